Source: an optimization exercise on an open RTL-to-GDS flow (aim: small area, a short achievable clock period and few clock cycles). Production flows keep margins and buffers that such runs may drop.
Where RTL was checked, it was by simulation tests only, not by an equivalence proof against the original.
Order is by start time. A run may have started before the one above it ended, and the first run may already hold edits.
Some runs may be left out. An edit can pass the tests and still lose a function that they never use.
No functional check of the RTL was part of runs 3, 5 to 10, 13, 14, 16 to 20, 25, 26, 31, 32 and 35.
No activity file was given, so power comes from the tool's default toggle rates.

File: flow/config.mk
export PLATFORM = sky130hd
export DESIGN_NAME = seq_multi
export DESIGN_NICKNAME = seq_multi
export VERILOG_FILES = /design/flow/design.v
export SDC_FILE = /design/flow/constraint.sdc
export NUM_CORES = 4
export LEC_CHECK = 0
export CAP_MARGIN = 20
export CORE_MARGIN = 2
export CORE_UTILIZATION = 40
export SLEW_MARGIN = 20
File: flow/constraint.sdc
create_clock -name core_clock -period 5.0 [get_ports {clk}]
set_input_delay 1.0000 -clock core_clock [delete_from_list [all_inputs] [get_ports {clk}]]
set_output_delay 1.0000 -clock core_clock [all_outputs]
set_load 0.01 [all_outputs]
File: flow/design.v
`timescale 1ns / 1ps
module seq_multi #(
    parameter WIDTH = 32
) 
(
    input wire logic clk,
    input wire logic rst,
    input wire logic start,
    input wire logic [WIDTH - 1:0] multiplier,
    input wire logic [WIDTH - 1:0] multiplicand,
    output logic busy,
    output logic [(WIDTH * 2) - 1:0] product
);
    logic[(WIDTH * 2):0] product_reg;
    logic[WIDTH - 1:0] multiplicand_reg;
    logic state;
    logic nextState;
    logic[7:0] counter;  
    localparam IDLE  = 1'b0;
    localparam BUSY  = 1'b1; 
    always_ff@(posedge clk)
    begin
        if (rst) begin
            state <= IDLE;
            counter <= 0;
            nextState <= IDLE;
        end else begin
        state <= nextState;
        case(state)
            IDLE:
                if (start) begin
                    product_reg <= multiplier;
                    multiplicand_reg <= multiplicand;
                    counter <= 0;
                    nextState <= BUSY;
                end
            BUSY: begin
                counter <= counter + 1;
                if (counter == WIDTH - 1)
                    nextState <= IDLE;
                else begin
                    if (product_reg[0])
                        product_reg <= {product_reg[(WIDTH * 2):WIDTH] + multiplicand_reg, product_reg[WIDTH - 1:0]} >> 1;
                    else
                        product_reg <= product_reg >> 1;
                end
            end 
        endcase
        end
    end
    assign busy = state == BUSY | nextState == BUSY;
    assign product = product_reg[(WIDTH * 2) - 1:0];
endmodule
File: flow/run.sh
#!/bin/bash
# synth_recipe.tcl (not shown) runs the flow's synth.tcl, then flattens the netlist and writes it again
# the make line also repeats each setting of config.mk as NAME=value (left out here)
make -C /OpenROAD-flow-scripts/flow DESIGN_CONFIG=/design/flow/config.mk WORK_HOME=/design/flow/orfs CLKGATE_MAP_FILE= SYNTH_SCRIPT=/design/flow/synth_recipe.tcl finish
==> metrics.yaml, run 1 <==
fin_ws_ps: 1778
clock_latency_ps: 370
finalCritPeriodShare_pct: 64.44
hp-start: "nextState"
multi_input_area_um2: 2892
fp.dieW_um: 127.5
final_cells: 866
grt_max_degree: 48
first_iter_violations: 368
antenna_found_initial: 0
fmax_mhz: 310.4
rsz0062_at_grt: "no"
ys_seq_elements: 106
fp.dieArea_um2: 16260
overflow: 0
detail_route.wl_per_cell_um: 18.49
critPathLaunchType: "register"
numCtsBuffers: 9
chipHeight_um: 127.5
routed_wl_um: 16010
cts.sinks: 106
place_inst: 850
ant_nets: 0
synth_fp_nets: 656
htreeDepth: 3
hold_viol: 0
peakVddDrop_v: 0.0001837
clk_pin_slew_ps: 80
leakage_uw: 0.002820
synth_seq_area_share_pct: 50.51
drive_gt1_share_pct: 10.03
start_util_pct: 40.60
min_period_ps: 3222
vias: 4959
synth_edf_count: 96
track_usage_pct: 19.96
row_count: 45
dpl.hpwl_um: 11650
max_slew.worst_pin.slew_ps: 991.0
grt_pass1_wl_um: 25810
dp_slack_ps: 1619
regArea_um2: 3084
power_density_nw_per_um2: 286.7
ys_warn_count: 1
yosysUniqueCellTypes: 66
syn_inst: 555
drt-vias-per-instance: 5.726
gp_congestion: 0.8840
area_growth_pct: 29.25
r2r_start: "product_reg[32]"
cts_setup_buffers: 0
worst_clock_skew_ps: 11.71
hold_path.class: "reg2reg"
antenna_cells: 0
largest_reg_flops: 64
criticalPathCategory: "reg2reg"
synth_area_um2: 6103
cts_hold_buf: 0
dr.pass1.iters: 5
cts_tree: "yes"
ctsResizeCount: 0
status: "no timing/DRC/antenna violations"
nets: 774
finalSetupTns_ps: 0
maxCapViolations: 0
relSlewSlack_pct: 33.94
io_buffer_count: 131
crit_required_ps: 5120
critical_path_arrival_ps: 3340
ys_async_sr_fraction_pct: 0
ff2ff_path_depth: 8
drc: 0
crit_start: "product_reg[32]"
hold_depth: 1
slew_violations: 0
num-fill-cells: 1339
ioPinCount: 132
root_buffer: "clkbuf_16"
ys.flop_type: "edfxtp_1"
avgSynthCellArea_um2: 11.00
grt_pass1_vias: 5017
clockBufferDepth: 2
crit_path_end_kind: "register"
critPathMaxFanout: 4
fp.coreArea_um2: 15030
setup_violations: 0
[synthesized netlist by cell type, types with 4 or more instances]
cell type	number	share of area, %
nor3_1	14	1.1
mux2_2	32	5.9
inv_1	5	0.31
a41oi_1	6	0.86
nand4_1	15	1.5
nor3b_1	4	0.49
or3_1	8	0.82
o21ai_0	33	2.7
and3_1	7	0.72
nand2b_1	4	0.41
clkbuf_1	24	1.5
o311ai_0	4	0.57
ha_1	33	6.8
edfxtp_1	96	47
xor2_1	4	0.57
xnor2_1	7	1.0
o211ai_1	5	0.62
nand3_1	17	1.4
o31ai_1	4	0.49
mux2i_1	7	1.1
nor2_1	45	2.8
a32o_1	4	0.66
dfxtp_1	10	3.3
a21oi_1	43	3.5
a21o_1	18	2.2
nand2_1	40	2.5
a211oi_1	8	0.98
[critical path: stages, from the launching register on]
cell and delay [ps]:
edfxtp_1 430, ha_1 260, fa_1 420, a211oi_1 410
o211ai_1 210, a211oi_1 490, nor4b_1 190, or3_1 340
a32o_1 240
[per-stage QoR]
stage	hold slack, ps	util [%]	area [µm²]	power, µW
floorplan	453.9	-	6108	1342
global placement	502.8	50.44	7582	1530
detailed placement	488.0	50.44	7582	1535
CTS	503.9	52.48	7889	2278
global route	519.0	52.48	7889	2356
finish	498.3	52.48	7889	2262
[power by group]
part | switching (µW) | internal, µW | total [µW]
clock network | 374 | 370 | 744
registers | 42.2 | 1030 | 1070
logic | 231 | 219 | 450
total | 647 | 1610 | 2260
[placed cells by master, fill, tap and decap left out, types with 3 or more instances in the layout]
master,Yosys,final
inv_1,5,5
clkbuf_16,0,9
or3_1,8,8
clkdlybuf4s50_1,0,131
xor2_1,4,4
o31ai_1,4,4
dfxtp_1,10,9
a211oi_1,8,8
o311ai_0,4,4
buf_4,0,5
a21o_1,18,18
nor3b_1,4,4
nand2_1,40,40
nand2b_1,4,4
o21ai_0,33,33
edfxtp_1,96,96
a221o_1,3,3
nor2_1,45,44
a41oi_1,6,6
nand4_1,15,15
and3_1,7,7
a21oi_1,43,43
nor3_1,14,13
inv_8,0,3
nand3_1,17,17
o211ai_1,5,5
o21bai_1,3,3
o21a_1,3,3
mux2_2,32,32
ha_1,33,33
o22ai_1,3,3
a32o_1,4,4
mux2i_1,7,7
xnor2_1,7,7
[cell families (layout without fill, tap and decap cells)]
group | after synthesis | after routing | synth area share, %
AND/OR/NAND/NOR | 168 | 168 | 13.51
AO/OA/AOI/OAI | 162 | 162 | 17.92
flip-flops | 106 | 106 | 50.51
multiplexers | 39 | 39 | 7.052
buffers and inverters | 35 | 158 | 2.337
adder cells (fa/ha/maj) | 34 | 34 | 7.093
XOR/XNOR | 11 | 11 | 1.578
[final cells by class]
class                           instances  share of cell area [%]
Sequential cell                       106                   39.10
Multi-Input combinational cell        414                   36.65
Tap cell                              188                   2.982
Clock buffer                           10                   3.029
Inverter                                6                  0.2855
Clock inverter                          6                  0.8565
Timing Repair Buffer                  136                   17.10
[per-layer routing]
metal | vias up | part of all wire (%) | global-route usage [%]
li1 | 2404 | - | -
met1 | 2397 | 45 | 25.56
met2 | 143 | 48 | 33.47
met3 | 15 | 5.9 | 5.151
met4 | 0 | 1.3 | 5.753
met5 | - | 0 | 0
[worst paths after layout]
path	slack [ps]	end
max	1780	product_reg[57]
min	500	state
min reg2reg	500	state
max reg2reg	1780	product_reg[57]
Testbench counts, summed over its fixed seeds: cycles 17,920.
==> run 2, diff against run 1 <==
==> flow/design.v (replaced) <==
module seq_multi #(
    parameter WIDTH = 32
)
(
    input wire logic clk,
    input wire logic rst,
    input wire logic start,
    input wire logic [WIDTH - 1:0] multiplier,
    input wire logic [WIDTH - 1:0] multiplicand,
    output logic busy,
    output logic [(WIDTH * 2) - 1:0] product
);
    logic [31:0] m;           
    logic [32:0] h;           
    logic [32:0] x;           
    logic [2:0]  cnt;
    logic neg_a, one_a, two_a, neg_b, one_b, two_b;
    wire accept = start & ~busy;
    function automatic [2:0] benc(input b1, input b0, input bp);
        benc[2] = b1 & ~(b0 & bp);                      
        benc[1] = b0 ^ bp;                              
        benc[0] = (b1 & ~b0 & ~bp) | (~b1 & b0 & bp);   
    endfunction
    wire [33:0] sel_a = ({34{one_a}} & {2'b00, m}) | ({34{two_a}} & {1'b0, m, 1'b0});
    wire [33:0] sel_b = ({34{one_b}} & {2'b00, m}) | ({34{two_b}} & {1'b0, m, 1'b0});
    wire [33:0] ppa = sel_a ^ {34{neg_a}};
    wire [33:0] ppb = sel_b ^ {34{neg_b}};
    wire [36:0] op_h  = {{4{h[32]}}, h};
    wire [36:0] op_a  = {{3{ppa[33]}}, ppa};
    wire [36:0] op_b  = {ppb[33], ppb, 2'b00};
    wire [36:0] cs_s, cs_c;
    assign cs_s[0] = op_h[0];
    assign cs_c[0] = op_a[0];
    assign cs_s[1] = op_h[1] ^ op_a[1] ^ neg_b;
    assign cs_c[1] = neg_b;
    genvar i;
    generate
        for (i = 2; i < 37; i = i + 1) begin : g_csa
            assign cs_s[i] = op_h[i] ^ op_a[i] ^ op_b[i];
        end
        for (i = 2; i < 37; i = i + 1) begin : g_csc
            if (i == 2)
                assign cs_c[i] = (op_h[1] & op_a[1]) | (op_h[1] & neg_b) | (op_a[1] & neg_b);
            else
                assign cs_c[i] = (op_h[i-1] & op_a[i-1]) | (op_h[i-1] & op_b[i-1]) | (op_a[i-1] & op_b[i-1]);
        end
    endgenerate
    wire [36:0] sum = cs_s + cs_c + {36'd0, neg_a};
    wire [2:0] nxt_a = benc(x[5], x[4], x[3]);
    wire [2:0] nxt_b = benc(x[7], x[6], x[5]);
    wire [2:0] ini_a = benc(multiplier[2], multiplier[1], 1'b0);
    wire [2:0] ini_b = benc(multiplier[4], multiplier[3], multiplier[2]);
    wire [31:0] p0 = multiplier[0] ? multiplicand : 32'd0;
    always_ff @(posedge clk) begin
        if (rst) begin
            busy <= 1'b0;
            cnt <= 3'd0;
        end else if (accept) begin
            busy <= 1'b1;
            cnt <= 3'd0;
        end else if (busy) begin
            cnt <= cnt + 3'd1;
            if (cnt == 3'd7)
                busy <= 1'b0;
        end
        if (accept) begin
            m <= multiplicand;
            h <= {2'b00, p0[31:1]};
            x <= {p0[0], 1'b0, multiplier[31:1]};
            {neg_a, one_a, two_a} <= ini_a;
            {neg_b, one_b, two_b} <= ini_b;
        end else if (busy) begin
            h <= sum[36:4];
            x <= {sum[3:0], x[32:4]};
            {neg_a, one_a, two_a} <= nxt_a;
            {neg_b, one_b, two_b} <= nxt_b;
        end
    end
    assign product = {h[30:0], x};
endmodule
==> run 2 against run 1 <==
  * Fmax is 26% lower
  * Sequential cell count is 2 higher
  * Utilization fell by 4.4 points
  * Critical path depth up 6
  * Largest cell class is now multi-input gates
==> metrics.yaml, run 2 <==
rsz0062_at_grt: "no"
ys_async_sr_fraction_pct: 0
track_usage_pct: 19.44
critical-path-slowest-cell: "edfxtp_1"
max_slew.worst_pin.slew_ps: 968.9
min_period_ps: 4330
yosysUniqueCellTypes: 62
hold_viol: 0
synth_area_um2: 8761
vias: 6832
root_buffer: "clkbuf_16"
ys_seq_elements: 108
fp.dieW_um: 152.0
cts_hold_buf: 0
antenna_found_initial: 0
fp.coreArea_um2: 21690
htreeDepth: 3
finalCritPeriodShare_pct: 86.59
numCtsBuffers: 9
overflow: 0
synth_fp_nets: 1048
routed_wl_um: 22410
cts_tree: "yes"
critPathLaunchType: "register"
clock_latency_ps: 370
gp_congestion: 0.8835
avgSynthCellArea_um2: 9.681
dpl.hpwl_um: 16390
crit_chain: "inv_1 -> buf_4 -> xnor2_1 -> fa_1 -> inv_1 -> ha_1 -> a21o_1 -> a221o_1 -> o21ai_1 -> o21ai_1 -> a21oi_1 -> o21ai_1 -> nor4b_1 -> nor3_1"
detail_route.wl_per_cell_um: 17.78
synth_edf_count: 101
grt_max_degree: 75
finalSetupTns_ps: 0
cp_slowest_stage_delay_ps: 560
ys.flop_type: "edfxtp_1"
grt_pass1_vias: 6747
fp.dieArea_um2: 23100
yosys.area.top_type: "edfxtp_1"
antenna_cells: 0
ys_warn_count: 1
slew_violations: 0
chipHeight_um: 152.0
crit_required_ps: 5130
nets: 1118
fin_util_pct: 48.11
hold_path.class: "reg2reg"
critical_path_arrival_ps: 4460
dr.pass1.iters: 8
grt_pass1_wl_um: 36070
ant_nets: 0
first_iter_violations: 566
setup_violations: 0
critPathMaxFanout: 14
worst_clock_skew_ps: 13.90
fmax_mhz: 231.0
final_common_cell: "clkdlybuf4s50_1"
cts_setup_buffers: 0
ctsResizeCount: 0
drt-vias-per-instance: 5.422
synth_seq_area_share_pct: 36.22
syn_inst: 905
cp_common_cell: "o21ai_1"
start_util_pct: 40.39
ys_top_cells_by_count: "edfxtp_1, inv_1, xnor2_1"
clockBufferDepth: 2
cts.sinks: 108
yosysTopAreaCellShare_pct: 34.62
drc: 0
r2r_setup_slack_ps: 670
synthTopCellsByArea: "edfxtp_1, xnor2_1, fa_1, ha_1, a22oi_1"
maxCapViolations: 0
relSlewSlack_pct: 35.41
row_count: 54
ioPinCount: 132
clk_pin_slew_ps: 90
final_cell_mix: "clkdlybuf4s50_1, edfxtp_1, inv_1"
drive_gt1_share_pct: 4.286
criticalPathCategory: "reg2reg"
io_buffer_count: 131
crit_path_end_kind: "register"
area_growth_pct: 19.11
status: "no timing/DRC/antenna violations"
[run 2: changes by cell type in the layout (fill, tap and decap cells not counted), moves of 8 or more]
cell,delta
ha_1,+8
nor2_1,-12
nand4_1,-11
nand3_1,+26
fa_1,+34
xnor2_1,+77
xor2_1,+10
mux2_2,-31
a22o_1,+30
o21ai_1,+17
or3_1,-8
a22oi_1,+60
inv_1,+95
nand2_1,+8
[run 2: per-layer routing]
metal  up-vias  routed length, µm  global-route usage, %
li1       3330                  -                      -
met5         -                  0                      0
met2       168              10780                  32.52
met4         0                315                  4.139
met3        20                974                  4.307
met1      3314              10340                  26.00
[run 2: final cells by class]
type	count	area, µm²
Sequential cell	108	3174
Timing Repair Buffer	145	1441
Inverter	103	389.1
Fill cell	2065	11250
Clock buffer	9	225.2
Tap cell	280	350.3
Multi-Input combinational cell	608	4756
Clock inverter	7	98.84
[run 2: critical path, delay by kind of cell, from the launching register on]
kind / cells / cell delay [ps]
fa+ha+maj: 2 / 890
buf+inv: 3 / 450
simple gates: 2 / 420
flops: 1 / 560
compound gates: 6 / 1600
xor+xnor: 1 / 150
[run 2: final timing paths]
check,startpoint,to,cells after the start
hold reg to reg,x[31],x[31],2
setup / recovery,neg_a,h[27],14
hold / removal,x[31],x[31],2
setup reg to reg,neg_a,h[27],14
[run 2: logic make-up after synthesis]
group	Yosys count	synth area share [%]
XOR/XNOR	98	9.797
buffers and inverters	189	9.497
AND/OR/NAND/NOR	172	9.426
AO/OA/AOI/OAI	259	20.85
multiplexers	3	0.3570
adder cells (fa/ha/maj)	76	13.85
flip-flops	108	36.22
[run 2: stage by stage]
stage / hold slack, ps / setup slack, ps / cells / area, µm²
floorplan: 500.1 / 594.4 / 905 / 8761
global placement: 512.6 / 766.7 / 1244 / 10110
detailed placement: 515.5 / 702.0 / 1244 / 10110
CTS: 533.0 / 683.0 / 1260 / 10440
global route: 541.3 / 427.8 / 1260 / 10440
finish: 522.6 / 670.4 / 1260 / 10440
Testbench counts for the RTL of run 2, summed over its fixed seeds: cycles 4,608.
Power of run 2 is not shown: the default activity estimate is doubtful for this run.
==> run 3, diff against run 2 <==
==> flow/design.v (replaced) <==
module seq_multi #(
    parameter WIDTH = 32
)
(
    input wire logic clk,
    input wire logic rst,
    input wire logic start,
    input wire logic [WIDTH - 1:0] multiplier,
    input wire logic [WIDTH - 1:0] multiplicand,
    output logic busy,
    output logic [(WIDTH * 2) - 1:0] product
);
    logic [63:0] s, c;         
    logic [31:0] m;            
    logic [31:17] q;           
    wire accept = start & ~busy;
    wire [63:0] pa = s + c;
    assign product = pa;
    wire [31:0] ms = busy ? m : multiplicand;
    wire [33:0] qa = {1'b0, multiplier, 1'b0};     
    wire [16:0] qb = {1'b0, q[31:17], 1'b0};       
    wire ng0 = busy ? ((qb[2]) & ~((qb[1]) & (qb[0]))) : ((qa[2]) & ~((qa[1]) & (qa[0])));
    wire on0 = busy ? ((qb[1]) ^ (qb[0])) : ((qa[1]) ^ (qa[0]));
    wire tw0 = busy ? (((qb[2]) & ~(qb[1]) & ~(qb[0])) | (~(qb[2]) & (qb[1]) & (qb[0]))) : (((qa[2]) & ~(qa[1]) & ~(qa[0])) | (~(qa[2]) & (qa[1]) & (qa[0])));
    wire ng1 = busy ? ((qb[4]) & ~((qb[3]) & (qb[2]))) : ((qa[4]) & ~((qa[3]) & (qa[2])));
    wire on1 = busy ? ((qb[3]) ^ (qb[2])) : ((qa[3]) ^ (qa[2]));
    wire tw1 = busy ? (((qb[4]) & ~(qb[3]) & ~(qb[2])) | (~(qb[4]) & (qb[3]) & (qb[2]))) : (((qa[4]) & ~(qa[3]) & ~(qa[2])) | (~(qa[4]) & (qa[3]) & (qa[2])));
    wire ng2 = busy ? ((qb[6]) & ~((qb[5]) & (qb[4]))) : ((qa[6]) & ~((qa[5]) & (qa[4])));
    wire on2 = busy ? ((qb[5]) ^ (qb[4])) : ((qa[5]) ^ (qa[4]));
    wire tw2 = busy ? (((qb[6]) & ~(qb[5]) & ~(qb[4])) | (~(qb[6]) & (qb[5]) & (qb[4]))) : (((qa[6]) & ~(qa[5]) & ~(qa[4])) | (~(qa[6]) & (qa[5]) & (qa[4])));
    wire ng3 = busy ? ((qb[8]) & ~((qb[7]) & (qb[6]))) : ((qa[8]) & ~((qa[7]) & (qa[6])));
    wire on3 = busy ? ((qb[7]) ^ (qb[6])) : ((qa[7]) ^ (qa[6]));
    wire tw3 = busy ? (((qb[8]) & ~(qb[7]) & ~(qb[6])) | (~(qb[8]) & (qb[7]) & (qb[6]))) : (((qa[8]) & ~(qa[7]) & ~(qa[6])) | (~(qa[8]) & (qa[7]) & (qa[6])));
    wire ng4 = busy ? ((qb[10]) & ~((qb[9]) & (qb[8]))) : ((qa[10]) & ~((qa[9]) & (qa[8])));
    wire on4 = busy ? ((qb[9]) ^ (qb[8])) : ((qa[9]) ^ (qa[8]));
    wire tw4 = busy ? (((qb[10]) & ~(qb[9]) & ~(qb[8])) | (~(qb[10]) & (qb[9]) & (qb[8]))) : (((qa[10]) & ~(qa[9]) & ~(qa[8])) | (~(qa[10]) & (qa[9]) & (qa[8])));
    wire ng5 = busy ? ((qb[12]) & ~((qb[11]) & (qb[10]))) : ((qa[12]) & ~((qa[11]) & (qa[10])));
    wire on5 = busy ? ((qb[11]) ^ (qb[10])) : ((qa[11]) ^ (qa[10]));
    wire tw5 = busy ? (((qb[12]) & ~(qb[11]) & ~(qb[10])) | (~(qb[12]) & (qb[11]) & (qb[10]))) : (((qa[12]) & ~(qa[11]) & ~(qa[10])) | (~(qa[12]) & (qa[11]) & (qa[10])));
    wire ng6 = busy ? ((qb[14]) & ~((qb[13]) & (qb[12]))) : ((qa[14]) & ~((qa[13]) & (qa[12])));
    wire on6 = busy ? ((qb[13]) ^ (qb[12])) : ((qa[13]) ^ (qa[12]));
    wire tw6 = busy ? (((qb[14]) & ~(qb[13]) & ~(qb[12])) | (~(qb[14]) & (qb[13]) & (qb[12]))) : (((qa[14]) & ~(qa[13]) & ~(qa[12])) | (~(qa[14]) & (qa[13]) & (qa[12])));
    wire ng7 = busy ? ((qb[16]) & ~((qb[15]) & (qb[14]))) : ((qa[16]) & ~((qa[15]) & (qa[14])));
    wire on7 = busy ? ((qb[15]) ^ (qb[14])) : ((qa[15]) ^ (qa[14]));
    wire tw7 = busy ? (((qb[16]) & ~(qb[15]) & ~(qb[14])) | (~(qb[16]) & (qb[15]) & (qb[14]))) : (((qa[16]) & ~(qa[15]) & ~(qa[14])) | (~(qa[16]) & (qa[15]) & (qa[14])));
    wire [7:0] ng = {ng7, ng6, ng5, ng4, ng3, ng2, ng1, ng0};
    wire [7:0] on = {on7, on6, on5, on4, on3, on2, on1, on0};
    wire [7:0] tw = {tw7, tw6, tw5, tw4, tw3, tw2, tw1, tw0};
    wire on8 = ~busy & (multiplier[16] ^ multiplier[15]);
    wire tw8 = ~busy & multiplier[16] & multiplier[15];
    wire [33:0] ms2 = {1'b0, ms, 1'b0};    
    wire [32:0] pp0 = (({33{on[0]}} & ms2[33:1]) | ({33{tw[0]}} & ms2[32:0])) ^ {33{ng[0]}};
    wire [32:0] pp1 = (({33{on[1]}} & ms2[33:1]) | ({33{tw[1]}} & ms2[32:0])) ^ {33{ng[1]}};
    wire [32:0] pp2 = (({33{on[2]}} & ms2[33:1]) | ({33{tw[2]}} & ms2[32:0])) ^ {33{ng[2]}};
    wire [32:0] pp3 = (({33{on[3]}} & ms2[33:1]) | ({33{tw[3]}} & ms2[32:0])) ^ {33{ng[3]}};
    wire [32:0] pp4 = (({33{on[4]}} & ms2[33:1]) | ({33{tw[4]}} & ms2[32:0])) ^ {33{ng[4]}};
    wire [32:0] pp5 = (({33{on[5]}} & ms2[33:1]) | ({33{tw[5]}} & ms2[32:0])) ^ {33{ng[5]}};
    wire [32:0] pp6 = (({33{on[6]}} & ms2[33:1]) | ({33{tw[6]}} & ms2[32:0])) ^ {33{ng[6]}};
    wire [32:0] pp7 = (({33{on[7]}} & ms2[33:1]) | ({33{tw[7]}} & ms2[32:0])) ^ {33{ng[7]}};
    wire [32:0] u8 = ({33{on8}} & ms2[33:1]) | ({33{tw8}} & ms2[32:0]);
    wire hs0, hc0;
    wire hs1, hc1;
    wire fs0, fc0;
    wire hs2, hc2;
    wire fs1, fc1;
    wire hs3, hc3;
    wire fs2, fc2;
    wire fs3, fc3;
    wire hs4, hc4;
    wire fs4, fc4;
    wire fs5, fc5;
    wire hs5, hc5;
    wire fs6, fc6;
    wire fs7, fc7;
    wire fs8, fc8;
    wire fs9, fc9;
    wire fs10, fc10;
    wire fs11, fc11;
    wire fs12, fc12;
    wire fs13, fc13;
    wire fs14, fc14;
    wire fs15, fc15;
    wire fs16, fc16;
    wire fs17, fc17;
    wire fs18, fc18;
    wire fs19, fc19;
    wire fs20, fc20;
    wire fs21, fc21;
    wire fs22, fc22;
    wire fs23, fc23;
    wire fs24, fc24;
    wire fs25, fc25;
    wire fs26, fc26;
    wire fs27, fc27;
    wire fs28, fc28;
    wire fs29, fc29;
    wire fs30, fc30;
    wire fs31, fc31;
    wire fs32, fc32;
    wire fs33, fc33;
    wire fs34, fc34;
    wire fs35, fc35;
    wire fs36, fc36;
    wire fs37, fc37;
    wire fs38, fc38;
    wire fs39, fc39;
    wire fs40, fc40;
    wire fs41, fc41;
    wire fs42, fc42;
    wire fs43, fc43;
    wire fs44, fc44;
    wire fs45, fc45;
    wire fs46, fc46;
    wire fs47, fc47;
    wire fs48, fc48;
    wire fs49, fc49;
    wire fs50, fc50;
    wire fs51, fc51;
    wire fs52, fc52;
    wire fs53, fc53;
    wire fs54, fc54;
    wire fs55, fc55;
    wire fs56, fc56;
    wire fs57, fc57;
    wire fs58, fc58;
    wire fs59, fc59;
    wire fs60, fc60;
    wire fs61, fc61;
    wire fs62, fc62;
    wire fs63, fc63;
    wire fs64, fc64;
    wire fs65, fc65;
    wire fs66, fc66;
    wire fs67, fc67;
    wire fs68, fc68;
    wire fs69, fc69;
    wire fs70, fc70;
    wire fs71, fc71;
    wire fs72, fc72;
    wire fs73, fc73;
    wire hs6, hc6;
    wire fs74, fc74;
    wire fs75, fc75;
    wire fs76, fc76;
    wire hs7, hc7;
    wire fs77, fc77;
    wire hs8, hc8;
    wire hs9, hc9;
    wire hs10, hc10;
    wire fs78, fc78;
    wire hs11, hc11;
    wire fs79, fc79;
    wire hs12, hc12;
    wire fs80, fc80;
    wire fs81, fc81;
    wire fs82, fc82;
    wire fs83, fc83;
    wire fs84, fc84;
    wire fs85, fc85;
    wire fs86, fc86;
    wire fs87, fc87;
    wire fs88, fc88;
    wire fs89, fc89;
    wire fs90, fc90;
    wire fs91, fc91;
    wire fs92, fc92;
    wire fs93, fc93;
    wire fs94, fc94;
    wire fs95, fc95;
    wire fs96, fc96;
    wire fs97, fc97;
    wire fs98, fc98;
    wire fs99, fc99;
    wire fs100, fc100;
    wire fs101, fc101;
    wire fs102, fc102;
    wire fs103, fc103;
    wire fs104, fc104;
    wire fs105, fc105;
    wire fs106, fc106;
    wire fs107, fc107;
    wire fs108, fc108;
    wire fs109, fc109;
    wire fs110, fc110;
    wire fs111, fc111;
    wire fs112, fc112;
    wire fs113, fc113;
    wire fs114, fc114;
    wire fs115, fc115;
    wire fs116, fc116;
    wire fs117, fc117;
    wire fs118, fc118;
    wire fs119, fc119;
    wire fs120, fc120;
    wire fs121, fc121;
    wire fs122, fc122;
    wire fs123, fc123;
    wire fs124, fc124;
    wire fs125, fc125;
    wire fs126, fc126;
    wire fs127, fc127;
    wire fs128, fc128;
    wire fs129, fc129;
    wire fs130, fc130;
    wire fs131, fc131;
    wire fs132, fc132;
    wire fs133, fc133;
    wire fs134, fc134;
    wire fs135, fc135;
    wire fs136, fc136;
    wire fs137, fc137;
    wire fs138, fc138;
    wire fs139, fc139;
    wire fs140, fc140;
    wire fs141, fc141;
    wire fs142, fc142;
    wire fs143, fc143;
    wire fs144, fc144;
    wire fs145, fc145;
    wire fs146, fc146;
    wire fs147, fc147;
    wire fs148, fc148;
    wire hs13, hc13;
    wire fs149, fc149;
    wire hs14, hc14;
    wire hs15, hc15;
    wire hs16, hc16;
    wire fs150, fc150;
    wire fs151, fc151;
    wire fs152, fc152;
    wire fs153, fc153;
    wire fs154, fc154;
    wire fs155, fc155;
    wire fs156, fc156;
    wire fs157, fc157;
    wire fs158, fc158;
    wire fs159, fc159;
    wire fs160, fc160;
    wire fs161, fc161;
    wire fs162, fc162;
    wire fs163, fc163;
    wire fs164, fc164;
    wire fs165, fc165;
    wire fs166, fc166;
    wire fs167, fc167;
    wire fs168, fc168;
    wire fs169, fc169;
    wire fs170, fc170;
    wire fs171, fc171;
    wire fs172, fc172;
    wire fs173, fc173;
    wire fs174, fc174;
    wire fs175, fc175;
    wire fs176, fc176;
    wire fs177, fc177;
    wire fs178, fc178;
    wire fs179, fc179;
    wire fs180, fc180;
    wire fs181, fc181;
    wire fs182, fc182;
    wire fs183, fc183;
    wire fs184, fc184;
    wire fs185, fc185;
    wire fs186, fc186;
    wire fs187, fc187;
    wire fs188, fc188;
    wire fs189, fc189;
    wire fs190, fc190;
    wire fs191, fc191;
    wire hs17, hc17;
    wire hs18, hc18;
    wire hs19, hc19;
    wire fs192, fc192;
    wire fs193, fc193;
    wire fs194, fc194;
    wire fs195, fc195;
    wire fs196, fc196;
    wire fs197, fc197;
    wire fs198, fc198;
    wire fs199, fc199;
    wire fs200, fc200;
    wire fs201, fc201;
    wire fs202, fc202;
    wire fs203, fc203;
    wire fs204, fc204;
    wire fs205, fc205;
    wire fs206, fc206;
    wire fs207, fc207;
    wire fs208, fc208;
    wire fs209, fc209;
    wire fs210, fc210;
    wire fs211, fc211;
    wire fs212, fc212;
    wire fs213, fc213;
    wire fs214, fc214;
    wire fs215, fc215;
    wire fs216, fc216;
    wire fs217, fc217;
    wire fs218, fc218;
    wire fs219, fc219;
    wire fs220, fc220;
    wire fs221, fc221;
    wire fs222, fc222;
    wire fs223, fc223;
    wire fs224, fc224;
    wire fs225, fc225;
    wire fs226, fc226;
    wire fs227, fc227;
    wire fs228, fc228;
    wire fs229, fc229;
    wire fs230, fc230;
    wire fs231, fc231;
    wire fs232, fc232;
    wire fs233, fc233;
    wire fs234, fc234;
    wire fs235, fc235;
    wire fs236, fc236;
    wire fs237, fc237;
    wire hs20, hc20;
    assign hs0 = (ng[4]) ^ (pp0[8]);
    assign hc0 = (ng[4]) & (pp0[8]);
    assign hs1 = (pp0[9]) ^ (pp1[7]);
    assign hc1 = (pp0[9]) & (pp1[7]);
    assign fs0 = (ng[5]) ^ (pp0[10]) ^ (pp1[8]);
    assign fc0 = ((ng[5]) & (pp0[10])) | ((ng[5]) & (pp1[8])) | ((pp0[10]) & (pp1[8]));
    assign hs2 = (pp2[6]) ^ (pp3[4]);
    assign hc2 = (pp2[6]) & (pp3[4]);
    assign fs1 = (pp0[11]) ^ (pp1[9]) ^ (pp2[7]);
    assign fc1 = ((pp0[11]) & (pp1[9])) | ((pp0[11]) & (pp2[7])) | ((pp1[9]) & (pp2[7]));
    assign hs3 = (pp3[5]) ^ (pp4[3]);
    assign hc3 = (pp3[5]) & (pp4[3]);
    assign fs2 = (ng[6]) ^ (pp0[12]) ^ (pp1[10]);
    assign fc2 = ((ng[6]) & (pp0[12])) | ((ng[6]) & (pp1[10])) | ((pp0[12]) & (pp1[10]));
    assign fs3 = (pp2[8]) ^ (pp3[6]) ^ (pp4[4]);
    assign fc3 = ((pp2[8]) & (pp3[6])) | ((pp2[8]) & (pp4[4])) | ((pp3[6]) & (pp4[4]));
    assign hs4 = (pp5[2]) ^ (pp6[0]);
    assign hc4 = (pp5[2]) & (pp6[0]);
    assign fs4 = (pp0[13]) ^ (pp1[11]) ^ (pp2[9]);
    assign fc4 = ((pp0[13]) & (pp1[11])) | ((pp0[13]) & (pp2[9])) | ((pp1[11]) & (pp2[9]));
    assign fs5 = (pp3[7]) ^ (pp4[5]) ^ (pp5[3]);
    assign fc5 = ((pp3[7]) & (pp4[5])) | ((pp3[7]) & (pp5[3])) | ((pp4[5]) & (pp5[3]));
    assign hs5 = (pp6[1]) ^ ((busy & pa[30]));
    assign hc5 = (pp6[1]) & ((busy & pa[30]));
    assign fs6 = (pp0[14]) ^ (pp1[12]) ^ (pp2[10]);
    assign fc6 = ((pp0[14]) & (pp1[12])) | ((pp0[14]) & (pp2[10])) | ((pp1[12]) & (pp2[10]));
    assign fs7 = (pp3[8]) ^ (pp4[6]) ^ (pp5[4]);
    assign fc7 = ((pp3[8]) & (pp4[6])) | ((pp3[8]) & (pp5[4])) | ((pp4[6]) & (pp5[4]));
    assign fs8 = (pp6[2]) ^ (pp7[0]) ^ ((busy & pa[31]) | ng[7]);
    assign fc8 = ((pp6[2]) & (pp7[0])) | ((pp6[2]) & ((busy & pa[31]) | ng[7])) | ((pp7[0]) & ((busy & pa[31]) | ng[7]));
    assign fs9 = (pp0[15]) ^ (pp1[13]) ^ (pp2[11]);
    assign fc9 = ((pp0[15]) & (pp1[13])) | ((pp0[15]) & (pp2[11])) | ((pp1[13]) & (pp2[11]));
    assign fs10 = (pp3[9]) ^ (pp4[7]) ^ (pp5[5]);
    assign fc10 = ((pp3[9]) & (pp4[7])) | ((pp3[9]) & (pp5[5])) | ((pp4[7]) & (pp5[5]));
    assign fs11 = (pp6[3]) ^ (pp7[1]) ^ ((busy & pa[32]));
    assign fc11 = ((pp6[3]) & (pp7[1])) | ((pp6[3]) & ((busy & pa[32]))) | ((pp7[1]) & ((busy & pa[32])));
    assign fs12 = (pp0[16]) ^ (pp1[14]) ^ (pp2[12]);
    assign fc12 = ((pp0[16]) & (pp1[14])) | ((pp0[16]) & (pp2[12])) | ((pp1[14]) & (pp2[12]));
    assign fs13 = (pp3[10]) ^ (pp4[8]) ^ (pp5[6]);
    assign fc13 = ((pp3[10]) & (pp4[8])) | ((pp3[10]) & (pp5[6])) | ((pp4[8]) & (pp5[6]));
    assign fs14 = (pp6[4]) ^ (pp7[2]) ^ (u8[0] | (busy & pa[33]));
    assign fc14 = ((pp6[4]) & (pp7[2])) | ((pp6[4]) & (u8[0] | (busy & pa[33]))) | ((pp7[2]) & (u8[0] | (busy & pa[33])));
    assign fs15 = (pp0[17]) ^ (pp1[15]) ^ (pp2[13]);
    assign fc15 = ((pp0[17]) & (pp1[15])) | ((pp0[17]) & (pp2[13])) | ((pp1[15]) & (pp2[13]));
    assign fs16 = (pp3[11]) ^ (pp4[9]) ^ (pp5[7]);
    assign fc16 = ((pp3[11]) & (pp4[9])) | ((pp3[11]) & (pp5[7])) | ((pp4[9]) & (pp5[7]));
    assign fs17 = (pp6[5]) ^ (pp7[3]) ^ (u8[1] | (busy & pa[34]));
    assign fc17 = ((pp6[5]) & (pp7[3])) | ((pp6[5]) & (u8[1] | (busy & pa[34]))) | ((pp7[3]) & (u8[1] | (busy & pa[34])));
    assign fs18 = (pp0[18]) ^ (pp1[16]) ^ (pp2[14]);
    assign fc18 = ((pp0[18]) & (pp1[16])) | ((pp0[18]) & (pp2[14])) | ((pp1[16]) & (pp2[14]));
    assign fs19 = (pp3[12]) ^ (pp4[10]) ^ (pp5[8]);
    assign fc19 = ((pp3[12]) & (pp4[10])) | ((pp3[12]) & (pp5[8])) | ((pp4[10]) & (pp5[8]));
    assign fs20 = (pp6[6]) ^ (pp7[4]) ^ (u8[2] | (busy & pa[35]));
    assign fc20 = ((pp6[6]) & (pp7[4])) | ((pp6[6]) & (u8[2] | (busy & pa[35]))) | ((pp7[4]) & (u8[2] | (busy & pa[35])));
    assign fs21 = (pp0[19]) ^ (pp1[17]) ^ (pp2[15]);
    assign fc21 = ((pp0[19]) & (pp1[17])) | ((pp0[19]) & (pp2[15])) | ((pp1[17]) & (pp2[15]));
    assign fs22 = (pp3[13]) ^ (pp4[11]) ^ (pp5[9]);
    assign fc22 = ((pp3[13]) & (pp4[11])) | ((pp3[13]) & (pp5[9])) | ((pp4[11]) & (pp5[9]));
    assign fs23 = (pp6[7]) ^ (pp7[5]) ^ (u8[3] | (busy & pa[36]));
    assign fc23 = ((pp6[7]) & (pp7[5])) | ((pp6[7]) & (u8[3] | (busy & pa[36]))) | ((pp7[5]) & (u8[3] | (busy & pa[36])));
    assign fs24 = (pp0[20]) ^ (pp1[18]) ^ (pp2[16]);
    assign fc24 = ((pp0[20]) & (pp1[18])) | ((pp0[20]) & (pp2[16])) | ((pp1[18]) & (pp2[16]));
    assign fs25 = (pp3[14]) ^ (pp4[12]) ^ (pp5[10]);
    assign fc25 = ((pp3[14]) & (pp4[12])) | ((pp3[14]) & (pp5[10])) | ((pp4[12]) & (pp5[10]));
    assign fs26 = (pp6[8]) ^ (pp7[6]) ^ (u8[4] | (busy & pa[37]));
    assign fc26 = ((pp6[8]) & (pp7[6])) | ((pp6[8]) & (u8[4] | (busy & pa[37]))) | ((pp7[6]) & (u8[4] | (busy & pa[37])));
    assign fs27 = (pp0[21]) ^ (pp1[19]) ^ (pp2[17]);
    assign fc27 = ((pp0[21]) & (pp1[19])) | ((pp0[21]) & (pp2[17])) | ((pp1[19]) & (pp2[17]));
    assign fs28 = (pp3[15]) ^ (pp4[13]) ^ (pp5[11]);
    assign fc28 = ((pp3[15]) & (pp4[13])) | ((pp3[15]) & (pp5[11])) | ((pp4[13]) & (pp5[11]));
    assign fs29 = (pp6[9]) ^ (pp7[7]) ^ (u8[5] | (busy & pa[38]));
    assign fc29 = ((pp6[9]) & (pp7[7])) | ((pp6[9]) & (u8[5] | (busy & pa[38]))) | ((pp7[7]) & (u8[5] | (busy & pa[38])));
    assign fs30 = (pp0[22]) ^ (pp1[20]) ^ (pp2[18]);
    assign fc30 = ((pp0[22]) & (pp1[20])) | ((pp0[22]) & (pp2[18])) | ((pp1[20]) & (pp2[18]));
    assign fs31 = (pp3[16]) ^ (pp4[14]) ^ (pp5[12]);
    assign fc31 = ((pp3[16]) & (pp4[14])) | ((pp3[16]) & (pp5[12])) | ((pp4[14]) & (pp5[12]));
    assign fs32 = (pp6[10]) ^ (pp7[8]) ^ (u8[6] | (busy & pa[39]));
    assign fc32 = ((pp6[10]) & (pp7[8])) | ((pp6[10]) & (u8[6] | (busy & pa[39]))) | ((pp7[8]) & (u8[6] | (busy & pa[39])));
    assign fs33 = (pp0[23]) ^ (pp1[21]) ^ (pp2[19]);
    assign fc33 = ((pp0[23]) & (pp1[21])) | ((pp0[23]) & (pp2[19])) | ((pp1[21]) & (pp2[19]));
    assign fs34 = (pp3[17]) ^ (pp4[15]) ^ (pp5[13]);
    assign fc34 = ((pp3[17]) & (pp4[15])) | ((pp3[17]) & (pp5[13])) | ((pp4[15]) & (pp5[13]));
    assign fs35 = (pp6[11]) ^ (pp7[9]) ^ (u8[7] | (busy & pa[40]));
    assign fc35 = ((pp6[11]) & (pp7[9])) | ((pp6[11]) & (u8[7] | (busy & pa[40]))) | ((pp7[9]) & (u8[7] | (busy & pa[40])));
    assign fs36 = (pp0[24]) ^ (pp1[22]) ^ (pp2[20]);
    assign fc36 = ((pp0[24]) & (pp1[22])) | ((pp0[24]) & (pp2[20])) | ((pp1[22]) & (pp2[20]));
    assign fs37 = (pp3[18]) ^ (pp4[16]) ^ (pp5[14]);
    assign fc37 = ((pp3[18]) & (pp4[16])) | ((pp3[18]) & (pp5[14])) | ((pp4[16]) & (pp5[14]));
    assign fs38 = (pp6[12]) ^ (pp7[10]) ^ (u8[8] | (busy & pa[41]));
    assign fc38 = ((pp6[12]) & (pp7[10])) | ((pp6[12]) & (u8[8] | (busy & pa[41]))) | ((pp7[10]) & (u8[8] | (busy & pa[41])));
    assign fs39 = (pp0[25]) ^ (pp1[23]) ^ (pp2[21]);
    assign fc39 = ((pp0[25]) & (pp1[23])) | ((pp0[25]) & (pp2[21])) | ((pp1[23]) & (pp2[21]));
    assign fs40 = (pp3[19]) ^ (pp4[17]) ^ (pp5[15]);
    assign fc40 = ((pp3[19]) & (pp4[17])) | ((pp3[19]) & (pp5[15])) | ((pp4[17]) & (pp5[15]));
    assign fs41 = (pp6[13]) ^ (pp7[11]) ^ (u8[9] | (busy & pa[42]));
    assign fc41 = ((pp6[13]) & (pp7[11])) | ((pp6[13]) & (u8[9] | (busy & pa[42]))) | ((pp7[11]) & (u8[9] | (busy & pa[42])));
    assign fs42 = (pp0[26]) ^ (pp1[24]) ^ (pp2[22]);
    assign fc42 = ((pp0[26]) & (pp1[24])) | ((pp0[26]) & (pp2[22])) | ((pp1[24]) & (pp2[22]));
    assign fs43 = (pp3[20]) ^ (pp4[18]) ^ (pp5[16]);
    assign fc43 = ((pp3[20]) & (pp4[18])) | ((pp3[20]) & (pp5[16])) | ((pp4[18]) & (pp5[16]));
    assign fs44 = (pp6[14]) ^ (pp7[12]) ^ (u8[10] | (busy & pa[43]));
    assign fc44 = ((pp6[14]) & (pp7[12])) | ((pp6[14]) & (u8[10] | (busy & pa[43]))) | ((pp7[12]) & (u8[10] | (busy & pa[43])));
    assign fs45 = (pp0[27]) ^ (pp1[25]) ^ (pp2[23]);
    assign fc45 = ((pp0[27]) & (pp1[25])) | ((pp0[27]) & (pp2[23])) | ((pp1[25]) & (pp2[23]));
    assign fs46 = (pp3[21]) ^ (pp4[19]) ^ (pp5[17]);
    assign fc46 = ((pp3[21]) & (pp4[19])) | ((pp3[21]) & (pp5[17])) | ((pp4[19]) & (pp5[17]));
    assign fs47 = (pp6[15]) ^ (pp7[13]) ^ (u8[11] | (busy & pa[44]));
    assign fc47 = ((pp6[15]) & (pp7[13])) | ((pp6[15]) & (u8[11] | (busy & pa[44]))) | ((pp7[13]) & (u8[11] | (busy & pa[44])));
    assign fs48 = (pp0[28]) ^ (pp1[26]) ^ (pp2[24]);
    assign fc48 = ((pp0[28]) & (pp1[26])) | ((pp0[28]) & (pp2[24])) | ((pp1[26]) & (pp2[24]));
    assign fs49 = (pp3[22]) ^ (pp4[20]) ^ (pp5[18]);
    assign fc49 = ((pp3[22]) & (pp4[20])) | ((pp3[22]) & (pp5[18])) | ((pp4[20]) & (pp5[18]));
    assign fs50 = (pp6[16]) ^ (pp7[14]) ^ (u8[12] | (busy & pa[45]));
    assign fc50 = ((pp6[16]) & (pp7[14])) | ((pp6[16]) & (u8[12] | (busy & pa[45]))) | ((pp7[14]) & (u8[12] | (busy & pa[45])));
    assign fs51 = (pp0[29]) ^ (pp1[27]) ^ (pp2[25]);
    assign fc51 = ((pp0[29]) & (pp1[27])) | ((pp0[29]) & (pp2[25])) | ((pp1[27]) & (pp2[25]));
    assign fs52 = (pp3[23]) ^ (pp4[21]) ^ (pp5[19]);
    assign fc52 = ((pp3[23]) & (pp4[21])) | ((pp3[23]) & (pp5[19])) | ((pp4[21]) & (pp5[19]));
    assign fs53 = (pp6[17]) ^ (pp7[15]) ^ (u8[13] | (busy & pa[46]));
    assign fc53 = ((pp6[17]) & (pp7[15])) | ((pp6[17]) & (u8[13] | (busy & pa[46]))) | ((pp7[15]) & (u8[13] | (busy & pa[46])));
    assign fs54 = (pp0[30]) ^ (pp1[28]) ^ (pp2[26]);
    assign fc54 = ((pp0[30]) & (pp1[28])) | ((pp0[30]) & (pp2[26])) | ((pp1[28]) & (pp2[26]));
    assign fs55 = (pp3[24]) ^ (pp4[22]) ^ (pp5[20]);
    assign fc55 = ((pp3[24]) & (pp4[22])) | ((pp3[24]) & (pp5[20])) | ((pp4[22]) & (pp5[20]));
    assign fs56 = (pp6[18]) ^ (pp7[16]) ^ (u8[14] | (busy & pa[47]));
    assign fc56 = ((pp6[18]) & (pp7[16])) | ((pp6[18]) & (u8[14] | (busy & pa[47]))) | ((pp7[16]) & (u8[14] | (busy & pa[47])));
    assign fs57 = (pp0[31]) ^ (pp1[29]) ^ (pp2[27]);
    assign fc57 = ((pp0[31]) & (pp1[29])) | ((pp0[31]) & (pp2[27])) | ((pp1[29]) & (pp2[27]));
    assign fs58 = (pp3[25]) ^ (pp4[23]) ^ (pp5[21]);
    assign fc58 = ((pp3[25]) & (pp4[23])) | ((pp3[25]) & (pp5[21])) | ((pp4[23]) & (pp5[21]));
    assign fs59 = (pp6[19]) ^ (pp7[17]) ^ (u8[15] | (busy & pa[48]));
    assign fc59 = ((pp6[19]) & (pp7[17])) | ((pp6[19]) & (u8[15] | (busy & pa[48]))) | ((pp7[17]) & (u8[15] | (busy & pa[48])));
    assign fs60 = (pp0[32]) ^ (pp1[30]) ^ (pp2[28]);
    assign fc60 = ((pp0[32]) & (pp1[30])) | ((pp0[32]) & (pp2[28])) | ((pp1[30]) & (pp2[28]));
    assign fs61 = (pp3[26]) ^ (pp4[24]) ^ (pp5[22]);
    assign fc61 = ((pp3[26]) & (pp4[24])) | ((pp3[26]) & (pp5[22])) | ((pp4[24]) & (pp5[22]));
    assign fs62 = (pp6[20]) ^ (pp7[18]) ^ (u8[16] | (busy & pa[49]));
    assign fc62 = ((pp6[20]) & (pp7[18])) | ((pp6[20]) & (u8[16] | (busy & pa[49]))) | ((pp7[18]) & (u8[16] | (busy & pa[49])));
    assign fs63 = (ng[0]) ^ (pp1[31]) ^ (pp2[29]);
    assign fc63 = ((ng[0]) & (pp1[31])) | ((ng[0]) & (pp2[29])) | ((pp1[31]) & (pp2[29]));
    assign fs64 = (pp3[27]) ^ (pp4[25]) ^ (pp5[23]);
    assign fc64 = ((pp3[27]) & (pp4[25])) | ((pp3[27]) & (pp5[23])) | ((pp4[25]) & (pp5[23]));
    assign fs65 = (pp6[21]) ^ (pp7[19]) ^ (u8[17] | (busy & pa[50]));
    assign fc65 = ((pp6[21]) & (pp7[19])) | ((pp6[21]) & (u8[17] | (busy & pa[50]))) | ((pp7[19]) & (u8[17] | (busy & pa[50])));
    assign fs66 = (ng[0]) ^ (pp1[32]) ^ (pp2[30]);
    assign fc66 = ((ng[0]) & (pp1[32])) | ((ng[0]) & (pp2[30])) | ((pp1[32]) & (pp2[30]));
    assign fs67 = (pp3[28]) ^ (pp4[26]) ^ (pp5[24]);
    assign fc67 = ((pp3[28]) & (pp4[26])) | ((pp3[28]) & (pp5[24])) | ((pp4[26]) & (pp5[24]));
    assign fs68 = (pp6[22]) ^ (pp7[20]) ^ (u8[18] | (busy & pa[51]));
    assign fc68 = ((pp6[22]) & (pp7[20])) | ((pp6[22]) & (u8[18] | (busy & pa[51]))) | ((pp7[20]) & (u8[18] | (busy & pa[51])));
    assign fs69 = (~ng[0]) ^ (~ng[1]) ^ (pp2[31]);
    assign fc69 = ((~ng[0]) & (~ng[1])) | ((~ng[0]) & (pp2[31])) | ((~ng[1]) & (pp2[31]));
    assign fs70 = (pp3[29]) ^ (pp4[27]) ^ (pp5[25]);
    assign fc70 = ((pp3[29]) & (pp4[27])) | ((pp3[29]) & (pp5[25])) | ((pp4[27]) & (pp5[25]));
    assign fs71 = (pp6[23]) ^ (pp7[21]) ^ (u8[19] | (busy & pa[52]));
    assign fc71 = ((pp6[23]) & (pp7[21])) | ((pp6[23]) & (u8[19] | (busy & pa[52]))) | ((pp7[21]) & (u8[19] | (busy & pa[52])));
    assign fs72 = (1'b1) ^ (pp2[32]) ^ (pp3[30]);
    assign fc72 = ((1'b1) & (pp2[32])) | ((1'b1) & (pp3[30])) | ((pp2[32]) & (pp3[30]));
    assign fs73 = (pp4[28]) ^ (pp5[26]) ^ (pp6[24]);
    assign fc73 = ((pp4[28]) & (pp5[26])) | ((pp4[28]) & (pp6[24])) | ((pp5[26]) & (pp6[24]));
    assign hs6 = (pp7[22]) ^ (u8[20] | (busy & pa[53]));
    assign hc6 = (pp7[22]) & (u8[20] | (busy & pa[53]));
    assign fs74 = (~ng[2]) ^ (pp3[31]) ^ (pp4[29]);
    assign fc74 = ((~ng[2]) & (pp3[31])) | ((~ng[2]) & (pp4[29])) | ((pp3[31]) & (pp4[29]));
    assign fs75 = (pp5[27]) ^ (pp6[25]) ^ (pp7[23]);
    assign fc75 = ((pp5[27]) & (pp6[25])) | ((pp5[27]) & (pp7[23])) | ((pp6[25]) & (pp7[23]));
    assign fs76 = (1'b1) ^ (pp3[32]) ^ (pp4[30]);
    assign fc76 = ((1'b1) & (pp3[32])) | ((1'b1) & (pp4[30])) | ((pp3[32]) & (pp4[30]));
    assign hs7 = (pp5[28]) ^ (pp6[26]);
    assign hc7 = (pp5[28]) & (pp6[26]);
    assign fs77 = (~ng[3]) ^ (pp4[31]) ^ (pp5[29]);
    assign fc77 = ((~ng[3]) & (pp4[31])) | ((~ng[3]) & (pp5[29])) | ((pp4[31]) & (pp5[29]));
    assign hs8 = (1'b1) ^ (pp4[32]);
    assign hc8 = (1'b1) & (pp4[32]);
    assign hs9 = (ng[2]) ^ (pp0[4]);
    assign hc9 = (ng[2]) & (pp0[4]);
    assign hs10 = (pp0[5]) ^ (pp1[3]);
    assign hc10 = (pp0[5]) & (pp1[3]);
    assign fs78 = (ng[3]) ^ (pp0[6]) ^ (pp1[4]);
    assign fc78 = ((ng[3]) & (pp0[6])) | ((ng[3]) & (pp1[4])) | ((pp0[6]) & (pp1[4]));
    assign hs11 = (pp2[2]) ^ (pp3[0]);
    assign hc11 = (pp2[2]) & (pp3[0]);
    assign fs79 = (pp0[7]) ^ (pp1[5]) ^ (pp2[3]);
    assign fc79 = ((pp0[7]) & (pp1[5])) | ((pp0[7]) & (pp2[3])) | ((pp1[5]) & (pp2[3]));
    assign hs12 = (pp3[1]) ^ ((busy & pa[24]));
    assign hc12 = (pp3[1]) & ((busy & pa[24]));
    assign fs80 = (pp1[6]) ^ (pp2[4]) ^ (pp3[2]);
    assign fc80 = ((pp1[6]) & (pp2[4])) | ((pp1[6]) & (pp3[2])) | ((pp2[4]) & (pp3[2]));
    assign fs81 = (pp4[0]) ^ (hs0) ^ ((busy & pa[25]));
    assign fc81 = ((pp4[0]) & (hs0)) | ((pp4[0]) & ((busy & pa[25]))) | ((hs0) & ((busy & pa[25])));
    assign fs82 = (pp2[5]) ^ (pp3[3]) ^ (pp4[1]);
    assign fc82 = ((pp2[5]) & (pp3[3])) | ((pp2[5]) & (pp4[1])) | ((pp3[3]) & (pp4[1]));
    assign fs83 = (hc0) ^ (hs1) ^ ((busy & pa[26]));
    assign fc83 = ((hc0) & (hs1)) | ((hc0) & ((busy & pa[26]))) | ((hs1) & ((busy & pa[26])));
    assign fs84 = (pp4[2]) ^ (pp5[0]) ^ (hc1);
    assign fc84 = ((pp4[2]) & (pp5[0])) | ((pp4[2]) & (hc1)) | ((pp5[0]) & (hc1));
    assign fs85 = (hs2) ^ ((busy & pa[27])) ^ (fs0);
    assign fc85 = ((hs2) & ((busy & pa[27]))) | ((hs2) & (fs0)) | (((busy & pa[27])) & (fs0));
    assign fs86 = (pp5[1]) ^ (hc2) ^ (hs3);
    assign fc86 = ((pp5[1]) & (hc2)) | ((pp5[1]) & (hs3)) | ((hc2) & (hs3));
    assign fs87 = ((busy & pa[28])) ^ (fc0) ^ (fs1);
    assign fc87 = (((busy & pa[28])) & (fc0)) | (((busy & pa[28])) & (fs1)) | ((fc0) & (fs1));
    assign fs88 = (hc3) ^ (hs4) ^ ((busy & pa[29]));
    assign fc88 = ((hc3) & (hs4)) | ((hc3) & ((busy & pa[29]))) | ((hs4) & ((busy & pa[29])));
    assign fs89 = (fc1) ^ (fs2) ^ (fs3);
    assign fc89 = ((fc1) & (fs2)) | ((fc1) & (fs3)) | ((fs2) & (fs3));
    assign fs90 = (hc4) ^ (fc2) ^ (fc3);
    assign fc90 = ((hc4) & (fc2)) | ((hc4) & (fc3)) | ((fc2) & (fc3));
    assign fs91 = (fs4) ^ (fs5) ^ (hs5);
    assign fc91 = ((fs4) & (fs5)) | ((fs4) & (hs5)) | ((fs5) & (hs5));
    assign fs92 = (fc4) ^ (fc5) ^ (fs6);
    assign fc92 = ((fc4) & (fc5)) | ((fc4) & (fs6)) | ((fc5) & (fs6));
    assign fs93 = (fs7) ^ (hc5) ^ (fs8);
    assign fc93 = ((fs7) & (hc5)) | ((fs7) & (fs8)) | ((hc5) & (fs8));
    assign fs94 = (fc6) ^ (fc7) ^ (fs9);
    assign fc94 = ((fc6) & (fc7)) | ((fc6) & (fs9)) | ((fc7) & (fs9));
    assign fs95 = (fs10) ^ (fc8) ^ (fs11);
    assign fc95 = ((fs10) & (fc8)) | ((fs10) & (fs11)) | ((fc8) & (fs11));
    assign fs96 = (fc9) ^ (fc10) ^ (fs12);
    assign fc96 = ((fc9) & (fc10)) | ((fc9) & (fs12)) | ((fc10) & (fs12));
    assign fs97 = (fs13) ^ (fc11) ^ (fs14);
    assign fc97 = ((fs13) & (fc11)) | ((fs13) & (fs14)) | ((fc11) & (fs14));
    assign fs98 = (fc12) ^ (fc13) ^ (fs15);
    assign fc98 = ((fc12) & (fc13)) | ((fc12) & (fs15)) | ((fc13) & (fs15));
    assign fs99 = (fs16) ^ (fc14) ^ (fs17);
    assign fc99 = ((fs16) & (fc14)) | ((fs16) & (fs17)) | ((fc14) & (fs17));
    assign fs100 = (fc15) ^ (fc16) ^ (fs18);
    assign fc100 = ((fc15) & (fc16)) | ((fc15) & (fs18)) | ((fc16) & (fs18));
    assign fs101 = (fs19) ^ (fc17) ^ (fs20);
    assign fc101 = ((fs19) & (fc17)) | ((fs19) & (fs20)) | ((fc17) & (fs20));
    assign fs102 = (fc18) ^ (fc19) ^ (fs21);
    assign fc102 = ((fc18) & (fc19)) | ((fc18) & (fs21)) | ((fc19) & (fs21));
    assign fs103 = (fs22) ^ (fc20) ^ (fs23);
    assign fc103 = ((fs22) & (fc20)) | ((fs22) & (fs23)) | ((fc20) & (fs23));
    assign fs104 = (fc21) ^ (fc22) ^ (fs24);
    assign fc104 = ((fc21) & (fc22)) | ((fc21) & (fs24)) | ((fc22) & (fs24));
    assign fs105 = (fs25) ^ (fc23) ^ (fs26);
    assign fc105 = ((fs25) & (fc23)) | ((fs25) & (fs26)) | ((fc23) & (fs26));
    assign fs106 = (fc24) ^ (fc25) ^ (fs27);
    assign fc106 = ((fc24) & (fc25)) | ((fc24) & (fs27)) | ((fc25) & (fs27));
    assign fs107 = (fs28) ^ (fc26) ^ (fs29);
    assign fc107 = ((fs28) & (fc26)) | ((fs28) & (fs29)) | ((fc26) & (fs29));
    assign fs108 = (fc27) ^ (fc28) ^ (fs30);
    assign fc108 = ((fc27) & (fc28)) | ((fc27) & (fs30)) | ((fc28) & (fs30));
    assign fs109 = (fs31) ^ (fc29) ^ (fs32);
    assign fc109 = ((fs31) & (fc29)) | ((fs31) & (fs32)) | ((fc29) & (fs32));
    assign fs110 = (fc30) ^ (fc31) ^ (fs33);
    assign fc110 = ((fc30) & (fc31)) | ((fc30) & (fs33)) | ((fc31) & (fs33));
    assign fs111 = (fs34) ^ (fc32) ^ (fs35);
    assign fc111 = ((fs34) & (fc32)) | ((fs34) & (fs35)) | ((fc32) & (fs35));
    assign fs112 = (fc33) ^ (fc34) ^ (fs36);
    assign fc112 = ((fc33) & (fc34)) | ((fc33) & (fs36)) | ((fc34) & (fs36));
    assign fs113 = (fs37) ^ (fc35) ^ (fs38);
    assign fc113 = ((fs37) & (fc35)) | ((fs37) & (fs38)) | ((fc35) & (fs38));
    assign fs114 = (fc36) ^ (fc37) ^ (fs39);
    assign fc114 = ((fc36) & (fc37)) | ((fc36) & (fs39)) | ((fc37) & (fs39));
    assign fs115 = (fs40) ^ (fc38) ^ (fs41);
    assign fc115 = ((fs40) & (fc38)) | ((fs40) & (fs41)) | ((fc38) & (fs41));
    assign fs116 = (fc39) ^ (fc40) ^ (fs42);
    assign fc116 = ((fc39) & (fc40)) | ((fc39) & (fs42)) | ((fc40) & (fs42));
    assign fs117 = (fs43) ^ (fc41) ^ (fs44);
    assign fc117 = ((fs43) & (fc41)) | ((fs43) & (fs44)) | ((fc41) & (fs44));
    assign fs118 = (fc42) ^ (fc43) ^ (fs45);
    assign fc118 = ((fc42) & (fc43)) | ((fc42) & (fs45)) | ((fc43) & (fs45));
    assign fs119 = (fs46) ^ (fc44) ^ (fs47);
    assign fc119 = ((fs46) & (fc44)) | ((fs46) & (fs47)) | ((fc44) & (fs47));
    assign fs120 = (fc45) ^ (fc46) ^ (fs48);
    assign fc120 = ((fc45) & (fc46)) | ((fc45) & (fs48)) | ((fc46) & (fs48));
    assign fs121 = (fs49) ^ (fc47) ^ (fs50);
    assign fc121 = ((fs49) & (fc47)) | ((fs49) & (fs50)) | ((fc47) & (fs50));
    assign fs122 = (fc48) ^ (fc49) ^ (fs51);
    assign fc122 = ((fc48) & (fc49)) | ((fc48) & (fs51)) | ((fc49) & (fs51));
    assign fs123 = (fs52) ^ (fc50) ^ (fs53);
    assign fc123 = ((fs52) & (fc50)) | ((fs52) & (fs53)) | ((fc50) & (fs53));
    assign fs124 = (fc51) ^ (fc52) ^ (fs54);
    assign fc124 = ((fc51) & (fc52)) | ((fc51) & (fs54)) | ((fc52) & (fs54));
    assign fs125 = (fs55) ^ (fc53) ^ (fs56);
    assign fc125 = ((fs55) & (fc53)) | ((fs55) & (fs56)) | ((fc53) & (fs56));
    assign fs126 = (fc54) ^ (fc55) ^ (fs57);
    assign fc126 = ((fc54) & (fc55)) | ((fc54) & (fs57)) | ((fc55) & (fs57));
    assign fs127 = (fs58) ^ (fc56) ^ (fs59);
    assign fc127 = ((fs58) & (fc56)) | ((fs58) & (fs59)) | ((fc56) & (fs59));
    assign fs128 = (fc57) ^ (fc58) ^ (fs60);
    assign fc128 = ((fc57) & (fc58)) | ((fc57) & (fs60)) | ((fc58) & (fs60));
    assign fs129 = (fs61) ^ (fc59) ^ (fs62);
    assign fc129 = ((fs61) & (fc59)) | ((fs61) & (fs62)) | ((fc59) & (fs62));
    assign fs130 = (fc60) ^ (fc61) ^ (fs63);
    assign fc130 = ((fc60) & (fc61)) | ((fc60) & (fs63)) | ((fc61) & (fs63));
    assign fs131 = (fs64) ^ (fc62) ^ (fs65);
    assign fc131 = ((fs64) & (fc62)) | ((fs64) & (fs65)) | ((fc62) & (fs65));
    assign fs132 = (fc63) ^ (fc64) ^ (fs66);
    assign fc132 = ((fc63) & (fc64)) | ((fc63) & (fs66)) | ((fc64) & (fs66));
    assign fs133 = (fs67) ^ (fc65) ^ (fs68);
    assign fc133 = ((fs67) & (fc65)) | ((fs67) & (fs68)) | ((fc65) & (fs68));
    assign fs134 = (fc66) ^ (fc67) ^ (fs69);
    assign fc134 = ((fc66) & (fc67)) | ((fc66) & (fs69)) | ((fc67) & (fs69));
    assign fs135 = (fs70) ^ (fc68) ^ (fs71);
    assign fc135 = ((fs70) & (fc68)) | ((fs70) & (fs71)) | ((fc68) & (fs71));
    assign fs136 = (fc69) ^ (fc70) ^ (fs72);
    assign fc136 = ((fc69) & (fc70)) | ((fc69) & (fs72)) | ((fc70) & (fs72));
    assign fs137 = (fs73) ^ (hs6) ^ (fc71);
    assign fc137 = ((fs73) & (hs6)) | ((fs73) & (fc71)) | ((hs6) & (fc71));
    assign fs138 = (u8[21] | (busy & pa[54])) ^ (fc72) ^ (fc73);
    assign fc138 = ((u8[21] | (busy & pa[54])) & (fc72)) | ((u8[21] | (busy & pa[54])) & (fc73)) | ((fc72) & (fc73));
    assign fs139 = (fs74) ^ (fs75) ^ (hc6);
    assign fc139 = ((fs74) & (fs75)) | ((fs74) & (hc6)) | ((fs75) & (hc6));
    assign fs140 = (pp7[24]) ^ (hs7) ^ (u8[22] | (busy & pa[55]));
    assign fc140 = ((pp7[24]) & (hs7)) | ((pp7[24]) & (u8[22] | (busy & pa[55]))) | ((hs7) & (u8[22] | (busy & pa[55])));
    assign fs141 = (fc74) ^ (fc75) ^ (fs76);
    assign fc141 = ((fc74) & (fc75)) | ((fc74) & (fs76)) | ((fc75) & (fs76));
    assign fs142 = (pp6[27]) ^ (pp7[25]) ^ (hc7);
    assign fc142 = ((pp6[27]) & (pp7[25])) | ((pp6[27]) & (hc7)) | ((pp7[25]) & (hc7));
    assign fs143 = (u8[23] | (busy & pa[56])) ^ (fc76) ^ (fs77);
    assign fc143 = ((u8[23] | (busy & pa[56])) & (fc76)) | ((u8[23] | (busy & pa[56])) & (fs77)) | ((fc76) & (fs77));
    assign fs144 = (pp5[30]) ^ (pp6[28]) ^ (pp7[26]);
    assign fc144 = ((pp5[30]) & (pp6[28])) | ((pp5[30]) & (pp7[26])) | ((pp6[28]) & (pp7[26]));
    assign fs145 = (hs8) ^ (u8[24] | (busy & pa[57])) ^ (fc77);
    assign fc145 = ((hs8) & (u8[24] | (busy & pa[57]))) | ((hs8) & (fc77)) | ((u8[24] | (busy & pa[57])) & (fc77));
    assign fs146 = (~ng[4]) ^ (pp5[31]) ^ (pp6[29]);
    assign fc146 = ((~ng[4]) & (pp5[31])) | ((~ng[4]) & (pp6[29])) | ((pp5[31]) & (pp6[29]));
    assign fs147 = (pp7[27]) ^ (hc8) ^ (u8[25] | (busy & pa[58]));
    assign fc147 = ((pp7[27]) & (hc8)) | ((pp7[27]) & (u8[25] | (busy & pa[58]))) | ((hc8) & (u8[25] | (busy & pa[58])));
    assign fs148 = (1'b1) ^ (pp5[32]) ^ (pp6[30]);
    assign fc148 = ((1'b1) & (pp5[32])) | ((1'b1) & (pp6[30])) | ((pp5[32]) & (pp6[30]));
    assign hs13 = (pp7[28]) ^ (u8[26] | (busy & pa[59]));
    assign hc13 = (pp7[28]) & (u8[26] | (busy & pa[59]));
    assign fs149 = (~ng[5]) ^ (pp6[31]) ^ (pp7[29]);
    assign fc149 = ((~ng[5]) & (pp6[31])) | ((~ng[5]) & (pp7[29])) | ((pp6[31]) & (pp7[29]));
    assign hs14 = (1'b1) ^ (pp6[32]);
    assign hc14 = (1'b1) & (pp6[32]);
    assign hs15 = (ng[1]) ^ (pp0[2]);
    assign hc15 = (ng[1]) & (pp0[2]);
    assign hs16 = (pp0[3]) ^ (pp1[1]);
    assign hc16 = (pp0[3]) & (pp1[1]);
    assign fs150 = (pp1[2]) ^ (pp2[0]) ^ (hs9);
    assign fc150 = ((pp1[2]) & (pp2[0])) | ((pp1[2]) & (hs9)) | ((pp2[0]) & (hs9));
    assign fs151 = (pp2[1]) ^ (hc9) ^ (hs10);
    assign fc151 = ((pp2[1]) & (hc9)) | ((pp2[1]) & (hs10)) | ((hc9) & (hs10));
    assign fs152 = (hc10) ^ (hs11) ^ ((busy & pa[23]));
    assign fc152 = ((hc10) & (hs11)) | ((hc10) & ((busy & pa[23]))) | ((hs11) & ((busy & pa[23])));
    assign fs153 = (hc11) ^ (fc78) ^ (fs79);
    assign fc153 = ((hc11) & (fc78)) | ((hc11) & (fs79)) | ((fc78) & (fs79));
    assign fs154 = (fc79) ^ (fs80) ^ (hc12);
    assign fc154 = ((fc79) & (fs80)) | ((fc79) & (hc12)) | ((fs80) & (hc12));
    assign fs155 = (fc80) ^ (fs82) ^ (fc81);
    assign fc155 = ((fc80) & (fs82)) | ((fc80) & (fc81)) | ((fs82) & (fc81));
    assign fs156 = (fc82) ^ (fs84) ^ (fc83);
    assign fc156 = ((fc82) & (fs84)) | ((fc82) & (fc83)) | ((fs84) & (fc83));
    assign fs157 = (fc84) ^ (fs86) ^ (fc85);
    assign fc157 = ((fc84) & (fs86)) | ((fc84) & (fc85)) | ((fs86) & (fc85));
    assign fs158 = (fc86) ^ (fs88) ^ (fc87);
    assign fc158 = ((fc86) & (fs88)) | ((fc86) & (fc87)) | ((fs88) & (fc87));
    assign fs159 = (fc88) ^ (fs90) ^ (fc89);
    assign fc159 = ((fc88) & (fs90)) | ((fc88) & (fc89)) | ((fs90) & (fc89));
    assign fs160 = (fc90) ^ (fs92) ^ (fc91);
    assign fc160 = ((fc90) & (fs92)) | ((fc90) & (fc91)) | ((fs92) & (fc91));
    assign fs161 = (fc92) ^ (fs94) ^ (fc93);
    assign fc161 = ((fc92) & (fs94)) | ((fc92) & (fc93)) | ((fs94) & (fc93));
    assign fs162 = (fc94) ^ (fs96) ^ (fc95);
    assign fc162 = ((fc94) & (fs96)) | ((fc94) & (fc95)) | ((fs96) & (fc95));
    assign fs163 = (fc96) ^ (fs98) ^ (fc97);
    assign fc163 = ((fc96) & (fs98)) | ((fc96) & (fc97)) | ((fs98) & (fc97));
    assign fs164 = (fc98) ^ (fs100) ^ (fc99);
    assign fc164 = ((fc98) & (fs100)) | ((fc98) & (fc99)) | ((fs100) & (fc99));
    assign fs165 = (fc100) ^ (fs102) ^ (fc101);
    assign fc165 = ((fc100) & (fs102)) | ((fc100) & (fc101)) | ((fs102) & (fc101));
    assign fs166 = (fc102) ^ (fs104) ^ (fc103);
    assign fc166 = ((fc102) & (fs104)) | ((fc102) & (fc103)) | ((fs104) & (fc103));
    assign fs167 = (fc104) ^ (fs106) ^ (fc105);
    assign fc167 = ((fc104) & (fs106)) | ((fc104) & (fc105)) | ((fs106) & (fc105));
    assign fs168 = (fc106) ^ (fs108) ^ (fc107);
    assign fc168 = ((fc106) & (fs108)) | ((fc106) & (fc107)) | ((fs108) & (fc107));
    assign fs169 = (fc108) ^ (fs110) ^ (fc109);
    assign fc169 = ((fc108) & (fs110)) | ((fc108) & (fc109)) | ((fs110) & (fc109));
    assign fs170 = (fc110) ^ (fs112) ^ (fc111);
    assign fc170 = ((fc110) & (fs112)) | ((fc110) & (fc111)) | ((fs112) & (fc111));
    assign fs171 = (fc112) ^ (fs114) ^ (fc113);
    assign fc171 = ((fc112) & (fs114)) | ((fc112) & (fc113)) | ((fs114) & (fc113));
    assign fs172 = (fc114) ^ (fs116) ^ (fc115);
    assign fc172 = ((fc114) & (fs116)) | ((fc114) & (fc115)) | ((fs116) & (fc115));
    assign fs173 = (fc116) ^ (fs118) ^ (fc117);
    assign fc173 = ((fc116) & (fs118)) | ((fc116) & (fc117)) | ((fs118) & (fc117));
    assign fs174 = (fc118) ^ (fs120) ^ (fc119);
    assign fc174 = ((fc118) & (fs120)) | ((fc118) & (fc119)) | ((fs120) & (fc119));
    assign fs175 = (fc120) ^ (fs122) ^ (fc121);
    assign fc175 = ((fc120) & (fs122)) | ((fc120) & (fc121)) | ((fs122) & (fc121));
    assign fs176 = (fc122) ^ (fs124) ^ (fc123);
    assign fc176 = ((fc122) & (fs124)) | ((fc122) & (fc123)) | ((fs124) & (fc123));
    assign fs177 = (fc124) ^ (fs126) ^ (fc125);
    assign fc177 = ((fc124) & (fs126)) | ((fc124) & (fc125)) | ((fs126) & (fc125));
    assign fs178 = (fc126) ^ (fs128) ^ (fc127);
    assign fc178 = ((fc126) & (fs128)) | ((fc126) & (fc127)) | ((fs128) & (fc127));
    assign fs179 = (fc128) ^ (fs130) ^ (fc129);
    assign fc179 = ((fc128) & (fs130)) | ((fc128) & (fc129)) | ((fs130) & (fc129));
    assign fs180 = (fc130) ^ (fs132) ^ (fc131);
    assign fc180 = ((fc130) & (fs132)) | ((fc130) & (fc131)) | ((fs132) & (fc131));
    assign fs181 = (fc132) ^ (fs134) ^ (fc133);
    assign fc181 = ((fc132) & (fs134)) | ((fc132) & (fc133)) | ((fs134) & (fc133));
    assign fs182 = (fc134) ^ (fs136) ^ (fc135);
    assign fc182 = ((fc134) & (fs136)) | ((fc134) & (fc135)) | ((fs136) & (fc135));
    assign fs183 = (fs138) ^ (fc136) ^ (fs139);
    assign fc183 = ((fs138) & (fc136)) | ((fs138) & (fs139)) | ((fc136) & (fs139));
    assign fs184 = (fs140) ^ (fc138) ^ (fs141);
    assign fc184 = ((fs140) & (fc138)) | ((fs140) & (fs141)) | ((fc138) & (fs141));
    assign fs185 = (fs142) ^ (fc140) ^ (fc141);
    assign fc185 = ((fs142) & (fc140)) | ((fs142) & (fc141)) | ((fc140) & (fc141));
    assign fs186 = (fs144) ^ (fc142) ^ (fs145);
    assign fc186 = ((fs144) & (fc142)) | ((fs144) & (fs145)) | ((fc142) & (fs145));
    assign fs187 = (fc144) ^ (fs146) ^ (fs147);
    assign fc187 = ((fc144) & (fs146)) | ((fc144) & (fs147)) | ((fs146) & (fs147));
    assign fs188 = (fc146) ^ (fs148) ^ (hs13);
    assign fc188 = ((fc146) & (fs148)) | ((fc146) & (hs13)) | ((fs148) & (hs13));
    assign fs189 = (u8[27] | (busy & pa[60])) ^ (fc148) ^ (fs149);
    assign fc189 = ((u8[27] | (busy & pa[60])) & (fc148)) | ((u8[27] | (busy & pa[60])) & (fs149)) | ((fc148) & (fs149));
    assign fs190 = (pp7[30]) ^ (hs14) ^ (u8[28] | (busy & pa[61]));
    assign fc190 = ((pp7[30]) & (hs14)) | ((pp7[30]) & (u8[28] | (busy & pa[61]))) | ((hs14) & (u8[28] | (busy & pa[61])));
    assign fs191 = (~ng[6]) ^ (pp7[31]) ^ (hc14);
    assign fc191 = ((~ng[6]) & (pp7[31])) | ((~ng[6]) & (hc14)) | ((pp7[31]) & (hc14));
    assign hs17 = (1'b1) ^ (pp7[32]);
    assign hc17 = (1'b1) & (pp7[32]);
    assign hs18 = (ng[0]) ^ (pp0[0]);
    assign hc18 = (ng[0]) & (pp0[0]);
    assign hs19 = (pp0[1]) ^ ((busy & pa[18]));
    assign hc19 = (pp0[1]) & ((busy & pa[18]));
    assign fs192 = (pp1[0]) ^ (hs15) ^ ((busy & pa[19]));
    assign fc192 = ((pp1[0]) & (hs15)) | ((pp1[0]) & ((busy & pa[19]))) | ((hs15) & ((busy & pa[19])));
    assign fs193 = (hc15) ^ (hs16) ^ ((busy & pa[20]));
    assign fc193 = ((hc15) & (hs16)) | ((hc15) & ((busy & pa[20]))) | ((hs16) & ((busy & pa[20])));
    assign fs194 = (hc16) ^ ((busy & pa[21])) ^ (fs150);
    assign fc194 = ((hc16) & ((busy & pa[21]))) | ((hc16) & (fs150)) | (((busy & pa[21])) & (fs150));
    assign fs195 = ((busy & pa[22])) ^ (fc150) ^ (fs151);
    assign fc195 = (((busy & pa[22])) & (fc150)) | (((busy & pa[22])) & (fs151)) | ((fc150) & (fs151));
    assign fs196 = (fs78) ^ (fc151) ^ (fs152);
    assign fc196 = ((fs78) & (fc151)) | ((fs78) & (fs152)) | ((fc151) & (fs152));
    assign fs197 = (hs12) ^ (fc152) ^ (fs153);
    assign fc197 = ((hs12) & (fc152)) | ((hs12) & (fs153)) | ((fc152) & (fs153));
    assign fs198 = (fs81) ^ (fc153) ^ (fs154);
    assign fc198 = ((fs81) & (fc153)) | ((fs81) & (fs154)) | ((fc153) & (fs154));
    assign fs199 = (fs83) ^ (fc154) ^ (fs155);
    assign fc199 = ((fs83) & (fc154)) | ((fs83) & (fs155)) | ((fc154) & (fs155));
    assign fs200 = (fs85) ^ (fc155) ^ (fs156);
    assign fc200 = ((fs85) & (fc155)) | ((fs85) & (fs156)) | ((fc155) & (fs156));
    assign fs201 = (fs87) ^ (fc156) ^ (fs157);
    assign fc201 = ((fs87) & (fc156)) | ((fs87) & (fs157)) | ((fc156) & (fs157));
    assign fs202 = (fs89) ^ (fc157) ^ (fs158);
    assign fc202 = ((fs89) & (fc157)) | ((fs89) & (fs158)) | ((fc157) & (fs158));
    assign fs203 = (fs91) ^ (fc158) ^ (fs159);
    assign fc203 = ((fs91) & (fc158)) | ((fs91) & (fs159)) | ((fc158) & (fs159));
    assign fs204 = (fs93) ^ (fc159) ^ (fs160);
    assign fc204 = ((fs93) & (fc159)) | ((fs93) & (fs160)) | ((fc159) & (fs160));
    assign fs205 = (fs95) ^ (fc160) ^ (fs161);
    assign fc205 = ((fs95) & (fc160)) | ((fs95) & (fs161)) | ((fc160) & (fs161));
    assign fs206 = (fs97) ^ (fc161) ^ (fs162);
    assign fc206 = ((fs97) & (fc161)) | ((fs97) & (fs162)) | ((fc161) & (fs162));
    assign fs207 = (fs99) ^ (fc162) ^ (fs163);
    assign fc207 = ((fs99) & (fc162)) | ((fs99) & (fs163)) | ((fc162) & (fs163));
    assign fs208 = (fs101) ^ (fc163) ^ (fs164);
    assign fc208 = ((fs101) & (fc163)) | ((fs101) & (fs164)) | ((fc163) & (fs164));
    assign fs209 = (fs103) ^ (fc164) ^ (fs165);
    assign fc209 = ((fs103) & (fc164)) | ((fs103) & (fs165)) | ((fc164) & (fs165));
    assign fs210 = (fs105) ^ (fc165) ^ (fs166);
    assign fc210 = ((fs105) & (fc165)) | ((fs105) & (fs166)) | ((fc165) & (fs166));
    assign fs211 = (fs107) ^ (fc166) ^ (fs167);
    assign fc211 = ((fs107) & (fc166)) | ((fs107) & (fs167)) | ((fc166) & (fs167));
    assign fs212 = (fs109) ^ (fc167) ^ (fs168);
    assign fc212 = ((fs109) & (fc167)) | ((fs109) & (fs168)) | ((fc167) & (fs168));
    assign fs213 = (fs111) ^ (fc168) ^ (fs169);
    assign fc213 = ((fs111) & (fc168)) | ((fs111) & (fs169)) | ((fc168) & (fs169));
    assign fs214 = (fs113) ^ (fc169) ^ (fs170);
    assign fc214 = ((fs113) & (fc169)) | ((fs113) & (fs170)) | ((fc169) & (fs170));
    assign fs215 = (fs115) ^ (fc170) ^ (fs171);
    assign fc215 = ((fs115) & (fc170)) | ((fs115) & (fs171)) | ((fc170) & (fs171));
    assign fs216 = (fs117) ^ (fc171) ^ (fs172);
    assign fc216 = ((fs117) & (fc171)) | ((fs117) & (fs172)) | ((fc171) & (fs172));
    assign fs217 = (fs119) ^ (fc172) ^ (fs173);
    assign fc217 = ((fs119) & (fc172)) | ((fs119) & (fs173)) | ((fc172) & (fs173));
    assign fs218 = (fs121) ^ (fc173) ^ (fs174);
    assign fc218 = ((fs121) & (fc173)) | ((fs121) & (fs174)) | ((fc173) & (fs174));
    assign fs219 = (fs123) ^ (fc174) ^ (fs175);
    assign fc219 = ((fs123) & (fc174)) | ((fs123) & (fs175)) | ((fc174) & (fs175));
    assign fs220 = (fs125) ^ (fc175) ^ (fs176);
    assign fc220 = ((fs125) & (fc175)) | ((fs125) & (fs176)) | ((fc175) & (fs176));
    assign fs221 = (fs127) ^ (fc176) ^ (fs177);
    assign fc221 = ((fs127) & (fc176)) | ((fs127) & (fs177)) | ((fc176) & (fs177));
    assign fs222 = (fs129) ^ (fc177) ^ (fs178);
    assign fc222 = ((fs129) & (fc177)) | ((fs129) & (fs178)) | ((fc177) & (fs178));
    assign fs223 = (fs131) ^ (fc178) ^ (fs179);
    assign fc223 = ((fs131) & (fc178)) | ((fs131) & (fs179)) | ((fc178) & (fs179));
    assign fs224 = (fs133) ^ (fc179) ^ (fs180);
    assign fc224 = ((fs133) & (fc179)) | ((fs133) & (fs180)) | ((fc179) & (fs180));
    assign fs225 = (fs135) ^ (fc180) ^ (fs181);
    assign fc225 = ((fs135) & (fc180)) | ((fs135) & (fs181)) | ((fc180) & (fs181));
    assign fs226 = (fs137) ^ (fc181) ^ (fs182);
    assign fc226 = ((fs137) & (fc181)) | ((fs137) & (fs182)) | ((fc181) & (fs182));
    assign fs227 = (fc137) ^ (fs183) ^ (fc182);
    assign fc227 = ((fc137) & (fs183)) | ((fc137) & (fc182)) | ((fs183) & (fc182));
    assign fs228 = (fc139) ^ (fs184) ^ (fc183);
    assign fc228 = ((fc139) & (fs184)) | ((fc139) & (fc183)) | ((fs184) & (fc183));
    assign fs229 = (fs143) ^ (fc184) ^ (fs185);
    assign fc229 = ((fs143) & (fc184)) | ((fs143) & (fs185)) | ((fc184) & (fs185));
    assign fs230 = (fc143) ^ (fc185) ^ (fs186);
    assign fc230 = ((fc143) & (fc185)) | ((fc143) & (fs186)) | ((fc185) & (fs186));
    assign fs231 = (fc145) ^ (fs187) ^ (fc186);
    assign fc231 = ((fc145) & (fs187)) | ((fc145) & (fc186)) | ((fs187) & (fc186));
    assign fs232 = (fc147) ^ (fs188) ^ (fc187);
    assign fc232 = ((fc147) & (fs188)) | ((fc147) & (fc187)) | ((fs188) & (fc187));
    assign fs233 = (hc13) ^ (fs189) ^ (fc188);
    assign fc233 = ((hc13) & (fs189)) | ((hc13) & (fc188)) | ((fs189) & (fc188));
    assign fs234 = (fc149) ^ (fs190) ^ (fc189);
    assign fc234 = ((fc149) & (fs190)) | ((fc149) & (fc189)) | ((fs190) & (fc189));
    assign fs235 = (u8[29] | (busy & pa[62])) ^ (fs191) ^ (fc190);
    assign fc235 = ((u8[29] | (busy & pa[62])) & (fs191)) | ((u8[29] | (busy & pa[62])) & (fc190)) | ((fs191) & (fc190));
    assign fs236 = (hs17) ^ (u8[30] | (busy & pa[63])) ^ (fc191);
    assign fc236 = ((hs17) & (u8[30] | (busy & pa[63]))) | ((hs17) & (fc191)) | ((u8[30] | (busy & pa[63])) & (fc191));
    assign fs237 = (~ng[7]) ^ (u8[31]) ^ (hc17);
    assign fc237 = ((~ng[7]) & (u8[31])) | ((~ng[7]) & (hc17)) | ((u8[31]) & (hc17));
    assign hs20 = (1'b1) ^ (u8[32]);
    assign hc20 = (1'b1) & (u8[32]);
    wire [63:0] ts = {1'b1, 1'b1, 1'b1, 1'b1, 1'b1, 1'b1, 1'b1, 1'b1, 1'b1, 1'b1, 1'b1, 1'b1, 1'b1, 1'b1, 1'b1, hs20, fs237, fc235, fs235, fs234, fs233, fs232, fc230, fc229, fs229, fs228, fc226, fc225, fc224, fc223, fc222, fc221, fc220, fc219, fc218, fc217, fc216, fc215, fc214, fc213, fc212, fc211, fc210, fc209, fc208, fc207, fc206, fc205, fc204, fc203, fc202, fc201, fc200, fc199, fc198, fc197, fc196, fc195, fc194, fc193, fc192, hc19, hc18, hs18};
    wire [63:0] tc = {1'b0, 1'b0, 1'b0, 1'b0, 1'b0, 1'b0, 1'b0, 1'b0, 1'b0, 1'b0, 1'b0, 1'b0, 1'b0, 1'b0, hc20, fc237, fc236, fs236, fc234, fc233, fc232, fc231, fs231, fs230, fc228, fc227, fs227, fs226, fs225, fs224, fs223, fs222, fs221, fs220, fs219, fs218, fs217, fs216, fs215, fs214, fs213, fs212, fs211, fs210, fs209, fs208, fs207, fs206, fs205, fs204, fs203, fs202, fs201, fs200, fs199, fs198, fs197, fs196, fs195, fs194, fs193, fs192, hs19, (busy & pa[17])};
    wire [63:0] s_b = {ts[46:0], pa[16:0]};
    wire [63:0] c_b = {tc[46:0], 17'd0};
    always_ff @(posedge clk) begin
        busy <= ~rst & accept;
        if (~busy) begin
            m <= multiplicand;
            q <= multiplier[31:17];
        end
        if (accept) begin
            s <= ts;
            c <= tc;
        end else if (busy) begin
            s <= s_b;
            c <= c_b;
        end else begin
            s <= pa;
            c <= 64'd0;
        end
    end
endmodule
==> run 3 against run 2 <==
  * Now fails the layout checks on negative setup slack
  * Critical endpoint is now s[38]
  * Final cell count rose to 2.9 times the previous value
  * Die area grew 150%
  * Non-clock buffer count up 437
  * Highest routed layer unchanged
  * Fmax is 15% lower
  * Critical path type unchanged
  * Worst hold slack gained 70 ps
  * Sequential cell count is 68 higher
  * Critical path depth increased by 4
  * First-iteration DRC count rose to 4.0 times the previous value
  * Setup slack worse by 750 ps
  * Synthesized cell count grew to 2.8 times the previous value
  * Clock-buffer cell count is 12 higher
==> metrics.yaml, run 3 <==
path_buf_inv: 3
start_util_pct: 40.54
gp_congestion: 0.9741
grt_pass1_vias: 20610
fp.coreArea_um2: 54030
final_cells: 3619
area_growth_pct: 30.96
ys.flop_type: "dfxtp_1"
drive_gt1_share_pct: 26.41
final_common_cell: "buf_4"
fin_ws_ps: -77.82
dpl_cell_area_um2: 26810
dp_slack_ps: -529.7
criticalPathCategory: "reg2reg"
ant_nets: 0
finalCritPeriodShare_pct: 101.6
fmax_mhz: 196.9
htreeDepth: 4
crit_path_end_kind: "register"
ys_async_sr_fraction_pct: 0
final_area_um2: 28680
grt_max_degree: 90
overflow: 0
routed_wl_um: 85180
cts.sinks: 176
crit_chain: "ha_4 -> nand4_1 -> or3_4 -> or2_1 -> or3b_1 -> o2111a_2 -> buf_6 -> buf_6 -> a211o_4 -> a21o_4 -> a211o_1 -> o221ai_4 -> fa_1 -> fa_2 -> fa_2 -> buf_12 -> mux2i_1 -> o21ai_1"
worst_clock_skew_ps: 13.65
slew_violations: 0
clk_pin_slew_ps: 70
cp_slowest_stage_delay_ps: 570
place_inst: 3555
min_period_ps: 5078
critical-path-slowest-cell: "fa_2"
ys_seq_elements: 176
critPathMaxFanout: 3
final_cell_mix: "buf_4, inv_1, xnor2_1"
row_count: 85
yosysUniqueCellTypes: 85
synth_edf_count: 15
maxCapViolations: 0
nets: 3308
crit_required_ps: 5370
grt_pass1_wl_um: 127700
syn_inst: 2500
yosys.area.top_type: "fa_1"
numCtsBuffers: 17
io_buffer_count: 131
antenna_cells: 0
clock_latency_ps: 500
ys_top_cells_by_count: "inv_1, xnor2_1, fa_1"
num-fill-cells: 4990
yosysTopAreaCellShare_pct: 21.39
hold_path.class: "reg2reg"
rsz0062_at_grt: "yes"
setup_violations: 6
synth_area_um2: 21900
vias: 20790
detail_route.wl_per_cell_um: 23.54
so_faults: "negative setup slack"
crit_family: "adder cells"
critical_path_arrival_ps: 5450
cts_tree: "yes"
synth_seq_area_share_pct: 16.77
avgSynthCellArea_um2: 8.761
ioPinCount: 132
synth_fp_nets: 2897
dpl.hpwl_um: 69250
critPathLaunchType: "register"
drc: 0
chipHeight_um: 238
cts_hold_buf: 0
fp.dieW_um: 238
drt-vias-per-instance: 5.746
max_slew.worst_pin.slew_ps: 942.1
track_usage_pct: 29.95
root_buffer: "clkbuf_16"
first_iter_violations: 2276
synth.most_common_cell: "inv_1"
relSlewSlack_pct: 37.06
antenna_found_initial: 0
hold_viol: 0
status: "complete, but fails checks"
synthTopCellsByArea: "fa_1, dfxtp_1, xnor2_1, a22oi_1, ha_1"
clockBufferDepth: 2
fp.dieArea_um2: 56640
dr.pass1.iters: 6
ys_warn_count: 1
-- run 3: cell types whose count changed after synthesis, sizes merged, moves of 85 or more --
cell	change
fa	+199
xnor2	+195
inv	+184
a22oi	+169
dfxtp	+154
clkbuf	+120
nand2	+118
edfxtp	-86
a21oi	+85
-- run 3: metal layers --
metal  track usage [%]  part of all wire [%]
met2             44.66                    43
met4             9.943                   3.1
met5                 0                     0
met1             43.87                    45
met3             4.975                   9.2
-- run 3: repair_timing --
item                                    4_1_cts  5_1_grt
endpoints found under the setup margin      103       99
pin swaps                                    44       71
gates cloned                                  0        0
gates resized for setup                     129      144
setup buffers                                19       19
-- run 3: per-stage QoR --
| step | util [%] | setup TNS (ps) | hold slack (ps) |
|---|---|---|---|
| after global placement | 49.62 | -27170 | 585.3 |
| after floorplan | - | -284.4 | 453.4 |
| after detailed placement | 49.62 | -29860 | 592.7 |
| after CTS | 51.87 | -265.8 | 620.0 |
| after global routing | 53.09 | -3092 | 589.4 |
| final | 53.09 | -265.0 | 592.2 |
-- run 3: worst paths after layout --
check        startpoint    end  slack [ps]  cells past startpoint
max reg2reg       s[29]  s[38]         -80                     18
min                m[0]  s[17]         590                      2
min reg2reg        m[0]  s[17]         590                      2
max               s[29]  s[38]         -80                     18
-- run 3: cells by family after synthesis --
kind of cell             count (synthesis)  synth area share [%]
XOR/XNOR                               319                 12.76
AND/OR/NAND/NOR                        416                 9.043
multiplexers                            76                 3.696
other                                    1               0.01712
buffers and inverters                  478                 9.020
AO/OA/AOI/OAI                          704                 21.82
flip-flops                             176                 16.77
adder cells (fa/ha/maj)                330                 26.87
-- run 3: area by class of cell --
| class | instances | area, µm² | area share, % |
|---|---|---|---|
| repair buffers | 582 | 5075 | 17.69 |
| well taps | 696 | 870.8 | 3.036 |
| clock inverters | 10 | 77.57 | 0.2704 |
| inverters | 288 | 1081 | 3.769 |
| multi-input cells | 1846 | 17420 | 60.74 |
| clock buffers | 21 | 460.4 | 1.605 |
| flip-flops and latches | 176 | 3697 | 12.89 |
-- run 3: worst reg2reg max path: cells and delay by family (launching register included) --
family                     cells  cell delay, ps
adders and majority gates      4            1820
and+or+nand+nor                4            1050
AOI/OAI and AO/OA              6            1210
buffers and inverters          3             400
DFF                            1             340
muxes                          1             130
Power of run 3 is not shown: the default activity estimate is doubtful for this run.
==> run 4, diff against run 3 <==
==> flow/design.v: back to that of run 2 <==
--- a/flow/config.mk
+++ b/flow/config.mk
@@ -6,6 +6,8 @@
 export NUM_CORES = 4
 export LEC_CHECK = 0
+export ABC_CLOCK_PERIOD_IN_PS = 2000
 export CAP_MARGIN = 20
 export CORE_MARGIN = 2
 export CORE_UTILIZATION = 40
+export SETUP_SLACK_MARGIN = 2.6
 export SLEW_MARGIN = 20
==> run 4 against run 3 <==
  * The run now finishes clean
  * Highest routed layer unchanged
  * Clock-buffer cell count down 11
  * Area after synthesis is 60% lower
  * Worst hold slack got worse by 70 ps
  * Sequential share of layout area rose by 14 points
  * Critical path depth decreased by 4
==> metrics.yaml, run 4 <==
hold_path.class: "reg2reg"
detail_route.wl_per_cell_um: 18.58
num-fill-cells: 1910
maxCapViolations: 0
rsz0062_at_grt: "yes"
ys_top_cells_by_count: "edfxtp_1, inv_1, xnor2_1"
cts_hold_buf: 0
cts.sinks: 108
ant_nets: 0
grt_pass1_wl_um: 38430
avgSynthCellArea_um2: 9.681
final_common_cell: "clkdlybuf4s50_1"
grt_pass1_vias: 7169
routed_wl_um: 24260
cts_tree: "yes"
area_growth_pct: 36.15
start_util_pct: 40.39
synth_seq_area_share_pct: 36.22
numCtsBuffers: 9
row_count: 54
clk_pin_slew_ps: 80
slew_violations: 0
fp.dieArea_um2: 23100
setup_violations: 0
fmax_mhz: 269.4
critical_path_arrival_ps: 3820
crit_family: "compound AO/OA/AOI/OAI gates"
yosys.area.top_type: "edfxtp_1"
synth_area_um2: 8761
critPathMaxFanout: 6
ioPinCount: 132
drc: 0
path_buf_inv: 2
final_cell_mix: "clkdlybuf4s50_1, edfxtp_1, inv_1"
ys.flop_type: "edfxtp_1"
track_usage_pct: 20.66
drive_gt1_share_pct: 23.00
io_buffer_count: 131
finalCritPeriodShare_pct: 74.25
max_slew.worst_pin.slew_ps: 774.2
root_buffer: "clkbuf_16"
yosysTopAreaCellShare_pct: 34.62
crit_required_ps: 5100
cp_common_cell: "a211o_1"
drt-vias-per-instance: 5.456
dr.pass1.iters: 5
fp.dieW_um: 152.0
ys_warn_count: 1
min_period_ps: 3712
clockBufferDepth: 2
synth_fp_nets: 1048
hold_viol: 0
crit_chain: "buf_6 -> buf_4 -> a22oi_2 -> xnor2_2 -> fa_2 -> ha_2 -> a211o_1 -> a211oi_2 -> nor2_1 -> a211o_1 -> a2111oi_4 -> nor4_2 -> mux2i_1 -> o311ai_1"
critPathLaunchType: "register"
vias: 7126
clock_latency_ps: 370
finalSetupTns_ps: 0
ys_async_sr_fraction_pct: 0
worst_clock_skew_ps: 13.98
synth_edf_count: 101
antenna_found_initial: 0
htreeDepth: 3
gp_congestion: 0.8584
grt_max_degree: 55
nets: 1164
relSlewSlack_pct: 48.22
antenna_cells: 0
ys_seq_elements: 108
synthTopCellsByArea: "edfxtp_1, xnor2_1, fa_1, ha_1, a22oi_1"
cp_slowest_stage_delay_ps: 450
dpl.hpwl_um: 16920
critical-path-slowest-cell: "fa_2"
fp.coreArea_um2: 21690
overflow: 0
crit_path_end_kind: "register"
chipHeight_um: 152.0
first_iter_violations: 492
criticalPathCategory: "reg2reg"
yosysUniqueCellTypes: 62
syn_inst: 905
status: "no timing/DRC/antenna violations"
==> run 4: tightest hold or removal path: stages (launching register included) <==
cell	delay, ps
dfxtp_1	350
nand2b_1	70
o21ai_0	60
==> run 4: repair_timing <==
| action | CTS | global route |
|---|---|---|
| buffers inserted | 32 | 13 |
| setup endpoints to repair | 158 | 87 |
| resized for setup | 100 | 66 |
| pin swaps | 34 | 39 |
| gates cloned | 3 | 0 |
==> run 4: cell families (layout without fill, tap and decap cells) <==
| logic type | Yosys count | in the layout | synth area share (%) |
|---|---|---|---|
| mux | 3 | 3 | 0.3570 |
| flops | 108 | 108 | 36.22 |
| xor+xnor | 98 | 98 | 9.797 |
| simple gates | 172 | 172 | 9.426 |
| fa+ha+maj | 76 | 76 | 13.85 |
| buf+inv | 189 | 310 | 9.497 |
| compound gates | 259 | 259 | 20.85 |
==> run 4: cell type report <==
| class | count | area (µm²) | share of cell area, % |
|---|---|---|---|
| well taps | 280 | 350.3 | 2.937 |
| clock buffers | 10 | 239.0 | 2.004 |
| multi-input cells | 608 | 5748 | 48.19 |
| repair buffers | 190 | 1907 | 15.99 |
| flip-flops and latches | 108 | 3177 | 26.63 |
| inverters | 103 | 434.2 | 3.640 |
| clock inverters | 6 | 63.81 | 0.5350 |
| repair inverters | 1 | 8.758 | 0.07343 |
==> run 4: through the flow <==
step                      cells  utilization (%)  hold WS, ps  instance area (µm²)  worst slack [ps]
after global placement     1242            47.81        502.4                10370             797.4
after floorplan             905                -        500.1                 9228              1308
after CTS                  1293            52.85        523.5                11460              1337
final                      1306            55.00        522.0                11930              1288
after global routing       1306            55.00        562.0                11930              1139
after detailed placement   1242            47.81        511.2                10370             656.6
==> run 4: final timing paths <==
kind,from,to,slack [ps],depth (start not counted)
min reg2reg,x[31],x[31],520,2
min,x[31],x[31],520,2
max reg2reg,one_a,h[26],1290,14
max,one_a,h[26],1290,14
==> run 4: metal layers <==
layer / routed length (µm) / share of wire, % / track usage [%]
met4: 437 / 1.8 / 6.053
met5: 0 / 0 / 0
met1: 11050 / 46 / 27.56
met3: 937 / 3.9 / 3.679
met2: 11840 / 49 / 34.53
Testbench counts for the RTL of run 4, summed over its fixed seeds: cycles 4,608.
Power of run 4 is not shown: the default activity estimate is doubtful for this run.
--- run 5: outline of the changes from run 4 ---
flow/design.v: 80 -> 970 lines; modules unchanged: 0
  seq_multi: edited, 80 -> 970 lines, shown in part
==> module seq_multi, changes in run 5, first 42 of 1021 lines <==
@@ -11,70 +11,960 @@
     output logic [(WIDTH * 2) - 1:0] product
 );
-    logic [31:0] m;           
-    logic [32:0] h;           
-    logic [32:0] x;           
-    logic [2:0]  cnt;
-    logic neg_a, one_a, two_a, neg_b, one_b, two_b;
+    logic [63:0] s, c;         
+    logic [31:0] m;            
+    logic [31:17] q;           
+    logic n8;                  
     wire accept = start & ~busy;
-    function automatic [2:0] benc(input b1, input b0, input bp);
-        benc[2] = b1 & ~(b0 & bp);                      
-        benc[1] = b0 ^ bp;                              
-        benc[0] = (b1 & ~b0 & ~bp) | (~b1 & b0 & bp);   
-    endfunction
-    wire [33:0] sel_a = ({34{one_a}} & {2'b00, m}) | ({34{two_a}} & {1'b0, m, 1'b0});
-    wire [33:0] sel_b = ({34{one_b}} & {2'b00, m}) | ({34{two_b}} & {1'b0, m, 1'b0});
-    wire [33:0] ppa = sel_a ^ {34{neg_a}};
-    wire [33:0] ppb = sel_b ^ {34{neg_b}};
-    wire [36:0] op_h  = {{4{h[32]}}, h};
-    wire [36:0] op_a  = {{3{ppa[33]}}, ppa};
-    wire [36:0] op_b  = {ppb[33], ppb, 2'b00};
-    wire [36:0] cs_s, cs_c;
-    assign cs_s[0] = op_h[0];
-    assign cs_c[0] = op_a[0];
-    assign cs_s[1] = op_h[1] ^ op_a[1] ^ neg_b;
-    assign cs_c[1] = neg_b;
-    genvar i;
-    generate
-        for (i = 2; i < 37; i = i + 1) begin : g_csa
-            assign cs_s[i] = op_h[i] ^ op_a[i] ^ op_b[i];
-        end
-        for (i = 2; i < 37; i = i + 1) begin : g_csc
-            if (i == 2)
-                assign cs_c[i] = (op_h[1] & op_a[1]) | (op_h[1] & neg_b) | (op_a[1] & neg_b);
-            else
-                assign cs_c[i] = (op_h[i-1] & op_a[i-1]) | (op_h[i-1] & op_b[i-1]) | (op_a[i-1] & op_b[i-1]);
-        end
-    endgenerate
--- a/flow/config.mk
+++ b/flow/config.mk
@@ -6,8 +6,6 @@
 export NUM_CORES = 4
 export LEC_CHECK = 0
-export ABC_CLOCK_PERIOD_IN_PS = 2000
 export CAP_MARGIN = 20
 export CORE_MARGIN = 2
 export CORE_UTILIZATION = 40
-export SETUP_SLACK_MARGIN = 2.6
 export SLEW_MARGIN = 20
==> run 5 against run 4 <==
  * Sequential cell count is 68 higher
  * Via count grew to 3.3 times the previous value
  * Non-clock buffer count is 324 higher
  * Final cell count grew to 3.0 times the previous value
  * Sequential share of layout area is 14 points lower
  * Register-to-register slack worse by 1100 ps
  * Largest cell class unchanged
  * Clock-buffer cell count is 9 higher
==> metrics.yaml, run 5 <==
dpl.hpwl_um: 85080
yosys.area.top_type: "fa_1"
ys_seq_elements: 176
synthTopCellsByArea: "fa_1, dfxtp_1, xnor2_1, o22ai_1, inv_1"
row_count: 89
drive_gt1_share_pct: 15.94
avgSynthCellArea_um2: 8.268
setup_violations: 0
vias: 23450
synth_fp_nets: 3353
htreeDepth: 4
numCtsBuffers: 17
drc: 0
max_slew.worst_pin.slew_ps: 796.4
crit_path_end_kind: "primary output"
antenna_found_initial: 2
cts_hold_buf: 0
min_period_ps: 4894
clockBufferDepth: 2
synth_seq_area_share_pct: 15.33
use_met3_pct: 6.959
crit_family: "compound AO/OA/AOI/OAI gates"
critPathLaunchType: "register"
fmax_mhz: 204.3
fp.dieW_um: 248.8
met1_usage_pct: 47.18
ys_top_cells_by_count: "inv_1, fa_1, xnor2_1"
clk_pin_slew_ps: 80
crit_chain: "ha_2 -> and3_1 -> and3_1 -> a21oi_1 -> o21ai_1 -> a31oi_4 -> o41ai_4 -> a311oi_2 -> xnor2_1 -> clkdlybuf4s50_1"
critical-path-slowest-cell: "clkdlybuf4s50_1"
start_util_pct: 40.54
clock_latency_ps: 500
grt_pass1_vias: 23230
final_cells: 3960
dr.pass1.iters: 6
hold_viol: 0
root_buffer: "clkbuf_16"
nets: 3628
grt_max_degree: 58
relSlewSlack_pct: 46.35
io_buffer_count: 131
overflow: 0
crit_required_ps: 4000
worst_clock_skew_ps: 11.46
drt-vias-per-instance: 5.921
ioPinCount: 132
rsz0062_at_grt: "yes"
yosysUniqueCellTypes: 73
synth_area_um2: 23970
ant_nets: 0
slew_violations: 0
area_growth_pct: 22.98
critPathMaxFanout: 9
cts.sinks: 176
gp_congestion: 1.010
status: "no timing/DRC/antenna violations"
fp.coreArea_um2: 59130
syn_inst: 2899
synth.most_common_cell: "inv_1"
synth_edf_count: 15
ys.flop_type: "dfxtp_1"
criticalPathCategory: "reg2out"
ys_warn_count: 1
finalSetupTns_ps: 0
fp.dieArea_um2: 61900
routed_wl_um: 103300
grt_use_met2_pct: 48.70
cts_tree: "yes"
maxCapViolations: 0
final_cell_mix: "inv_1, buf_4, fa_1"
path_buf_inv: 1
detail_route.wl_per_cell_um: 26.08
yosysTopAreaCellShare_pct: 23.55
ys_async_sr_fraction_pct: 0
first_iter_violations: 2947
grt_pass1_wl_um: 151800
critical_path_arrival_ps: 3890
track_usage_pct: 32.99
finalCritPeriodShare_pct: 97.89
final_area_um2: 29480
cp_slowest_stage_delay_ps: 600
dpl_cell_area_um2: 28580
cp_common_cell: "and3_1"
chipHeight_um: 248.8
place_inst: 3922
hold_path.class: "reg2reg"
final_common_cell: "inv_1"
grt.busiest_layer: "met2"
## run 5: worst paths after layout
kind	startpoint	to	slack, ps	depth (start not counted)
setup / recovery	s[22]	product[61]	110	10
hold / removal	m[19]	m[19]	550	2
setup reg to reg	busy	s[31]	180	16
hold reg to reg	m[19]	m[19]	550	2
## run 5: cell type report
type,count,area [µm²]
Fill cell,5695,29650
Multi-Input combinational cell,2102,18270
Timing Repair Buffer,514,4583
Sequential cell,176,3677
Inverter,363,1364
Tap cell,773,967.2
Clock buffer,19,442.9
Clock inverter,12,170.2
Antenna cell,1,2.502
## run 5: what timing repair did
action,4_1_cts,5_1_grt
gates resized for setup,11,43
pin swaps,3,11
cloned,0,1
endpoints found under the hold margin,0,0
buffers inserted,2,3
setup endpoints to repair,16,53
## run 5: stage by stage
step	worst slack, ps	utilization, %	hold WS, ps
6_report	105.6	49.85	545.9
5_1_grt	-4.601	49.85	598.2
4_1_cts	4.056	49.50	539.9
3_5_place_dp	-512.2	48.34	519.7
3_3_place_gp	-537.6	48.34	508.4
2_1_floorplan	43.40	-	542.4
## run 5: logic make-up (layout without fill, tap and decap cells)
family	after synthesis	in the layout	synth area share [%]
AOI/OAI and AO/OA	796	796	21.12
buffers and inverters	621	908	9.808
and+or+nand+nor	528	528	9.996
adders and majority gates	387	387	29.03
xor gates and xnor gates	310	310	11.36
DFF	176	176	15.33
muxes	80	80	3.341
other	1	2	0.01565
## run 5: metal layers
metal  vias to the layer above  wire (µm)
li1                      10340          -
met1                     11510      44260
met2                      1393      43420
met3                       203      11380
met4                         2       4227
met5                         -         12
## run 5: worst min-delay path, stage by stage (launching register included)
cell	delay [ps]
dfxtp_1	350
mux2i_1	100
inv_1	70
Power of run 5 is not shown: the default activity estimate is doubtful for this run.
==> run 6, diff against run 5 <==
==> flow/flow/run.sh (new file) <==
#!/bin/bash
# The standard layout, with the port buffers made of buf_4 cells instead of the
# delay-buffer cells buffer_ports picks by default.
set -euo pipefail
export BUFFER_PORTS_ARGS="-buffer_cell sky130_fd_sc_hd__buf_4"
bash standard.sh finish > standard.log 2>&1
==> flow/standard.sh (new file) <==
#!/bin/bash
# synth_recipe.tcl (not shown) runs the flow's synth.tcl, then flattens the netlist and writes it again
# the make line also repeats each setting of config.mk as NAME=value (left out here)
make -C /OpenROAD-flow-scripts/flow DESIGN_CONFIG=/design/flow/config.mk WORK_HOME=/design/flow/orfs CLKGATE_MAP_FILE= SYNTH_SCRIPT=/design/flow/synth_recipe.tcl "${@:-finish}"
removed: flow/run.sh
==> run 6 against run 5 <==
  * Synthesized cell count is the same
  * Cell area decreased by 5.8%
  * Register-to-register slack lost 50 ps
  * Critical path depth is 8 higher
  * Setup slack better by 25 ps
  * Worst hold slack worse by 12 ps
  * Die area unchanged
  * Largest cell class unchanged
  * Sequential cell count unchanged
  * Routed wire length shrank 0.89%
==> metrics.yaml, run 6 <==
status: "no timing/DRC/antenna violations"
final_common_cell: "inv_1"
place_inst: 3758
avgSynthCellArea_um2: 8.268
grt_pass1_wl_um: 149900
synth_area_um2: 23970
drive_gt1_share_pct: 14.19
grt_max_degree: 111
worst_clock_skew_ps: 16.89
area_growth_pct: 15.91
ant_nets: 0
drc: 0
synth_seq_area_share_pct: 15.33
clk_pin_slew_ps: 80
chipHeight_um: 248.8
hold_viol: 0
max_slew.worst_pin.slew_ps: 777.9
clock_latency_ps: 500
ys_async_sr_fraction_pct: 0
grt_pass1_vias: 22390
ys_warn_count: 1
start_util_pct: 40.54
setup_violations: 0
fin_util_pct: 46.98
slew_violations: 0
ioPinCount: 132
syn_inst: 2899
yosysTopAreaCellShare_pct: 23.55
clockBufferDepth: 2
ys_top_cells_by_count: "inv_1, fa_1, xnor2_1"
fp.dieW_um: 248.8
finalCritPeriodShare_pct: 97.38
rsz0062_at_grt: "no"
dpl.hpwl_um: 82980
overflow: 0
synth_edf_count: 15
row_count: 89
maxCapViolations: 0
ys_seq_elements: 176
final_cells: 3792
synth_fp_nets: 3353
track_usage_pct: 32.77
drt-vias-per-instance: 5.997
criticalPathCategory: "reg2reg"
critPathMaxFanout: 60
crit_required_ps: 5390
fp.dieArea_um2: 61900
cts.sinks: 176
numCtsBuffers: 17
min_period_ps: 4869
synthTopCellsByArea: "fa_1, dfxtp_1, xnor2_1, o22ai_1, inv_1"
crit_path_end_kind: "register"
htreeDepth: 4
fmax_mhz: 205.4
gp_congestion: 1.029
finalSetupTns_ps: 0
yosys.area.top_type: "fa_1"
relSlewSlack_pct: 47.77
antenna_found_initial: 2
fp.coreArea_um2: 59130
yosysUniqueCellTypes: 73
dr.pass1.iters: 6
nets: 3461
io_buffer_count: 131
final_area_um2: 27780
dpl_cell_area_um2: 27150
synth.most_common_cell: "inv_1"
vias: 22740
detail_route.wl_per_cell_um: 27.00
r2r_setup_slack_ps: 130
multi_input_area_um2: 18090
num-fill-cells: 5811
final_cell_mix: "inv_1, buf_4, fa_1"
ys.flop_type: "dfxtp_1"
first_iter_violations: 2711
routed_wl_um: 102400
hold_path.class: "reg2reg"
critical_path_arrival_ps: 5260
root_buffer: "clkbuf_16"
critPathLaunchType: "register"
regArea_um2: 3677
cts_tree: "yes"
[run 6: cell counts after synthesis]
No cell type changed its count.
[run 6: repair_timing]
action / CTS / global route
resized for setup: 0 / 5
setup endpoints to repair: 0 / 23
hold buffers: 0 / 0
setup buffers: 0 / 3
[run 6: per-stage QoR]
| step | setup slack (ps) | hold slack [ps] |
|---|---|---|
| global route | 27.29 | 561.6 |
| detailed placement | -379.5 | 510.5 |
| CTS | 90.76 | 527.8 |
| floorplan | 43.40 | 542.4 |
| global placement | -393.0 | 492.5 |
| finish | 131.1 | 534.2 |
[run 6: area by class of cell]
type / count / area share (%)
Antenna cell: 2 / 0.01801
Multi-Input combinational cell: 2102 / 65.11
Sequential cell: 176 / 13.24
Clock inverter: 11 / 0.4729
Timing Repair Buffer: 347 / 11.19
Tap cell: 773 / 3.481
Inverter: 363 / 4.909
Clock buffer: 18 / 1.581
[run 6: worst paths after layout]
path	start	end	cells past startpoint
setup / recovery	busy	s[27]	18
hold / removal	m[19]	m[19]	2
setup reg to reg	busy	s[27]	18
hold reg to reg	m[19]	m[19]	2
[run 6: critical path, stage by stage, from the launching register on]
cell and delay, ps:
dfxtp_4 550, buf_12 310, mux2i_1 340, buf_12 200
inv_1 70, mux2i_1 130, a221oi_1 90, buf_4 170
a21oi_1 400, fa_1 270, inv_1 60, fa_1 530
inv_1 70, fa_1 510, fa_1 520, nand2_1 100
nand2_1 100, a21oi_1 180, a21oi_1 60
[run 6: kinds of logic (layout without fill, tap and decap cells)]
kind of cell    after synthesis  after routing  synth area share [%]
other cells                   1              3               0.01565
flops                       176            176                 15.33
xor+xnor                    310            310                 11.36
compound gates              796            796                 21.12
fa+ha+maj                   387            387                 29.03
buf+inv                     621            739                 9.808
simple gates                528            528                 9.996
mux                          80             80                 3.341
[run 6: per-layer routing]
| metal | wire [µm] | up-vias | share of wire, % | global-route usage [%] |
|---|---|---|---|---|
| met4 | 4234 | 0 | 4.1 | 12.31 |
| met5 | 0 | - | 0 | 0 |
| met2 | 43270 | 1405 | 42 | 48.56 |
| li1 | - | 10000 | - | - |
| met3 | 11210 | 193 | 11 | 7.837 |
| met1 | 43660 | 11140 | 43 | 46.11 |
Power of run 6 is not shown: the default activity estimate is doubtful for this run.
==> run 7, diff against run 6 <==
--- a/flow/config.mk
+++ b/flow/config.mk
@@ -9,3 +9,4 @@
 export CORE_MARGIN = 2
 export CORE_UTILIZATION = 40
+export SETUP_SLACK_MARGIN = 0.5
 export SLEW_MARGIN = 20
==> run 7 against run 6 <==
  * Routed wire length grew 2.2%
  * Cell area grew 3.6%
  * Via count grew 1.7%
  * Clock-buffer cell count shrank 1
  * Clock skew shrank 1.9 ps
  * First-iteration DRC count grew 8.3%
  * Setup slack gained 370 ps
  * Global-route usage grew 0.30 points
  * Non-clock buffer count shrank 3
  * Critical path depth shrank 8
  * Fmax grew 8.3%
  * Sequential share of layout area shrank 0.44 points
==> metrics.yaml, run 7 <==
syn_inst: 2899
relSlewSlack_pct: 45.66
htreeDepth: 4
routed_wl_um: 104600
synth_edf_count: 15
yosys.area_share.simple_pct: 9.996
synthMuxAreaShare_pct: 3.341
antenna_found_initial: 4
ys_top_cells_by_count: "inv_1, fa_1, xnor2_1"
fp.dieArea_um2: 61900
vias: 23130
hold_path.class: "reg2reg"
cts.sinks: 176
rsz0062_at_grt: "yes"
yosysTopAreaCellShare_pct: 23.55
crit_path_end_kind: "primary output"
slew_violations: 0
start_util_pct: 40.54
clockBufferDepth: 2
nets: 3458
synth_top_family_by_area: "adder cells"
synthTopCellsByArea: "fa_1, dfxtp_1, xnor2_1, o22ai_1, inv_1"
cts_tree: "yes"
status: "no timing/DRC/antenna violations"
yosysUniqueCellTypes: 73
root_buffer: "clkbuf_16"
hold_viol: 0
gp_congestion: 1.005
maxCapViolations: 0
critPathMaxFanout: 7
r2r_start: "busy"
synthXorXnorAreaFrac_pct: 11.36
final_common_cell: "inv_1"
first_iter_violations: 2935
overflow: 0
dr.pass1.iters: 6
grt_pass1_vias: 22230
synth_area_um2: 23970
ys_warn_count: 1
critical_path_arrival_ps: 3500
ys_seq_elements: 176
r2r_setup_slack_ps: 510
worstHoldEndpoint: "m[18]"
fp.coreArea_um2: 59130
grt_pass1_wl_um: 152100
dpl.hpwl_um: 81970
synth_compound_area_share_pct: 21.12
dpl_cell_area_um2: 26760
ys_async_sr_fraction_pct: 0
min_period_ps: 4496
track_usage_pct: 33.07
final_cell_mix: "inv_1, buf_4, xnor2_1"
row_count: 89
drt-vias-per-instance: 6.099
hp-start: "m[18]"
final_area_um2: 28800
detail_route.wl_per_cell_um: 27.59
area_growth_pct: 20.13
io_buffer_count: 131
ff2ff_path_depth: 15
synthAdderAreaFrac_pct: 29.03
setup_violations: 0
fp.dieW_um: 248.8
worst_clock_skew_ps: 15.03
chipHeight_um: 248.8
avgSynthCellArea_um2: 8.268
ioPinCount: 132
clk_pin_slew_ps: 80
drc: 0
finalCritPeriodShare_pct: 89.91
grt_max_degree: 60
synth.most_common_cell: "inv_1"
hold_depth: 2
max_slew.worst_pin.slew_ps: 813.2
critPathLaunchType: "register"
yosys.area.top_type: "fa_1"
clock_latency_ps: 510
fmax_mhz: 222.4
cts_hold_buf: 0
r2r-end: "c[26]"
crit_required_ps: 4000
synth_seq_area_share_pct: 15.33
synth_fp_nets: 3353
num-fill-cells: 5693
criticalPathCategory: "reg2out"
numCtsBuffers: 17
ant_nets: 0
drive_gt1_share_pct: 20.22
ys.flop_type: "dfxtp_1"
==> run 7: metrics by stage <==
| step | instances | utilization (%) | hold slack [ps] | setup slack (ps) | TNS (ps) |
|---|---|---|---|---|---|
| 2_1_floorplan | 2899 | - | 508.2 | 459.1 | 0 |
| 3_3_place_gp | 3709 | 45.25 | 498.0 | 2.677 | 0 |
| 3_5_place_dp | 3709 | 45.25 | 517.6 | -8.908 | -8.908 |
| 4_1_cts | 3751 | 46.96 | 537.3 | 460.7 | 0 |
| 5_1_grt | 3791 | 48.69 | 552.1 | 396.1 | 0 |
| 6_report | 3792 | 48.70 | 547.5 | 504.3 | 0 |
==> run 7: metal layers <==
metal | track usage, % | wire length (µm) | vias to the layer above | part of all wire (%)
li1 | - | - | 10010 | -
met4 | 9.385 | 3148 | 0 | 3.0
met1 | 47.79 | 44590 | 11580 | 43
met2 | 49.83 | 45680 | 1360 | 44
met3 | 6.688 | 11210 | 188 | 11
met5 | 0 | 0 | - | 0
==> run 7: final cells by class <==
class	count	area (µm²)	share of cell area, %
multi-input cells	2102	19000	65.98
diodes	2	5.005	0.01738
clock buffers	17	425.4	1.477
flip-flops and latches	176	3685	12.80
repair buffers	344	3128	10.86
inverters	363	1378	4.784
well taps	773	967.2	3.359
clock inverters	15	209.0	0.7256
==> run 7: cell families (layout without fill, tap and decap cells) <==
| group | Yosys count | count (layout) |
|---|---|---|
| AOI/OAI and AO/OA | 796 | 796 |
| xor gates and xnor gates | 310 | 310 |
| adders and majority gates | 387 | 387 |
| buffers and inverters | 621 | 739 |
| DFF | 176 | 176 |
| muxes | 80 | 80 |
| other | 1 | 3 |
| and+or+nand+nor | 528 | 528 |
==> run 7: critical path, stage by stage, from the launching register on <==
cell	delay [ps]
dfxtp_1	310
ha_2	500
and3_1	280
and3_1	240
a21oi_1	80
o21ai_1	150
a31oi_4	100
o41a_1	540
o31a_1	310
xnor2_2	270
buf_4	190
==> run 7: worst max-delay path by stage <==
stage / to / depth (start not counted) / from / slack [ps]
floorplan: s[19] / 16 / multiplier[1] / 460
global placement: s[27] / 18 / multiplier[3] / 3
detailed placement: s[27] / 18 / multiplier[3] / -9
CTS: s[20] / 18 / multiplier[1] / 460
global route: s[20] / 17 / q[17] / 400
finish: product[53] / 10 / s[24] / 500
==> run 7: what timing repair did <==
item	in CTS	in global routing
setup buffers	8	37
cloned	2	2
hold endpoints to repair	0	0
setup endpoints to repair	88	98
resized for setup	45	173
pin swaps	16	90
Power of run 7 is not shown: the default activity estimate is doubtful for this run.
--- run 8: outline of the changes from run 7 ---
flow/design.v: 970 -> 975 lines; modules unchanged: 0
  seq_multi: edited, 970 -> 975 lines, shown in part
==> module seq_multi as of run 8, first 38 of 975 lines <==
module seq_multi #(
    parameter WIDTH = 32
)
(
    input wire logic clk,
    input wire logic rst,
    input wire logic start,
    input wire logic [WIDTH - 1:0] multiplier,
    input wire logic [WIDTH - 1:0] multiplicand,
    output logic busy,
    output logic [(WIDTH * 2) - 1:0] product
);
    logic [63:0] s, c;         
    logic [31:0] m;            
    logic [31:17] q;           
    logic n8;                  
    logic bm, bq, bx, bd;
    wire accept = start & ~busy;
    assign product = s + c;
    wire [31:0] ms = bm ? m : multiplicand;
    wire [32:0] qa = {multiplier, 1'b0};     
    wire ng0 = ~bq & (qa[2]);
    wire on0 = ~bq & (qa[1] ^ qa[0]);
    wire tw0 = ~bq & ((qa[2] & ~qa[1] & ~qa[0]) | (~qa[2] & qa[1] & qa[0]));
    wire ng1 = bq ? (q[19]) : (qa[4]);
    wire on1 = bq ? (q[18] ^ q[17]) : (qa[3] ^ qa[2]);
    wire tw1 = bq ? ((q[19] & ~q[18] & ~q[17]) | (~q[19] & q[18] & q[17])) : ((qa[4] & ~qa[3] & ~qa[2]) | (~qa[4] & qa[3] & qa[2]));
    wire ng2 = bq ? (q[21]) : (qa[6]);
    wire on2 = bq ? (q[20] ^ q[19]) : (qa[5] ^ qa[4]);
    wire tw2 = bq ? ((q[21] & ~q[20] & ~q[19]) | (~q[21] & q[20] & q[19])) : ((qa[6] & ~qa[5] & ~qa[4]) | (~qa[6] & qa[5] & qa[4]));
    wire ng3 = bq ? (q[23]) : (qa[8]);
    wire on3 = bq ? (q[22] ^ q[21]) : (qa[7] ^ qa[6]);
    wire tw3 = bq ? ((q[23] & ~q[22] & ~q[21]) | (~q[23] & q[22] & q[21])) : ((qa[8] & ~qa[7] & ~qa[6]) | (~qa[8] & qa[7] & qa[6]));
    wire ng4 = bq ? (q[25]) : (qa[10]);
    wire on4 = bq ? (q[24] ^ q[23]) : (qa[9] ^ qa[8]);
    wire tw4 = bq ? ((q[25] & ~q[24] & ~q[23]) | (~q[25] & q[24] & q[23])) : ((qa[10] & ~qa[9] & ~qa[8]) | (~qa[10] & qa[9] & qa[8]));
    wire ng5 = bq ? (q[27]) : (qa[12]);
    wire on5 = bq ? (q[26] ^ q[25]) : (qa[11] ^ qa[10]);
==> run 8 against run 7 <==
  * Still clean
  * Non-clock buffer count fell by 10
  * Setup slack improved by 27 ps
  * First-iteration DRC count decreased by 6.7%
  * Critical endpoint is now product[57]
  * Highest routed layer is now met5
==> metrics.yaml, run 8 <==
status: "no timing/DRC/antenna violations"
clockBufferDepth: 2
fin_util_pct: 48.64
num-fill-cells: 5611
grt_pass1_wl_um: 146100
slew_violations: 0
final_cells: 3701
overflow: 0
dp_slack_ps: -280.2
finalSetupTns_ps: 0
ioPinCount: 132
ys_warn_count: 1
cts_tree: "yes"
cts.sinks: 180
clock_latency_ps: 510
relSlewSlack_pct: 37.14
min_period_ps: 4469
track_usage_pct: 33.12
r2r_setup_slack_ps: 540
hold_viol: 0
final_cell_mix: "inv_1, buf_4, o22ai_1"
start_util_pct: 40.57
fin_ws_ps: 531.2
numCtsBuffers: 17
clk_pin_slew_ps: 80
drc: 0
worst_clock_skew_ps: 15.36
critPathMaxFanout: 9
synth_edf_count: 15
ys_async_sr_fraction_pct: 0
critical-path-slowest-cell: "ha_2"
drt-vias-per-instance: 6.011
dr.pass1.iters: 6
synth.most_common_cell: "inv_1"
place_inst: 3624
drive_gt1_share_pct: 18.67
grt_max_degree: 56
cts_hold_buf: 0
nets: 3378
root_buffer: "clkbuf_16"
row_count: 88
criticalPathCategory: "reg2out"
grt_use_met2_pct: 47.99
maxCapViolations: 0
fp.coreArea_um2: 57920
avgSynthCellArea_um2: 8.453
yosys.area.top_type: "fa_1"
antenna_found_initial: 1
routed_wl_um: 101700
yosysTopAreaCellShare_pct: 24.02
yosysUniqueCellTypes: 76
synth_seq_area_share_pct: 15.97
ys.flop_type: "dfxtp_1"
io_buffer_count: 131
finalCritPeriodShare_pct: 89.38
hold_path.class: "reg2reg"
syn_inst: 2780
ys_top_cells_by_count: "inv_1, fa_1, o22ai_1"
synth_fp_nets: 3235
setup_violations: 0
gp_congestion: 0.9987
use_met3_pct: 9.956
fmax_mhz: 223.8
fp.dieW_um: 246.4
multi_input_area_um2: 18320
crit_family: "compound AO/OA/AOI/OAI gates"
critPathLaunchType: "register"
crit_chain: "ha_2 -> a21o_1 -> a21o_1 -> a211oi_1 -> o31a_1 -> o221ai_2 -> a31oi_4 -> o311ai_1 -> xnor2_1 -> buf_4 -> buf_4"
ys_seq_elements: 180
dpl.hpwl_um: 78160
detail_route.wl_per_cell_um: 27.48
grt_pass1_vias: 21470
htreeDepth: 4
met1_usage_pct: 46.86
fp.dieArea_um2: 60700
max_slew.worst_pin.slew_ps: 916.7
rsz0062_at_grt: "yes"
grt.busiest_layer: "met2"
area_growth_pct: 19.87
crit_path_end_kind: "primary output"
ant_nets: 0
critical_path_arrival_ps: 3470
path_buf_inv: 2
cp_slowest_stage_delay_ps: 370
final_common_cell: "inv_1"
regArea_um2: 3764
synthTopCellsByArea: "fa_1, dfxtp_1, xnor2_1, o22ai_1, inv_1"
first_iter_violations: 2739
vias: 22250
chipHeight_um: 246.4
crit_required_ps: 4000
synth_area_um2: 23500
[run 8: cell types whose count changed after synthesis, sizes merged, moves of 22 or more]
cell / change
a21oi: -87
xor2: +41
nor2: -49
nand2: +22
a221oi: -34
clkbuf: -45
mux2i: -37
[run 8: cell type report]
cell class                 instances  area share, %
tap                              765          3.398
antenna                            1       0.008884
clock buffer                      18          1.524
clock inverter                    13         0.6130
inverter                         361          4.811
multi-input combinational       2029          65.03
sequential                       180          13.36
timing repair buffer             334          11.25
[run 8: final timing paths]
| kind | from | depth (start not counted) | end |
|---|---|---|---|
| max | c[22] | 11 | product[57] |
| min | busy | 1 | busy |
| max reg2reg | q[19] | 17 | s[24] |
| min reg2reg | busy | 1 | busy |
[run 8: kinds of logic after synthesis]
| kind of cell | count (synthesis) | share of synthesized area (%) |
|---|---|---|
| xor gates and xnor gates | 339 | 12.64 |
| adders and majority gates | 388 | 29.67 |
| buffers and inverters | 571 | 9.307 |
| DFF | 180 | 15.97 |
| and+or+nand+nor | 518 | 10.21 |
| AOI/OAI and AO/OA | 740 | 20.33 |
| muxes | 44 | 1.880 |
[run 8: through the flow]
step | cell area (µm²) | hold slack [ps]
2_1_floorplan | 23620 | 442.8
3_3_place_gp | 26480 | 403.8
3_5_place_dp | 26500 | 408.3
4_1_cts | 27360 | 418.6
5_1_grt | 28170 | 449.3
6_report | 28170 | 415.8
[run 8: timing repair]
action,CTS,global route
setup buffers,9,29
pin swaps,6,36
gates resized for setup,35,98
setup endpoints to repair,51,75
cloned,0,7
[run 8: worst register-to-register path: stages (launching register included)]
cell,delay (ps)
edfxtp_1,410
or3b_2,480
nand3_1,100
o21ai_2,70
buf_12,180
o22ai_2,240
xnor2_2,140
ha_1,280
fa_1,550
inv_1,60
fa_1,410
inv_1,90
fa_1,410
inv_2,110
fa_2,310
nor2_1,100
a211oi_2,320
a21oi_1,70
[run 8: routing by layer]
layer | share of wire [%] | vias to the layer above
li1 | - | 9638
met1 | 42 | 10910
met2 | 42 | 1503
met3 | 13 | 191
met4 | 3.8 | 2
met5 | 0.013 | -
Power of run 8 is not shown: the default activity estimate is doubtful for this run.
==> run 9: too many edits to list; what changed since run 8 <==
flow/design.v: 975 -> 975 lines; modules unchanged: 0
  seq_multi: edited, 975 -> 975 lines, shown in part
==> module seq_multi, changes in run 9, first 33 of 795 lines <==
@@ -404,5 +404,5 @@
     assign hc20 = (ng[0] | xb[34]) & (pp1[32]);
     assign fs0 = (xb[35]) ^ (~ng[0]) ^ (~ng[1]);
-    assign fc0 = ((xb[35]) & (~ng[0])) | ((~ng[1]) & ((xb[35]) ^ (~ng[0])));
+    assign fc0 = ((xb[35]) ^ (~ng[0])) ? (~ng[1]) : (xb[35]);
     assign hs21 = (1'b1) ^ (xb[36]);
     assign hc21 = (1'b1) & (xb[36]);
@@ -412,183 +412,183 @@
     assign hc23 = (yb[9]) & (pp1[7]);
     assign fs1 = (yb[10]) ^ (ng[5]) ^ (pp1[8]);
-    assign fc1 = ((yb[10]) & (ng[5])) | ((pp1[8]) & ((yb[10]) ^ (ng[5])));
+    assign fc1 = ((yb[10]) ^ (ng[5])) ? (pp1[8]) : (yb[10]);
     assign hs24 = (pp2[6]) ^ (pp3[4]);
     assign hc24 = (pp2[6]) & (pp3[4]);
     assign fs2 = (yb[11]) ^ (pp1[9]) ^ (pp2[7]);
-    assign fc2 = ((yb[11]) & (pp1[9])) | ((pp2[7]) & ((yb[11]) ^ (pp1[9])));
+    assign fc2 = ((yb[11]) ^ (pp1[9])) ? (pp2[7]) : (yb[11]);
     assign hs25 = (pp3[5]) ^ (pp4[3]);
     assign hc25 = (pp3[5]) & (pp4[3]);
     assign fs3 = (yb[12]) ^ (ng[6]) ^ (pp1[10]);
-    assign fc3 = ((yb[12]) & (ng[6])) | ((pp1[10]) & ((yb[12]) ^ (ng[6])));
+    assign fc3 = ((yb[12]) ^ (ng[6])) ? (pp1[10]) : (yb[12]);
     assign fs4 = (pp2[8]) ^ (pp3[6]) ^ (pp4[4]);
-    assign fc4 = ((pp2[8]) & (pp3[6])) | ((pp4[4]) & ((pp2[8]) ^ (pp3[6])));
+    assign fc4 = ((pp2[8]) ^ (pp3[6])) ? (pp4[4]) : (pp2[8]);
     assign hs26 = (pp5[2]) ^ (pp6[0]);
     assign hc26 = (pp5[2]) & (pp6[0]);
     assign fs5 = (yb[13]) ^ (pp1[11]) ^ (pp2[9]);
-    assign fc5 = ((yb[13]) & (pp1[11])) | ((pp2[9]) & ((yb[13]) ^ (pp1[11])));
+    assign fc5 = ((yb[13]) ^ (pp1[11])) ? (pp2[9]) : (yb[13]);
     assign fs6 = (pp3[7]) ^ (pp4[5]) ^ (pp5[3]);
-    assign fc6 = ((pp3[7]) & (pp4[5])) | ((pp5[3]) & ((pp3[7]) ^ (pp4[5])));
+    assign fc6 = ((pp3[7]) ^ (pp4[5])) ? (pp5[3]) : (pp3[7]);
==> run 9 against run 8 <==
  * Still clean
  * Global-route usage shrank 2.9 points
  * Area after synthesis grew 11%
  * Utilization shrank 1.3 points
  * Register-to-register slack gained 80 ps
  * Sequential share of layout area shrank 0.99 points
  * Via count grew 10%
  * Fmax shrank 6.7%
  * Clock-buffer cell count shrank 1
  * Routed wire length grew 2.8%
==> metrics.yaml, run 9 <==
relSlewSlack_pct: 34.41
synth_fp_nets: 3293
antenna_found_initial: 1
grt_max_degree: 91
clockBufferDepth: 2
hold_viol: 0
whs_ps: 417.6
crit_path_end_kind: "primary output"
fp.coreArea_um2: 64350
num-fill-cells: 6256
synth_area_um2: 26030
path_buf_inv: 3
drt-vias-per-instance: 5.976
clk_pin_slew_ps: 100
met1_usage_pct: 44.23
fmax_mhz: 208.8
rsz0062_at_grt: "yes"
ys_async_sr_fraction_pct: 0
cp_common_cell: "o211ai_1"
avgSynthCellArea_um2: 8.443
gp_congestion: 0.9792
row_count: 93
use_met3_pct: 6.093
grt_pass1_wl_um: 151100
yosys.area_share.simple_pct: 10.04
synthXorXnorAreaFrac_pct: 30.02
synth_seq_area_share_pct: 14.42
synth_compound_area_share_pct: 20.23
routed_wl_um: 104600
cp_slowest_stage_delay_ps: 400
dr.pass1.iters: 6
status: "no timing/DRC/antenna violations"
grt.busiest_layer: "met1"
synth_edf_count: 15
dpl.hpwl_um: 81020
final_cell_mix: "xnor2_1, buf_4, nand2_1"
numCtsBuffers: 17
chipHeight_um: 259.1
finalSetupTns_ps: 0
area_growth_pct: 17.15
fp.dieW_um: 259.1
fin_ws_ps: 210.9
criticalPathCategory: "reg2out"
nets: 3440
synthAdderAreaFrac_pct: 15.79
setup_violations: 0
final_common_cell: "xnor2_1"
grt_pass1_vias: 22630
ioPinCount: 132
yosys.area.top_type: "xnor2_1"
clock_latency_ps: 500
hold_path.class: "reg2reg"
critPathMaxFanout: 3
ys_warn_count: 1
max_slew.worst_pin.slew_ps: 983.8
critical_path_arrival_ps: 3790
worst_clock_skew_ps: 31.10
ys.flop_type: "dfxtp_1"
min_period_ps: 4789
root_buffer: "clkbuf_16"
maxCapViolations: 0
dp_slack_ps: 98.98
crit_required_ps: 4000
drc: 0
grt_use_met2_pct: 42.69
ys_top_cells_by_count: "xnor2_1, nand2_1, maj3_1"
htreeDepth: 4
crit_chain: "ha_4 -> inv_2 -> fa_2 -> nor2b_1 -> o21a_1 -> o21ai_4 -> a211oi_2 -> o311a_1 -> o211ai_1 -> o211ai_1 -> a311oi_1 -> buf_4 -> o211ai_1 -> o211a_1 -> xor2_2 -> buf_4"
crit_family: "compound AO/OA/AOI/OAI gates"
cts.sinks: 180
slew_violations: 0
synthTopCellsByArea: "xnor2_1, dfxtp_1, maj3_1, ha_1, xor2_1"
cts_tree: "yes"
track_usage_pct: 30.24
critPathLaunchType: "register"
ys_seq_elements: 180
cts_hold_buf: 0
finalCritPeriodShare_pct: 95.78
overflow: 0
synth.most_common_cell: "xnor2_1"
vias: 24500
yosysTopAreaCellShare_pct: 21.77
start_util_pct: 40.45
fp.dieArea_um2: 67130
syn_inst: 3083
io_buffer_count: 131
drive_gt1_share_pct: 19.09
yosysUniqueCellTypes: 91
detail_route.wl_per_cell_um: 25.50
critical-path-slowest-cell: "o311a_1"
synth_top_family_by_area: "XOR/XNOR gates"
synthMuxAreaShare_pct: 3.240
ant_nets: 0
first_iter_violations: 3192
[run 9: cell types whose count changed after synthesis, moves of 50 or more]
cell      before  now
clkbuf_1     163  109
fa_1         282   36
inv_1        354  154
maj3_1         0  171
o22ai_1      267  130
o32ai_1        0   97
xnor2_1      254  647
xor2_1        85  135
[run 9: cell type report]
type                            count  area (µm²)  area share (%)
Antenna cell                        2       5.005         0.01641
Clock inverter                     15       215.2          0.7058
Multi-Input combinational cell   2527       21510           70.55
Tap cell                          855        1070           3.508
Sequential cell                   180        3774           12.38
Clock buffer                       17       425.4           1.395
Timing Repair Buffer              345        2893           9.487
Inverter                          159       596.8           1.957
[run 9: worst paths after layout]
path         start  depth (start not counted)  slack (ps)           to
max reg2reg  q[29]                         11         620        c[37]
min           busy                          1         420         busy
min reg2reg   busy                          1         420         busy
max           s[0]                         16         210  product[60]
[run 9: kinds of logic after synthesis]
kind of cell | Yosys count
adders and majority gates | 344
DFF | 180
and+or+nand+nor | 560
muxes | 73
xor gates and xnor gates | 826
AOI/OAI and AO/OA | 724
buffers and inverters | 376
[run 9: stage by stage]
stage                     std cells  util (%)  area (µm²)
final                          4100     47.39       30490
after global routing           4098     47.38       30490
after CTS                      4074     46.73       30070
after detailed placement       4027     44.92       28900
after global placement         4027     44.92       28900
after floorplan                3083         -       26070
[run 9: per-layer routing]
metal  up-vias  share of wire, %
met5         -             0.018
met4         4               4.3
met3       210                11
met2      1409                40
met1     11770                44
li1      11110                 -
[run 9: timing repair]
item | 4_1_cts | 5_1_grt
pin swaps | 31 | 22
gates cloned | 0 | 0
resized for setup | 75 | 42
setup endpoints to repair | 30 | 51
setup buffers | 15 | 24
endpoints found under the hold margin | 0 | 0
Power of run 9 is not shown: the default activity estimate is doubtful for this run.
--- run 10: outline of the changes from run 9 ---
flow/design.v: 975 -> 872 lines; modules unchanged: 0
  seq_multi: edited, 975 -> 872 lines, shown in part
==> module seq_multi, changes in run 10, first 57 of 1266 lines <==
@@ -17,5 +17,5 @@
     logic bm, bq, bx, bd;
     wire accept = start & ~busy;
-    assign product = s + c;
+    assign product = {s[63:16] + c[63:16], s[15:0]};
     wire [31:0] ms = bm ? m : multiplicand;
     wire [32:0] qa = {multiplier, 1'b0};     
@@ -60,46 +60,27 @@
     wire [32:0] pp7 = (({33{on[7]}} & ms2[33:1]) | ({33{tw[7]}} & ms2[32:0])) ^ {33{ng[7]}};
     wire [32:0] pp8 = (({33{on[8]}} & ms2[33:1]) | ({33{tw[8]}} & ms2[32:0])) ^ {33{ng[8]}};
+    wire [31:0] lo = s[30:0] + c[30:0];
+    wire cy = lo[31];
     wire [47:0] corr = {q[31] ? m : 32'd0, 16'd0};
-    wire [47:0] xr = s[63:16] ^ c[63:16] ^ corr;
-    wire [48:0] yr = {(s[63:16] & c[63:16]) | (s[63:16] & corr) | (c[63:16] & corr), 1'b0};
+    wire [47:0] sh = {s[63:31], 15'd0};
+    wire [47:0] ch = {c[63:31], 15'd0};
+    wire [47:0] xr = {sh[47:15] ^ ch[47:15] ^ corr[47:15], lo[30:16]};
+    wire [48:0] yr = {(sh & ch) | (sh & corr) | (ch & corr), 1'b0};
     wire [47:0] xb = {48{bx}} & xr;
     wire [48:0] yb = {49{bx}} & yr;
-    wire [16:0] lo = s[15:0] + c[15:0];
-    wire cy = lo[16];
     wire hs0, hc0;
     wire hs1, hc1;
     wire hs2, hc2;
     wire hs3, hc3;
-    wire hs4, hc4;
-    wire hs5, hc5;
-    wire hs6, hc6;
-    wire hs7, hc7;
-    wire hs8, hc8;
-    wire hs9, hc9;
-    wire hs10, hc10;
-    wire hs11, hc11;
-    wire hs12, hc12;
-    wire hs13, hc13;
-    wire hs14, hc14;
-    wire hs15, hc15;
-    wire hs16, hc16;
-    wire hs17, hc17;
-    wire hs18, hc18;
-    wire hs19, hc19;
-    wire hs20, hc20;
     wire fs0, fc0;
-    wire hs21, hc21;
-    wire hs22, hc22;
-    wire hs23, hc23;
+    wire hs4, hc4;
     wire fs1, fc1;
-    wire hs24, hc24;
+    wire hs5, hc5;
     wire fs2, fc2;
-    wire hs25, hc25;
     wire fs3, fc3;
+    wire hs6, hc6;
     wire fs4, fc4;
==> run 10 against run 9 <==
  * Die area is 10% lower
  * Final cell count is 8.8% lower
  * Cell area is 6.8% lower
  * Register-to-register slack worse by 220 ps
  * Non-clock buffer count is 39 higher
==> metrics.yaml, run 10 <==
relSlewSlack_pct: 38.76
detail_route.wl_per_cell_um: 26.59
cp_slowest_stage_delay_ps: 610
ys_seq_elements: 180
drive_gt1_share_pct: 21.25
cts.sinks: 180
crit_start: "s[1]"
row_count: 88
fp.coreArea_um2: 57700
fp.dieW_um: 245.5
min_period_ps: 4600
cp.depth: 21
io_buffer_count: 131
final_common_cell: "buf_4"
finalCritPeriodShare_pct: 92.01
start_util_pct: 40.44
synthTopCellsByArea: "fa_1, dfxtp_1, xnor2_1, o22ai_1, inv_1"
nets: 3381
drc: 0
syn_inst: 2786
hold_depth: 1
grt_pass1_wl_um: 144900
slew_violations: 0
vias: 22370
hp-start: "busy"
crit_required_ps: 5380
worst_clock_skew_ps: 29.09
dpl.hpwl_um: 76860
synth.most_common_cell: "inv_1"
ant_nets: 0
critical_path_arrival_ps: 4980
whs_ps: 424.8
numCtsBuffers: 17
critPathLaunchType: "register"
rsz0062_at_grt: "yes"
hold_viol: 0
critPathMaxFanout: 2
clk_pin_slew_ps: 100
setup_violations: 0
ioPinCount: 132
yosys.area.top_type: "fa_1"
clock_latency_ps: 510
final_cells: 3740
maxCapViolations: 0
max_slew.worst_pin.slew_ps: 918.5
status: "no timing/DRC/antenna violations"
fp.dieArea_um2: 60280
path_buf_inv: 6
ff2ff_path_depth: 21
gp_congestion: 1.006
antenna_found_initial: 1
grt_pass1_vias: 21520
area_growth_pct: 21.78
synth_area_um2: 23330
fmax_mhz: 217.4
synth_seq_area_share_pct: 16.77
r2r_setup_slack_ps: 400
hold_path.class: "reg2reg"
track_usage_pct: 32.82
htreeDepth: 4
critical-path-slowest-cell: "fa_2"
ys_warn_count: 1
num-fill-cells: 5622
synth_fp_nets: 3206
cts_tree: "yes"
overflow: 0
crit_family: "adder cells"
chipHeight_um: 245.5
avgSynthCellArea_um2: 8.375
r2r_start: "s[1]"
routed_wl_um: 99430
final_cell_mix: "buf_4, inv_1, xnor2_1"
root_buffer: "clkbuf_16"
ys.flop_type: "dfxtp_1"
ys_async_sr_fraction_pct: 0
cp_common_cell: "fa_2"
ys_top_cells_by_count: "inv_1, fa_1, xnor2_1"
yosysTopAreaCellShare_pct: 22.99
drt-vias-per-instance: 5.980
cts_hold_buf: 0
yosysUniqueCellTypes: 79
clockBufferDepth: 2
first_iter_violations: 3030
place_inst: 3644
crit_path_end_kind: "register"
criticalPathCategory: "reg2reg"
grt_max_degree: 73
synth_edf_count: 31
dr.pass1.iters: 6
crit_chain: "buf_6 -> ha_4 -> a21o_1 -> nand4_1 -> a21oi_2 -> o21ai_1 -> nand2_2 -> a21oi_4 -> o21ai_1 -> buf_4 -> a21oi_2 -> a211oi_2 -> buf_4 -> fa_2 -> inv_2 -> fa_2 -> inv_2 -> fa_2 -> inv_2 -> fa_2 -> o22ai_2"
## run 10: cell count changes after synthesis, sizes merged, moves of 17 or more
cell	delta
a21o	-17
a221oi	-17
buf	-60
clkbuf	+71
fa	+232
ha	-22
inv	+181
maj3	-201
o21ai	+27
o22ai	+130
o32ai	-124
xnor2	-389
xnor3	-23
xor2	-57
## run 10: kinds of logic after synthesis
kind of cell	count (synthesis)	share of synthesized area, %
mux	58	2.488
compound gates	723	19.70
buf+inv	568	9.513
flops	180	16.77
simple gates	561	11.07
fa+ha+maj	353	27.55
xor+xnor	343	12.91
## run 10: worst reg2reg max path, stage by stage, from the launching register on
cell and delay (ps):
edfxtp_1 410, buf_6 140, ha_4 240, a21o_1 190, nand4_1 190, a21oi_2 220, o21ai_1 110, nand2_2 130
a21oi_4 90, o21ai_1 140, buf_4 140, a21oi_2 50, a211oi_2 140, buf_4 180, fa_2 440, inv_2 70
fa_2 190, inv_2 40, fa_2 590, inv_2 50, fa_2 610, o22ai_2 90
## run 10: path summary, 6_finish.rpt
check / to
worst max-delay path: c[16]
worst max register to register: c[16]
worst min-delay path: busy
worst min register to register: busy
## run 10: cell type report
type / count / area, µm² / area share [%]
diodes: 1 / 2.502 / 0.008807
flip-flops and latches: 180 / 3934 / 13.84
multi-input cells: 2038 / 18150 / 63.88
repair buffers: 384 / 3455 / 12.16
clock buffers: 17 / 425.4 / 1.497
clock inverters: 15 / 212.7 / 0.7486
inverters: 340 / 1276 / 4.491
well taps: 765 / 957.2 / 3.369
## run 10: per-stage QoR
| stage | util (%) | TNS [ps] | cell area (µm²) | worst slack [ps] |
|---|---|---|---|---|
| after global placement | 45.90 | -1075 | 26480 | -243.3 |
| after CTS | 48.37 | 0 | 27910 | 397.7 |
| final | 49.25 | 0 | 28410 | 399.5 |
| after floorplan | - | 0 | 23460 | 497.6 |
| after global routing | 49.25 | 0 | 28410 | 267.9 |
| after detailed placement | 45.90 | -1313 | 26480 | -243.2 |
## run 10: routing by layer
layer / GRT usage, % / vias to the layer above / part of all wire (%)
li1: - / 9674 / -
met4: 10.45 / 0 / 3.4
met1: 48.98 / 11090 / 44
met2: 46.01 / 1420 / 41
met3: 8.000 / 187 / 12
met5: 0 / - / 0
## run 10: repair_timing
item	4_1_cts	5_1_grt
setup buffers	38	25
gates cloned	0	0
gates resized for setup	113	86
endpoints found under the setup margin	71	90
pin swaps	58	58
Power of run 10 is not shown: the default activity estimate is doubtful for this run.
## Run 11: large edit since run 10, in outline
flow/design.v: 872 -> 912 lines; modules unchanged: 0
  seq_multi: edited, 872 -> 912 lines, shown in part
==> module seq_multi, changes in run 11, first 59 of 1173 lines <==
@@ -60,13 +60,11 @@
     wire [32:0] pp7 = (({33{on[7]}} & ms2[33:1]) | ({33{tw[7]}} & ms2[32:0])) ^ {33{ng[7]}};
     wire [32:0] pp8 = (({33{on[8]}} & ms2[33:1]) | ({33{tw[8]}} & ms2[32:0])) ^ {33{ng[8]}};
-    wire [31:0] lo = s[30:0] + c[30:0];
-    wire cy = lo[31];
-    wire [47:0] corr = {q[31] ? m : 32'd0, 16'd0};
-    wire [47:0] sh = {s[63:31], 15'd0};
-    wire [47:0] ch = {c[63:31], 15'd0};
-    wire [47:0] xr = {sh[47:15] ^ ch[47:15] ^ corr[47:15], lo[30:16]};
-    wire [48:0] yr = {(sh & ch) | (sh & corr) | (ch & corr), 1'b0};
+    wire [47:0] corr = {q[31] ? m : 32'd0, 1'b0, q[31], 14'd0};
+    wire [47:0] xr = s[63:16] ^ c[63:16] ^ corr;
+    wire [48:0] yr = {(s[63:16] & c[63:16]) | (s[63:16] & corr) | (c[63:16] & corr), 1'b0};
     wire [47:0] xb = {48{bx}} & xr;
     wire [48:0] yb = {49{bx}} & yr;
+    wire [16:0] lo = s[15:0] + c[15:0];
+    wire cy = lo[16];
     wire hs0, hc0;
     wire hs1, hc1;
@@ -82,4 +80,5 @@
     wire fs4, fc4;
     wire fs5, fc5;
+    wire hs7, hc7;
     wire fs6, fc6;
     wire fs7, fc7;
@@ -151,22 +150,22 @@
     wire fs73, fc73;
     wire fs74, fc74;
-    wire hs7, hc7;
     wire fs75, fc75;
     wire fs76, fc76;
     wire fs77, fc77;
-    wire hs8, hc8;
     wire fs78, fc78;
-    wire hs9, hc9;
-    wire hs10, hc10;
-    wire hs11, hc11;
     wire fs79, fc79;
-    wire hs12, hc12;
+    wire hs8, hc8;
     wire fs80, fc80;
-    wire hs13, hc13;
     wire fs81, fc81;
     wire fs82, fc82;
+    wire hs9, hc9;
     wire fs83, fc83;
+    wire hs10, hc10;
+    wire hs11, hc11;
+    wire hs12, hc12;
     wire fs84, fc84;
+    wire hs13, hc13;
     wire fs85, fc85;
+    wire hs14, hc14;
     wire fs86, fc86;
     wire fs87, fc87;
@@ -233,9 +232,5 @@
     wire fs148, fc148;
     wire fs149, fc149;
-    wire hs14, hc14;
==> run 11 against run 10 <==
  * Utilization down 1.2 points
  * Sequential share of layout area up 0.63 points
  * Non-clock buffer count down 48
  * Synthesized cell count down 4.3%
  * Critical path depth down 8
==> metrics.yaml, run 11 <==
synth_edf_count: 31
numCtsBuffers: 17
vias: 21350
rsz0062_at_grt: "yes"
worst_clock_skew_ps: 25.16
first_iter_violations: 2661
finalCritPeriodShare_pct: 90.27
crit_path_end_kind: "primary output"
dr.pass1.iters: 6
synth_area_um2: 22930
syn_inst: 2665
track_usage_pct: 32.51
status: "no timing/DRC/antenna violations"
fp.dieW_um: 243.5
synth_seq_area_share_pct: 17.06
maxCapViolations: 0
clock_latency_ps: 510
critPathLaunchType: "register"
critPathMaxFanout: 3
synth_fp_nets: 3101
routed_wl_um: 96920
yosys.area.top_type: "fa_1"
hold_viol: 0
synthTopCellsByArea: "fa_1, dfxtp_1, xnor2_1, o22ai_1, inv_1"
area_growth_pct: 18.27
critical-path-slowest-cell: "fa_2"
hold_path.class: "reg2reg"
cts.sinks: 180
antenna_found_initial: 2
dpl.hpwl_um: 75060
final_cell_mix: "inv_1, buf_4, o22ai_1"
ys_warn_count: 1
ys_top_cells_by_count: "inv_1, fa_1, o22ai_1"
criticalPathCategory: "reg2out"
cp_common_cell: "buf_4"
start_util_pct: 40.60
synth.most_common_cell: "inv_1"
slew_violations: 0
relSlewSlack_pct: 36.17
drt-vias-per-instance: 5.982
gp_congestion: 0.9645
fp.dieArea_um2: 59270
crit_family: "compound AO/OA/AOI/OAI gates"
ys.flop_type: "dfxtp_1"
detail_route.wl_per_cell_um: 27.16
path_buf_inv: 3
grt_pass1_wl_um: 141500
ant_nets: 0
clockBufferDepth: 2
crit_chain: "ha_4 -> inv_4 -> fa_2 -> nor2b_4 -> o2111ai_4 -> a311oi_2 -> buf_4 -> nor4_4 -> o31a_1 -> o31ai_4 -> a31oi_2 -> xnor2_2 -> buf_4"
crit_required_ps: 4000
drc: 0
io_buffer_count: 131
overflow: 0
whs_ps: 427.9
num-fill-cells: 5459
grt_max_degree: 74
root_buffer: "clkbuf_16"
avgSynthCellArea_um2: 8.606
yosysTopAreaCellShare_pct: 24.70
clk_pin_slew_ps: 90
finalSetupTns_ps: 0
row_count: 87
ys_seq_elements: 180
fmax_mhz: 221.6
ys_async_sr_fraction_pct: 0
setup_violations: 0
cp_slowest_stage_delay_ps: 380
grt_pass1_vias: 20680
min_period_ps: 4514
fp.coreArea_um2: 56500
nets: 3235
htreeDepth: 4
final_common_cell: "inv_1"
cts_hold_buf: 0
max_slew.worst_pin.slew_ps: 957.5
drive_gt1_share_pct: 17.25
chipHeight_um: 243.5
critical_path_arrival_ps: 3510
yosysUniqueCellTypes: 78
ioPinCount: 132
cts_tree: "yes"
==> run 11: logic make-up (layout without fill, tap and decap cells) <==
group / count (synthesis) / after routing / share of synthesized area [%]
other cells: 0 / 1 / 0
buf+inv: 562 / 709 / 9.531
compound gates: 723 / 723 / 20.02
simple gates: 450 / 450 / 9.149
fa+ha+maj: 369 / 369 / 29.39
xor+xnor: 335 / 335 / 12.83
mux: 46 / 46 / 2.013
flops: 180 / 180 / 17.06
==> run 11: worst register-to-register path, stage by stage, from the launching register on <==
cell,delay [ps]
dfxtp_4,450
buf_12,210
mux2i_2,420
inv_1,180
o21ai_0,240
a22oi_1,180
o21ai_1,380
ha_1,320
fa_1,500
inv_1,60
fa_1,550
inv_1,60
fa_1,440
nor2_1,110
a21oi_1,60
==> run 11: layer usage <==
metal	global-route usage [%]	share of wire, %	wire length (µm)
met1	47.39	43	41630
met4	11.62	4.1	3990
met3	8.196	12	11640
met5	0	0.024	23
met2	46.20	41	39640
==> run 11: what timing repair did <==
item                       in CTS  in global routing
gates cloned                    0                  1
setup endpoints to repair      87                 74
pin swaps                      11                 27
gates resized for setup        32                 65
buffers inserted               16                 18
==> run 11: layout make-up <==
type                       count  area, µm²  area share [%]
multi-input combinational   1923      17340           63.94
sequential                   180       3926           14.48
timing repair buffer         336       3028           11.16
inverter                     341       1282           4.728
tap                          756      945.9           3.487
clock buffer                  18      429.2           1.582
clock inverter                14      165.2          0.6089
antenna                        1      2.502        0.009226
==> run 11: stage by stage <==
step / cells / cell area (µm²) / setup slack, ps / util (%)
final: 3569 / 27120 / 486.5 / 48.01
after global routing: 3568 / 27120 / 396.5 / 48.01
after CTS: 3549 / 26700 / 423.9 / 47.26
after detailed placement: 3501 / 25820 / -428.4 / 45.70
after global placement: 3501 / 25820 / -556.8 / 45.70
after floorplan: 2665 / 22970 / 436.9 / -
==> run 11: worst paths after layout <==
| kind | from | end | slack (ps) | cells after the start |
|---|---|---|---|---|
| hold reg to reg | busy | busy | 430 | 1 |
| setup reg to reg | bm | s[14] | 550 | 14 |
| setup / recovery | s[16] | product[62] | 490 | 13 |
| hold / removal | busy | busy | 430 | 1 |
Testbench counts for the RTL of run 11, summed over its fixed seeds: cycles 1,024.
Power of run 11 is not shown: the default activity estimate is doubtful for this run.
==> run 12, diff against run 11 <==
--- a/flow/config.mk
+++ b/flow/config.mk
@@ -8,5 +8,5 @@
 export CAP_MARGIN = 20
 export CORE_MARGIN = 2
-export CORE_UTILIZATION = 40
-export SETUP_SLACK_MARGIN = 0.5
+export CORE_UTILIZATION = 45
+export SETUP_SLACK_MARGIN = 1.0
 export SLEW_MARGIN = 20
==> run 12 against run 11 <==
  * Fmax is 2.5% higher
  * Setup slack better by 110 ps
  * Non-clock buffer count grew 282
  * Utilization grew 20 points
  * Synthesized cell count did not move
  * Critical path depth shrank 1
  * Critical endpoint is now product[54]
==> metrics.yaml, run 12 <==
status: "no timing/DRC/antenna violations"
critical_path_arrival_ps: 3400
synth_fp_nets: 3101
antenna_found_initial: 1
fp.dieArea_um2: 52790
drt-vias-per-instance: 6.433
drive_gt1_share_pct: 43.65
avgSynthCellArea_um2: 8.606
fp.dieW_um: 229.8
synthXorXnorAreaFrac_pct: 12.83
cts.sinks: 180
detail_route.wl_per_cell_um: 30.54
synth_compound_area_share_pct: 20.02
grt_pass1_wl_um: 152900
synthMuxAreaShare_pct: 2.013
max_slew.worst_pin.slew_ps: 1148
dpl.hpwl_um: 73870
finalCritPeriodShare_pct: 88.10
yosysUniqueCellTypes: 78
dp_slack_ps: -81.59
critPathMaxFanout: 9
htreeDepth: 4
critPathLaunchType: "register"
synth_area_um2: 22930
final_common_cell: "buf_4"
ys_async_sr_fraction_pct: 0
fin_ws_ps: 595.1
ys_top_cells_by_count: "inv_1, fa_1, o22ai_1"
yosys.area_share.simple_pct: 9.149
first_iter_violations: 3801
hold_path.class: "reg2reg"
synth_seq_area_share_pct: 17.06
synth_edf_count: 31
dpl_cell_area_um2: 25700
clock_latency_ps: 510
synth_top_family_by_area: "adder cells"
final_cell_mix: "buf_4, inv_1, nand2_1"
cts_tree: "yes"
rsz0062_at_grt: "yes"
synthAdderAreaFrac_pct: 29.39
final_area_um2: 34330
relSlewSlack_pct: 23.47
io_buffer_count: 131
synth.most_common_cell: "inv_1"
ys_warn_count: 1
clockBufferDepth: 2
dr.pass1.iters: 6
ys.flop_type: "dfxtp_1"
synthTopCellsByArea: "fa_1, dfxtp_1, xnor2_1, o22ai_1, inv_1"
routed_wl_um: 115000
crit_required_ps: 4000
yosysTopAreaCellShare_pct: 24.70
fp.coreArea_um2: 50270
slew_violations: 0
area_growth_pct: 49.68
clk_pin_slew_ps: 80
crit_path_end_kind: "primary output"
chipHeight_um: 229.8
syn_inst: 2665
gp_congestion: 1.012
overflow: 0
ys_seq_elements: 180
min_period_ps: 4405
setup_violations: 0
track_usage_pct: 39.77
grt_max_degree: 74
drc: 0
row_count: 82
hold_viol: 0
maxCapViolations: 0
vias: 24230
ioPinCount: 132
worst_clock_skew_ps: 12.87
numCtsBuffers: 17
grt_pass1_vias: 22660
num-fill-cells: 3673
root_buffer: "clkbuf_16"
yosys.area.top_type: "fa_1"
ant_nets: 0
start_util_pct: 45.62
fmax_mhz: 227.0
criticalPathCategory: "reg2out"
nets: 3518
-- run 12: kinds of logic after synthesis --
family          count (synthesis)
xor+xnor                      335
compound gates                723
mux                            46
fa+ha+maj                     369
simple gates                  450
flops                         180
buf+inv                       562
-- run 12: worst max-delay path, stage by stage (launching register included) --
cell	delay [ps]
dfxtp_1	350
ha_2	490
nand4_1	120
or2_1	280
a311oi_2	200
buf_4	180
nor4_4	40
o31a_1	370
o31ai_4	290
buf_4	160
buf_6	100
xor2_4	190
buf_6	130
-- run 12: area by class of cell --
| type | instances | area (µm²) | area share (%) |
|---|---|---|---|
| sequential | 180 | 3940 | 11.48 |
| antenna | 1 | 2.502 | 0.007289 |
| clock buffer | 20 | 467.9 | 1.363 |
| clock inverter | 10 | 112.6 | 0.3280 |
| multi-input combinational | 1924 | 21010 | 61.21 |
| inverter | 341 | 1300 | 3.787 |
| tap | 672 | 840.8 | 2.449 |
| timing repair buffer | 618 | 6654 | 19.38 |
-- run 12: path summary, 6_finish.rpt --
path                            cells past startpoint  slack [ps]   from     endpoint
worst min register to register                      1         420   busy         busy
worst max register to register                     14         640  q[17]        c[36]
worst max-delay path                               12         600  c[29]  product[54]
worst min-delay path                                1         420   busy         busy
-- run 12: stage by stage --
step | cells | utilization [%] | setup TNS, ps | hold slack (ps)
2_1_floorplan | 2665 | - | 0 | 442.8
3_3_place_gp | 3366 | 51.12 | 0 | 403.5
3_5_place_dp | 3366 | 51.12 | -279.6 | 412.3
4_1_cts | 3609 | 61.14 | 0 | 423.9
5_1_grt | 3765 | 68.28 | 0 | 449.0
6_report | 3766 | 68.29 | 0 | 421.4
-- run 12: timing repair --
action,4_1_cts,5_1_grt
gates cloned,20,11
pin swaps,203,280
hold buffers,0,0
setup endpoints to repair,129,134
setup buffers,193,145
endpoints found under the hold margin,0,0
resized for setup,452,472
-- run 12: metal layers --
layer	GRT usage (%)	share of wire, %
met1	55.06	38
met2	57.09	41
met3	10.16	13
met4	20.87	7.3
met5	0	0
Power of run 12 is not shown: the default activity estimate is doubtful for this run.
==> run 13, diff against run 12 <==
--- a/flow/design.v
+++ b/flow/design.v
@@ -17,34 +17,38 @@
     logic bm, bq, bx, bd;
     wire accept = start & ~busy;
+    wire pa_m = start & ~bm;
+    wire pa_q = start & ~bq;
+    wire pa_x = start & ~bx;
+    wire pa_d = start & ~bd;
     assign product = {s[63:16] + c[63:16], s[15:0]};
-    wire [31:0] ms = bm ? m : multiplicand;
+    wire [31:0] ms = pa_m ? multiplicand : m;
     wire [32:0] qa = {multiplier, 1'b0};     
-    wire ng0 = ~bq & (qa[2]);
-    wire on0 = ~bq & (qa[1] ^ qa[0]);
-    wire tw0 = ~bq & ((qa[2] & ~qa[1] & ~qa[0]) | (~qa[2] & qa[1] & qa[0]));
-    wire ng1 = bq ? (q[19]) : (qa[4]);
-    wire on1 = bq ? (q[18] ^ q[17]) : (qa[3] ^ qa[2]);
-    wire tw1 = bq ? ((q[19] & ~q[18] & ~q[17]) | (~q[19] & q[18] & q[17])) : ((qa[4] & ~qa[3] & ~qa[2]) | (~qa[4] & qa[3] & qa[2]));
-    wire ng2 = bq ? (q[21]) : (qa[6]);
-    wire on2 = bq ? (q[20] ^ q[19]) : (qa[5] ^ qa[4]);
-    wire tw2 = bq ? ((q[21] & ~q[20] & ~q[19]) | (~q[21] & q[20] & q[19])) : ((qa[6] & ~qa[5] & ~qa[4]) | (~qa[6] & qa[5] & qa[4]));
-    wire ng3 = bq ? (q[23]) : (qa[8]);
-    wire on3 = bq ? (q[22] ^ q[21]) : (qa[7] ^ qa[6]);
-    wire tw3 = bq ? ((q[23] & ~q[22] & ~q[21]) | (~q[23] & q[22] & q[21])) : ((qa[8] & ~qa[7] & ~qa[6]) | (~qa[8] & qa[7] & qa[6]));
-    wire ng4 = bq ? (q[25]) : (qa[10]);
-    wire on4 = bq ? (q[24] ^ q[23]) : (qa[9] ^ qa[8]);
-    wire tw4 = bq ? ((q[25] & ~q[24] & ~q[23]) | (~q[25] & q[24] & q[23])) : ((qa[10] & ~qa[9] & ~qa[8]) | (~qa[10] & qa[9] & qa[8]));
-    wire ng5 = bq ? (q[27]) : (qa[12]);
-    wire on5 = bq ? (q[26] ^ q[25]) : (qa[11] ^ qa[10]);
-    wire tw5 = bq ? ((q[27] & ~q[26] & ~q[25]) | (~q[27] & q[26] & q[25])) : ((qa[12] & ~qa[11] & ~qa[10]) | (~qa[12] & qa[11] & qa[10]));
-    wire ng6 = bq ? (q[29]) : (qa[14]);
-    wire on6 = bq ? (q[28] ^ q[27]) : (qa[13] ^ qa[12]);
-    wire tw6 = bq ? ((q[29] & ~q[28] & ~q[27]) | (~q[29] & q[28] & q[27])) : ((qa[14] & ~qa[13] & ~qa[12]) | (~qa[14] & qa[13] & qa[12]));
-    wire ng7 = bq ? (q[31]) : (qa[16]);
-    wire on7 = bq ? (q[30] ^ q[29]) : (qa[15] ^ qa[14]);
-    wire tw7 = bq ? ((q[31] & ~q[30] & ~q[29]) | (~q[31] & q[30] & q[29])) : ((qa[16] & ~qa[15] & ~qa[14]) | (~qa[16] & qa[15] & qa[14]));
-    wire ng8 = ~bq & (qa[18]);
-    wire on8 = ~bq & (qa[17] ^ qa[16]);
-    wire tw8 = ~bq & ((qa[18] & ~qa[17] & ~qa[16]) | (~qa[18] & qa[17] & qa[16]));
+    wire ng0 = pa_q & (qa[2]);
+    wire on0 = pa_q & (qa[1] ^ qa[0]);
+    wire tw0 = pa_q & ((qa[2] & ~qa[1] & ~qa[0]) | (~qa[2] & qa[1] & qa[0]));
+    wire ng1 = pa_q ? (qa[4]) : (q[19]);
+    wire on1 = pa_q ? (qa[3] ^ qa[2]) : (q[18] ^ q[17]);
+    wire tw1 = pa_q ? ((qa[4] & ~qa[3] & ~qa[2]) | (~qa[4] & qa[3] & qa[2])) : ((q[19] & ~q[18] & ~q[17]) | (~q[19] & q[18] & q[17]));
+    wire ng2 = pa_q ? (qa[6]) : (q[21]);
+    wire on2 = pa_q ? (qa[5] ^ qa[4]) : (q[20] ^ q[19]);
+    wire tw2 = pa_q ? ((qa[6] & ~qa[5] & ~qa[4]) | (~qa[6] & qa[5] & qa[4])) : ((q[21] & ~q[20] & ~q[19]) | (~q[21] & q[20] & q[19]));
+    wire ng3 = pa_q ? (qa[8]) : (q[23]);
+    wire on3 = pa_q ? (qa[7] ^ qa[6]) : (q[22] ^ q[21]);
+    wire tw3 = pa_q ? ((qa[8] & ~qa[7] & ~qa[6]) | (~qa[8] & qa[7] & qa[6])) : ((q[23] & ~q[22] & ~q[21]) | (~q[23] & q[22] & q[21]));
+    wire ng4 = pa_q ? (qa[10]) : (q[25]);
+    wire on4 = pa_q ? (qa[9] ^ qa[8]) : (q[24] ^ q[23]);
+    wire tw4 = pa_q ? ((qa[10] & ~qa[9] & ~qa[8]) | (~qa[10] & qa[9] & qa[8])) : ((q[25] & ~q[24] & ~q[23]) | (~q[25] & q[24] & q[23]));
+    wire ng5 = pa_q ? (qa[12]) : (q[27]);
+    wire on5 = pa_q ? (qa[11] ^ qa[10]) : (q[26] ^ q[25]);
+    wire tw5 = pa_q ? ((qa[12] & ~qa[11] & ~qa[10]) | (~qa[12] & qa[11] & qa[10])) : ((q[27] & ~q[26] & ~q[25]) | (~q[27] & q[26] & q[25]));
+    wire ng6 = pa_q ? (qa[14]) : (q[29]);
+    wire on6 = pa_q ? (qa[13] ^ qa[12]) : (q[28] ^ q[27]);
+    wire tw6 = pa_q ? ((qa[14] & ~qa[13] & ~qa[12]) | (~qa[14] & qa[13] & qa[12])) : ((q[29] & ~q[28] & ~q[27]) | (~q[29] & q[28] & q[27]));
+    wire ng7 = pa_q ? (qa[16]) : (q[31]);
+    wire on7 = pa_q ? (qa[15] ^ qa[14]) : (q[30] ^ q[29]);
+    wire tw7 = pa_q ? ((qa[16] & ~qa[15] & ~qa[14]) | (~qa[16] & qa[15] & qa[14])) : ((q[31] & ~q[30] & ~q[29]) | (~q[31] & q[30] & q[29]));
+    wire ng8 = pa_q & (qa[18]);
+    wire on8 = pa_q & (qa[17] ^ qa[16]);
+    wire tw8 = pa_q & ((qa[18] & ~qa[17] & ~qa[16]) | (~qa[18] & qa[17] & qa[16]));
     wire [8:0] ng = {ng8, ng7, ng6, ng5, ng4, ng3, ng2, ng1, ng0};
     wire [8:0] on = {on8, on7, on6, on5, on4, on3, on2, on1, on0};
@@ -63,6 +67,6 @@
     wire [47:0] xr = s[63:16] ^ c[63:16] ^ corr;
     wire [48:0] yr = {(s[63:16] & c[63:16]) | (s[63:16] & corr) | (c[63:16] & corr), 1'b0};
-    wire [47:0] xb = {48{bx}} & xr;
-    wire [48:0] yb = {49{bx}} & yr;
+    wire [47:0] xb = {48{~pa_x}} & xr;
+    wire [48:0] yb = {49{~pa_x}} & yr;
     wire [16:0] lo = s[15:0] + c[15:0];
     wire cy = lo[16];
@@ -368,6 +372,6 @@
     assign hs7 = (pp6[1]) ^ (pp0[13] | xb[13]);
     assign hc7 = (pp6[1]) & (pp0[13] | xb[13]);
-    assign fs6 = ((~bq & ng[7]) | yb[14]) ^ (pp1[12]) ^ (pp2[10]);
-    assign fc6 = (((~bq & ng[7]) | yb[14]) & (pp1[12])) | ((pp2[10]) & (((~bq & ng[7]) | yb[14]) ^ (pp1[12])));
+    assign fs6 = ((pa_q & ng[7]) | yb[14]) ^ (pp1[12]) ^ (pp2[10]);
+    assign fc6 = (((pa_q & ng[7]) | yb[14]) & (pp1[12])) | ((pp2[10]) & (((pa_q & ng[7]) | yb[14]) ^ (pp1[12])));
     assign fs7 = (pp3[8]) ^ (pp4[6]) ^ (pp5[4]);
     assign fc7 = ((pp3[8]) & (pp4[6])) | ((pp5[4]) & ((pp3[8]) ^ (pp4[6])));
@@ -694,6 +698,6 @@
     assign hs16 = (1'b1) ^ (xb[46]);
     assign hc16 = (1'b1) & (xb[46]);
-    assign hs17 = ((bx & n8)) ^ (ng[0]);
-    assign hc17 = ((bx & n8)) & (ng[0]);
+    assign hs17 = (n8) ^ (ng[0]);
+    assign hc17 = (n8) & (ng[0]);
     assign hs18 = (yb[2]) ^ (ng[1]);
     assign hc18 = (yb[2]) & (ng[1]);
@@ -788,6 +792,6 @@
     assign fs203 = (xb[47]) ^ (hc16) ^ (~ng[7]);
     assign fc203 = ((xb[47]) & (hc16)) | ((~ng[7]) & ((xb[47]) ^ (hc16)));
-    assign hs20 = ((bx & cy)) ^ (hs17);
-    assign hc20 = ((bx & cy)) & (hs17);
+    assign hs20 = ((~pa_x & cy)) ^ (hs17);
+    assign hc20 = ((~pa_x & cy)) & (hs17);
     assign fs204 = (yb[1]) ^ (hc17) ^ (pp0[1] | xb[1]);
     assign fc204 = ((yb[1]) & (hc17)) | ((pp0[1] | xb[1]) & ((yb[1]) ^ (hc17)));
@@ -894,18 +898,14 @@
         bx <= ~rst & start & ~bx;
         bd <= ~rst & start & ~bd;
-        if (~bm) begin
+        if (~bm)
             m <= multiplicand;
-            q <= multiplier[31:17];
-            n8 <= multiplier[17];
-        end
-        if (start & ~bd) begin
+        q <= accept ? multiplier[31:17] : 15'd0;
+        n8 <= accept & multiplier[17];
+        if (pa_d) begin
             s <= ts;
             c <= tc;
-        end else if (bd) begin
+        end else begin
             s <= {ts[47:0], lo[15:0]};
             c <= {tc[47:0], 16'd0};
-        end else begin
-            s[63:16] <= product[63:16];
-            c <= 64'd0;
         end
     end
--- a/flow/config.mk
+++ b/flow/config.mk
@@ -8,5 +8,5 @@
 export CAP_MARGIN = 20
 export CORE_MARGIN = 2
-export CORE_UTILIZATION = 45
-export SETUP_SLACK_MARGIN = 1.0
+export CORE_UTILIZATION = 40
+export SETUP_SLACK_MARGIN = 0.5
 export SLEW_MARGIN = 20
==> run 13 against run 12 <==
  * Still clean
  * Setup slack lost 170 ps
  * Routed wire length shrank 22%
  * Sequential cell count grew 1
  * First-iteration DRC count shrank 47%
  * Final cell count shrank 3.5%
  * Via count shrank 15%
  * Clock-buffer cell count shrank 2
  * Critical endpoint is now c[32]
==> metrics.yaml, run 13 <==
status: "no timing/DRC/antenna violations"
nets: 3301
detail_route.wl_per_cell_um: 24.63
rsz0062_at_grt: "yes"
overflow: 0
numCtsBuffers: 17
synth_fp_nets: 3095
final_common_cell: "inv_1"
gp_congestion: 0.9684
ys_seq_elements: 181
hold_viol: 0
avgSynthCellArea_um2: 8.622
yosysUniqueCellTypes: 81
synth_area_um2: 22930
dpl.hpwl_um: 70030
ys_top_cells_by_count: "inv_1, nand2_1, fa_1"
start_util_pct: 40.58
hold_path.class: "reg2reg"
crit_family: "adder cells"
syn_inst: 2659
ys.flop_type: "dfxtp_1"
clk_pin_slew_ps: 80
htreeDepth: 4
root_buffer: "clkbuf_16"
criticalPathCategory: "in2reg"
synth_seq_area_share_pct: 17.20
ys_async_sr_fraction_pct: 0
ys_warn_count: 1
fmax_mhz: 218.7
synthTopCellsByArea: "fa_1, dfxtp_1, xnor2_1, o22ai_1, inv_1"
place_inst: 3555
cp_slowest_stage_delay_ps: 600
maxCapViolations: 0
critPathMaxFanout: 8
synth_top_family_by_area: "adder cells"
slew_violations: 0
crit_path_end_kind: "register"
antenna_cells: 0
chipHeight_um: 243.4
yosys.area_share.simple_pct: 11.73
num-fill-cells: 5321
drc: 0
final_cell_mix: "inv_1, buf_4, nand2_1"
setup_violations: 0
dpl_cell_area_um2: 26900
critical-path-slowest-cell: "fa_2"
synthMuxAreaShare_pct: 3.285
critical_path_arrival_ps: 5020
grt_max_degree: 80
path_buf_inv: 8
whs_ps: 568.4
ant_nets: 0
finalCritPeriodShare_pct: 91.45
vias: 20560
relSlewSlack_pct: 35.71
synthAdderAreaFrac_pct: 29.40
fp.dieW_um: 243.4
clock_latency_ps: 520
cts_tree: "yes"
yosys.area.top_type: "fa_1"
io_buffer_count: 131
synth_compound_area_share_pct: 15.74
dr.pass1.iters: 6
row_count: 87
fp.dieArea_um2: 59250
final_cells: 3634
synth.most_common_cell: "inv_1"
synth_edf_count: 32
grt_pass1_vias: 20080
fp.coreArea_um2: 56500
final_area_um2: 28480
drive_gt1_share_pct: 23.63
drt-vias-per-instance: 5.657
track_usage_pct: 30.14
clockBufferDepth: 2
synthXorXnorAreaFrac_pct: 12.87
crit_required_ps: 5450
grt_pass1_wl_um: 132000
first_iter_violations: 2031
worst_clock_skew_ps: 26.85
ioPinCount: 132
max_slew.worst_pin.slew_ps: 964.3
min_period_ps: 4573
critPathLaunchType: "input pin"
crit_chain: "buf_6 -> nor2b_4 -> buf_12 -> buf_12 -> buf_4 -> mux2i_4 -> buf_12 -> buf_6 -> o22ai_1 -> xnor2_1 -> fa_1 -> fa_1 -> inv_2 -> fa_1 -> inv_1 -> fa_2 -> nand2_2 -> nand2_2"
area_growth_pct: 24.20
cts.sinks: 181
routed_wl_um: 89490
yosysTopAreaCellShare_pct: 24.71
antenna_found_initial: 0
[run 13: cell count changes after synthesis, sizes merged, moves of 30 or more]
cell and delta:
a22oi -32, and2 +32, buf +41, clkbuf -56, mux2 +30, nand2 +113, o21ai -53
[run 13: final timing paths]
| check | startpoint | endpoint | slack, ps | cells after the start |
|---|---|---|---|---|
| hold reg to reg | c[0] | s[0] | 570 | 3 |
| setup reg to reg | q[31] | c[34] | 640 | 12 |
| setup / recovery | start | c[32] | 430 | 18 |
| hold / removal | c[0] | s[0] | 570 | 3 |
[run 13: final cells by class]
cell class / count / area, µm² / area share (%)
Multi-Input combinational cell: 1935 / 17730 / 62.27
Clock inverter: 14 / 137.6 / 0.4833
Tap cell: 756 / 945.9 / 3.322
Sequential cell: 181 / 3944 / 13.85
Timing Repair Buffer: 393 / 4024 / 14.13
Inverter: 337 / 1265 / 4.442
Clock buffer: 18 / 429.2 / 1.507
[run 13: layer usage]
layer / track usage [%] / wire (µm) / vias to the layer above
met4: 10.09 / 2988 / 0
met1: 45.38 / 39890 / 10180
met5: 0 / 0 / -
met2: 41.52 / 36530 / 1150
met3: 7.535 / 10080 / 145
li1: - / - / 9087
[run 13: cells by family (layout without fill, tap and decap cells)]
| family | Yosys count | count (layout) |
|---|---|---|
| compound gates | 570 | 570 |
| mux | 71 | 71 |
| flops | 181 | 181 |
| buf+inv | 543 | 762 |
| xor+xnor | 337 | 337 |
| fa+ha+maj | 369 | 369 |
| simple gates | 588 | 588 |
[run 13: repair_timing]
| action | 4_1_cts | 5_1_grt |
|---|---|---|
| buffers inserted | 9 | 36 |
| hold buffers | 0 | 0 |
| endpoints found under the setup margin | 24 | 94 |
| resized for setup | 14 | 149 |
| pin swaps | 5 | 87 |
| gates cloned | 0 | 2 |
[run 13: metrics by stage]
step / util, % / setup slack (ps) / setup TNS, ps
2_1_floorplan: - / 457.9 / 0
3_3_place_gp: 47.61 / -148.4 / -2064
3_5_place_dp: 47.61 / -175.8 / -2961
4_1_cts: 48.85 / 456.4 / 0
5_1_grt: 50.40 / 351.7 / 0
6_report: 50.40 / 427.3 / 0
[run 13: tightest hold or removal path, stage by stage (launching register included)]
cell and delay [ps]:
dfxtp_1 320, ha_1 120, nand2_1 40, o21ai_0 60
Power of run 13 is not shown: the default activity estimate is doubtful for this run.
==> run 14, diff against run 13 <==
--- a/flow/design.v
+++ b/flow/design.v
@@ -17,38 +17,34 @@
     logic bm, bq, bx, bd;
     wire accept = start & ~busy;
-    wire pa_m = start & ~bm;
-    wire pa_q = start & ~bq;
-    wire pa_x = start & ~bx;
-    wire pa_d = start & ~bd;
     assign product = {s[63:16] + c[63:16], s[15:0]};
-    wire [31:0] ms = pa_m ? multiplicand : m;
+    wire [31:0] ms = bm ? m : multiplicand;
     wire [32:0] qa = {multiplier, 1'b0};     
-    wire ng0 = pa_q & (qa[2]);
-    wire on0 = pa_q & (qa[1] ^ qa[0]);
-    wire tw0 = pa_q & ((qa[2] & ~qa[1] & ~qa[0]) | (~qa[2] & qa[1] & qa[0]));
-    wire ng1 = pa_q ? (qa[4]) : (q[19]);
-    wire on1 = pa_q ? (qa[3] ^ qa[2]) : (q[18] ^ q[17]);
-    wire tw1 = pa_q ? ((qa[4] & ~qa[3] & ~qa[2]) | (~qa[4] & qa[3] & qa[2])) : ((q[19] & ~q[18] & ~q[17]) | (~q[19] & q[18] & q[17]));
-    wire ng2 = pa_q ? (qa[6]) : (q[21]);
-    wire on2 = pa_q ? (qa[5] ^ qa[4]) : (q[20] ^ q[19]);
-    wire tw2 = pa_q ? ((qa[6] & ~qa[5] & ~qa[4]) | (~qa[6] & qa[5] & qa[4])) : ((q[21] & ~q[20] & ~q[19]) | (~q[21] & q[20] & q[19]));
-    wire ng3 = pa_q ? (qa[8]) : (q[23]);
-    wire on3 = pa_q ? (qa[7] ^ qa[6]) : (q[22] ^ q[21]);
-    wire tw3 = pa_q ? ((qa[8] & ~qa[7] & ~qa[6]) | (~qa[8] & qa[7] & qa[6])) : ((q[23] & ~q[22] & ~q[21]) | (~q[23] & q[22] & q[21]));
-    wire ng4 = pa_q ? (qa[10]) : (q[25]);
-    wire on4 = pa_q ? (qa[9] ^ qa[8]) : (q[24] ^ q[23]);
-    wire tw4 = pa_q ? ((qa[10] & ~qa[9] & ~qa[8]) | (~qa[10] & qa[9] & qa[8])) : ((q[25] & ~q[24] & ~q[23]) | (~q[25] & q[24] & q[23]));
-    wire ng5 = pa_q ? (qa[12]) : (q[27]);
-    wire on5 = pa_q ? (qa[11] ^ qa[10]) : (q[26] ^ q[25]);
-    wire tw5 = pa_q ? ((qa[12] & ~qa[11] & ~qa[10]) | (~qa[12] & qa[11] & qa[10])) : ((q[27] & ~q[26] & ~q[25]) | (~q[27] & q[26] & q[25]));
-    wire ng6 = pa_q ? (qa[14]) : (q[29]);
-    wire on6 = pa_q ? (qa[13] ^ qa[12]) : (q[28] ^ q[27]);
-    wire tw6 = pa_q ? ((qa[14] & ~qa[13] & ~qa[12]) | (~qa[14] & qa[13] & qa[12])) : ((q[29] & ~q[28] & ~q[27]) | (~q[29] & q[28] & q[27]));
-    wire ng7 = pa_q ? (qa[16]) : (q[31]);
-    wire on7 = pa_q ? (qa[15] ^ qa[14]) : (q[30] ^ q[29]);
-    wire tw7 = pa_q ? ((qa[16] & ~qa[15] & ~qa[14]) | (~qa[16] & qa[15] & qa[14])) : ((q[31] & ~q[30] & ~q[29]) | (~q[31] & q[30] & q[29]));
-    wire ng8 = pa_q & (qa[18]);
-    wire on8 = pa_q & (qa[17] ^ qa[16]);
-    wire tw8 = pa_q & ((qa[18] & ~qa[17] & ~qa[16]) | (~qa[18] & qa[17] & qa[16]));
+    wire ng0 = ~bq & (qa[2]);
+    wire on0 = ~bq & (qa[1] ^ qa[0]);
+    wire tw0 = ~bq & ((qa[2] & ~qa[1] & ~qa[0]) | (~qa[2] & qa[1] & qa[0]));
+    wire ng1 = bq ? (q[19]) : (qa[4]);
+    wire on1 = bq ? (q[18] ^ q[17]) : (qa[3] ^ qa[2]);
+    wire tw1 = bq ? ((q[19] & ~q[18] & ~q[17]) | (~q[19] & q[18] & q[17])) : ((qa[4] & ~qa[3] & ~qa[2]) | (~qa[4] & qa[3] & qa[2]));
+    wire ng2 = bq ? (q[21]) : (qa[6]);
+    wire on2 = bq ? (q[20] ^ q[19]) : (qa[5] ^ qa[4]);
+    wire tw2 = bq ? ((q[21] & ~q[20] & ~q[19]) | (~q[21] & q[20] & q[19])) : ((qa[6] & ~qa[5] & ~qa[4]) | (~qa[6] & qa[5] & qa[4]));
+    wire ng3 = bq ? (q[23]) : (qa[8]);
+    wire on3 = bq ? (q[22] ^ q[21]) : (qa[7] ^ qa[6]);
+    wire tw3 = bq ? ((q[23] & ~q[22] & ~q[21]) | (~q[23] & q[22] & q[21])) : ((qa[8] & ~qa[7] & ~qa[6]) | (~qa[8] & qa[7] & qa[6]));
+    wire ng4 = bq ? (q[25]) : (qa[10]);
+    wire on4 = bq ? (q[24] ^ q[23]) : (qa[9] ^ qa[8]);
+    wire tw4 = bq ? ((q[25] & ~q[24] & ~q[23]) | (~q[25] & q[24] & q[23])) : ((qa[10] & ~qa[9] & ~qa[8]) | (~qa[10] & qa[9] & qa[8]));
+    wire ng5 = bq ? (q[27]) : (qa[12]);
+    wire on5 = bq ? (q[26] ^ q[25]) : (qa[11] ^ qa[10]);
+    wire tw5 = bq ? ((q[27] & ~q[26] & ~q[25]) | (~q[27] & q[26] & q[25])) : ((qa[12] & ~qa[11] & ~qa[10]) | (~qa[12] & qa[11] & qa[10]));
+    wire ng6 = bq ? (q[29]) : (qa[14]);
+    wire on6 = bq ? (q[28] ^ q[27]) : (qa[13] ^ qa[12]);
+    wire tw6 = bq ? ((q[29] & ~q[28] & ~q[27]) | (~q[29] & q[28] & q[27])) : ((qa[14] & ~qa[13] & ~qa[12]) | (~qa[14] & qa[13] & qa[12]));
+    wire ng7 = bq ? (q[31]) : (qa[16]);
+    wire on7 = bq ? (q[30] ^ q[29]) : (qa[15] ^ qa[14]);
+    wire tw7 = bq ? ((q[31] & ~q[30] & ~q[29]) | (~q[31] & q[30] & q[29])) : ((qa[16] & ~qa[15] & ~qa[14]) | (~qa[16] & qa[15] & qa[14]));
+    wire ng8 = ~bq & (qa[18]);
+    wire on8 = ~bq & (qa[17] ^ qa[16]);
+    wire tw8 = ~bq & ((qa[18] & ~qa[17] & ~qa[16]) | (~qa[18] & qa[17] & qa[16]));
     wire [8:0] ng = {ng8, ng7, ng6, ng5, ng4, ng3, ng2, ng1, ng0};
     wire [8:0] on = {on8, on7, on6, on5, on4, on3, on2, on1, on0};
@@ -67,6 +63,6 @@
     wire [47:0] xr = s[63:16] ^ c[63:16] ^ corr;
     wire [48:0] yr = {(s[63:16] & c[63:16]) | (s[63:16] & corr) | (c[63:16] & corr), 1'b0};
-    wire [47:0] xb = {48{~pa_x}} & xr;
-    wire [48:0] yb = {49{~pa_x}} & yr;
+    wire [47:0] xb = {48{bx}} & xr;
+    wire [48:0] yb = {49{bx}} & yr;
     wire [16:0] lo = s[15:0] + c[15:0];
     wire cy = lo[16];
@@ -372,6 +368,6 @@
     assign hs7 = (pp6[1]) ^ (pp0[13] | xb[13]);
     assign hc7 = (pp6[1]) & (pp0[13] | xb[13]);
-    assign fs6 = ((pa_q & ng[7]) | yb[14]) ^ (pp1[12]) ^ (pp2[10]);
-    assign fc6 = (((pa_q & ng[7]) | yb[14]) & (pp1[12])) | ((pp2[10]) & (((pa_q & ng[7]) | yb[14]) ^ (pp1[12])));
+    assign fs6 = ((~bq & ng[7]) | yb[14]) ^ (pp1[12]) ^ (pp2[10]);
+    assign fc6 = (((~bq & ng[7]) | yb[14]) & (pp1[12])) | ((pp2[10]) & (((~bq & ng[7]) | yb[14]) ^ (pp1[12])));
     assign fs7 = (pp3[8]) ^ (pp4[6]) ^ (pp5[4]);
     assign fc7 = ((pp3[8]) & (pp4[6])) | ((pp5[4]) & ((pp3[8]) ^ (pp4[6])));
@@ -698,6 +694,6 @@
     assign hs16 = (1'b1) ^ (xb[46]);
     assign hc16 = (1'b1) & (xb[46]);
-    assign hs17 = (n8) ^ (ng[0]);
-    assign hc17 = (n8) & (ng[0]);
+    assign hs17 = ((bx & n8)) ^ (ng[0]);
+    assign hc17 = ((bx & n8)) & (ng[0]);
     assign hs18 = (yb[2]) ^ (ng[1]);
     assign hc18 = (yb[2]) & (ng[1]);
@@ -792,6 +788,6 @@
     assign fs203 = (xb[47]) ^ (hc16) ^ (~ng[7]);
     assign fc203 = ((xb[47]) & (hc16)) | ((~ng[7]) & ((xb[47]) ^ (hc16)));
-    assign hs20 = ((~pa_x & cy)) ^ (hs17);
-    assign hc20 = ((~pa_x & cy)) & (hs17);
+    assign hs20 = ((bx & cy)) ^ (hs17);
+    assign hc20 = ((bx & cy)) & (hs17);
     assign fs204 = (yb[1]) ^ (hc17) ^ (pp0[1] | xb[1]);
     assign fc204 = ((yb[1]) & (hc17)) | ((pp0[1] | xb[1]) & ((yb[1]) ^ (hc17)));
@@ -898,12 +894,13 @@
         bx <= ~rst & start & ~bx;
         bd <= ~rst & start & ~bd;
-        if (~bm)
+        if (~bm) begin
             m <= multiplicand;
-        q <= accept ? multiplier[31:17] : 15'd0;
-        n8 <= accept & multiplier[17];
-        if (pa_d) begin
+            q <= multiplier[31:17];
+            n8 <= multiplier[17];
+        end
+        if (start & ~bd) begin
             s <= ts;
             c <= tc;
-        end else begin
+        end else if (bd) begin
             s <= {ts[47:0], lo[15:0]};
             c <= {tc[47:0], 16'd0};
==> run 14 against run 13 <==
  * Still clean
  * Clock-buffer cell count unchanged
  * Non-clock buffer count shrank 99
  * Sequential cell count is 1 lower
  * Utilization decreased by 3.0 points
  * Setup slack better by 120 ps
  * Die area increased by 2.1%
  * Global-route usage is 0.11 points lower
  * Critical path depth fell by 6
  * Area after synthesis grew 2.1%
  * Worst hold slack lost 150 ps
==> metrics.yaml, run 14 <==
status: "no timing/DRC/antenna violations"
first_iter_violations: 2433
cts.sinks: 180
slew_violations: 0
place_inst: 3433
grt_max_degree: 64
dp_slack_ps: -81.78
cts_hold_buf: 0
whs_ps: 419.4
critical_path_arrival_ps: 4700
crit_path_end_kind: "register"
syn_inst: 2601
setup_violations: 0
grt_pass1_vias: 20410
io_buffer_count: 131
fmax_mhz: 224.6
gp_congestion: 0.9587
min_period_ps: 4453
ys_seq_elements: 180
maxCapViolations: 0
avgSynthCellArea_um2: 9.001
row_count: 88
ys_warn_count: 1
antenna_found_initial: 0
fin_util_pct: 47.40
hold_path.class: "reg2reg"
ys_async_sr_fraction_pct: 0
r2r_setup_slack_ps: 550
max_slew.worst_pin.slew_ps: 1102
synth_area_um2: 23410
synth_seq_area_share_pct: 20.31
synth_edf_count: 115
clockBufferDepth: 2
nets: 3150
critPathMaxFanout: 17
finalCritPeriodShare_pct: 89.05
grt_pass1_wl_um: 133600
fp.dieW_um: 245.9
detail_route.wl_per_cell_um: 25.89
dpl.hpwl_um: 68950
hold_viol: 0
htreeDepth: 4
area_growth_pct: 17.05
drt-vias-per-instance: 5.905
crit_required_ps: 5250
ys.flop_type: "edfxtp_1"
synth_fp_nets: 3037
ys_top_cells_by_count: "inv_1, fa_1, o22ai_1"
ant_nets: 0
fin_ws_ps: 547.5
yosysTopAreaCellShare_pct: 24.20
drive_gt1_share_pct: 15.99
chipHeight_um: 245.9
final_cells: 3492
critPathLaunchType: "register"
cts_tree: "yes"
track_usage_pct: 30.03
fp.dieArea_um2: 60480
vias: 20620
rsz0062_at_grt: "yes"
relSlewSlack_pct: 26.38
final_common_cell: "inv_1"
drc: 0
yosysUniqueCellTypes: 63
dr.pass1.iters: 6
root_buffer: "clkbuf_16"
overflow: 0
criticalPathCategory: "reg2reg"
synth.most_common_cell: "inv_1"
clk_pin_slew_ps: 80
yosys.area.top_type: "fa_1"
clock_latency_ps: 510
synthTopCellsByArea: "fa_1, edfxtp_1, xnor2_1, o22ai_1, dfxtp_1"
ioPinCount: 132
fp.coreArea_um2: 57810
antenna_cells: 0
start_util_pct: 40.50
numCtsBuffers: 17
final_cell_mix: "inv_1, fa_1, xnor2_1"
routed_wl_um: 90410
worst_clock_skew_ps: 16.54
## run 14: area by class of cell
type                    instances  area (µm²)
repair buffers                294        2815
multi-input cells            1887       17010
fillers                      5461       30400
clock inverters                14       163.9
clock buffers                  18       439.2
flip-flops and latches        180        4763
well taps                     765       957.2
inverters                     334        1256
## run 14: final timing paths
kind / from / to / cells past startpoint
setup / recovery: bm / c[27] / 12
hold / removal: busy / busy / 1
setup reg to reg: bm / c[27] / 12
hold reg to reg: busy / busy / 1
## run 14: metal layers
layer  wire length, µm  vias up  track usage [%]
li1                  -     9004                -
met1             36990    10040            41.96
met2             38080     1374            43.15
met3             10880      207            8.131
met4              4465        0            13.57
met5                 0        -                0
## run 14: cells by family after synthesis
| logic type | synth area share (%) |
|---|---|
| DFF | 20.31 |
| buffers and inverters | 8.888 |
| AOI/OAI and AO/OA | 17.47 |
| xor gates and xnor gates | 12.27 |
| and+or+nand+nor | 8.332 |
| adders and majority gates | 28.80 |
| muxes | 3.934 |
## run 14: timing repair
| action | 4_1_cts | 5_1_grt |
|---|---|---|
| setup endpoints to repair | 21 | 51 |
| cloned | 0 | 1 |
| endpoints found under the hold margin | 0 | 0 |
| pin swaps | 4 | 22 |
| setup buffers | 8 | 18 |
| gates resized for setup | 14 | 62 |
## run 14: per-stage QoR
step / TNS, ps / cell area (µm²)
after floorplan: 0 / 23460
after global placement: -76.93 / 26250
after detailed placement: -333.4 / 26250
after CTS: 0 / 26990
after global routing: 0 / 27400
final: 0 / 27400
## run 14: critical path: stages, from the launching register on
cell and delay [ps]:
dfxtp_4 410, buf_12 200, mux2i_2 310, buf_4 310
o22ai_1 140, xnor2_1 240, fa_1 490, fa_1 560
inv_1 60, fa_1 520, fa_2 670, buf_4 150
mux2i_1 60
Power of run 14 is not shown: the default activity estimate is doubtful for this run.
==> run 15, diff against run 14 <==
--- a/flow/design.v
+++ b/flow/design.v
@@ -905,4 +905,7 @@
             s <= {ts[47:0], lo[15:0]};
             c <= {tc[47:0], 16'd0};
+        end else begin
+            s[63:16] <= product[63:16];
+            c <= 64'd0;
         end
     end
--- a/flow/config.mk
+++ b/flow/config.mk
@@ -8,5 +8,5 @@
 export CAP_MARGIN = 20
 export CORE_MARGIN = 2
-export CORE_UTILIZATION = 40
+export CORE_UTILIZATION = 50
 export SETUP_SLACK_MARGIN = 0.5
 export SLEW_MARGIN = 20
==> run 15 against run 14 <==
  * Cell area decreased by 2.2%
  * Sequential share of layout area decreased by 2.7 points
  * Register-to-register slack improved by 50 ps
  * Via count increased by 3.5%
  * Clock-buffer cell count decreased by 1
  * Critical path depth decreased by 2
  * Die area decreased by 21%
  * Sequential cell count unchanged
  * Worst hold slack got worse by 6.1 ps
  * Critical path type is now reg2out
  * Largest cell class unchanged
==> metrics.yaml, run 15 <==
status: "no timing/DRC/antenna violations"
setup_violations: 0
clockBufferDepth: 2
start_util_pct: 50.65
chipHeight_um: 218.2
maxCapViolations: 0
ys_top_cells_by_count: "inv_1, fa_1, o22ai_1"
dpl.hpwl_um: 73340
crit_chain: "ha_2 -> and3_1 -> and3_1 -> and4_1 -> or3_1 -> a21oi_2 -> o31a_2 -> o21ai_0 -> xor2_1 -> buf_4"
routed_wl_um: 94920
finalSetupTns_ps: 0
ys_async_sr_fraction_pct: 0
row_count: 78
final_cell_mix: "inv_1, o22ai_1, buf_4"
fp.coreArea_um2: 45280
ys_seq_elements: 180
grt_pass1_wl_um: 139300
cp_slowest_stage_delay_ps: 400
drc: 0
cts_tree: "yes"
io_buffer_count: 131
final_common_cell: "inv_1"
dpl_cell_area_um2: 25570
grt_max_degree: 74
synth_edf_count: 31
criticalPathCategory: "reg2out"
overflow: 0
yosys.area.top_type: "fa_1"
worst_clock_skew_ps: 22.80
ant_nets: 0
fp.dieW_um: 218.2
clk_pin_slew_ps: 80
min_period_ps: 4439
ioPinCount: 132
syn_inst: 2665
fp.dieArea_um2: 47600
numCtsBuffers: 17
antenna_cells: 0
synth_seq_area_share_pct: 17.06
max_slew.worst_pin.slew_ps: 929.0
ff2ff_path_depth: 10
synth_area_um2: 22930
cts.sinks: 180
rsz0062_at_grt: "yes"
hold_path.class: "reg2reg"
crit_required_ps: 4000
avgSynthCellArea_um2: 8.606
drt-vias-per-instance: 6.278
crit_start: "c[25]"
ys.flop_type: "dfxtp_1"
drive_gt1_share_pct: 16.51
gp_congestion: 1.006
vias: 21330
area_growth_pct: 16.85
yosysUniqueCellTypes: 78
cp_common_cell: "and3_1"
nets: 3221
first_iter_violations: 3111
critPathMaxFanout: 7
hold_viol: 0
slew_violations: 0
htreeDepth: 4
synth.most_common_cell: "inv_1"
critical-path-slowest-cell: "or3_1"
r2r_setup_slack_ps: 600
final_cells: 3398
clock_latency_ps: 510
grt_pass1_vias: 20640
ys_warn_count: 1
dr.pass1.iters: 6
yosysTopAreaCellShare_pct: 24.70
fmax_mhz: 225.3
final_area_um2: 26800
r2r_start: "bq"
antenna_found_initial: 2
finalCritPeriodShare_pct: 88.78
synthTopCellsByArea: "fa_1, dfxtp_1, xnor2_1, o22ai_1, inv_1"
detail_route.wl_per_cell_um: 27.93
track_usage_pct: 40.43
r2r-end: "c[33]"
synth_fp_nets: 3101
root_buffer: "clkbuf_16"
relSlewSlack_pct: 38.07
critPathLaunchType: "register"
place_inst: 3334
num-fill-cells: 4145
crit_path_end_kind: "primary output"
endpoint: "product[51]"
critical_path_arrival_ps: 3440
==> run 15: cell types whose count changed after synthesis, sizes merged, moves of 9 or more <==
| cell | change |
|---|---|
| a31oi | +9 |
| nor3 | -11 |
| edfxtp | -84 |
| dfxtp | +84 |
| nor2 | -13 |
| xnor2 | +10 |
| mux2i | -47 |
| a21o | +9 |
| o22ai | +9 |
| clkbuf | +19 |
==> run 15: what timing repair did <==
item | in CTS | in global routing
cloned | 0 | 1
buffers inserted | 10 | 21
gates resized for setup | 14 | 63
pin swaps | 6 | 18
hold buffers | 0 | 0
setup endpoints to repair | 48 | 71
==> run 15: routing by layer <==
| layer | vias to the layer above | routed length (µm) | share of wire, % | track usage (%) |
|---|---|---|---|---|
| met4 | 4 | 3261 | 3.4 | 13.20 |
| met2 | 1438 | 38470 | 41 | 55.52 |
| met5 | - | 40 | 0.042 | 0 |
| met1 | 10510 | 40240 | 42 | 59.99 |
| met3 | 185 | 12900 | 14 | 12.29 |
| li1 | 9202 | - | - | - |
==> run 15: worst min path at each step <==
stage / startpoint / endpoint / slack, ps / depth (start not counted)
floorplan: busy / busy / 440 / 1
global placement: busy / busy / 410 / 1
detailed placement: busy / busy / 410 / 1
CTS: busy / busy / 420 / 1
global route: busy / busy / 450 / 1
finish: busy / busy / 410 / 1
==> run 15: area by class of cell <==
class | count | area [µm²] | share of cell area, %
Clock buffer | 17 | 425.4 | 1.587
Clock inverter | 15 | 162.7 | 0.6070
Inverter | 341 | 1290 | 4.814
Multi-Input combinational cell | 1923 | 17270 | 64.43
Sequential cell | 180 | 3924 | 14.64
Tap cell | 600 | 750.7 | 2.801
Timing Repair Buffer | 322 | 2979 | 11.12
==> run 15: through the flow <==
stage / util, % / hold WS [ps] / worst slack (ps)
2_1_floorplan: - / 442.8 / 436.9
3_3_place_gp: 56.47 / 405.4 / -98.92
3_5_place_dp: 56.47 / 407.2 / -91.38
4_1_cts: 58.19 / 418.1 / 396.6
5_1_grt: 59.18 / 448.2 / 422.9
6_report: 59.18 / 413.3 / 560.9
==> run 15: cells by family (layout without fill, tap and decap cells) <==
logic type	Yosys count	count (layout)	synth area share, %
simple gates	450	450	9.149
fa+ha+maj	369	369	29.39
flops	180	180	17.06
xor+xnor	335	335	12.83
mux	46	46	2.013
buf+inv	562	695	9.531
compound gates	723	723	20.02
==> run 15: critical path, delay by kind of cell, from the launching register on <==
kind	cells	cell delay, ps
buf+inv	1	190
fa+ha+maj	1	350
simple gates	4	1050
xor+xnor	1	330
flops	1	340
compound gates	3	670
Testbench counts for the RTL of run 15, summed over its fixed seeds: cycles 1,024.
Power of run 15 is not shown: the default activity estimate is doubtful for this run.
==> run 16, diff against run 15 <==
--- a/flow/design.v
+++ b/flow/design.v
@@ -17,5 +17,6 @@
     logic bm, bq, bx, bd;
     wire accept = start & ~busy;
-    assign product = {s[63:16] + c[63:16], s[15:0]};
+    wire [47:0] hsum;
+    assign product = {hsum, s[15:0]};
     wire [31:0] ms = bm ? m : multiplicand;
     wire [32:0] qa = {multiplier, 1'b0};     
@@ -65,6 +66,178 @@
     wire [47:0] xb = {48{bx}} & xr;
     wire [48:0] yb = {49{bx}} & yr;
-    wire [16:0] lo = s[15:0] + c[15:0];
+    wire [16:0] lo;
     wire cy = lo[16];
+    wire [47:0] ha_p = s[63:16] ^ c[63:16];
+    wire [47:0] ha_g = s[63:16] & c[63:16];
+    wire ha_gg0 = ha_g[1] | (ha_p[1] & ha_g[0]);
+    wire ha_gg1 = ha_g[3] | (ha_p[3] & ha_g[2]);
+    wire ha_pp1 = ha_p[3] & ha_p[2];
+    wire ha_gg2 = ha_g[5] | (ha_p[5] & ha_g[4]);
+    wire ha_pp2 = ha_p[5] & ha_p[4];
+    wire ha_gg3 = ha_g[7] | (ha_p[7] & ha_g[6]);
+    wire ha_pp3 = ha_p[7] & ha_p[6];
+    wire ha_gg4 = ha_g[9] | (ha_p[9] & ha_g[8]);
+    wire ha_pp4 = ha_p[9] & ha_p[8];
+    wire ha_gg5 = ha_g[11] | (ha_p[11] & ha_g[10]);
+    wire ha_pp5 = ha_p[11] & ha_p[10];
+    wire ha_gg6 = ha_g[13] | (ha_p[13] & ha_g[12]);
+    wire ha_pp6 = ha_p[13] & ha_p[12];
+    wire ha_gg7 = ha_g[15] | (ha_p[15] & ha_g[14]);
+    wire ha_pp7 = ha_p[15] & ha_p[14];
+    wire ha_gg8 = ha_g[17] | (ha_p[17] & ha_g[16]);
+    wire ha_pp8 = ha_p[17] & ha_p[16];
+    wire ha_gg9 = ha_g[19] | (ha_p[19] & ha_g[18]);
+    wire ha_pp9 = ha_p[19] & ha_p[18];
+    wire ha_gg10 = ha_g[21] | (ha_p[21] & ha_g[20]);
+    wire ha_pp10 = ha_p[21] & ha_p[20];
+    wire ha_gg11 = ha_g[23] | (ha_p[23] & ha_g[22]);
+    wire ha_pp11 = ha_p[23] & ha_p[22];
+    wire ha_gg12 = ha_g[25] | (ha_p[25] & ha_g[24]);
+    wire ha_pp12 = ha_p[25] & ha_p[24];
+    wire ha_gg13 = ha_g[27] | (ha_p[27] & ha_g[26]);
+    wire ha_pp13 = ha_p[27] & ha_p[26];
+    wire ha_gg14 = ha_g[29] | (ha_p[29] & ha_g[28]);
+    wire ha_pp14 = ha_p[29] & ha_p[28];
+    wire ha_gg15 = ha_g[31] | (ha_p[31] & ha_g[30]);
+    wire ha_pp15 = ha_p[31] & ha_p[30];
+    wire ha_gg16 = ha_g[33] | (ha_p[33] & ha_g[32]);
+    wire ha_pp16 = ha_p[33] & ha_p[32];
+    wire ha_gg17 = ha_g[35] | (ha_p[35] & ha_g[34]);
+    wire ha_pp17 = ha_p[35] & ha_p[34];
+    wire ha_gg18 = ha_g[37] | (ha_p[37] & ha_g[36]);
+    wire ha_pp18 = ha_p[37] & ha_p[36];
+    wire ha_gg19 = ha_g[39] | (ha_p[39] & ha_g[38]);
+    wire ha_pp19 = ha_p[39] & ha_p[38];
+    wire ha_gg20 = ha_g[41] | (ha_p[41] & ha_g[40]);
+    wire ha_pp20 = ha_p[41] & ha_p[40];
+    wire ha_gg21 = ha_g[43] | (ha_p[43] & ha_g[42]);
+    wire ha_pp21 = ha_p[43] & ha_p[42];
+    wire ha_gg22 = ha_g[45] | (ha_p[45] & ha_g[44]);
+    wire ha_pp22 = ha_p[45] & ha_p[44];
+    wire ha_gg23 = ha_g[47] | (ha_p[47] & ha_g[46]);
+    wire ha_pp23 = ha_p[47] & ha_p[46];
+    wire ha_gg24 = ha_gg1 | (ha_pp1 & ha_gg0);
+    wire ha_gg25 = ha_gg3 | (ha_pp3 & ha_gg2);
+    wire ha_pp25 = ha_pp3 & ha_pp2;
+    wire ha_gg26 = ha_gg5 | (ha_pp5 & ha_gg4);
+    wire ha_pp26 = ha_pp5 & ha_pp4;
+    wire ha_gg27 = ha_gg7 | (ha_pp7 & ha_gg6);
+    wire ha_pp27 = ha_pp7 & ha_pp6;
+    wire ha_gg28 = ha_gg9 | (ha_pp9 & ha_gg8);
+    wire ha_pp28 = ha_pp9 & ha_pp8;
+    wire ha_gg29 = ha_gg11 | (ha_pp11 & ha_gg10);
+    wire ha_pp29 = ha_pp11 & ha_pp10;
+    wire ha_gg30 = ha_gg13 | (ha_pp13 & ha_gg12);
+    wire ha_pp30 = ha_pp13 & ha_pp12;
+    wire ha_gg31 = ha_gg15 | (ha_pp15 & ha_gg14);
+    wire ha_pp31 = ha_pp15 & ha_pp14;
+    wire ha_gg32 = ha_gg17 | (ha_pp17 & ha_gg16);
+    wire ha_pp32 = ha_pp17 & ha_pp16;
+    wire ha_gg33 = ha_gg19 | (ha_pp19 & ha_gg18);
+    wire ha_pp33 = ha_pp19 & ha_pp18;
+    wire ha_gg34 = ha_gg21 | (ha_pp21 & ha_gg20);
+    wire ha_pp34 = ha_pp21 & ha_pp20;
+    wire ha_gg35 = ha_gg23 | (ha_pp23 & ha_gg22);
+    wire ha_pp35 = ha_pp23 & ha_pp22;
+    wire ha_gg36 = ha_gg25 | (ha_pp25 & ha_gg24);
+    wire ha_gg37 = ha_gg27 | (ha_pp27 & ha_gg26);
+    wire ha_pp37 = ha_pp27 & ha_pp26;
+    wire ha_gg38 = ha_gg29 | (ha_pp29 & ha_gg28);
+    wire ha_pp38 = ha_pp29 & ha_pp28;
+    wire ha_gg39 = ha_gg31 | (ha_pp31 & ha_gg30);
+    wire ha_pp39 = ha_pp31 & ha_pp30;
+    wire ha_gg40 = ha_gg33 | (ha_pp33 & ha_gg32);
+    wire ha_pp40 = ha_pp33 & ha_pp32;
+    wire ha_gg41 = ha_gg35 | (ha_pp35 & ha_gg34);
+    wire ha_pp41 = ha_pp35 & ha_pp34;
+    wire ha_gg42 = ha_gg37 | (ha_pp37 & ha_gg36);
+    wire ha_gg43 = ha_gg39 | (ha_pp39 & ha_gg38);
+    wire ha_pp43 = ha_pp39 & ha_pp38;
+    wire ha_gg44 = ha_gg41 | (ha_pp41 & ha_gg40);
+    wire ha_pp44 = ha_pp41 & ha_pp40;
+    wire ha_gg45 = ha_gg43 | (ha_pp43 & ha_gg42);
+    wire ha_gg46 = ha_gg44 | (ha_pp44 & ha_gg45);
+    wire ha_gg47 = ha_gg38 | (ha_pp38 & ha_gg42);
+    wire ha_gg48 = ha_gg40 | (ha_pp40 & ha_gg45);
+    wire ha_gg49 = ha_gg26 | (ha_pp26 & ha_gg36);
+    wire ha_gg50 = ha_gg28 | (ha_pp28 & ha_gg42);
+    wire ha_gg51 = ha_gg30 | (ha_pp30 & ha_gg47);
+    wire ha_gg52 = ha_gg32 | (ha_pp32 & ha_gg45);
+    wire ha_gg53 = ha_gg34 | (ha_pp34 & ha_gg48);
+    wire ha_gg54 = ha_gg2 | (ha_pp2 & ha_gg24);
+    wire ha_gg55 = ha_gg4 | (ha_pp4 & ha_gg36);
+    wire ha_gg56 = ha_gg6 | (ha_pp6 & ha_gg49);
+    wire ha_gg57 = ha_gg8 | (ha_pp8 & ha_gg42);
+    wire ha_gg58 = ha_gg10 | (ha_pp10 & ha_gg50);
+    wire ha_gg59 = ha_gg12 | (ha_pp12 & ha_gg47);
+    wire ha_gg60 = ha_gg14 | (ha_pp14 & ha_gg51);
+    wire ha_gg61 = ha_gg16 | (ha_pp16 & ha_gg45);
+    wire ha_gg62 = ha_gg18 | (ha_pp18 & ha_gg52);
+    wire ha_gg63 = ha_gg20 | (ha_pp20 & ha_gg48);
+    wire ha_gg64 = ha_gg22 | (ha_pp22 & ha_gg53);
+    wire ha_gg65 = ha_g[2] | (ha_p[2] & ha_gg0);
+    wire ha_gg66 = ha_g[4] | (ha_p[4] & ha_gg24);
+    wire ha_gg67 = ha_g[6] | (ha_p[6] & ha_gg54);
+    wire ha_gg68 = ha_g[8] | (ha_p[8] & ha_gg36);
+    wire ha_gg69 = ha_g[10] | (ha_p[10] & ha_gg55);
+    wire ha_gg70 = ha_g[12] | (ha_p[12] & ha_gg49);
+    wire ha_gg71 = ha_g[14] | (ha_p[14] & ha_gg56);
+    wire ha_gg72 = ha_g[16] | (ha_p[16] & ha_gg42);
+    wire ha_gg73 = ha_g[18] | (ha_p[18] & ha_gg57);
+    wire ha_gg74 = ha_g[20] | (ha_p[20] & ha_gg50);
+    wire ha_gg75 = ha_g[22] | (ha_p[22] & ha_gg58);
+    wire ha_gg76 = ha_g[24] | (ha_p[24] & ha_gg47);
+    wire ha_gg77 = ha_g[26] | (ha_p[26] & ha_gg59);
+    wire ha_gg78 = ha_g[28] | (ha_p[28] & ha_gg51);
+    wire ha_gg79 = ha_g[30] | (ha_p[30] & ha_gg60);
+    wire ha_gg80 = ha_g[32] | (ha_p[32] & ha_gg45);
+    wire ha_gg81 = ha_g[34] | (ha_p[34] & ha_gg61);
+    wire ha_gg82 = ha_g[36] | (ha_p[36] & ha_gg52);
+    wire ha_gg83 = ha_g[38] | (ha_p[38] & ha_gg62);
+    wire ha_gg84 = ha_g[40] | (ha_p[40] & ha_gg48);
+    wire ha_gg85 = ha_g[42] | (ha_p[42] & ha_gg63);
+    wire ha_gg86 = ha_g[44] | (ha_p[44] & ha_gg53);
+    wire ha_gg87 = ha_g[46] | (ha_p[46] & ha_gg64);
+    assign hsum = {ha_p[47] ^ ha_gg87, ha_p[46] ^ ha_gg64, ha_p[45] ^ ha_gg86, ha_p[44] ^ ha_gg53, ha_p[43] ^ ha_gg85, ha_p[42] ^ ha_gg63, ha_p[41] ^ ha_gg84, ha_p[40] ^ ha_gg48, ha_p[39] ^ ha_gg83, ha_p[38] ^ ha_gg62, ha_p[37] ^ ha_gg82, ha_p[36] ^ ha_gg52, ha_p[35] ^ ha_gg81, ha_p[34] ^ ha_gg61, ha_p[33] ^ ha_gg80, ha_p[32] ^ ha_gg45, ha_p[31] ^ ha_gg79, ha_p[30] ^ ha_gg60, ha_p[29] ^ ha_gg78, ha_p[28] ^ ha_gg51, ha_p[27] ^ ha_gg77, ha_p[26] ^ ha_gg59, ha_p[25] ^ ha_gg76, ha_p[24] ^ ha_gg47, ha_p[23] ^ ha_gg75, ha_p[22] ^ ha_gg58, ha_p[21] ^ ha_gg74, ha_p[20] ^ ha_gg50, ha_p[19] ^ ha_gg73, ha_p[18] ^ ha_gg57, ha_p[17] ^ ha_gg72, ha_p[16] ^ ha_gg42, ha_p[15] ^ ha_gg71, ha_p[14] ^ ha_gg56, ha_p[13] ^ ha_gg70, ha_p[12] ^ ha_gg49, ha_p[11] ^ ha_gg69, ha_p[10] ^ ha_gg55, ha_p[9] ^ ha_gg68, ha_p[8] ^ ha_gg36, ha_p[7] ^ ha_gg67, ha_p[6] ^ ha_gg54, ha_p[5] ^ ha_gg66, ha_p[4] ^ ha_gg24, ha_p[3] ^ ha_gg65, ha_p[2] ^ ha_gg0, ha_p[1] ^ ha_g[0], ha_p[0]};
+    wire [15:0] la_p = s[15:0] ^ c[15:0];
+    wire [15:0] la_g = s[15:0] & c[15:0];
+    wire la_gg0 = la_g[1] | (la_p[1] & la_g[0]);
+    wire la_gg1 = la_g[3] | (la_p[3] & la_g[2]);
+    wire la_pp1 = la_p[3] & la_p[2];
+    wire la_gg2 = la_g[5] | (la_p[5] & la_g[4]);
+    wire la_pp2 = la_p[5] & la_p[4];
+    wire la_gg3 = la_g[7] | (la_p[7] & la_g[6]);
+    wire la_pp3 = la_p[7] & la_p[6];
+    wire la_gg4 = la_g[9] | (la_p[9] & la_g[8]);
+    wire la_pp4 = la_p[9] & la_p[8];
+    wire la_gg5 = la_g[11] | (la_p[11] & la_g[10]);
+    wire la_pp5 = la_p[11] & la_p[10];
+    wire la_gg6 = la_g[13] | (la_p[13] & la_g[12]);
+    wire la_pp6 = la_p[13] & la_p[12];
+    wire la_gg7 = la_g[15] | (la_p[15] & la_g[14]);
+    wire la_pp7 = la_p[15] & la_p[14];
+    wire la_gg8 = la_gg1 | (la_pp1 & la_gg0);
+    wire la_gg9 = la_gg3 | (la_pp3 & la_gg2);
+    wire la_pp9 = la_pp3 & la_pp2;
+    wire la_gg10 = la_gg5 | (la_pp5 & la_gg4);
+    wire la_pp10 = la_pp5 & la_pp4;
+    wire la_gg11 = la_gg7 | (la_pp7 & la_gg6);
+    wire la_pp11 = la_pp7 & la_pp6;
+    wire la_gg12 = la_gg9 | (la_pp9 & la_gg8);
+    wire la_gg13 = la_gg11 | (la_pp11 & la_gg10);
+    wire la_pp13 = la_pp11 & la_pp10;
+    wire la_gg14 = la_gg13 | (la_pp13 & la_gg12);
+    wire la_gg15 = la_gg10 | (la_pp10 & la_gg12);
+    wire la_gg16 = la_gg2 | (la_pp2 & la_gg8);
+    wire la_gg17 = la_gg4 | (la_pp4 & la_gg12);
+    wire la_gg18 = la_gg6 | (la_pp6 & la_gg15);
+    wire la_gg19 = la_g[2] | (la_p[2] & la_gg0);
+    wire la_gg20 = la_g[4] | (la_p[4] & la_gg8);
+    wire la_gg21 = la_g[6] | (la_p[6] & la_gg16);
+    wire la_gg22 = la_g[8] | (la_p[8] & la_gg12);
+    wire la_gg23 = la_g[10] | (la_p[10] & la_gg17);
+    wire la_gg24 = la_g[12] | (la_p[12] & la_gg15);
+    wire la_gg25 = la_g[14] | (la_p[14] & la_gg18);
+    assign lo = {la_gg14, la_p[15] ^ la_gg25, la_p[14] ^ la_gg18, la_p[13] ^ la_gg24, la_p[12] ^ la_gg15, la_p[11] ^ la_gg23, la_p[10] ^ la_gg17, la_p[9] ^ la_gg22, la_p[8] ^ la_gg12, la_p[7] ^ la_gg21, la_p[6] ^ la_gg16, la_p[5] ^ la_gg20, la_p[4] ^ la_gg8, la_p[3] ^ la_gg19, la_p[2] ^ la_gg0, la_p[1] ^ la_g[0], la_p[0]};
     wire hs0, hc0;
     wire hs1, hc1;
==> run 16 against run 15 <==
  * Routed wire length down 11%
  * Sequential share of layout area rose by 0.81 points
  * Fmax shrank 5.7%
  * Synthesized cell count is 8.6% lower
  * Clock-buffer cell count grew 1
==> metrics.yaml, run 16 <==
fp.dieArea_um2: 45390
overflow: 0
syn_inst: 2437
synth_seq_area_share_pct: 17.91
final_cell_mix: "inv_1, fa_1, o22ai_1"
root_buffer: "clkbuf_16"
r2r_start: "q[19]"
ys_seq_elements: 180
area_growth_pct: 16.58
critPathMaxFanout: 4
finalCritPeriodShare_pct: 94.18
first_iter_violations: 2692
worst_clock_skew_ps: 24.59
chipHeight_um: 213.1
rsz0062_at_grt: "yes"
synth.most_common_cell: "inv_1"
min_period_ps: 4709
synth_area_um2: 21850
synth_edf_count: 31
critical_path_arrival_ps: 3710
fp.coreArea_um2: 43080
routed_wl_um: 84460
ys.flop_type: "dfxtp_1"
grt_max_degree: 82
setup_violations: 0
synthTopCellsByArea: "fa_1, dfxtp_1, xnor2_1, o22ai_1, inv_1"
relSlewSlack_pct: 28.58
ys_async_sr_fraction_pct: 0
ys_top_cells_by_count: "inv_1, fa_1, o22ai_1"
slew_violations: 0
regArea_um2: 3936
crit_required_ps: 4000
yosys.area.top_type: "fa_1"
detail_route.wl_per_cell_um: 26.96
num-fill-cells: 3869
ant_nets: 0
avgSynthCellArea_um2: 8.967
finalSetupTns_ps: 0
yosysUniqueCellTypes: 50
numCtsBuffers: 17
crit_start: "c[16]"
dr.pass1.iters: 6
fmax_mhz: 212.4
nets: 2998
status: "no timing/DRC/antenna violations"
hp-start: "busy"
cts_tree: "yes"
hold_viol: 0
drive_gt1_share_pct: 16.45
track_usage_pct: 38.23
fp.dieW_um: 213.1
clockBufferDepth: 2
drt-vias-per-instance: 6.153
vias: 19280
yosysTopAreaCellShare_pct: 28.67
max_slew.worst_pin.slew_ps: 1071
ys_warn_count: 1
htreeDepth: 4
io_buffer_count: 131
multi_input_area_um2: 16360
row_count: 76
grt_pass1_vias: 19130
clk_pin_slew_ps: 80
clock_latency_ps: 520
fin_ws_ps: 291.1
critPathLaunchType: "register"
gp_congestion: 1.020
synth_fp_nets: 2901
ioPinCount: 132
maxCapViolations: 0
cts.sinks: 180
dp_slack_ps: 132.2
crit_path_end_kind: "primary output"
criticalPathCategory: "reg2out"
start_util_pct: 50.73
final_common_cell: "inv_1"
antenna_found_initial: 1
hold_path.class: "reg2reg"
grt_pass1_wl_um: 125100
whs_ps: 423.4
dpl.hpwl_um: 62650
drc: 0
## run 16: cell count changes after synthesis, moves of 14 or more
| cell | change |
|---|---|
| xor2_1 | +23 |
| nand4_1 | -14 |
| a21o_1 | -17 |
| fa_1 | +30 |
| clkbuf_1 | -57 |
| buf_2 | +46 |
| xnor2_1 | -48 |
| buf_1 | -17 |
| a21oi_1 | -23 |
## run 16: final timing paths
| kind | slack, ps | end | cells past startpoint |
|---|---|---|---|
| max | 290 | product[54] | 15 |
| min | 420 | busy | 1 |
| max reg2reg | 600 | s[29] | 14 |
| min reg2reg | 420 | busy | 1 |
## run 16: through the flow
stage	util (%)	instance area [µm²]	cells
after detailed placement	56.29	24250	3077
final	59.14	25480	3133
after global routing	59.14	25470	3132
after CTS	58.43	25170	3123
after floorplan	-	21870	2437
after global placement	56.29	24250	3077
## run 16: per-layer routing
layer,GRT usage [%],vias to the layer above,share of wire (%)
li1,-,8199,-
met1,54.64,9555,41
met2,53.33,1339,41
met3,11.35,183,13
met4,16.81,2,4.7
met5,0,-,0.014
## run 16: kinds of logic (layout without fill, tap and decap cells)
| family | after synthesis | count (layout) | share of synthesized area (%) |
|---|---|---|---|
| AO/OA/AOI/OAI | 590 | 590 | 16.59 |
| buffers and inverters | 527 | 637 | 9.642 |
| adder cells (fa/ha/maj) | 397 | 397 | 33.48 |
| AND/OR/NAND/NOR | 388 | 388 | 7.879 |
| XOR/XNOR | 309 | 309 | 12.38 |
| flip-flops | 180 | 180 | 17.91 |
| multiplexers | 46 | 46 | 2.107 |
| other | 0 | 1 | 0 |
## run 16: repair_timing
action | in CTS | in global routing
setup endpoints to repair | 33 | 67
endpoints found under the hold margin | 0 | 0
resized for setup | 41 | 58
hold buffers | 0 | 0
pin swaps | 16 | 16
setup buffers | 14 | 9
## run 16: area by class of cell
type	instances	area share, %
repair buffers	269	10.21
inverters	336	4.960
well taps	585	2.873
clock inverters	14	0.5648
flip-flops and latches	180	15.45
diodes	1	0.009823
multi-input cells	1730	64.21
clock buffers	18	1.724
## run 16: critical path, stage by stage (launching register included)
cell and delay [ps]:
dfxtp_2 350, ha_4 130, inv_2 40, fa_2 340, nand2b_4 170, a21oi_4 230
nor2_4 80, o21ai_4 180, a31o_4 210, a31oi_4 150, buf_6 180, o21ai_2 160
a21o_1 140, a21o_1 150, fa_2 510, buf_4 180
Power of run 16 is not shown: the default activity estimate is doubtful for this run.
==> run 17, diff against run 16 <==
--- a/flow/design.v
+++ b/flow/design.v
@@ -117,87 +117,167 @@
     wire ha_gg23 = ha_g[47] | (ha_p[47] & ha_g[46]);
     wire ha_pp23 = ha_p[47] & ha_p[46];
-    wire ha_gg24 = ha_gg1 | (ha_pp1 & ha_gg0);
-    wire ha_gg25 = ha_gg3 | (ha_pp3 & ha_gg2);
-    wire ha_pp25 = ha_pp3 & ha_pp2;
-    wire ha_gg26 = ha_gg5 | (ha_pp5 & ha_gg4);
-    wire ha_pp26 = ha_pp5 & ha_pp4;
-    wire ha_gg27 = ha_gg7 | (ha_pp7 & ha_gg6);
-    wire ha_pp27 = ha_pp7 & ha_pp6;
-    wire ha_gg28 = ha_gg9 | (ha_pp9 & ha_gg8);
-    wire ha_pp28 = ha_pp9 & ha_pp8;
-    wire ha_gg29 = ha_gg11 | (ha_pp11 & ha_gg10);
-    wire ha_pp29 = ha_pp11 & ha_pp10;
-    wire ha_gg30 = ha_gg13 | (ha_pp13 & ha_gg12);
-    wire ha_pp30 = ha_pp13 & ha_pp12;
-    wire ha_gg31 = ha_gg15 | (ha_pp15 & ha_gg14);
-    wire ha_pp31 = ha_pp15 & ha_pp14;
-    wire ha_gg32 = ha_gg17 | (ha_pp17 & ha_gg16);
-    wire ha_pp32 = ha_pp17 & ha_pp16;
-    wire ha_gg33 = ha_gg19 | (ha_pp19 & ha_gg18);
-    wire ha_pp33 = ha_pp19 & ha_pp18;
-    wire ha_gg34 = ha_gg21 | (ha_pp21 & ha_gg20);
-    wire ha_pp34 = ha_pp21 & ha_pp20;
-    wire ha_gg35 = ha_gg23 | (ha_pp23 & ha_gg22);
-    wire ha_pp35 = ha_pp23 & ha_pp22;
-    wire ha_gg36 = ha_gg25 | (ha_pp25 & ha_gg24);
-    wire ha_gg37 = ha_gg27 | (ha_pp27 & ha_gg26);
-    wire ha_pp37 = ha_pp27 & ha_pp26;
-    wire ha_gg38 = ha_gg29 | (ha_pp29 & ha_gg28);
-    wire ha_pp38 = ha_pp29 & ha_pp28;
-    wire ha_gg39 = ha_gg31 | (ha_pp31 & ha_gg30);
-    wire ha_pp39 = ha_pp31 & ha_pp30;
-    wire ha_gg40 = ha_gg33 | (ha_pp33 & ha_gg32);
-    wire ha_pp40 = ha_pp33 & ha_pp32;
-    wire ha_gg41 = ha_gg35 | (ha_pp35 & ha_gg34);
-    wire ha_pp41 = ha_pp35 & ha_pp34;
-    wire ha_gg42 = ha_gg37 | (ha_pp37 & ha_gg36);
-    wire ha_gg43 = ha_gg39 | (ha_pp39 & ha_gg38);
-    wire ha_pp43 = ha_pp39 & ha_pp38;
-    wire ha_gg44 = ha_gg41 | (ha_pp41 & ha_gg40);
-    wire ha_pp44 = ha_pp41 & ha_pp40;
-    wire ha_gg45 = ha_gg43 | (ha_pp43 & ha_gg42);
-    wire ha_gg46 = ha_gg44 | (ha_pp44 & ha_gg45);
-    wire ha_gg47 = ha_gg38 | (ha_pp38 & ha_gg42);
-    wire ha_gg48 = ha_gg40 | (ha_pp40 & ha_gg45);
-    wire ha_gg49 = ha_gg26 | (ha_pp26 & ha_gg36);
-    wire ha_gg50 = ha_gg28 | (ha_pp28 & ha_gg42);
-    wire ha_gg51 = ha_gg30 | (ha_pp30 & ha_gg47);
-    wire ha_gg52 = ha_gg32 | (ha_pp32 & ha_gg45);
-    wire ha_gg53 = ha_gg34 | (ha_pp34 & ha_gg48);
-    wire ha_gg54 = ha_gg2 | (ha_pp2 & ha_gg24);
-    wire ha_gg55 = ha_gg4 | (ha_pp4 & ha_gg36);
-    wire ha_gg56 = ha_gg6 | (ha_pp6 & ha_gg49);
-    wire ha_gg57 = ha_gg8 | (ha_pp8 & ha_gg42);
-    wire ha_gg58 = ha_gg10 | (ha_pp10 & ha_gg50);
-    wire ha_gg59 = ha_gg12 | (ha_pp12 & ha_gg47);
-    wire ha_gg60 = ha_gg14 | (ha_pp14 & ha_gg51);
-    wire ha_gg61 = ha_gg16 | (ha_pp16 & ha_gg45);
-    wire ha_gg62 = ha_gg18 | (ha_pp18 & ha_gg52);
-    wire ha_gg63 = ha_gg20 | (ha_pp20 & ha_gg48);
-    wire ha_gg64 = ha_gg22 | (ha_pp22 & ha_gg53);
-    wire ha_gg65 = ha_g[2] | (ha_p[2] & ha_gg0);
-    wire ha_gg66 = ha_g[4] | (ha_p[4] & ha_gg24);
-    wire ha_gg67 = ha_g[6] | (ha_p[6] & ha_gg54);
-    wire ha_gg68 = ha_g[8] | (ha_p[8] & ha_gg36);
-    wire ha_gg69 = ha_g[10] | (ha_p[10] & ha_gg55);
-    wire ha_gg70 = ha_g[12] | (ha_p[12] & ha_gg49);
-    wire ha_gg71 = ha_g[14] | (ha_p[14] & ha_gg56);
-    wire ha_gg72 = ha_g[16] | (ha_p[16] & ha_gg42);
-    wire ha_gg73 = ha_g[18] | (ha_p[18] & ha_gg57);
-    wire ha_gg74 = ha_g[20] | (ha_p[20] & ha_gg50);
-    wire ha_gg75 = ha_g[22] | (ha_p[22] & ha_gg58);
-    wire ha_gg76 = ha_g[24] | (ha_p[24] & ha_gg47);
-    wire ha_gg77 = ha_g[26] | (ha_p[26] & ha_gg59);
-    wire ha_gg78 = ha_g[28] | (ha_p[28] & ha_gg51);
-    wire ha_gg79 = ha_g[30] | (ha_p[30] & ha_gg60);
-    wire ha_gg80 = ha_g[32] | (ha_p[32] & ha_gg45);
-    wire ha_gg81 = ha_g[34] | (ha_p[34] & ha_gg61);
-    wire ha_gg82 = ha_g[36] | (ha_p[36] & ha_gg52);
-    wire ha_gg83 = ha_g[38] | (ha_p[38] & ha_gg62);
-    wire ha_gg84 = ha_g[40] | (ha_p[40] & ha_gg48);
-    wire ha_gg85 = ha_g[42] | (ha_p[42] & ha_gg63);
-    wire ha_gg86 = ha_g[44] | (ha_p[44] & ha_gg53);
-    wire ha_gg87 = ha_g[46] | (ha_p[46] & ha_gg64);
-    assign hsum = {ha_p[47] ^ ha_gg87, ha_p[46] ^ ha_gg64, ha_p[45] ^ ha_gg86, ha_p[44] ^ ha_gg53, ha_p[43] ^ ha_gg85, ha_p[42] ^ ha_gg63, ha_p[41] ^ ha_gg84, ha_p[40] ^ ha_gg48, ha_p[39] ^ ha_gg83, ha_p[38] ^ ha_gg62, ha_p[37] ^ ha_gg82, ha_p[36] ^ ha_gg52, ha_p[35] ^ ha_gg81, ha_p[34] ^ ha_gg61, ha_p[33] ^ ha_gg80, ha_p[32] ^ ha_gg45, ha_p[31] ^ ha_gg79, ha_p[30] ^ ha_gg60, ha_p[29] ^ ha_gg78, ha_p[28] ^ ha_gg51, ha_p[27] ^ ha_gg77, ha_p[26] ^ ha_gg59, ha_p[25] ^ ha_gg76, ha_p[24] ^ ha_gg47, ha_p[23] ^ ha_gg75, ha_p[22] ^ ha_gg58, ha_p[21] ^ ha_gg74, ha_p[20] ^ ha_gg50, ha_p[19] ^ ha_gg73, ha_p[18] ^ ha_gg57, ha_p[17] ^ ha_gg72, ha_p[16] ^ ha_gg42, ha_p[15] ^ ha_gg71, ha_p[14] ^ ha_gg56, ha_p[13] ^ ha_gg70, ha_p[12] ^ ha_gg49, ha_p[11] ^ ha_gg69, ha_p[10] ^ ha_gg55, ha_p[9] ^ ha_gg68, ha_p[8] ^ ha_gg36, ha_p[7] ^ ha_gg67, ha_p[6] ^ ha_gg54, ha_p[5] ^ ha_gg66, ha_p[4] ^ ha_gg24, ha_p[3] ^ ha_gg65, ha_p[2] ^ ha_gg0, ha_p[1] ^ ha_g[0], ha_p[0]};
+    wire ha_gg24 = ha_g[2] | (ha_p[2] & ha_gg0);
+    wire ha_gg25 = ha_gg1 | (ha_pp1 & ha_gg0);
+    wire ha_gg26 = ha_g[6] | (ha_p[6] & ha_gg2);
+    wire ha_pp26 = ha_p[6] & ha_pp2;
+    wire ha_gg27 = ha_gg3 | (ha_pp3 & ha_gg2);
+    wire ha_pp27 = ha_pp3 & ha_pp2;
+    wire ha_gg28 = ha_g[10] | (ha_p[10] & ha_gg4);
+    wire ha_pp28 = ha_p[10] & ha_pp4;
+    wire ha_gg29 = ha_gg5 | (ha_pp5 & ha_gg4);
+    wire ha_pp29 = ha_pp5 & ha_pp4;
+    wire ha_gg30 = ha_g[14] | (ha_p[14] & ha_gg6);
+    wire ha_pp30 = ha_p[14] & ha_pp6;
+    wire ha_gg31 = ha_gg7 | (ha_pp7 & ha_gg6);
+    wire ha_pp31 = ha_pp7 & ha_pp6;
+    wire ha_gg32 = ha_g[18] | (ha_p[18] & ha_gg8);
+    wire ha_pp32 = ha_p[18] & ha_pp8;
+    wire ha_gg33 = ha_gg9 | (ha_pp9 & ha_gg8);
+    wire ha_pp33 = ha_pp9 & ha_pp8;
+    wire ha_gg34 = ha_g[22] | (ha_p[22] & ha_gg10);
+    wire ha_pp34 = ha_p[22] & ha_pp10;
+    wire ha_gg35 = ha_gg11 | (ha_pp11 & ha_gg10);
+    wire ha_pp35 = ha_pp11 & ha_pp10;
+    wire ha_gg36 = ha_g[26] | (ha_p[26] & ha_gg12);
+    wire ha_pp36 = ha_p[26] & ha_pp12;
+    wire ha_gg37 = ha_gg13 | (ha_pp13 & ha_gg12);
+    wire ha_pp37 = ha_pp13 & ha_pp12;
+    wire ha_gg38 = ha_g[30] | (ha_p[30] & ha_gg14);
+    wire ha_pp38 = ha_p[30] & ha_pp14;
+    wire ha_gg39 = ha_gg15 | (ha_pp15 & ha_gg14);
+    wire ha_pp39 = ha_pp15 & ha_pp14;
+    wire ha_gg40 = ha_g[34] | (ha_p[34] & ha_gg16);
+    wire ha_pp40 = ha_p[34] & ha_pp16;
+    wire ha_gg41 = ha_gg17 | (ha_pp17 & ha_gg16);
+    wire ha_pp41 = ha_pp17 & ha_pp16;
+    wire ha_gg42 = ha_g[38] | (ha_p[38] & ha_gg18);
+    wire ha_pp42 = ha_p[38] & ha_pp18;
+    wire ha_gg43 = ha_gg19 | (ha_pp19 & ha_gg18);
+    wire ha_pp43 = ha_pp19 & ha_pp18;
+    wire ha_gg44 = ha_g[42] | (ha_p[42] & ha_gg20);
+    wire ha_pp44 = ha_p[42] & ha_pp20;
+    wire ha_gg45 = ha_gg21 | (ha_pp21 & ha_gg20);
+    wire ha_pp45 = ha_pp21 & ha_pp20;
+    wire ha_gg46 = ha_g[46] | (ha_p[46] & ha_gg22);
+    wire ha_pp46 = ha_p[46] & ha_pp22;
+    wire ha_gg47 = ha_gg23 | (ha_pp23 & ha_gg22);
+    wire ha_pp47 = ha_pp23 & ha_pp22;
+    wire ha_gg48 = ha_g[4] | (ha_p[4] & ha_gg25);
+    wire ha_gg49 = ha_gg2 | (ha_pp2 & ha_gg25);
+    wire ha_gg50 = ha_gg26 | (ha_pp26 & ha_gg25);
+    wire ha_gg51 = ha_gg27 | (ha_pp27 & ha_gg25);
+    wire ha_gg52 = ha_g[12] | (ha_p[12] & ha_gg29);
+    wire ha_pp52 = ha_p[12] & ha_pp29;
+    wire ha_gg53 = ha_gg6 | (ha_pp6 & ha_gg29);
+    wire ha_pp53 = ha_pp6 & ha_pp29;
+    wire ha_gg54 = ha_gg30 | (ha_pp30 & ha_gg29);
+    wire ha_pp54 = ha_pp30 & ha_pp29;
+    wire ha_gg55 = ha_gg31 | (ha_pp31 & ha_gg29);
+    wire ha_pp55 = ha_pp31 & ha_pp29;
+    wire ha_gg56 = ha_g[20] | (ha_p[20] & ha_gg33);
+    wire ha_pp56 = ha_p[20] & ha_pp33;
+    wire ha_gg57 = ha_gg10 | (ha_pp10 & ha_gg33);
+    wire ha_pp57 = ha_pp10 & ha_pp33;
+    wire ha_gg58 = ha_gg34 | (ha_pp34 & ha_gg33);
+    wire ha_pp58 = ha_pp34 & ha_pp33;
+    wire ha_gg59 = ha_gg35 | (ha_pp35 & ha_gg33);
+    wire ha_pp59 = ha_pp35 & ha_pp33;
+    wire ha_gg60 = ha_g[28] | (ha_p[28] & ha_gg37);
+    wire ha_pp60 = ha_p[28] & ha_pp37;
+    wire ha_gg61 = ha_gg14 | (ha_pp14 & ha_gg37);
+    wire ha_pp61 = ha_pp14 & ha_pp37;
+    wire ha_gg62 = ha_gg38 | (ha_pp38 & ha_gg37);
+    wire ha_pp62 = ha_pp38 & ha_pp37;
+    wire ha_gg63 = ha_gg39 | (ha_pp39 & ha_gg37);
+    wire ha_pp63 = ha_pp39 & ha_pp37;
+    wire ha_gg64 = ha_g[36] | (ha_p[36] & ha_gg41);
+    wire ha_pp64 = ha_p[36] & ha_pp41;
+    wire ha_gg65 = ha_gg18 | (ha_pp18 & ha_gg41);
+    wire ha_pp65 = ha_pp18 & ha_pp41;
+    wire ha_gg66 = ha_gg42 | (ha_pp42 & ha_gg41);
+    wire ha_pp66 = ha_pp42 & ha_pp41;
+    wire ha_gg67 = ha_gg43 | (ha_pp43 & ha_gg41);
+    wire ha_pp67 = ha_pp43 & ha_pp41;
+    wire ha_gg68 = ha_g[44] | (ha_p[44] & ha_gg45);
+    wire ha_pp68 = ha_p[44] & ha_pp45;
+    wire ha_gg69 = ha_gg22 | (ha_pp22 & ha_gg45);
+    wire ha_pp69 = ha_pp22 & ha_pp45;
+    wire ha_gg70 = ha_gg46 | (ha_pp46 & ha_gg45);
+    wire ha_pp70 = ha_pp46 & ha_pp45;
+    wire ha_gg71 = ha_gg47 | (ha_pp47 & ha_gg45);
+    wire ha_pp71 = ha_pp47 & ha_pp45;
+    wire ha_gg72 = ha_g[8] | (ha_p[8] & ha_gg51);
+    wire ha_gg73 = ha_gg4 | (ha_pp4 & ha_gg51);
+    wire ha_gg74 = ha_gg28 | (ha_pp28 & ha_gg51);
+    wire ha_gg75 = ha_gg29 | (ha_pp29 & ha_gg51);
+    wire ha_gg76 = ha_gg52 | (ha_pp52 & ha_gg51);
+    wire ha_gg77 = ha_gg53 | (ha_pp53 & ha_gg51);
+    wire ha_gg78 = ha_gg54 | (ha_pp54 & ha_gg51);
+    wire ha_gg79 = ha_gg55 | (ha_pp55 & ha_gg51);
+    wire ha_gg80 = ha_g[24] | (ha_p[24] & ha_gg59);
+    wire ha_pp80 = ha_p[24] & ha_pp59;
+    wire ha_gg81 = ha_gg12 | (ha_pp12 & ha_gg59);
+    wire ha_pp81 = ha_pp12 & ha_pp59;
+    wire ha_gg82 = ha_gg36 | (ha_pp36 & ha_gg59);
+    wire ha_pp82 = ha_pp36 & ha_pp59;
+    wire ha_gg83 = ha_gg37 | (ha_pp37 & ha_gg59);
+    wire ha_pp83 = ha_pp37 & ha_pp59;
+    wire ha_gg84 = ha_gg60 | (ha_pp60 & ha_gg59);
+    wire ha_pp84 = ha_pp60 & ha_pp59;
+    wire ha_gg85 = ha_gg61 | (ha_pp61 & ha_gg59);
+    wire ha_pp85 = ha_pp61 & ha_pp59;
+    wire ha_gg86 = ha_gg62 | (ha_pp62 & ha_gg59);
+    wire ha_pp86 = ha_pp62 & ha_pp59;
+    wire ha_gg87 = ha_gg63 | (ha_pp63 & ha_gg59);
+    wire ha_pp87 = ha_pp63 & ha_pp59;
+    wire ha_gg88 = ha_g[40] | (ha_p[40] & ha_gg67);
+    wire ha_pp88 = ha_p[40] & ha_pp67;
+    wire ha_gg89 = ha_gg20 | (ha_pp20 & ha_gg67);
+    wire ha_pp89 = ha_pp20 & ha_pp67;
+    wire ha_gg90 = ha_gg44 | (ha_pp44 & ha_gg67);
+    wire ha_pp90 = ha_pp44 & ha_pp67;
+    wire ha_gg91 = ha_gg45 | (ha_pp45 & ha_gg67);
+    wire ha_pp91 = ha_pp45 & ha_pp67;
+    wire ha_gg92 = ha_gg68 | (ha_pp68 & ha_gg67);
+    wire ha_pp92 = ha_pp68 & ha_pp67;
+    wire ha_gg93 = ha_gg69 | (ha_pp69 & ha_gg67);
+    wire ha_pp93 = ha_pp69 & ha_pp67;
+    wire ha_gg94 = ha_gg70 | (ha_pp70 & ha_gg67);
+    wire ha_pp94 = ha_pp70 & ha_pp67;
+    wire ha_gg95 = ha_gg71 | (ha_pp71 & ha_gg67);
+    wire ha_pp95 = ha_pp71 & ha_pp67;
+    wire ha_gg96 = ha_g[16] | (ha_p[16] & ha_gg79);
+    wire ha_gg97 = ha_gg8 | (ha_pp8 & ha_gg79);
+    wire ha_gg98 = ha_gg32 | (ha_pp32 & ha_gg79);
+    wire ha_gg99 = ha_gg33 | (ha_pp33 & ha_gg79);
+    wire ha_gg100 = ha_gg56 | (ha_pp56 & ha_gg79);
+    wire ha_gg101 = ha_gg57 | (ha_pp57 & ha_gg79);
+    wire ha_gg102 = ha_gg58 | (ha_pp58 & ha_gg79);
+    wire ha_gg103 = ha_gg59 | (ha_pp59 & ha_gg79);
+    wire ha_gg104 = ha_gg80 | (ha_pp80 & ha_gg79);
+    wire ha_gg105 = ha_gg81 | (ha_pp81 & ha_gg79);
+    wire ha_gg106 = ha_gg82 | (ha_pp82 & ha_gg79);
+    wire ha_gg107 = ha_gg83 | (ha_pp83 & ha_gg79);
+    wire ha_gg108 = ha_gg84 | (ha_pp84 & ha_gg79);
+    wire ha_gg109 = ha_gg85 | (ha_pp85 & ha_gg79);
+    wire ha_gg110 = ha_gg86 | (ha_pp86 & ha_gg79);
+    wire ha_gg111 = ha_gg87 | (ha_pp87 & ha_gg79);
+    wire ha_gg112 = ha_g[32] | (ha_p[32] & ha_gg111);
+    wire ha_gg113 = ha_gg16 | (ha_pp16 & ha_gg111);
+    wire ha_gg114 = ha_gg40 | (ha_pp40 & ha_gg111);
+    wire ha_gg115 = ha_gg41 | (ha_pp41 & ha_gg111);
+    wire ha_gg116 = ha_gg64 | (ha_pp64 & ha_gg111);
+    wire ha_gg117 = ha_gg65 | (ha_pp65 & ha_gg111);
+    wire ha_gg118 = ha_gg66 | (ha_pp66 & ha_gg111);
+    wire ha_gg119 = ha_gg67 | (ha_pp67 & ha_gg111);
+    wire ha_gg120 = ha_gg88 | (ha_pp88 & ha_gg111);
+    wire ha_gg121 = ha_gg89 | (ha_pp89 & ha_gg111);
+    wire ha_gg122 = ha_gg90 | (ha_pp90 & ha_gg111);
+    wire ha_gg123 = ha_gg91 | (ha_pp91 & ha_gg111);
+    wire ha_gg124 = ha_gg92 | (ha_pp92 & ha_gg111);
+    wire ha_gg125 = ha_gg93 | (ha_pp93 & ha_gg111);
+    wire ha_gg126 = ha_gg94 | (ha_pp94 & ha_gg111);
+    wire ha_gg127 = ha_gg95 | (ha_pp95 & ha_gg111);
+    assign hsum = {ha_p[47] ^ ha_gg126, ha_p[46] ^ ha_gg125, ha_p[45] ^ ha_gg124, ha_p[44] ^ ha_gg123, ha_p[43] ^ ha_gg122, ha_p[42] ^ ha_gg121, ha_p[41] ^ ha_gg120, ha_p[40] ^ ha_gg119, ha_p[39] ^ ha_gg118, ha_p[38] ^ ha_gg117, ha_p[37] ^ ha_gg116, ha_p[36] ^ ha_gg115, ha_p[35] ^ ha_gg114, ha_p[34] ^ ha_gg113, ha_p[33] ^ ha_gg112, ha_p[32] ^ ha_gg111, ha_p[31] ^ ha_gg110, ha_p[30] ^ ha_gg109, ha_p[29] ^ ha_gg108, ha_p[28] ^ ha_gg107, ha_p[27] ^ ha_gg106, ha_p[26] ^ ha_gg105, ha_p[25] ^ ha_gg104, ha_p[24] ^ ha_gg103, ha_p[23] ^ ha_gg102, ha_p[22] ^ ha_gg101, ha_p[21] ^ ha_gg100, ha_p[20] ^ ha_gg99, ha_p[19] ^ ha_gg98, ha_p[18] ^ ha_gg97, ha_p[17] ^ ha_gg96, ha_p[16] ^ ha_gg79, ha_p[15] ^ ha_gg78, ha_p[14] ^ ha_gg77, ha_p[13] ^ ha_gg76, ha_p[12] ^ ha_gg75, ha_p[11] ^ ha_gg74, ha_p[10] ^ ha_gg73, ha_p[9] ^ ha_gg72, ha_p[8] ^ ha_gg51, ha_p[7] ^ ha_gg50, ha_p[6] ^ ha_gg49, ha_p[5] ^ ha_gg48, ha_p[4] ^ ha_gg25, ha_p[3] ^ ha_gg24, ha_p[2] ^ ha_gg0, ha_p[1] ^ ha_g[0], ha_p[0]};
     wire [15:0] la_p = s[15:0] ^ c[15:0];
     wire [15:0] la_g = s[15:0] & c[15:0];
==> run 17 against run 16 <==
  * Cell area up 0.51%
  * Area after synthesis rose by 0.65%
  * Synthesized cell count increased by 2.2%
  * Utilization barely moved
  * Routed wire length up 2.8%
  * Worst hold slack got worse by 7.7 ps
  * First-iteration DRC count down 8.6%
  * Sequential cell count is the same
  * Critical path type unchanged
  * Critical endpoint is now product[40]
  * Sequential share of layout area down 0.092 points
  * Setup slack improved by 250 ps
==> metrics.yaml, run 17 <==
ioPinCount: 132
critPathMaxFanout: 6
nets: 3045
row_count: 76
max_slew.worst_pin.slew_ps: 929.1
htreeDepth: 4
io_buffer_count: 131
synth_edf_count: 31
fp.dieArea_um2: 45680
ys_seq_elements: 180
drt-vias-per-instance: 6.187
fp.coreArea_um2: 43270
antenna_found_initial: 0
criticalPathCategory: "reg2out"
drc: 0
maxCapViolations: 0
status: "no timing/DRC/antenna violations"
worst_clock_skew_ps: 23.88
gp_congestion: 1.014
hold_viol: 0
drive_gt1_share_pct: 16.35
chipHeight_um: 213.7
finalSetupTns_ps: 0
ys_warn_count: 1
avgSynthCellArea_um2: 8.829
fp.dieW_um: 213.7
numCtsBuffers: 17
ys_async_sr_fraction_pct: 0
yosysTopAreaCellShare_pct: 26.85
cts_tree: "yes"
min_period_ps: 4460
overflow: 0
critical_path_arrival_ps: 3460
relSlewSlack_pct: 37.83
clock_latency_ps: 510
first_iter_violations: 2460
final_common_cell: "inv_1"
grt_max_degree: 68
area_growth_pct: 16.42
syn_inst: 2491
critPathLaunchType: "register"
track_usage_pct: 38.85
cts_hold_buf: 0
crit_required_ps: 4000
rsz0062_at_grt: "yes"
synth_seq_area_share_pct: 17.79
synth_area_um2: 21990
fmax_mhz: 224.2
dpl.hpwl_um: 65190
root_buffer: "clkbuf_16"
slew_violations: 0
hold_path.class: "reg2reg"
setup_violations: 0
cts.sinks: 180
ys.flop_type: "dfxtp_1"
yosysUniqueCellTypes: 68
dr.pass1.iters: 5
crit_path_end_kind: "primary output"
ant_nets: 0
ys_top_cells_by_count: "inv_1, fa_1, o22ai_1"
start_util_pct: 50.83
antenna_cells: 0
synthTopCellsByArea: "fa_1, dfxtp_1, xnor2_1, o22ai_1, inv_1"
routed_wl_um: 86820
detail_route.wl_per_cell_um: 27.16
synth_fp_nets: 2938
yosys.area.top_type: "fa_1"
clockBufferDepth: 2
finalCritPeriodShare_pct: 89.21
synth.most_common_cell: "inv_1"
vias: 19770
grt_pass1_wl_um: 128000
grt_pass1_vias: 19480
clk_pin_slew_ps: 80
final_cell_mix: "inv_1, fa_1, o22ai_1"
-- run 17: cell types whose count changed after synthesis, sizes merged, moves of 5 or more --
cell | previous run | this run
a21boi | 0 | 5
a21oi | 75 | 65
and3 | 13 | 22
buf | 77 | 38
clkbuf | 114 | 157
fa | 313 | 295
nand2b | 11 | 17
nor3 | 4 | 12
xnor2 | 228 | 260
xor2 | 81 | 62
-- run 17: worst max-delay path, cell delays in order (launching register included) --
cell and delay (ps):
dfxtp_1 390, ha_4 230, a21o_1 160, a22o_1 220, a21o_1 170, a221o_2 480, a21boi_4 350, o21ai_4 150
xor2_1 570, buf_4 240
-- run 17: worst paths after layout --
path         start     endpoint  slack (ps)  cells past startpoint
max reg2reg     bm        s[31]         640                     14
min           busy         busy         420                      1
min reg2reg   busy         busy         420                      1
max          c[23]  product[40]         540                      9
-- run 17: logic make-up (layout without fill, tap and decap cells) --
family	after synthesis	in the layout	synth area share [%]
AO/OA/AOI/OAI	621	622	17.93
XOR/XNOR	322	322	12.82
adder cells (fa/ha/maj)	380	380	31.69
buffers and inverters	534	653	9.392
flip-flops	180	180	17.79
multiplexers	43	43	1.957
AND/OR/NAND/NOR	411	411	8.414
-- run 17: area by class of cell --
cell class / count / area (µm²)
Sequential cell: 180 / 3933
Inverter: 339 / 1272
Timing Repair Buffer: 282 / 2511
Clock buffer: 17 / 425.4
Multi-Input combinational cell: 1778 / 16550
Clock inverter: 15 / 183.9
Fill cell: 3868 / 17660
Tap cell: 585 / 732.0
-- run 17: timing repair --
item | 4_1_cts | 5_1_grt
resized for setup | 28 | 56
pin swaps | 13 | 15
endpoints found under the hold margin | 0 | 0
buffers inserted | 15 | 15
cloned | 1 | 0
endpoints found under the setup margin | 31 | 54
-- run 17: routing by layer --
metal | track usage (%) | up-vias | routed length [µm]
met5 | 0 | - | 0
met4 | 17.07 | 0 | 4261
met3 | 12.64 | 198 | 11270
met2 | 53.74 | 1284 | 35670
met1 | 55.25 | 9816 | 35620
li1 | - | 8475 | -
-- run 17: per-stage QoR --
stage	std cells	setup slack, ps	util (%)	hold WS (ps)	area [µm²]
after floorplan	2491	505.7	-	442.8	22020
after global placement	3133	-364.9	56.18	400.9	24310
after detailed placement	3133	-119.9	56.20	409.1	24310
after CTS	3181	499.3	58.34	419.1	25240
after global routing	3196	439.5	59.18	456.6	25600
final	3196	539.6	59.18	415.7	25600
Power of run 17 is not shown: the default activity estimate is doubtful for this run.
==> run 18, diff against run 17 <==
==> flow/flow/run.sh (replaced) <==
#!/bin/bash
# The standard layout, with the port buffers made of buf_1 cells instead of the
# delay-buffer cells buffer_ports picks by default.
set -euo pipefail
export BUFFER_PORTS_ARGS="-buffer_cell sky130_fd_sc_hd__buf_1"
bash standard.sh finish > standard.log 2>&1
==> run 18 against run 17 <==
  * Setup slack better by 2.8 ps
  * Routed wire length shrank 0.76%
  * Critical path type unchanged
  * Utilization down 0.69 points
  * Clock-buffer cell count increased by 1
  * Sequential share of layout area up 0.16 points
  * Die area is the same
  * Global-route usage decreased by 0.30 points
  * Still clean on timing, DRC and antenna
  * Non-clock buffer count increased by 16
==> metrics.yaml, run 18 <==
maxCapViolations: 0
overflow: 0
chipHeight_um: 213.7
worst_clock_skew_ps: 17.86
synth_fp_nets: 2938
io_buffer_count: 131
synthTopCellsByArea: "fa_1, dfxtp_1, xnor2_1, o22ai_1, inv_1"
synth_area_um2: 21990
fin_ws_ps: 542.4
ys_warn_count: 1
hold_depth: 1
final_cell_mix: "inv_1, fa_1, o22ai_1"
ys_top_cells_by_count: "inv_1, fa_1, o22ai_1"
yosys.area.top_type: "fa_1"
hp-start: "busy"
rsz0062_at_grt: "yes"
syn_inst: 2491
ys_seq_elements: 180
multi_input_area_um2: 16470
synth_seq_area_share_pct: 17.79
root_buffer: "clkbuf_16"
routed_wl_um: 86160
cts.sinks: 180
place_inst: 3148
whs_ps: 424.8
critical_path_arrival_ps: 3460
regArea_um2: 3928
max_slew.worst_pin.slew_ps: 957.4
first_iter_violations: 2811
grt_pass1_vias: 19240
fmax_mhz: 224.3
row_count: 76
detail_route.wl_per_cell_um: 26.82
synth_edf_count: 31
gp_congestion: 1.002
status: "no timing/DRC/antenna violations"
ys_async_sr_fraction_pct: 0
numCtsBuffers: 17
clockBufferDepth: 2
setup_violations: 0
crit_start: "c[42]"
ioPinCount: 132
track_usage_pct: 38.55
clock_latency_ps: 500
ys.flop_type: "dfxtp_1"
final_common_cell: "inv_1"
vias: 19810
nets: 3060
drc: 0
critPathLaunchType: "register"
dpl.hpwl_um: 65800
slew_violations: 0
drt-vias-per-instance: 6.166
final_cells: 3212
clk_pin_slew_ps: 80
cts_tree: "yes"
critPathMaxFanout: 7
num-fill-cells: 3903
crit_path_end_kind: "primary output"
r2r_start: "bm"
min_period_ps: 4458
yosysUniqueCellTypes: 68
htreeDepth: 4
dp_slack_ps: -94.29
start_util_pct: 50.83
dr.pass1.iters: 6
area_growth_pct: 15.05
worstHoldEndpoint: "busy"
finalSetupTns_ps: 0
grt_pass1_wl_um: 126900
fp.dieW_um: 213.7
r2r_setup_slack_ps: 650
yosysTopAreaCellShare_pct: 26.85
finalCritPeriodShare_pct: 89.15
fp.dieArea_um2: 45680
crit_required_ps: 4000
ant_nets: 0
grt_max_degree: 76
relSlewSlack_pct: 36.18
fp.coreArea_um2: 43270
hold_viol: 0
criticalPathCategory: "reg2out"
synth.most_common_cell: "inv_1"
drive_gt1_share_pct: 12.22
antenna_found_initial: 1
ff2ff_path_depth: 13
r2r-end: "s[33]"
hold_path.class: "reg2reg"
avgSynthCellArea_um2: 8.829
run 18: worst max-delay path by stage:
stage	endpoint	slack, ps	depth (start not counted)
2_1_floorplan	s[41]	510	14
3_3_place_gp	s[28]	20	16
3_5_place_dp	s[28]	-90	16
4_1_cts	product[59]	450	14
5_1_grt	product[53]	450	13
6_report	product[58]	540	10
run 18: layout make-up:
| cell class | count | area share, % |
|---|---|---|
| diodes | 1 | 0.009889 |
| clock buffers | 18 | 1.696 |
| clock inverters | 14 | 0.6725 |
| inverters | 339 | 5.029 |
| multi-input cells | 1777 | 65.11 |
| flip-flops and latches | 180 | 15.52 |
| well taps | 585 | 2.893 |
| repair buffers | 298 | 9.073 |
run 18: logic make-up (layout without fill, tap and decap cells):
group                      after synthesis  count (layout)  synth area share, %
DFF                                    180             180                17.79
muxes                                   43              43                1.957
AOI/OAI and AO/OA                      621             621                17.93
adders and majority gates              380             380                31.69
other                                    0               1                    0
buffers and inverters                  534             669                9.392
and+or+nand+nor                        411             411                8.414
xor gates and xnor gates               322             322                12.82
run 18: per-stage QoR:
step / cell area (µm²) / utilization [%]
finish: 25300 / 58.48
detailed placement: 24070 / 55.63
floorplan: 22020 / -
CTS: 24920 / 57.59
global placement: 24070 / 55.63
global route: 25300 / 58.48
run 18: worst max-delay path: stages (launching register included):
cell and delay, ps:
dfxtp_1 340, ha_1 410, and4_1 290, and3_1 270, a221o_1 420, a41oi_4 320, o31ai_2 110, buf_4 180
a31oi_2 250, xnor2_2 170, buf_2 180
run 18: per-layer routing:
layer	vias to the layer above	share of wire (%)	track usage, %
li1	8516	-	-
met1	9775	42	55.78
met2	1312	41	53.07
met3	200	13	11.34
met4	2	4.7	17.05
met5	-	0.015	0
run 18: timing repair:
action	in CTS	in global routing
setup endpoints to repair	52	81
pin swaps	12	22
gates cloned	0	1
gates resized for setup	28	61
buffers inserted	11	19
hold buffers	0	0
hold endpoints to repair	0	0
Power of run 18 is not shown: the default activity estimate is doubtful for this run.
==> run 19, diff against run 18 <==
--- a/flow/config.mk
+++ b/flow/config.mk
@@ -9,4 +9,4 @@
 export CORE_MARGIN = 2
 export CORE_UTILIZATION = 50
-export SETUP_SLACK_MARGIN = 0.5
+export SETUP_SLACK_MARGIN = 0.3
 export SLEW_MARGIN = 20
==> run 19 against run 18 <==
  * Still clean
  * Global-route usage is 0.85 points lower
  * Non-clock buffer count is 25 lower
  * Via count is 1.3% lower
  * Utilization is 1.3 points lower
  * Sequential share of layout area is 0.34 points higher
  * Worst hold slack worse by 11 ps
  * Final cell count is 0.78% lower
  * Die area stayed put
  * Routed wire length is 2.0% lower
  * Area after synthesis stayed put
==> metrics.yaml, run 19 <==
synthTopCellsByArea: "fa_1, dfxtp_1, xnor2_1, o22ai_1, inv_1"
worst_clock_skew_ps: 20.04
cts_tree: "yes"
setup_violations: 0
io_buffer_count: 131
htreeDepth: 4
ff2ff_path_depth: 13
dr.pass1.iters: 6
critical_path_arrival_ps: 3630
ioPinCount: 132
cts.sinks: 180
final_common_cell: "inv_1"
dpl.hpwl_um: 65280
drive_gt1_share_pct: 8.997
status: "no timing/DRC/antenna violations"
hold_path.class: "reg2reg"
yosysTopAreaCellShare_pct: 26.85
synth_edf_count: 31
nets: 3035
fmax_mhz: 216.0
hold_depth: 1
row_count: 76
synth_area_um2: 21990
whs_ps: 413.9
place_inst: 3141
gp_congestion: 0.9967
first_iter_violations: 2860
synth.most_common_cell: "inv_1"
crit_required_ps: 4000
grt.busiest_layer: "met1"
cp_slowest_stage_delay_ps: 450
slew_violations: 0
detail_route.wl_per_cell_um: 26.51
ys_top_cells_by_count: "inv_1, fa_1, o22ai_1"
critical-path-slowest-cell: "a221o_2"
grt_use_met2_pct: 53.67
clockBufferDepth: 2
fp.coreArea_um2: 43270
yosys.area.top_type: "fa_1"
clk_pin_slew_ps: 80
cts_hold_buf: 0
fp.dieW_um: 213.7
met1_usage_pct: 54.94
criticalPathCategory: "reg2out"
critPathMaxFanout: 6
crit_path_end_kind: "primary output"
drc: 0
fp.dieArea_um2: 45680
ys.flop_type: "dfxtp_1"
vias: 19550
synth_fp_nets: 2938
maxCapViolations: 0
crit_chain: "ha_1 -> a21oi_2 -> o21ai_0 -> a211o_1 -> a221o_2 -> a21boi_4 -> o21ai_4 -> a31o_1 -> xor2_1 -> buf_1"
final_cells: 3187
chipHeight_um: 213.7
yosysUniqueCellTypes: 68
syn_inst: 2491
start_util_pct: 50.83
ys_async_sr_fraction_pct: 0
avgSynthCellArea_um2: 8.829
ys_seq_elements: 180
drt-vias-per-instance: 6.135
min_period_ps: 4630
synth_seq_area_share_pct: 17.79
ys_warn_count: 1
track_usage_pct: 37.70
area_growth_pct: 12.42
routed_wl_um: 84480
critPathLaunchType: "register"
finalCritPeriodShare_pct: 92.60
rsz0062_at_grt: "no"
clock_latency_ps: 500
ant_nets: 0
numCtsBuffers: 17
hold_viol: 0
final_cell_mix: "inv_1, fa_1, o22ai_1"
relSlewSlack_pct: 31.11
finalSetupTns_ps: 0
max_slew.worst_pin.slew_ps: 1033
use_met3_pct: 9.666
grt_pass1_wl_um: 124700
grt_max_degree: 80
antenna_found_initial: 1
grt_pass1_vias: 19110
root_buffer: "clkbuf_16"
overflow: 0
## run 19: cell counts after synthesis
Identical to the previous run, type by type.
## run 19: cell families after synthesis
family | share of synthesized area, %
DFF | 17.79
and+or+nand+nor | 8.414
adders and majority gates | 31.69
buffers and inverters | 9.392
AOI/OAI and AO/OA | 17.93
muxes | 1.957
xor gates and xnor gates | 12.82
## run 19: per-layer routing
layer  wire [µm]  part of all wire, %  vias to the layer above
li1            -                    -                     8468
met1       35640                   42                     9682
met2       35220                   42                     1237
met3       10190                   12                      164
met4        3428                  4.1                        0
met5           0                    0                        -
## run 19: final cells by class
cell class,instances,area (µm²)
Antenna cell,1,2.502
Clock buffer,20,446.7
Clock inverter,12,145.1
Fill cell,3943,18540
Inverter,339,1272
Multi-Input combinational cell,1777,16220
Sequential cell,180,3921
Tap cell,585,732.0
Timing Repair Buffer,273,1987
## run 19: metrics by stage
step	area [µm²]	utilization, %	setup WS, ps
after floorplan	22000	-	310.4
after global placement	23950	55.36	41.23
after detailed placement	23950	55.36	-16.97
after CTS	24600	56.87	302.1
after global routing	24720	57.14	258.4
final	24730	57.15	369.9
## run 19: worst max-delay path, delay by kind of cell, from the launching register on
kind                       cells  cell delay [ps]
adders and majority gates      1              370
buffers and inverters          1              200
DFF                            1              300
xor gates and xnor gates       1              370
AOI/OAI and AO/OA              7             1890
## run 19: repair_timing
item / in CTS / in global routing
setup buffers: 4 / 9
gates resized for setup: 7 / 7
endpoints found under the setup margin: 9 / 19
pin swaps: 4 / 7
## run 19: path summary, 6_finish.rpt
| kind | endpoint | slack [ps] | from |
|---|---|---|---|
| setup / recovery | product[42] | 370 | c[27] |
| setup reg to reg | s[22] | 460 | bm |
| hold / removal | busy | 410 | busy |
| hold reg to reg | busy | 410 | busy |
Power of run 19 is not shown: the default activity estimate is doubtful for this run.
==> run 20, diff against run 19 <==
--- a/flow/config.mk
+++ b/flow/config.mk
@@ -9,4 +9,4 @@
 export CORE_MARGIN = 2
 export CORE_UTILIZATION = 50
-export SETUP_SLACK_MARGIN = 0.3
+export SETUP_SLACK_MARGIN = 0.7
 export SLEW_MARGIN = 20
==> run 20 against run 19 <==
  * Sequential cell count unchanged
  * First-iteration DRC count up 0.66%
  * Fmax up 3.9%
  * Critical endpoint is now product[45]
  * Largest cell class unchanged
==> metrics.yaml, run 20 <==
crit_required_ps: 4000
num-fill-cells: 3714
io_buffer_count: 131
grt_pass1_vias: 19590
maxCapViolations: 0
cp_slowest_stage_delay_ps: 460
relSlewSlack_pct: 29.43
row_count: 76
dr.pass1.iters: 7
slew_violations: 0
start_util_pct: 50.83
clk_pin_slew_ps: 70
min_period_ps: 4458
drt-vias-per-instance: 6.150
syn_inst: 2491
synth.most_common_cell: "inv_1"
worst_clock_skew_ps: 11.08
clock_latency_ps: 510
grt_max_degree: 80
dpl.hpwl_um: 68810
yosys.area.top_type: "fa_1"
track_usage_pct: 39.74
critPathMaxFanout: 5
fp.dieW_um: 213.7
ys_async_sr_fraction_pct: 0
critical-path-slowest-cell: "a221o_2"
final_cell_mix: "inv_1, o22ai_1, xnor2_1, fa_1, buf_4"
ys_seq_elements: 180
finalCritPeriodShare_pct: 89.15
area_growth_pct: 24.85
crit_chain: "ha_4 -> a21oi_4 -> o21ai_1 -> a211o_1 -> a221o_2 -> buf_6 -> a21boi_4 -> o211ai_1 -> a21oi_2 -> xnor2_1 -> buf_2"
hold_viol: 0
fin_util_pct: 63.47
root_buffer: "clkbuf_16"
regArea_um2: 3953
fmax_mhz: 224.3
numCtsBuffers: 17
synth_edf_count: 31
finalSetupTns_ps: 0
ys_top_cells_by_count: "inv_1, fa_1, o22ai_1"
path_buf_inv: 2
detail_route.wl_per_cell_um: 27.54
htreeDepth: 4
hold_path.class: "reg2reg"
rsz0062_at_grt: "yes"
grt_pass1_wl_um: 129800
nets: 3199
cts.sinks: 180
overflow: 0
drive_gt1_share_pct: 23.11
gp_congestion: 1.022
max_slew.worst_pin.slew_ps: 1059
critical_path_arrival_ps: 3460
ioPinCount: 132
drc: 0
yosysTopAreaCellShare_pct: 26.85
crit_path_end_kind: "primary output"
clockBufferDepth: 2
avgSynthCellArea_um2: 8.829
antenna_found_initial: 3
synth_fp_nets: 2938
synth_area_um2: 21990
yosysUniqueCellTypes: 68
chipHeight_um: 213.7
crit_family: "compound AO/OA/AOI/OAI gates"
synthTopCellsByArea: "fa_1, dfxtp_1, xnor2_1, o22ai_1, inv_1"
cts_tree: "yes"
status: "no timing/DRC/antenna violations"
fp.coreArea_um2: 43270
fp.dieArea_um2: 45680
ant_nets: 0
critPathLaunchType: "register"
criticalPathCategory: "reg2out"
final_common_cell: "inv_1"
routed_wl_um: 92310
vias: 20620
first_iter_violations: 2879
ys_warn_count: 1
synth_seq_area_share_pct: 17.79
ys.flop_type: "dfxtp_1"
setup_violations: 0
cts_hold_buf: 0
multi_input_area_um2: 17300
whs_ps: 422.2
-- run 20: cell counts after synthesis --
Identical to the previous run, type by type.
-- run 20: cell type report --
cell class | instances | area share (%)
sequential | 180 | 14.39
clock inverter | 12 | 0.4374
timing repair buffer | 437 | 13.17
clock buffer | 20 | 1.668
tap | 585 | 2.666
inverter | 339 | 4.634
multi-input combinational | 1777 | 63.01
antenna | 2 | 0.01823
-- run 20: kinds of logic after synthesis --
group / count (synthesis) / synth area share, %
buffers and inverters: 534 / 9.392
XOR/XNOR: 322 / 12.82
flip-flops: 180 / 17.79
multiplexers: 43 / 1.957
AND/OR/NAND/NOR: 411 / 8.414
adder cells (fa/ha/maj): 380 / 31.69
AO/OA/AOI/OAI: 621 / 17.93
-- run 20: path summary, 6_finish.rpt --
path | from | end | slack [ps] | depth (start not counted)
worst max register to register | bm | c[17] | 710 | 13
worst max-delay path | s[27] | product[45] | 540 | 11
worst min-delay path | busy | busy | 420 | 1
worst min register to register | busy | busy | 420 | 1
-- run 20: metal layers --
layer,share of wire (%),track usage (%)
met1,41,57.45
met2,41,55.61
met3,14,12.61
met5,0.0054,0
met4,4.8,14.37
-- run 20: what timing repair did --
action                                  4_1_cts  5_1_grt
gates cloned                                  1        6
resized for setup                            90      220
endpoints found under the setup margin       68      118
buffers inserted                             33       99
pin swaps                                    31       93
-- run 20: metrics by stage --
| stage | area [µm²] | worst slack [ps] | cells |
|---|---|---|---|
| 3_5_place_dp | 24330 | 69.73 | 3179 |
| 2_1_floorplan | 22260 | 669.4 | 2491 |
| 6_report | 27460 | 542.4 | 3352 |
| 5_1_grt | 27460 | 521.8 | 3350 |
| 4_1_cts | 25600 | 545.0 | 3245 |
| 3_3_place_gp | 24330 | 139.5 | 3179 |
Power of run 20 is not shown: the default activity estimate is doubtful for this run.
==> run 21, diff against run 20 <==
--- a/flow/design.v
+++ b/flow/design.v
@@ -17,6 +17,7 @@
     logic bm, bq, bx, bd;
     wire accept = start & ~busy;
-    wire [47:0] hsum;
-    assign product = {hsum, s[15:0]};
+    wire need_b = |multiplier[31:17];
+    wire [63:0] psum;
+    assign product = psum;
     wire [31:0] ms = bm ? m : multiplicand;
     wire [32:0] qa = {multiplier, 1'b0};     
@@ -68,6 +69,6 @@
     wire [16:0] lo;
     wire cy = lo[16];
-    wire [47:0] ha_p = s[63:16] ^ c[63:16];
-    wire [47:0] ha_g = s[63:16] & c[63:16];
+    wire [63:0] ha_p = s ^ c;
+    wire [63:0] ha_g = s & c;
     wire ha_gg0 = ha_g[1] | (ha_p[1] & ha_g[0]);
     wire ha_gg1 = ha_g[3] | (ha_p[3] & ha_g[2]);
@@ -117,167 +118,279 @@
     wire ha_gg23 = ha_g[47] | (ha_p[47] & ha_g[46]);
     wire ha_pp23 = ha_p[47] & ha_p[46];
-    wire ha_gg24 = ha_g[2] | (ha_p[2] & ha_gg0);
-    wire ha_gg25 = ha_gg1 | (ha_pp1 & ha_gg0);
-    wire ha_gg26 = ha_g[6] | (ha_p[6] & ha_gg2);
-    wire ha_pp26 = ha_p[6] & ha_pp2;
-    wire ha_gg27 = ha_gg3 | (ha_pp3 & ha_gg2);
-    wire ha_pp27 = ha_pp3 & ha_pp2;
-    wire ha_gg28 = ha_g[10] | (ha_p[10] & ha_gg4);
-    wire ha_pp28 = ha_p[10] & ha_pp4;
-    wire ha_gg29 = ha_gg5 | (ha_pp5 & ha_gg4);
-    wire ha_pp29 = ha_pp5 & ha_pp4;
-    wire ha_gg30 = ha_g[14] | (ha_p[14] & ha_gg6);
-    wire ha_pp30 = ha_p[14] & ha_pp6;
-    wire ha_gg31 = ha_gg7 | (ha_pp7 & ha_gg6);
-    wire ha_pp31 = ha_pp7 & ha_pp6;
-    wire ha_gg32 = ha_g[18] | (ha_p[18] & ha_gg8);
-    wire ha_pp32 = ha_p[18] & ha_pp8;
-    wire ha_gg33 = ha_gg9 | (ha_pp9 & ha_gg8);
-    wire ha_pp33 = ha_pp9 & ha_pp8;
-    wire ha_gg34 = ha_g[22] | (ha_p[22] & ha_gg10);
-    wire ha_pp34 = ha_p[22] & ha_pp10;
-    wire ha_gg35 = ha_gg11 | (ha_pp11 & ha_gg10);
-    wire ha_pp35 = ha_pp11 & ha_pp10;
-    wire ha_gg36 = ha_g[26] | (ha_p[26] & ha_gg12);
-    wire ha_pp36 = ha_p[26] & ha_pp12;
-    wire ha_gg37 = ha_gg13 | (ha_pp13 & ha_gg12);
-    wire ha_pp37 = ha_pp13 & ha_pp12;
-    wire ha_gg38 = ha_g[30] | (ha_p[30] & ha_gg14);
-    wire ha_pp38 = ha_p[30] & ha_pp14;
-    wire ha_gg39 = ha_gg15 | (ha_pp15 & ha_gg14);
-    wire ha_pp39 = ha_pp15 & ha_pp14;
-    wire ha_gg40 = ha_g[34] | (ha_p[34] & ha_gg16);
-    wire ha_pp40 = ha_p[34] & ha_pp16;
-    wire ha_gg41 = ha_gg17 | (ha_pp17 & ha_gg16);
-    wire ha_pp41 = ha_pp17 & ha_pp16;
-    wire ha_gg42 = ha_g[38] | (ha_p[38] & ha_gg18);
-    wire ha_pp42 = ha_p[38] & ha_pp18;
-    wire ha_gg43 = ha_gg19 | (ha_pp19 & ha_gg18);
-    wire ha_pp43 = ha_pp19 & ha_pp18;
-    wire ha_gg44 = ha_g[42] | (ha_p[42] & ha_gg20);
-    wire ha_pp44 = ha_p[42] & ha_pp20;
-    wire ha_gg45 = ha_gg21 | (ha_pp21 & ha_gg20);
-    wire ha_pp45 = ha_pp21 & ha_pp20;
-    wire ha_gg46 = ha_g[46] | (ha_p[46] & ha_gg22);
-    wire ha_pp46 = ha_p[46] & ha_pp22;
-    wire ha_gg47 = ha_gg23 | (ha_pp23 & ha_gg22);
-    wire ha_pp47 = ha_pp23 & ha_pp22;
-    wire ha_gg48 = ha_g[4] | (ha_p[4] & ha_gg25);
-    wire ha_gg49 = ha_gg2 | (ha_pp2 & ha_gg25);
-    wire ha_gg50 = ha_gg26 | (ha_pp26 & ha_gg25);
-    wire ha_gg51 = ha_gg27 | (ha_pp27 & ha_gg25);
-    wire ha_gg52 = ha_g[12] | (ha_p[12] & ha_gg29);
-    wire ha_pp52 = ha_p[12] & ha_pp29;
-    wire ha_gg53 = ha_gg6 | (ha_pp6 & ha_gg29);
-    wire ha_pp53 = ha_pp6 & ha_pp29;
-    wire ha_gg54 = ha_gg30 | (ha_pp30 & ha_gg29);
-    wire ha_pp54 = ha_pp30 & ha_pp29;
-    wire ha_gg55 = ha_gg31 | (ha_pp31 & ha_gg29);
-    wire ha_pp55 = ha_pp31 & ha_pp29;
-    wire ha_gg56 = ha_g[20] | (ha_p[20] & ha_gg33);
-    wire ha_pp56 = ha_p[20] & ha_pp33;
-    wire ha_gg57 = ha_gg10 | (ha_pp10 & ha_gg33);
-    wire ha_pp57 = ha_pp10 & ha_pp33;
-    wire ha_gg58 = ha_gg34 | (ha_pp34 & ha_gg33);
-    wire ha_pp58 = ha_pp34 & ha_pp33;
-    wire ha_gg59 = ha_gg35 | (ha_pp35 & ha_gg33);
-    wire ha_pp59 = ha_pp35 & ha_pp33;
-    wire ha_gg60 = ha_g[28] | (ha_p[28] & ha_gg37);
-    wire ha_pp60 = ha_p[28] & ha_pp37;
-    wire ha_gg61 = ha_gg14 | (ha_pp14 & ha_gg37);
-    wire ha_pp61 = ha_pp14 & ha_pp37;
-    wire ha_gg62 = ha_gg38 | (ha_pp38 & ha_gg37);
-    wire ha_pp62 = ha_pp38 & ha_pp37;
-    wire ha_gg63 = ha_gg39 | (ha_pp39 & ha_gg37);
-    wire ha_pp63 = ha_pp39 & ha_pp37;
-    wire ha_gg64 = ha_g[36] | (ha_p[36] & ha_gg41);
-    wire ha_pp64 = ha_p[36] & ha_pp41;
-    wire ha_gg65 = ha_gg18 | (ha_pp18 & ha_gg41);
-    wire ha_pp65 = ha_pp18 & ha_pp41;
-    wire ha_gg66 = ha_gg42 | (ha_pp42 & ha_gg41);
-    wire ha_pp66 = ha_pp42 & ha_pp41;
-    wire ha_gg67 = ha_gg43 | (ha_pp43 & ha_gg41);
-    wire ha_pp67 = ha_pp43 & ha_pp41;
-    wire ha_gg68 = ha_g[44] | (ha_p[44] & ha_gg45);
-    wire ha_pp68 = ha_p[44] & ha_pp45;
-    wire ha_gg69 = ha_gg22 | (ha_pp22 & ha_gg45);
-    wire ha_pp69 = ha_pp22 & ha_pp45;
-    wire ha_gg70 = ha_gg46 | (ha_pp46 & ha_gg45);
-    wire ha_pp70 = ha_pp46 & ha_pp45;
-    wire ha_gg71 = ha_gg47 | (ha_pp47 & ha_gg45);
-    wire ha_pp71 = ha_pp47 & ha_pp45;
-    wire ha_gg72 = ha_g[8] | (ha_p[8] & ha_gg51);
-    wire ha_gg73 = ha_gg4 | (ha_pp4 & ha_gg51);
-    wire ha_gg74 = ha_gg28 | (ha_pp28 & ha_gg51);
-    wire ha_gg75 = ha_gg29 | (ha_pp29 & ha_gg51);
-    wire ha_gg76 = ha_gg52 | (ha_pp52 & ha_gg51);
-    wire ha_gg77 = ha_gg53 | (ha_pp53 & ha_gg51);
-    wire ha_gg78 = ha_gg54 | (ha_pp54 & ha_gg51);
-    wire ha_gg79 = ha_gg55 | (ha_pp55 & ha_gg51);
-    wire ha_gg80 = ha_g[24] | (ha_p[24] & ha_gg59);
-    wire ha_pp80 = ha_p[24] & ha_pp59;
-    wire ha_gg81 = ha_gg12 | (ha_pp12 & ha_gg59);
-    wire ha_pp81 = ha_pp12 & ha_pp59;
-    wire ha_gg82 = ha_gg36 | (ha_pp36 & ha_gg59);
-    wire ha_pp82 = ha_pp36 & ha_pp59;
-    wire ha_gg83 = ha_gg37 | (ha_pp37 & ha_gg59);
-    wire ha_pp83 = ha_pp37 & ha_pp59;
-    wire ha_gg84 = ha_gg60 | (ha_pp60 & ha_gg59);
-    wire ha_pp84 = ha_pp60 & ha_pp59;
-    wire ha_gg85 = ha_gg61 | (ha_pp61 & ha_gg59);
-    wire ha_pp85 = ha_pp61 & ha_pp59;
-    wire ha_gg86 = ha_gg62 | (ha_pp62 & ha_gg59);
-    wire ha_pp86 = ha_pp62 & ha_pp59;
-    wire ha_gg87 = ha_gg63 | (ha_pp63 & ha_gg59);
-    wire ha_pp87 = ha_pp63 & ha_pp59;
-    wire ha_gg88 = ha_g[40] | (ha_p[40] & ha_gg67);
-    wire ha_pp88 = ha_p[40] & ha_pp67;
-    wire ha_gg89 = ha_gg20 | (ha_pp20 & ha_gg67);
-    wire ha_pp89 = ha_pp20 & ha_pp67;
-    wire ha_gg90 = ha_gg44 | (ha_pp44 & ha_gg67);
-    wire ha_pp90 = ha_pp44 & ha_pp67;
-    wire ha_gg91 = ha_gg45 | (ha_pp45 & ha_gg67);
-    wire ha_pp91 = ha_pp45 & ha_pp67;
-    wire ha_gg92 = ha_gg68 | (ha_pp68 & ha_gg67);
-    wire ha_pp92 = ha_pp68 & ha_pp67;
-    wire ha_gg93 = ha_gg69 | (ha_pp69 & ha_gg67);
-    wire ha_pp93 = ha_pp69 & ha_pp67;
-    wire ha_gg94 = ha_gg70 | (ha_pp70 & ha_gg67);
-    wire ha_pp94 = ha_pp70 & ha_pp67;
-    wire ha_gg95 = ha_gg71 | (ha_pp71 & ha_gg67);
-    wire ha_pp95 = ha_pp71 & ha_pp67;
-    wire ha_gg96 = ha_g[16] | (ha_p[16] & ha_gg79);
-    wire ha_gg97 = ha_gg8 | (ha_pp8 & ha_gg79);
-    wire ha_gg98 = ha_gg32 | (ha_pp32 & ha_gg79);
-    wire ha_gg99 = ha_gg33 | (ha_pp33 & ha_gg79);
-    wire ha_gg100 = ha_gg56 | (ha_pp56 & ha_gg79);
-    wire ha_gg101 = ha_gg57 | (ha_pp57 & ha_gg79);
-    wire ha_gg102 = ha_gg58 | (ha_pp58 & ha_gg79);
-    wire ha_gg103 = ha_gg59 | (ha_pp59 & ha_gg79);
-    wire ha_gg104 = ha_gg80 | (ha_pp80 & ha_gg79);
-    wire ha_gg105 = ha_gg81 | (ha_pp81 & ha_gg79);
-    wire ha_gg106 = ha_gg82 | (ha_pp82 & ha_gg79);
-    wire ha_gg107 = ha_gg83 | (ha_pp83 & ha_gg79);
-    wire ha_gg108 = ha_gg84 | (ha_pp84 & ha_gg79);
-    wire ha_gg109 = ha_gg85 | (ha_pp85 & ha_gg79);
-    wire ha_gg110 = ha_gg86 | (ha_pp86 & ha_gg79);
-    wire ha_gg111 = ha_gg87 | (ha_pp87 & ha_gg79);
-    wire ha_gg112 = ha_g[32] | (ha_p[32] & ha_gg111);
-    wire ha_gg113 = ha_gg16 | (ha_pp16 & ha_gg111);
-    wire ha_gg114 = ha_gg40 | (ha_pp40 & ha_gg111);
-    wire ha_gg115 = ha_gg41 | (ha_pp41 & ha_gg111);
-    wire ha_gg116 = ha_gg64 | (ha_pp64 & ha_gg111);
-    wire ha_gg117 = ha_gg65 | (ha_pp65 & ha_gg111);
-    wire ha_gg118 = ha_gg66 | (ha_pp66 & ha_gg111);
-    wire ha_gg119 = ha_gg67 | (ha_pp67 & ha_gg111);
-    wire ha_gg120 = ha_gg88 | (ha_pp88 & ha_gg111);
-    wire ha_gg121 = ha_gg89 | (ha_pp89 & ha_gg111);
-    wire ha_gg122 = ha_gg90 | (ha_pp90 & ha_gg111);
-    wire ha_gg123 = ha_gg91 | (ha_pp91 & ha_gg111);
-    wire ha_gg124 = ha_gg92 | (ha_pp92 & ha_gg111);
-    wire ha_gg125 = ha_gg93 | (ha_pp93 & ha_gg111);
-    wire ha_gg126 = ha_gg94 | (ha_pp94 & ha_gg111);
-    wire ha_gg127 = ha_gg95 | (ha_pp95 & ha_gg111);
-    assign hsum = {ha_p[47] ^ ha_gg126, ha_p[46] ^ ha_gg125, ha_p[45] ^ ha_gg124, ha_p[44] ^ ha_gg123, ha_p[43] ^ ha_gg122, ha_p[42] ^ ha_gg121, ha_p[41] ^ ha_gg120, ha_p[40] ^ ha_gg119, ha_p[39] ^ ha_gg118, ha_p[38] ^ ha_gg117, ha_p[37] ^ ha_gg116, ha_p[36] ^ ha_gg115, ha_p[35] ^ ha_gg114, ha_p[34] ^ ha_gg113, ha_p[33] ^ ha_gg112, ha_p[32] ^ ha_gg111, ha_p[31] ^ ha_gg110, ha_p[30] ^ ha_gg109, ha_p[29] ^ ha_gg108, ha_p[28] ^ ha_gg107, ha_p[27] ^ ha_gg106, ha_p[26] ^ ha_gg105, ha_p[25] ^ ha_gg104, ha_p[24] ^ ha_gg103, ha_p[23] ^ ha_gg102, ha_p[22] ^ ha_gg101, ha_p[21] ^ ha_gg100, ha_p[20] ^ ha_gg99, ha_p[19] ^ ha_gg98, ha_p[18] ^ ha_gg97, ha_p[17] ^ ha_gg96, ha_p[16] ^ ha_gg79, ha_p[15] ^ ha_gg78, ha_p[14] ^ ha_gg77, ha_p[13] ^ ha_gg76, ha_p[12] ^ ha_gg75, ha_p[11] ^ ha_gg74, ha_p[10] ^ ha_gg73, ha_p[9] ^ ha_gg72, ha_p[8] ^ ha_gg51, ha_p[7] ^ ha_gg50, ha_p[6] ^ ha_gg49, ha_p[5] ^ ha_gg48, ha_p[4] ^ ha_gg25, ha_p[3] ^ ha_gg24, ha_p[2] ^ ha_gg0, ha_p[1] ^ ha_g[0], ha_p[0]};
+    wire ha_gg24 = ha_g[49] | (ha_p[49] & ha_g[48]);
+    wire ha_pp24 = ha_p[49] & ha_p[48];
+    wire ha_gg25 = ha_g[51] | (ha_p[51] & ha_g[50]);
+    wire ha_pp25 = ha_p[51] & ha_p[50];
+    wire ha_gg26 = ha_g[53] | (ha_p[53] & ha_g[52]);
+    wire ha_pp26 = ha_p[53] & ha_p[52];
+    wire ha_gg27 = ha_g[55] | (ha_p[55] & ha_g[54]);
+    wire ha_pp27 = ha_p[55] & ha_p[54];
+    wire ha_gg28 = ha_g[57] | (ha_p[57] & ha_g[56]);
+    wire ha_pp28 = ha_p[57] & ha_p[56];
+    wire ha_gg29 = ha_g[59] | (ha_p[59] & ha_g[58]);
+    wire ha_pp29 = ha_p[59] & ha_p[58];
+    wire ha_gg30 = ha_g[61] | (ha_p[61] & ha_g[60]);
+    wire ha_pp30 = ha_p[61] & ha_p[60];
+    wire ha_gg31 = ha_g[63] | (ha_p[63] & ha_g[62]);
+    wire ha_pp31 = ha_p[63] & ha_p[62];
+    wire ha_gg32 = ha_g[2] | (ha_p[2] & ha_gg0);
+    wire ha_gg33 = ha_gg1 | (ha_pp1 & ha_gg0);
+    wire ha_gg34 = ha_g[6] | (ha_p[6] & ha_gg2);
+    wire ha_pp34 = ha_p[6] & ha_pp2;
+    wire ha_gg35 = ha_gg3 | (ha_pp3 & ha_gg2);
+    wire ha_pp35 = ha_pp3 & ha_pp2;
+    wire ha_gg36 = ha_g[10] | (ha_p[10] & ha_gg4);
+    wire ha_pp36 = ha_p[10] & ha_pp4;
+    wire ha_gg37 = ha_gg5 | (ha_pp5 & ha_gg4);
+    wire ha_pp37 = ha_pp5 & ha_pp4;
+    wire ha_gg38 = ha_g[14] | (ha_p[14] & ha_gg6);
+    wire ha_pp38 = ha_p[14] & ha_pp6;
+    wire ha_gg39 = ha_gg7 | (ha_pp7 & ha_gg6);
+    wire ha_pp39 = ha_pp7 & ha_pp6;
+    wire ha_gg40 = ha_g[18] | (ha_p[18] & ha_gg8);
+    wire ha_pp40 = ha_p[18] & ha_pp8;
+    wire ha_gg41 = ha_gg9 | (ha_pp9 & ha_gg8);
+    wire ha_pp41 = ha_pp9 & ha_pp8;
+    wire ha_gg42 = ha_g[22] | (ha_p[22] & ha_gg10);
+    wire ha_pp42 = ha_p[22] & ha_pp10;
+    wire ha_gg43 = ha_gg11 | (ha_pp11 & ha_gg10);
+    wire ha_pp43 = ha_pp11 & ha_pp10;
+    wire ha_gg44 = ha_g[26] | (ha_p[26] & ha_gg12);
+    wire ha_pp44 = ha_p[26] & ha_pp12;
+    wire ha_gg45 = ha_gg13 | (ha_pp13 & ha_gg12);
+    wire ha_pp45 = ha_pp13 & ha_pp12;
+    wire ha_gg46 = ha_g[30] | (ha_p[30] & ha_gg14);
+    wire ha_pp46 = ha_p[30] & ha_pp14;
+    wire ha_gg47 = ha_gg15 | (ha_pp15 & ha_gg14);
+    wire ha_pp47 = ha_pp15 & ha_pp14;
+    wire ha_gg48 = ha_g[34] | (ha_p[34] & ha_gg16);
+    wire ha_pp48 = ha_p[34] & ha_pp16;
+    wire ha_gg49 = ha_gg17 | (ha_pp17 & ha_gg16);
+    wire ha_pp49 = ha_pp17 & ha_pp16;
+    wire ha_gg50 = ha_g[38] | (ha_p[38] & ha_gg18);
+    wire ha_pp50 = ha_p[38] & ha_pp18;
+    wire ha_gg51 = ha_gg19 | (ha_pp19 & ha_gg18);
+    wire ha_pp51 = ha_pp19 & ha_pp18;
+    wire ha_gg52 = ha_g[42] | (ha_p[42] & ha_gg20);
+    wire ha_pp52 = ha_p[42] & ha_pp20;
+    wire ha_gg53 = ha_gg21 | (ha_pp21 & ha_gg20);
+    wire ha_pp53 = ha_pp21 & ha_pp20;
+    wire ha_gg54 = ha_g[46] | (ha_p[46] & ha_gg22);
+    wire ha_pp54 = ha_p[46] & ha_pp22;
+    wire ha_gg55 = ha_gg23 | (ha_pp23 & ha_gg22);
+    wire ha_pp55 = ha_pp23 & ha_pp22;
+    wire ha_gg56 = ha_g[50] | (ha_p[50] & ha_gg24);
+    wire ha_pp56 = ha_p[50] & ha_pp24;
+    wire ha_gg57 = ha_gg25 | (ha_pp25 & ha_gg24);
+    wire ha_pp57 = ha_pp25 & ha_pp24;
+    wire ha_gg58 = ha_g[54] | (ha_p[54] & ha_gg26);
+    wire ha_pp58 = ha_p[54] & ha_pp26;
+    wire ha_gg59 = ha_gg27 | (ha_pp27 & ha_gg26);
+    wire ha_pp59 = ha_pp27 & ha_pp26;
+    wire ha_gg60 = ha_g[58] | (ha_p[58] & ha_gg28);
+    wire ha_pp60 = ha_p[58] & ha_pp28;
+    wire ha_gg61 = ha_gg29 | (ha_pp29 & ha_gg28);
+    wire ha_pp61 = ha_pp29 & ha_pp28;
+    wire ha_gg62 = ha_g[62] | (ha_p[62] & ha_gg30);
+    wire ha_pp62 = ha_p[62] & ha_pp30;
+    wire ha_gg63 = ha_gg31 | (ha_pp31 & ha_gg30);
+    wire ha_pp63 = ha_pp31 & ha_pp30;
+    wire ha_gg64 = ha_g[4] | (ha_p[4] & ha_gg33);
+    wire ha_gg65 = ha_gg2 | (ha_pp2 & ha_gg33);
+    wire ha_gg66 = ha_gg34 | (ha_pp34 & ha_gg33);
+    wire ha_gg67 = ha_gg35 | (ha_pp35 & ha_gg33);
+    wire ha_gg68 = ha_g[12] | (ha_p[12] & ha_gg37);
+    wire ha_pp68 = ha_p[12] & ha_pp37;
+    wire ha_gg69 = ha_gg6 | (ha_pp6 & ha_gg37);
+    wire ha_pp69 = ha_pp6 & ha_pp37;
+    wire ha_gg70 = ha_gg38 | (ha_pp38 & ha_gg37);
+    wire ha_pp70 = ha_pp38 & ha_pp37;
+    wire ha_gg71 = ha_gg39 | (ha_pp39 & ha_gg37);
+    wire ha_pp71 = ha_pp39 & ha_pp37;
+    wire ha_gg72 = ha_g[20] | (ha_p[20] & ha_gg41);
+    wire ha_pp72 = ha_p[20] & ha_pp41;
+    wire ha_gg73 = ha_gg10 | (ha_pp10 & ha_gg41);
+    wire ha_pp73 = ha_pp10 & ha_pp41;
+    wire ha_gg74 = ha_gg42 | (ha_pp42 & ha_gg41);
+    wire ha_pp74 = ha_pp42 & ha_pp41;
+    wire ha_gg75 = ha_gg43 | (ha_pp43 & ha_gg41);
+    wire ha_pp75 = ha_pp43 & ha_pp41;
+    wire ha_gg76 = ha_g[28] | (ha_p[28] & ha_gg45);
+    wire ha_pp76 = ha_p[28] & ha_pp45;
+    wire ha_gg77 = ha_gg14 | (ha_pp14 & ha_gg45);
+    wire ha_pp77 = ha_pp14 & ha_pp45;
+    wire ha_gg78 = ha_gg46 | (ha_pp46 & ha_gg45);
+    wire ha_pp78 = ha_pp46 & ha_pp45;
+    wire ha_gg79 = ha_gg47 | (ha_pp47 & ha_gg45);
+    wire ha_pp79 = ha_pp47 & ha_pp45;
+    wire ha_gg80 = ha_g[36] | (ha_p[36] & ha_gg49);
+    wire ha_pp80 = ha_p[36] & ha_pp49;
+    wire ha_gg81 = ha_gg18 | (ha_pp18 & ha_gg49);
+    wire ha_pp81 = ha_pp18 & ha_pp49;
+    wire ha_gg82 = ha_gg50 | (ha_pp50 & ha_gg49);
+    wire ha_pp82 = ha_pp50 & ha_pp49;
+    wire ha_gg83 = ha_gg51 | (ha_pp51 & ha_gg49);
+    wire ha_pp83 = ha_pp51 & ha_pp49;
+    wire ha_gg84 = ha_g[44] | (ha_p[44] & ha_gg53);
+    wire ha_pp84 = ha_p[44] & ha_pp53;
+    wire ha_gg85 = ha_gg22 | (ha_pp22 & ha_gg53);
+    wire ha_pp85 = ha_pp22 & ha_pp53;
+    wire ha_gg86 = ha_gg54 | (ha_pp54 & ha_gg53);
+    wire ha_pp86 = ha_pp54 & ha_pp53;
+    wire ha_gg87 = ha_gg55 | (ha_pp55 & ha_gg53);
+    wire ha_pp87 = ha_pp55 & ha_pp53;
+    wire ha_gg88 = ha_g[52] | (ha_p[52] & ha_gg57);
+    wire ha_pp88 = ha_p[52] & ha_pp57;
+    wire ha_gg89 = ha_gg26 | (ha_pp26 & ha_gg57);
+    wire ha_pp89 = ha_pp26 & ha_pp57;
+    wire ha_gg90 = ha_gg58 | (ha_pp58 & ha_gg57);
+    wire ha_pp90 = ha_pp58 & ha_pp57;
+    wire ha_gg91 = ha_gg59 | (ha_pp59 & ha_gg57);
+    wire ha_pp91 = ha_pp59 & ha_pp57;
+    wire ha_gg92 = ha_g[60] | (ha_p[60] & ha_gg61);
+    wire ha_pp92 = ha_p[60] & ha_pp61;
+    wire ha_gg93 = ha_gg30 | (ha_pp30 & ha_gg61);
+    wire ha_pp93 = ha_pp30 & ha_pp61;
+    wire ha_gg94 = ha_gg62 | (ha_pp62 & ha_gg61);
+    wire ha_pp94 = ha_pp62 & ha_pp61;
+    wire ha_gg95 = ha_gg63 | (ha_pp63 & ha_gg61);
+    wire ha_pp95 = ha_pp63 & ha_pp61;
+    wire ha_gg96 = ha_g[8] | (ha_p[8] & ha_gg67);
+    wire ha_gg97 = ha_gg4 | (ha_pp4 & ha_gg67);
+    wire ha_gg98 = ha_gg36 | (ha_pp36 & ha_gg67);
+    wire ha_gg99 = ha_gg37 | (ha_pp37 & ha_gg67);
+    wire ha_gg100 = ha_gg68 | (ha_pp68 & ha_gg67);
+    wire ha_gg101 = ha_gg69 | (ha_pp69 & ha_gg67);
+    wire ha_gg102 = ha_gg70 | (ha_pp70 & ha_gg67);
+    wire ha_gg103 = ha_gg71 | (ha_pp71 & ha_gg67);
+    wire ha_gg104 = ha_g[24] | (ha_p[24] & ha_gg75);
+    wire ha_pp104 = ha_p[24] & ha_pp75;
+    wire ha_gg105 = ha_gg12 | (ha_pp12 & ha_gg75);
+    wire ha_pp105 = ha_pp12 & ha_pp75;
+    wire ha_gg106 = ha_gg44 | (ha_pp44 & ha_gg75);
+    wire ha_pp106 = ha_pp44 & ha_pp75;
+    wire ha_gg107 = ha_gg45 | (ha_pp45 & ha_gg75);
+    wire ha_pp107 = ha_pp45 & ha_pp75;
+    wire ha_gg108 = ha_gg76 | (ha_pp76 & ha_gg75);
+    wire ha_pp108 = ha_pp76 & ha_pp75;
+    wire ha_gg109 = ha_gg77 | (ha_pp77 & ha_gg75);
+    wire ha_pp109 = ha_pp77 & ha_pp75;
+    wire ha_gg110 = ha_gg78 | (ha_pp78 & ha_gg75);
+    wire ha_pp110 = ha_pp78 & ha_pp75;
+    wire ha_gg111 = ha_gg79 | (ha_pp79 & ha_gg75);
+    wire ha_pp111 = ha_pp79 & ha_pp75;
+    wire ha_gg112 = ha_g[40] | (ha_p[40] & ha_gg83);
+    wire ha_pp112 = ha_p[40] & ha_pp83;
+    wire ha_gg113 = ha_gg20 | (ha_pp20 & ha_gg83);
+    wire ha_pp113 = ha_pp20 & ha_pp83;
+    wire ha_gg114 = ha_gg52 | (ha_pp52 & ha_gg83);
+    wire ha_pp114 = ha_pp52 & ha_pp83;
+    wire ha_gg115 = ha_gg53 | (ha_pp53 & ha_gg83);
+    wire ha_pp115 = ha_pp53 & ha_pp83;
+    wire ha_gg116 = ha_gg84 | (ha_pp84 & ha_gg83);
+    wire ha_pp116 = ha_pp84 & ha_pp83;
+    wire ha_gg117 = ha_gg85 | (ha_pp85 & ha_gg83);
+    wire ha_pp117 = ha_pp85 & ha_pp83;
+    wire ha_gg118 = ha_gg86 | (ha_pp86 & ha_gg83);
+    wire ha_pp118 = ha_pp86 & ha_pp83;
+    wire ha_gg119 = ha_gg87 | (ha_pp87 & ha_gg83);
+    wire ha_pp119 = ha_pp87 & ha_pp83;
+    wire ha_gg120 = ha_g[56] | (ha_p[56] & ha_gg91);
+    wire ha_pp120 = ha_p[56] & ha_pp91;
+    wire ha_gg121 = ha_gg28 | (ha_pp28 & ha_gg91);
+    wire ha_pp121 = ha_pp28 & ha_pp91;
+    wire ha_gg122 = ha_gg60 | (ha_pp60 & ha_gg91);
+    wire ha_pp122 = ha_pp60 & ha_pp91;
+    wire ha_gg123 = ha_gg61 | (ha_pp61 & ha_gg91);
+    wire ha_pp123 = ha_pp61 & ha_pp91;
+    wire ha_gg124 = ha_gg92 | (ha_pp92 & ha_gg91);
+    wire ha_pp124 = ha_pp92 & ha_pp91;
+    wire ha_gg125 = ha_gg93 | (ha_pp93 & ha_gg91);
+    wire ha_pp125 = ha_pp93 & ha_pp91;
+    wire ha_gg126 = ha_gg94 | (ha_pp94 & ha_gg91);
+    wire ha_pp126 = ha_pp94 & ha_pp91;
+    wire ha_gg127 = ha_gg95 | (ha_pp95 & ha_gg91);
+    wire ha_pp127 = ha_pp95 & ha_pp91;
+    wire ha_gg128 = ha_g[16] | (ha_p[16] & ha_gg103);
+    wire ha_gg129 = ha_gg8 | (ha_pp8 & ha_gg103);
+    wire ha_gg130 = ha_gg40 | (ha_pp40 & ha_gg103);
+    wire ha_gg131 = ha_gg41 | (ha_pp41 & ha_gg103);
+    wire ha_gg132 = ha_gg72 | (ha_pp72 & ha_gg103);
+    wire ha_gg133 = ha_gg73 | (ha_pp73 & ha_gg103);
+    wire ha_gg134 = ha_gg74 | (ha_pp74 & ha_gg103);
+    wire ha_gg135 = ha_gg75 | (ha_pp75 & ha_gg103);
+    wire ha_gg136 = ha_gg104 | (ha_pp104 & ha_gg103);
+    wire ha_gg137 = ha_gg105 | (ha_pp105 & ha_gg103);
+    wire ha_gg138 = ha_gg106 | (ha_pp106 & ha_gg103);
+    wire ha_gg139 = ha_gg107 | (ha_pp107 & ha_gg103);
+    wire ha_gg140 = ha_gg108 | (ha_pp108 & ha_gg103);
+    wire ha_gg141 = ha_gg109 | (ha_pp109 & ha_gg103);
+    wire ha_gg142 = ha_gg110 | (ha_pp110 & ha_gg103);
+    wire ha_gg143 = ha_gg111 | (ha_pp111 & ha_gg103);
+    wire ha_gg144 = ha_g[48] | (ha_p[48] & ha_gg119);
+    wire ha_pp144 = ha_p[48] & ha_pp119;
+    wire ha_gg145 = ha_gg24 | (ha_pp24 & ha_gg119);
+    wire ha_pp145 = ha_pp24 & ha_pp119;
+    wire ha_gg146 = ha_gg56 | (ha_pp56 & ha_gg119);
+    wire ha_pp146 = ha_pp56 & ha_pp119;
+    wire ha_gg147 = ha_gg57 | (ha_pp57 & ha_gg119);
+    wire ha_pp147 = ha_pp57 & ha_pp119;
+    wire ha_gg148 = ha_gg88 | (ha_pp88 & ha_gg119);
+    wire ha_pp148 = ha_pp88 & ha_pp119;
+    wire ha_gg149 = ha_gg89 | (ha_pp89 & ha_gg119);
+    wire ha_pp149 = ha_pp89 & ha_pp119;
+    wire ha_gg150 = ha_gg90 | (ha_pp90 & ha_gg119);
+    wire ha_pp150 = ha_pp90 & ha_pp119;
+    wire ha_gg151 = ha_gg91 | (ha_pp91 & ha_gg119);
+    wire ha_pp151 = ha_pp91 & ha_pp119;
+    wire ha_gg152 = ha_gg120 | (ha_pp120 & ha_gg119);
+    wire ha_pp152 = ha_pp120 & ha_pp119;
+    wire ha_gg153 = ha_gg121 | (ha_pp121 & ha_gg119);
+    wire ha_pp153 = ha_pp121 & ha_pp119;
+    wire ha_gg154 = ha_gg122 | (ha_pp122 & ha_gg119);
+    wire ha_pp154 = ha_pp122 & ha_pp119;
+    wire ha_gg155 = ha_gg123 | (ha_pp123 & ha_gg119);
+    wire ha_pp155 = ha_pp123 & ha_pp119;
+    wire ha_gg156 = ha_gg124 | (ha_pp124 & ha_gg119);
+    wire ha_pp156 = ha_pp124 & ha_pp119;
+    wire ha_gg157 = ha_gg125 | (ha_pp125 & ha_gg119);
+    wire ha_pp157 = ha_pp125 & ha_pp119;
+    wire ha_gg158 = ha_gg126 | (ha_pp126 & ha_gg119);
+    wire ha_pp158 = ha_pp126 & ha_pp119;
+    wire ha_gg159 = ha_gg127 | (ha_pp127 & ha_gg119);
+    wire ha_pp159 = ha_pp127 & ha_pp119;
+    wire ha_gg160 = ha_g[32] | (ha_p[32] & ha_gg143);
+    wire ha_gg161 = ha_gg16 | (ha_pp16 & ha_gg143);
+    wire ha_gg162 = ha_gg48 | (ha_pp48 & ha_gg143);
+    wire ha_gg163 = ha_gg49 | (ha_pp49 & ha_gg143);
+    wire ha_gg164 = ha_gg80 | (ha_pp80 & ha_gg143);
+    wire ha_gg165 = ha_gg81 | (ha_pp81 & ha_gg143);
+    wire ha_gg166 = ha_gg82 | (ha_pp82 & ha_gg143);
+    wire ha_gg167 = ha_gg83 | (ha_pp83 & ha_gg143);
+    wire ha_gg168 = ha_gg112 | (ha_pp112 & ha_gg143);
+    wire ha_gg169 = ha_gg113 | (ha_pp113 & ha_gg143);
+    wire ha_gg170 = ha_gg114 | (ha_pp114 & ha_gg143);
+    wire ha_gg171 = ha_gg115 | (ha_pp115 & ha_gg143);
+    wire ha_gg172 = ha_gg116 | (ha_pp116 & ha_gg143);
+    wire ha_gg173 = ha_gg117 | (ha_pp117 & ha_gg143);
+    wire ha_gg174 = ha_gg118 | (ha_pp118 & ha_gg143);
+    wire ha_gg175 = ha_gg119 | (ha_pp119 & ha_gg143);
+    wire ha_gg176 = ha_gg144 | (ha_pp144 & ha_gg143);
+    wire ha_gg177 = ha_gg145 | (ha_pp145 & ha_gg143);
+    wire ha_gg178 = ha_gg146 | (ha_pp146 & ha_gg143);
+    wire ha_gg179 = ha_gg147 | (ha_pp147 & ha_gg143);
+    wire ha_gg180 = ha_gg148 | (ha_pp148 & ha_gg143);
+    wire ha_gg181 = ha_gg149 | (ha_pp149 & ha_gg143);
+    wire ha_gg182 = ha_gg150 | (ha_pp150 & ha_gg143);
+    wire ha_gg183 = ha_gg151 | (ha_pp151 & ha_gg143);
+    wire ha_gg184 = ha_gg152 | (ha_pp152 & ha_gg143);
+    wire ha_gg185 = ha_gg153 | (ha_pp153 & ha_gg143);
+    wire ha_gg186 = ha_gg154 | (ha_pp154 & ha_gg143);
+    wire ha_gg187 = ha_gg155 | (ha_pp155 & ha_gg143);
+    wire ha_gg188 = ha_gg156 | (ha_pp156 & ha_gg143);
+    wire ha_gg189 = ha_gg157 | (ha_pp157 & ha_gg143);
+    wire ha_gg190 = ha_gg158 | (ha_pp158 & ha_gg143);
+    wire ha_gg191 = ha_gg159 | (ha_pp159 & ha_gg143);
+    assign psum = {ha_p[63] ^ ha_gg190, ha_p[62] ^ ha_gg189, ha_p[61] ^ ha_gg188, ha_p[60] ^ ha_gg187, ha_p[59] ^ ha_gg186, ha_p[58] ^ ha_gg185, ha_p[57] ^ ha_gg184, ha_p[56] ^ ha_gg183, ha_p[55] ^ ha_gg182, ha_p[54] ^ ha_gg181, ha_p[53] ^ ha_gg180, ha_p[52] ^ ha_gg179, ha_p[51] ^ ha_gg178, ha_p[50] ^ ha_gg177, ha_p[49] ^ ha_gg176, ha_p[48] ^ ha_gg175, ha_p[47] ^ ha_gg174, ha_p[46] ^ ha_gg173, ha_p[45] ^ ha_gg172, ha_p[44] ^ ha_gg171, ha_p[43] ^ ha_gg170, ha_p[42] ^ ha_gg169, ha_p[41] ^ ha_gg168, ha_p[40] ^ ha_gg167, ha_p[39] ^ ha_gg166, ha_p[38] ^ ha_gg165, ha_p[37] ^ ha_gg164, ha_p[36] ^ ha_gg163, ha_p[35] ^ ha_gg162, ha_p[34] ^ ha_gg161, ha_p[33] ^ ha_gg160, ha_p[32] ^ ha_gg143, ha_p[31] ^ ha_gg142, ha_p[30] ^ ha_gg141, ha_p[29] ^ ha_gg140, ha_p[28] ^ ha_gg139, ha_p[27] ^ ha_gg138, ha_p[26] ^ ha_gg137, ha_p[25] ^ ha_gg136, ha_p[24] ^ ha_gg135, ha_p[23] ^ ha_gg134, ha_p[22] ^ ha_gg133, ha_p[21] ^ ha_gg132, ha_p[20] ^ ha_gg131, ha_p[19] ^ ha_gg130, ha_p[18] ^ ha_gg129, ha_p[17] ^ ha_gg128, ha_p[16] ^ ha_gg103, ha_p[15] ^ ha_gg102, ha_p[14] ^ ha_gg101, ha_p[13] ^ ha_gg100, ha_p[12] ^ ha_gg99, ha_p[11] ^ ha_gg98, ha_p[10] ^ ha_gg97, ha_p[9] ^ ha_gg96, ha_p[8] ^ ha_gg67, ha_p[7] ^ ha_gg66, ha_p[6] ^ ha_gg65, ha_p[5] ^ ha_gg64, ha_p[4] ^ ha_gg33, ha_p[3] ^ ha_gg32, ha_p[2] ^ ha_gg0, ha_p[1] ^ ha_g[0], ha_p[0]};
     wire [15:0] la_p = s[15:0] ^ c[15:0];
     wire [15:0] la_g = s[15:0] & c[15:0];
@@ -1142,9 +1255,9 @@
     wire [63:0] tc = {1'b0, 1'b0, 1'b0, 1'b0, 1'b0, 1'b0, 1'b0, 1'b0, 1'b0, 1'b0, 1'b0, 1'b0, 1'b0, 1'b0, fc251, fc250, fc249, fs249, fc247, fc246, fc245, fs245, fs244, fs243, fs242, fs241, fs240, fs239, fs238, fs237, fs236, fs235, fs234, fs233, fs232, fs231, fs230, fs229, fs228, fs227, fs226, fs225, fs224, fs223, fs222, fs221, fs220, fs219, fs218, fs217, fs216, fs215, fs214, fs213, fs212, fs211, fs210, fs209, fs208, fs207, fs206, fs205, fs204, hs20};
     always_ff @(posedge clk) begin
-        busy <= ~rst & accept;
-        bm <= ~rst & start & ~bm;
-        bq <= ~rst & start & ~bq;
-        bx <= ~rst & start & ~bx;
-        bd <= ~rst & start & ~bd;
+        busy <= ~rst & accept & need_b;
+        bm <= ~rst & start & ~bm & need_b;
+        bq <= ~rst & start & ~bq & need_b;
+        bx <= ~rst & start & ~bx & need_b;
+        bd <= ~rst & start & ~bd & need_b;
         if (~bm) begin
             m <= multiplicand;
@@ -1159,5 +1272,5 @@
             c <= {tc[47:0], 16'd0};
         end else begin
-            s[63:16] <= product[63:16];
+            s <= product;
             c <= 64'd0;
         end
--- a/flow/config.mk
+++ b/flow/config.mk
@@ -9,4 +9,4 @@
 export CORE_MARGIN = 2
 export CORE_UTILIZATION = 50
-export SETUP_SLACK_MARGIN = 0.7
+export SETUP_SLACK_MARGIN = 0.5
 export SLEW_MARGIN = 20
==> run 21 against run 20 <==
  * Still clean on timing, DRC and antenna
  * Die area is 0.48% lower
  * Synthesized cell count increased by 1.6%
  * Clock skew is 8.5 ps higher
  * Critical endpoint is now product[55]
==> metrics.yaml, run 21 <==
root_buffer: "clkbuf_16"
ys.flop_type: "dfxtp_1"
antenna_found_initial: 0
cts_tree: "yes"
synthTopCellsByArea: "fa_1, dfxtp_1, xnor2_1, o22ai_1, inv_1"
row_count: 76
slew_violations: 0
grt_pass1_wl_um: 132900
critPathLaunchType: "register"
hold_path.class: "reg2reg"
max_slew.worst_pin.slew_ps: 1052
yosysUniqueCellTypes: 63
ys_async_sr_fraction_pct: 0
clock_latency_ps: 510
area_growth_pct: 18.24
ys_seq_elements: 180
final_area_um2: 25880
first_iter_violations: 3066
ys_top_cells_by_count: "inv_1, fa_1, o22ai_1"
yosysTopAreaCellShare_pct: 26.62
htreeDepth: 4
synth_edf_count: 15
final_common_cell: "inv_1"
gp_congestion: 1.023
min_period_ps: 4527
drive_gt1_share_pct: 14.15
yosys.area.top_type: "fa_1"
final_cell_mix: "inv_1, fa_1, o22ai_1"
fmax_mhz: 220.9
ys_warn_count: 1
fp.dieW_um: 213.2
rsz0062_at_grt: "yes"
overflow: 0
synth.most_common_cell: "inv_1"
worst_clock_skew_ps: 19.61
cts.sinks: 180
dpl.hpwl_um: 69290
hold_viol: 0
nets: 3136
clk_pin_slew_ps: 90
detail_route.wl_per_cell_um: 28.03
setup_violations: 0
critPathMaxFanout: 4
ioPinCount: 132
grt_pass1_vias: 19770
ant_nets: 0
routed_wl_um: 92300
synth_seq_area_share_pct: 17.15
numCtsBuffers: 17
io_buffer_count: 131
avgSynthCellArea_um2: 8.647
start_util_pct: 50.70
syn_inst: 2531
drt-vias-per-instance: 6.220
clockBufferDepth: 2
finalCritPeriodShare_pct: 90.53
crit_required_ps: 4000
maxCapViolations: 0
fp.dieArea_um2: 45460
crit_path_end_kind: "primary output"
dr.pass1.iters: 6
grt_max_degree: 56
critical_path_arrival_ps: 3530
vias: 20480
relSlewSlack_pct: 29.72
synth_area_um2: 21890
track_usage_pct: 40.97
fp.coreArea_um2: 43170
dpl_cell_area_um2: 24190
synth_fp_nets: 2974
drc: 0
chipHeight_um: 213.2
criticalPathCategory: "reg2out"
status: "no timing/DRC/antenna violations"
==> run 21: cell count changes after synthesis, sizes merged, moves of 8 or more <==
cell,delta
a21o,-8
a21oi,+25
buf,-21
dfxtp,+16
edfxtp,-16
inv,+14
nor2,+15
==> run 21: path summary, 6_finish.rpt <==
kind                 end  slack, ps  start  depth (start not counted)
max          product[55]        470  s[13]                         11
min                 busy        420   busy                          1
max reg2reg        s[47]        570     bm                         14
min reg2reg         busy        420   busy                          1
==> run 21: final cells by class <==
type | instances | area (µm²)
fillers | 3935 | 17290
multi-input cells | 1821 | 16830
flip-flops and latches | 180 | 3781
repair buffers | 321 | 2601
inverters | 352 | 1329
well taps | 585 | 732.0
clock buffers | 18 | 439.2
clock inverters | 14 | 157.7
diodes | 2 | 5.005
==> run 21: cells by family after synthesis <==
group                      after synthesis  synth area share [%]
DFF                                    180                 17.15
xor gates and xnor gates               329                 13.17
and+or+nand+nor                        448                 9.404
adders and majority gates              376                 31.48
muxes                                   46                 2.110
AOI/OAI and AO/OA                      622                 17.60
buffers and inverters                  530                 9.090
==> run 21: critical path, cell delays in order, from the launching register on <==
cell and delay, ps:
dfxtp_2 340, ha_4 250, and4_4 190, nor2b_4 120, a221o_1 310, a311o_2 430
a31o_4 300, a31oi_4 290, o21ai_4 140, a41oi_2 260, xnor2_2 190, buf_2 200
==> run 21: layer usage <==
layer / routed length, µm / GRT usage (%) / vias to the layer above
met5: 0 / 0 / -
met4: 3651 / 13.27 / 0
met3: 13450 / 14.22 / 211
met2: 37640 / 57.73 / 1479
met1: 37560 / 58.53 / 10070
li1: - / - / 8727
==> run 21: through the flow <==
step / std cells / setup TNS [ps] / setup WS (ps) / util [%] / hold WS, ps
after global placement: 3209 / -173.0 / -50.23 / 56.04 / 401.7
after CTS: 3262 / 0 / 421.6 / 58.69 / 422.0
final: 3293 / 0 / 473.4 / 59.94 / 417.0
after floorplan: 2531 / 0 / 494.3 / - / 442.8
after global routing: 3291 / 0 / 405.7 / 59.93 / 455.4
after detailed placement: 3209 / -129.7 / -43.87 / 56.04 / 412.1
==> run 21: what timing repair did <==
| action | in CTS | in global routing |
|---|---|---|
| buffers inserted | 20 | 27 |
| gates cloned | 1 | 2 |
| pin swaps | 28 | 23 |
| hold buffers | 0 | 0 |
| gates resized for setup | 74 | 74 |
| setup endpoints to repair | 44 | 73 |
Testbench counts for the RTL of run 21, summed over its fixed seeds: cycles 907.
Power of run 21 is not shown: the default activity estimate is doubtful for this run.
==> run 22, diff against run 21 <==
--- a/flow/config.mk
+++ b/flow/config.mk
@@ -8,5 +8,5 @@
 export CAP_MARGIN = 20
 export CORE_MARGIN = 2
-export CORE_UTILIZATION = 50
+export CORE_UTILIZATION = 55
 export SETUP_SLACK_MARGIN = 0.5
 export SLEW_MARGIN = 20
==> run 22 against run 21 <==
  * Still clean
  * Global-route usage increased by 2.0 points
  * Setup slack improved by 24 ps
  * Die area decreased by 8.9%
  * Area after synthesis unchanged
  * Final cell count decreased by 1.9%
  * Clock-buffer cell count increased by 2
  * Sequential share of layout area increased by 0.070 points
  * Register-to-register slack improved by 80 ps
  * Non-clock buffer count decreased by 3
  * Utilization increased by 5.0 points
  * Critical path type unchanged
==> metrics.yaml, run 22 <==
status: "no timing/DRC/antenna violations"
clockBufferDepth: 2
crit_required_ps: 4000
yosysTopAreaCellShare_pct: 26.62
numCtsBuffers: 17
setup_violations: 0
area_growth_pct: 17.44
root_buffer: "clkbuf_16"
worst_clock_skew_ps: 17.42
maxCapViolations: 0
grt_pass1_vias: 19850
max_slew.worst_pin.slew_ps: 1132
cp_slowest_stage_delay_ps: 390
critical-path-slowest-cell: "a311o_1"
finalCritPeriodShare_pct: 90.06
synth.most_common_cell: "inv_1"
critical_path_arrival_ps: 3500
cts_hold_buf: 0
synth_seq_area_share_pct: 17.15
fp.dieW_um: 203.5
syn_inst: 2531
final_cells: 3229
overflow: 0
min_period_ps: 4503
ys_async_sr_fraction_pct: 0
drive_gt1_share_pct: 14.98
final_common_cell: "inv_1"
row_count: 73
chipHeight_um: 203.5
crit_chain: "ha_4 -> and4_4 -> nor2b_4 -> a221o_1 -> a311o_1 -> a31o_4 -> a31oi_4 -> buf_6 -> nor2b_1 -> o21a_2 -> nor2_2 -> xnor2_1 -> buf_2"
cts.sinks: 180
hold_path.class: "reg2reg"
drt-vias-per-instance: 6.282
final_cell_mix: "inv_1, fa_1, o22ai_1"
finalSetupTns_ps: 0
fmax_mhz: 222.1
vias: 20290
place_inst: 3148
drc: 0
ioPinCount: 132
synth_fp_nets: 2974
relSlewSlack_pct: 24.32
ys_seq_elements: 180
htreeDepth: 4
yosysUniqueCellTypes: 63
grt_max_degree: 70
slew_violations: 0
antenna_found_initial: 2
dr.pass1.iters: 6
routed_wl_um: 87680
io_buffer_count: 131
criticalPathCategory: "reg2out"
clock_latency_ps: 500
synth_edf_count: 15
dpl.hpwl_um: 66350
rsz0062_at_grt: "yes"
first_iter_violations: 2595
nets: 3133
avgSynthCellArea_um2: 8.647
synth_area_um2: 21890
clk_pin_slew_ps: 80
start_util_pct: 55.34
track_usage_pct: 42.99
cts_tree: "yes"
fp.dieArea_um2: 41400
hold_viol: 0
fp.coreArea_um2: 39550
ant_nets: 0
ys_top_cells_by_count: "inv_1, fa_1, o22ai_1"
ys_warn_count: 1
yosys.area.top_type: "fa_1"
synthTopCellsByArea: "fa_1, dfxtp_1, xnor2_1, o22ai_1, inv_1"
grt_pass1_wl_um: 129400
critPathLaunchType: "register"
ys.flop_type: "dfxtp_1"
gp_congestion: 1.014
detail_route.wl_per_cell_um: 27.15
critPathMaxFanout: 4
crit_path_end_kind: "primary output"
## run 22: cell types whose count changed in the layout (fill, tap and decap cells not counted), sizes merged
| cell | delta |
|---|---|
| clkinv | -1 |
| buf | -6 |
| bufbuf | -1 |
| clkbuf | +6 |
| diode | -1 |
| clkinvlp | -1 |
## run 22: worst max-delay path, delay by kind of cell, from the launching register on
kind	cells	cell delay [ps]
AOI/OAI and AO/OA	5	1520
xor gates and xnor gates	1	110
adders and majority gates	1	250
buffers and inverters	2	290
DFF	1	350
and+or+nand+nor	4	470
## run 22: path summary, 6_finish.rpt
path / start / endpoint / slack, ps / depth (start not counted)
worst max-delay path: c[14] / product[50] / 500 / 13
worst min-delay path: busy / busy / 430 / 1
worst max register to register: bm / s[24] / 650 / 15
worst min register to register: busy / busy / 430 / 1
## run 22: what timing repair did
item,CTS,global route
setup buffers,17,31
endpoints found under the setup margin,56,110
gates cloned,0,0
pin swaps,35,40
resized for setup,85,78
hold endpoints to repair,0,0
## run 22: layout make-up
type	count	area (µm²)
clock buffer	20	446.7
sequential	180	3774
tap	525	656.9
inverter	352	1333
clock inverter	12	110.1
antenna	1	2.502
timing repair buffer	318	2481
multi-input combinational	1821	16900
fill	3386	13850
## run 22: per-layer routing
layer	vias to the layer above	routed length [µm]	share of wire (%)	global-route usage (%)
met1	9977	35340	40	60.79
met5	-	15	0.017	1.190
met3	183	12650	14	15.80
li1	8722	-	-	-
met2	1402	36240	41	59.82
met4	2	3430	3.9	15.77
## run 22: stage by stage
step | hold slack [ps] | utilization, % | setup WS, ps | area (µm²)
global placement | 398.9 | 60.87 | -40.70 | 24070
global route | 438.7 | 64.99 | 378.0 | 25700
CTS | 425.7 | 63.66 | 418.1 | 25180
floorplan | 442.8 | - | 494.3 | 21930
finish | 427.9 | 64.99 | 497.2 | 25700
detailed placement | 411.2 | 60.87 | -47.24 | 24070
## run 22: cell families (layout without fill, tap and decap cells)
family	after synthesis	in the layout	share of synthesized area, %
AO/OA/AOI/OAI	622	622	17.60
XOR/XNOR	329	329	13.17
buffers and inverters	530	702	9.090
adder cells (fa/ha/maj)	376	376	31.48
multiplexers	46	46	2.110
flip-flops	180	180	17.15
AND/OR/NAND/NOR	448	448	9.404
other	0	1	0
Power of run 22 is not shown: the default activity estimate is doubtful for this run.
==> run 23, diff against run 22 <==
--- a/flow/config.mk
+++ b/flow/config.mk
@@ -6,7 +6,7 @@
 export NUM_CORES = 4
 export LEC_CHECK = 0
-export CAP_MARGIN = 20
+export CAP_MARGIN = 5
 export CORE_MARGIN = 2
 export CORE_UTILIZATION = 55
 export SETUP_SLACK_MARGIN = 0.5
-export SLEW_MARGIN = 20
+export SLEW_MARGIN = 5
==> run 23 against run 22 <==
  * Global-route usage stayed put
  * Setup slack is the same
  * Utilization did not move
  * Worst hold slack unchanged
  * Clock skew unchanged
  * Clock-buffer cell count unchanged
  * Final cell count is the same
  * Cell area unchanged
  * Sequential cell count is the same
  * Die area did not move
  * First-iteration DRC count unchanged
  * Fmax did not move
==> metrics.yaml, run 23 <==
synth_fp_nets: 2974
first_iter_violations: 2595
drc: 0
ff2ff_path_depth: 15
finalSetupTns_ps: 0
ioPinCount: 132
yosys.area.top_type: "fa_1"
ys_top_cells_by_count: "inv_1, fa_1, o22ai_1"
synth_seq_area_share_pct: 17.15
io_buffer_count: 131
synthTopCellsByArea: "fa_1, dfxtp_1, xnor2_1, o22ai_1, inv_1"
numCtsBuffers: 17
clk_pin_slew_ps: 80
dr.pass1.iters: 6
ys_warn_count: 1
routed_wl_um: 87680
cts_hold_buf: 0
criticalPathCategory: "reg2out"
critical_path_arrival_ps: 3500
critPathLaunchType: "register"
nets: 3133
hp-start: "busy"
max_slew.worst_pin.slew_ps: 1132
status: "no timing/DRC/antenna violations"
hold_viol: 0
fp.coreArea_um2: 39550
synth_edf_count: 15
drive_gt1_share_pct: 14.98
grt_max_degree: 70
finalCritPeriodShare_pct: 90.06
crit_required_ps: 4000
htreeDepth: 4
whs_ps: 427.9
overflow: 0
vias: 20290
yosysTopAreaCellShare_pct: 26.62
chipHeight_um: 203.5
detail_route.wl_per_cell_um: 27.15
fin_util_pct: 64.99
worst_clock_skew_ps: 17.42
clockBufferDepth: 2
drt-vias-per-instance: 6.282
r2r_setup_slack_ps: 650
syn_inst: 2531
cts_tree: "yes"
relSlewSlack_pct: 24.32
gp_congestion: 1.014
grt_pass1_vias: 19850
slew_violations: 0
worstHoldEndpoint: "busy"
synth.most_common_cell: "inv_1"
cts.sinks: 180
root_buffer: "clkbuf_16"
final_area_um2: 25700
antenna_found_initial: 2
ant_nets: 0
avgSynthCellArea_um2: 8.647
dpl_cell_area_um2: 24070
fmax_mhz: 222.1
crit_path_end_kind: "primary output"
critPathMaxFanout: 4
grt_pass1_wl_um: 129400
setup_violations: 0
final_common_cell: "inv_1"
ys_seq_elements: 180
clock_latency_ps: 500
dpl.hpwl_um: 66350
fp.dieW_um: 203.5
row_count: 73
ys.flop_type: "dfxtp_1"
final_cell_mix: "inv_1, fa_1, o22ai_1"
start_util_pct: 55.34
rsz0062_at_grt: "yes"
r2r_start: "bm"
track_usage_pct: 42.99
synth_area_um2: 21890
r2r-end: "s[24]"
yosysUniqueCellTypes: 63
area_growth_pct: 17.44
fp.dieArea_um2: 41400
ys_async_sr_fraction_pct: 0
maxCapViolations: 0
hold_path.class: "reg2reg"
hold_depth: 1
min_period_ps: 4503
## run 23: cell counts after synthesis
No cell type changed its count.
## run 23: cells by family after synthesis
group / count (synthesis) / synth area share, %
adder cells (fa/ha/maj): 376 / 31.48
XOR/XNOR: 329 / 13.17
AND/OR/NAND/NOR: 448 / 9.404
buffers and inverters: 530 / 9.090
flip-flops: 180 / 17.15
multiplexers: 46 / 2.110
AO/OA/AOI/OAI: 622 / 17.60
## run 23: metrics by stage
step	instances	setup WS, ps
4_1_cts	3197	418.1
5_1_grt	3229	378.0
3_5_place_dp	3148	-47.24
3_3_place_gp	3148	-40.70
6_report	3229	497.2
2_1_floorplan	2531	494.3
## run 23: final cells by class
cell class	count	area, µm²
multi-input cells	1821	16900
fillers	3386	13850
flip-flops and latches	180	3774
repair buffers	318	2481
inverters	352	1333
well taps	525	656.9
clock buffers	20	446.7
clock inverters	12	110.1
diodes	1	2.502
## run 23: worst max-delay path by stage
stage,from,to,cells past startpoint
6_report,c[14],product[50],13
5_1_grt,c[0],product[38],14
4_1_cts,c[0],product[27],15
3_5_place_dp,multiplier[15],s[17],15
3_3_place_gp,multiplier[15],s[37],16
2_1_floorplan,multiplier[1],s[14],16
## run 23: worst max-delay path: stages (launching register included)
cell and delay, ps:
dfxtp_2 350, ha_4 250, and4_4 170, nor2b_4 130, a221o_1 310, a311o_1 390, a31o_4 310, a31oi_4 260
buf_6 150, nor2b_1 50, o21a_2 250, nor2_2 120, xnor2_1 110, buf_2 140
## run 23: timing repair
item / in CTS / in global routing
resized for setup: 85 / 78
endpoints found under the setup margin: 56 / 110
setup buffers: 17 / 31
pin swaps: 35 / 40
## run 23: routing by layer
layer / track usage [%] / routed length (µm)
met5: 1.190 / 15
met4: 15.77 / 3430
met3: 15.80 / 12650
met2: 59.82 / 36240
met1: 60.79 / 35340
Power of run 23 is not shown: the default activity estimate is doubtful for this run.
==> run 24, diff against run 23 <==
--- a/flow/config.mk
+++ b/flow/config.mk
@@ -6,7 +6,8 @@
 export NUM_CORES = 4
 export LEC_CHECK = 0
-export CAP_MARGIN = 5
+export CAP_MARGIN = 20
 export CORE_MARGIN = 2
 export CORE_UTILIZATION = 55
 export SETUP_SLACK_MARGIN = 0.5
-export SLEW_MARGIN = 5
+export SLEW_MARGIN = 20
+export TNS_END_PERCENT = 20
==> run 24 against run 23 <==
  * Still clean on timing, DRC and antenna
  * Highest routed layer unchanged
  * Critical endpoint is now product[40]
  * Largest cell class unchanged
  * Fmax fell by 2.4%
  * Via count rose by 0.10%
  * Clock skew fell by 5.5 ps
==> metrics.yaml, run 24 <==
area_growth_pct: 16.18
ys.flop_type: "dfxtp_1"
yosysTopAreaCellShare_pct: 26.62
final_cell_mix: "inv_1, fa_1, o22ai_1"
detail_route.wl_per_cell_um: 27.16
nets: 3111
ys_warn_count: 1
clk_pin_slew_ps: 80
clockBufferDepth: 2
ys_top_cells_by_count: "inv_1, fa_1, o22ai_1"
clock_latency_ps: 510
htreeDepth: 4
finalCritPeriodShare_pct: 92.24
cts_tree: "yes"
io_buffer_count: 131
syn_inst: 2531
avgSynthCellArea_um2: 8.647
synthXorXnorAreaFrac_pct: 13.17
track_usage_pct: 42.59
yosysUniqueCellTypes: 63
synthAdderAreaFrac_pct: 31.48
vias: 20310
crit_required_ps: 4000
critPathMaxFanout: 5
ys_seq_elements: 180
yosys.area_share.simple_pct: 9.404
cts_hold_buf: 0
worst_clock_skew_ps: 11.93
ioPinCount: 132
max_slew.worst_pin.slew_ps: 1078
grt_max_degree: 63
ant_nets: 0
num-fill-cells: 3421
multi_input_area_um2: 16770
chipHeight_um: 203.5
numCtsBuffers: 17
status: "no timing/DRC/antenna violations"
drt-vias-per-instance: 6.334
cts.sinks: 180
synth_edf_count: 15
row_count: 73
start_util_pct: 55.34
synthMuxAreaShare_pct: 2.110
final_common_cell: "inv_1"
fmax_mhz: 216.8
first_iter_violations: 2840
min_period_ps: 4612
setup_violations: 0
fp.coreArea_um2: 39550
synth.most_common_cell: "inv_1"
synth_compound_area_share_pct: 17.60
fp.dieArea_um2: 41400
root_buffer: "clkbuf_16"
synth_seq_area_share_pct: 17.15
drc: 0
dpl.hpwl_um: 65940
synthTopCellsByArea: "fa_1, dfxtp_1, xnor2_1, o22ai_1, inv_1"
criticalPathCategory: "reg2out"
hold_path.class: "reg2reg"
grt_pass1_vias: 19470
dr.pass1.iters: 5
maxCapViolations: 0
crit_path_end_kind: "primary output"
synth_fp_nets: 2974
fp.dieW_um: 203.5
routed_wl_um: 87090
yosys.area.top_type: "fa_1"
ys_async_sr_fraction_pct: 0
fin_util_pct: 64.30
antenna_cells: 0
gp_congestion: 1.023
slew_violations: 0
overflow: 0
synth_top_family_by_area: "adder cells"
regArea_um2: 3772
antenna_found_initial: 4
rsz0062_at_grt: "yes"
grt_pass1_wl_um: 128200
drive_gt1_share_pct: 12.87
hold_viol: 0
critPathLaunchType: "register"
relSlewSlack_pct: 27.94
critical_path_arrival_ps: 3610
synth_area_um2: 21890
-- run 24: cell counts after synthesis --
No cell type changed its count.
-- run 24: what timing repair did --
action | CTS | global route
setup buffers | 18 | 17
gates resized for setup | 64 | 71
endpoints found under the setup margin | 45 | 92
cloned | 0 | 1
pin swaps | 21 | 27
-- run 24: metrics by stage --
stage               cells  setup TNS [ps]  hold slack (ps)  cell area (µm²)  worst slack [ps]
global placement     3138          -71.08            399.1            23960            -47.99
CTS                  3188               0            419.3            25030             377.3
finish               3206               0            417.8            25430             388.0
global route         3206               0            449.7            25430             298.4
detailed placement   3138          -190.7            401.8            23960            -63.19
floorplan            2531               0            442.8            21920             494.3
-- run 24: cell families (layout without fill, tap and decap cells) --
group | after synthesis | count (layout)
AOI/OAI and AO/OA | 622 | 622
buffers and inverters | 530 | 680
and+or+nand+nor | 448 | 448
adders and majority gates | 376 | 376
xor gates and xnor gates | 329 | 329
DFF | 180 | 180
muxes | 46 | 46
-- run 24: final cells by class --
type                       count  area share (%)
tap                          525           2.583
multi-input combinational   1821           65.96
clock buffer                  17           1.673
timing repair buffer         296           9.049
sequential                   180           14.84
inverter                     352           5.226
clock inverter                15          0.6741
-- run 24: final timing paths --
kind	from	endpoint	slack, ps	cells after the start
worst max-delay path	c[0]	product[40]	390	14
worst min-delay path	busy	busy	420	1
worst max register to register	bm	s[37]	390	14
worst min register to register	busy	busy	420	1
-- run 24: per-layer routing --
| layer | part of all wire (%) | track usage [%] | up-vias |
|---|---|---|---|
| met1 | 41 | 62.70 | 9922 |
| met3 | 14 | 12.21 | 203 |
| met4 | 4.5 | 17.02 | 4 |
| met5 | 0.023 | 0 | - |
| li1 | - | - | 8688 |
| met2 | 40 | 58.52 | 1490 |
-- run 24: critical path: stages (launching register included) --
cell and delay (ps):
dfxtp_2 320, ha_2 160, inv_2 30, fa_2 330, nand2b_4 150, a21o_1 210
a31oi_4 170, a311o_1 310, a31o_4 280, inv_8 60, o21ai_4 220, a21oi_4 100
buf_12 160, xnor2_2 370, buf_1 230
Power of run 24 is not shown: the default activity estimate is doubtful for this run.
==> run 25, diff against run 24 <==
--- a/flow/design.v
+++ b/flow/design.v
@@ -67,6 +67,5 @@
     wire [47:0] xb = {48{bx}} & xr;
     wire [48:0] yb = {49{bx}} & yr;
-    wire [16:0] lo;
-    wire cy = lo[16];
+    wire cy;                   
     wire [63:0] ha_p = s ^ c;
     wire [63:0] ha_g = s & c;
@@ -393,44 +392,5 @@
     wire ha_gg191 = ha_gg159 | (ha_pp159 & ha_gg143);
     assign psum = {ha_p[63] ^ ha_gg190, ha_p[62] ^ ha_gg189, ha_p[61] ^ ha_gg188, ha_p[60] ^ ha_gg187, ha_p[59] ^ ha_gg186, ha_p[58] ^ ha_gg185, ha_p[57] ^ ha_gg184, ha_p[56] ^ ha_gg183, ha_p[55] ^ ha_gg182, ha_p[54] ^ ha_gg181, ha_p[53] ^ ha_gg180, ha_p[52] ^ ha_gg179, ha_p[51] ^ ha_gg178, ha_p[50] ^ ha_gg177, ha_p[49] ^ ha_gg176, ha_p[48] ^ ha_gg175, ha_p[47] ^ ha_gg174, ha_p[46] ^ ha_gg173, ha_p[45] ^ ha_gg172, ha_p[44] ^ ha_gg171, ha_p[43] ^ ha_gg170, ha_p[42] ^ ha_gg169, ha_p[41] ^ ha_gg168, ha_p[40] ^ ha_gg167, ha_p[39] ^ ha_gg166, ha_p[38] ^ ha_gg165, ha_p[37] ^ ha_gg164, ha_p[36] ^ ha_gg163, ha_p[35] ^ ha_gg162, ha_p[34] ^ ha_gg161, ha_p[33] ^ ha_gg160, ha_p[32] ^ ha_gg143, ha_p[31] ^ ha_gg142, ha_p[30] ^ ha_gg141, ha_p[29] ^ ha_gg140, ha_p[28] ^ ha_gg139, ha_p[27] ^ ha_gg138, ha_p[26] ^ ha_gg137, ha_p[25] ^ ha_gg136, ha_p[24] ^ ha_gg135, ha_p[23] ^ ha_gg134, ha_p[22] ^ ha_gg133, ha_p[21] ^ ha_gg132, ha_p[20] ^ ha_gg131, ha_p[19] ^ ha_gg130, ha_p[18] ^ ha_gg129, ha_p[17] ^ ha_gg128, ha_p[16] ^ ha_gg103, ha_p[15] ^ ha_gg102, ha_p[14] ^ ha_gg101, ha_p[13] ^ ha_gg100, ha_p[12] ^ ha_gg99, ha_p[11] ^ ha_gg98, ha_p[10] ^ ha_gg97, ha_p[9] ^ ha_gg96, ha_p[8] ^ ha_gg67, ha_p[7] ^ ha_gg66, ha_p[6] ^ ha_gg65, ha_p[5] ^ ha_gg64, ha_p[4] ^ ha_gg33, ha_p[3] ^ ha_gg32, ha_p[2] ^ ha_gg0, ha_p[1] ^ ha_g[0], ha_p[0]};
-    wire [15:0] la_p = s[15:0] ^ c[15:0];
-    wire [15:0] la_g = s[15:0] & c[15:0];
-    wire la_gg0 = la_g[1] | (la_p[1] & la_g[0]);
-    wire la_gg1 = la_g[3] | (la_p[3] & la_g[2]);
-    wire la_pp1 = la_p[3] & la_p[2];
-    wire la_gg2 = la_g[5] | (la_p[5] & la_g[4]);
-    wire la_pp2 = la_p[5] & la_p[4];
-    wire la_gg3 = la_g[7] | (la_p[7] & la_g[6]);
-    wire la_pp3 = la_p[7] & la_p[6];
-    wire la_gg4 = la_g[9] | (la_p[9] & la_g[8]);
-    wire la_pp4 = la_p[9] & la_p[8];
-    wire la_gg5 = la_g[11] | (la_p[11] & la_g[10]);
-    wire la_pp5 = la_p[11] & la_p[10];
-    wire la_gg6 = la_g[13] | (la_p[13] & la_g[12]);
-    wire la_pp6 = la_p[13] & la_p[12];
-    wire la_gg7 = la_g[15] | (la_p[15] & la_g[14]);
-    wire la_pp7 = la_p[15] & la_p[14];
-    wire la_gg8 = la_gg1 | (la_pp1 & la_gg0);
-    wire la_gg9 = la_gg3 | (la_pp3 & la_gg2);
-    wire la_pp9 = la_pp3 & la_pp2;
-    wire la_gg10 = la_gg5 | (la_pp5 & la_gg4);
-    wire la_pp10 = la_pp5 & la_pp4;
-    wire la_gg11 = la_gg7 | (la_pp7 & la_gg6);
-    wire la_pp11 = la_pp7 & la_pp6;
-    wire la_gg12 = la_gg9 | (la_pp9 & la_gg8);
-    wire la_gg13 = la_gg11 | (la_pp11 & la_gg10);
-    wire la_pp13 = la_pp11 & la_pp10;
-    wire la_gg14 = la_gg13 | (la_pp13 & la_gg12);
-    wire la_gg15 = la_gg10 | (la_pp10 & la_gg12);
-    wire la_gg16 = la_gg2 | (la_pp2 & la_gg8);
-    wire la_gg17 = la_gg4 | (la_pp4 & la_gg12);
-    wire la_gg18 = la_gg6 | (la_pp6 & la_gg15);
-    wire la_gg19 = la_g[2] | (la_p[2] & la_gg0);
-    wire la_gg20 = la_g[4] | (la_p[4] & la_gg8);
-    wire la_gg21 = la_g[6] | (la_p[6] & la_gg16);
-    wire la_gg22 = la_g[8] | (la_p[8] & la_gg12);
-    wire la_gg23 = la_g[10] | (la_p[10] & la_gg17);
-    wire la_gg24 = la_g[12] | (la_p[12] & la_gg15);
-    wire la_gg25 = la_g[14] | (la_p[14] & la_gg18);
-    assign lo = {la_gg14, la_p[15] ^ la_gg25, la_p[14] ^ la_gg18, la_p[13] ^ la_gg24, la_p[12] ^ la_gg15, la_p[11] ^ la_gg23, la_p[10] ^ la_gg17, la_p[9] ^ la_gg22, la_p[8] ^ la_gg12, la_p[7] ^ la_gg21, la_p[6] ^ la_gg16, la_p[5] ^ la_gg20, la_p[4] ^ la_gg8, la_p[3] ^ la_gg19, la_p[2] ^ la_gg0, la_p[1] ^ la_g[0], la_p[0]};
+    assign cy = ha_gg103;
     wire hs0, hc0;
     wire hs1, hc1;
@@ -1269,5 +1229,5 @@
             c <= tc;
         end else if (bd) begin
-            s <= {ts[47:0], lo[15:0]};
+            s <= {ts[47:0], product[15:0]};
             c <= {tc[47:0], 16'd0};
         end else begin
--- a/flow/config.mk
+++ b/flow/config.mk
@@ -11,3 +11,2 @@
 export SETUP_SLACK_MARGIN = 0.5
 export SLEW_MARGIN = 20
-export TNS_END_PERCENT = 20
==> run 25 against run 24 <==
  * Still clean
  * Sequential cell count stayed put
  * Final cell count fell by 0.53%
  * Die area shrank 1.0%
  * Clock-buffer cell count increased by 1
  * Fmax is 0.16% lower
  * Worst hold slack gained 3.2 ps
  * Critical path depth is 1 lower
  * Cell area down 0.47%
  * Global-route usage increased by 0.096 points
  * Sequential share of layout area hardly changed
  * Via count fell by 0.41%
  * Critical path type unchanged
==> metrics.yaml, run 25 <==
synth_seq_area_share_pct: 17.33
fp.dieW_um: 202.4
synth_fp_nets: 2929
worstHoldEndpoint: "busy"
critPathLaunchType: "register"
regArea_um2: 3764
hold_depth: 1
chipHeight_um: 202.4
criticalPathCategory: "reg2out"
crit_required_ps: 4000
final_common_cell: "inv_1"
dpl_cell_area_um2: 23820
critPathMaxFanout: 5
overflow: 0
numCtsBuffers: 17
final_cells: 3189
num-fill-cells: 3308
ys_warn_count: 1
hp-start: "busy"
slew_violations: 0
path_buf_inv: 3
synthTopCellsByArea: "fa_1, dfxtp_1, xnor2_1, o22ai_1, inv_1"
track_usage_pct: 42.68
worst_clock_skew_ps: 13.76
fmax_mhz: 216.5
area_growth_pct: 16.86
final_cell_mix: "inv_1, o22ai_1, fa_1"
start_util_pct: 55.91
max_slew.worst_pin.slew_ps: 976.1
cts.sinks: 180
root_buffer: "clkbuf_16"
antenna_cells: 0
syn_inst: 2490
multi_input_area_um2: 16560
min_period_ps: 4619
vias: 20220
clockBufferDepth: 2
row_count: 72
crit_path_end_kind: "primary output"
top_layer_used: "met4"
clk_pin_slew_ps: 80
io_buffer_count: 131
grt_pass1_vias: 19340
ant_nets: 0
hold_path.class: "reg2reg"
finalSetupTns_ps: 0
clock_latency_ps: 490
ys_seq_elements: 180
fp.coreArea_um2: 38740
first_iter_violations: 2606
drt-met1-wl_um: 35440
r2r-end: "c[17]"
status: "no timing/DRC/antenna violations"
drive_gt1_share_pct: 14.64
grt_pass1_wl_um: 127800
crit_chain: "ha_1 -> a21oi_1 -> o21ai_0 -> inv_1 -> o221ai_2 -> nor2_4 -> o31ai_4 -> buf_6 -> a31oi_4 -> nor2b_2 -> nor3_2 -> a211oi_1 -> buf_2"
fin_ws_ps: 380.6
cts_tree: "yes"
wl_met3_um: 12630
drc: 0
ys.flop_type: "dfxtp_1"
nets: 3098
synth_area_um2: 21660
synth.most_common_cell: "inv_1"
setup_violations: 0
grt_max_degree: 65
rsz0062_at_grt: "yes"
crit_family: "compound AO/OA/AOI/OAI gates"
synth_edf_count: 15
yosysUniqueCellTypes: 61
ioPinCount: 132
place_inst: 3107
routed_wl_um: 86700
ys_async_sr_fraction_pct: 0
critical-path-slowest-cell: "o21ai_0"
yosys.area.top_type: "fa_1"
relSlewSlack_pct: 34.77
cp_slowest_stage_delay_ps: 440
final_area_um2: 25310
hold_viol: 0
finalCritPeriodShare_pct: 92.39
cts_hold_buf: 0
ff2ff_path_depth: 12
r2r_setup_slack_ps: 570
yosysTopAreaCellShare_pct: 26.53
avgSynthCellArea_um2: 8.698
dr.pass1.iters: 10
gp_congestion: 1.056
ys_top_cells_by_count: "inv_1, fa_1, o22ai_1"
detail_route.wl_per_cell_um: 27.19
maxCapViolations: 0
antenna_found_initial: 0
dpl.hpwl_um: 67080
htreeDepth: 4
r2r_start: "q[31]"
fp.dieArea_um2: 40980
critical_path_arrival_ps: 3620
met2_length_um: 34600
dp_slack_ps: -163.2
drt-vias-per-instance: 6.342
[run 25: cell types whose count changed after synthesis, moves of 4 or more]
| cell | change |
|---|---|
| xor2_1 | +23 |
| xnor2_1 | -20 |
| nor2_1 | -18 |
| a21o_1 | +10 |
| nand2_1 | +7 |
| nor3_1 | -6 |
| a21oi_1 | -5 |
| a2bb2oi_1 | +5 |
| and3_1 | -5 |
| inv_1 | -5 |
| o22ai_1 | +5 |
| a31oi_1 | +4 |
| fa_1 | -4 |
| nand3_1 | -4 |
[run 25: layer usage]
layer	vias to the layer above	track usage (%)
li1	8608	-
met1	9881	62.68
met2	1528	58.02
met3	207	13.64
met4	0	16.48
met5	-	0
[run 25: per-stage QoR]
step	hold slack (ps)	utilization [%]
after floorplan	442.8	-
after global placement	400.6	61.49
after detailed placement	403.4	61.49
after CTS	422.3	64.11
after global routing	448.2	65.33
final	420.9	65.33
[run 25: final cells by class]
cell class              count  area share (%)
inverters                 346           5.132
repair buffers            326           9.739
clock buffers              18           1.696
well taps                 518           2.561
multi-input cells        1788           65.45
clock inverters            13          0.5537
flip-flops and latches    180           14.87
[run 25: worst max-delay path by stage]
| stage | startpoint | endpoint | slack, ps | depth (start not counted) |
|---|---|---|---|---|
| 3_5_place_dp | multiplier[17] | s[37] | -160 | 16 |
| 3_3_place_gp | multiplier[17] | s[37] | -160 | 16 |
| 5_1_grt | c[30] | product[58] | 280 | 11 |
| 6_report | s[25] | product[60] | 380 | 13 |
| 2_1_floorplan | multiplier[13] | s[36] | 470 | 15 |
| 4_1_cts | s[0] | product[60] | 330 | 15 |
[run 25: cells by family (layout without fill, tap and decap cells)]
logic type / count (synthesis) / in the layout / synth area share, %
fa+ha+maj: 372 / 372 / 31.44
buf+inv: 522 / 703 / 9.047
xor+xnor: 332 / 332 / 13.43
mux: 47 / 47 / 2.172
compound gates: 631 / 631 / 18.20
simple gates: 406 / 406 / 8.383
flops: 180 / 180 / 17.33
[run 25: timing repair]
item	CTS	global route
pin swaps	29	41
endpoints found under the setup margin	42	101
gates resized for setup	52	95
buffers inserted	31	20
Power of run 25 is not shown: the default activity estimate is doubtful for this run.
==> run 26: too many edits to list; what changed since run 25 <==
flow/design.v: 1238 -> 1536 lines; modules unchanged: 0
  seq_multi: edited, 1238 -> 1536 lines, shown in part
==> module seq_multi, changes in run 26, first 41 of 959 lines <==
@@ -67,330 +67,628 @@
     wire [47:0] xb = {48{bx}} & xr;
     wire [48:0] yb = {49{bx}} & yr;
-    wire cy;                   
+    wire [16:0] lo;
+    wire cy = lo[16];
     wire [63:0] ha_p = s ^ c;
     wire [63:0] ha_g = s & c;
     wire ha_gg0 = ha_g[1] | (ha_p[1] & ha_g[0]);
-    wire ha_gg1 = ha_g[3] | (ha_p[3] & ha_g[2]);
-    wire ha_pp1 = ha_p[3] & ha_p[2];
-    wire ha_gg2 = ha_g[5] | (ha_p[5] & ha_g[4]);
-    wire ha_pp2 = ha_p[5] & ha_p[4];
-    wire ha_gg3 = ha_g[7] | (ha_p[7] & ha_g[6]);
-    wire ha_pp3 = ha_p[7] & ha_p[6];
-    wire ha_gg4 = ha_g[9] | (ha_p[9] & ha_g[8]);
-    wire ha_pp4 = ha_p[9] & ha_p[8];
-    wire ha_gg5 = ha_g[11] | (ha_p[11] & ha_g[10]);
-    wire ha_pp5 = ha_p[11] & ha_p[10];
-    wire ha_gg6 = ha_g[13] | (ha_p[13] & ha_g[12]);
-    wire ha_pp6 = ha_p[13] & ha_p[12];
-    wire ha_gg7 = ha_g[15] | (ha_p[15] & ha_g[14]);
-    wire ha_pp7 = ha_p[15] & ha_p[14];
-    wire ha_gg8 = ha_g[17] | (ha_p[17] & ha_g[16]);
-    wire ha_pp8 = ha_p[17] & ha_p[16];
-    wire ha_gg9 = ha_g[19] | (ha_p[19] & ha_g[18]);
-    wire ha_pp9 = ha_p[19] & ha_p[18];
-    wire ha_gg10 = ha_g[21] | (ha_p[21] & ha_g[20]);
-    wire ha_pp10 = ha_p[21] & ha_p[20];
-    wire ha_gg11 = ha_g[23] | (ha_p[23] & ha_g[22]);
-    wire ha_pp11 = ha_p[23] & ha_p[22];
-    wire ha_gg12 = ha_g[25] | (ha_p[25] & ha_g[24]);
-    wire ha_pp12 = ha_p[25] & ha_p[24];
-    wire ha_gg13 = ha_g[27] | (ha_p[27] & ha_g[26]);
-    wire ha_pp13 = ha_p[27] & ha_p[26];
-    wire ha_gg14 = ha_g[29] | (ha_p[29] & ha_g[28]);
-    wire ha_pp14 = ha_p[29] & ha_p[28];
-    wire ha_gg15 = ha_g[31] | (ha_p[31] & ha_g[30]);
-    wire ha_pp15 = ha_p[31] & ha_p[30];
-    wire ha_gg16 = ha_g[33] | (ha_p[33] & ha_g[32]);
-    wire ha_pp16 = ha_p[33] & ha_p[32];
==> run 26 against run 25 <==
  * Critical path type is now reg2reg
  * First-iteration DRC count increased by 19%
  * Global-route usage increased by 1.2 points
  * Setup slack improved by 160 ps
==> metrics.yaml, run 26 <==
fmax_mhz: 224.4
drt-vias-per-instance: 6.508
ff2ff_path_depth: 13
syn_inst: 2792
dr.pass1.iters: 7
grt.busiest_layer: "met2"
ys_top_cells_by_count: "inv_1, fa_1, o22ai_1"
crit_chain: "buf_4 -> nand2_1 -> fa_1 -> nand2b_1 -> inv_1 -> fa_1 -> inv_1 -> fa_1 -> fa_1 -> inv_1 -> fa_1 -> a21oi_1 -> a22oi_1"
hp-start: "busy"
ys_async_sr_fraction_pct: 0
critPathLaunchType: "register"
status: "no timing/DRC/antenna violations"
cp_slowest_stage_delay_ps: 580
yosysUniqueCellTypes: 99
maxCapViolations: 0
r2r-end: "s[39]"
max_slew.worst_pin.slew_ps: 1024
r2r_setup_slack_ps: 540
slew_violations: 0
fp.dieW_um: 211.8
num-fill-cells: 3821
ys_warn_count: 1
synth_area_um2: 23750
fp.dieArea_um2: 44860
synth.most_common_cell: "inv_1"
nets: 3336
critical-path-slowest-cell: "edfxtp_1"
crit_path_end_kind: "register"
htreeDepth: 4
first_iter_violations: 3113
area_growth_pct: 13.82
avgSynthCellArea_um2: 8.507
grt_pass1_vias: 21800
track_usage_pct: 43.87
detail_route.wl_per_cell_um: 28.09
drc: 0
cts_hold_buf: 0
critPathMaxFanout: 17
yosys.area.top_type: "fa_1"
hold_path.class: "reg2reg"
gp_congestion: 1.037
grt_use_met2_pct: 61.92
vias: 22730
routed_wl_um: 98080
rsz0062_at_grt: "yes"
numCtsBuffers: 17
clk_pin_slew_ps: 80
synth_seq_area_share_pct: 15.80
r2r_start: "q[31]"
criticalPathCategory: "reg2reg"
antenna_cells: 0
clock_latency_ps: 500
finalCritPeriodShare_pct: 89.14
yosysTopAreaCellShare_pct: 24.36
met1_usage_pct: 60.50
critical_path_arrival_ps: 4810
ys_seq_elements: 180
grt_max_degree: 58
fp.coreArea_um2: 42890
use_met3_pct: 17.68
antenna_found_initial: 0
synth_edf_count: 15
start_util_pct: 55.38
ys.flop_type: "dfxtp_1"
synthTopCellsByArea: "fa_1, dfxtp_1, xnor2_1, o22ai_1, inv_1"
crit_required_ps: 5360
grt_pass1_wl_um: 142500
drive_gt1_share_pct: 12.49
clockBufferDepth: 2
ant_nets: 0
min_period_ps: 4457
ioPinCount: 132
cts.sinks: 180
final_common_cell: "inv_1"
worst_clock_skew_ps: 13.73
root_buffer: "clkbuf_16"
hold_viol: 0
io_buffer_count: 131
fin_util_pct: 63.04
overflow: 0
worstHoldEndpoint: "busy"
chipHeight_um: 211.8
cts_tree: "yes"
dpl.hpwl_um: 75540
hold_depth: 1
synth_fp_nets: 3234
final_cell_mix: "inv_1, o22ai_1, fa_1"
relSlewSlack_pct: 31.09
row_count: 76
setup_violations: 0
cp_common_cell: "fa_1"
[run 26: cell count changes after synthesis, sizes merged, moves of 9 or more]
cell / before / now
nor2: 94 / 123
or3: 1 / 10
nand3: 9 / 19
a21o: 25 / 35
xor2: 87 / 65
a211oi: 7 / 17
clkbuf: 162 / 177
nand4: 7 / 24
buf: 14 / 33
o21ai: 134 / 155
xnor2: 245 / 271
inv: 345 / 356
a21oi: 83 / 114
[run 26: final cells by class]
cell class	count	area, µm²	share of cell area, %
timing repair buffer	293	2177	8.053
inverter	358	1346	4.980
sequential	180	3765	13.93
clock buffer	17	425.4	1.574
clock inverter	15	178.9	0.6619
multi-input combinational	2044	18410	68.10
tap	585	732.0	2.708
[run 26: kinds of logic (layout without fill, tap and decap cells)]
logic type / Yosys count / in the layout / share of synthesized area (%)
mux: 53 / 53 / 2.234
compound gates: 763 / 763 / 21.07
fa+ha+maj: 375 / 375 / 28.89
buf+inv: 568 / 683 / 9.135
flops: 180 / 180 / 15.80
simple gates: 517 / 517 / 10.42
xor+xnor: 336 / 336 / 12.45
[run 26: layer usage]
layer | routed length [µm] | part of all wire (%) | vias up
met5 | 0 | 0 | -
met1 | 38950 | 40 | 11100
met4 | 4163 | 4.2 | 0
li1 | - | - | 9658
met2 | 39780 | 41 | 1706
met3 | 15190 | 15 | 263
[run 26: timing repair]
action	CTS	global route
pin swaps	8	29
resized for setup	31	90
endpoints found under the setup margin	37	89
setup buffers	6	37
gates cloned	0	1
[run 26: worst max path at each step]
| stage | startpoint | end | slack (ps) | cells past startpoint |
|---|---|---|---|---|
| 2_1_floorplan | multiplier[1] | c[13] | 500 | 14 |
| 3_3_place_gp | multiplier[15] | c[20] | -5 | 14 |
| 3_5_place_dp | multiplier[15] | c[20] | -80 | 14 |
| 4_1_cts | c[9] | product[58] | 490 | 11 |
| 5_1_grt | c[6] | product[58] | 440 | 12 |
| 6_report | q[31] | s[39] | 540 | 13 |
[run 26: critical path, delay by kind of cell (launching register included)]
family | cells | cell delay, ps
DFF | 1 | 580
buffers and inverters | 4 | 540
adders and majority gates | 5 | 2570
AOI/OAI and AO/OA | 2 | 320
and+or+nand+nor | 2 | 310
[run 26: through the flow]
step                std cells  worst slack (ps)  area (µm²)  hold slack (ps)  setup TNS (ps)
floorplan                2792             495.7       23780            442.8               0
global placement         3416            -5.208       25600            398.3          -5.208
detailed placement       3416            -84.52       25600            404.0          -399.3
CTS                      3454             493.8       26380            415.8               0
global route             3492             436.6       27030            429.9               0
finish                   3492             542.8       27030            411.7               0
Power of run 26 is not shown: the default activity estimate is doubtful for this run.
==> run 27, diff against run 26 <==
==> flow/design.v: back to that of run 21 <==
--- a/flow/config.mk
+++ b/flow/config.mk
@@ -8,5 +8,5 @@
 export CAP_MARGIN = 20
 export CORE_MARGIN = 2
-export CORE_UTILIZATION = 55
+export CORE_UTILIZATION = 65
 export SETUP_SLACK_MARGIN = 0.5
 export SLEW_MARGIN = 20
==> run 27 against run 26 <==
  * Die area down 22%
  * Synthesized cell count down 9.3%
  * Utilization up 13 points
  * Worst hold slack better by 12 ps
  * Sequential cell count unchanged
  * First-iteration DRC count down 4.7%
  * Clock skew up 4.7 ps
  * Critical endpoint is now product[53]
==> metrics.yaml, run 27 <==
vias: 20890
synth_seq_area_share_pct: 17.15
grt_max_degree: 65
routed_wl_um: 85110
fmax_mhz: 218.8
r2r_setup_slack_ps: 520
area_growth_pct: 15.96
gp_congestion: 1.068
relSlewSlack_pct: 22.00
ys_warn_count: 1
first_iter_violations: 2968
yosysUniqueCellTypes: 63
avgSynthCellArea_um2: 8.647
synthTopCellsByArea: "fa_1, dfxtp_1, xnor2_1, o22ai_1, inv_1"
yosysTopAreaCellShare_pct: 26.62
critPathMaxFanout: 4
dpl.hpwl_um: 63630
synth_area_um2: 21890
dr.pass1.iters: 8
detail_route.wl_per_cell_um: 27.11
grt_pass1_wl_um: 125900
cp_slowest_stage_delay_ps: 350
htreeDepth: 4
hold_viol: 0
fin_util_pct: 76.07
crit_path_end_kind: "primary output"
crit_chain: "ha_4 -> inv_2 -> fa_2 -> nand2b_4 -> a21o_1 -> a31oi_4 -> a311o_1 -> a31o_4 -> a31oi_4 -> o21ai_4 -> buf_4 -> a21oi_4 -> xnor2_2 -> buf_2"
ys_seq_elements: 180
drc: 0
row_count: 67
clk_pin_slew_ps: 80
min_period_ps: 4570
critical_path_arrival_ps: 3570
ys_async_sr_fraction_pct: 0
final_cell_mix: "inv_1, fa_1, o22ai_1"
track_usage_pct: 48.07
nets: 3119
cp_common_cell: "a31oi_4"
ioPinCount: 132
finalCritPeriodShare_pct: 91.40
chipHeight_um: 187.5
final_common_cell: "inv_1"
synth_edf_count: 15
root_buffer: "clkbuf_16"
status: "no timing/DRC/antenna violations"
drt-vias-per-instance: 6.653
fp.dieW_um: 187.5
ant_nets: 0
ys_top_cells_by_count: "inv_1, fa_1, o22ai_1"
rsz0062_at_grt: "yes"
crit_family: "compound AO/OA/AOI/OAI gates"
critical-path-slowest-cell: "dfxtp_2"
finalSetupTns_ps: 0
slew_violations: 0
yosys.area.top_type: "fa_1"
grt_pass1_vias: 20370
start_util_pct: 65.60
drive_gt1_share_pct: 13.65
ys.flop_type: "dfxtp_1"
cts_tree: "yes"
antenna_found_initial: 2
numCtsBuffers: 17
maxCapViolations: 0
fp.coreArea_um2: 33360
critPathLaunchType: "register"
hold_path.class: "reg2reg"
path_buf_inv: 3
clock_latency_ps: 460
cts.sinks: 180
crit_required_ps: 4000
synth_fp_nets: 2974
syn_inst: 2531
overflow: 0
max_slew.worst_pin.slew_ps: 1169
io_buffer_count: 131
criticalPathCategory: "reg2out"
clockBufferDepth: 2
synth.most_common_cell: "inv_1"
setup_violations: 0
worst_clock_skew_ps: 18.42
fp.dieArea_um2: 35150
-- run 27: kinds of logic after synthesis --
| group | after synthesis | synth area share [%] |
|---|---|---|
| AND/OR/NAND/NOR | 448 | 9.404 |
| XOR/XNOR | 329 | 13.17 |
| multiplexers | 46 | 2.110 |
| AO/OA/AOI/OAI | 622 | 17.60 |
| adder cells (fa/ha/maj) | 376 | 31.48 |
| buffers and inverters | 530 | 9.090 |
| flip-flops | 180 | 17.15 |
-- run 27: metal layers --
metal | GRT usage, % | vias to the layer above | share of wire, %
met5 | 0 | - | 0
met4 | 20.78 | 0 | 5.8
met3 | 19.20 | 336 | 17
met2 | 67.23 | 1879 | 40
met1 | 66.07 | 9980 | 37
li1 | - | 8690 | -
-- run 27: cell type report --
type	instances	area (µm²)
antenna	2	5.005
inverter	352	1331
tap	448	560.5
timing repair buffer	304	2318
clock inverter	14	158.9
sequential	180	3780
fill	2457	7985
clock buffer	18	429.2
multi-input combinational	1821	16800
-- run 27: worst paths after layout --
path,startpoint,endpoint,depth (start not counted)
min reg2reg,busy,busy,1
max reg2reg,q[31],c[49],10
max,c[0],product[53],14
min,busy,busy,1
-- run 27: stage by stage --
step / worst slack (ps) / std cells / hold WS, ps / instance area, µm²
after floorplan: 494.3 / 2531 / 442.8 / 21930
after global placement: 7.873 / 3065 / 401.6 / 23820
after detailed placement: -53.62 / 3065 / 413.0 / 23820
after CTS: 464.3 / 3105 / 424.9 / 24720
after global routing: 370.1 / 3137 / 452.6 / 25370
final: 430.0 / 3139 / 423.9 / 25380
-- run 27: timing repair --
action	CTS	global route
setup endpoints to repair	61	87
pin swaps	13	42
cloned	0	1
setup buffers	8	31
hold buffers	0	0
gates resized for setup	57	98
-- run 27: worst reg2reg max path: cells and delay by family (launching register included) --
family | cells | cell delay [ps]
compound gates | 2 | 740
fa+ha+maj | 5 | 2810
flops | 1 | 410
simple gates | 1 | 110
buf+inv | 2 | 260
Testbench counts for the RTL of run 27, summed over its fixed seeds: cycles 907.
Power of run 27 is not shown: the default activity estimate is doubtful for this run.
==> run 28, diff against run 27 <==
--- a/flow/config.mk
+++ b/flow/config.mk
@@ -8,5 +8,6 @@
 export CAP_MARGIN = 20
 export CORE_MARGIN = 2
-export CORE_UTILIZATION = 65
+export CORE_UTILIZATION = 55
+export GPL_TIMING_DRIVEN = 0
 export SETUP_SLACK_MARGIN = 0.5
 export SLEW_MARGIN = 20
==> run 28 against run 27 <==
  * Global-route usage up 3.3 points
  * Utilization fell by 7.5 points
  * Worst hold slack improved by 10 ps
  * Clock skew barely moved
  * Non-clock buffer count grew 171
  * Still clean on timing, DRC and antenna
==> metrics.yaml, run 28 <==
dr.pass1.iters: 8
synthXorXnorAreaFrac_pct: 13.17
overflow: 0
synth_top_family_by_area: "adder cells"
antenna_cells: 0
finalCritPeriodShare_pct: 92.60
ys_seq_elements: 180
synth.most_common_cell: "inv_1"
crit_required_ps: 4000
ys_async_sr_fraction_pct: 0
num-fill-cells: 3156
hold_path.class: "reg2reg"
fin_util_pct: 68.62
clockBufferDepth: 2
first_iter_violations: 3829
dpl.hpwl_um: 82010
avgSynthCellArea_um2: 8.647
fmax_mhz: 216.0
ys_warn_count: 1
maxCapViolations: 0
numCtsBuffers: 17
worst_clock_skew_ps: 18.22
crit_path_end_kind: "primary output"
slew_violations: 0
status: "no timing/DRC/antenna violations"
synthTopCellsByArea: "fa_1, dfxtp_1, xnor2_1, o22ai_1, inv_1"
chipHeight_um: 203.5
grt_pass1_vias: 21670
syn_inst: 2531
criticalPathCategory: "reg2out"
synth_compound_area_share_pct: 17.60
crit_chain: "ha_4 -> inv_2 -> fa_2 -> nand2b_4 -> a21o_1 -> a31oi_4 -> a311o_1 -> a31o_4 -> inv_8 -> o22ai_4 -> o221ai_4 -> o21ai_2 -> nor2_1 -> xnor2_1 -> buf_2"
yosysUniqueCellTypes: 63
synth_fp_nets: 2974
cts_hold_buf: 0
start_util_pct: 55.34
synth_edf_count: 15
vias: 22690
synth_area_um2: 21890
min_period_ps: 4630
detail_route.wl_per_cell_um: 31.91
critPathLaunchType: "register"
cts_tree: "yes"
fp.coreArea_um2: 39550
ant_nets: 0
antenna_found_initial: 5
relSlewSlack_pct: 22.62
track_usage_pct: 51.34
fp.dieArea_um2: 41400
critPathMaxFanout: 5
cp_slowest_stage_delay_ps: 360
finalSetupTns_ps: 0
io_buffer_count: 129
clock_latency_ps: 510
ys.flop_type: "dfxtp_1"
yosys.area.top_type: "fa_1"
root_buffer: "clkbuf_16"
nets: 3290
area_growth_pct: 23.99
synthMuxAreaShare_pct: 2.110
hold_viol: 0
ioPinCount: 132
path_buf_inv: 3
gp_congestion: 1.074
grt_pass1_wl_um: 150000
drc: 0
yosysTopAreaCellShare_pct: 26.62
critical_path_arrival_ps: 3630
synthAdderAreaFrac_pct: 31.48
crit_family: "compound AO/OA/AOI/OAI gates"
critical-path-slowest-cell: "a311o_1"
fp.dieW_um: 203.5
drt-vias-per-instance: 6.702
grt_max_degree: 19
yosys.area_share.simple_pct: 9.404
max_slew.worst_pin.slew_ps: 1161
synth_seq_area_share_pct: 17.15
clk_pin_slew_ps: 70
setup_violations: 0
final_cell_mix: "inv_1, fa_1, o22ai_1"
rsz0062_at_grt: "yes"
routed_wl_um: 108000
row_count: 73
final_common_cell: "inv_1"
ys_top_cells_by_count: "inv_1, fa_1, o22ai_1"
htreeDepth: 4
drive_gt1_share_pct: 19.97
cts.sinks: 180
-- run 28: cell types whose count changed in the layout (fill, tap and decap cells not counted), moves of 11 or more --
cell | previous run | this run
buf_6 | 5 | 19
mux2i_1 | 36 | 9
buf_4 | 132 | 166
o22ai_2 | 2 | 22
buf_2 | 15 | 26
mux2i_4 | 4 | 36
clkbuf_4 | 0 | 18
clkbuf_8 | 0 | 15
clkbuf_1 | 1 | 47
buf_12 | 35 | 16
fa_1 | 275 | 256
fa_2 | 16 | 35
clkbuf_2 | 9 | 50
o22ai_1 | 274 | 254
-- run 28: cells by family (layout without fill, tap and decap cells) --
logic type | Yosys count | after routing
AO/OA/AOI/OAI | 622 | 622
XOR/XNOR | 329 | 329
adder cells (fa/ha/maj) | 376 | 376
buffers and inverters | 530 | 859
flip-flops | 180 | 180
multiplexers | 46 | 46
AND/OR/NAND/NOR | 448 | 448
-- run 28: worst paths after layout --
path / slack, ps / startpoint / endpoint / cells after the start
worst max-delay path: 370 / c[0] / product[63] / 15
worst min-delay path: 430 / busy / busy / 1
worst max register to register: 450 / q[31] / c[31] / 12
worst min register to register: 430 / busy / busy / 1
-- run 28: through the flow --
step | cell area [µm²] | setup slack [ps] | hold slack (ps) | std cells
3_5_place_dp | 23130 | -1078 | 414.4 | 3185
4_1_cts | 26030 | 432.8 | 431.1 | 3321
5_1_grt | 27140 | 274.0 | 452.9 | 3385
6_report | 27140 | 369.9 | 434.2 | 3385
3_3_place_gp | 23070 | -1370 | 401.4 | 3185
2_1_floorplan | 21930 | 494.3 | 442.8 | 2531
-- run 28: what timing repair did --
action                                  4_1_cts  5_1_grt
buffers inserted                            103       61
pin swaps                                    39       70
resized for setup                           383      216
cloned                                        1        3
endpoints found under the setup margin      158      126
-- run 28: worst register-to-register path: stages, from the launching register on --
cell      delay (ps)
edfxtp_1         450
buf_8            160
buf_4            120
clkbuf_2         300
nand2_1          190
fa_1             580
o22ai_1          150
fa_1             570
inv_1             60
fa_1             440
fa_1             540
fa_2             720
o22ai_1          120
-- run 28: per-layer routing --
layer | share of wire (%) | vias to the layer above | global-route usage (%)
li1 | - | 9068 | -
met1 | 36 | 10860 | 65.58
met2 | 40 | 2170 | 73.60
met3 | 15 | 576 | 18.79
met4 | 8.7 | 10 | 32.35
met5 | 0.053 | - | 0
-- run 28: area by class of cell --
| class | count | area [µm²] | area share (%) |
|---|---|---|---|
| repair buffers | 297 | 2026 | 7.465 |
| well taps | 525 | 656.9 | 2.421 |
| plain buffers | 178 | 1267 | 4.671 |
| clock inverters | 14 | 190.2 | 0.7008 |
| flip-flops and latches | 180 | 3770 | 13.89 |
| inverters | 352 | 1334 | 4.915 |
| clock buffers | 18 | 439.2 | 1.618 |
| multi-input cells | 1821 | 17450 | 64.32 |
Power of run 28 is not shown: the default activity estimate is doubtful for this run.
==> run 29, diff against run 28 <==
--- a/flow/config.mk
+++ b/flow/config.mk
@@ -9,5 +9,5 @@
 export CORE_MARGIN = 2
 export CORE_UTILIZATION = 55
-export GPL_TIMING_DRIVEN = 0
+export PLACE_DENSITY = 0.68
 export SETUP_SLACK_MARGIN = 0.5
 export SLEW_MARGIN = 20
==> run 29 against run 28 <==
  * Still clean
  * Synthesized cell count is the same
  * Clock skew shrank 1.7 ps
  * Cell area shrank 6.2%
  * Worst hold slack lost 18 ps
  * Register-to-register slack gained 160 ps
  * Non-clock buffer count shrank 159
  * Sequential share of layout area grew 0.94 points
  * Clock-buffer cell count is the same
  * Area after synthesis is the same
  * Global-route usage shrank 9.3 points
  * First-iteration DRC count shrank 19%
  * Setup slack gained 10 ps
  * Critical endpoint is now product[43]
==> metrics.yaml, run 29 <==
row_count: 73
regArea_um2: 3777
cts_tree: "yes"
ys_warn_count: 1
critPathMaxFanout: 5
start_util_pct: 55.34
avgSynthCellArea_um2: 8.647
nets: 3131
synth_fp_nets: 2974
detail_route.wl_per_cell_um: 26.57
root_buffer: "clkbuf_16"
synthTopCellsByArea: "fa_1, dfxtp_1, xnor2_1, o22ai_1, inv_1"
dpl.hpwl_um: 64670
antenna_cells: 0
fp.dieW_um: 203.5
yosysUniqueCellTypes: 63
synth_edf_count: 15
drc: 0
first_iter_violations: 3085
ant_nets: 0
cts.sinks: 180
crit_path_end_kind: "primary output"
vias: 20520
clock_latency_ps: 510
gp_congestion: 1.056
ys_async_sr_fraction_pct: 0
io_buffer_count: 131
clockBufferDepth: 2
drive_gt1_share_pct: 14.44
final_common_cell: "inv_1"
multi_input_area_um2: 16820
slew_violations: 0
fin_ws_ps: 380.3
crit_required_ps: 4000
ioPinCount: 132
maxCapViolations: 0
htreeDepth: 4
cts_hold_buf: 0
dp_slack_ps: -84.52
max_slew.worst_pin.slew_ps: 1042
synth.most_common_cell: "inv_1"
yosys.area.top_type: "fa_1"
final_area_um2: 25470
criticalPathCategory: "reg2out"
hold_path.class: "reg2reg"
synth_seq_area_share_pct: 17.15
relSlewSlack_pct: 30.35
dpl_cell_area_um2: 23840
status: "no timing/DRC/antenna violations"
antenna_found_initial: 0
clk_pin_slew_ps: 80
grt_max_degree: 65
hold_viol: 0
setup_violations: 0
r2r_setup_slack_ps: 610
ys_top_cells_by_count: "inv_1, fa_1, o22ai_1"
rsz0062_at_grt: "yes"
ff2ff_path_depth: 11
routed_wl_um: 85700
numCtsBuffers: 17
finalCritPeriodShare_pct: 92.39
dr.pass1.iters: 6
syn_inst: 2531
area_growth_pct: 16.36
grt_pass1_vias: 20180
critPathLaunchType: "register"
overflow: 0
finalSetupTns_ps: 0
track_usage_pct: 42.07
synth_area_um2: 21890
fp.coreArea_um2: 39550
chipHeight_um: 203.5
grt_pass1_wl_um: 127900
drt-vias-per-instance: 6.362
min_period_ps: 4620
num-fill-cells: 3353
hold_depth: 1
fmax_mhz: 216.5
critical_path_arrival_ps: 3620
final_cell_mix: "inv_1, fa_1, o22ai_1"
ys_seq_elements: 180
yosysTopAreaCellShare_pct: 26.62
worst_clock_skew_ps: 16.53
fp.dieArea_um2: 41400
ys.flop_type: "dfxtp_1"
run 29: layout make-up:
cell class | count | area share, %
clock buffers | 18 | 1.685
well taps | 525 | 2.579
repair buffers | 316 | 9.006
flip-flops and latches | 180 | 14.83
inverters | 352 | 5.218
clock inverters | 14 | 0.6436
multi-input cells | 1821 | 66.03
run 29: final timing paths:
path,startpoint,endpoint
worst max-delay path,c[0],product[43]
worst min register to register,busy,busy
worst max register to register,bq,s[35]
worst min-delay path,busy,busy
run 29: repair_timing:
item,in CTS,in global routing
buffers inserted,20,32
gates resized for setup,66,89
cloned,0,0
pin swaps,20,53
endpoints found under the setup margin,84,101
run 29: kinds of logic (layout without fill, tap and decap cells):
| group | after synthesis | count (layout) | share of synthesized area (%) |
|---|---|---|---|
| adder cells (fa/ha/maj) | 376 | 376 | 31.48 |
| multiplexers | 46 | 46 | 2.110 |
| AND/OR/NAND/NOR | 448 | 448 | 9.404 |
| flip-flops | 180 | 180 | 17.15 |
| XOR/XNOR | 329 | 329 | 13.17 |
| buffers and inverters | 530 | 700 | 9.090 |
| AO/OA/AOI/OAI | 622 | 622 | 17.60 |
run 29: critical path, cell delays in order, from the launching register on:
cell and delay, ps:
dfxtp_1 320, ha_1 140, inv_1 50, fa_2 350, nand2b_4 150, a21o_1 220, a31oi_4 160, a311o_1 320
a31o_4 290, inv_8 70, o21ai_4 290, a21oi_2 160, o21ai_2 170, xor2_1 230, buf_2 170
run 29: stage by stage:
| stage | hold WS (ps) | cells | utilization, % |
|---|---|---|---|
| CTS | 420.0 | 3194 | 62.97 |
| floorplan | 442.8 | 2531 | - |
| global placement | 398.4 | 3142 | 60.29 |
| global route | 446.9 | 3226 | 64.39 |
| detailed placement | 403.7 | 3142 | 60.29 |
| finish | 416.5 | 3226 | 64.39 |
run 29: per-layer routing:
layer | track usage, % | routed length [µm] | share of wire, %
met5 | 0 | 42 | 0.049
met4 | 19.08 | 4388 | 5.1
met3 | 13.25 | 12210 | 14
met2 | 58.73 | 34860 | 41
met1 | 59.48 | 34210 | 40
Power of run 29 is not shown: the default activity estimate is doubtful for this run.
==> run 30, diff against run 29 <==
--- a/flow/config.mk
+++ b/flow/config.mk
@@ -6,8 +6,8 @@
 export NUM_CORES = 4
 export LEC_CHECK = 0
+export ABC_AREA = 1
 export CAP_MARGIN = 20
 export CORE_MARGIN = 2
 export CORE_UTILIZATION = 55
-export PLACE_DENSITY = 0.68
 export SETUP_SLACK_MARGIN = 0.5
 export SLEW_MARGIN = 20
==> run 30 against run 29 <==
  * Still clean on timing, DRC and antenna
  * Setup slack improved by 130 ps
  * Register-to-register slack got worse by 90 ps
  * First-iteration DRC count rose by 6.6%
  * Area after synthesis increased by 8.0%
  * Global-route usage increased by 1.2 points
  * Fmax grew 3.0%
  * Worst hold slack improved by 30 ps
  * Sequential share of layout area shrank 0.74 points
  * Routed wire length up 13%
  * Sequential cell count unchanged
  * Largest cell class unchanged
  * Highest routed layer is now met4
==> metrics.yaml, run 30 <==
status: "no timing/DRC/antenna violations"
crit_chain: "buf_1 -> inv_2 -> nor4_2 -> buf_4 -> nor4_4 -> buf_4 -> clkbuf_16 -> o22ai_2 -> xor2_1 -> fa_1 -> fa_1 -> inv_1 -> fa_1 -> fa_2 -> o22ai_1"
finalCritPeriodShare_pct: 89.74
synth_edf_count: 15
cp_slowest_stage_delay_ps: 630
avgSynthCellArea_um2: 7.779
grt_pass1_wl_um: 139900
critPathLaunchType: "input pin"
dr.pass1.iters: 6
grt_pass1_vias: 21790
first_iter_violations: 3290
root_buffer: "clkbuf_16"
routed_wl_um: 96860
final_cell_mix: "nand2_1, inv_1, fa_1"
cts.sinks: 180
yosysTopAreaCellShare_pct: 24.64
start_util_pct: 55.99
overflow: 0
relSlewSlack_pct: 30.97
antenna_found_initial: 0
drive_gt1_share_pct: 11.61
ys_seq_elements: 180
hold_path.class: "reg2reg"
dpl.hpwl_um: 76110
ys.flop_type: "dfxtp_1"
hold_viol: 0
dpl_cell_area_um2: 25610
crit_path_end_kind: "register"
numCtsBuffers: 17
yosysUniqueCellTypes: 54
synth_fp_nets: 3482
chipHeight_um: 211.3
whs_ps: 446.2
area_growth_pct: 12.79
crit_required_ps: 5320
clock_latency_ps: 500
min_period_ps: 4487
grt_max_degree: 59
fp.dieW_um: 211.3
detail_route.wl_per_cell_um: 25.88
row_count: 75
setup_violations: 0
track_usage_pct: 43.29
final_common_cell: "nand2_1"
num-fill-cells: 3851
htreeDepth: 4
synth_area_um2: 23640
maxCapViolations: 0
fmax_mhz: 222.9
ys_top_cells_by_count: "inv_1, nand2_1, fa_1"
cts_tree: "yes"
drc: 0
critical-path-slowest-cell: "fa_2"
nets: 3635
fp.coreArea_um2: 42230
synth.most_common_cell: "inv_1"
ioPinCount: 132
clockBufferDepth: 2
syn_inst: 3039
regArea_um2: 3759
critical_path_arrival_ps: 4800
drt-vias-per-instance: 6.110
ys_warn_count: 1
fp.dieArea_um2: 44660
synthTopCellsByArea: "fa_1, dfxtp_1, xor2_1, inv_1, nand2_1"
cts_hold_buf: 0
critPathMaxFanout: 16
yosys.area.top_type: "fa_1"
max_slew.worst_pin.slew_ps: 1034
antenna_cells: 0
clk_pin_slew_ps: 80
slew_violations: 0
final_area_um2: 26670
synth_seq_area_share_pct: 15.88
io_buffer_count: 131
worst_clock_skew_ps: 21.69
cp_common_cell: "fa_1"
multi_input_area_um2: 17010
criticalPathCategory: "in2reg"
gp_congestion: 1.072
ant_nets: 0
ys_async_sr_fraction_pct: 0
rsz0062_at_grt: "yes"
vias: 22870
## run 30: cell types whose count changed in the layout (fill, tap and decap cells not counted), sizes merged, moves of 17 or more
cell / before / now
xnor2: 265 / 8
a21oi: 90 / 71
and3: 20 / 0
o211ai: 7 / 29
nand2: 188 / 578
and2: 39 / 22
nand3: 13 / 93
xor2: 64 / 250
mux2i: 45 / 0
o221ai: 4 / 26
o21ai: 137 / 84
inv: 355 / 597
or2: 3 / 26
## run 30: path summary, 6_finish.rpt
kind / from / endpoint / slack (ps) / cells past startpoint
worst max-delay path: multiplier[1] / c[41] / 510 / 15
worst min-delay path: busy / busy / 450 / 1
worst max register to register: bm / c[36] / 520 / 12
worst min register to register: busy / busy / 450 / 1
## run 30: repair_timing
| item | 4_1_cts | 5_1_grt |
|---|---|---|
| gates resized for setup | 14 | 53 |
| cloned | 0 | 5 |
| endpoints found under the setup margin | 38 | 89 |
| pin swaps | 0 | 13 |
| buffers inserted | 2 | 8 |
## run 30: per-layer routing
layer	share of wire, %	vias to the layer above	wire, µm	track usage, %
met4	5.4	0	5201	19.31
met3	15	264	14780	16.75
met1	40	10950	38590	60.66
met5	0	-	0	0
li1	-	9969	-	-
met2	40	1682	38280	58.70
## run 30: cells by family after synthesis
kind of cell | Yosys count | share of synthesized area, %
compound gates | 572 | 16.50
xor+xnor | 258 | 9.558
fa+ha+maj | 376 | 29.14
buf+inv | 772 | 13.33
flops | 180 | 15.88
simple gates | 881 | 15.60
## run 30: worst max-delay path: cells and delay by family
| kind | cells | cell delay (ps) |
|---|---|---|
| simple gates | 2 | 330 |
| fa+ha+maj | 4 | 2240 |
| buf+inv | 6 | 830 |
| compound gates | 2 | 220 |
| xor+xnor | 1 | 180 |
## run 30: through the flow
step	worst slack [ps]	setup TNS [ps]	util, %	std cells
finish	513.0	0	63.15	3743
detailed placement	-192.8	-858.5	60.64	3697
global route	458.0	0	63.15	3743
CTS	483.0	0	62.20	3730
global placement	-180.2	-685.6	60.64	3697
floorplan	505.0	0	-	3039
## run 30: area by class of cell
| type | count | area share [%] |
|---|---|---|
| well taps | 539 | 2.529 |
| repair buffers | 313 | 8.910 |
| multi-input cells | 2087 | 63.78 |
| flip-flops and latches | 180 | 14.10 |
| clock inverters | 14 | 0.6053 |
| clock buffers | 17 | 1.595 |
| inverters | 593 | 8.488 |
Power of run 30 is not shown: the default activity estimate is doubtful for this run.
==> run 31, diff against run 30 <==
--- a/flow/design.v
+++ b/flow/design.v
@@ -1260,9 +1260,7 @@
         bx <= ~rst & start & ~bx & need_b;
         bd <= ~rst & start & ~bd & need_b;
-        if (~bm) begin
-            m <= multiplicand;
-            q <= multiplier[31:17];
-            n8 <= multiplier[17];
-        end
+        m <= multiplicand;
+        q <= multiplier[31:17];
+        n8 <= multiplier[17];
         if (start & ~bd) begin
             s <= ts;
--- a/flow/config.mk
+++ b/flow/config.mk
@@ -6,5 +6,4 @@
 export NUM_CORES = 4
 export LEC_CHECK = 0
-export ABC_AREA = 1
 export CAP_MARGIN = 20
 export CORE_MARGIN = 2
==> run 31 against run 30 <==
  * Clock skew shrank 2.7 ps
  * Via count shrank 13%
  * Global-route usage shrank 1.3 points
  * Critical path type is now reg2out
  * Die area shrank 6.9%
  * Setup slack lost 150 ps
  * Clock-buffer cell count grew 1
  * First-iteration DRC count shrank 22%
==> metrics.yaml, run 31 <==
io_buffer_count: 131
numCtsBuffers: 17
gp_congestion: 0.9739
critical_path_arrival_ps: 3630
hold_path.class: "reg2reg"
fmax_mhz: 215.8
critPathMaxFanout: 6
final_common_cell: "inv_1"
rsz0062_at_grt: "yes"
avgSynthCellArea_um2: 8.860
max_slew.worst_pin.slew_ps: 1253
grt_pass1_vias: 19160
clk_pin_slew_ps: 90
yosysTopAreaCellShare_pct: 26.51
fp.coreArea_um2: 39550
start_util_pct: 55.56
synth_fp_nets: 2923
num-fill-cells: 3348
hold_viol: 0
track_usage_pct: 41.98
criticalPathCategory: "reg2out"
ioPinCount: 132
routed_wl_um: 86780
slew_violations: 0
area_growth_pct: 16.36
crit_required_ps: 4000
ys_warn_count: 1
dr.pass1.iters: 5
yosys.area.top_type: "fa_1"
chipHeight_um: 203.9
root_buffer: "clkbuf_16"
maxCapViolations: 0
first_iter_violations: 2574
nets: 3062
ys_top_cells_by_count: "inv_1, fa_1, o22ai_1"
cts.sinks: 180
finalCritPeriodShare_pct: 92.68
drc: 0
grt_pass1_wl_um: 127200
overflow: 0
synth_area_um2: 21970
vias: 19960
detail_route.wl_per_cell_um: 27.49
setup_violations: 0
ys.flop_type: "dfxtp_1"
crit_chain: "ha_1 -> and4_1 -> and2_2 -> nand2b_4 -> a2111o_1 -> a21o_1 -> a31o_4 -> nand2_2 -> a21oi_1 -> xnor2_1 -> buf_2"
synth_seq_area_share_pct: 16.40
ant_nets: 0
min_period_ps: 4634
critical-path-slowest-cell: "a2111o_1"
dpl.hpwl_um: 64360
ys_seq_elements: 180
synthTopCellsByArea: "fa_1, dfxtp_1, xnor2_1, o22ai_1, inv_1"
status: "no timing/DRC/antenna violations"
syn_inst: 2480
crit_path_end_kind: "primary output"
relSlewSlack_pct: 16.48
row_count: 73
worst_clock_skew_ps: 19.03
grt_max_degree: 59
htreeDepth: 4
dp_slack_ps: -477.0
fin_ws_ps: 366.2
yosysUniqueCellTypes: 81
antenna_cells: 0
drt-vias-per-instance: 6.323
synth_edf_count: 0
cts_tree: "yes"
clockBufferDepth: 2
critPathLaunchType: "register"
antenna_found_initial: 1
final_cell_mix: "inv_1, o22ai_1, fa_1"
synth.most_common_cell: "inv_1"
cp_slowest_stage_delay_ps: 530
ys_async_sr_fraction_pct: 0
clock_latency_ps: 500
fp.dieW_um: 203.9
fp.dieArea_um2: 41570
drive_gt1_share_pct: 15.24
## run 31: timing repair
action	in CTS	in global routing
pin swaps	20	45
hold buffers	0	0
resized for setup	40	99
setup endpoints to repair	114	111
cloned	1	4
buffers inserted	11	19
## run 31: metrics by stage
step	TNS, ps	hold slack [ps]	instance area [µm²]	std cells	util, %
global route	0	433.3	25570	3157	64.65
detailed placement	-16980	402.5	24030	3090	60.75
finish	0	416.4	25570	3157	64.65
CTS	0	418.0	24960	3134	63.12
floorplan	0	442.8	22030	2480	-
global placement	-14690	403.4	24030	3090	60.75
## run 31: path summary, 6_finish.rpt
kind | startpoint | slack (ps) | to | cells past startpoint
worst max-delay path | c[25] | 370 | product[52] | 11
worst min-delay path | busy | 420 | busy | 1
worst max register to register | bq | 560 | s[36] | 12
worst min register to register | busy | 420 | busy | 1
## run 31: per-layer routing
metal / global-route usage [%] / wire length, µm / vias to the layer above
met5: 0 / 0 / -
met3: 13.50 / 12340 / 194
met1: 62.85 / 36670 / 9834
met2: 56.11 / 34270 / 1418
met4: 14.86 / 3491 / 0
li1: - / - / 8517
## run 31: cell families after synthesis
kind of cell    synth area share, %
compound gates                17.12
xor+xnor                      13.46
fa+ha+maj                     31.35
buf+inv                       8.666
flops                         16.40
mux                           3.821
simple gates                  9.185
## run 31: cell type report
class,instances,area (µm²),area share [%]
Clock buffer,18,439.2,1.718
Clock inverter,14,193.9,0.7585
Timing Repair Buffer,295,2331,9.116
Inverter,326,1224,4.786
Multi-Input combinational cell,1799,17110,66.91
Tap cell,525,656.9,2.569
Sequential cell,180,3616,14.14
## run 31: worst max-delay path, delay by kind of cell (launching register included)
kind                       cells  cell delay [ps]
buffers and inverters          1              200
xor gates and xnor gates       1              310
adders and majority gates      1              410
and+or+nand+nor                4              690
DFF                            1              370
AOI/OAI and AO/OA              4             1140
Power of run 31 is not shown: the default activity estimate is doubtful for this run.
==> run 32, diff against run 31 <==
--- a/flow/config.mk
+++ b/flow/config.mk
@@ -8,5 +8,5 @@
 export CAP_MARGIN = 20
 export CORE_MARGIN = 2
-export CORE_UTILIZATION = 55
+export CORE_UTILIZATION = 60
 export SETUP_SLACK_MARGIN = 0.5
 export SLEW_MARGIN = 20
==> run 32 against run 31 <==
  * First-iteration DRC count up 2.6%
  * Largest cell class unchanged
  * Cell area fell by 0.49%
  * Still clean on timing, DRC and antenna
  * Synthesized cell count unchanged
  * Non-clock buffer count up 9
==> metrics.yaml, run 32 <==
status: "no timing/DRC/antenna violations"
hold_viol: 0
vias: 20150
hold_path.class: "reg2reg"
top_layer_used: "met5"
synth_seq_area_share_pct: 16.40
rsz0062_at_grt: "yes"
grt_max_degree: 52
yosys.area_share.simple_pct: 9.185
cp_slowest_stage_delay_ps: 530
detail_route.wl_per_cell_um: 27.21
overflow: 0
wl_met3_um: 12910
synthMuxAreaShare_pct: 3.821
hp-start: "bd"
crit_chain: "ha_1 -> and4_1 -> and2_2 -> nand2b_4 -> a2111o_1 -> a21o_1 -> a31o_4 -> a31oi_4 -> a21oi_2 -> xnor2_2 -> buf_6 -> buf_6"
finalCritPeriodShare_pct: 92.34
ioPinCount: 132
ys_seq_elements: 180
ys_warn_count: 1
root_buffer: "clkbuf_16"
grt_pass1_vias: 19430
htreeDepth: 4
ys_async_sr_fraction_pct: 0
nets: 3070
yosys.area.top_type: "fa_1"
drt-vias-per-instance: 6.478
clock_latency_ps: 470
synthTopCellsByArea: "fa_1, dfxtp_1, xnor2_1, o22ai_1, inv_1"
cp_common_cell: "buf_6"
dr.pass1.iters: 6
worst_clock_skew_ps: 15.26
cts.sinks: 180
drt-met1-wl_um: 34170
avgSynthCellArea_um2: 8.860
min_period_ps: 4617
synth_edf_count: 0
hold_depth: 1
io_buffer_count: 131
drive_gt1_share_pct: 14.89
ys.flop_type: "dfxtp_1"
dpl.hpwl_um: 64200
synthAdderAreaFrac_pct: 31.35
row_count: 70
critPathMaxFanout: 5
met2_length_um: 34050
yosysUniqueCellTypes: 81
drc: 0
grt_pass1_wl_um: 124600
dp_slack_ps: -134.6
synth_area_um2: 21970
relSlewSlack_pct: 46.75
clockBufferDepth: 2
critPathLaunchType: "register"
ys_top_cells_by_count: "inv_1, fa_1, o22ai_1"
cp.depth: 12
synth_fp_nets: 2923
criticalPathCategory: "reg2out"
fin_ws_ps: 382.9
crit_required_ps: 4000
final_cell_mix: "inv_1, o22ai_1, fa_1"
clk_pin_slew_ps: 80
gp_congestion: 1.026
fp.coreArea_um2: 36350
finalSetupTns_ps: 0
synth.most_common_cell: "inv_1"
slew_violations: 0
path_buf_inv: 2
ant_nets: 0
synth_compound_area_share_pct: 17.12
syn_inst: 2480
first_iter_violations: 2640
cts_hold_buf: 0
synthXorXnorAreaFrac_pct: 13.46
r2r_start: "bq"
fp.dieArea_um2: 38170
crit_path_end_kind: "primary output"
fmax_mhz: 216.6
numCtsBuffers: 17
ff2ff_path_depth: 12
maxCapViolations: 0
fp.dieW_um: 195.4
critical_path_arrival_ps: 3620
cts_tree: "yes"
max_slew.worst_pin.slew_ps: 798.8
setup_violations: 0
crit_start: "s[26]"
crit_family: "compound AO/OA/AOI/OAI gates"
synth_top_family_by_area: "adder cells"
routed_wl_um: 84640
chipHeight_um: 195.4
area_growth_pct: 15.79
yosysTopAreaCellShare_pct: 26.51
track_usage_pct: 44.33
final_common_cell: "inv_1"
antenna_found_initial: 4
start_util_pct: 60.45
critical-path-slowest-cell: "a2111o_1"
[run 32: repair_timing]
action | in CTS | in global routing
pin swaps | 17 | 47
setup buffers | 14 | 29
resized for setup | 38 | 86
gates cloned | 0 | 2
setup endpoints to repair | 39 | 96
[run 32: path summary, 6_finish.rpt]
path | endpoint | slack, ps
worst max-delay path | product[54] | 380
worst min register to register | bd | 400
worst max register to register | s[14] | 630
worst min-delay path | bd | 400
[run 32: routing by layer]
layer,vias to the layer above,global-route usage (%)
met5,-,0
met4,4,15.38
met3,215,15.22
met2,1564,60.71
met1,9831,64.88
li1,8533,-
[run 32: stage by stage]
stage                     hold WS, ps  std cells  utilization [%]  instance area (µm²)
after floorplan                 442.8       2480                -                22030
after global placement          382.1       3031            65.83                23930
after detailed placement        388.9       3031            65.83                23930
after CTS                       400.2       3077            68.33                24840
after global routing            417.9       3108            69.99                25440
final                           400.4       3110            70.00                25440
[run 32: cell type report]
cell class / instances / area, µm²
Multi-Input combinational cell: 1798 / 17010
Fill cell: 2889 / 10900
Sequential cell: 180 / 3616
Timing Repair Buffer: 304 / 2382
Inverter: 326 / 1224
Tap cell: 468 / 585.6
Clock buffer: 20 / 446.7
Clock inverter: 12 / 171.4
Antenna cell: 2 / 5.005
[run 32: cell families after synthesis]
logic type / after synthesis
xor+xnor: 335
mux: 80
compound gates: 585
flops: 180
simple gates: 422
fa+ha+maj: 376
buf+inv: 502
[run 32: worst register-to-register path: cells and delay by family (launching register included)]
family / cells / cell delay (ps)
fa+ha+maj: 4 / 2150
flops: 1 / 600
xor+xnor: 1 / 180
compound gates: 1 / 90
mux: 2 / 490
buf+inv: 4 / 710
Power of run 32 is not shown: the default activity estimate is doubtful for this run.
==> run 33, diff against run 32 <==
--- a/flow/design.v
+++ b/flow/design.v
@@ -1260,7 +1260,9 @@
         bx <= ~rst & start & ~bx & need_b;
         bd <= ~rst & start & ~bd & need_b;
-        m <= multiplicand;
-        q <= multiplier[31:17];
-        n8 <= multiplier[17];
+        if (~bm) begin
+            m <= multiplicand;
+            q <= multiplier[31:17];
+            n8 <= multiplier[17];
+        end
         if (start & ~bd) begin
             s <= ts;
--- a/flow/config.mk
+++ b/flow/config.mk
@@ -8,5 +8,7 @@
 export CAP_MARGIN = 20
 export CORE_MARGIN = 2
-export CORE_UTILIZATION = 60
+export CORE_UTILIZATION = 55
+export CTS_CLUSTER_DIAMETER = 150
+export CTS_CLUSTER_SIZE = 40
 export SETUP_SLACK_MARGIN = 0.5
 export SLEW_MARGIN = 20
==> run 33 against run 32 <==
  * Still clean
  * Via count up 0.69%
  * Setup slack better by 110 ps
  * Final cell count up 3.8%
  * Area after synthesis is 0.40% lower
  * Non-clock buffer count is 14 higher
  * Worst hold slack improved by 27 ps
  * Clock-buffer cell count stayed put
  * Sequential cell count did not move
  * Largest cell class unchanged
==> metrics.yaml, run 33 <==
row_count: 73
ant_nets: 0
track_usage_pct: 42.99
endpoint: "product[50]"
hold_viol: 0
rsz0062_at_grt: "yes"
ioPinCount: 132
critPathMaxFanout: 4
clk_pin_slew_ps: 80
finalSetupTns_ps: 0
final_common_cell: "inv_1"
syn_inst: 2531
whs_ps: 427.9
cp.depth: 13
fmax_mhz: 222.1
dr.pass1.iters: 6
clockBufferDepth: 2
io_buffer_count: 131
synthMuxAreaShare_pct: 2.110
r2r_start: "bm"
synth.most_common_cell: "inv_1"
crit_path_end_kind: "primary output"
vias: 20290
cts_hold_buf: 0
synth_edf_count: 15
ys.flop_type: "dfxtp_1"
cts.sinks: 180
avgSynthCellArea_um2: 8.647
min_period_ps: 4503
yosys.area_share.simple_pct: 9.404
fp.dieW_um: 203.5
ys_seq_elements: 180
numCtsBuffers: 17
worst_clock_skew_ps: 17.42
detail_route.wl_per_cell_um: 27.15
critPathLaunchType: "register"
regArea_um2: 3774
drc: 0
chipHeight_um: 203.5
slew_violations: 0
gp_congestion: 1.014
start_util_pct: 55.34
path_buf_inv: 2
yosysUniqueCellTypes: 63
area_growth_pct: 17.44
yosys.area.top_type: "fa_1"
finalCritPeriodShare_pct: 90.06
max_slew.worst_pin.slew_ps: 1132
crit_required_ps: 4000
num-fill-cells: 3386
criticalPathCategory: "reg2out"
setup_violations: 0
grt_pass1_vias: 19850
synthAdderAreaFrac_pct: 31.48
synthXorXnorAreaFrac_pct: 13.17
first_iter_violations: 2595
crit_start: "c[14]"
root_buffer: "clkbuf_16"
clock_latency_ps: 500
overflow: 0
status: "no timing/DRC/antenna violations"
synth_fp_nets: 2974
antenna_found_initial: 2
synthTopCellsByArea: "fa_1, dfxtp_1, xnor2_1, o22ai_1, inv_1"
routed_wl_um: 87680
hold_path.class: "reg2reg"
nets: 3133
fp.coreArea_um2: 39550
grt_pass1_wl_um: 129400
relSlewSlack_pct: 24.32
cp_slowest_stage_delay_ps: 390
ff2ff_path_depth: 15
final_cell_mix: "inv_1, fa_1, o22ai_1"
dpl.hpwl_um: 66350
synth_seq_area_share_pct: 17.15
grt_max_degree: 70
multi_input_area_um2: 16900
ys_warn_count: 1
crit_family: "compound AO/OA/AOI/OAI gates"
synth_area_um2: 21890
synth_top_family_by_area: "adder cells"
r2r_setup_slack_ps: 650
ys_top_cells_by_count: "inv_1, fa_1, o22ai_1"
synth_compound_area_share_pct: 17.60
fin_util_pct: 64.99
yosysTopAreaCellShare_pct: 26.62
fp.dieArea_um2: 41400
crit_chain: "ha_4 -> and4_4 -> nor2b_4 -> a221o_1 -> a311o_1 -> a31o_4 -> a31oi_4 -> buf_6 -> nor2b_1 -> o21a_2 -> nor2_2 -> xnor2_1 -> buf_2"
critical_path_arrival_ps: 3500
ys_async_sr_fraction_pct: 0
cts_tree: "yes"
htreeDepth: 4
maxCapViolations: 0
r2r-end: "s[24]"
drt-vias-per-instance: 6.282
drive_gt1_share_pct: 14.98
critical-path-slowest-cell: "a311o_1"
-- run 33: cell count changes after synthesis, sizes merged, moves of 24 or more --
cell,previous run,this run
nor2b,37,8
nand2,161,188
mux2,31,1
inv,325,349
o21ai,96,137
a22oi,2,34
-- run 33: cell families after synthesis --
logic type	after synthesis
buf+inv	530
simple gates	448
xor+xnor	329
fa+ha+maj	376
flops	180
compound gates	622
mux	46
-- run 33: how the worst min path moves through the flow --
stage | startpoint | to | slack, ps | cells past startpoint
final | busy | busy | 430 | 1
after global routing | busy | busy | 440 | 1
after CTS | busy | busy | 430 | 1
after detailed placement | busy | busy | 410 | 1
after global placement | busy | busy | 400 | 1
after floorplan | busy | busy | 440 | 1
-- run 33: routing by layer --
layer	wire length, µm	track usage [%]	part of all wire [%]	up-vias
met3	12650	15.80	14	183
met1	35340	60.79	40	9977
met4	3430	15.77	3.9	2
li1	-	-	-	8722
met5	15	1.190	0.017	-
met2	36240	59.82	41	1402
-- run 33: layout make-up --
type	instances	area share (%)
Antenna cell	1	0.009736
Inverter	352	5.184
Multi-Input combinational cell	1821	65.75
Clock inverter	12	0.4284
Sequential cell	180	14.68
Tap cell	525	2.556
Clock buffer	20	1.738
Timing Repair Buffer	318	9.653
-- run 33: what timing repair did --
action	CTS	global route
cloned	0	0
setup endpoints to repair	56	110
buffers inserted	17	31
pin swaps	35	40
resized for setup	85	78
-- run 33: through the flow --
stage	worst slack, ps	std cells	instance area [µm²]
2_1_floorplan	494.3	2531	21930
3_3_place_gp	-40.70	3148	24070
3_5_place_dp	-47.24	3148	24070
4_1_cts	418.1	3197	25180
5_1_grt	378.0	3229	25700
6_report	497.2	3229	25700
Testbench counts for the RTL of run 33, summed over its fixed seeds: cycles 907.
Power of run 33 is not shown: the default activity estimate is doubtful for this run.
==> run 34, diff against run 33 <==
--- a/flow/config.mk
+++ b/flow/config.mk
@@ -9,6 +9,4 @@
 export CORE_MARGIN = 2
 export CORE_UTILIZATION = 55
-export CTS_CLUSTER_DIAMETER = 150
-export CTS_CLUSTER_SIZE = 40
-export SETUP_SLACK_MARGIN = 0.5
+export SETUP_SLACK_MARGIN = 0.45
 export SLEW_MARGIN = 20
==> run 34 against run 33 <==
  * First-iteration DRC count rose by 8.6%
  * Via count rose by 1.5%
  * Non-clock buffer count rose by 8
  * Die area did not move
  * Sequential cell count did not move
  * Register-to-register slack got worse by 130 ps
  * Cell area fell by 0.28%
==> metrics.yaml, run 34 <==
start_util_pct: 55.34
root_buffer: "clkbuf_16"
detail_route.wl_per_cell_um: 27.64
io_buffer_count: 131
maxCapViolations: 0
crit_required_ps: 4000
cts.sinks: 180
ys_async_sr_fraction_pct: 0
fp.coreArea_um2: 39550
rsz0062_at_grt: "yes"
numCtsBuffers: 17
synthTopCellsByArea: "fa_1, dfxtp_1, xnor2_1, o22ai_1, inv_1"
yosysUniqueCellTypes: 63
relSlewSlack_pct: 32.33
ys_seq_elements: 180
synth_seq_area_share_pct: 17.15
final_cell_mix: "inv_1, fa_1, o22ai_1"
drive_gt1_share_pct: 14.13
fin_util_pct: 64.80
chipHeight_um: 203.5
nets: 3141
fp.dieArea_um2: 41400
ant_nets: 0
worst_clock_skew_ps: 20.29
yosys.area.top_type: "fa_1"
clk_pin_slew_ps: 80
ys_top_cells_by_count: "inv_1, fa_1, o22ai_1"
fmax_mhz: 218.5
ioPinCount: 132
criticalPathCategory: "reg2out"
grt_pass1_wl_um: 130000
htreeDepth: 4
status: "no timing/DRC/antenna violations"
slew_violations: 0
synth_edf_count: 15
min_period_ps: 4576
dr.pass1.iters: 6
yosysTopAreaCellShare_pct: 26.62
routed_wl_um: 89470
cts_tree: "yes"
critical_path_arrival_ps: 3580
avgSynthCellArea_um2: 8.647
clock_latency_ps: 510
area_growth_pct: 17.11
gp_congestion: 1.052
synth.most_common_cell: "inv_1"
hold_path.class: "reg2reg"
grt_max_degree: 51
track_usage_pct: 43.39
grt_pass1_vias: 19720
first_iter_violations: 2818
fp.dieW_um: 203.5
vias: 20580
critPathMaxFanout: 5
critPathLaunchType: "register"
drt-vias-per-instance: 6.358
finalCritPeriodShare_pct: 91.52
row_count: 73
clockBufferDepth: 2
final_common_cell: "inv_1"
antenna_found_initial: 2
cts_hold_buf: 0
num-fill-cells: 3420
hold_viol: 0
ys.flop_type: "dfxtp_1"
r2r_setup_slack_ps: 520
setup_violations: 0
synth_area_um2: 21890
ys_warn_count: 1
drc: 0
dpl.hpwl_um: 67510
synth_fp_nets: 2974
max_slew.worst_pin.slew_ps: 1013
syn_inst: 2531
overflow: 0
crit_path_end_kind: "primary output"
[run 34: stage by stage]
step / std cells / instance area [µm²] / setup slack, ps / setup TNS [ps] / hold WS (ps)
floorplan: 2531 / 21900 / 413.8 / 0 / 442.8
global placement: 3153 / 24000 / -100.1 / -105.2 / 398.6
detailed placement: 3153 / 24000 / -129.6 / -331.5 / 401.8
CTS: 3210 / 25140 / 397.3 / 0 / 418.8
global route: 3236 / 25630 / 283.8 / 0 / 450.1
finish: 3237 / 25630 / 424.1 / 0 / 416.8
[run 34: final cells by class]
type                       instances  area [µm²]  area share [%]
timing repair buffer             326        2496           9.739
antenna                            1       2.502        0.009764
clock buffer                      19       442.9           1.728
clock inverter                    13       140.1          0.5468
sequential                       180        3774           14.72
inverter                         352        1329           5.185
multi-input combinational       1821       16790           65.50
tap                              525       656.9           2.563
[run 34: what timing repair did]
action                                  in CTS  in global routing
cloned                                       0                  3
setup buffers                               25                 23
gates resized for setup                     76                 64
pin swaps                                   31                 32
endpoints found under the setup margin      42                 69
[run 34: cell families after synthesis]
group	synth area share, %
buffers and inverters	9.090
AND/OR/NAND/NOR	9.404
multiplexers	2.110
adder cells (fa/ha/maj)	31.48
XOR/XNOR	13.17
flip-flops	17.15
AO/OA/AOI/OAI	17.60
[run 34: metal layers]
layer / GRT usage [%] / part of all wire (%)
met2: 58.40 / 40
met3: 14.65 / 15
met1: 62.89 / 40
met5: 0 / 0.020
met4: 18.85 / 4.9
[run 34: path summary, 6_finish.rpt]
check | startpoint | to | cells after the start
min reg2reg | busy | busy | 1
min | busy | busy | 1
max | c[0] | product[41] | 14
max reg2reg | q[31] | s[37] | 13
[run 34: worst max-delay path: stages, from the launching register on]
cell,delay (ps)
dfxtp_2,350
ha_4,130
inv_2,30
fa_2,340
nand2b_4,150
a21o_1,200
a31oi_4,160
a311o_1,330
a31o_4,280
inv_8,70
o21ai_4,240
a21o_1,240
a21oi_2,100
xnor2_2,270
buf_2,190
Power of run 34 is not shown: the default activity estimate is doubtful for this run.
==> run 35, diff against run 34 <==
--- a/flow/design.v
+++ b/flow/design.v
@@ -17,5 +17,6 @@
     logic bm, bq, bx, bd;
     wire accept = start & ~busy;
-    wire need_b = |multiplier[31:17];
+    wire mz = ~|multiplicand;
+    wire need_b = |multiplier[31:17] & ~mz;
     wire [63:0] psum;
     assign product = psum;
@@ -46,5 +47,5 @@
     wire on7 = bq ? (q[30] ^ q[29]) : (qa[15] ^ qa[14]);
     wire tw7 = bq ? ((q[31] & ~q[30] & ~q[29]) | (~q[31] & q[30] & q[29])) : ((qa[16] & ~qa[15] & ~qa[14]) | (~qa[16] & qa[15] & qa[14]));
-    wire ng8 = ~bq & (qa[18]);
+    wire ng8 = ~bq & (qa[18]) & ~mz;
     wire on8 = ~bq & (qa[17] ^ qa[16]);
     wire tw8 = ~bq & ((qa[18] & ~qa[17] & ~qa[16]) | (~qa[18] & qa[17] & qa[16]));
@@ -67,6 +68,5 @@
     wire [47:0] xb = {48{bx}} & xr;
     wire [48:0] yb = {49{bx}} & yr;
-    wire [16:0] lo;
-    wire cy = lo[16];
+    wire cy;                   
     wire [63:0] ha_p = s ^ c;
     wire [63:0] ha_g = s & c;
@@ -393,44 +393,5 @@
     wire ha_gg191 = ha_gg159 | (ha_pp159 & ha_gg143);
     assign psum = {ha_p[63] ^ ha_gg190, ha_p[62] ^ ha_gg189, ha_p[61] ^ ha_gg188, ha_p[60] ^ ha_gg187, ha_p[59] ^ ha_gg186, ha_p[58] ^ ha_gg185, ha_p[57] ^ ha_gg184, ha_p[56] ^ ha_gg183, ha_p[55] ^ ha_gg182, ha_p[54] ^ ha_gg181, ha_p[53] ^ ha_gg180, ha_p[52] ^ ha_gg179, ha_p[51] ^ ha_gg178, ha_p[50] ^ ha_gg177, ha_p[49] ^ ha_gg176, ha_p[48] ^ ha_gg175, ha_p[47] ^ ha_gg174, ha_p[46] ^ ha_gg173, ha_p[45] ^ ha_gg172, ha_p[44] ^ ha_gg171, ha_p[43] ^ ha_gg170, ha_p[42] ^ ha_gg169, ha_p[41] ^ ha_gg168, ha_p[40] ^ ha_gg167, ha_p[39] ^ ha_gg166, ha_p[38] ^ ha_gg165, ha_p[37] ^ ha_gg164, ha_p[36] ^ ha_gg163, ha_p[35] ^ ha_gg162, ha_p[34] ^ ha_gg161, ha_p[33] ^ ha_gg160, ha_p[32] ^ ha_gg143, ha_p[31] ^ ha_gg142, ha_p[30] ^ ha_gg141, ha_p[29] ^ ha_gg140, ha_p[28] ^ ha_gg139, ha_p[27] ^ ha_gg138, ha_p[26] ^ ha_gg137, ha_p[25] ^ ha_gg136, ha_p[24] ^ ha_gg135, ha_p[23] ^ ha_gg134, ha_p[22] ^ ha_gg133, ha_p[21] ^ ha_gg132, ha_p[20] ^ ha_gg131, ha_p[19] ^ ha_gg130, ha_p[18] ^ ha_gg129, ha_p[17] ^ ha_gg128, ha_p[16] ^ ha_gg103, ha_p[15] ^ ha_gg102, ha_p[14] ^ ha_gg101, ha_p[13] ^ ha_gg100, ha_p[12] ^ ha_gg99, ha_p[11] ^ ha_gg98, ha_p[10] ^ ha_gg97, ha_p[9] ^ ha_gg96, ha_p[8] ^ ha_gg67, ha_p[7] ^ ha_gg66, ha_p[6] ^ ha_gg65, ha_p[5] ^ ha_gg64, ha_p[4] ^ ha_gg33, ha_p[3] ^ ha_gg32, ha_p[2] ^ ha_gg0, ha_p[1] ^ ha_g[0], ha_p[0]};
-    wire [15:0] la_p = s[15:0] ^ c[15:0];
-    wire [15:0] la_g = s[15:0] & c[15:0];
-    wire la_gg0 = la_g[1] | (la_p[1] & la_g[0]);
-    wire la_gg1 = la_g[3] | (la_p[3] & la_g[2]);
-    wire la_pp1 = la_p[3] & la_p[2];
-    wire la_gg2 = la_g[5] | (la_p[5] & la_g[4]);
-    wire la_pp2 = la_p[5] & la_p[4];
-    wire la_gg3 = la_g[7] | (la_p[7] & la_g[6]);
-    wire la_pp3 = la_p[7] & la_p[6];
-    wire la_gg4 = la_g[9] | (la_p[9] & la_g[8]);
-    wire la_pp4 = la_p[9] & la_p[8];
-    wire la_gg5 = la_g[11] | (la_p[11] & la_g[10]);
-    wire la_pp5 = la_p[11] & la_p[10];
-    wire la_gg6 = la_g[13] | (la_p[13] & la_g[12]);
-    wire la_pp6 = la_p[13] & la_p[12];
-    wire la_gg7 = la_g[15] | (la_p[15] & la_g[14]);
-    wire la_pp7 = la_p[15] & la_p[14];
-    wire la_gg8 = la_gg1 | (la_pp1 & la_gg0);
-    wire la_gg9 = la_gg3 | (la_pp3 & la_gg2);
-    wire la_pp9 = la_pp3 & la_pp2;
-    wire la_gg10 = la_gg5 | (la_pp5 & la_gg4);
-    wire la_pp10 = la_pp5 & la_pp4;
-    wire la_gg11 = la_gg7 | (la_pp7 & la_gg6);
-    wire la_pp11 = la_pp7 & la_pp6;
-    wire la_gg12 = la_gg9 | (la_pp9 & la_gg8);
-    wire la_gg13 = la_gg11 | (la_pp11 & la_gg10);
-    wire la_pp13 = la_pp11 & la_pp10;
-    wire la_gg14 = la_gg13 | (la_pp13 & la_gg12);
-    wire la_gg15 = la_gg10 | (la_pp10 & la_gg12);
-    wire la_gg16 = la_gg2 | (la_pp2 & la_gg8);
-    wire la_gg17 = la_gg4 | (la_pp4 & la_gg12);
-    wire la_gg18 = la_gg6 | (la_pp6 & la_gg15);
-    wire la_gg19 = la_g[2] | (la_p[2] & la_gg0);
-    wire la_gg20 = la_g[4] | (la_p[4] & la_gg8);
-    wire la_gg21 = la_g[6] | (la_p[6] & la_gg16);
-    wire la_gg22 = la_g[8] | (la_p[8] & la_gg12);
-    wire la_gg23 = la_g[10] | (la_p[10] & la_gg17);
-    wire la_gg24 = la_g[12] | (la_p[12] & la_gg15);
-    wire la_gg25 = la_g[14] | (la_p[14] & la_gg18);
-    assign lo = {la_gg14, la_p[15] ^ la_gg25, la_p[14] ^ la_gg18, la_p[13] ^ la_gg24, la_p[12] ^ la_gg15, la_p[11] ^ la_gg23, la_p[10] ^ la_gg17, la_p[9] ^ la_gg22, la_p[8] ^ la_gg12, la_p[7] ^ la_gg21, la_p[6] ^ la_gg16, la_p[5] ^ la_gg20, la_p[4] ^ la_gg8, la_p[3] ^ la_gg19, la_p[2] ^ la_gg0, la_p[1] ^ la_g[0], la_p[0]};
+    assign cy = ha_gg103;
     wire hs0, hc0;
     wire hs1, hc1;
@@ -1260,14 +1221,12 @@
         bx <= ~rst & start & ~bx & need_b;
         bd <= ~rst & start & ~bd & need_b;
-        if (~bm) begin
-            m <= multiplicand;
-            q <= multiplier[31:17];
-            n8 <= multiplier[17];
-        end
+        m <= multiplicand;
+        q <= multiplier[31:17];
+        n8 <= multiplier[17] & ~mz;
         if (start & ~bd) begin
             s <= ts;
             c <= tc;
         end else if (bd) begin
-            s <= {ts[47:0], lo[15:0]};
+            s <= {ts[47:0], product[15:0]};
             c <= {tc[47:0], 16'd0};
         end else begin
--- a/flow/config.mk
+++ b/flow/config.mk
@@ -9,4 +9,4 @@
 export CORE_MARGIN = 2
 export CORE_UTILIZATION = 55
-export SETUP_SLACK_MARGIN = 0.45
+export SETUP_SLACK_MARGIN = 0.5
 export SLEW_MARGIN = 20
==> run 35 against run 34 <==
  * Still clean
  * Clock-buffer cell count fell by 2
  * Setup slack gained 9.6 ps
  * Sequential share of layout area down 0.91 points
  * Die area increased by 0.49%
  * Critical path depth down 1
  * Via count fell by 0.16%
  * Fmax rose by 0.21%
==> metrics.yaml, run 35 <==
fp.dieArea_um2: 41610
synth_fp_nets: 2956
synth.most_common_cell: "inv_1"
synth_edf_count: 0
io_buffer_count: 131
gp_congestion: 1.025
ys.flop_type: "dfxtp_1"
fin_util_pct: 66.56
clockBufferDepth: 2
dpl_cell_area_um2: 24640
r2r-end: "s[31]"
crit_family: "compound AO/OA/AOI/OAI gates"
track_usage_pct: 43.13
critPathLaunchType: "register"
ant_nets: 0
dpl.hpwl_um: 66600
cts.sinks: 181
setup_violations: 0
cts_tree: "yes"
syn_inst: 2517
numCtsBuffers: 17
crit_start: "c[25]"
overflow: 0
r2r_setup_slack_ps: 620
synthTopCellsByArea: "fa_1, dfxtp_1, xnor2_1, o22ai_1, inv_1"
first_iter_violations: 2691
nets: 3139
antenna_found_initial: 1
finalCritPeriodShare_pct: 91.33
yosys.area.top_type: "fa_1"
critical_path_arrival_ps: 3570
avgSynthCellArea_um2: 8.739
synth_area_um2: 21990
area_growth_pct: 19.96
drive_gt1_share_pct: 19.17
ys_seq_elements: 181
crit_required_ps: 4000
routed_wl_um: 89430
crit_chain: "ha_4 -> a21o_1 -> a31o_1 -> a221oi_2 -> o31ai_2 -> buf_4 -> o211ai_1 -> a21o_1 -> a21o_1 -> nand3b_1 -> o21ai_2 -> xnor2_1 -> buf_2"
r2r_start: "bm"
min_period_ps: 4566
critPathMaxFanout: 5
path_buf_inv: 2
dr.pass1.iters: 7
synth_compound_area_share_pct: 17.29
relSlewSlack_pct: 31.48
whs_ps: 446.4
row_count: 73
crit_path_end_kind: "primary output"
fmax_mhz: 219.0
final_common_cell: "inv_1"
clock_latency_ps: 500
synth_seq_area_share_pct: 16.47
cp.depth: 13
clk_pin_slew_ps: 90
max_slew.worst_pin.slew_ps: 1027
cts_hold_buf: 0
ff2ff_path_depth: 12
maxCapViolations: 0
ys_top_cells_by_count: "inv_1, fa_1, o22ai_1"
chipHeight_um: 204.0
grt_max_degree: 47
vias: 20550
final_cell_mix: "inv_1, o22ai_1, xnor2_1"
hold_path.class: "reg2reg"
final_area_um2: 26390
status: "no timing/DRC/antenna violations"
cp_common_cell: "a21o_1"
hold_viol: 0
endpoint: "product[43]"
rsz0062_at_grt: "yes"
num-fill-cells: 3311
yosysTopAreaCellShare_pct: 26.12
cp_slowest_stage_delay_ps: 340
htreeDepth: 4
synth_top_family_by_area: "adder cells"
critical-path-slowest-cell: "dfxtp_2"
drc: 0
grt_pass1_vias: 19930
worst_clock_skew_ps: 18.57
fp.coreArea_um2: 39640
yosysUniqueCellTypes: 73
synthXorXnorAreaFrac_pct: 12.98
drt-vias-per-instance: 6.344
synthMuxAreaShare_pct: 3.868
fp.dieW_um: 204.0
detail_route.wl_per_cell_um: 27.61
slew_violations: 0
criticalPathCategory: "reg2out"
ys_async_sr_fraction_pct: 0
root_buffer: "clkbuf_16"
grt_pass1_wl_um: 130900
start_util_pct: 55.49
synthAdderAreaFrac_pct: 30.96
ioPinCount: 132
yosys.area_share.simple_pct: 9.642
ys_warn_count: 1
==> run 35: cells by family after synthesis <==
kind of cell,Yosys count
AO/OA/AOI/OAI,598
XOR/XNOR,325
adder cells (fa/ha/maj),372
buffers and inverters,513
flip-flops,181
multiplexers,81
AND/OR/NAND/NOR,447
==> run 35: how the worst min path moves through the flow <==
stage               from   end  slack (ps)  depth (start not counted)
finish              busy  busy         450                          1
global route        busy  busy         450                          1
CTS                 busy  busy         440                          1
detailed placement  busy  busy         430                          1
global placement    busy  busy         400                          1
floorplan           busy  busy         440                          1
==> run 35: cell type report <==
class	instances	area, µm²	share of cell area [%]
Clock buffer	17	425.4	1.612
Antenna cell	1	2.502	0.009484
Tap cell	525	656.9	2.490
Multi-Input combinational cell	1823	17320	65.65
Inverter	335	1257	4.766
Timing Repair Buffer	342	2892	10.96
Sequential cell	181	3645	13.81
Clock inverter	15	183.9	0.6971
==> run 35: stage by stage <==
| step | setup TNS (ps) | std cells | setup slack, ps |
|---|---|---|---|
| 2_1_floorplan | 0 | 2517 | 390.6 |
| 3_3_place_gp | -461.3 | 3160 | -188.2 |
| 3_5_place_dp | -3315 | 3160 | -228.9 |
| 4_1_cts | 0 | 3211 | 409.7 |
| 5_1_grt | 0 | 3238 | 312.3 |
| 6_report | 0 | 3239 | 433.7 |
==> run 35: timing repair <==
item                       in CTS  in global routing
setup buffers                  18                 26
resized for setup              67                155
setup endpoints to repair      71                118
pin swaps                      35                102
gates cloned                    1                  1
==> run 35: metal layers <==
metal	GRT usage, %	share of wire (%)	vias up
met5	0	0	-
met4	17.44	4.8	0
met3	15.91	15	207
met2	58.76	40	1547
met1	61.49	40	10060
li1	-	-	8737
Power of run 35 is not shown: the default activity estimate is doubtful for this run.
==> run 36, diff against run 35 <==
--- a/flow/design.v
+++ b/flow/design.v
@@ -17,6 +17,5 @@
     logic bm, bq, bx, bd;
     wire accept = start & ~busy;
-    wire mz = ~|multiplicand;
-    wire need_b = |multiplier[31:17] & ~mz;
+    wire need_b = |multiplier[31:17];
     wire [63:0] psum;
     assign product = psum;
@@ -47,5 +46,5 @@
     wire on7 = bq ? (q[30] ^ q[29]) : (qa[15] ^ qa[14]);
     wire tw7 = bq ? ((q[31] & ~q[30] & ~q[29]) | (~q[31] & q[30] & q[29])) : ((qa[16] & ~qa[15] & ~qa[14]) | (~qa[16] & qa[15] & qa[14]));
-    wire ng8 = ~bq & (qa[18]) & ~mz;
+    wire ng8 = ~bq & (qa[18]);
     wire on8 = ~bq & (qa[17] ^ qa[16]);
     wire tw8 = ~bq & ((qa[18] & ~qa[17] & ~qa[16]) | (~qa[18] & qa[17] & qa[16]));
@@ -1223,5 +1222,5 @@
         m <= multiplicand;
         q <= multiplier[31:17];
-        n8 <= multiplier[17] & ~mz;
+        n8 <= multiplier[17];
         if (start & ~bd) begin
             s <= ts;
==> run 36 against run 35 <==
  * Still clean on timing, DRC and antenna
  * Routed wire length shrank 3.0%
  * Cell area decreased by 5.1%
  * Worst hold slack lost 24 ps
  * Sequential cell count down 1
  * Area after synthesis shrank 2.1%
  * Utilization is 1.8 points lower
  * Critical path depth down 1
  * Clock skew up 7.9 ps
  * Register-to-register slack improved by 20 ps
  * Fmax is 0.37% higher
  * Synthesized cell count down 3.3%
  * Sequential share of layout area rose by 0.64 points
==> metrics.yaml, run 36 <==
status: "no timing/DRC/antenna violations"
vias: 19700
crit_path_end_kind: "primary output"
routed_wl_um: 86750
finalCritPeriodShare_pct: 90.98
cts_tree: "yes"
numCtsBuffers: 17
grt.busiest_layer: "met1"
grt_pass1_wl_um: 129300
clockBufferDepth: 2
ys_seq_elements: 180
cp_slowest_stage_delay_ps: 470
dr.pass1.iters: 5
crit_family: "compound AO/OA/AOI/OAI gates"
fmax_mhz: 219.8
ant_nets: 0
first_iter_violations: 2395
ys_top_cells_by_count: "inv_1, fa_1, o22ai_1"
use_met3_pct: 15.45
critPathLaunchType: "register"
hold_path.class: "reg2reg"
synth.most_common_cell: "inv_1"
chipHeight_um: 201.9
grt_max_degree: 55
dpl.hpwl_um: 65750
grt_pass1_vias: 19490
nets: 3009
criticalPathCategory: "reg2out"
overflow: 0
finalSetupTns_ps: 0
final_cell_mix: "inv_1, fa_1, o22ai_1"
hp-start: "busy"
gp_congestion: 0.9948
worst_clock_skew_ps: 26.45
crit_required_ps: 4000
met1_usage_pct: 61.73
clk_pin_slew_ps: 90
drt-vias-per-instance: 6.351
yosysUniqueCellTypes: 63
row_count: 72
ff2ff_path_depth: 14
track_usage_pct: 43.15
hold_depth: 1
synthTopCellsByArea: "fa_1, dfxtp_1, xnor2_1, o22ai_1, inv_1"
relSlewSlack_pct: 23.05
htreeDepth: 4
synth_fp_nets: 2874
slew_violations: 0
hold_viol: 0
critical-path-slowest-cell: "dfxtp_1"
r2r_start: "bm"
syn_inst: 2435
drc: 0
fp.coreArea_um2: 38650
ys_async_sr_fraction_pct: 0
max_slew.worst_pin.slew_ps: 1150
detail_route.wl_per_cell_um: 27.96
maxCapViolations: 0
fin_util_pct: 64.76
clock_latency_ps: 500
drive_gt1_share_pct: 14.94
synth_seq_area_share_pct: 16.73
yosysTopAreaCellShare_pct: 26.67
start_util_pct: 55.74
yosys.area.top_type: "fa_1"
io_buffer_count: 131
setup_violations: 0
rsz0062_at_grt: "yes"
min_period_ps: 4549
critical_path_arrival_ps: 3550
ioPinCount: 132
avgSynthCellArea_um2: 8.847
path_buf_inv: 2
ys_warn_count: 1
antenna_found_initial: 1
fp.dieW_um: 201.9
area_growth_pct: 16.18
final_common_cell: "inv_1"
grt_use_met2_pct: 58.70
cts.sinks: 180
crit_chain: "ha_4 -> a21oi_2 -> o21ai_1 -> a221o_1 -> o2111a_2 -> o2111ai_4 -> and2_4 -> o21bai_4 -> a311oi_4 -> buf_4 -> a211oi_2 -> buf_2"
synth_edf_count: 0
critPathMaxFanout: 5
root_buffer: "clkbuf_16"
synth_area_um2: 21540
ys.flop_type: "dfxtp_1"
r2r-end: "s[27]"
fp.dieArea_um2: 40770
worstHoldEndpoint: "busy"
r2r_setup_slack_ps: 640
run 36: cell count changes after synthesis, sizes merged, moves of 12 or more:
cell	before	now
a21oi	100	116
a22o	18	0
inv	332	300
nor2	113	95
xnor2	246	267
xor2	79	67
run 36: per-layer routing:
layer  routed length, µm  up-vias  share of wire (%)
met1               35520     9687                 41
met4                3936        0                4.5
met2               34460     1440                 40
met5                   0        -                  0
li1                    -     8380                  -
met3               12830      194                 15
run 36: cells by family (layout without fill, tap and decap cells):
logic type	Yosys count	count (layout)	synth area share [%]
fa+ha+maj	372	372	31.61
other cells	0	1	0
compound gates	594	595	17.11
mux	80	80	3.897
xor+xnor	334	334	13.58
buf+inv	475	622	8.277
flops	180	180	16.73
simple gates	400	400	8.805
run 36: worst max-delay path by stage:
stage	from	end	slack, ps	depth (start not counted)
4_1_cts	bq	s[27]	500	14
6_report	c[11]	product[54]	450	12
2_1_floorplan	multiplier[1]	c[41]	500	13
3_3_place_gp	multiplier[15]	s[27]	-370	16
5_1_grt	c[38]	product[54]	360	12
3_5_place_dp	multiplier[15]	s[27]	-410	16
run 36: final cells by class:
type | count | area [µm²]
inverter | 303 | 1137
clock inverter | 14 | 138.9
sequential | 180 | 3617
antenna | 1 | 2.502
timing repair buffer | 287 | 2183
fill | 3294 | 13620
tap | 518 | 648.1
clock buffer | 18 | 429.2
multi-input combinational | 1781 | 16870
run 36: timing repair:
item / in CTS / in global routing
pin swaps: 16 / 27
endpoints found under the setup margin: 87 / 88
hold buffers: 0 / 0
buffers inserted: 9 / 21
cloned: 1 / 1
resized for setup: 36 / 64
run 36: per-stage QoR:
| stage | hold WS [ps] | cells | setup slack, ps | area, µm² |
|---|---|---|---|---|
| finish | 422.3 | 3102 | 450.8 | 25030 |
| global route | 459.7 | 3101 | 362.1 | 25020 |
| CTS | 427.9 | 3079 | 499.9 | 24580 |
| detailed placement | 410.6 | 3037 | -405.8 | 23760 |
| global placement | 404.1 | 3037 | -372.6 | 23760 |
| floorplan | 442.8 | 2435 | 504.6 | 21760 |
Testbench counts for the RTL of run 36, summed over its fixed seeds: cycles 907.
Power of run 36 is not shown: the default activity estimate is doubtful for this run.

## re-timing with driven ports
The flow's constraints put no driver on any port. The routed layouts listed below were extracted and timed again, unchanged, in two steps. Step 1 assumes that a clkbuf_16 drives the clock port and a buf_2 every other input. Step 2 times the ports against the registers' clock, not the clock port: input delays grow and output delays shrink by t, the midpoint of the rising clock arrivals with the driver on. a / b / c = ideal / step 1 / step 2; a / b = the first two.
run | shift t [ns] | slack for setup (ns) | latest minus earliest clock arrival (ns) | worst slew at a driven data input, ns
run 1 | 0.401 | 1.778 / 1.778 / 1.671 | 0.013 / 0.013 | 0.05
run 2 | 0.412 | 0.670 / 0.670 / 0.670 | 0.017 / 0.018 | 0.04
run 3 | 0.555 | -0.078 / -0.078 / -0.432 | 0.014 / 0.014 | 0.06
run 4 | 0.407 | 1.288 / 1.288 / 1.288 | 0.014 / 0.014 | 0.07
run 5 | 0.549 | 0.106 / 0.050 / -0.403 | 0.012 / 0.012 | 0.06
run 6 | 0.552 | 0.131 / 0.123 / -0.328 | 0.017 / 0.017 | 0.08
run 7 | 0.571 | 0.504 / 0.437 / 0.011 | 0.016 / 0.016 | 0.06
run 8 | 0.554 | 0.531 / 0.478 / 0.043 | 0.015 / 0.015 | 0.08
run 9 | 0.548 | 0.211 / 0.147 / 0.143 | 0.031 / 0.031 | 0.05
run 10 | 0.557 | 0.400 / 0.348 / 0.021 | 0.029 / 0.029 | 0.05
run 11 | 0.553 | 0.486 / 0.426 / 0.092 | 0.025 / 0.025 | 0.09
run 12 | 0.558 | 0.595 / 0.535 / 0.087 | 0.013 / 0.013 | 0.08
run 13 | 0.575 | 0.427 / 0.453 / -0.122 | 0.028 / 0.028 | 0.06
run 14 | 0.564 | 0.547 / 0.531 / 0.026 | 0.017 / 0.017 | 0.05
run 15 | 0.557 | 0.561 / 0.499 / 0.090 | 0.023 / 0.023 | 0.07
run 16 | 0.567 | 0.291 / 0.233 / 0.119 | 0.025 / 0.025 | 0.07
run 17 | 0.555 | 0.540 / 0.479 / 0.137 | 0.023 / 0.024 | 0.08
run 18 | 0.556 | 0.542 / 0.482 / 0.097 | 0.018 / 0.018 | 0.05
run 19 | 0.549 | 0.370 / 0.310 / -0.059 | 0.021 / 0.020 | 0.06
run 20 | 0.572 | 0.542 / 0.479 / 0.225 | 0.012 / 0.012 | 0.06
run 21 | 0.556 | 0.473 / 0.415 / 0.019 | 0.020 / 0.019 | 0.06
run 22 | 0.551 | 0.497 / 0.437 / 0.104 | 0.017 / 0.018 | 0.05
run 23 | 0.551 | 0.497 / 0.437 / 0.104 | 0.017 / 0.018 | 0.05
run 24 | 0.562 | 0.388 / 0.329 / -0.030 | 0.012 / 0.012 | 0.05
run 25 | 0.546 | 0.381 / 0.322 / 0.089 | 0.014 / 0.014 | 0.06
run 26 | 0.553 | 0.543 / 0.512 / 0.058 | 0.014 / 0.014 | 0.07
run 27 | 0.513 | 0.430 / 0.372 / 0.068 | 0.019 / 0.018 | 0.06
run 28 | 0.559 | 0.370 / 0.310 / -0.043 | 0.019 / 0.018 | 0.05
run 29 | 0.560 | 0.380 / 0.322 / 0.072 | 0.016 / 0.016 | 0.06
run 30 | 0.546 | 0.513 / 0.516 / 0.007 | 0.022 / 0.021 | 0.05
run 31 | 0.554 | 0.366 / 0.306 / -0.009 | 0.019 / 0.019 | 0.04
run 32 | 0.524 | 0.383 / 0.324 / 0.025 | 0.016 / 0.015 | 0.06
run 33 | 0.551 | 0.497 / 0.437 / 0.104 | 0.017 / 0.018 | 0.05
run 34 | 0.555 | 0.424 / 0.366 / 0.049 | 0.021 / 0.021 | 0.04
run 35 | 0.550 | 0.434 / 0.374 / -0.035 | 0.019 / 0.018 | 0.04
run 36 | 0.549 | 0.451 / 0.391 / 0.027 | 0.027 / 0.026 | 0.05
With both steps, setup timing fails in 8 of these runs, where it was met with ideal ports. The setup slack of run 13, which loses most, moves by +0.026 ns with the drivers and by -0.549 ns with both steps.
